Source: an optimization exercise on an open RTL-to-GDS flow (aim: small area, a short achievable clock period and few clock cycles). Production flows keep margins and buffers that such runs may drop. Where RTL was checked, it was by simulation tests only, not by an equivalence proof against the original. Order is by start time. A run may have started before the one above it ended, and the first run may already hold edits. Not every run is shown, and edits may drop behaviour that the tests do not exercise. Only the layout flow was run in run 2; the RTL was not checked for function there.

==> design.v <==
module D_FF #(
    parameter DWidth = 32,
    parameter RValue = '0
)(
    input   logic                   clk_i,
    input   logic                   rst_ni,
    input   logic                   write_en_i,
    input   logic   [DWidth-1:0]    write_data_i,
    output  logic   [DWidth-1:0]    read_data_o
);
    always_ff @(posedge clk_i) begin
        if (!rst_ni) begin
            read_data_o <= RValue;
        end else if (write_en_i) begin
            read_data_o <= write_data_i;
        end
    end
endmodule
module COUNTER #(
    parameter DWidth = 64,
    parameter RValue = '0,
    parameter FValue = (1 << 64) - 1
)(
    input   logic                   clk_i,
    input   logic                   rst_ni,
    input   logic                   cnt_en_i,
    output  logic                   cnt_done_o,
    output  logic   [DWidth-1:0]    cnt_data_o
);
    localparam      TRUE   = 1'b1;
    localparam      FALSE  = 1'b0;
    always_ff @(posedge clk_i or negedge rst_ni) begin
        if (!rst_ni) begin
            cnt_data_o <= RValue;
            cnt_done_o <= FALSE;
        end else if (cnt_en_i) begin
            if (cnt_data_o == $unsigned(FValue)) begin
                cnt_done_o <= TRUE;
            end else begin
                cnt_done_o <= FALSE;
            end
            cnt_data_o <= cnt_data_o + 1'b1;
        end
    end
endmodule
module MUX2TO1 #(
    parameter DWidth = 32
)(
    input   logic   [DWidth-1:0]    data0_i,
    input   logic   [DWidth-1:0]    data1_i,
    input   logic                   select_i,
    output  logic   [DWidth-1:0]    data_o
);
    always_comb begin
        unique case (select_i)
            1'b0:    data_o = data0_i;
            default: data_o = data1_i;
        endcase
    end
endmodule
module MUX3TO1 #(
    parameter DWidth = 32
)(
    input   logic   [DWidth-1:0]    data0_i,
    input   logic   [DWidth-1:0]    data1_i,
    input   logic   [DWidth-1:0]    data2_i,
    input   logic   [1:0]           select_i,
    output  logic   [DWidth-1:0]    data_o
);
    always_comb begin
        unique case (select_i)
            2'b00:   data_o = data0_i;
            2'b01:   data_o = data1_i;
            2'b10:   data_o = data2_i;
            default: data_o = '0;
        endcase
    end
endmodule
module MUX4TO1 #(
    parameter DWidth = 32
)(
    input   logic   [DWidth-1:0]    data0_i,
    input   logic   [DWidth-1:0]    data1_i,
    input   logic   [DWidth-1:0]    data2_i,
    input   logic   [DWidth-1:0]    data3_i,
    input   logic   [1:0]           select_i,
    output  logic   [DWidth-1:0]    data_o
);
    always_comb begin
        unique case (select_i)
            2'b00:   data_o = data0_i;
            2'b01:   data_o = data1_i;
            2'b10:   data_o = data2_i;
            default: data_o = data3_i;
        endcase
    end
endmodule
module MUX5TO1 #(
    parameter DWidth = 32
)(
    input   logic   [DWidth-1:0]    data0_i,
    input   logic   [DWidth-1:0]    data1_i,
    input   logic   [DWidth-1:0]    data2_i,
    input   logic   [DWidth-1:0]    data3_i,
    input   logic   [DWidth-1:0]    data4_i,
    input   logic   [2:0]           select_i,
    output  logic   [DWidth-1:0]    data_o
);
    always_comb begin
        unique case (select_i)
            3'b000:  data_o = data0_i;
            3'b001:  data_o = data1_i;
            3'b010:  data_o = data2_i;
            3'b011:  data_o = data3_i;
            3'b100:  data_o = data4_i;
            default: data_o = '0;
        endcase
    end
endmodule
module CACHE_SRAM #(
    parameter DWidth = 56,
    parameter Depth  = 128,
    localparam Index = $clog2(Depth)
)(
    input   logic                   clk_i,
    input   logic                   csb_i,
    input   logic                   oeb_i,
    input   logic                   web_i,
    input   logic   [Index-1:0]     addr_i,
    input   logic   [DWidth-1:0]    data_i,
    output  logic   [DWidth-1:0]    data_o
);
    logic   [DWidth-1:0]            mem[0:Depth-1];
    logic   [DWidth-1:0]            rdata_q;
    always_ff @(posedge clk_i) begin
        if (!csb_i) begin
            if (!web_i) begin
                mem[addr_i] <= data_i;
            end else begin
                rdata_q <= mem[addr_i];
            end
        end
    end
    assign  data_o = rdata_q;
endmodule
module INSTR_CACHE #(
    parameter DWidth = 32,
    localparam Depth = 32,
    localparam Tag   = DWidth - 2 - $clog2(Depth),
    localparam Index = $clog2(Depth),
    localparam Valid = 1
)(
    input   logic                   clk_i,
    input   logic                   rst_ni,
    input   logic                   read_i,
    input   logic   [DWidth-1:0]    addr_i,
    input   logic   [DWidth-1:0]    imem_rdata_i,
    input   logic                   imem_ready_i,
    output  logic   [DWidth-1:0]    imem_addr_o,
    output  logic                   imem_req_o,
    output  logic   [DWidth-1:0]    instr_o,
    output  logic                   hit_o
);
    localparam      TRUE   = 1'b1;
    localparam      FALSE  = 1'b0;
    logic   [DWidth-1:0]            latched_instr;
    D_FF #(.DWidth(DWidth), .RValue('0)) FF_INSTR(
        .clk_i                      (clk_i),
        .rst_ni                     (rst_ni),
        .write_en_i                 (hit_o),
        .write_data_i               (instr_o),
        .read_data_o                (latched_instr)
    );
    logic   [DWidth-3:0]            cnt_value;
    logic                           cnt_done;
    COUNTER #(.DWidth(DWidth-2), .RValue('0), .FValue(Depth-1)) COUNTER_ICACHE(
        .clk_i                      (clk_i),
        .rst_ni                     (rst_ni),
        .cnt_en_i                   (!cnt_done),
        .cnt_done_o                 (cnt_done),
        .cnt_data_o                 (cnt_value)
    );
    typedef enum logic [1:0] {  
        StIdle, StRead, StWrite, StReset
    } cache_state_e;
    cache_state_e                   cache_state_d, cache_state_q;
    logic                           cen;
    logic                           wen;
    logic                           oen;
    logic   [DWidth-1:0]            addr;
    logic                           valid;
    logic   [DWidth-1:0]            wdata;
    logic                           hit;
    logic   [Valid+Tag+DWidth-1:0]  cache_line;
    always_comb begin
        unique case (cache_state_q)
            StIdle: begin
                cache_state_d = (read_i) ? StRead : StIdle;
                cen           = ((cache_state_d == StRead));
                wen           = FALSE;
                oen           = TRUE;
                addr          = addr_i;
                valid         = FALSE;
                wdata         = imem_rdata_i;
                hit_o         = FALSE;
                imem_req_o    = FALSE;
                instr_o       = latched_instr;
            end
            StRead: begin
                cache_state_d = (hit) ? (read_i) ? StRead : StIdle : (imem_ready_i) ? StWrite : StRead;
                cen           = ((cache_state_d == StRead) || (cache_state_d == StWrite));
                wen           = ((cache_state_d == StWrite));
                oen           = TRUE;
                addr          = addr_i;
                valid         = ((cache_state_d == StWrite));
                wdata         = imem_rdata_i;
                hit_o         = hit;
                imem_req_o    = !hit;
                instr_o       = (hit) ? cache_line[DWidth-1:0] : latched_instr;
            end
            StWrite: begin
                cache_state_d = (read_i) ? StRead : StIdle;
                cen           = ((cache_state_d == StRead));
                wen           = FALSE;
                oen           = TRUE;
                addr          = addr_i;
                valid         = FALSE;
                wdata         = imem_rdata_i;
                hit_o         = TRUE;
                imem_req_o    = FALSE;
                instr_o       = imem_rdata_i;
            end
            default: begin
                cache_state_d = (cnt_done) ? StIdle : StReset;
                cen           = ((cache_state_d == StReset));
                wen           = ((cache_state_d == StReset));
                oen           = FALSE;
                addr          = {cnt_value, 2'b0};
                valid         = FALSE;
                wdata         = '0;
                hit_o         = FALSE;
                imem_req_o    = FALSE;
                instr_o       = '0;
            end
        endcase
    end
    assign  imem_addr_o = addr_i;
    D_FF #(.DWidth(2), .RValue(StReset)) FF_CACHE_STATE (
        .clk_i                      (clk_i),
        .rst_ni                     (rst_ni),
        .write_en_i                 (1'b1),
        .write_data_i               (cache_state_d[1:0]),
        .read_data_o                (cache_state_q[1:0])
    );
    assign  hit = cache_line[Valid+Tag+DWidth-1] &&
                  (cache_line[Valid+Tag+DWidth-2:DWidth] == addr[DWidth-1:($clog2(Depth)+2)]);
    CACHE_SRAM #(.Depth(Depth), .DWidth(Valid+Tag+DWidth)) ICACHE_SRAM(
        .clk_i                      (clk_i),
        .csb_i                      (!cen),
        .web_i                      (!wen),
        .addr_i                     (addr[Index+1:2]),
        .oeb_i                      (!oen),
        .data_i                     ({valid, addr[DWidth-1:($clog2(Depth)+2)], wdata}),
        .data_o                     (cache_line)
    );
endmodule
module ALU #(
    parameter DWidth  = 32,
    parameter OpWidth = 5,
    localparam ShWidth = $clog2(DWidth)
)(
    input   logic   [DWidth-1:0]    a_i,
    input   logic   [DWidth-1:0]    b_i,
    input   logic   [OpWidth-1:0]   op_sel_i,
    output  logic   [DWidth-1:0]    res_o,
    output  logic                   zero_o
);
    localparam      ADD    = 5'b0_0000;
    localparam      SUB    = 5'b1_0000;
    localparam      SLL    = 5'b0_0001;
    localparam      SLT    = 5'b0_0010;
    localparam      SLTU   = 5'b0_0011;
    localparam      XOR    = 5'b0_0100;
    localparam      SRL    = 5'b0_0101;
    localparam      SRA    = 5'b1_0101;
    localparam      OR     = 5'b0_0110;
    localparam      AND    = 5'b0_0111;
    localparam      MUL    = 5'b0_1000;
    localparam      MULH   = 5'b0_1001;
    localparam      MULHSU = 5'b0_1010;
    localparam      MULHU  = 5'b0_1011;
    logic                           a_tc;
    logic                           b_tc;
    logic   signed [DWidth:0]       mul_a;
    logic   signed [DWidth:0]       mul_b;
    logic   signed [DWidth*2+1:0]   mul_full;
    logic   [DWidth*2-1:0]          mul_result;
    assign  a_tc       = !(op_sel_i[1] & op_sel_i[0]);
    assign  b_tc       = !op_sel_i[1];
    assign  mul_a      = {a_tc & a_i[DWidth-1], a_i};
    assign  mul_b      = {b_tc & b_i[DWidth-1], b_i};
    assign  mul_full   = mul_a * mul_b;
    assign  mul_result = mul_full[DWidth*2-1:0];
    always_comb begin
        unique case(op_sel_i)
            ADD:     res_o = a_i + b_i;
            SUB:     res_o = a_i - b_i;
            SLL:     res_o = a_i << b_i[ShWidth-1:0];
            SLT:     res_o = $signed(a_i) < $signed(b_i);
            SLTU:    res_o = a_i < b_i;
            XOR:     res_o = a_i ^ b_i;
            SRL:     res_o = a_i >> b_i[ShWidth-1:0];
            SRA:     res_o = $unsigned($signed(a_i) >>> b_i[ShWidth-1:0]);
            OR:      res_o = a_i | b_i;
            AND:     res_o = a_i & b_i;
            MUL:     res_o = mul_result[DWidth-1:0];
            MULH,
            MULHSU,
            MULHU:   res_o = mul_result[DWidth*2-1:DWidth];
            default: res_o = '0;
        endcase
    end
    assign  zero_o  = ~(|res_o);
endmodule
module CSR #(
    parameter DWidth = 32,
    parameter AWidth = 12
)(
    input   logic                   clk_i,
    input   logic                   rst_ni,
    input   logic   [DWidth*2-1:0]  cycle_i,
    input   logic   [DWidth*2-1:0]  instret_i,
    input   logic   [AWidth-1:0]    read_addr_i,
    input   logic   [AWidth-1:0]    write_addr_i,
    input   logic   [DWidth-1:0]    write_data_i,
    input   logic                   write_en_i,
    output  logic   [DWidth-1:0]    read_data_o
);
    logic   [DWidth-1:0]            latched_rdata;
    D_FF #(.DWidth(DWidth), .RValue('0)) FF_RDATA (
        .clk_i                      (clk_i),
        .rst_ni                     (rst_ni),
        .write_en_i                 (1'b1),
        .write_data_i               (read_data_o),
        .read_data_o                (latched_rdata)
    );
    logic   [DWidth*2-1:0]          mcycle;
    D_FF #(.DWidth(DWidth*2), .RValue('0)) FF_MCYCLE (
        .clk_i                      (clk_i),
        .rst_ni                     (rst_ni),
        .write_en_i                 (1'b1),
        .write_data_i               (cycle_i),
        .read_data_o                (mcycle)
    );
    logic   [DWidth*2-1:0]          minstret;
    D_FF #(.DWidth(DWidth*2), .RValue('0)) FF_MINSTRET (
        .clk_i                      (clk_i),
        .rst_ni                     (rst_ni),
        .write_en_i                 (1'b1),
        .write_data_i               (instret_i),
        .read_data_o                (minstret)
    );
    always_comb begin
        unique case (read_addr_i)
            'hB00:   read_data_o = mcycle[DWidth-1:0];
            'hB80:   read_data_o = mcycle[DWidth*2-1:DWidth];
            'hB02:   read_data_o = minstret[DWidth-1:0];
            'hB82:   read_data_o = minstret[DWidth*2-1:DWidth];
            default: read_data_o = latched_rdata;
        endcase
    end
endmodule
module REGFILE #(
    parameter DWidth   = 32,
    parameter NumofReg = 32,
    localparam AWidth  = $clog2(NumofReg)
)(
    input   logic                   clk_i,
    input   logic                   rst_ni,
    input   logic   [AWidth-1:0]    read1_addr_i,
    input   logic   [AWidth-1:0]    read2_addr_i,
    input   logic   [AWidth-1:0]    write_addr_i,
    input   logic   [DWidth-1:0]    write_data_i,
    input   logic                   write_en_i,
    output  logic   [DWidth-1:0]    read1_data_o,
    output  logic   [DWidth-1:0]    read2_data_o
);
    logic   [DWidth-1:0]            GPR[0:NumofReg-1];
    assign  GPR[0] = '0;
    assign  read1_data_o = GPR[read1_addr_i];
    assign  read2_data_o = GPR[read2_addr_i];
    logic                           write_en[1:NumofReg-1];
    always_comb begin
        for (int unsigned i = 1; i < NumofReg; i = i + 1) begin
            if ((i == write_addr_i) && write_en_i) begin
                write_en[i] = 1'b1;
            end else begin
                write_en[i] = 1'b0;
            end
        end
    end
    for (genvar j = 1; j < NumofReg; j = j + 1) begin : gen_gpr
        D_FF #(.DWidth(DWidth), .RValue('0)) FF_GPR(
            .clk_i                  (clk_i),
            .rst_ni                 (rst_ni),
            .write_en_i             (write_en[j]),
            .write_data_i           (write_data_i),
            .read_data_o            (GPR[j])
        );
    end
endmodule
module DECODER #(
    parameter DWidth   = 32,
    parameter OpWidth  = 5,
    parameter NumofReg = 32,
    parameter CWidth   = 12,
    localparam AWidth  = $clog2(NumofReg)
)(
    input   logic                   clk_i,
    input   logic                   rst_ni,
    output  logic                   pc_en_o,
    output  logic                   iaddr_en_o,
    input   logic                   imem_ready_i,
    input   logic   [DWidth-1:0]    imem_rdata_i,
    output  logic                   imem_read_o,
    output  logic                   br_sel_o,
    output  logic                   pc_br_en_o,
    output  logic   [DWidth-1:0]    alu_b_imm_o,
    output  logic   [1:0]           alu_a_sel_o,
    output  logic   [1:0]           alu_b_sel_o,
    output  logic   [OpWidth-1:0]   alu_op_sel_o,
    input   logic                   flag_zero_i,
    output  logic   [2:0]           ls_ext_sel_o,
    output  logic   [1:0]           rf_write_sel_o,
    output  logic   [AWidth-1:0]    rf_write_addr_o,
    output  logic                   rf_write_en_o,
    output  logic   [AWidth-1:0]    rf_read1_addr_o,
    output  logic   [AWidth-1:0]    rf_read2_addr_o,
    output  logic                   csr_write_sel_o,
    output  logic                   csr_write_en_o,
    output  logic   [CWidth-1:0]    csr_read_addr_o,
    output  logic   [CWidth-1:0]    csr_write_addr_o,
    output  logic   [DWidth*2-1:0]  csr_instret_o,
    input   logic                   dmem_ready_i,
    output  logic                   dmem_req_o,
    output  logic                   dmem_write_o
);
    localparam      TRUE   = 1'b1;
    localparam      FALSE  = 1'b0;
    localparam      READ   = 1'b0;
    localparam      WRITE  = 1'b1;
    localparam      ADD    = 5'b0_0000;
    localparam      SUB    = 5'b1_0000;
    localparam      SLL    = 5'b0_0001;
    localparam      SLT    = 5'b0_0010;
    localparam      SLTU   = 5'b0_0011;
    localparam      XOR    = 5'b0_0100;
    localparam      SRL    = 5'b0_0101;
    localparam      SRA    = 5'b1_0101;
    localparam      OR     = 5'b0_0110;
    localparam      AND    = 5'b0_0111;
    localparam      MUL    = 5'b0_1000;
    localparam      MULH   = 5'b0_1001;
    localparam      MULHSU = 5'b0_1010;
    localparam      MULHU  = 5'b0_1011;
    localparam      READ1_DATA      = 2'b00;
    localparam      PROGRAM_COUNTER = 2'b01;
    localparam      CSR_RDATA       = 2'b10;
    localparam      N_READ1_DATA    = 2'b11;
    localparam      READ2_DATA      = 2'b00;
    localparam      IMMEDIATE       = 2'b01;
    localparam      N_IMMEDIATE     = 2'b11;
    localparam      PC_ALU          = 1'b0;
    localparam      PC_IMM          = 1'b1;
    localparam      WB_ALU_PC       = 2'b00;
    localparam      WB_DMEM         = 2'b01;
    localparam      WB_JALx         = 2'b10;
    localparam      WB_CSR          = 2'b11;
    localparam      WB_CSR_ALU      = 1'b0;
    localparam      WB_CSR_IMM      = 1'b1;
    localparam      LUI             = 7'b0110111;
    localparam      AUIPC           = 7'b0010111;
    localparam      JAL             = 7'b1101111;
    localparam      JALR            = 7'b1100111;
    localparam      BRANCH          = 7'b1100011;
    localparam      LOAD            = 7'b0000011;
    localparam      STORE           = 7'b0100011;
    localparam      IMM             = 7'b0010011;
    localparam      REG             = 7'b0110011;
    localparam      CSR             = 7'b1110011;
    localparam      BEQ             = 3'b000;
    localparam      BNE             = 3'b001;
    localparam      BLT             = 3'b100;
    localparam      BLTU            = 3'b110;
    localparam      BGE             = 3'b101;
    localparam      BGEU            = 3'b111;
    localparam     CSRRW            = 3'b001;
    localparam     CSRRS            = 3'b010;
    localparam     CSRRC            = 3'b011;
    localparam     CSRRWI           = 3'b101;
    localparam     CSRRSI           = 3'b110;
    localparam     CSRRCI           = 3'b111;
    typedef enum logic [1:0] {  
        StFetch, StExecute, StDmem, StJump
    } dec_state_e;
    dec_state_e                     dec_state_d, dec_state_q;
    logic                           ld_st;
    logic                           jp_br;
    logic                           rf_wb_en;
    logic                           csr_wb_en;
    logic                           dmem_rw;
    always_comb begin
        unique case (dec_state_q)
            StFetch: begin
                dec_state_d      = imem_ready_i ? StExecute : StFetch;
                imem_read_o      = !imem_ready_i;
                pc_en_o          = ((dec_state_d == StExecute));
                iaddr_en_o       = ((dec_state_d == StExecute));
                rf_write_en_o    = FALSE;
                csr_write_en_o   = FALSE;
                pc_br_en_o       = FALSE;
                dmem_write_o     = FALSE;
                dmem_req_o       = FALSE;
            end
            StExecute: begin
                dec_state_d      = ld_st ? StDmem : jp_br ? StJump : StFetch;
                imem_read_o      = ((dec_state_d == StFetch));
                pc_en_o          = jp_br ? TRUE : FALSE;
                iaddr_en_o       = FALSE;
                rf_write_en_o    = ld_st ? FALSE : rf_wb_en ? TRUE : FALSE;
                csr_write_en_o   = csr_wb_en ? TRUE : FALSE;
                pc_br_en_o       = jp_br ? TRUE : FALSE;
                dmem_write_o     = ld_st ? dmem_rw : FALSE;
                dmem_req_o       = ld_st ? TRUE : FALSE;
            end
            StDmem: begin
                dec_state_d      = dmem_ready_i ? StFetch : StDmem;
                imem_read_o      = ((dec_state_d == StFetch));
                pc_en_o          = FALSE;
                iaddr_en_o       = FALSE;
                rf_write_en_o    = dmem_ready_i ? rf_wb_en ? TRUE : FALSE : FALSE;
                csr_write_en_o   = FALSE;
                pc_br_en_o       = FALSE;
                dmem_write_o     = dmem_ready_i ? FALSE : dmem_rw;
                dmem_req_o       = dmem_ready_i ? FALSE : TRUE;
            end
            default: begin  
                dec_state_d      = StFetch;
                imem_read_o      = ((dec_state_d == StFetch));
                pc_en_o          = FALSE;
                iaddr_en_o       = FALSE;
                rf_write_en_o    = FALSE;
                csr_write_en_o   = FALSE;
                pc_br_en_o       = FALSE;
                dmem_write_o     = FALSE;
                dmem_req_o       = FALSE;
            end
        endcase
    end
    D_FF #(.DWidth(2), .RValue(StFetch)) FF_DEC_STATE(
        .clk_i                      (clk_i),
        .rst_ni                     (rst_ni),
        .write_en_i                 (1'b1),
        .write_data_i               (dec_state_d[1:0]),
        .read_data_o                (dec_state_q[1:0])
    );
    COUNTER #(.DWidth(DWidth*2), .RValue('0)) COUNTER_INSTRET(
        .clk_i                      (clk_i),
        .rst_ni                     (rst_ni),
        .cnt_en_i                   ((dec_state_q != StFetch) && ((dec_state_d == StFetch))),
        .cnt_done_o                 (),
        .cnt_data_o                 (csr_instret_o)
    );
    always_comb begin
        unique case (imem_rdata_i[6:0])
            LUI: begin
                alu_b_imm_o          = {imem_rdata_i[31:12], 12'h0};
                alu_a_sel_o          = '0;                      
                alu_b_sel_o          = IMMEDIATE;               
                alu_op_sel_o         = ADD;                     
                rf_read1_addr_o      = '0;                      
                rf_read2_addr_o      = '0;                      
                rf_write_addr_o      = imem_rdata_i[11:7];
                rf_write_sel_o       = WB_ALU_PC;               
                br_sel_o             = '0;                      
                jp_br                = FALSE;
                rf_wb_en             = TRUE;
                ld_st                = FALSE;
                dmem_rw              = '0;                      
                ls_ext_sel_o         = '0;                      
                csr_wb_en            = FALSE;
                csr_read_addr_o      = '0;                      
                csr_write_addr_o     = '0;                      
                csr_write_sel_o      = '0;                      
            end
            AUIPC: begin
                alu_b_imm_o          = {imem_rdata_i[31:12], 12'h0};
                alu_a_sel_o          = PROGRAM_COUNTER;         
                alu_b_sel_o          = IMMEDIATE;               
                alu_op_sel_o         = ADD;                     
                rf_read1_addr_o      = '0;                      
                rf_read2_addr_o      = '0;                      
                rf_write_addr_o      = imem_rdata_i[11:7];
                rf_write_sel_o       = WB_ALU_PC;               
                br_sel_o             = '0;                      
                jp_br                = FALSE;
                rf_wb_en             = TRUE;
                ld_st                = FALSE;
                dmem_rw              = '0;                      
                ls_ext_sel_o         = '0;                      
                csr_wb_en            = FALSE;
                csr_read_addr_o      = '0;                      
                csr_write_addr_o     = '0;                      
                csr_write_sel_o      = '0;                      
            end
            JAL: begin
                alu_b_imm_o          = {{11{imem_rdata_i[31]}}, imem_rdata_i[31], imem_rdata_i[19:12], imem_rdata_i[20], imem_rdata_i[30:21], 1'b0};
                alu_a_sel_o          = PROGRAM_COUNTER;         
                alu_b_sel_o          = IMMEDIATE;               
                alu_op_sel_o         = ADD;                     
                rf_read1_addr_o      = '0;                      
                rf_read2_addr_o      = '0;                      
                rf_write_addr_o      = imem_rdata_i[11:7];
                rf_write_sel_o       = WB_JALx;                 
                br_sel_o             = PC_ALU;                  
                jp_br                = TRUE;
                rf_wb_en             = TRUE;
                ld_st                = FALSE;
                dmem_rw              = '0;                      
                ls_ext_sel_o         = '0;                      
                csr_wb_en            = FALSE;
                csr_read_addr_o      = '0;                      
                csr_write_addr_o     = '0;                      
                csr_write_sel_o      = '0;                      
            end
            JALR: begin
                alu_b_imm_o          = {{20{imem_rdata_i[31]}}, imem_rdata_i[31:20]};
                alu_a_sel_o          = READ1_DATA;              
                alu_b_sel_o          = IMMEDIATE;               
                alu_op_sel_o         = ADD;                     
                rf_read1_addr_o      = imem_rdata_i[19:15];
                rf_read2_addr_o      = '0;                      
                rf_write_addr_o      = imem_rdata_i[11:7];
                rf_write_sel_o       = WB_JALx;                 
                br_sel_o             = PC_ALU;                  
                jp_br                = TRUE;
                rf_wb_en             = TRUE;
                ld_st                = FALSE;
                dmem_rw              = '0;                      
                ls_ext_sel_o         = '0;                      
                csr_wb_en            = FALSE;
                csr_read_addr_o      = '0;                      
                csr_write_addr_o     = '0;                      
                csr_write_sel_o      = '0;                      
            end
            BRANCH: begin
                alu_b_imm_o          = {{19{imem_rdata_i[31]}}, imem_rdata_i[31],imem_rdata_i[7], imem_rdata_i[30:25], imem_rdata_i[11:8], 1'b0};
                alu_a_sel_o          = READ1_DATA;              
                alu_b_sel_o          = READ2_DATA;              
                rf_read1_addr_o      = imem_rdata_i[19:15];
                rf_read2_addr_o      = imem_rdata_i[24:20];
                rf_write_addr_o      = '0;                      
                rf_write_sel_o       = '0;                      
                br_sel_o             = PC_IMM;                  
                unique case (imem_rdata_i[14:12])
                    BEQ: begin
                        alu_op_sel_o = SUB;
                        jp_br        = flag_zero_i;
                    end
                    BNE: begin
                        alu_op_sel_o = SUB;
                        jp_br        = !flag_zero_i;
                    end
                    BLT: begin
                        alu_op_sel_o = SLT;
                        jp_br        = !flag_zero_i;
                    end
                    BLTU: begin
                        alu_op_sel_o = SLTU;
                        jp_br        = !flag_zero_i;
                    end
                    BGE: begin
                        alu_op_sel_o = SLT;
                        jp_br        = flag_zero_i;
                    end
                    BGEU: begin
                        alu_op_sel_o = SLTU;
                        jp_br        = flag_zero_i;
                    end
                    default: begin                              
                        alu_op_sel_o = '0;                      
                        jp_br        = FALSE;
                    end
                endcase
                rf_wb_en             = FALSE;
                ld_st                = FALSE;
                dmem_rw              = '0;                      
                ls_ext_sel_o         = '0;                      
                csr_wb_en            = FALSE;
                csr_read_addr_o      = '0;                      
                csr_write_addr_o     = '0;                      
                csr_write_sel_o      = '0;                      
            end
            LOAD: begin
                alu_b_imm_o          = {{20{imem_rdata_i[31]}}, imem_rdata_i[31:20]};
                alu_a_sel_o          = READ1_DATA;              
                alu_b_sel_o          = IMMEDIATE;               
                alu_op_sel_o         = ADD;                     
                rf_read1_addr_o      = imem_rdata_i[19:15];
                rf_read2_addr_o      = '0;                      
                rf_write_addr_o      = imem_rdata_i[11:7];
                rf_write_sel_o       = WB_DMEM;                 
                br_sel_o             = '0;                      
                jp_br                = FALSE;
                rf_wb_en             = TRUE;
                ld_st                = TRUE;
                dmem_rw              = READ;
                ls_ext_sel_o         = imem_rdata_i[14:12];
                csr_wb_en            = FALSE;
                csr_read_addr_o      = '0;                      
                csr_write_addr_o     = '0;                      
                csr_write_sel_o      = '0;                      
            end
            STORE: begin
                alu_b_imm_o          = {{20{imem_rdata_i[31]}}, imem_rdata_i[31:25], imem_rdata_i[11:7]};
                alu_a_sel_o          = READ1_DATA;              
                alu_b_sel_o          = IMMEDIATE;               
                alu_op_sel_o         = ADD;                     
                rf_read1_addr_o      = imem_rdata_i[19:15];
                rf_read2_addr_o      = imem_rdata_i[24:20];
                rf_write_addr_o      = '0;                      
                rf_write_sel_o       = '0;                      
                br_sel_o             = '0;                      
                jp_br                = FALSE;
                rf_wb_en             = FALSE;
                ld_st                = TRUE;
                dmem_rw              = WRITE;
                ls_ext_sel_o         = imem_rdata_i[14:12];
                csr_wb_en            = FALSE;
                csr_read_addr_o      = '0;                      
                csr_write_addr_o     = '0;                      
                csr_write_sel_o      = '0;                      
            end
            IMM: begin
                unique case ({imem_rdata_i[30], imem_rdata_i[25], imem_rdata_i[14:12]})
                    SLL,
                    SRL,
                    SRA: begin
                        alu_b_imm_o  = {{20{1'b0}}, imem_rdata_i[24:20]};
                        alu_op_sel_o = {imem_rdata_i[30], imem_rdata_i[25], imem_rdata_i[14:12]};
                    end
                    default: begin
                        alu_b_imm_o  = {{20{imem_rdata_i[31]}}, imem_rdata_i[31:20]};
                        alu_op_sel_o = {2'b0, imem_rdata_i[14:12]};
                    end
                endcase
                alu_a_sel_o          = READ1_DATA;              
                alu_b_sel_o          = IMMEDIATE;               
                rf_read1_addr_o      = imem_rdata_i[19:15];
                rf_read2_addr_o      = '0;                      
                rf_write_addr_o      = imem_rdata_i[11:7];
                rf_write_sel_o       = WB_ALU_PC;               
                br_sel_o             = '0;                      
                jp_br                = FALSE;
                rf_wb_en             = TRUE;
                ld_st                = FALSE;
                dmem_rw              = '0;                      
                ls_ext_sel_o         = '0;                      
                csr_wb_en            = FALSE;
                csr_read_addr_o      = '0;                      
                csr_write_addr_o     = '0;                      
                csr_write_sel_o      = '0;                      
            end
            REG: begin
                alu_b_imm_o          = '0;                      
                alu_a_sel_o          = READ1_DATA;              
                alu_b_sel_o          = READ2_DATA;              
                alu_op_sel_o         = {imem_rdata_i[30], imem_rdata_i[25], imem_rdata_i[14:12]};
                rf_read1_addr_o      = imem_rdata_i[19:15];
                rf_read2_addr_o      = imem_rdata_i[24:20];
                rf_write_addr_o      = imem_rdata_i[11:7];
                rf_write_sel_o       = WB_ALU_PC;               
                br_sel_o             = '0;                      
                jp_br                = FALSE;
                rf_wb_en             = TRUE;
                ld_st                = FALSE;
                dmem_rw              = '0;                      
                ls_ext_sel_o         = '0;                      
                csr_wb_en            = FALSE;
                csr_read_addr_o      = '0;                      
                csr_write_addr_o     = '0;                      
                csr_write_sel_o      = '0;                      
            end
            CSR: begin
                rf_read2_addr_o      = '0;                      
                rf_write_addr_o      = imem_rdata_i[11:7];
                rf_write_sel_o       = WB_CSR;                  
                br_sel_o             = '0;                      
                jp_br                = FALSE;
                rf_wb_en             = TRUE;
                ld_st                = FALSE;
                dmem_rw              = '0;                      
                ls_ext_sel_o         = '0;                      
                csr_read_addr_o      = imem_rdata_i[31:20];
                csr_write_addr_o     = imem_rdata_i[31:20];
                unique case (imem_rdata_i[14:12])
                    CSRRW: begin
                        alu_b_imm_o     = '0;                               
                        alu_a_sel_o     = READ1_DATA;                       
                        alu_b_sel_o     = IMMEDIATE;                        
                        alu_op_sel_o    = ADD;                              
                        rf_read1_addr_o = imem_rdata_i[19:15];
                        csr_wb_en       = TRUE;
                        csr_write_sel_o = WB_CSR_ALU;
                    end
                    CSRRS: begin
                        alu_b_imm_o     = '0;                               
                        alu_a_sel_o     = READ1_DATA;                       
                        alu_b_sel_o     = CSR_RDATA;                        
                        alu_op_sel_o    = OR;                               
                        rf_read1_addr_o = imem_rdata_i[19:15];
                        csr_wb_en       = (imem_rdata_i[19:15] == '0) ? FALSE : TRUE;
                        csr_write_sel_o = WB_CSR_ALU;
                    end
                    CSRRC: begin
                        alu_b_imm_o     = '0;
                        alu_a_sel_o     = N_READ1_DATA;                     
                        alu_b_sel_o     = CSR_RDATA;                        
                        alu_op_sel_o    = AND;                              
                        rf_read1_addr_o = imem_rdata_i[19:15];
                        csr_wb_en       = (imem_rdata_i[19:15] == '0) ? FALSE : TRUE;
                        csr_write_sel_o = WB_CSR_ALU;
                    end
                    CSRRWI: begin
                        alu_b_imm_o     = {27'd0, imem_rdata_i[19:15]};     
                        alu_a_sel_o     = '0;                               
                        alu_b_sel_o     = '0;                               
                        alu_op_sel_o    = '0;                               
                        rf_read1_addr_o = '0;                               
                        csr_wb_en       = TRUE;
                        csr_write_sel_o = WB_CSR_IMM;
                    end
                    CSRRSI: begin
                        alu_b_imm_o     = {27'd0, imem_rdata_i[19:15]};     
                        alu_a_sel_o     = CSR_RDATA;                        
                        alu_b_sel_o     = IMMEDIATE;                        
                        alu_op_sel_o    = OR;                               
                        rf_read1_addr_o = '0;                               
                        csr_wb_en       = (imem_rdata_i[19:15] == '0) ? FALSE : TRUE;
                        csr_write_sel_o = WB_CSR_ALU;
                    end
                    CSRRCI: begin
                        alu_b_imm_o     = {27'd0, imem_rdata_i[19:15]};     
                        alu_a_sel_o     = CSR_RDATA;                        
                        alu_b_sel_o     = N_IMMEDIATE;                      
                        alu_op_sel_o    = AND;                              
                        rf_read1_addr_o = imem_rdata_i[19:15];
                        csr_wb_en       = (imem_rdata_i[19:15] == '0) ? FALSE : TRUE;
                        csr_write_sel_o = WB_CSR_ALU;
                    end
                    default: begin  
                        alu_b_imm_o     = '0;
                        alu_a_sel_o     = '0;
                        alu_b_sel_o     = '0;
                        alu_op_sel_o    = '0;
                        rf_read1_addr_o = '0;
                        csr_wb_en       = FALSE;
                        csr_write_sel_o = '0;
                    end
                endcase
            end
            default: begin
                alu_b_imm_o          = '0;
                alu_a_sel_o          = '0;
                alu_b_sel_o          = '0;
                alu_op_sel_o         = '0;
                rf_read1_addr_o      = '0;
                rf_read2_addr_o      = '0;
                rf_write_addr_o      = '0;
                rf_write_sel_o       = '0;
                br_sel_o             = PC_ALU;
                jp_br                = FALSE;
                rf_wb_en             = FALSE;
                ld_st                = FALSE;
                dmem_rw              = '0;
                ls_ext_sel_o         = '0;
                csr_wb_en            = FALSE;
                csr_read_addr_o      = '0;
                csr_write_addr_o     = '0;
                csr_write_sel_o      = '0;
            end
        endcase
    end
endmodule
module SCALAR_CORE #(
    parameter DWidth     = 32,
    localparam NumofReg  = 32,
    localparam AWidth    = $clog2(NumofReg),
    localparam CWidth    = 12,
    localparam OpWidth   = 5
)(
    input   logic                   clk_i,
    input   logic                   rst_ni,
    input   logic                   imem_ready_i,
    input   logic   [DWidth-1:0]    imem_rdata_i,
    output  logic   [DWidth-1:0]    imem_addr_o,
    output  logic                   imem_req_o,
    input   logic                   dmem_ready_i,
    input   logic   [DWidth-1:0]    dmem_rdata_i,
    output  logic   [DWidth-1:0]    dmem_wdata_o,
    output  logic   [DWidth-1:0]    dmem_addr_o,
    output  logic                   dmem_req_o,
    output  logic                   dmem_write_o
);
    logic   [DWidth*2-1:0]          cycle;
    COUNTER #(.DWidth(DWidth*2), .RValue('0)) COUNTER_CYCLE(
        .clk_i                      (clk_i),
        .rst_ni                     (rst_ni),
        .cnt_en_i                   (1'b1),
        .cnt_done_o                 (),
        .cnt_data_o                 (cycle)
    );
    logic   [DWidth-3:0]            inc_iaddr;
    assign inc_iaddr = imem_addr_o[DWidth-1:2] + {{(DWidth-3){1'b0}}, 1'b1};
    logic   [DWidth-1:0]            branch_addr;
    logic                           dec_br_en;
    logic   [DWidth-1:0]            pc_iaddr_d;
    MUX2TO1 #(.DWidth(DWidth)) MUX_PC(
        .data0_i                    ({inc_iaddr, 2'b0}),
        .data1_i                    (branch_addr),
        .select_i                   (dec_br_en),
        .data_o                     (pc_iaddr_d)
    );
    logic                           dec_pc_en;
    logic   [DWidth-1:0]            pc_iaddr_q;
    D_FF #(.DWidth(DWidth), .RValue('0)) FF_PC (
        .clk_i                      (clk_i),
        .rst_ni                     (rst_ni),
        .write_en_i                 (dec_pc_en),
        .write_data_i               (pc_iaddr_d),
        .read_data_o                (pc_iaddr_q)
    );
    logic                           dec_iaddr_en;
    logic   [DWidth-1:0]            ir_addr_q;
    D_FF #(.DWidth(DWidth), .RValue('0)) FF_IADDR(
        .clk_i                      (clk_i),
        .rst_ni                     (rst_ni),
        .write_en_i                 (dec_iaddr_en),
        .write_data_i               (pc_iaddr_q),
        .read_data_o                (ir_addr_q)
    );
    assign  imem_addr_o = pc_iaddr_q;
    logic   [1:0]                   dec_a_sel;
    logic   [DWidth-1:0]            dec_b_imm;
    logic   [1:0]                   dec_b_sel;
    logic   [OpWidth-1:0]           dec_alu_op_sel;
    logic                           alu_zero;
    logic   [2:0]                   dec_ls_ext_sel;
    logic   [1:0]                   dec_rf_write_sel;
    logic                           dec_br_sel;
    logic   [AWidth-1:0]            dec_read1_addr;
    logic   [AWidth-1:0]            dec_read2_addr;
    logic   [AWidth-1:0]            dec_write_addr;
    logic                           dec_write_en;
    logic                           dec_cwrite_sel;
    logic   [CWidth-1:0]            dec_cread_addr;
    logic   [CWidth-1:0]            dec_cwrite_addr;
    logic                           dec_cwrite_en;
    logic   [DWidth*2-1:0]          dec_instret;
    DECODER #(.DWidth(DWidth), .OpWidth(OpWidth), .NumofReg(NumofReg),
              .CWidth(CWidth)) DECODER(
        .clk_i                      (clk_i),
        .rst_ni                     (rst_ni),
        .pc_en_o                    (dec_pc_en),
        .iaddr_en_o                 (dec_iaddr_en),
        .imem_ready_i               (imem_ready_i),
        .imem_rdata_i               (imem_rdata_i),
        .imem_read_o                (imem_req_o),
        .br_sel_o                   (dec_br_sel),
        .pc_br_en_o                 (dec_br_en),
        .alu_b_imm_o                (dec_b_imm),
        .alu_a_sel_o                (dec_a_sel),
        .alu_b_sel_o                (dec_b_sel),
        .alu_op_sel_o               (dec_alu_op_sel),
        .flag_zero_i                (alu_zero),
        .ls_ext_sel_o               (dec_ls_ext_sel),
        .rf_write_sel_o             (dec_rf_write_sel),
        .rf_write_addr_o            (dec_write_addr),
        .rf_write_en_o              (dec_write_en),
        .rf_read1_addr_o            (dec_read1_addr),
        .rf_read2_addr_o            (dec_read2_addr),
        .csr_write_sel_o            (dec_cwrite_sel),
        .csr_write_en_o             (dec_cwrite_en),
        .csr_read_addr_o            (dec_cread_addr),
        .csr_write_addr_o           (dec_cwrite_addr),
        .csr_instret_o              (dec_instret),
        .dmem_ready_i               (dmem_ready_i),
        .dmem_req_o                 (dmem_req_o),
        .dmem_write_o               (dmem_write_o)
    );
    logic   [DWidth-1:0]            rf_write_data;
    logic   [DWidth-1:0]            rf_read1_data;
    logic   [DWidth-1:0]            rf_read2_data;
    REGFILE #(.DWidth(DWidth), .NumofReg(NumofReg)) SRF(
        .clk_i                      (clk_i),
        .rst_ni                     (rst_ni),
        .read1_addr_i               (dec_read1_addr),
        .read2_addr_i               (dec_read2_addr),
        .write_addr_i               (dec_write_addr),
        .write_data_i               (rf_write_data),
        .write_en_i                 (dec_write_en),
        .read1_data_o               (rf_read1_data),
        .read2_data_o               (rf_read2_data)
    );
    logic   [DWidth-1:0]            csr_write_data;
    logic   [DWidth-1:0]            csr_read_data;
    CSR #(.DWidth(DWidth), .AWidth(CWidth)) CSR(
        .clk_i                      (clk_i),
        .rst_ni                     (rst_ni),
        .cycle_i                    (cycle),
        .instret_i                  (dec_instret),
        .read_addr_i                (dec_cread_addr),
        .write_addr_i               (dec_cwrite_addr),
        .write_data_i               (csr_write_data),
        .write_en_i                 (dec_cwrite_en),
        .read_data_o                (csr_read_data)
    );
    logic   [DWidth-1:0]            alu_a;
    logic   [DWidth-1:0]            alu_b;
    MUX4TO1 #(.DWidth(DWidth)) MUX_ALU_A(
        .data0_i                    (rf_read1_data),
        .data1_i                    (ir_addr_q),
        .data2_i                    (csr_read_data),
        .data3_i                    (~rf_read1_data),
        .select_i                   (dec_a_sel),
        .data_o                     (alu_a)
    );
    MUX4TO1 #(.DWidth(DWidth)) MUX_ALU_B(
        .data0_i                    (rf_read2_data),
        .data1_i                    (dec_b_imm),
        .data2_i                    (csr_read_data),
        .data3_i                    (~dec_b_imm),
        .select_i                   (dec_b_sel),
        .data_o                     (alu_b)
    );
    logic   [DWidth-1:0]            alu_res;
    ALU #(.DWidth(DWidth), .OpWidth(OpWidth)) ALU(
        .a_i                        (alu_a),
        .b_i                        (alu_b),
        .op_sel_i                   (dec_alu_op_sel),
        .res_o                      (alu_res),
        .zero_o                     (alu_zero)
    );
    logic   [DWidth-1:0]            br_inc_pc;
    assign br_inc_pc = dec_b_imm + ir_addr_q;
    MUX2TO1 #(.DWidth(DWidth)) MUX_BR(
        .data0_i                    (alu_res),
        .data1_i                    (br_inc_pc),
        .select_i                   (dec_br_sel),
        .data_o                     (branch_addr)
    );
    assign  dmem_addr_o = alu_res;
    MUX5TO1 #(.DWidth(DWidth)) MUX_LD(
        .data0_i                    ({{24{rf_read2_data[7]}}, rf_read2_data[7:0]}),    
        .data1_i                    ({{16{rf_read2_data[15]}}, rf_read2_data[15:0]}),  
        .data2_i                    (rf_read2_data[31:0]),                             
        .data3_i                    ({{24{1'b0}}, rf_read2_data[7:0]}),                
        .data4_i                    ({{16{1'b0}}, rf_read2_data[15:0]}),               
        .select_i                   (dec_ls_ext_sel),
        .data_o                     (dmem_wdata_o)
    );
    logic   [DWidth-1:0]            data_rdata;
    MUX3TO1 #(.DWidth(DWidth)) MUX_ST(
        .data0_i                    ({{24{dmem_rdata_i[7]}}, dmem_rdata_i[7:0]}),      
        .data1_i                    ({{16{dmem_rdata_i[15]}}, dmem_rdata_i[15:0]}),    
        .data2_i                    (dmem_rdata_i[31:0]),                              
        .select_i                   (dec_ls_ext_sel[1:0]),
        .data_o                     (data_rdata)
    );
    MUX4TO1 #(.DWidth(DWidth)) MUX_WB(
        .data0_i                    (alu_res),
        .data1_i                    (data_rdata),
        .data2_i                    ({imem_addr_o[DWidth-1:2], 2'b0}),
        .data3_i                    (csr_read_data),
        .select_i                   (dec_rf_write_sel),
        .data_o                     (rf_write_data)
    );
    MUX2TO1 #(.DWidth(DWidth)) MUX_WB_CSR(
        .data0_i                    (alu_res),
        .data1_i                    (dec_b_imm),
        .select_i                   (dec_cwrite_sel),
        .data_o                     (csr_write_data)
    );
endmodule
module CPU_TOP #(
    parameter DWidth = 32
)(
    input   logic                   clk_i,
    input   logic                   rst_ni,
    input   logic                   imem_ready_i,
    input   logic   [DWidth-1:0]    imem_rdata_i,
    output  logic   [DWidth-1:0]    imem_addr_o,
    output  logic                   imem_req_o,
    input   logic                   dmem_ready_i,
    input   logic   [DWidth-1:0]    dmem_rdata_i,
    output  logic   [DWidth-1:0]    dmem_wdata_o,
    output  logic   [DWidth-1:0]    dmem_addr_o,
    output  logic                   dmem_req_o,
    output  logic                   dmem_write_o
);
    logic                           icache_read;
    logic   [DWidth-1:0]            icache_addr;
    logic   [DWidth-1:0]            icache_rdata;
    logic                           icache_hit;
    INSTR_CACHE #(.DWidth(DWidth)) ICACHE(
        .clk_i                      (clk_i),
        .rst_ni                     (rst_ni),
        .read_i                     (icache_read),
        .addr_i                     (icache_addr),
        .imem_rdata_i               (imem_rdata_i),
        .imem_ready_i               (imem_ready_i),
        .imem_addr_o                (imem_addr_o),
        .imem_req_o                 (imem_req_o),
        .instr_o                    (icache_rdata),
        .hit_o                      (icache_hit)
    );
    SCALAR_CORE #(.DWidth(DWidth)) SCORE(
        .clk_i                      (clk_i),
        .rst_ni                     (rst_ni),
        .imem_ready_i               (icache_hit),
        .imem_rdata_i               (icache_rdata),
        .imem_addr_o                (icache_addr),
        .imem_req_o                 (icache_read),
        .dmem_ready_i               (dmem_ready_i),
        .dmem_rdata_i               (dmem_rdata_i),
        .dmem_wdata_o               (dmem_wdata_o),
        .dmem_addr_o                (dmem_addr_o),
        .dmem_req_o                 (dmem_req_o),
        .dmem_write_o               (dmem_write_o)
    );
endmodule
==> run.sh <==
#!/bin/bash
# synth_recipe.tcl (not shown) runs the flow's synth.tcl, then flattens the netlist and writes it again
# the make line also repeats each setting of config.mk as NAME=value (left out here)
make -C /OpenROAD-flow-scripts/flow DESIGN_CONFIG=/design/flow/config.mk WORK_HOME=/design/flow/orfs CLKGATE_MAP_FILE= SYNTH_SCRIPT=/design/flow/synth_recipe.tcl finish
==> config.mk <==
export PLATFORM = sky130hd
export DESIGN_NAME = CPU_TOP
export DESIGN_NICKNAME = CPU_TOP
export VERILOG_FILES = /design/flow/design.v
export SDC_FILE = /design/flow/constraint.sdc
export NUM_CORES = 8
export LEC_CHECK = 0
export CAP_MARGIN = 20
export CORE_MARGIN = 2
export CORE_UTILIZATION = 30
export PLACE_DENSITY = 0.5
export SETUP_SLACK_MARGIN = 0.4
export SLEW_MARGIN = 20
==> constraint.sdc <==
create_clock -name core_clock -period 26.0 [get_ports {clk_i}]
set_input_delay 5.2000 -clock core_clock [delete_from_list [all_inputs] [get_ports {clk_i}]]
set_output_delay 5.2000 -clock core_clock [all_outputs]
set_load 0.01 [all_outputs]
==> flow_summary.json, run 1 <==
{
  "crit_arrival_ns": 20.18,
  "report.final.slew_viol_count": 0,
  "crit_required_ns": 20.80,
  "nNetsFinal": 19900,
  "htreeDepth": 5,
  "wire_per_inst_um": 39.4,
  "crit_path_frequent_cell": "buf_4",
  "vias": 163000,
  "clk_path_buf_depth": 4,
  "slew_headroom_pct": 6.43,
  "die_x_um": 799,
  "rows": 291,
  "synth_edf_count": 1914,
  "setup_viol": 0,
  "post-place-ws_ns": -0.473,
  "grt_use_total_pct": 32.4,
  "clkTransAtPathRegs_ns": 0.06,
  "antenna_found_initial": 126,
  "hp-class": "register to register",
  "syn_area_um2": 190000,
  "place_area_um2": 208000,
  "final_common_cell": "nand2_1",
  "whs_endpoint": "ICACHE.FF_INSTR.read_data_o[6]",
  "ios": 167,
  "regToRegSetupSlack_ns": 4.68,
  "fin_crit_ns": 25.38,
  "max_freq_mhz": 39.4,
  "r2r-end": "ICACHE.ICACHE_SRAM.rdata_q[21]",
  "worst_slew_pin_slew_ns": 1.39,
  "syn_area_per_cell_um2": 10.6,
  "drc_errors": 0,
  "critical_path_class": "input pin to primary output",
  "status": "finished clean",
  "most-common-layout-cells": "nand2_1, edfxtp_1, a21oi_1, dfxtp_1, inv_1",
  "synthArstFlopShare_pct": 4.78,
  "routed_wl_um": 1070000,
  "cp_slowest_cell": "nor3_1",
  "core_um2": 629000,
  "start_kind": "input pin",
  "finClkSkew_ns": 0.133,
  "slowest_delay_ns": 1.05,
  "n_fill_cell": 62900,
  "drive_above_1_share_pct": 14.5,
  "grt_pass1_wl_um": 1420000,
  "clkLatencyLatePin_ns": 1.06,
  "drv_cap": 0,
  "vias_per_cell": 6.01,
  "cts_hold_buf": 0,
  "r2r_cells": 58,
  "synth_flop_cell": "edfxtp_1",
  "min_from": "ICACHE.FF_INSTR.read_data_o[6]",
  "setup_ws_ns": 0.624,
  "area_delta_synth_final_pct": 16.6,
  "worstReg2RegStart": "ICACHE.FF_CACHE_STATE.read_data_o[0]",
  "ys_seq_elements": 3325,
  "rsz0062_at_grt": "no",
  "critPathCaptureType": "primary output",
  "synth_cells": 17900,
  "dr.pass1.iters": 10,
  "finalHoldViolCount": 0,
  "synth_cell_type_count": 118,
  "fin_crit_sh_pct": 97.6,
  "die_h_um": 799,
  "hpwl_um": 735000,
  "dieArea_um2": 638000,
  "first_global_vias": 155000,
  "drt_iter0_markers": 25100,
  "whs_path_depth": 2,
  "utilization_pct": 35.2,
  "numCtsBuffers": 363,
  "initial_core_util_pct": 30.1,
  "clock-sinks": 3325,
  "yosysWarnings": 20,
  "ant_nets": 0,
  "ys_seq_area_share_pct": 45.6,
  "finish.instance_area_um2": 221000,
  "gp_congestion": 1.03,
  "io_buffers": 166,
  "grt_overflow": 0,
  "grt_max_degree": 187,
  "cts_tree": "yes",
  "crit_path_max_fanout": 8,
  "root_buffer": "clkbuf_16"
}
## layer usage
layer,vias up,wire length (um),track usage [%]
met4,55,73700,17.8
met3,2618,118000,8.84
met5,-,509,0.142
li1,64700,-,-
met1,84400,428000,43.6
met2,10900,446000,47.2
## worst max path at each step
| stage | cells after the start | endpoint | from | slack (ns) |
|---|---|---|---|---|
| after floorplan | 50 | dmem_addr_o[31] | imem_rdata_i[29] | 2.32 |
| after global placement | 50 | dmem_addr_o[30] | imem_rdata_i[21] | -0.50 |
| after detailed placement | 47 | dmem_addr_o[30] | imem_rdata_i[4] | -0.47 |
| after CTS | 52 | dmem_addr_o[27] | imem_rdata_i[19] | 0.42 |
| after global routing | 52 | dmem_addr_o[30] | imem_rdata_i[0] | 0.44 |
| final | 53 | dmem_addr_o[27] | imem_rdata_i[18] | 0.62 |
## sequential cells by signal, summed over array words and instances, names as in the netlist
name,count
SCORE.DECODER.COUNTER_INSTRET.cnt_data_o,64
SCORE.CSR.FF_MCYCLE.read_data_o,64
ICACHE.FF_INSTR.read_data_o,32
SCORE.FF_PC.read_data_o,32
SCORE.COUNTER_CYCLE.cnt_data_o,64
ICACHE.COUNTER_ICACHE.cnt_done_o,1
ICACHE.FF_CACHE_STATE.read_data_o,2
ICACHE.ICACHE_SRAM.mem,1856
SCORE.FF_IADDR.read_data_o,32
ICACHE.COUNTER_ICACHE.cnt_data_o,30
ICACHE.ICACHE_SRAM.rdata_q,58
SCORE.DECODER.FF_DEC_STATE.read_data_o,2
SCORE.SRF.gen_gpr.FF_GPR.read_data_o,992
SCORE.CSR.FF_RDATA.read_data_o,32
SCORE.CSR.FF_MINSTRET.read_data_o,64
## logic make-up (layout without fill, tap and decap cells)
group,after synthesis,count (layout),share of synthesized area [%]
muxes,704,704,6.84
and+or+nand+nor,5804,5804,13.2
buffers and inverters,2468,3192,5.01
other,0,47,0
DFF,3325,3325,45.6
xor gates and xnor gates,329,329,1.52
AOI/OAI and AO/OA,3823,3823,13.5
adders and majority gates,1480,1480,14.2
## through the flow
stage | cells | hold slack (ns) | TNS, ns
final | 27100 | 0.456 | 0
after global routing | 27000 | 0.474 | 0
after CTS | 27000 | 0.454 | 0
after detailed placement | 26300 | 0.445 | -1.06
after global placement | 26300 | 0.440 | -1.04
after floorplan | 17900 | 0.432 | 0
## final cells by class
class	count	area (um^2)	share of cell area, %
inverters	1194	4490	2.03
repair buffers	1344	11400	5.16
diodes	47	118	0.0532
multi-input cells	12100	96200	43.5
flip-flops and latches	3325	86500	39.1
clock buffers	470	9880	4.47
well taps	8350	10400	4.73
clock inverters	184	1980	0.895
## synth_stat cells (all sizes together) (73+ instances only)
master | n | area (um^2)
clkbuf | 950 | 3570
o211ai | 84 | 631
edfxtp | 1914 | 57500
a22oi | 601 | 4510
nand3 | 385 | 1930
ha | 352 | 4400
o21ai | 351 | 1760
xor2 | 107 | 937
xnor2 | 222 | 1940
mux2 | 75 | 848
mux4 | 465 | 10500
nand4 | 194 | 1220
buf | 324 | 1450
fa | 1128 | 22600
nor4 | 86 | 618
nand2 | 3171 | 11900
a21oi | 1456 | 7290
and3 | 172 | 1080
a22o | 105 | 921
nor3 | 178 | 938
dfxtp | 1252 | 25100
a211oi | 152 | 1160
inv | 1178 | 4420
mux2i | 164 | 1640
a21o | 73 | 548
and2 | 198 | 1240
a221oi | 162 | 1450
dfrtp | 159 | 3980
nor2 | 1167 | 4390
## worst max-delay path, delay by kind of cell
kind            cells  cell delay [ns]
fa+ha+maj          10             4.43
buf+inv            16             3.40
mux                 1             0.21
simple gates       12             3.38
compound gates     14             3.48
## timing repair
action                     in CTS  in global routing
resized for setup               8                 56
setup buffers                   7                 35
pin swaps                       2                 15
setup endpoints to repair      17                 18
Testbench counts, summed over its fixed seeds: cycles 417,237.
Power of run 1 is not shown: the default activity estimate is doubtful for this run.
==> run 2, diff against run 1 <==
==> design.v (replaced) <==
module CPU_TOP #(
    parameter DWidth = 32
)(
    input   logic                   clk_i,
    input   logic                   rst_ni,
    input   logic                   imem_ready_i,
    input   logic   [DWidth-1:0]    imem_rdata_i,
    output  logic   [DWidth-1:0]    imem_addr_o,
    output  logic                   imem_req_o,
    input   logic                   dmem_ready_i,
    input   logic   [DWidth-1:0]    dmem_rdata_i,
    output  logic   [DWidth-1:0]    dmem_wdata_o,
    output  logic   [DWidth-1:0]    dmem_addr_o,
    output  logic                   dmem_req_o,
    output  logic                   dmem_write_o
);
    localparam logic [4:0] OP_LUI   = 5'b01101;
    localparam logic [4:0] OP_AUIPC = 5'b00101;
    localparam logic [4:0] OP_JAL   = 5'b11011;
    localparam logic [4:0] OP_JALR  = 5'b11001;
    localparam logic [4:0] OP_BR    = 5'b11000;
    localparam logic [4:0] OP_LD    = 5'b00000;
    localparam logic [4:0] OP_ST    = 5'b01000;
    localparam logic [4:0] OP_IMM   = 5'b00100;
    localparam logic [4:0] OP_REG   = 5'b01100;
    localparam logic [4:0] OP_SYS   = 5'b11100;
    logic   [29:0]  fpc;             
    logic   [29:0]  hi;              
    logic   [4:0]   cnt;             
    logic           ireq;
    logic   [31:0]  lbuf [0:15];
    logic   [29:0]  fdist;
    logic           at_hi, lb_hit, f_out, fill_done, byp;
    assign fdist      = hi - fpc;
    assign at_hi     = (fdist == 30'd0);
    assign lb_hit    = (fdist[29:5] == 25'd0) && (fdist[4:0] != 5'd0) && (fdist[4:0] <= cnt);
    assign f_out     = !(lb_hit || at_hi);
    assign fill_done = ireq && imem_ready_i;
    assign byp       = fill_done && at_hi;
    assign imem_req_o  = ireq;
    assign imem_addr_o = {hi, 2'b00};
    always_ff @(posedge clk_i or negedge rst_ni) begin
        if (!rst_ni) begin
            ireq <= 1'b0;
            hi   <= '0;
            cnt  <= '0;
        end else if (!ireq || fill_done) begin
            if (f_out) begin
                hi   <= fpc;
                cnt  <= '0;
                ireq <= 1'b1;
            end else begin
                if (fill_done) begin
                    hi  <= hi + 30'd1;
                    cnt <= cnt[4] ? cnt : cnt + 5'd1;
                end
                ireq <= fill_done ? at_hi : (fdist[29:1] == 29'd0);
            end
        end
    end
    always_ff @(posedge clk_i) begin
        if (fill_done) lbuf[hi[3:0]] <= imem_rdata_i;
    end
    logic   [31:0]  lword, fword;
    logic           favail, pred_tk;
    logic   [29:0]  pred_tgt;
    assign lword    = lbuf[fpc[3:0]];
    assign fword    = byp ? imem_rdata_i : lword;
    assign favail   = lb_hit || byp;
    assign pred_tk  = lb_hit && (lword[6:0] == 7'b1100011) && lword[31];
    assign pred_tgt = fpc + {{20{lword[31]}}, lword[7], lword[30:25], lword[11:9]};
    logic   [31:0]  ir;
    logic   [29:0]  ir_pc;
    logic           ir_v, ir_pred;
    logic           ex_fire, redirect;
    logic   [29:0]  redir_tgt;
    always_ff @(posedge clk_i or negedge rst_ni) begin
        if (!rst_ni) begin
            ir_v <= 1'b0;
            fpc  <= '0;
        end else if (redirect) begin
            ir_v <= 1'b0;
            fpc  <= redir_tgt;
        end else if (!ir_v || ex_fire) begin
            ir_v <= favail;
            if (favail) fpc <= pred_tk ? pred_tgt : fpc + 30'd1;
        end
    end
    always_ff @(posedge clk_i) begin
        if ((!ir_v || ex_fire) && !redirect && favail) begin
            ir      <= fword;
            ir_pc   <= fpc;
            ir_pred <= pred_tk;
        end
    end
    logic   [4:0]   opc, rd, rs1a, rs2a;
    logic   [2:0]   f3;
    logic           is_lui, is_auipc, is_jal, is_jalr, is_br, is_ld, is_st;
    logic           is_imm, is_reg, is_sys, is_mul, is_alu;
    logic           uses_rs1, uses_rs2, writes_rd;
    assign opc  = ir[6:2];
    assign rd   = ir[11:7];
    assign f3   = ir[14:12];
    assign rs1a = ir[19:15];
    assign rs2a = ir[24:20];
    assign is_lui   = (opc == OP_LUI);
    assign is_auipc = (opc == OP_AUIPC);
    assign is_jal   = (opc == OP_JAL);
    assign is_jalr  = (opc == OP_JALR);
    assign is_br    = (opc == OP_BR);
    assign is_ld    = (opc == OP_LD);
    assign is_st    = (opc == OP_ST);
    assign is_imm   = (opc == OP_IMM);
    assign is_reg   = (opc == OP_REG);
    assign is_sys   = (opc == OP_SYS);
    assign is_mul   = is_reg && ir[25];
    assign is_alu   = is_imm || (is_reg && !ir[25]);
    assign uses_rs1  = is_jalr || is_br || is_ld || is_st || is_imm || is_reg;
    assign uses_rs2  = is_br || is_st || is_reg;
    assign writes_rd = (is_lui || is_auipc || is_jal || is_jalr || is_imm || is_reg || is_sys)
                       && (rd != 5'd0);
    logic   [31:0]  imm_i, imm_s, imm_u, imm;
    assign imm_i = {{20{ir[31]}}, ir[31:20]};
    assign imm_s = {{20{ir[31]}}, ir[31:25], ir[11:7]};
    assign imm_u = {ir[31:12], 12'h0};
    assign imm   = is_st ? imm_s : (is_lui || is_auipc) ? imm_u : imm_i;
    logic   [31:0]  rf [1:31];
    logic   [31:0]  rv1, rv2;
    assign rv1 = (rs1a == 5'd0) ? 32'd0 : rf[rs1a];
    assign rv2 = (rs2a == 5'd0) ? 32'd0 : rf[rs2a];
    logic   [31:0]  opa, opb;
    logic           do_sub;
    logic   [32:0]  addsub;
    logic           eq, ltu, lts;
    assign opa    = is_lui ? 32'd0 : is_auipc ? {ir_pc, 2'b00} : rv1;
    assign opb    = (is_reg || is_br) ? rv2 : imm;
    assign do_sub = is_br || (is_reg && ir[30] && (f3 == 3'b000))
                    || (is_alu && (f3[2:1] == 2'b01));
    assign addsub = {1'b0, opa} + {1'b0, do_sub ? ~opb : opb} + {32'd0, do_sub};
    assign eq     = (opa == opb);
    assign ltu    = !addsub[32];
    assign lts    = (opa[31] != opb[31]) ? opa[31] : addsub[31];
    logic   [31:0]  sh_in, sh_r, sh_l;
    logic   [32:0]  sh_x;
    always_comb begin
        for (int i = 0; i < 32; i++) sh_in[i] = (f3 == 3'b001) ? opa[31-i] : opa[i];
    end
    assign sh_x = $signed({ir[30] && (f3 == 3'b101) && opa[31], sh_in}) >>> opb[4:0];
    assign sh_r = sh_x[31:0];
    always_comb begin
        for (int i = 0; i < 32; i++) sh_l[i] = sh_r[31-i];
    end
    logic   [31:0]  alu_out;
    always_comb begin
        if (is_alu) begin
            unique case (f3)
                3'b000:  alu_out = addsub[31:0];
                3'b001:  alu_out = sh_l;
                3'b010:  alu_out = {31'd0, lts};
                3'b011:  alu_out = {31'd0, ltu};
                3'b100:  alu_out = opa ^ opb;
                3'b101:  alu_out = sh_r;
                3'b110:  alu_out = opa | opb;
                default: alu_out = opa & opb;
            endcase
        end else begin
            alu_out = addsub[31:0];
        end
    end
    logic   [1:0]   mstep;
    logic   [33:0]  macc;
    logic   [23:0]  mlo;
    logic   [32:0]  ma;
    logic   [8:0]   mb;
    logic   [41:0]  mprod, msum;
    logic   [31:0]  mul_res;
    assign ma = {(f3 != 3'b011) && rv1[31], rv1};
    always_comb begin
        unique case (mstep)
            2'd0:    mb = {1'b0, rv2[7:0]};
            2'd1:    mb = {1'b0, rv2[15:8]};
            2'd2:    mb = {1'b0, rv2[23:16]};
            default: mb = {!f3[1] && rv2[31], rv2[31:24]};
        endcase
    end
    assign mprod   = $signed(ma) * $signed(mb);
    assign msum    = $signed({{8{macc[33]}}, macc} & {42{mstep != 2'd0}}) + $signed(mprod);
    assign mul_res = (f3 == 3'b000) ? {msum[7:0], mlo} : msum[39:8];
    logic   [63:0]  mcycle, minstret;
    logic   [31:0]  csr_val;
    assign csr_val = ir[21] ? (ir[27] ? minstret[63:32] : minstret[31:0])
                            : (ir[27] ? mcycle[63:32]   : mcycle[31:0]);
    logic           br_tk;
    logic   [29:0]  link_w, pcrel_tgt;
    always_comb begin
        unique case (f3)
            3'b000:  br_tk = eq;
            3'b001:  br_tk = !eq;
            3'b100:  br_tk = lts;
            3'b101:  br_tk = !lts;
            3'b110:  br_tk = ltu;
            3'b111:  br_tk = !ltu;
            default: br_tk = 1'b0;
        endcase
    end
    assign link_w    = ir_pc + 30'd1;
    assign pcrel_tgt = ir_pc + (is_jal ? {{12{ir[31]}}, ir[19:12], ir[20], ir[30:22]}
                                       : {{20{ir[31]}}, ir[7], ir[30:25], ir[11:9]});
    assign redirect  = ex_fire && (is_jal || is_jalr || (is_br && (br_tk != ir_pred)));
    assign redir_tgt = is_jalr ? addsub[31:2] : (is_br && !br_tk) ? link_w : pcrel_tgt;
    logic           dreq, dwe;
    logic   [31:0]  daddr, dwdata;
    logic           ld_pend;
    logic   [4:0]   ld_rd;
    logic   [1:0]   ld_f3;
    logic           wb_v;
    logic   [4:0]   wb_rd;
    logic   [1:0]   wb_f3;
    logic   [31:0]  wb_raw, wb_data;
    logic           d_done, mem_op;
    assign dmem_req_o   = dreq;
    assign dmem_write_o = dwe;
    assign dmem_addr_o  = daddr;
    assign dmem_wdata_o = dwdata;
    assign d_done = dreq && dmem_ready_i;
    assign mem_op = is_ld || is_st;
    assign wb_data = wb_f3[1] ? wb_raw
                   : wb_f3[0] ? {{16{wb_raw[15]}}, wb_raw[15:0]}
                   :            {{24{wb_raw[7]}},  wb_raw[7:0]};
    logic           haz, stall, ex_wr;
    assign ex_wr = writes_rd && (!is_mul || (mstep == 2'd3));
    assign haz   = (ld_pend && (ld_rd != 5'd0) &&
                       ((uses_rs1 && rs1a == ld_rd) || (uses_rs2 && rs2a == ld_rd) ||
                        (writes_rd && rd == ld_rd)))
                || (wb_v && ((uses_rs1 && rs1a == wb_rd) || (uses_rs2 && rs2a == wb_rd) || ex_wr))
                || (mem_op && dreq && !dmem_ready_i);
    assign stall   = haz || (is_mul && (mstep != 2'd3));
    assign ex_fire = ir_v && !stall;
    always_ff @(posedge clk_i or negedge rst_ni) begin
        if (!rst_ni) begin
            dreq    <= 1'b0;
            ld_pend <= 1'b0;
            wb_v    <= 1'b0;
            mstep   <= '0;
        end else begin
            if (ex_fire && mem_op) dreq <= 1'b1;
            else if (d_done)       dreq <= 1'b0;
            if (ex_fire && is_ld)  ld_pend <= 1'b1;
            else if (d_done)       ld_pend <= 1'b0;
            wb_v <= d_done && ld_pend && (ld_rd != 5'd0);
            if (ir_v && is_mul && !haz) mstep <= mstep + 2'd1;
        end
    end
    always_ff @(posedge clk_i) begin
        if (ex_fire && mem_op) begin
            daddr  <= addsub[31:0];
            dwe    <= is_st;
            dwdata <= f3[1] ? rv2 : f3[0] ? {{16{rv2[15]}}, rv2[15:0]} : {{24{rv2[7]}}, rv2[7:0]};
        end
        if (ex_fire && is_ld) begin
            ld_rd <= rd;
            ld_f3 <= f3[1:0];
        end
        if (d_done) begin
            wb_rd  <= ld_rd;
            wb_f3  <= ld_f3;
            wb_raw <= dmem_rdata_i;
        end
        if (ir_v && is_mul && !haz) begin
            macc <= msum[41:8];
            mlo  <= {msum[7:0], mlo[23:8]};
        end
    end
    logic   [31:0]  wd;
    assign wd = is_mul ? mul_res : is_sys ? csr_val : (is_jal || is_jalr) ? {link_w, 2'b00} : alu_out;
    always_ff @(posedge clk_i) begin
        if (wb_v)
            rf[wb_rd] <= wb_data;
        else if (ex_fire && writes_rd)
            rf[rd] <= wd;
    end
    always_ff @(posedge clk_i or negedge rst_ni) begin
        if (!rst_ni) begin
            mcycle   <= '0;
            minstret <= '0;
        end else begin
            mcycle <= mcycle + 64'd1;
            if (ex_fire) minstret <= minstret + 64'd1;
        end
    end
endmodule
==> run 2 against run 1 <==
  * Still clean
  * Final area shrank 43%
  * Sequential share of layout area is 6.3 points higher
  * Utilization fell by 0.69 points
  * Clock-buffer cell count is 214 lower
  * Fmax grew 100%
  * Synthesized cell count fell by 55%
  * Largest cell class is now registers
==> flow_summary.json, run 2 <==
{
  "status": "finished clean",
  "finalHoldViolCount": 0,
  "ys_seq_elements": 1944,
  "synthMuxAreaShare_pct": 17.9,
  "utilization_pct": 34.5,
  "antenna_found_initial": 27,
  "hp-class": "register to register",
  "die_x_um": 611,
  "crit_path_max_fanout": 68,
  "drive_above_1_share_pct": 19.0,
  "synth_compound_area_share_pct": 7.83,
  "fin_crit_sh_pct": 48.8,
  "rows": 222,
  "gp_congestion": 0.979,
  "synth_cells": 8077,
  "clkLatencyLatePin_ns": 0.91,
  "initial_core_util_pct": 30.2,
  "finClkSkew_ns": 0.0541,
  "htreeDepth": 4,
  "numCtsBuffers": 212,
  "dieArea_um2": 373000,
  "start_kind": "register",
  "crit_required_ns": 26.67,
  "vias": 74800,
  "critPathCaptureType": "register",
  "drv_cap": 0,
  "post-cts-setup-buffers": 0,
  "synth_xor_area_share_pct": 2.76,
  "max_freq_mhz": 78.8,
  "rsz0062_at_grt": "no",
  "dr.pass1.iters": 7,
  "grt_use_total_pct": 22.0,
  "finish.instance_area_um2": 126000,
  "syn_area_per_cell_um2": 13.7,
  "largest_reg_flops": 992,
  "yosysWarnings": 1,
  "synth_fa_ha_area_share_pct": 8.38,
  "clock-sinks": 1944,
  "min_from": "ld_f3[0]",
  "first_global_vias": 74400,
  "cts_hold_buf": 0,
  "io_buffers": 164,
  "synth_cell_type_count": 96,
  "clkTransAtPathRegs_ns": 0.06,
  "drc_errors": 0,
  "ys_seq_area_share_pct": 51.8,
  "grt_max_degree": 122,
  "area_delta_synth_final_pct": 14.2,
  "hpwl_um": 282000,
  "die_h_um": 611,
  "drt_iter0_markers": 8628,
  "synth_top_family_by_area": "multiplexers",
  "yosysTopAreaCell": "edfxtp_1",
  "cts_resized": 0,
  "slowest_delay_ns": 0.92,
  "place_area_um2": 119000,
  "yosysMostFrequentCell": "edfxtp_1",
  "critical_path_class": "register to register",
  "synth_flop_cell": "edfxtp_1",
  "fin_crit_ns": 12.70,
  "grt_overflow": 0,
  "clk_path_buf_depth": 4,
  "crit_arrival_ns": 13.37,
  "cp_slowest_cell": "dfxtp_4",
  "synth_area_leaders": "edfxtp_1, mux4_2, fa_1, dfrtp_1, ha_1",
  "routed_wl_um": 420000,
  "root_buffer": "clkbuf_16",
  "ant_nets": 0,
  "regToRegSetupSlack_ns": 13.30,
  "synthArstFlopShare_pct": 10.3,
  "slew_headroom_pct": 14.2,
  "syn_area_um2": 111000,
  "report.final.slew_viol_count": 0,
  "timing.setup.tns_ns": 0,
  "synth_commonest_cells": "edfxtp_1, mux4_2, nand2_1",
  "setup_viol": 0,
  "worst_slew_pin_slew_ns": 1.27,
  "synth_simple_gate_area_share_pct": 7.70,
  "synth_edf_count": 1734,
  "core_um2": 366000,
  "ios": 167,
  "grt_pass1_wl_um": 584000,
  "wire_per_inst_um": 31.7,
  "nNetsFinal": 8916,
  "cts_tree": "yes",
  "final_common_cell": "edfxtp_1",
  "yosysTopAreaCellShare_pct": 47.1,
  "vias_per_cell": 5.63,
  "most-common-layout-cells": "edfxtp_1, mux4_2, nand2_1, inv_1, nor2_1"
}
==> run 2: cell types whose count changed after synthesis, sizes merged, moves of 574 or more <==
| cell | before | now |
|---|---|---|
| inv | 1178 | 517 |
| clkbuf | 950 | 280 |
| a22oi | 601 | 27 |
| nor2 | 1167 | 521 |
| a21oi | 1456 | 445 |
| nand2 | 3171 | 619 |
| fa | 1128 | 280 |
| dfxtp | 1252 | 10 |
==> run 2: path summary, 6_finish.rpt <==
check                                    end  cells past startpoint
worst max-delay path               rf[4][30]                     36
worst min-delay path                wb_f3[0]                      0
worst max register to register     rf[4][30]                     36
worst min register to register      wb_f3[0]                      0
max in group asynchronous              hi[7]                      3
min in group asynchronous       minstret[55]                      1
==> run 2: final cells by class <==
cell class | count | area [um^2]
repair buffers | 448 | 3850
clock inverters | 137 | 1470
fillers | 35300 | 240000
inverters | 522 | 1960
flip-flops and latches | 1944 | 57300
multi-input cells | 5147 | 50000
clock buffers | 256 | 5600
diodes | 8 | 20.0
well taps | 4816 | 6030
==> run 2: critical path: cells and delay by family, from the launching register on <==
family                     cells  cell delay, ns
and+or+nand+nor                5            0.58
muxes                          3            1.19
DFF                            1            0.92
AOI/OAI and AO/OA             12            3.38
buffers and inverters          9            3.12
xor gates and xnor gates       1            0.57
adders and majority gates      6            2.49
==> run 2: stage by stage <==
step | hold WS, ns | setup slack (ns) | instances
6_report | 0.435 | 13.30 | 13300
5_1_grt | 0.434 | 12.74 | 13300
4_1_cts | 0.436 | 13.40 | 13300
3_5_place_dp | 0.421 | 13.50 | 12900
3_3_place_gp | 0.411 | 13.56 | 12900
2_1_floorplan | 0.400 | 14.53 | 8078
==> run 2: per-layer routing <==
| layer | share of wire, % | track usage, % | up-vias |
|---|---|---|---|
| met2 | 47 | 35.4 | 3415 |
| met3 | 7.2 | 3.05 | 763 |
| li1 | - | - | 31200 |
| met5 | 0.026 | 0 | - |
| met4 | 5.5 | 10.3 | 18 |
| met1 | 41 | 29.3 | 39400 |
==> run 2: logic make-up after synthesis <==
kind of cell               Yosys count
other                                1
buffers and inverters              987
adders and majority gates          573
muxes                             1051
xor gates and xnor gates           349
DFF                               1944
and+or+nand+nor                   1840
AOI/OAI and AO/OA                 1332
Power of run 2 is not shown: the default activity estimate is doubtful for this run.
==> run 3, diff against run 2 <==
--- a/design.v
+++ b/design.v
@@ -1,4 +1,6 @@
 module CPU_TOP #(
-    parameter DWidth = 32
+    parameter DWidth = 32,
+    parameter LbBits = 5,           
+    parameter PfDist = 19           
 )(
     input   logic                   clk_i,
@@ -27,12 +29,12 @@
     logic   [29:0]  fpc;             
     logic   [29:0]  hi;              
-    logic   [4:0]   cnt;             
+    logic   [LbBits:0] cnt;          
     logic           ireq;
-    logic   [31:0]  lbuf [0:15];
+    logic   [31:0]  lbuf [0:(1<<LbBits)-1];
     logic   [29:0]  fdist;
     logic           at_hi, lb_hit, f_out, fill_done, byp;
     assign fdist      = hi - fpc;
     assign at_hi     = (fdist == 30'd0);
-    assign lb_hit    = (fdist[29:5] == 25'd0) && (fdist[4:0] != 5'd0) && (fdist[4:0] <= cnt);
+    assign lb_hit    = (fdist[29:LbBits+1] == '0) && (fdist[LbBits:0] != '0) && (fdist[LbBits:0] <= cnt);
     assign f_out     = !(lb_hit || at_hi);
     assign fill_done = ireq && imem_ready_i;
@@ -53,17 +55,17 @@
                 if (fill_done) begin
                     hi  <= hi + 30'd1;
-                    cnt <= cnt[4] ? cnt : cnt + 5'd1;
+                    cnt <= cnt[LbBits] ? cnt : cnt + 1'b1;
                 end
-                ireq <= fill_done ? at_hi : (fdist[29:1] == 29'd0);
+                ireq <= fill_done ? (fdist < PfDist - 1) : (fdist < PfDist);
             end
         end
     end
     always_ff @(posedge clk_i) begin
-        if (fill_done) lbuf[hi[3:0]] <= imem_rdata_i;
+        if (fill_done) lbuf[hi[LbBits-1:0]] <= imem_rdata_i;
     end
     logic   [31:0]  lword, fword;
     logic           favail, pred_tk;
     logic   [29:0]  pred_tgt;
-    assign lword    = lbuf[fpc[3:0]];
+    assign lword    = lbuf[fpc[LbBits-1:0]];
     assign fword    = byp ? imem_rdata_i : lword;
     assign favail   = lb_hit || byp;
==> run 3 against run 2 <==
  * Clock-buffer cell count is 112 higher
  * Fmax is 3.2% lower
  * Non-clock buffer count rose by 55
  * Clock skew increased by 0.058 ns
  * Final area is 18% higher
  * Synthesized cell count grew 8.6%
  * Sequential share of layout area increased by 3.5 points
  * Cell count is 13% higher
  * Critical path depth fell by 2
  * Hold slack hardly changed
  * Synthesized area grew 17%
==> flow_summary.json, run 3 <==
{
  "status": "finished clean",
  "most-common-layout-cells": "edfxtp_1, mux4_2, nand2_1, nor2_1, inv_1",
  "dieArea_um2": 436000,
  "largest_reg_flops": 1024,
  "vias": 83200,
  "r2r_cells": 34,
  "routed_wl_um": 484000,
  "ys_seq_elements": 2457,
  "crit_arrival_ns": 13.84,
  "ios": 167,
  "grt_pass1_wl_um": 668000,
  "fin_crit_ns": 13.12,
  "drive_above_1_share_pct": 20.2,
  "worst_slew_pin_slew_ns": 1.33,
  "ys_seq_area_share_pct": 56.2,
  "gp_congestion": 0.969,
  "grt_use_total_pct": 21.7,
  "final_common_cell": "edfxtp_1",
  "critPathCaptureType": "register",
  "drv_cap": 0,
  "die_h_um": 660,
  "synth_cells": 8772,
  "drt_iter0_markers": 8866,
  "yosysWarnings": 1,
  "synthArstFlopShare_pct": 8.18,
  "slew_headroom_pct": 10.9,
  "regToRegSetupSlack_ns": 12.88,
  "numCtsBuffers": 288,
  "io_buffers": 164,
  "synth_commonest_cells": "edfxtp_1, mux4_2, nand2_1",
  "rsz0062_at_grt": "no",
  "crit_path_max_fanout": 41,
  "wire_per_inst_um": 32.2,
  "first_global_vias": 83800,
  "yosysMostFrequentCell": "edfxtp_1",
  "grt_overflow": 0,
  "clkTransAtPathRegs_ns": 0.06,
  "yosysTopAreaCell": "edfxtp_1",
  "synth_flop_cell": "edfxtp_1",
  "timing.setup.tns_ns": 0,
  "syn_area_um2": 129000,
  "setup_viol": 0,
  "synth_cell_type_count": 104,
  "antenna_found_initial": 36,
  "cts_hold_buf": 0,
  "root_buffer": "clkbuf_16",
  "whs_endpoint": "wb_f3[1]",
  "nNetsFinal": 9709,
  "finalHoldViolCount": 0,
  "yosysTopAreaCellShare_pct": 52.2,
  "whs_path_depth": 0,
  "core_um2": 430000,
  "syn_area_per_cell_um2": 14.7,
  "hpwl_um": 309000,
  "htreeDepth": 5,
  "drc_errors": 0,
  "ant_nets": 0,
  "max_freq_mhz": 76.2,
  "cts_resized": 0,
  "synth_edf_count": 2246,
  "post-cts-setup-buffers": 0,
  "die_x_um": 660,
  "cp_slowest_cell": "dfxtp_4",
  "hp-class": "register to register",
  "dr.pass1.iters": 5,
  "min_from": "ld_f3[1]",
  "critical_path_class": "register to register",
  "slowest_delay_ns": 0.93,
  "area_delta_synth_final_pct": 15.1,
  "synth_area_leaders": "edfxtp_1, mux4_2, fa_1, dfrtp_1, ha_1",
  "finClkSkew_ns": 0.112,
  "cts_tree": "yes",
  "grt_max_degree": 123,
  "start_kind": "register",
  "r2r-end": "rf[28][29]",
  "report.final.slew_viol_count": 0,
  "rows": 241,
  "vias_per_cell": 5.54,
  "clkLatencyLatePin_ns": 0.97,
  "fin_crit_sh_pct": 50.5,
  "clk_path_buf_depth": 4,
  "initial_core_util_pct": 30.1,
  "n_fill_cell": 41400,
  "clock-sinks": 2457,
  "crit_required_ns": 26.72
}
-- run 3: cell types whose count changed after synthesis, moves of 33 or more --
cell      delta
inv_1       -33
o21ai_0     +59
nor2_1      +78
and3_1      -39
and2_1      -36
edfxtp_1   +512
mux2_2      -56
mux2i_1     +38
mux4_2     +133
-- run 3: area by class of cell --
type	instances	area, um^2	area share [%]
multi-input combinational	5328	53500	36.0
timing repair buffer	503	4270	2.87
clock buffer	368	7690	5.17
antenna	14	35.0	0.0235
clock inverter	154	1600	1.08
sequential	2457	72700	48.9
inverter	489	1840	1.24
tap	5710	7140	4.80
-- run 3: worst max-delay path by stage --
stage	startpoint	end	slack (ns)	cells past startpoint
2_1_floorplan	register	rf[10][31]	15.03	37
5_1_grt	register	rf[26][23]	12.25	35
3_5_place_dp	register	rf[14][23]	12.69	34
3_3_place_gp	register	rf[20][29]	12.76	33
6_report	register	rf[28][29]	12.88	34
4_1_cts	register	rf[12][23]	12.60	34
-- run 3: metal layers --
layer,global-route usage (%),share of wire (%),up-vias
li1,-,-,34500
met3,3.88,7.0,890
met4,9.93,5.2,14
met5,0,0.018,-
met2,35.5,48,3632
met1,28.1,40,44200
-- run 3: cell families (layout without fill, tap and decap cells) --
logic type      after synthesis  after routing  synth area share [%]
flops                      2457           2457                  56.2
simple gates               1837           1837                  6.39
compound gates             1376           1376                  6.75
mux                        1191           1191                  17.9
buf+inv                     988           1514                  3.18
fa+ha+maj                   574            574                  7.18
xor+xnor                    348            348                  2.36
other cells                   1             16               0.00290
-- run 3: metrics by stage --
step | std cells | area [um^2] | utilization [%] | setup slack, ns | hold WS [ns]
2_1_floorplan | 8773 | 129000 | - | 15.03 | 0.400
5_1_grt | 15000 | 149000 | 34.6 | 12.25 | 0.433
6_report | 15000 | 149000 | 34.6 | 12.88 | 0.436
3_5_place_dp | 14500 | 139000 | 32.4 | 12.69 | 0.424
4_1_cts | 15000 | 149000 | 34.6 | 12.60 | 0.428
3_3_place_gp | 14500 | 139000 | 32.4 | 12.76 | 0.411
-- run 3: worst max-delay path, delay by kind of cell, from the launching register on --
| family | cells | cell delay [ns] |
|---|---|---|
| DFF | 1 | 0.93 |
| muxes | 4 | 1.62 |
| adders and majority gates | 6 | 2.76 |
| AOI/OAI and AO/OA | 9 | 3.08 |
| buffers and inverters | 8 | 3.01 |
| and+or+nand+nor | 6 | 0.99 |
| xor gates and xnor gates | 1 | 0.28 |
Testbench counts for the RTL of run 3, summed over its fixed seeds: cycles 191,576.
Power of run 3 is not shown: the default activity estimate is doubtful for this run.
==> run 4, diff against run 3 <==
==> design.v (replaced) <==
module MUL_STEP (
    input   logic   [32:0]  a,
    input   logic   [8:0]   b,
    input   logic   [33:0]  acc,
    input   logic           acc_en,
    output  logic   [41:0]  sum
);
    logic t1, t2, t3, t4, t5, t6, t7, t8, t9, t10, t11, t12, t13, t14, t15, t16, t17, t18, t19, t20, t21, t22, t23, t24, t25, t26, t27, t28, t29, t30, t31, t32, t33, t34, t35, t36, t37, t38, t39, t40, t41, t42, t43, t44, t45, t46, t47, t48, t49, t50, t51, t52, t53, t54, t55, t56, t57, t58, t59, t60, t61, t62, t63, t64, t65, t66, t67, t68, t69, t70, t71, t72, t73, t74, t75, t76, t77, t78, t79, t80, t81, t82, t83, t84, t85, t86, t87, t88, t89, t90, t91, t92, t93, t94, t95, t96, t97, t98, t99, t100, t101, t102, t103, t104, t105, t106, t107, t108, t109, t110, t111, t112, t113, t114, t115, t116, t117, t118, t119, t120, t121, t122, t123, t124, t125, t126, t127, t128, t129, t130, t131, t132, t133, t134, t135, t136, t137, t138, t139, t140, t141, t142, t143, t144, t145, t146, t147, t148, t149, t150, t151, t152, t153, t154, t155, t156, t157, t158, t159, t160, t161, t162, t163, t164, t165, t166, t167, t168, t169, t170, t171, t172, t173, t174, t175, t176, t177, t178, t179, t180, t181, t182, t183, t184, t185, t186, t187, t188, t189, t190, t191, t192, t193, t194, t195, t196, t197, t198, t199, t200, t201, t202, t203, t204, t205, t206, t207, t208, t209, t210, t211, t212, t213, t214, t215, t216, t217, t218, t219, t220, t221, t222, t223, t224, t225, t226, t227, t228, t229, t230, t231, t232, t233, t234, t235, t236, t237, t238, t239, t240, t241, t242, t243, t244, t245, t246, t247, t248, t249, t250, t251, t252, t253, t254, t255, t256, t257, t258, t259, t260, t261, t262, t263, t264, t265, t266, t267, t268, t269, t270, t271, t272, t273, t274, t275, t276, t277, t278, t279, t280, t281, t282, t283, t284, t285, t286, t287, t288, t289, t290, t291, t292, t293, t294, t295, t296, t297, t298, t299, t300, t301, t302, t303, t304, t305, t306, t307, t308, t309, t310, t311, t312, t313, t314, t315, t316, t317, t318, t319, t320, t321, t322, t323, t324, t325, t326, t327, t328, t329, t330, t331, t332, t333, t334, t335, t336, t337, t338, t339, t340, t341, t342, t343, t344, t345, t346, t347, t348, t349, t350, t351, t352, t353, t354, t355, t356, t357, t358, t359, t360, t361, t362, t363, t364, t365, t366, t367, t368, t369, t370, t371, t372, t373, t374, t375, t376, t377, t378, t379, t380, t381, t382, t383, t384, t385, t386, t387, t388, t389, t390, t391, t392, t393, t394, t395, t396, t397, t398, t399, t400, t401, t402, t403, t404, t405, t406, t407, t408, t409, t410, t411, t412, t413, t414, t415, t416, t417, t418, t419, t420, t421, t422, t423, t424, t425, t426, t427, t428, t429, t430, t431, t432, t433, t434, t435, t436, t437, t438, t439, t440, t441, t442, t443, t444, t445, t446, t447, t448, t449, t450, t451, t452, t453, t454, t455, t456, t457, t458, t459, t460, t461, t462, t463, t464, t465, t466, t467, t468, t469, t470, t471, t472, t473, t474, t475, t476, t477, t478, t479, t480, t481, t482, t483, t484, t485, t486, t487, t488, t489, t490, t491, t492, t493, t494, t495, t496, t497, t498, t499, t500, t501, t502, t503, t504, t505, t506, t507, t508, t509, t510, t511, t512, t513, t514, t515, t516, t517, t518, t519, t520, t521, t522, t523, t524, t525, t526, t527, t528, t529, t530, t531, t532, t533, t534, t535, t536, t537, t538, t539, t540, t541, t542, t543, t544, t545, t546, t547, t548, t549, t550, t551, t552, t553, t554, t555, t556, t557, t558, t559, t560, t561, t562, t563, t564, t565, t566, t567, t568, t569, t570, t571, t572, t573, t574, t575, t576, t577, t578, t579, t580, t581, t582, t583, t584, t585, t586, t587, t588, t589, t590, t591, t592, t593, t594, t595, t596, t597, t598, t599, t600, t601, t602, t603, t604, t605, t606, t607, t608, t609, t610, t611, t612, t613, t614, t615, t616, t617, t618, t619, t620, t621, t622, t623, t624, t625, t626, t627, t628, t629, t630, t631, t632, t633, t634, t635, t636, t637, t638, t639, t640, t641, t642, t643, t644, t645, t646, t647, t648, t649, t650, t651, t652, t653, t654, t655, t656, t657, t658, t659, t660, t661, t662, t663, t664, t665, t666, t667, t668, t669, t670, t671, t672, t673, t674, t675, t676, t677, t678, t679, t680, t681, t682, t683, t684, t685, t686, t687, t688, t689, t690, t691, t692, t693, t694, t695, t696, t697, t698, t699, t700, t701, t702, t703, t704, t705, t706, t707, t708, t709, t710, t711, t712, t713, t714, t715, t716, t717, t718, t719, t720, t721, t722, t723, t724, t725, t726, t727, t728, t729, t730, t731, t732, t733, t734, t735, t736, t737, t738, t739, t740, t741, t742, t743, t744, t745, t746, t747, t748, t749, t750, t751, t752, t753, t754, t755, t756, t757, t758, t759, t760, t761, t762, t763, t764, t765, t766, t767, t768, t769, t770, t771, t772, t773, t774, t775, t776, t777, t778, t779, t780, t781, t782, t783, t784, t785, t786, t787, t788, t789, t790, t791, t792, t793, t794, t795, t796, t797, t798, t799, t800, t801, t802, t803, t804, t805, t806, t807, t808, t809, t810, t811, t812, t813, t814, t815, t816, t817, t818, t819, t820, t821, t822, t823, t824, t825, t826, t827, t828, t829, t830, t831, t832, t833, t834, t835, t836, t837, t838, t839, t840, t841, t842, t843, t844, t845, t846, t847, t848, t849, t850, t851, t852, t853, t854, t855, t856, t857, t858, t859, t860, t861, t862, t863, t864, t865, t866, t867, t868, t869, t870, t871, t872, t873, t874, t875, t876, t877;
    assign t1 = a[0] & b[0];
    assign t2 = a[0] & b[1];
    assign t3 = a[0] & b[2];
    assign t4 = a[0] & b[3];
    assign t5 = a[0] & b[4];
    assign t6 = a[0] & b[5];
    assign t7 = a[0] & b[6];
    assign t8 = a[0] & b[7];
    assign t9 = ~(a[0] & b[8]);
    assign t10 = a[1] & b[0];
    assign t11 = a[1] & b[1];
    assign t12 = a[1] & b[2];
    assign t13 = a[1] & b[3];
    assign t14 = a[1] & b[4];
    assign t15 = a[1] & b[5];
    assign t16 = a[1] & b[6];
    assign t17 = a[1] & b[7];
    assign t18 = ~(a[1] & b[8]);
    assign t19 = a[2] & b[0];
    assign t20 = a[2] & b[1];
    assign t21 = a[2] & b[2];
    assign t22 = a[2] & b[3];
    assign t23 = a[2] & b[4];
    assign t24 = a[2] & b[5];
    assign t25 = a[2] & b[6];
    assign t26 = a[2] & b[7];
    assign t27 = ~(a[2] & b[8]);
    assign t28 = a[3] & b[0];
    assign t29 = a[3] & b[1];
    assign t30 = a[3] & b[2];
    assign t31 = a[3] & b[3];
    assign t32 = a[3] & b[4];
    assign t33 = a[3] & b[5];
    assign t34 = a[3] & b[6];
    assign t35 = a[3] & b[7];
    assign t36 = ~(a[3] & b[8]);
    assign t37 = a[4] & b[0];
    assign t38 = a[4] & b[1];
    assign t39 = a[4] & b[2];
    assign t40 = a[4] & b[3];
    assign t41 = a[4] & b[4];
    assign t42 = a[4] & b[5];
    assign t43 = a[4] & b[6];
    assign t44 = a[4] & b[7];
    assign t45 = ~(a[4] & b[8]);
    assign t46 = a[5] & b[0];
    assign t47 = a[5] & b[1];
    assign t48 = a[5] & b[2];
    assign t49 = a[5] & b[3];
    assign t50 = a[5] & b[4];
    assign t51 = a[5] & b[5];
    assign t52 = a[5] & b[6];
    assign t53 = a[5] & b[7];
    assign t54 = ~(a[5] & b[8]);
    assign t55 = a[6] & b[0];
    assign t56 = a[6] & b[1];
    assign t57 = a[6] & b[2];
    assign t58 = a[6] & b[3];
    assign t59 = a[6] & b[4];
    assign t60 = a[6] & b[5];
    assign t61 = a[6] & b[6];
    assign t62 = a[6] & b[7];
    assign t63 = ~(a[6] & b[8]);
    assign t64 = a[7] & b[0];
    assign t65 = a[7] & b[1];
    assign t66 = a[7] & b[2];
    assign t67 = a[7] & b[3];
    assign t68 = a[7] & b[4];
    assign t69 = a[7] & b[5];
    assign t70 = a[7] & b[6];
    assign t71 = a[7] & b[7];
    assign t72 = ~(a[7] & b[8]);
    assign t73 = a[8] & b[0];
    assign t74 = a[8] & b[1];
    assign t75 = a[8] & b[2];
    assign t76 = a[8] & b[3];
    assign t77 = a[8] & b[4];
    assign t78 = a[8] & b[5];
    assign t79 = a[8] & b[6];
    assign t80 = a[8] & b[7];
    assign t81 = ~(a[8] & b[8]);
    assign t82 = a[9] & b[0];
    assign t83 = a[9] & b[1];
    assign t84 = a[9] & b[2];
    assign t85 = a[9] & b[3];
    assign t86 = a[9] & b[4];
    assign t87 = a[9] & b[5];
    assign t88 = a[9] & b[6];
    assign t89 = a[9] & b[7];
    assign t90 = ~(a[9] & b[8]);
    assign t91 = a[10] & b[0];
    assign t92 = a[10] & b[1];
    assign t93 = a[10] & b[2];
    assign t94 = a[10] & b[3];
    assign t95 = a[10] & b[4];
    assign t96 = a[10] & b[5];
    assign t97 = a[10] & b[6];
    assign t98 = a[10] & b[7];
    assign t99 = ~(a[10] & b[8]);
    assign t100 = a[11] & b[0];
    assign t101 = a[11] & b[1];
    assign t102 = a[11] & b[2];
    assign t103 = a[11] & b[3];
    assign t104 = a[11] & b[4];
    assign t105 = a[11] & b[5];
    assign t106 = a[11] & b[6];
    assign t107 = a[11] & b[7];
    assign t108 = ~(a[11] & b[8]);
    assign t109 = a[12] & b[0];
    assign t110 = a[12] & b[1];
    assign t111 = a[12] & b[2];
    assign t112 = a[12] & b[3];
    assign t113 = a[12] & b[4];
    assign t114 = a[12] & b[5];
    assign t115 = a[12] & b[6];
    assign t116 = a[12] & b[7];
    assign t117 = ~(a[12] & b[8]);
    assign t118 = a[13] & b[0];
    assign t119 = a[13] & b[1];
    assign t120 = a[13] & b[2];
    assign t121 = a[13] & b[3];
    assign t122 = a[13] & b[4];
    assign t123 = a[13] & b[5];
    assign t124 = a[13] & b[6];
    assign t125 = a[13] & b[7];
    assign t126 = ~(a[13] & b[8]);
    assign t127 = a[14] & b[0];
    assign t128 = a[14] & b[1];
    assign t129 = a[14] & b[2];
    assign t130 = a[14] & b[3];
    assign t131 = a[14] & b[4];
    assign t132 = a[14] & b[5];
    assign t133 = a[14] & b[6];
    assign t134 = a[14] & b[7];
    assign t135 = ~(a[14] & b[8]);
    assign t136 = a[15] & b[0];
    assign t137 = a[15] & b[1];
    assign t138 = a[15] & b[2];
    assign t139 = a[15] & b[3];
    assign t140 = a[15] & b[4];
    assign t141 = a[15] & b[5];
    assign t142 = a[15] & b[6];
    assign t143 = a[15] & b[7];
    assign t144 = ~(a[15] & b[8]);
    assign t145 = a[16] & b[0];
    assign t146 = a[16] & b[1];
    assign t147 = a[16] & b[2];
    assign t148 = a[16] & b[3];
    assign t149 = a[16] & b[4];
    assign t150 = a[16] & b[5];
    assign t151 = a[16] & b[6];
    assign t152 = a[16] & b[7];
    assign t153 = ~(a[16] & b[8]);
    assign t154 = a[17] & b[0];
    assign t155 = a[17] & b[1];
    assign t156 = a[17] & b[2];
    assign t157 = a[17] & b[3];
    assign t158 = a[17] & b[4];
    assign t159 = a[17] & b[5];
    assign t160 = a[17] & b[6];
    assign t161 = a[17] & b[7];
    assign t162 = ~(a[17] & b[8]);
    assign t163 = a[18] & b[0];
    assign t164 = a[18] & b[1];
    assign t165 = a[18] & b[2];
    assign t166 = a[18] & b[3];
    assign t167 = a[18] & b[4];
    assign t168 = a[18] & b[5];
    assign t169 = a[18] & b[6];
    assign t170 = a[18] & b[7];
    assign t171 = ~(a[18] & b[8]);
    assign t172 = a[19] & b[0];
    assign t173 = a[19] & b[1];
    assign t174 = a[19] & b[2];
    assign t175 = a[19] & b[3];
    assign t176 = a[19] & b[4];
    assign t177 = a[19] & b[5];
    assign t178 = a[19] & b[6];
    assign t179 = a[19] & b[7];
    assign t180 = ~(a[19] & b[8]);
    assign t181 = a[20] & b[0];
    assign t182 = a[20] & b[1];
    assign t183 = a[20] & b[2];
    assign t184 = a[20] & b[3];
    assign t185 = a[20] & b[4];
    assign t186 = a[20] & b[5];
    assign t187 = a[20] & b[6];
    assign t188 = a[20] & b[7];
    assign t189 = ~(a[20] & b[8]);
    assign t190 = a[21] & b[0];
    assign t191 = a[21] & b[1];
    assign t192 = a[21] & b[2];
    assign t193 = a[21] & b[3];
    assign t194 = a[21] & b[4];
    assign t195 = a[21] & b[5];
    assign t196 = a[21] & b[6];
    assign t197 = a[21] & b[7];
    assign t198 = ~(a[21] & b[8]);
    assign t199 = a[22] & b[0];
    assign t200 = a[22] & b[1];
    assign t201 = a[22] & b[2];
    assign t202 = a[22] & b[3];
    assign t203 = a[22] & b[4];
    assign t204 = a[22] & b[5];
    assign t205 = a[22] & b[6];
    assign t206 = a[22] & b[7];
    assign t207 = ~(a[22] & b[8]);
    assign t208 = a[23] & b[0];
    assign t209 = a[23] & b[1];
    assign t210 = a[23] & b[2];
    assign t211 = a[23] & b[3];
    assign t212 = a[23] & b[4];
    assign t213 = a[23] & b[5];
    assign t214 = a[23] & b[6];
    assign t215 = a[23] & b[7];
    assign t216 = ~(a[23] & b[8]);
    assign t217 = a[24] & b[0];
    assign t218 = a[24] & b[1];
    assign t219 = a[24] & b[2];
    assign t220 = a[24] & b[3];
    assign t221 = a[24] & b[4];
    assign t222 = a[24] & b[5];
    assign t223 = a[24] & b[6];
    assign t224 = a[24] & b[7];
    assign t225 = ~(a[24] & b[8]);
    assign t226 = a[25] & b[0];
    assign t227 = a[25] & b[1];
    assign t228 = a[25] & b[2];
    assign t229 = a[25] & b[3];
    assign t230 = a[25] & b[4];
    assign t231 = a[25] & b[5];
    assign t232 = a[25] & b[6];
    assign t233 = a[25] & b[7];
    assign t234 = ~(a[25] & b[8]);
    assign t235 = a[26] & b[0];
    assign t236 = a[26] & b[1];
    assign t237 = a[26] & b[2];
    assign t238 = a[26] & b[3];
    assign t239 = a[26] & b[4];
    assign t240 = a[26] & b[5];
    assign t241 = a[26] & b[6];
    assign t242 = a[26] & b[7];
    assign t243 = ~(a[26] & b[8]);
    assign t244 = a[27] & b[0];
    assign t245 = a[27] & b[1];
    assign t246 = a[27] & b[2];
    assign t247 = a[27] & b[3];
    assign t248 = a[27] & b[4];
    assign t249 = a[27] & b[5];
    assign t250 = a[27] & b[6];
    assign t251 = a[27] & b[7];
    assign t252 = ~(a[27] & b[8]);
    assign t253 = a[28] & b[0];
    assign t254 = a[28] & b[1];
    assign t255 = a[28] & b[2];
    assign t256 = a[28] & b[3];
    assign t257 = a[28] & b[4];
    assign t258 = a[28] & b[5];
    assign t259 = a[28] & b[6];
    assign t260 = a[28] & b[7];
    assign t261 = ~(a[28] & b[8]);
    assign t262 = a[29] & b[0];
    assign t263 = a[29] & b[1];
    assign t264 = a[29] & b[2];
    assign t265 = a[29] & b[3];
    assign t266 = a[29] & b[4];
    assign t267 = a[29] & b[5];
    assign t268 = a[29] & b[6];
    assign t269 = a[29] & b[7];
    assign t270 = ~(a[29] & b[8]);
    assign t271 = a[30] & b[0];
    assign t272 = a[30] & b[1];
    assign t273 = a[30] & b[2];
    assign t274 = a[30] & b[3];
    assign t275 = a[30] & b[4];
    assign t276 = a[30] & b[5];
    assign t277 = a[30] & b[6];
    assign t278 = a[30] & b[7];
    assign t279 = ~(a[30] & b[8]);
    assign t280 = a[31] & b[0];
    assign t281 = a[31] & b[1];
    assign t282 = a[31] & b[2];
    assign t283 = a[31] & b[3];
    assign t284 = a[31] & b[4];
    assign t285 = a[31] & b[5];
    assign t286 = a[31] & b[6];
    assign t287 = a[31] & b[7];
    assign t288 = ~(a[31] & b[8]);
    assign t289 = ~(a[32] & b[0]);
    assign t290 = ~(a[32] & b[1]);
    assign t291 = ~(a[32] & b[2]);
    assign t292 = ~(a[32] & b[3]);
    assign t293 = ~(a[32] & b[4]);
    assign t294 = ~(a[32] & b[5]);
    assign t295 = ~(a[32] & b[6]);
    assign t296 = ~(a[32] & b[7]);
    assign t297 = a[32] & b[8];
    assign t298 = acc[0] & acc_en;
    assign t299 = acc[1] & acc_en;
    assign t300 = acc[2] & acc_en;
    assign t301 = acc[3] & acc_en;
    assign t302 = acc[4] & acc_en;
    assign t303 = acc[5] & acc_en;
    assign t304 = acc[6] & acc_en;
    assign t305 = acc[7] & acc_en;
    assign t306 = acc[8] & acc_en;
    assign t307 = acc[9] & acc_en;
    assign t308 = acc[10] & acc_en;
    assign t309 = acc[11] & acc_en;
    assign t310 = acc[12] & acc_en;
    assign t311 = acc[13] & acc_en;
    assign t312 = acc[14] & acc_en;
    assign t313 = acc[15] & acc_en;
    assign t314 = acc[16] & acc_en;
    assign t315 = acc[17] & acc_en;
    assign t316 = acc[18] & acc_en;
    assign t317 = acc[19] & acc_en;
    assign t318 = acc[20] & acc_en;
    assign t319 = acc[21] & acc_en;
    assign t320 = acc[22] & acc_en;
    assign t321 = acc[23] & acc_en;
    assign t322 = acc[24] & acc_en;
    assign t323 = acc[25] & acc_en;
    assign t324 = acc[26] & acc_en;
    assign t325 = acc[27] & acc_en;
    assign t326 = acc[28] & acc_en;
    assign t327 = acc[29] & acc_en;
    assign t328 = acc[30] & acc_en;
    assign t329 = acc[31] & acc_en;
    assign t330 = acc[32] & acc_en;
    assign t331 = ~(acc[33] & acc_en);
    assign t332 = t9 ^ t17 ^ t25;
    assign t333 = (t9 & t17) | (t9 & t25) | (t17 & t25);
    assign t334 = t18 ^ t26 ^ t34;
    assign t335 = (t18 & t26) | (t18 & t34) | (t26 & t34);
    assign t336 = t27 ^ t35 ^ t43;
    assign t337 = (t27 & t35) | (t27 & t43) | (t35 & t43);
    assign t338 = t36 ^ t44 ^ t52;
    assign t339 = (t36 & t44) | (t36 & t52) | (t44 & t52);
    assign t340 = t45 ^ t53 ^ t61;
    assign t341 = (t45 & t53) | (t45 & t61) | (t53 & t61);
    assign t342 = t54 ^ t62 ^ t70;
    assign t343 = (t54 & t62) | (t54 & t70) | (t62 & t70);
    assign t344 = t63 ^ t71 ^ t79;
    assign t345 = (t63 & t71) | (t63 & t79) | (t71 & t79);
    assign t346 = t72 ^ t80 ^ t88;
    assign t347 = (t72 & t80) | (t72 & t88) | (t80 & t88);
    assign t348 = t81 ^ t89 ^ t97;
    assign t349 = (t81 & t89) | (t81 & t97) | (t89 & t97);
    assign t350 = t90 ^ t98 ^ t106;
    assign t351 = (t90 & t98) | (t90 & t106) | (t98 & t106);
    assign t352 = t99 ^ t107 ^ t115;
    assign t353 = (t99 & t107) | (t99 & t115) | (t107 & t115);
    assign t354 = t108 ^ t116 ^ t124;
    assign t355 = (t108 & t116) | (t108 & t124) | (t116 & t124);
    assign t356 = t117 ^ t125 ^ t133;
    assign t357 = (t117 & t125) | (t117 & t133) | (t125 & t133);
    assign t358 = t126 ^ t134 ^ t142;
    assign t359 = (t126 & t134) | (t126 & t142) | (t134 & t142);
    assign t360 = t135 ^ t143 ^ t151;
    assign t361 = (t135 & t143) | (t135 & t151) | (t143 & t151);
    assign t362 = t144 ^ t152 ^ t160;
    assign t363 = (t144 & t152) | (t144 & t160) | (t152 & t160);
    assign t364 = t153 ^ t161 ^ t169;
    assign t365 = (t153 & t161) | (t153 & t169) | (t161 & t169);
    assign t366 = t162 ^ t170 ^ t178;
    assign t367 = (t162 & t170) | (t162 & t178) | (t170 & t178);
    assign t368 = t171 ^ t179 ^ t187;
    assign t369 = (t171 & t179) | (t171 & t187) | (t179 & t187);
    assign t370 = t180 ^ t188 ^ t196;
    assign t371 = (t180 & t188) | (t180 & t196) | (t188 & t196);
    assign t372 = t189 ^ t197 ^ t205;
    assign t373 = (t189 & t197) | (t189 & t205) | (t197 & t205);
    assign t374 = t198 ^ t206 ^ t214;
    assign t375 = (t198 & t206) | (t198 & t214) | (t206 & t214);
    assign t376 = t207 ^ t215 ^ t223;
    assign t377 = (t207 & t215) | (t207 & t223) | (t215 & t223);
    assign t378 = t216 ^ t224 ^ t232;
    assign t379 = (t216 & t224) | (t216 & t232) | (t224 & t232);
    assign t380 = t225 ^ t233 ^ t241;
    assign t381 = (t225 & t233) | (t225 & t241) | (t233 & t241);
    assign t382 = t249 ^ t257;
    assign t383 = t249 & t257;
    assign t384 = t234 ^ t242 ^ t250;
    assign t385 = (t234 & t242) | (t234 & t250) | (t242 & t250);
    assign t386 = t258 ^ t266;
    assign t387 = t258 & t266;
    assign t388 = t243 ^ t251;
    assign t389 = t243 & t251;
    assign t390 = t6 ^ t14;
    assign t391 = t6 & t14;
    assign t392 = t7 ^ t15 ^ t23;
    assign t393 = (t7 & t15) | (t7 & t23) | (t15 & t23);
    assign t394 = t31 ^ t39;
    assign t395 = t31 & t39;
    assign t396 = t8 ^ t16 ^ t24;
    assign t397 = (t8 & t16) | (t8 & t24) | (t16 & t24);
    assign t398 = t32 ^ t40 ^ t48;
    assign t399 = (t32 & t40) | (t32 & t48) | (t40 & t48);
    assign t400 = t56 ^ t64;
    assign t401 = t56 & t64;
    assign t402 = t33 ^ t41 ^ t49;
    assign t403 = (t33 & t41) | (t33 & t49) | (t41 & t49);
    assign t404 = t57 ^ t65 ^ t73;
    assign t405 = (t57 & t65) | (t57 & t73) | (t65 & t73);
    assign t406 = t306 ^ 1'b1 ^ t332;
    assign t407 = (t306 & 1'b1) | (t306 & t332) | (1'b1 & t332);
    assign t408 = t42 ^ t50 ^ t58;
    assign t409 = (t42 & t50) | (t42 & t58) | (t50 & t58);
    assign t410 = t66 ^ t74 ^ t82;
    assign t411 = (t66 & t74) | (t66 & t82) | (t74 & t82);
    assign t412 = t307 ^ t333 ^ t334;
    assign t413 = (t307 & t333) | (t307 & t334) | (t333 & t334);
    assign t414 = t51 ^ t59 ^ t67;
    assign t415 = (t51 & t59) | (t51 & t67) | (t59 & t67);
    assign t416 = t75 ^ t83 ^ t91;
    assign t417 = (t75 & t83) | (t75 & t91) | (t83 & t91);
    assign t418 = t308 ^ t335 ^ t336;
    assign t419 = (t308 & t335) | (t308 & t336) | (t335 & t336);
    assign t420 = t60 ^ t68 ^ t76;
    assign t421 = (t60 & t68) | (t60 & t76) | (t68 & t76);
    assign t422 = t84 ^ t92 ^ t100;
    assign t423 = (t84 & t92) | (t84 & t100) | (t92 & t100);
    assign t424 = t309 ^ t337 ^ t338;
    assign t425 = (t309 & t337) | (t309 & t338) | (t337 & t338);
    assign t426 = t69 ^ t77 ^ t85;
    assign t427 = (t69 & t77) | (t69 & t85) | (t77 & t85);
    assign t428 = t93 ^ t101 ^ t109;
    assign t429 = (t93 & t101) | (t93 & t109) | (t101 & t109);
    assign t430 = t310 ^ t339 ^ t340;
    assign t431 = (t310 & t339) | (t310 & t340) | (t339 & t340);
    assign t432 = t78 ^ t86 ^ t94;
    assign t433 = (t78 & t86) | (t78 & t94) | (t86 & t94);
    assign t434 = t102 ^ t110 ^ t118;
    assign t435 = (t102 & t110) | (t102 & t118) | (t110 & t118);
    assign t436 = t311 ^ t341 ^ t342;
    assign t437 = (t311 & t341) | (t311 & t342) | (t341 & t342);
    assign t438 = t87 ^ t95 ^ t103;
    assign t439 = (t87 & t95) | (t87 & t103) | (t95 & t103);
    assign t440 = t111 ^ t119 ^ t127;
    assign t441 = (t111 & t119) | (t111 & t127) | (t119 & t127);
    assign t442 = t312 ^ t343 ^ t344;
    assign t443 = (t312 & t343) | (t312 & t344) | (t343 & t344);
    assign t444 = t96 ^ t104 ^ t112;
    assign t445 = (t96 & t104) | (t96 & t112) | (t104 & t112);
    assign t446 = t120 ^ t128 ^ t136;
    assign t447 = (t120 & t128) | (t120 & t136) | (t128 & t136);
    assign t448 = t313 ^ t345 ^ t346;
    assign t449 = (t313 & t345) | (t313 & t346) | (t345 & t346);
    assign t450 = t105 ^ t113 ^ t121;
    assign t451 = (t105 & t113) | (t105 & t121) | (t113 & t121);
    assign t452 = t129 ^ t137 ^ t145;
    assign t453 = (t129 & t137) | (t129 & t145) | (t137 & t145);
    assign t454 = t314 ^ t347 ^ t348;
    assign t455 = (t314 & t347) | (t314 & t348) | (t347 & t348);
    assign t456 = t114 ^ t122 ^ t130;
    assign t457 = (t114 & t122) | (t114 & t130) | (t122 & t130);
    assign t458 = t138 ^ t146 ^ t154;
    assign t459 = (t138 & t146) | (t138 & t154) | (t146 & t154);
    assign t460 = t315 ^ t349 ^ t350;
    assign t461 = (t315 & t349) | (t315 & t350) | (t349 & t350);
    assign t462 = t123 ^ t131 ^ t139;
    assign t463 = (t123 & t131) | (t123 & t139) | (t131 & t139);
    assign t464 = t147 ^ t155 ^ t163;
    assign t465 = (t147 & t155) | (t147 & t163) | (t155 & t163);
    assign t466 = t316 ^ t351 ^ t352;
    assign t467 = (t316 & t351) | (t316 & t352) | (t351 & t352);
    assign t468 = t132 ^ t140 ^ t148;
    assign t469 = (t132 & t140) | (t132 & t148) | (t140 & t148);
    assign t470 = t156 ^ t164 ^ t172;
    assign t471 = (t156 & t164) | (t156 & t172) | (t164 & t172);
    assign t472 = t317 ^ t353 ^ t354;
    assign t473 = (t317 & t353) | (t317 & t354) | (t353 & t354);
    assign t474 = t141 ^ t149 ^ t157;
    assign t475 = (t141 & t149) | (t141 & t157) | (t149 & t157);
    assign t476 = t165 ^ t173 ^ t181;
    assign t477 = (t165 & t173) | (t165 & t181) | (t173 & t181);
    assign t478 = t318 ^ t355 ^ t356;
    assign t479 = (t318 & t355) | (t318 & t356) | (t355 & t356);
    assign t480 = t150 ^ t158 ^ t166;
    assign t481 = (t150 & t158) | (t150 & t166) | (t158 & t166);
    assign t482 = t174 ^ t182 ^ t190;
    assign t483 = (t174 & t182) | (t174 & t190) | (t182 & t190);
    assign t484 = t319 ^ t357 ^ t358;
    assign t485 = (t319 & t357) | (t319 & t358) | (t357 & t358);
    assign t486 = t159 ^ t167 ^ t175;
    assign t487 = (t159 & t167) | (t159 & t175) | (t167 & t175);
    assign t488 = t183 ^ t191 ^ t199;
    assign t489 = (t183 & t191) | (t183 & t199) | (t191 & t199);
    assign t490 = t320 ^ t359 ^ t360;
    assign t491 = (t320 & t359) | (t320 & t360) | (t359 & t360);
    assign t492 = t168 ^ t176 ^ t184;
    assign t493 = (t168 & t176) | (t168 & t184) | (t176 & t184);
    assign t494 = t192 ^ t200 ^ t208;
    assign t495 = (t192 & t200) | (t192 & t208) | (t200 & t208);
    assign t496 = t321 ^ t361 ^ t362;
    assign t497 = (t321 & t361) | (t321 & t362) | (t361 & t362);
    assign t498 = t177 ^ t185 ^ t193;
    assign t499 = (t177 & t185) | (t177 & t193) | (t185 & t193);
    assign t500 = t201 ^ t209 ^ t217;
    assign t501 = (t201 & t209) | (t201 & t217) | (t209 & t217);
    assign t502 = t322 ^ t363 ^ t364;
    assign t503 = (t322 & t363) | (t322 & t364) | (t363 & t364);
    assign t504 = t186 ^ t194 ^ t202;
    assign t505 = (t186 & t194) | (t186 & t202) | (t194 & t202);
    assign t506 = t210 ^ t218 ^ t226;
    assign t507 = (t210 & t218) | (t210 & t226) | (t218 & t226);
    assign t508 = t323 ^ t365 ^ t366;
    assign t509 = (t323 & t365) | (t323 & t366) | (t365 & t366);
    assign t510 = t195 ^ t203 ^ t211;
    assign t511 = (t195 & t203) | (t195 & t211) | (t203 & t211);
    assign t512 = t219 ^ t227 ^ t235;
    assign t513 = (t219 & t227) | (t219 & t235) | (t227 & t235);
    assign t514 = t324 ^ t367 ^ t368;
    assign t515 = (t324 & t367) | (t324 & t368) | (t367 & t368);
    assign t516 = t204 ^ t212 ^ t220;
    assign t517 = (t204 & t212) | (t204 & t220) | (t212 & t220);
    assign t518 = t228 ^ t236 ^ t244;
    assign t519 = (t228 & t236) | (t228 & t244) | (t236 & t244);
    assign t520 = t325 ^ t369 ^ t370;
    assign t521 = (t325 & t369) | (t325 & t370) | (t369 & t370);
    assign t522 = t213 ^ t221 ^ t229;
    assign t523 = (t213 & t221) | (t213 & t229) | (t221 & t229);
    assign t524 = t237 ^ t245 ^ t253;
    assign t525 = (t237 & t245) | (t237 & t253) | (t245 & t253);
    assign t526 = t326 ^ t371 ^ t372;
    assign t527 = (t326 & t371) | (t326 & t372) | (t371 & t372);
    assign t528 = t222 ^ t230 ^ t238;
    assign t529 = (t222 & t230) | (t222 & t238) | (t230 & t238);
    assign t530 = t246 ^ t254 ^ t262;
    assign t531 = (t246 & t254) | (t246 & t262) | (t254 & t262);
    assign t532 = t327 ^ t373 ^ t374;
    assign t533 = (t327 & t373) | (t327 & t374) | (t373 & t374);
    assign t534 = t231 ^ t239 ^ t247;
    assign t535 = (t231 & t239) | (t231 & t247) | (t239 & t247);
    assign t536 = t255 ^ t263 ^ t271;
    assign t537 = (t255 & t263) | (t255 & t271) | (t263 & t271);
    assign t538 = t328 ^ t375 ^ t376;
    assign t539 = (t328 & t375) | (t328 & t376) | (t375 & t376);
    assign t540 = t240 ^ t248 ^ t256;
    assign t541 = (t240 & t248) | (t240 & t256) | (t248 & t256);
    assign t542 = t264 ^ t272 ^ t280;
    assign t543 = (t264 & t272) | (t264 & t280) | (t272 & t280);
    assign t544 = t329 ^ t377 ^ t378;
    assign t545 = (t329 & t377) | (t329 & t378) | (t377 & t378);
    assign t546 = t265 ^ t273 ^ t281;
    assign t547 = (t265 & t273) | (t265 & t281) | (t273 & t281);
    assign t548 = t289 ^ t330 ^ 1'b1;
    assign t549 = (t289 & t330) | (t289 & 1'b1) | (t330 & 1'b1);
    assign t550 = t379 ^ t380 ^ t382;
    assign t551 = (t379 & t380) | (t379 & t382) | (t380 & t382);
    assign t552 = t274 ^ t282 ^ t290;
    assign t553 = (t274 & t282) | (t274 & t290) | (t282 & t290);
    assign t554 = t331 ^ 1'b1 ^ t381;
    assign t555 = (t331 & 1'b1) | (t331 & t381) | (1'b1 & t381);
    assign t556 = t383 ^ t384 ^ t386;
    assign t557 = (t383 & t384) | (t383 & t386) | (t384 & t386);
    assign t558 = t259 ^ t267 ^ t275;
    assign t559 = (t259 & t267) | (t259 & t275) | (t267 & t275);
    assign t560 = t283 ^ t291 ^ 1'b1;
    assign t561 = (t283 & t291) | (t283 & 1'b1) | (t291 & 1'b1);
    assign t562 = t385 ^ t387 ^ t388;
    assign t563 = (t385 & t387) | (t385 & t388) | (t387 & t388);
    assign t564 = t252 ^ t260 ^ t268;
    assign t565 = (t252 & t260) | (t252 & t268) | (t260 & t268);
    assign t566 = t276 ^ t284 ^ t292;
    assign t567 = (t276 & t284) | (t276 & t292) | (t284 & t292);
    assign t568 = 1'b1 ^ t389;
    assign t569 = 1'b1 & t389;
    assign t570 = t261 ^ t269 ^ t277;
    assign t571 = (t261 & t269) | (t261 & t277) | (t269 & t277);
    assign t572 = t285 ^ t293;
    assign t573 = t285 & t293;
    assign t574 = t270 ^ t278;
    assign t575 = t270 & t278;
    assign t576 = t4 ^ t12;
    assign t577 = t4 & t12;
    assign t578 = t5 ^ t13 ^ t21;
    assign t579 = (t5 & t13) | (t5 & t21) | (t13 & t21);
    assign t580 = t29 ^ t37;
    assign t581 = t29 & t37;
    assign t582 = t22 ^ t30 ^ t38;
    assign t583 = (t22 & t30) | (t22 & t38) | (t30 & t38);
    assign t584 = t46 ^ t303 ^ t390;
    assign t585 = (t46 & t303) | (t46 & t390) | (t303 & t390);
    assign t586 = t47 ^ t55 ^ t304;
    assign t587 = (t47 & t55) | (t47 & t304) | (t55 & t304);
    assign t588 = t391 ^ t392 ^ t394;
    assign t589 = (t391 & t392) | (t391 & t394) | (t392 & t394);
    assign t590 = t305 ^ t393 ^ t395;
    assign t591 = (t305 & t393) | (t305 & t395) | (t393 & t395);
    assign t592 = t396 ^ t398 ^ t400;
    assign t593 = (t396 & t398) | (t396 & t400) | (t398 & t400);
    assign t594 = t397 ^ t399 ^ t401;
    assign t595 = (t397 & t399) | (t397 & t401) | (t399 & t401);
    assign t596 = t402 ^ t404 ^ t406;
    assign t597 = (t402 & t404) | (t402 & t406) | (t404 & t406);
    assign t598 = t403 ^ t405 ^ t407;
    assign t599 = (t403 & t405) | (t403 & t407) | (t405 & t407);
    assign t600 = t408 ^ t410 ^ t412;
    assign t601 = (t408 & t410) | (t408 & t412) | (t410 & t412);
    assign t602 = t409 ^ t411 ^ t413;
    assign t603 = (t409 & t411) | (t409 & t413) | (t411 & t413);
    assign t604 = t414 ^ t416 ^ t418;
    assign t605 = (t414 & t416) | (t414 & t418) | (t416 & t418);
    assign t606 = t415 ^ t417 ^ t419;
    assign t607 = (t415 & t417) | (t415 & t419) | (t417 & t419);
    assign t608 = t420 ^ t422 ^ t424;
    assign t609 = (t420 & t422) | (t420 & t424) | (t422 & t424);
    assign t610 = t421 ^ t423 ^ t425;
    assign t611 = (t421 & t423) | (t421 & t425) | (t423 & t425);
    assign t612 = t426 ^ t428 ^ t430;
    assign t613 = (t426 & t428) | (t426 & t430) | (t428 & t430);
    assign t614 = t427 ^ t429 ^ t431;
    assign t615 = (t427 & t429) | (t427 & t431) | (t429 & t431);
    assign t616 = t432 ^ t434 ^ t436;
    assign t617 = (t432 & t434) | (t432 & t436) | (t434 & t436);
    assign t618 = t433 ^ t435 ^ t437;
    assign t619 = (t433 & t435) | (t433 & t437) | (t435 & t437);
    assign t620 = t438 ^ t440 ^ t442;
    assign t621 = (t438 & t440) | (t438 & t442) | (t440 & t442);
    assign t622 = t439 ^ t441 ^ t443;
    assign t623 = (t439 & t441) | (t439 & t443) | (t441 & t443);
    assign t624 = t444 ^ t446 ^ t448;
    assign t625 = (t444 & t446) | (t444 & t448) | (t446 & t448);
    assign t626 = t445 ^ t447 ^ t449;
    assign t627 = (t445 & t447) | (t445 & t449) | (t447 & t449);
    assign t628 = t450 ^ t452 ^ t454;
    assign t629 = (t450 & t452) | (t450 & t454) | (t452 & t454);
    assign t630 = t451 ^ t453 ^ t455;
    assign t631 = (t451 & t453) | (t451 & t455) | (t453 & t455);
    assign t632 = t456 ^ t458 ^ t460;
    assign t633 = (t456 & t458) | (t456 & t460) | (t458 & t460);
    assign t634 = t457 ^ t459 ^ t461;
    assign t635 = (t457 & t459) | (t457 & t461) | (t459 & t461);
    assign t636 = t462 ^ t464 ^ t466;
    assign t637 = (t462 & t464) | (t462 & t466) | (t464 & t466);
    assign t638 = t463 ^ t465 ^ t467;
    assign t639 = (t463 & t465) | (t463 & t467) | (t465 & t467);
    assign t640 = t468 ^ t470 ^ t472;
    assign t641 = (t468 & t470) | (t468 & t472) | (t470 & t472);
    assign t642 = t469 ^ t471 ^ t473;
    assign t643 = (t469 & t471) | (t469 & t473) | (t471 & t473);
    assign t644 = t474 ^ t476 ^ t478;
    assign t645 = (t474 & t476) | (t474 & t478) | (t476 & t478);
    assign t646 = t475 ^ t477 ^ t479;
    assign t647 = (t475 & t477) | (t475 & t479) | (t477 & t479);
    assign t648 = t480 ^ t482 ^ t484;
    assign t649 = (t480 & t482) | (t480 & t484) | (t482 & t484);
    assign t650 = t481 ^ t483 ^ t485;
    assign t651 = (t481 & t483) | (t481 & t485) | (t483 & t485);
    assign t652 = t486 ^ t488 ^ t490;
    assign t653 = (t486 & t488) | (t486 & t490) | (t488 & t490);
    assign t654 = t487 ^ t489 ^ t491;
    assign t655 = (t487 & t489) | (t487 & t491) | (t489 & t491);
    assign t656 = t492 ^ t494 ^ t496;
    assign t657 = (t492 & t494) | (t492 & t496) | (t494 & t496);
    assign t658 = t493 ^ t495 ^ t497;
    assign t659 = (t493 & t495) | (t493 & t497) | (t495 & t497);
    assign t660 = t498 ^ t500 ^ t502;
    assign t661 = (t498 & t500) | (t498 & t502) | (t500 & t502);
    assign t662 = t499 ^ t501 ^ t503;
    assign t663 = (t499 & t501) | (t499 & t503) | (t501 & t503);
    assign t664 = t504 ^ t506 ^ t508;
    assign t665 = (t504 & t506) | (t504 & t508) | (t506 & t508);
    assign t666 = t505 ^ t507 ^ t509;
    assign t667 = (t505 & t507) | (t505 & t509) | (t507 & t509);
    assign t668 = t510 ^ t512 ^ t514;
    assign t669 = (t510 & t512) | (t510 & t514) | (t512 & t514);
    assign t670 = t511 ^ t513 ^ t515;
    assign t671 = (t511 & t513) | (t511 & t515) | (t513 & t515);
    assign t672 = t516 ^ t518 ^ t520;
    assign t673 = (t516 & t518) | (t516 & t520) | (t518 & t520);
    assign t674 = t517 ^ t519 ^ t521;
    assign t675 = (t517 & t519) | (t517 & t521) | (t519 & t521);
    assign t676 = t522 ^ t524 ^ t526;
    assign t677 = (t522 & t524) | (t522 & t526) | (t524 & t526);
    assign t678 = t523 ^ t525 ^ t527;
    assign t679 = (t523 & t525) | (t523 & t527) | (t525 & t527);
    assign t680 = t528 ^ t530 ^ t532;
    assign t681 = (t528 & t530) | (t528 & t532) | (t530 & t532);
    assign t682 = t529 ^ t531 ^ t533;
    assign t683 = (t529 & t531) | (t529 & t533) | (t531 & t533);
    assign t684 = t534 ^ t536 ^ t538;
    assign t685 = (t534 & t536) | (t534 & t538) | (t536 & t538);
    assign t686 = t535 ^ t537 ^ t539;
    assign t687 = (t535 & t537) | (t535 & t539) | (t537 & t539);
    assign t688 = t540 ^ t542 ^ t544;
    assign t689 = (t540 & t542) | (t540 & t544) | (t542 & t544);
    assign t690 = t541 ^ t543 ^ t545;
    assign t691 = (t541 & t543) | (t541 & t545) | (t543 & t545);
    assign t692 = t546 ^ t548 ^ t550;
    assign t693 = (t546 & t548) | (t546 & t550) | (t548 & t550);
    assign t694 = t547 ^ t549 ^ t551;
    assign t695 = (t547 & t549) | (t547 & t551) | (t549 & t551);
    assign t696 = t552 ^ t554 ^ t556;
    assign t697 = (t552 & t554) | (t552 & t556) | (t554 & t556);
    assign t698 = t553 ^ t555 ^ t557;
    assign t699 = (t553 & t555) | (t553 & t557) | (t555 & t557);
    assign t700 = t558 ^ t560 ^ t562;
    assign t701 = (t558 & t560) | (t558 & t562) | (t560 & t562);
    assign t702 = t559 ^ t561 ^ t563;
    assign t703 = (t559 & t561) | (t559 & t563) | (t561 & t563);
    assign t704 = t564 ^ t566 ^ t568;
    assign t705 = (t564 & t566) | (t564 & t568) | (t566 & t568);
    assign t706 = 1'b1 ^ t565 ^ t567;
    assign t707 = (1'b1 & t565) | (1'b1 & t567) | (t565 & t567);
    assign t708 = t569 ^ t570 ^ t572;
    assign t709 = (t569 & t570) | (t569 & t572) | (t570 & t572);
    assign t710 = t286 ^ t294 ^ 1'b1;
    assign t711 = (t286 & t294) | (t286 & 1'b1) | (t294 & 1'b1);
    assign t712 = t571 ^ t573 ^ t574;
    assign t713 = (t571 & t573) | (t571 & t574) | (t573 & t574);
    assign t714 = t279 ^ t287 ^ t295;
    assign t715 = (t279 & t287) | (t279 & t295) | (t287 & t295);
    assign t716 = 1'b1 ^ t575;
    assign t717 = 1'b1 & t575;
    assign t718 = t288 ^ t296;
    assign t719 = t288 & t296;
    assign t720 = t3 ^ t11;
    assign t721 = t3 & t11;
    assign t722 = t20 ^ t28 ^ t301;
    assign t723 = (t20 & t28) | (t20 & t301) | (t28 & t301);
    assign t724 = t302 ^ t577 ^ t578;
    assign t725 = (t302 & t577) | (t302 & t578) | (t577 & t578);
    assign t726 = t579 ^ t581 ^ t582;
    assign t727 = (t579 & t581) | (t579 & t582) | (t581 & t582);
    assign t728 = t583 ^ t585 ^ t586;
    assign t729 = (t583 & t585) | (t583 & t586) | (t585 & t586);
    assign t730 = t587 ^ t589 ^ t590;
    assign t731 = (t587 & t589) | (t587 & t590) | (t589 & t590);
    assign t732 = t591 ^ t593 ^ t594;
    assign t733 = (t591 & t593) | (t591 & t594) | (t593 & t594);
    assign t734 = t595 ^ t597 ^ t598;
    assign t735 = (t595 & t597) | (t595 & t598) | (t597 & t598);
    assign t736 = t599 ^ t601 ^ t602;
    assign t737 = (t599 & t601) | (t599 & t602) | (t601 & t602);
    assign t738 = t603 ^ t605 ^ t606;
    assign t739 = (t603 & t605) | (t603 & t606) | (t605 & t606);
    assign t740 = t607 ^ t609 ^ t610;
    assign t741 = (t607 & t609) | (t607 & t610) | (t609 & t610);
    assign t742 = t611 ^ t613 ^ t614;
    assign t743 = (t611 & t613) | (t611 & t614) | (t613 & t614);
    assign t744 = t615 ^ t617 ^ t618;
    assign t745 = (t615 & t617) | (t615 & t618) | (t617 & t618);
    assign t746 = t619 ^ t621 ^ t622;
    assign t747 = (t619 & t621) | (t619 & t622) | (t621 & t622);
    assign t748 = t623 ^ t625 ^ t626;
    assign t749 = (t623 & t625) | (t623 & t626) | (t625 & t626);
    assign t750 = t627 ^ t629 ^ t630;
    assign t751 = (t627 & t629) | (t627 & t630) | (t629 & t630);
    assign t752 = t631 ^ t633 ^ t634;
    assign t753 = (t631 & t633) | (t631 & t634) | (t633 & t634);
    assign t754 = t635 ^ t637 ^ t638;
    assign t755 = (t635 & t637) | (t635 & t638) | (t637 & t638);
    assign t756 = t639 ^ t641 ^ t642;
    assign t757 = (t639 & t641) | (t639 & t642) | (t641 & t642);
    assign t758 = t643 ^ t645 ^ t646;
    assign t759 = (t643 & t645) | (t643 & t646) | (t645 & t646);
    assign t760 = t647 ^ t649 ^ t650;
    assign t761 = (t647 & t649) | (t647 & t650) | (t649 & t650);
    assign t762 = t651 ^ t653 ^ t654;
    assign t763 = (t651 & t653) | (t651 & t654) | (t653 & t654);
    assign t764 = t655 ^ t657 ^ t658;
    assign t765 = (t655 & t657) | (t655 & t658) | (t657 & t658);
    assign t766 = t659 ^ t661 ^ t662;
    assign t767 = (t659 & t661) | (t659 & t662) | (t661 & t662);
    assign t768 = t663 ^ t665 ^ t666;
    assign t769 = (t663 & t665) | (t663 & t666) | (t665 & t666);
    assign t770 = t667 ^ t669 ^ t670;
    assign t771 = (t667 & t669) | (t667 & t670) | (t669 & t670);
    assign t772 = t671 ^ t673 ^ t674;
    assign t773 = (t671 & t673) | (t671 & t674) | (t673 & t674);
    assign t774 = t675 ^ t677 ^ t678;
    assign t775 = (t675 & t677) | (t675 & t678) | (t677 & t678);
    assign t776 = t679 ^ t681 ^ t682;
    assign t777 = (t679 & t681) | (t679 & t682) | (t681 & t682);
    assign t778 = t683 ^ t685 ^ t686;
    assign t779 = (t683 & t685) | (t683 & t686) | (t685 & t686);
    assign t780 = t687 ^ t689 ^ t690;
    assign t781 = (t687 & t689) | (t687 & t690) | (t689 & t690);
    assign t782 = t691 ^ t693 ^ t694;
    assign t783 = (t691 & t693) | (t691 & t694) | (t693 & t694);
    assign t784 = t695 ^ t697 ^ t698;
    assign t785 = (t695 & t697) | (t695 & t698) | (t697 & t698);
    assign t786 = t699 ^ t701 ^ t702;
    assign t787 = (t699 & t701) | (t699 & t702) | (t701 & t702);
    assign t788 = t703 ^ t705 ^ t706;
    assign t789 = (t703 & t705) | (t703 & t706) | (t705 & t706);
    assign t790 = t707 ^ t709 ^ t710;
    assign t791 = (t707 & t709) | (t707 & t710) | (t709 & t710);
    assign t792 = t711 ^ t713 ^ t714;
    assign t793 = (t711 & t713) | (t711 & t714) | (t713 & t714);
    assign t794 = 1'b1 ^ t715 ^ t717;
    assign t795 = (1'b1 & t715) | (1'b1 & t717) | (t715 & t717);
    assign t796 = t297 ^ 1'b1;
    assign t797 = t297 & 1'b1;
    assign t798 = t2 ^ t10;
    assign t799 = t2 & t10;
    assign t800 = t19 ^ t300 ^ t720;
    assign t801 = (t19 & t300) | (t19 & t720) | (t300 & t720);
    assign t802 = t576 ^ t721 ^ t722;
    assign t803 = (t576 & t721) | (t576 & t722) | (t721 & t722);
    assign t804 = t580 ^ t723 ^ t724;
    assign t805 = (t580 & t723) | (t580 & t724) | (t723 & t724);
    assign t806 = t584 ^ t725 ^ t726;
    assign t807 = (t584 & t725) | (t584 & t726) | (t725 & t726);
    assign t808 = t588 ^ t727 ^ t728;
    assign t809 = (t588 & t727) | (t588 & t728) | (t727 & t728);
    assign t810 = t592 ^ t729 ^ t730;
    assign t811 = (t592 & t729) | (t592 & t730) | (t729 & t730);
    assign t812 = t596 ^ t731 ^ t732;
    assign t813 = (t596 & t731) | (t596 & t732) | (t731 & t732);
    assign t814 = t600 ^ t733 ^ t734;
    assign t815 = (t600 & t733) | (t600 & t734) | (t733 & t734);
    assign t816 = t604 ^ t735 ^ t736;
    assign t817 = (t604 & t735) | (t604 & t736) | (t735 & t736);
    assign t818 = t608 ^ t737 ^ t738;
    assign t819 = (t608 & t737) | (t608 & t738) | (t737 & t738);
    assign t820 = t612 ^ t739 ^ t740;
    assign t821 = (t612 & t739) | (t612 & t740) | (t739 & t740);
    assign t822 = t616 ^ t741 ^ t742;
    assign t823 = (t616 & t741) | (t616 & t742) | (t741 & t742);
    assign t824 = t620 ^ t743 ^ t744;
    assign t825 = (t620 & t743) | (t620 & t744) | (t743 & t744);
    assign t826 = t624 ^ t745 ^ t746;
    assign t827 = (t624 & t745) | (t624 & t746) | (t745 & t746);
    assign t828 = t628 ^ t747 ^ t748;
    assign t829 = (t628 & t747) | (t628 & t748) | (t747 & t748);
    assign t830 = t632 ^ t749 ^ t750;
    assign t831 = (t632 & t749) | (t632 & t750) | (t749 & t750);
    assign t832 = t636 ^ t751 ^ t752;
    assign t833 = (t636 & t751) | (t636 & t752) | (t751 & t752);
    assign t834 = t640 ^ t753 ^ t754;
    assign t835 = (t640 & t753) | (t640 & t754) | (t753 & t754);
    assign t836 = t644 ^ t755 ^ t756;
    assign t837 = (t644 & t755) | (t644 & t756) | (t755 & t756);
    assign t838 = t648 ^ t757 ^ t758;
    assign t839 = (t648 & t757) | (t648 & t758) | (t757 & t758);
    assign t840 = t652 ^ t759 ^ t760;
    assign t841 = (t652 & t759) | (t652 & t760) | (t759 & t760);
    assign t842 = t656 ^ t761 ^ t762;
    assign t843 = (t656 & t761) | (t656 & t762) | (t761 & t762);
    assign t844 = t660 ^ t763 ^ t764;
    assign t845 = (t660 & t763) | (t660 & t764) | (t763 & t764);
    assign t846 = t664 ^ t765 ^ t766;
    assign t847 = (t664 & t765) | (t664 & t766) | (t765 & t766);
    assign t848 = t668 ^ t767 ^ t768;
    assign t849 = (t668 & t767) | (t668 & t768) | (t767 & t768);
    assign t850 = t672 ^ t769 ^ t770;
    assign t851 = (t672 & t769) | (t672 & t770) | (t769 & t770);
    assign t852 = t676 ^ t771 ^ t772;
    assign t853 = (t676 & t771) | (t676 & t772) | (t771 & t772);
    assign t854 = t680 ^ t773 ^ t774;
    assign t855 = (t680 & t773) | (t680 & t774) | (t773 & t774);
    assign t856 = t684 ^ t775 ^ t776;
    assign t857 = (t684 & t775) | (t684 & t776) | (t775 & t776);
    assign t858 = t688 ^ t777 ^ t778;
    assign t859 = (t688 & t777) | (t688 & t778) | (t777 & t778);
    assign t860 = t692 ^ t779 ^ t780;
    assign t861 = (t692 & t779) | (t692 & t780) | (t779 & t780);
    assign t862 = t696 ^ t781 ^ t782;
    assign t863 = (t696 & t781) | (t696 & t782) | (t781 & t782);
    assign t864 = t700 ^ t783 ^ t784;
    assign t865 = (t700 & t783) | (t700 & t784) | (t783 & t784);
    assign t866 = t704 ^ t785 ^ t786;
    assign t867 = (t704 & t785) | (t704 & t786) | (t785 & t786);
    assign t868 = t708 ^ t787 ^ t788;
    assign t869 = (t708 & t787) | (t708 & t788) | (t787 & t788);
    assign t870 = t712 ^ t789 ^ t790;
    assign t871 = (t712 & t789) | (t712 & t790) | (t789 & t790);
    assign t872 = t716 ^ t791 ^ t792;
    assign t873 = (t716 & t791) | (t716 & t792) | (t791 & t792);
    assign t874 = t718 ^ t793 ^ t794;
    assign t875 = (t718 & t793) | (t718 & t794) | (t793 & t794);
    assign t876 = t719 ^ t795 ^ t796;
    assign t877 = (t719 & t795) | (t719 & t796) | (t795 & t796);
    logic   [41:0]  r0, r1;
    assign r0 = {t797, t875, t873, t871, t869, t867, t865, t863, t861, t859, t857, t855, t853, t851, t849, t847, t845, t843, t841, t839, t837, t835, t833, t831, t829, t827, t825, t823, t821, t819, t817, t815, t813, t811, t809, t807, t805, t803, t801, t799, t299, t1};
    assign r1 = {t877, t876, t874, t872, t870, t868, t866, t864, t862, t860, t858, t856, t854, t852, t850, t848, t846, t844, t842, t840, t838, t836, t834, t832, t830, t828, t826, t824, t822, t820, t818, t816, t814, t812, t810, t808, t806, t804, t802, t800, t798, t298};
    assign sum = r0 + r1;
endmodule
module CPU_TOP #(
    parameter DWidth = 32,
    parameter LbBits = 5,           
    parameter PfDist = 30           
)(
    input   logic                   clk_i,
    input   logic                   rst_ni,
    input   logic                   imem_ready_i,
    input   logic   [DWidth-1:0]    imem_rdata_i,
    output  logic   [DWidth-1:0]    imem_addr_o,
    output  logic                   imem_req_o,
    input   logic                   dmem_ready_i,
    input   logic   [DWidth-1:0]    dmem_rdata_i,
    output  logic   [DWidth-1:0]    dmem_wdata_o,
    output  logic   [DWidth-1:0]    dmem_addr_o,
    output  logic                   dmem_req_o,
    output  logic                   dmem_write_o
);
    localparam logic [4:0] OP_LUI   = 5'b01101;
    localparam logic [4:0] OP_AUIPC = 5'b00101;
    localparam logic [4:0] OP_JAL   = 5'b11011;
    localparam logic [4:0] OP_JALR  = 5'b11001;
    localparam logic [4:0] OP_BR    = 5'b11000;
    localparam logic [4:0] OP_LD    = 5'b00000;
    localparam logic [4:0] OP_ST    = 5'b01000;
    localparam logic [4:0] OP_IMM   = 5'b00100;
    localparam logic [4:0] OP_REG   = 5'b01100;
    localparam logic [4:0] OP_SYS   = 5'b11100;
    logic   [29:0]      fpc;             
    logic   [29:0]      ra, hi;
    logic   [LbBits:0]  cnt;
    logic               ireq, rdy_q;
    logic   [31:2]      rdata_q;
    logic   [31:2]      lbuf [0:(1<<LbBits)-1];
    logic   [29:0]      d_hi, d_ra;
    logic               lb_hit, at_hi, covered, byp, ready, restart;
    assign d_hi    = hi - fpc;
    assign d_ra    = ra - fpc;
    assign lb_hit  = (d_hi[29:LbBits+1] == '0) && (d_hi[LbBits:0] != '0) && (d_hi[LbBits:0] <= cnt);
    assign at_hi   = (d_hi == '0);
    assign covered = lb_hit || at_hi || (d_ra == '0);
    assign byp     = rdy_q && at_hi;
    assign ready   = ireq && imem_ready_i;
    assign restart = !covered && (!ireq || imem_ready_i);
    logic               loop_v, pf_this, pf_next;
    logic   [29:0]      loop_start, d_ls;
    assign d_ls    = ra - loop_start;
    assign pf_this = (d_ra == '0) || ((d_ra < PfDist)     && (!loop_v || d_ls < (1 << LbBits)));
    assign pf_next =                  (d_ra < PfDist - 1) && (!loop_v || d_ls < (1 << LbBits) - 1);
    assign imem_req_o  = ireq;
    assign imem_addr_o = {ra, 2'b00};
    always_ff @(posedge clk_i or negedge rst_ni) begin
        if (!rst_ni) begin
            ra    <= '0;
            hi    <= '0;
            cnt   <= '0;
            ireq  <= 1'b0;
            rdy_q <= 1'b0;
        end else if (restart) begin
            ra    <= fpc;
            hi    <= fpc;
            cnt   <= '0;
            ireq  <= 1'b1;
            rdy_q <= 1'b0;
        end else begin
            rdy_q <= ready;
            if (ready) ra <= ra + 30'd1;
            if (!ireq || imem_ready_i)
                ireq <= imem_ready_i ? pf_next : pf_this;
            if (rdy_q) begin
                hi  <= hi + 30'd1;
                cnt <= cnt[LbBits] ? cnt : cnt + 1'b1;
            end
        end
    end
    always_ff @(posedge clk_i) begin
        rdata_q <= imem_rdata_i[31:2];
        if (rdy_q) lbuf[hi[LbBits-1:0]] <= rdata_q;
    end
    logic   [31:2]      lword, fword;
    logic               favail, pred_tk;
    logic   [29:0]      pred_tgt;
    logic   [10:0]      plo;
    logic   [19:0]      fpc_hm1;
    assign lword    = lbuf[fpc[LbBits-1:0]];
    assign fword    = byp ? rdata_q : lword;
    assign favail   = lb_hit || byp;
    logic   [10:0]      plo_l, plo_b;
    assign pred_tk  = (lb_hit && (lword[6:2] == OP_BR) && lword[31])
                   || (byp && (rdata_q[6:2] == OP_BR) && rdata_q[31]);
    assign plo_l    = {1'b0, fpc[9:0]} + {1'b0, lword[7], lword[30:25], lword[11:9]};
    assign plo_b    = {1'b0, fpc[9:0]} + {1'b0, rdata_q[7], rdata_q[30:25], rdata_q[11:9]};
    assign plo      = byp ? plo_b : plo_l;
    assign fpc_hm1  = fpc[29:10] - 20'd1;
    assign pred_tgt = {plo[10] ? fpc[29:10] : fpc_hm1, plo[9:0]};
    logic   [31:2]      ir;
    logic   [29:0]      ir_pc;
    logic               ir_v, ir_pred;
    logic               ex_fire, redirect;
    logic   [29:0]      redir_tgt;
    always_ff @(posedge clk_i or negedge rst_ni) begin
        if (!rst_ni) begin
            loop_v <= 1'b0;
        end else if (redirect) begin
            loop_v <= is_br && br_tk && ir[31];
        end else if ((!ir_v || ex_fire) && favail && pred_tk) begin
            loop_v <= 1'b1;
        end
    end
    always_ff @(posedge clk_i) begin
        if (redirect) begin
            if (is_br && br_tk && ir[31]) loop_start <= redir_tgt;
        end else if ((!ir_v || ex_fire) && favail && pred_tk) begin
            loop_start <= pred_tgt;
        end
    end
    always_ff @(posedge clk_i or negedge rst_ni) begin
        if (!rst_ni) begin
            ir_v <= 1'b0;
            fpc  <= '0;
        end else if (redirect) begin
            ir_v <= 1'b0;
            fpc  <= redir_tgt;
        end else if (!ir_v || ex_fire) begin
            ir_v <= favail;
            if (favail) fpc <= pred_tk ? pred_tgt : fpc + 30'd1;
        end
    end
    always_ff @(posedge clk_i) begin
        if ((!ir_v || ex_fire) && !redirect && favail) begin
            ir      <= fword;
            ir_pc   <= fpc;
            ir_pred <= pred_tk;
        end
    end
    logic   [4:0]   opc, rd, rs1a, rs2a;
    logic   [2:0]   f3;
    logic           is_lui, is_auipc, is_jal, is_jalr, is_br, is_ld, is_st;
    logic           is_imm, is_reg, is_sys, is_mul, is_alu;
    logic           uses_rs1, uses_rs2, writes_rd, sets_rd;
    assign opc  = ir[6:2];
    assign rd   = ir[11:7];
    assign f3   = ir[14:12];
    assign rs1a = ir[19:15];
    assign rs2a = ir[24:20];
    assign is_lui   = (opc == OP_LUI);
    assign is_auipc = (opc == OP_AUIPC);
    assign is_jal   = (opc == OP_JAL);
    assign is_jalr  = (opc == OP_JALR);
    assign is_br    = (opc == OP_BR);
    assign is_ld    = (opc == OP_LD);
    assign is_st    = (opc == OP_ST);
    assign is_imm   = (opc == OP_IMM);
    assign is_reg   = (opc == OP_REG);
    assign is_sys   = (opc == OP_SYS);
    assign is_mul   = is_reg && ir[25];
    assign is_alu   = is_imm || (is_reg && !ir[25]);
    assign uses_rs1  = is_jalr || is_br || is_ld || is_st || is_imm || is_reg;
    assign uses_rs2  = is_br || is_st || is_reg;
    assign writes_rd = (is_lui || is_auipc || is_jal || is_jalr || is_alu || is_sys)
                       && (rd != 5'd0);
    assign sets_rd   = (writes_rd || is_ld || is_mul) && (rd != 5'd0);
    logic   [31:0]  imm;
    always_comb begin
        if (is_st)                 imm = {{20{ir[31]}}, ir[31:25], ir[11:7]};
        else if (is_lui || is_auipc) imm = {ir[31:12], 12'h0};
        else                       imm = {{20{ir[31]}}, ir[31:20]};
    end
    logic   [31:0]  rf [1:31];
    logic   [31:0]  rv1, rv2;
    assign rv1 = (rs1a == 5'd0) ? 32'd0 : rf[rs1a];
    assign rv2 = (rs2a == 5'd0) ? 32'd0 : rf[rs2a];
    logic   [31:0]  opa, opb;
    logic           do_sub;
    logic   [32:0]  addsub;
    logic           eq, ltu, lts;
    assign opa    = is_lui ? 32'd0 : is_auipc ? {ir_pc, 2'b00} : rv1;
    assign opb    = (is_reg || is_br) ? rv2 : imm;
    assign do_sub = is_br || (is_reg && ir[30] && (f3 == 3'b000))
                    || (is_alu && (f3[2:1] == 2'b01));
    assign addsub = {1'b0, opa} + {1'b0, do_sub ? ~opb : opb} + {32'd0, do_sub};
    assign eq     = (opa == opb);
    assign ltu    = !addsub[32];
    assign lts    = (opa[31] != opb[31]) ? opa[31] : addsub[31];
    logic   [31:0]  sh_in, sh_r, sh_l;
    logic   [32:0]  sh_x;
    always_comb begin
        for (int i = 0; i < 32; i++) sh_in[i] = (f3 == 3'b001) ? opa[31-i] : opa[i];
    end
    assign sh_x = $signed({ir[30] && (f3 == 3'b101) && opa[31], sh_in}) >>> opb[4:0];
    assign sh_r = sh_x[31:0];
    always_comb begin
        for (int i = 0; i < 32; i++) sh_l[i] = sh_r[31-i];
    end
    logic   [31:0]  alu_out;
    always_comb begin
        if (is_alu) begin
            unique case (f3)
                3'b000:  alu_out = addsub[31:0];
                3'b001:  alu_out = sh_l;
                3'b010:  alu_out = {31'd0, lts};
                3'b011:  alu_out = {31'd0, ltu};
                3'b100:  alu_out = opa ^ opb;
                3'b101:  alu_out = sh_r;
                3'b110:  alu_out = opa | opb;
                default: alu_out = opa & opb;
            endcase
        end else begin
            alu_out = addsub[31:0];
        end
    end
    logic   [63:0]  mcycle, minstret;
    logic   [31:0]  csr_val;
    assign csr_val = ir[21] ? (ir[27] ? minstret[63:32] : minstret[31:0])
                            : (ir[27] ? mcycle[63:32]   : mcycle[31:0]);
    logic           br_tk;
    logic   [29:0]  link_w, pcrel_tgt;
    always_comb begin
        unique case (f3)
            3'b000:  br_tk = eq;
            3'b001:  br_tk = !eq;
            3'b100:  br_tk = lts;
            3'b101:  br_tk = !lts;
            3'b110:  br_tk = ltu;
            3'b111:  br_tk = !ltu;
            default: br_tk = 1'b0;
        endcase
    end
    assign link_w    = ir_pc + 30'd1;
    assign pcrel_tgt = ir_pc + (is_jal ? {{12{ir[31]}}, ir[19:12], ir[20], ir[30:22]}
                                       : {{20{ir[31]}}, ir[7], ir[30:25], ir[11:9]});
    assign redirect  = ex_fire && (is_jal || is_jalr || (is_br && (br_tk != ir_pred)));
    assign redir_tgt = is_jalr ? addsub[31:2] : (is_br && !br_tk) ? link_w : pcrel_tgt;
    logic           mul_busy, mul_lo;
    logic   [1:0]   mstep;
    logic   [4:0]   mul_rd;
    logic   [32:0]  ma_q, mb_q;
    logic   [33:0]  macc;
    logic   [23:0]  mlo;
    logic   [41:0]  msum;
    logic           mres_v, mres_we, mul_done;
    logic   [4:0]   mres_rd;
    logic   [31:0]  mres;
    MUL_STEP MSTEP (
        .a      (ma_q),
        .b      ((mstep == 2'd3) ? mb_q[8:0] : {1'b0, mb_q[7:0]}),
        .acc    (macc),
        .acc_en (mstep != 2'd0),
        .sum    (msum)
    );
    assign mul_done = mul_busy && (mstep == 2'd3) && (!mres_v || mres_we);
    always_ff @(posedge clk_i or negedge rst_ni) begin
        if (!rst_ni) begin
            mul_busy <= 1'b0;
            mstep    <= '0;
            mres_v   <= 1'b0;
        end else begin
            if (ex_fire && is_mul) begin
                mul_busy <= 1'b1;
                mstep    <= '0;
            end else if (mul_busy && mstep != 2'd3) begin
                mstep    <= mstep + 2'd1;
            end else if (mul_done) begin
                mul_busy <= 1'b0;
            end
            if (mul_done)     mres_v <= (mul_rd != 5'd0);
            else if (mres_we) mres_v <= 1'b0;
        end
    end
    always_ff @(posedge clk_i) begin
        if (ex_fire && is_mul) begin
            ma_q   <= {(f3 != 3'b011) && rv1[31], rv1};
            mb_q   <= {!f3[1] && rv2[31], rv2};
            mul_rd <= rd;
            mul_lo <= (f3 == 3'b000);
        end else if (mul_busy && mstep != 2'd3) begin
            macc   <= msum[41:8];
            mlo    <= {msum[7:0], mlo[23:8]};
            mb_q   <= {8'd0, mb_q[32:8]};
        end
        if (mul_done) begin
            mres    <= mul_lo ? {msum[7:0], mlo} : msum[39:8];
            mres_rd <= mul_rd;
        end
    end
    logic           dreq, dwe;
    logic   [31:0]  daddr, dwdata;
    logic           ld_pend;             
    logic   [4:0]   ld_rd;
    logic   [1:0]   ld_f3;
    logic           q_v, q_we;
    logic   [31:0]  q_addr, q_wdata;
    logic   [4:0]   q_rd;
    logic   [1:0]   q_f3;
    logic           mem_op, mem_issue, to_port;
    logic   [31:0]  st_data;
    assign dmem_req_o   = dreq;
    assign dmem_write_o = dwe;
    assign dmem_addr_o  = daddr;
    assign dmem_wdata_o = dwdata;
    assign mem_op    = is_ld || is_st;
    assign mem_issue = ex_fire && mem_op;
    assign to_port   = !dreq || dmem_ready_i;
    assign st_data   = f3[1] ? rv2 : f3[0] ? {{16{rv2[15]}}, rv2[15:0]} : {{24{rv2[7]}}, rv2[7:0]};
    always_ff @(posedge clk_i or negedge rst_ni) begin
        if (!rst_ni) begin
            dreq    <= 1'b0;
            ld_pend <= 1'b0;
            q_v     <= 1'b0;
        end else if (mem_issue) begin
            if (to_port) begin
                dreq    <= 1'b1;
                ld_pend <= is_ld;
            end else begin
                q_v     <= 1'b1;
            end
        end else if (dmem_ready_i) begin
            if (q_v) begin
                ld_pend <= !q_we;
                q_v     <= 1'b0;
            end else begin
                dreq    <= 1'b0;
                ld_pend <= 1'b0;
            end
        end
    end
    always_ff @(posedge clk_i) begin
        if (mem_issue && to_port) begin
            daddr  <= addsub[31:0];
            dwe    <= is_st;
            dwdata <= st_data;
            ld_rd  <= rd;
            ld_f3  <= f3[1:0];
        end else if (dmem_ready_i && q_v) begin
            daddr  <= q_addr;
            dwe    <= q_we;
            dwdata <= q_wdata;
            ld_rd  <= q_rd;
            ld_f3  <= q_f3;
        end
        if (mem_issue && !to_port) begin
            q_addr  <= addsub[31:0];
            q_we    <= is_st;
            q_wdata <= st_data;
            q_rd    <= rd;
            q_f3    <= f3[1:0];
        end
    end
    logic           wbl_v, wbl_we, wb_force;
    logic   [4:0]   wbl_rd;
    logic   [1:0]   wbl_f3;
    logic   [31:0]  wbl_raw, wbl_data;
    assign wbl_data = wbl_f3[1] ? wbl_raw
                    : wbl_f3[0] ? {{16{wbl_raw[15]}}, wbl_raw[15:0]}
                    :             {{24{wbl_raw[7]}},  wbl_raw[7:0]};
    assign wb_force = wbl_v && ld_pend;
    always_ff @(posedge clk_i or negedge rst_ni) begin
        if (!rst_ni)                              wbl_v <= 1'b0;
        else if (dmem_ready_i && ld_pend)         wbl_v <= (ld_rd != 5'd0);
        else if (wbl_we)                          wbl_v <= 1'b0;
    end
    always_ff @(posedge clk_i) begin
        if (dmem_ready_i && ld_pend) begin
            wbl_raw <= dmem_rdata_i;
            wbl_rd <= ld_rd;
            wbl_f3 <= ld_f3;
        end
    end
    logic           haz, ex_wr, ex_we;
    function automatic logic dep(input logic v, input logic [4:0] r);
        dep = v && (r != 5'd0) &&
              ((uses_rs1 && rs1a == r) || (uses_rs2 && rs2a == r) || (sets_rd && rd == r));
    endfunction
    assign ex_wr = writes_rd;
    assign haz   = dep(ld_pend, ld_rd) || dep(q_v && !q_we, q_rd) || dep(wbl_v, wbl_rd)
                || dep(mul_busy, mul_rd) || dep(mres_v, mres_rd)
                || (ex_wr && wb_force)
                || (mem_op && q_v)
                || (is_mul && mul_busy && !(mstep == 2'd3 && !mres_v));
    assign ex_fire = ir_v && !haz;
    logic   [31:0]  wd;
    assign wd      = is_sys ? csr_val : (is_jal || is_jalr) ? {link_w, 2'b00} : alu_out;
    assign ex_we   = ex_fire && ex_wr;
    assign wbl_we  = wbl_v && (wb_force || !ex_we);
    assign mres_we = mres_v && !wbl_v && !ex_we;
    always_ff @(posedge clk_i) begin
        if (ex_we)
            rf[rd] <= wd;
        else if (wbl_we)
            rf[wbl_rd] <= wbl_data;
        else if (mres_we)
            rf[mres_rd] <= mres;
    end
    always_ff @(posedge clk_i or negedge rst_ni) begin
        if (!rst_ni) begin
            mcycle   <= '0;
            minstret <= '0;
        end else begin
            mcycle <= mcycle + 64'd1;
            if (ex_fire) minstret <= minstret + 64'd1;
        end
    end
endmodule
==> flow/run.sh (new file) <==
#!/bin/bash
# The standard ORFS layout (standard.sh), with its timing repair aiming for
# setup slack well beyond the design's clock period, so that the resizer
# sizes and buffers the design for a shorter clock than 26 ns.
set -euo pipefail
bash standard.sh SETUP_SLACK_MARGIN=20 finish > standard_flow.log 2>&1
==> standard.sh (new file) <==
#!/bin/bash
# synth_recipe.tcl (not shown) runs the flow's synth.tcl, then flattens the netlist and writes it again
# the make line also repeats each setting of config.mk as NAME=value (left out here)
make -C /OpenROAD-flow-scripts/flow DESIGN_CONFIG=/design/flow/config.mk WORK_HOME=/design/flow/orfs CLKGATE_MAP_FILE= SYNTH_SCRIPT=/design/flow/synth_recipe.tcl "${@:-finish}"
--- a/config.mk
+++ b/config.mk
@@ -10,4 +10,3 @@
 export CORE_UTILIZATION = 30
 export PLACE_DENSITY = 0.5
-export SETUP_SLACK_MARGIN = 0.4
 export SLEW_MARGIN = 20
removed: run.sh
==> run 4 against run 3 <==
  * Final area increased by 19%
  * Still clean on timing, DRC and antenna
  * Die area increased by 9.7%
  * Synthesized cell count increased by 19%
  * Via count increased by 22%
==> flow_summary.json, run 4 <==
{
  "rsz0062_at_grt": "yes",
  "whs_endpoint": "wbl_f3[0]",
  "r2r-end": "loop_start[24]",
  "drt_iter0_markers": 12400,
  "ys_seq_area_share_pct": 55.4,
  "cp_slowest_cell": "edfxtp_1",
  "drv_cap": 0,
  "grt_use_total_pct": 23.1,
  "synth_fa_ha_area_share_pct": 6.29,
  "synth_xor_area_share_pct": 2.96,
  "grt_pass1_wl_um": 786000,
  "synth_top_family_by_area": "multiplexers",
  "gp_congestion": 0.968,
  "setup_ws_ns": 18.91,
  "critical_path_class": "register to primary output",
  "largest_reg_flops": 992,
  "most-common-layout-cells": "edfxtp_1, nand2_1, mux4_2, buf_4, nor2_1",
  "synth_flop_cell": "edfxtp_1",
  "finalHoldViolCount": 0,
  "worst-path-buf-inv": 1,
  "path_depth": 1,
  "core_um2": 471000,
  "grt_max_degree": 144,
  "regToRegSetupSlack_ns": 19.02,
  "cp_top_family": "flip-flops",
  "fin_crit_sh_pct": 27.3,
  "cts_tree": "yes",
  "synth_cell_type_count": 118,
  "crit_required_ns": 20.80,
  "report.final.slew_viol_count": 0,
  "hp-class": "register to register",
  "cts_hold_buf": 0,
  "htreeDepth": 5,
  "max_freq_mhz": 141,
  "yosysTopAreaCellShare_pct": 50.7,
  "synth_cells": 10400,
  "clkLatencyLatePin_ns": 1.00,
  "slowest_delay_ns": 0.66,
  "vias": 101000,
  "dieArea_um2": 478000,
  "final_common_cell": "edfxtp_1",
  "start_kind": "register",
  "drc_errors": 0,
  "setup_viol": 0,
  "synth_simple_gate_area_share_pct": 8.49,
  "clkTransAtPathRegs_ns": 0.06,
  "synth_commonest_cells": "edfxtp_1, nand2_1, mux4_2",
  "hpwl_um": 351000,
  "area_delta_synth_final_pct": 24.4,
  "post-place-ws_ns": 15.29,
  "die_x_um": 692,
  "min_from": "ld_f3[0]",
  "syn_area_per_cell_um2": 13.6,
  "finClkSkew_ns": 0.119,
  "drive_above_1_share_pct": 28.6,
  "die_h_um": 692,
  "routed_wl_um": 575000,
  "crit_arrival_ns": 1.89,
  "synth_area_leaders": "edfxtp_1, mux4_2, dfrtp_1, fa_1, mux2i_1",
  "vias_per_cell": 5.68,
  "clock-sinks": 2669,
  "antenna_found_initial": 26,
  "critical_path.cell_chain": "buf_2",
  "yosysTopAreaCell": "edfxtp_1",
  "rows": 252,
  "utilization_pct": 37.5,
  "root_buffer": "clkbuf_16",
  "nNetsFinal": 12000,
  "yosysWarnings": 1,
  "numCtsBuffers": 301,
  "wire_per_inst_um": 32.3,
  "synthArstFlopShare_pct": 8.84,
  "synth_edf_count": 2393,
  "grt_overflow": 0,
  "crit_path_max_fanout": 1,
  "timing.setup.tns_ns": 0,
  "worst_slew_pin_slew_ns": 1.39,
  "ys_seq_elements": 2669,
  "first_global_vias": 99400,
  "r2r_cells": 27,
  "critPathCaptureType": "primary output",
  "ios": 167,
  "syn_area_um2": 142000,
  "status": "finished clean",
  "dr.pass1.iters": 6,
  "yosysMostFrequentCell": "edfxtp_1",
  "fin_crit_ns": 7.09,
  "clk_path_buf_depth": 4,
  "synth_compound_area_share_pct": 8.15,
  "whs_path_depth": 0,
  "synthMuxAreaShare_pct": 15.3,
  "io_buffers": 162,
  "ant_nets": 0,
  "initial_core_util_pct": 30.1,
  "slew_headroom_pct": 6.80
}
run 4: cell types whose count changed after synthesis, moves of 102 or more:
| cell | change |
|---|---|
| xnor2_1 | +105 |
| edfxtp_1 | +147 |
| clkbuf_1 | +102 |
| mux4_2 | -125 |
| a22oi_1 | +116 |
| nand2_1 | +367 |
| and2_1 | +142 |
| mux2i_1 | +125 |
run 4: stage by stage:
step	cells	hold WS (ns)	instance area, um^2
2_1_floorplan	10400	0.400	144000
4_1_cts	17600	0.415	173000
3_3_place_gp	16600	0.408	153000
5_1_grt	17800	0.431	176000
3_5_place_dp	16600	0.412	153000
6_report	17800	0.430	176000
run 4: final cells by class:
type / count / area [um^2]
clock buffer: 398 / 8160
multi-input combinational: 6628 / 64900
clock inverter: 149 / 1340
timing repair buffer: 1171 / 13300
sequential: 2669 / 78700
inverter: 553 / 2200
antenna: 16 / 40.0
timing repair inverter: 1 / 8.76
fill: 44400 / 295000
tap: 6223 / 7790
run 4: timing repair:
action	4_1_cts	5_1_grt
resized for setup	1405	384
pin swaps	242	196
cloned	91	22
setup buffers	399	155
setup endpoints to repair	2680	2488
run 4: kinds of logic (layout without fill, tap and decap cells):
| kind of cell | Yosys count | count (layout) |
|---|---|---|
| compound gates | 1759 | 1767 |
| other cells | 1 | 18 |
| flops | 2669 | 2669 |
| simple gates | 2571 | 2589 |
| mux | 1232 | 1232 |
| fa+ha+maj | 559 | 559 |
| buf+inv | 1167 | 2272 |
| xor+xnor | 479 | 479 |
run 4: worst max path at each step:
stage               slack (ns)         endpoint    startpoint
floorplan                18.51        q_addr[0]  dmem_ready_i
global placement         15.29   loop_start[18]      register
detailed placement       15.29           ir[20]      register
CTS                      18.88  dmem_wdata_o[1]     dwdata[1]
global route             18.85  dmem_wdata_o[8]     dwdata[8]
finish                   18.91  dmem_wdata_o[1]     dwdata[1]
run 4: metal layers:
layer | routed length (um) | vias up | GRT usage (%)
li1 | - | 41700 | -
met1 | 236000 | 53200 | 31.6
met2 | 257000 | 5209 | 35.6
met3 | 53100 | 1054 | 4.69
met4 | 29600 | 14 | 9.52
met5 | 82 | - | 0
Testbench counts for the RTL of run 4, summed over its fixed seeds: cycles 172,768.
Power of run 4 is not shown: the default activity estimate is doubtful for this run.
==> run 5, diff against run 4 <==
==> design.v (replaced) <==
module MUL_STEP (
    input   logic   [31:0]  a,
    input   logic   [7:0]   b,
    input   logic   [31:0]  s_in,
    input   logic   [31:0]  c_in,
    input   logic           cin,
    input   logic           corr,
    input   logic   [31:0]  x1,
    input   logic   [31:0]  x2,
    output  logic   [39:0]  s,
    output  logic   [39:0]  c
);
    logic t1, t2, t3, t4, t5, t6, t7, t8, t9, t10, t11, t12, t13, t14, t15, t16, t17, t18, t19, t20, t21, t22, t23, t24, t25, t26, t27, t28, t29, t30, t31, t32, t33, t34, t35, t36, t37, t38, t39, t40, t41, t42, t43, t44, t45, t46, t47, t48, t49, t50, t51, t52, t53, t54, t55, t56, t57, t58, t59, t60, t61, t62, t63, t64, t65, t66, t67, t68, t69, t70, t71, t72, t73, t74, t75, t76, t77, t78, t79, t80, t81, t82, t83, t84, t85, t86, t87, t88, t89, t90, t91, t92, t93, t94, t95, t96, t97, t98, t99, t100, t101, t102, t103, t104, t105, t106, t107, t108, t109, t110, t111, t112, t113, t114, t115, t116, t117, t118, t119, t120, t121, t122, t123, t124, t125, t126, t127, t128, t129, t130, t131, t132, t133, t134, t135, t136, t137, t138, t139, t140, t141, t142, t143, t144, t145, t146, t147, t148, t149, t150, t151, t152, t153, t154, t155, t156, t157, t158, t159, t160, t161, t162, t163, t164, t165, t166, t167, t168, t169, t170, t171, t172, t173, t174, t175, t176, t177, t178, t179, t180, t181, t182, t183, t184, t185, t186, t187, t188, t189, t190, t191, t192, t193, t194, t195, t196, t197, t198, t199, t200, t201, t202, t203, t204, t205, t206, t207, t208, t209, t210, t211, t212, t213, t214, t215, t216, t217, t218, t219, t220, t221, t222, t223, t224, t225, t226, t227, t228, t229, t230, t231, t232, t233, t234, t235, t236, t237, t238, t239, t240, t241, t242, t243, t244, t245, t246, t247, t248, t249, t250, t251, t252, t253, t254, t255, t256, t257, t258, t259, t260, t261, t262, t263, t264, t265, t266, t267, t268, t269, t270, t271, t272, t273, t274, t275, t276, t277, t278, t279, t280, t281, t282, t283, t284, t285, t286, t287, t288, t289, t290, t291, t292, t293, t294, t295, t296, t297, t298, t299, t300, t301, t302, t303, t304, t305, t306, t307, t308, t309, t310, t311, t312, t313, t314, t315, t316, t317, t318, t319, t320, t321, t322, t323, t324, t325, t326, t327, t328, t329, t330, t331, t332, t333, t334, t335, t336, t337, t338, t339, t340, t341, t342, t343, t344, t345, t346, t347, t348, t349, t350, t351, t352, t353, t354, t355, t356, t357, t358, t359, t360, t361, t362, t363, t364, t365, t366, t367, t368, t369, t370, t371, t372, t373, t374, t375, t376, t377, t378, t379, t380, t381, t382, t383, t384, t385, t386, t387, t388, t389, t390, t391, t392, t393, t394, t395, t396, t397, t398, t399, t400, t401, t402, t403, t404, t405, t406, t407, t408, t409, t410, t411, t412, t413, t414, t415, t416, t417, t418, t419, t420, t421, t422, t423, t424, t425, t426, t427, t428, t429, t430, t431, t432, t433, t434, t435, t436, t437, t438, t439, t440, t441, t442, t443, t444, t445, t446, t447, t448, t449, t450, t451, t452, t453, t454, t455, t456, t457, t458, t459, t460, t461, t462, t463, t464, t465, t466, t467, t468, t469, t470, t471, t472, t473, t474, t475, t476, t477, t478, t479, t480, t481, t482, t483, t484, t485, t486, t487, t488, t489, t490, t491, t492, t493, t494, t495, t496, t497, t498, t499, t500, t501, t502, t503, t504, t505, t506, t507, t508, t509, t510, t511, t512, t513, t514, t515, t516, t517, t518, t519, t520, t521, t522, t523, t524, t525, t526, t527, t528, t529, t530, t531, t532, t533, t534, t535, t536, t537, t538, t539, t540, t541, t542, t543, t544, t545, t546, t547, t548, t549, t550, t551, t552, t553, t554, t555, t556, t557, t558, t559, t560, t561, t562, t563, t564, t565, t566, t567, t568, t569, t570, t571, t572, t573, t574, t575, t576, t577, t578, t579, t580, t581, t582, t583, t584, t585, t586, t587, t588, t589, t590, t591, t592, t593, t594, t595, t596, t597, t598, t599, t600, t601, t602, t603, t604, t605, t606, t607, t608, t609, t610, t611, t612, t613, t614, t615, t616, t617, t618, t619, t620, t621, t622, t623, t624, t625, t626, t627, t628, t629, t630, t631, t632, t633, t634, t635, t636, t637, t638, t639, t640, t641, t642, t643, t644, t645, t646, t647, t648, t649, t650, t651, t652, t653, t654, t655, t656, t657, t658, t659, t660, t661, t662, t663, t664, t665, t666, t667, t668, t669, t670, t671, t672, t673, t674, t675, t676, t677, t678, t679, t680, t681, t682, t683, t684, t685, t686, t687, t688, t689, t690, t691, t692, t693, t694, t695, t696, t697, t698, t699, t700, t701, t702, t703, t704, t705, t706, t707, t708, t709, t710, t711, t712, t713, t714, t715, t716, t717, t718, t719, t720, t721, t722, t723, t724, t725, t726, t727, t728, t729, t730, t731, t732, t733, t734, t735, t736, t737, t738, t739, t740, t741, t742, t743, t744, t745, t746, t747, t748, t749, t750, t751, t752, t753, t754, t755, t756, t757, t758, t759, t760, t761, t762, t763, t764, t765, t766, t767, t768, t769, t770, t771, t772, t773, t774, t775, t776, t777, t778, t779, t780, t781, t782, t783, t784, t785, t786, t787, t788, t789, t790, t791, t792, t793, t794, t795, t796, t797, t798, t799, t800, t801, t802, t803, t804, t805, t806, t807, t808, t809, t810, t811, t812, t813, t814, t815, t816, t817, t818, t819, t820, t821, t822, t823, t824, t825, t826, t827, t828, t829, t830, t831, t832, t833, t834, t835, t836, t837, t838, t839, t840, t841, t842, t843, t844, t845, t846, t847, t848, t849, t850, t851, t852, t853, t854, t855, t856, t857, t858, t859, t860, t861, t862, t863, t864, t865, t866, t867, t868, t869, t870, t871, t872, t873, t874, t875, t876, t877, t878, t879, t880, t881, t882, t883, t884, t885, t886, t887, t888, t889, t890, t891, t892, t893, t894, t895, t896, t897, t898, t899, t900, t901, t902, t903, t904, t905, t906, t907, t908, t909, t910, t911, t912, t913, t914, t915, t916, t917, t918, t919, t920, t921, t922, t923, t924, t925, t926, t927, t928, t929, t930, t931, t932, t933, t934, t935, t936, t937, t938, t939, t940, t941, t942, t943, t944, t945, t946, t947, t948, t949, t950, t951, t952, t953, t954, t955, t956, t957, t958, t959, t960, t961, t962, t963, t964, t965, t966, t967, t968, t969, t970, t971, t972, t973, t974, t975, t976, t977, t978, t979, t980, t981, t982, t983, t984, t985, t986, t987, t988, t989, t990, t991, t992, t993, t994, t995, t996, t997, t998, t999, t1000, t1001, t1002, t1003, t1004, t1005, t1006, t1007, t1008, t1009, t1010, t1011, t1012, t1013, t1014, t1015, t1016, t1017, t1018, t1019, t1020, t1021, t1022, t1023, t1024, t1025, t1026;
    assign t1 = a[0] & b[0];
    assign t2 = a[0] & b[1];
    assign t3 = a[0] & b[2];
    assign t4 = a[0] & b[3];
    assign t5 = a[0] & b[4];
    assign t6 = a[0] & b[5];
    assign t7 = a[0] & b[6];
    assign t8 = a[0] & b[7];
    assign t9 = a[1] & b[0];
    assign t10 = a[1] & b[1];
    assign t11 = a[1] & b[2];
    assign t12 = a[1] & b[3];
    assign t13 = a[1] & b[4];
    assign t14 = a[1] & b[5];
    assign t15 = a[1] & b[6];
    assign t16 = a[1] & b[7];
    assign t17 = a[2] & b[0];
    assign t18 = a[2] & b[1];
    assign t19 = a[2] & b[2];
    assign t20 = a[2] & b[3];
    assign t21 = a[2] & b[4];
    assign t22 = a[2] & b[5];
    assign t23 = a[2] & b[6];
    assign t24 = a[2] & b[7];
    assign t25 = a[3] & b[0];
    assign t26 = a[3] & b[1];
    assign t27 = a[3] & b[2];
    assign t28 = a[3] & b[3];
    assign t29 = a[3] & b[4];
    assign t30 = a[3] & b[5];
    assign t31 = a[3] & b[6];
    assign t32 = a[3] & b[7];
    assign t33 = a[4] & b[0];
    assign t34 = a[4] & b[1];
    assign t35 = a[4] & b[2];
    assign t36 = a[4] & b[3];
    assign t37 = a[4] & b[4];
    assign t38 = a[4] & b[5];
    assign t39 = a[4] & b[6];
    assign t40 = a[4] & b[7];
    assign t41 = a[5] & b[0];
    assign t42 = a[5] & b[1];
    assign t43 = a[5] & b[2];
    assign t44 = a[5] & b[3];
    assign t45 = a[5] & b[4];
    assign t46 = a[5] & b[5];
    assign t47 = a[5] & b[6];
    assign t48 = a[5] & b[7];
    assign t49 = a[6] & b[0];
    assign t50 = a[6] & b[1];
    assign t51 = a[6] & b[2];
    assign t52 = a[6] & b[3];
    assign t53 = a[6] & b[4];
    assign t54 = a[6] & b[5];
    assign t55 = a[6] & b[6];
    assign t56 = a[6] & b[7];
    assign t57 = a[7] & b[0];
    assign t58 = a[7] & b[1];
    assign t59 = a[7] & b[2];
    assign t60 = a[7] & b[3];
    assign t61 = a[7] & b[4];
    assign t62 = a[7] & b[5];
    assign t63 = a[7] & b[6];
    assign t64 = a[7] & b[7];
    assign t65 = a[8] & b[0];
    assign t66 = a[8] & b[1];
    assign t67 = a[8] & b[2];
    assign t68 = a[8] & b[3];
    assign t69 = a[8] & b[4];
    assign t70 = a[8] & b[5];
    assign t71 = a[8] & b[6];
    assign t72 = a[8] & b[7];
    assign t73 = a[9] & b[0];
    assign t74 = a[9] & b[1];
    assign t75 = a[9] & b[2];
    assign t76 = a[9] & b[3];
    assign t77 = a[9] & b[4];
    assign t78 = a[9] & b[5];
    assign t79 = a[9] & b[6];
    assign t80 = a[9] & b[7];
    assign t81 = a[10] & b[0];
    assign t82 = a[10] & b[1];
    assign t83 = a[10] & b[2];
    assign t84 = a[10] & b[3];
    assign t85 = a[10] & b[4];
    assign t86 = a[10] & b[5];
    assign t87 = a[10] & b[6];
    assign t88 = a[10] & b[7];
    assign t89 = a[11] & b[0];
    assign t90 = a[11] & b[1];
    assign t91 = a[11] & b[2];
    assign t92 = a[11] & b[3];
    assign t93 = a[11] & b[4];
    assign t94 = a[11] & b[5];
    assign t95 = a[11] & b[6];
    assign t96 = a[11] & b[7];
    assign t97 = a[12] & b[0];
    assign t98 = a[12] & b[1];
    assign t99 = a[12] & b[2];
    assign t100 = a[12] & b[3];
    assign t101 = a[12] & b[4];
    assign t102 = a[12] & b[5];
    assign t103 = a[12] & b[6];
    assign t104 = a[12] & b[7];
    assign t105 = a[13] & b[0];
    assign t106 = a[13] & b[1];
    assign t107 = a[13] & b[2];
    assign t108 = a[13] & b[3];
    assign t109 = a[13] & b[4];
    assign t110 = a[13] & b[5];
    assign t111 = a[13] & b[6];
    assign t112 = a[13] & b[7];
    assign t113 = a[14] & b[0];
    assign t114 = a[14] & b[1];
    assign t115 = a[14] & b[2];
    assign t116 = a[14] & b[3];
    assign t117 = a[14] & b[4];
    assign t118 = a[14] & b[5];
    assign t119 = a[14] & b[6];
    assign t120 = a[14] & b[7];
    assign t121 = a[15] & b[0];
    assign t122 = a[15] & b[1];
    assign t123 = a[15] & b[2];
    assign t124 = a[15] & b[3];
    assign t125 = a[15] & b[4];
    assign t126 = a[15] & b[5];
    assign t127 = a[15] & b[6];
    assign t128 = a[15] & b[7];
    assign t129 = a[16] & b[0];
    assign t130 = a[16] & b[1];
    assign t131 = a[16] & b[2];
    assign t132 = a[16] & b[3];
    assign t133 = a[16] & b[4];
    assign t134 = a[16] & b[5];
    assign t135 = a[16] & b[6];
    assign t136 = a[16] & b[7];
    assign t137 = a[17] & b[0];
    assign t138 = a[17] & b[1];
    assign t139 = a[17] & b[2];
    assign t140 = a[17] & b[3];
    assign t141 = a[17] & b[4];
    assign t142 = a[17] & b[5];
    assign t143 = a[17] & b[6];
    assign t144 = a[17] & b[7];
    assign t145 = a[18] & b[0];
    assign t146 = a[18] & b[1];
    assign t147 = a[18] & b[2];
    assign t148 = a[18] & b[3];
    assign t149 = a[18] & b[4];
    assign t150 = a[18] & b[5];
    assign t151 = a[18] & b[6];
    assign t152 = a[18] & b[7];
    assign t153 = a[19] & b[0];
    assign t154 = a[19] & b[1];
    assign t155 = a[19] & b[2];
    assign t156 = a[19] & b[3];
    assign t157 = a[19] & b[4];
    assign t158 = a[19] & b[5];
    assign t159 = a[19] & b[6];
    assign t160 = a[19] & b[7];
    assign t161 = a[20] & b[0];
    assign t162 = a[20] & b[1];
    assign t163 = a[20] & b[2];
    assign t164 = a[20] & b[3];
    assign t165 = a[20] & b[4];
    assign t166 = a[20] & b[5];
    assign t167 = a[20] & b[6];
    assign t168 = a[20] & b[7];
    assign t169 = a[21] & b[0];
    assign t170 = a[21] & b[1];
    assign t171 = a[21] & b[2];
    assign t172 = a[21] & b[3];
    assign t173 = a[21] & b[4];
    assign t174 = a[21] & b[5];
    assign t175 = a[21] & b[6];
    assign t176 = a[21] & b[7];
    assign t177 = a[22] & b[0];
    assign t178 = a[22] & b[1];
    assign t179 = a[22] & b[2];
    assign t180 = a[22] & b[3];
    assign t181 = a[22] & b[4];
    assign t182 = a[22] & b[5];
    assign t183 = a[22] & b[6];
    assign t184 = a[22] & b[7];
    assign t185 = a[23] & b[0];
    assign t186 = a[23] & b[1];
    assign t187 = a[23] & b[2];
    assign t188 = a[23] & b[3];
    assign t189 = a[23] & b[4];
    assign t190 = a[23] & b[5];
    assign t191 = a[23] & b[6];
    assign t192 = a[23] & b[7];
    assign t193 = a[24] & b[0];
    assign t194 = a[24] & b[1];
    assign t195 = a[24] & b[2];
    assign t196 = a[24] & b[3];
    assign t197 = a[24] & b[4];
    assign t198 = a[24] & b[5];
    assign t199 = a[24] & b[6];
    assign t200 = a[24] & b[7];
    assign t201 = a[25] & b[0];
    assign t202 = a[25] & b[1];
    assign t203 = a[25] & b[2];
    assign t204 = a[25] & b[3];
    assign t205 = a[25] & b[4];
    assign t206 = a[25] & b[5];
    assign t207 = a[25] & b[6];
    assign t208 = a[25] & b[7];
    assign t209 = a[26] & b[0];
    assign t210 = a[26] & b[1];
    assign t211 = a[26] & b[2];
    assign t212 = a[26] & b[3];
    assign t213 = a[26] & b[4];
    assign t214 = a[26] & b[5];
    assign t215 = a[26] & b[6];
    assign t216 = a[26] & b[7];
    assign t217 = a[27] & b[0];
    assign t218 = a[27] & b[1];
    assign t219 = a[27] & b[2];
    assign t220 = a[27] & b[3];
    assign t221 = a[27] & b[4];
    assign t222 = a[27] & b[5];
    assign t223 = a[27] & b[6];
    assign t224 = a[27] & b[7];
    assign t225 = a[28] & b[0];
    assign t226 = a[28] & b[1];
    assign t227 = a[28] & b[2];
    assign t228 = a[28] & b[3];
    assign t229 = a[28] & b[4];
    assign t230 = a[28] & b[5];
    assign t231 = a[28] & b[6];
    assign t232 = a[28] & b[7];
    assign t233 = a[29] & b[0];
    assign t234 = a[29] & b[1];
    assign t235 = a[29] & b[2];
    assign t236 = a[29] & b[3];
    assign t237 = a[29] & b[4];
    assign t238 = a[29] & b[5];
    assign t239 = a[29] & b[6];
    assign t240 = a[29] & b[7];
    assign t241 = a[30] & b[0];
    assign t242 = a[30] & b[1];
    assign t243 = a[30] & b[2];
    assign t244 = a[30] & b[3];
    assign t245 = a[30] & b[4];
    assign t246 = a[30] & b[5];
    assign t247 = a[30] & b[6];
    assign t248 = a[30] & b[7];
    assign t249 = a[31] & b[0];
    assign t250 = a[31] & b[1];
    assign t251 = a[31] & b[2];
    assign t252 = a[31] & b[3];
    assign t253 = a[31] & b[4];
    assign t254 = a[31] & b[5];
    assign t255 = a[31] & b[6];
    assign t256 = a[31] & b[7];
    assign t257 = s_in[0];
    assign t258 = c_in[0];
    assign t259 = s_in[1];
    assign t260 = c_in[1];
    assign t261 = s_in[2];
    assign t262 = c_in[2];
    assign t263 = s_in[3];
    assign t264 = c_in[3];
    assign t265 = s_in[4];
    assign t266 = c_in[4];
    assign t267 = s_in[5];
    assign t268 = c_in[5];
    assign t269 = s_in[6];
    assign t270 = c_in[6];
    assign t271 = s_in[7];
    assign t272 = c_in[7];
    assign t273 = s_in[8];
    assign t274 = c_in[8];
    assign t275 = s_in[9];
    assign t276 = c_in[9];
    assign t277 = s_in[10];
    assign t278 = c_in[10];
    assign t279 = s_in[11];
    assign t280 = c_in[11];
    assign t281 = s_in[12];
    assign t282 = c_in[12];
    assign t283 = s_in[13];
    assign t284 = c_in[13];
    assign t285 = s_in[14];
    assign t286 = c_in[14];
    assign t287 = s_in[15];
    assign t288 = c_in[15];
    assign t289 = s_in[16];
    assign t290 = c_in[16];
    assign t291 = s_in[17];
    assign t292 = c_in[17];
    assign t293 = s_in[18];
    assign t294 = c_in[18];
    assign t295 = s_in[19];
    assign t296 = c_in[19];
    assign t297 = s_in[20];
    assign t298 = c_in[20];
    assign t299 = s_in[21];
    assign t300 = c_in[21];
    assign t301 = s_in[22];
    assign t302 = c_in[22];
    assign t303 = s_in[23];
    assign t304 = c_in[23];
    assign t305 = s_in[24];
    assign t306 = c_in[24];
    assign t307 = s_in[25];
    assign t308 = c_in[25];
    assign t309 = s_in[26];
    assign t310 = c_in[26];
    assign t311 = s_in[27];
    assign t312 = c_in[27];
    assign t313 = s_in[28];
    assign t314 = c_in[28];
    assign t315 = s_in[29];
    assign t316 = c_in[29];
    assign t317 = s_in[30];
    assign t318 = c_in[30];
    assign t319 = s_in[31];
    assign t320 = c_in[31];
    assign t321 = cin;
    assign t322 = corr & ~x1[0];
    assign t323 = corr & ~x2[0];
    assign t324 = corr & ~x1[1];
    assign t325 = corr & ~x2[1];
    assign t326 = corr & ~x1[2];
    assign t327 = corr & ~x2[2];
    assign t328 = corr & ~x1[3];
    assign t329 = corr & ~x2[3];
    assign t330 = corr & ~x1[4];
    assign t331 = corr & ~x2[4];
    assign t332 = corr & ~x1[5];
    assign t333 = corr & ~x2[5];
    assign t334 = corr & ~x1[6];
    assign t335 = corr & ~x2[6];
    assign t336 = corr & ~x1[7];
    assign t337 = corr & ~x2[7];
    assign t338 = corr & ~x1[8];
    assign t339 = corr & ~x2[8];
    assign t340 = corr & ~x1[9];
    assign t341 = corr & ~x2[9];
    assign t342 = corr & ~x1[10];
    assign t343 = corr & ~x2[10];
    assign t344 = corr & ~x1[11];
    assign t345 = corr & ~x2[11];
    assign t346 = corr & ~x1[12];
    assign t347 = corr & ~x2[12];
    assign t348 = corr & ~x1[13];
    assign t349 = corr & ~x2[13];
    assign t350 = corr & ~x1[14];
    assign t351 = corr & ~x2[14];
    assign t352 = corr & ~x1[15];
    assign t353 = corr & ~x2[15];
    assign t354 = corr & ~x1[16];
    assign t355 = corr & ~x2[16];
    assign t356 = corr & ~x1[17];
    assign t357 = corr & ~x2[17];
    assign t358 = corr & ~x1[18];
    assign t359 = corr & ~x2[18];
    assign t360 = corr & ~x1[19];
    assign t361 = corr & ~x2[19];
    assign t362 = corr & ~x1[20];
    assign t363 = corr & ~x2[20];
    assign t364 = corr & ~x1[21];
    assign t365 = corr & ~x2[21];
    assign t366 = corr & ~x1[22];
    assign t367 = corr & ~x2[22];
    assign t368 = corr & ~x1[23];
    assign t369 = corr & ~x2[23];
    assign t370 = corr & ~x1[24];
    assign t371 = corr & ~x2[24];
    assign t372 = corr & ~x1[25];
    assign t373 = corr & ~x2[25];
    assign t374 = corr & ~x1[26];
    assign t375 = corr & ~x2[26];
    assign t376 = corr & ~x1[27];
    assign t377 = corr & ~x2[27];
    assign t378 = corr & ~x1[28];
    assign t379 = corr & ~x2[28];
    assign t380 = corr & ~x1[29];
    assign t381 = corr & ~x2[29];
    assign t382 = corr & ~x1[30];
    assign t383 = corr & ~x2[30];
    assign t384 = corr & ~x1[31];
    assign t385 = corr & ~x2[31];
    assign t386 = corr;
    assign t387 = t8 ^ t15;
    assign t388 = t8 & t15;
    assign t389 = t16 ^ t23 ^ t30;
    assign t390 = (t16 & t23) | (t16 & t30) | (t23 & t30);
    assign t391 = t37 ^ t44 ^ t51;
    assign t392 = (t37 & t44) | (t37 & t51) | (t44 & t51);
    assign t393 = t24 ^ t31 ^ t38;
    assign t394 = (t24 & t31) | (t24 & t38) | (t31 & t38);
    assign t395 = t45 ^ t52 ^ t59;
    assign t396 = (t45 & t52) | (t45 & t59) | (t52 & t59);
    assign t397 = t66 ^ t73 ^ t275;
    assign t398 = (t66 & t73) | (t66 & t275) | (t73 & t275);
    assign t399 = t32 ^ t39 ^ t46;
    assign t400 = (t32 & t39) | (t32 & t46) | (t39 & t46);
    assign t401 = t53 ^ t60 ^ t67;
    assign t402 = (t53 & t60) | (t53 & t67) | (t60 & t67);
    assign t403 = t74 ^ t81 ^ t277;
    assign t404 = (t74 & t81) | (t74 & t277) | (t81 & t277);
    assign t405 = t40 ^ t47 ^ t54;
    assign t406 = (t40 & t47) | (t40 & t54) | (t47 & t54);
    assign t407 = t61 ^ t68 ^ t75;
    assign t408 = (t61 & t68) | (t61 & t75) | (t68 & t75);
    assign t409 = t82 ^ t89 ^ t279;
    assign t410 = (t82 & t89) | (t82 & t279) | (t89 & t279);
    assign t411 = t48 ^ t55 ^ t62;
    assign t412 = (t48 & t55) | (t48 & t62) | (t55 & t62);
    assign t413 = t69 ^ t76 ^ t83;
    assign t414 = (t69 & t76) | (t69 & t83) | (t76 & t83);
    assign t415 = t90 ^ t97 ^ t281;
    assign t416 = (t90 & t97) | (t90 & t281) | (t97 & t281);
    assign t417 = t56 ^ t63 ^ t70;
    assign t418 = (t56 & t63) | (t56 & t70) | (t63 & t70);
    assign t419 = t77 ^ t84 ^ t91;
    assign t420 = (t77 & t84) | (t77 & t91) | (t84 & t91);
    assign t421 = t98 ^ t105 ^ t283;
    assign t422 = (t98 & t105) | (t98 & t283) | (t105 & t283);
    assign t423 = t64 ^ t71 ^ t78;
    assign t424 = (t64 & t71) | (t64 & t78) | (t71 & t78);
    assign t425 = t85 ^ t92 ^ t99;
    assign t426 = (t85 & t92) | (t85 & t99) | (t92 & t99);
    assign t427 = t106 ^ t113 ^ t285;
    assign t428 = (t106 & t113) | (t106 & t285) | (t113 & t285);
    assign t429 = t72 ^ t79 ^ t86;
    assign t430 = (t72 & t79) | (t72 & t86) | (t79 & t86);
    assign t431 = t93 ^ t100 ^ t107;
    assign t432 = (t93 & t100) | (t93 & t107) | (t100 & t107);
    assign t433 = t114 ^ t121 ^ t287;
    assign t434 = (t114 & t121) | (t114 & t287) | (t121 & t287);
    assign t435 = t80 ^ t87 ^ t94;
    assign t436 = (t80 & t87) | (t80 & t94) | (t87 & t94);
    assign t437 = t101 ^ t108 ^ t115;
    assign t438 = (t101 & t108) | (t101 & t115) | (t108 & t115);
    assign t439 = t122 ^ t129 ^ t289;
    assign t440 = (t122 & t129) | (t122 & t289) | (t129 & t289);
    assign t441 = t88 ^ t95 ^ t102;
    assign t442 = (t88 & t95) | (t88 & t102) | (t95 & t102);
    assign t443 = t109 ^ t116 ^ t123;
    assign t444 = (t109 & t116) | (t109 & t123) | (t116 & t123);
    assign t445 = t130 ^ t137 ^ t291;
    assign t446 = (t130 & t137) | (t130 & t291) | (t137 & t291);
    assign t447 = t96 ^ t103 ^ t110;
    assign t448 = (t96 & t103) | (t96 & t110) | (t103 & t110);
    assign t449 = t117 ^ t124 ^ t131;
    assign t450 = (t117 & t124) | (t117 & t131) | (t124 & t131);
    assign t451 = t138 ^ t145 ^ t293;
    assign t452 = (t138 & t145) | (t138 & t293) | (t145 & t293);
    assign t453 = t104 ^ t111 ^ t118;
    assign t454 = (t104 & t111) | (t104 & t118) | (t111 & t118);
    assign t455 = t125 ^ t132 ^ t139;
    assign t456 = (t125 & t132) | (t125 & t139) | (t132 & t139);
    assign t457 = t146 ^ t153 ^ t295;
    assign t458 = (t146 & t153) | (t146 & t295) | (t153 & t295);
    assign t459 = t112 ^ t119 ^ t126;
    assign t460 = (t112 & t119) | (t112 & t126) | (t119 & t126);
    assign t461 = t133 ^ t140 ^ t147;
    assign t462 = (t133 & t140) | (t133 & t147) | (t140 & t147);
    assign t463 = t154 ^ t161 ^ t297;
    assign t464 = (t154 & t161) | (t154 & t297) | (t161 & t297);
    assign t465 = t120 ^ t127 ^ t134;
    assign t466 = (t120 & t127) | (t120 & t134) | (t127 & t134);
    assign t467 = t141 ^ t148 ^ t155;
    assign t468 = (t141 & t148) | (t141 & t155) | (t148 & t155);
    assign t469 = t162 ^ t169 ^ t299;
    assign t470 = (t162 & t169) | (t162 & t299) | (t169 & t299);
    assign t471 = t128 ^ t135 ^ t142;
    assign t472 = (t128 & t135) | (t128 & t142) | (t135 & t142);
    assign t473 = t149 ^ t156 ^ t163;
    assign t474 = (t149 & t156) | (t149 & t163) | (t156 & t163);
    assign t475 = t170 ^ t177 ^ t301;
    assign t476 = (t170 & t177) | (t170 & t301) | (t177 & t301);
    assign t477 = t136 ^ t143 ^ t150;
    assign t478 = (t136 & t143) | (t136 & t150) | (t143 & t150);
    assign t479 = t157 ^ t164 ^ t171;
    assign t480 = (t157 & t164) | (t157 & t171) | (t164 & t171);
    assign t481 = t178 ^ t185 ^ t303;
    assign t482 = (t178 & t185) | (t178 & t303) | (t185 & t303);
    assign t483 = t144 ^ t151 ^ t158;
    assign t484 = (t144 & t151) | (t144 & t158) | (t151 & t158);
    assign t485 = t165 ^ t172 ^ t179;
    assign t486 = (t165 & t172) | (t165 & t179) | (t172 & t179);
    assign t487 = t186 ^ t193 ^ t305;
    assign t488 = (t186 & t193) | (t186 & t305) | (t193 & t305);
    assign t489 = t152 ^ t159 ^ t166;
    assign t490 = (t152 & t159) | (t152 & t166) | (t159 & t166);
    assign t491 = t173 ^ t180 ^ t187;
    assign t492 = (t173 & t180) | (t173 & t187) | (t180 & t187);
    assign t493 = t194 ^ t201 ^ t307;
    assign t494 = (t194 & t201) | (t194 & t307) | (t201 & t307);
    assign t495 = t160 ^ t167 ^ t174;
    assign t496 = (t160 & t167) | (t160 & t174) | (t167 & t174);
    assign t497 = t181 ^ t188 ^ t195;
    assign t498 = (t181 & t188) | (t181 & t195) | (t188 & t195);
    assign t499 = t202 ^ t209 ^ t309;
    assign t500 = (t202 & t209) | (t202 & t309) | (t209 & t309);
    assign t501 = t168 ^ t175 ^ t182;
    assign t502 = (t168 & t175) | (t168 & t182) | (t175 & t182);
    assign t503 = t189 ^ t196 ^ t203;
    assign t504 = (t189 & t196) | (t189 & t203) | (t196 & t203);
    assign t505 = t210 ^ t217 ^ t311;
    assign t506 = (t210 & t217) | (t210 & t311) | (t217 & t311);
    assign t507 = t176 ^ t183 ^ t190;
    assign t508 = (t176 & t183) | (t176 & t190) | (t183 & t190);
    assign t509 = t197 ^ t204 ^ t211;
    assign t510 = (t197 & t204) | (t197 & t211) | (t204 & t211);
    assign t511 = t218 ^ t225 ^ t313;
    assign t512 = (t218 & t225) | (t218 & t313) | (t225 & t313);
    assign t513 = t184 ^ t191 ^ t198;
    assign t514 = (t184 & t191) | (t184 & t198) | (t191 & t198);
    assign t515 = t205 ^ t212 ^ t219;
    assign t516 = (t205 & t212) | (t205 & t219) | (t212 & t219);
    assign t517 = t226 ^ t233 ^ t315;
    assign t518 = (t226 & t233) | (t226 & t315) | (t233 & t315);
    assign t519 = t192 ^ t199 ^ t206;
    assign t520 = (t192 & t199) | (t192 & t206) | (t199 & t206);
    assign t521 = t213 ^ t220 ^ t227;
    assign t522 = (t213 & t220) | (t213 & t227) | (t220 & t227);
    assign t523 = t234 ^ t241 ^ t317;
    assign t524 = (t234 & t241) | (t234 & t317) | (t241 & t317);
    assign t525 = t200 ^ t207 ^ t214;
    assign t526 = (t200 & t207) | (t200 & t214) | (t207 & t214);
    assign t527 = t221 ^ t228 ^ t235;
    assign t528 = (t221 & t228) | (t221 & t235) | (t228 & t235);
    assign t529 = t242 ^ t249 ^ t319;
    assign t530 = (t242 & t249) | (t242 & t319) | (t249 & t319);
    assign t531 = t208 ^ t215 ^ t222;
    assign t532 = (t208 & t215) | (t208 & t222) | (t215 & t222);
    assign t533 = t229 ^ t236;
    assign t534 = t229 & t236;
    assign t535 = t216 ^ t223;
    assign t536 = t216 & t223;
    assign t537 = t5 ^ t12;
    assign t538 = t5 & t12;
    assign t539 = t6 ^ t13 ^ t20;
    assign t540 = (t6 & t13) | (t6 & t20) | (t13 & t20);
    assign t541 = t27 ^ t34;
    assign t542 = t27 & t34;
    assign t543 = t7 ^ t14 ^ t21;
    assign t544 = (t7 & t14) | (t7 & t21) | (t14 & t21);
    assign t545 = t28 ^ t35 ^ t42;
    assign t546 = (t28 & t35) | (t28 & t42) | (t35 & t42);
    assign t547 = t49 ^ t269;
    assign t548 = t49 & t269;
    assign t549 = t22 ^ t29 ^ t36;
    assign t550 = (t22 & t29) | (t22 & t36) | (t29 & t36);
    assign t551 = t43 ^ t50 ^ t57;
    assign t552 = (t43 & t50) | (t43 & t57) | (t50 & t57);
    assign t553 = t271 ^ t272 ^ t387;
    assign t554 = (t271 & t272) | (t271 & t387) | (t272 & t387);
    assign t555 = t58 ^ t65 ^ t273;
    assign t556 = (t58 & t65) | (t58 & t273) | (t65 & t273);
    assign t557 = t274 ^ t322 ^ t323;
    assign t558 = (t274 & t322) | (t274 & t323) | (t322 & t323);
    assign t559 = t388 ^ t389 ^ t391;
    assign t560 = (t388 & t389) | (t388 & t391) | (t389 & t391);
    assign t561 = t276 ^ t324 ^ t325;
    assign t562 = (t276 & t324) | (t276 & t325) | (t324 & t325);
    assign t563 = t386 ^ t390 ^ t392;
    assign t564 = (t386 & t390) | (t386 & t392) | (t390 & t392);
    assign t565 = t393 ^ t395 ^ t397;
    assign t566 = (t393 & t395) | (t393 & t397) | (t395 & t397);
    assign t567 = t278 ^ t326 ^ t327;
    assign t568 = (t278 & t326) | (t278 & t327) | (t326 & t327);
    assign t569 = t394 ^ t396 ^ t398;
    assign t570 = (t394 & t396) | (t394 & t398) | (t396 & t398);
    assign t571 = t399 ^ t401 ^ t403;
    assign t572 = (t399 & t401) | (t399 & t403) | (t401 & t403);
    assign t573 = t280 ^ t328 ^ t329;
    assign t574 = (t280 & t328) | (t280 & t329) | (t328 & t329);
    assign t575 = t400 ^ t402 ^ t404;
    assign t576 = (t400 & t402) | (t400 & t404) | (t402 & t404);
    assign t577 = t405 ^ t407 ^ t409;
    assign t578 = (t405 & t407) | (t405 & t409) | (t407 & t409);
    assign t579 = t282 ^ t330 ^ t331;
    assign t580 = (t282 & t330) | (t282 & t331) | (t330 & t331);
    assign t581 = t406 ^ t408 ^ t410;
    assign t582 = (t406 & t408) | (t406 & t410) | (t408 & t410);
    assign t583 = t411 ^ t413 ^ t415;
    assign t584 = (t411 & t413) | (t411 & t415) | (t413 & t415);
    assign t585 = t284 ^ t332 ^ t333;
    assign t586 = (t284 & t332) | (t284 & t333) | (t332 & t333);
    assign t587 = t412 ^ t414 ^ t416;
    assign t588 = (t412 & t414) | (t412 & t416) | (t414 & t416);
    assign t589 = t417 ^ t419 ^ t421;
    assign t590 = (t417 & t419) | (t417 & t421) | (t419 & t421);
    assign t591 = t286 ^ t334 ^ t335;
    assign t592 = (t286 & t334) | (t286 & t335) | (t334 & t335);
    assign t593 = t418 ^ t420 ^ t422;
    assign t594 = (t418 & t420) | (t418 & t422) | (t420 & t422);
    assign t595 = t423 ^ t425 ^ t427;
    assign t596 = (t423 & t425) | (t423 & t427) | (t425 & t427);
    assign t597 = t288 ^ t336 ^ t337;
    assign t598 = (t288 & t336) | (t288 & t337) | (t336 & t337);
    assign t599 = t424 ^ t426 ^ t428;
    assign t600 = (t424 & t426) | (t424 & t428) | (t426 & t428);
    assign t601 = t429 ^ t431 ^ t433;
    assign t602 = (t429 & t431) | (t429 & t433) | (t431 & t433);
    assign t603 = t290 ^ t338 ^ t339;
    assign t604 = (t290 & t338) | (t290 & t339) | (t338 & t339);
    assign t605 = t430 ^ t432 ^ t434;
    assign t606 = (t430 & t432) | (t430 & t434) | (t432 & t434);
    assign t607 = t435 ^ t437 ^ t439;
    assign t608 = (t435 & t437) | (t435 & t439) | (t437 & t439);
    assign t609 = t292 ^ t340 ^ t341;
    assign t610 = (t292 & t340) | (t292 & t341) | (t340 & t341);
    assign t611 = t436 ^ t438 ^ t440;
    assign t612 = (t436 & t438) | (t436 & t440) | (t438 & t440);
    assign t613 = t441 ^ t443 ^ t445;
    assign t614 = (t441 & t443) | (t441 & t445) | (t443 & t445);
    assign t615 = t294 ^ t342 ^ t343;
    assign t616 = (t294 & t342) | (t294 & t343) | (t342 & t343);
    assign t617 = t442 ^ t444 ^ t446;
    assign t618 = (t442 & t444) | (t442 & t446) | (t444 & t446);
    assign t619 = t447 ^ t449 ^ t451;
    assign t620 = (t447 & t449) | (t447 & t451) | (t449 & t451);
    assign t621 = t296 ^ t344 ^ t345;
    assign t622 = (t296 & t344) | (t296 & t345) | (t344 & t345);
    assign t623 = t448 ^ t450 ^ t452;
    assign t624 = (t448 & t450) | (t448 & t452) | (t450 & t452);
    assign t625 = t453 ^ t455 ^ t457;
    assign t626 = (t453 & t455) | (t453 & t457) | (t455 & t457);
    assign t627 = t298 ^ t346 ^ t347;
    assign t628 = (t298 & t346) | (t298 & t347) | (t346 & t347);
    assign t629 = t454 ^ t456 ^ t458;
    assign t630 = (t454 & t456) | (t454 & t458) | (t456 & t458);
    assign t631 = t459 ^ t461 ^ t463;
    assign t632 = (t459 & t461) | (t459 & t463) | (t461 & t463);
    assign t633 = t300 ^ t348 ^ t349;
    assign t634 = (t300 & t348) | (t300 & t349) | (t348 & t349);
    assign t635 = t460 ^ t462 ^ t464;
    assign t636 = (t460 & t462) | (t460 & t464) | (t462 & t464);
    assign t637 = t465 ^ t467 ^ t469;
    assign t638 = (t465 & t467) | (t465 & t469) | (t467 & t469);
    assign t639 = t302 ^ t350 ^ t351;
    assign t640 = (t302 & t350) | (t302 & t351) | (t350 & t351);
    assign t641 = t466 ^ t468 ^ t470;
    assign t642 = (t466 & t468) | (t466 & t470) | (t468 & t470);
    assign t643 = t471 ^ t473 ^ t475;
    assign t644 = (t471 & t473) | (t471 & t475) | (t473 & t475);
    assign t645 = t304 ^ t352 ^ t353;
    assign t646 = (t304 & t352) | (t304 & t353) | (t352 & t353);
    assign t647 = t472 ^ t474 ^ t476;
    assign t648 = (t472 & t474) | (t472 & t476) | (t474 & t476);
    assign t649 = t477 ^ t479 ^ t481;
    assign t650 = (t477 & t479) | (t477 & t481) | (t479 & t481);
    assign t651 = t306 ^ t354 ^ t355;
    assign t652 = (t306 & t354) | (t306 & t355) | (t354 & t355);
    assign t653 = t478 ^ t480 ^ t482;
    assign t654 = (t478 & t480) | (t478 & t482) | (t480 & t482);
    assign t655 = t483 ^ t485 ^ t487;
    assign t656 = (t483 & t485) | (t483 & t487) | (t485 & t487);
    assign t657 = t308 ^ t356 ^ t357;
    assign t658 = (t308 & t356) | (t308 & t357) | (t356 & t357);
    assign t659 = t484 ^ t486 ^ t488;
    assign t660 = (t484 & t486) | (t484 & t488) | (t486 & t488);
    assign t661 = t489 ^ t491 ^ t493;
    assign t662 = (t489 & t491) | (t489 & t493) | (t491 & t493);
    assign t663 = t310 ^ t358 ^ t359;
    assign t664 = (t310 & t358) | (t310 & t359) | (t358 & t359);
    assign t665 = t490 ^ t492 ^ t494;
    assign t666 = (t490 & t492) | (t490 & t494) | (t492 & t494);
    assign t667 = t495 ^ t497 ^ t499;
    assign t668 = (t495 & t497) | (t495 & t499) | (t497 & t499);
    assign t669 = t312 ^ t360 ^ t361;
    assign t670 = (t312 & t360) | (t312 & t361) | (t360 & t361);
    assign t671 = t496 ^ t498 ^ t500;
    assign t672 = (t496 & t498) | (t496 & t500) | (t498 & t500);
    assign t673 = t501 ^ t503 ^ t505;
    assign t674 = (t501 & t503) | (t501 & t505) | (t503 & t505);
    assign t675 = t314 ^ t362 ^ t363;
    assign t676 = (t314 & t362) | (t314 & t363) | (t362 & t363);
    assign t677 = t502 ^ t504 ^ t506;
    assign t678 = (t502 & t504) | (t502 & t506) | (t504 & t506);
    assign t679 = t507 ^ t509 ^ t511;
    assign t680 = (t507 & t509) | (t507 & t511) | (t509 & t511);
    assign t681 = t316 ^ t364 ^ t365;
    assign t682 = (t316 & t364) | (t316 & t365) | (t364 & t365);
    assign t683 = t508 ^ t510 ^ t512;
    assign t684 = (t508 & t510) | (t508 & t512) | (t510 & t512);
    assign t685 = t513 ^ t515 ^ t517;
    assign t686 = (t513 & t515) | (t513 & t517) | (t515 & t517);
    assign t687 = t318 ^ t366 ^ t367;
    assign t688 = (t318 & t366) | (t318 & t367) | (t366 & t367);
    assign t689 = t514 ^ t516 ^ t518;
    assign t690 = (t514 & t516) | (t514 & t518) | (t516 & t518);
    assign t691 = t519 ^ t521 ^ t523;
    assign t692 = (t519 & t521) | (t519 & t523) | (t521 & t523);
    assign t693 = t320 ^ t368 ^ t369;
    assign t694 = (t320 & t368) | (t320 & t369) | (t368 & t369);
    assign t695 = t520 ^ t522 ^ t524;
    assign t696 = (t520 & t522) | (t520 & t524) | (t522 & t524);
    assign t697 = t525 ^ t527 ^ t529;
    assign t698 = (t525 & t527) | (t525 & t529) | (t527 & t529);
    assign t699 = t243 ^ t250 ^ t370;
    assign t700 = (t243 & t250) | (t243 & t370) | (t250 & t370);
    assign t701 = t371 ^ t526 ^ t528;
    assign t702 = (t371 & t526) | (t371 & t528) | (t526 & t528);
    assign t703 = t530 ^ t531 ^ t533;
    assign t704 = (t530 & t531) | (t530 & t533) | (t531 & t533);
    assign t705 = t230 ^ t237 ^ t244;
    assign t706 = (t230 & t237) | (t230 & t244) | (t237 & t244);
    assign t707 = t251 ^ t372 ^ t373;
    assign t708 = (t251 & t372) | (t251 & t373) | (t372 & t373);
    assign t709 = t532 ^ t534 ^ t535;
    assign t710 = (t532 & t534) | (t532 & t535) | (t534 & t535);
    assign t711 = t224 ^ t231 ^ t238;
    assign t712 = (t224 & t231) | (t224 & t238) | (t231 & t238);
    assign t713 = t245 ^ t252 ^ t374;
    assign t714 = (t245 & t252) | (t245 & t374) | (t252 & t374);
    assign t715 = t375 ^ t536;
    assign t716 = t375 & t536;
    assign t717 = t232 ^ t239 ^ t246;
    assign t718 = (t232 & t239) | (t232 & t246) | (t239 & t246);
    assign t719 = t253 ^ t376;
    assign t720 = t253 & t376;
    assign t721 = t240 ^ t247;
    assign t722 = t240 & t247;
    assign t723 = t3 ^ t10;
    assign t724 = t3 & t10;
    assign t725 = t4 ^ t11 ^ t18;
    assign t726 = (t4 & t11) | (t4 & t18) | (t11 & t18);
    assign t727 = t25 ^ t263;
    assign t728 = t25 & t263;
    assign t729 = t19 ^ t26 ^ t33;
    assign t730 = (t19 & t26) | (t19 & t33) | (t26 & t33);
    assign t731 = t265 ^ t266 ^ t537;
    assign t732 = (t265 & t266) | (t265 & t537) | (t266 & t537);
    assign t733 = t41 ^ t267 ^ t268;
    assign t734 = (t41 & t267) | (t41 & t268) | (t267 & t268);
    assign t735 = t538 ^ t539 ^ t541;
    assign t736 = (t538 & t539) | (t538 & t541) | (t539 & t541);
    assign t737 = t270 ^ t540 ^ t542;
    assign t738 = (t270 & t540) | (t270 & t542) | (t540 & t542);
    assign t739 = t543 ^ t545 ^ t547;
    assign t740 = (t543 & t545) | (t543 & t547) | (t545 & t547);
    assign t741 = t544 ^ t546 ^ t548;
    assign t742 = (t544 & t546) | (t544 & t548) | (t546 & t548);
    assign t743 = t549 ^ t551 ^ t553;
    assign t744 = (t549 & t551) | (t549 & t553) | (t551 & t553);
    assign t745 = t550 ^ t552 ^ t554;
    assign t746 = (t550 & t552) | (t550 & t554) | (t552 & t554);
    assign t747 = t555 ^ t557 ^ t559;
    assign t748 = (t555 & t557) | (t555 & t559) | (t557 & t559);
    assign t749 = t556 ^ t558 ^ t560;
    assign t750 = (t556 & t558) | (t556 & t560) | (t558 & t560);
    assign t751 = t561 ^ t563 ^ t565;
    assign t752 = (t561 & t563) | (t561 & t565) | (t563 & t565);
    assign t753 = t562 ^ t564 ^ t566;
    assign t754 = (t562 & t564) | (t562 & t566) | (t564 & t566);
    assign t755 = t567 ^ t569 ^ t571;
    assign t756 = (t567 & t569) | (t567 & t571) | (t569 & t571);
    assign t757 = t568 ^ t570 ^ t572;
    assign t758 = (t568 & t570) | (t568 & t572) | (t570 & t572);
    assign t759 = t573 ^ t575 ^ t577;
    assign t760 = (t573 & t575) | (t573 & t577) | (t575 & t577);
    assign t761 = t574 ^ t576 ^ t578;
    assign t762 = (t574 & t576) | (t574 & t578) | (t576 & t578);
    assign t763 = t579 ^ t581 ^ t583;
    assign t764 = (t579 & t581) | (t579 & t583) | (t581 & t583);
    assign t765 = t580 ^ t582 ^ t584;
    assign t766 = (t580 & t582) | (t580 & t584) | (t582 & t584);
    assign t767 = t585 ^ t587 ^ t589;
    assign t768 = (t585 & t587) | (t585 & t589) | (t587 & t589);
    assign t769 = t586 ^ t588 ^ t590;
    assign t770 = (t586 & t588) | (t586 & t590) | (t588 & t590);
    assign t771 = t591 ^ t593 ^ t595;
    assign t772 = (t591 & t593) | (t591 & t595) | (t593 & t595);
    assign t773 = t592 ^ t594 ^ t596;
    assign t774 = (t592 & t594) | (t592 & t596) | (t594 & t596);
    assign t775 = t597 ^ t599 ^ t601;
    assign t776 = (t597 & t599) | (t597 & t601) | (t599 & t601);
    assign t777 = t598 ^ t600 ^ t602;
    assign t778 = (t598 & t600) | (t598 & t602) | (t600 & t602);
    assign t779 = t603 ^ t605 ^ t607;
    assign t780 = (t603 & t605) | (t603 & t607) | (t605 & t607);
    assign t781 = t604 ^ t606 ^ t608;
    assign t782 = (t604 & t606) | (t604 & t608) | (t606 & t608);
    assign t783 = t609 ^ t611 ^ t613;
    assign t784 = (t609 & t611) | (t609 & t613) | (t611 & t613);
    assign t785 = t610 ^ t612 ^ t614;
    assign t786 = (t610 & t612) | (t610 & t614) | (t612 & t614);
    assign t787 = t615 ^ t617 ^ t619;
    assign t788 = (t615 & t617) | (t615 & t619) | (t617 & t619);
    assign t789 = t616 ^ t618 ^ t620;
    assign t790 = (t616 & t618) | (t616 & t620) | (t618 & t620);
    assign t791 = t621 ^ t623 ^ t625;
    assign t792 = (t621 & t623) | (t621 & t625) | (t623 & t625);
    assign t793 = t622 ^ t624 ^ t626;
    assign t794 = (t622 & t624) | (t622 & t626) | (t624 & t626);
    assign t795 = t627 ^ t629 ^ t631;
    assign t796 = (t627 & t629) | (t627 & t631) | (t629 & t631);
    assign t797 = t628 ^ t630 ^ t632;
    assign t798 = (t628 & t630) | (t628 & t632) | (t630 & t632);
    assign t799 = t633 ^ t635 ^ t637;
    assign t800 = (t633 & t635) | (t633 & t637) | (t635 & t637);
    assign t801 = t634 ^ t636 ^ t638;
    assign t802 = (t634 & t636) | (t634 & t638) | (t636 & t638);
    assign t803 = t639 ^ t641 ^ t643;
    assign t804 = (t639 & t641) | (t639 & t643) | (t641 & t643);
    assign t805 = t640 ^ t642 ^ t644;
    assign t806 = (t640 & t642) | (t640 & t644) | (t642 & t644);
    assign t807 = t645 ^ t647 ^ t649;
    assign t808 = (t645 & t647) | (t645 & t649) | (t647 & t649);
    assign t809 = t646 ^ t648 ^ t650;
    assign t810 = (t646 & t648) | (t646 & t650) | (t648 & t650);
    assign t811 = t651 ^ t653 ^ t655;
    assign t812 = (t651 & t653) | (t651 & t655) | (t653 & t655);
    assign t813 = t652 ^ t654 ^ t656;
    assign t814 = (t652 & t654) | (t652 & t656) | (t654 & t656);
    assign t815 = t657 ^ t659 ^ t661;
    assign t816 = (t657 & t659) | (t657 & t661) | (t659 & t661);
    assign t817 = t658 ^ t660 ^ t662;
    assign t818 = (t658 & t660) | (t658 & t662) | (t660 & t662);
    assign t819 = t663 ^ t665 ^ t667;
    assign t820 = (t663 & t665) | (t663 & t667) | (t665 & t667);
    assign t821 = t664 ^ t666 ^ t668;
    assign t822 = (t664 & t666) | (t664 & t668) | (t666 & t668);
    assign t823 = t669 ^ t671 ^ t673;
    assign t824 = (t669 & t671) | (t669 & t673) | (t671 & t673);
    assign t825 = t670 ^ t672 ^ t674;
    assign t826 = (t670 & t672) | (t670 & t674) | (t672 & t674);
    assign t827 = t675 ^ t677 ^ t679;
    assign t828 = (t675 & t677) | (t675 & t679) | (t677 & t679);
    assign t829 = t676 ^ t678 ^ t680;
    assign t830 = (t676 & t678) | (t676 & t680) | (t678 & t680);
    assign t831 = t681 ^ t683 ^ t685;
    assign t832 = (t681 & t683) | (t681 & t685) | (t683 & t685);
    assign t833 = t682 ^ t684 ^ t686;
    assign t834 = (t682 & t684) | (t682 & t686) | (t684 & t686);
    assign t835 = t687 ^ t689 ^ t691;
    assign t836 = (t687 & t689) | (t687 & t691) | (t689 & t691);
    assign t837 = t688 ^ t690 ^ t692;
    assign t838 = (t688 & t690) | (t688 & t692) | (t690 & t692);
    assign t839 = t693 ^ t695 ^ t697;
    assign t840 = (t693 & t695) | (t693 & t697) | (t695 & t697);
    assign t841 = t694 ^ t696 ^ t698;
    assign t842 = (t694 & t696) | (t694 & t698) | (t696 & t698);
    assign t843 = t699 ^ t701 ^ t703;
    assign t844 = (t699 & t701) | (t699 & t703) | (t701 & t703);
    assign t845 = t700 ^ t702 ^ t704;
    assign t846 = (t700 & t702) | (t700 & t704) | (t702 & t704);
    assign t847 = t705 ^ t707 ^ t709;
    assign t848 = (t705 & t707) | (t705 & t709) | (t707 & t709);
    assign t849 = t706 ^ t708 ^ t710;
    assign t850 = (t706 & t708) | (t706 & t710) | (t708 & t710);
    assign t851 = t711 ^ t713 ^ t715;
    assign t852 = (t711 & t713) | (t711 & t715) | (t713 & t715);
    assign t853 = t377 ^ t712 ^ t714;
    assign t854 = (t377 & t712) | (t377 & t714) | (t712 & t714);
    assign t855 = t716 ^ t717 ^ t719;
    assign t856 = (t716 & t717) | (t716 & t719) | (t717 & t719);
    assign t857 = t254 ^ t378 ^ t379;
    assign t858 = (t254 & t378) | (t254 & t379) | (t378 & t379);
    assign t859 = t718 ^ t720 ^ t721;
    assign t860 = (t718 & t720) | (t718 & t721) | (t720 & t721);
    assign t861 = t248 ^ t255 ^ t380;
    assign t862 = (t248 & t255) | (t248 & t380) | (t255 & t380);
    assign t863 = t381 ^ t722;
    assign t864 = t381 & t722;
    assign t865 = t256 ^ t382;
    assign t866 = t256 & t382;
    assign t867 = t1 ^ t257;
    assign t868 = t1 & t257;
    assign t869 = t2 ^ t9 ^ t259;
    assign t870 = (t2 & t9) | (t2 & t259) | (t9 & t259);
    assign t871 = t17 ^ t261 ^ t262;
    assign t872 = (t17 & t261) | (t17 & t262) | (t261 & t262);
    assign t873 = t264 ^ t724 ^ t725;
    assign t874 = (t264 & t724) | (t264 & t725) | (t724 & t725);
    assign t875 = t726 ^ t728 ^ t729;
    assign t876 = (t726 & t728) | (t726 & t729) | (t728 & t729);
    assign t877 = t730 ^ t732 ^ t733;
    assign t878 = (t730 & t732) | (t730 & t733) | (t732 & t733);
    assign t879 = t734 ^ t736 ^ t737;
    assign t880 = (t734 & t736) | (t734 & t737) | (t736 & t737);
    assign t881 = t738 ^ t740 ^ t741;
    assign t882 = (t738 & t740) | (t738 & t741) | (t740 & t741);
    assign t883 = t742 ^ t744 ^ t745;
    assign t884 = (t742 & t744) | (t742 & t745) | (t744 & t745);
    assign t885 = t746 ^ t748 ^ t749;
    assign t886 = (t746 & t748) | (t746 & t749) | (t748 & t749);
    assign t887 = t750 ^ t752 ^ t753;
    assign t888 = (t750 & t752) | (t750 & t753) | (t752 & t753);
    assign t889 = t754 ^ t756 ^ t757;
    assign t890 = (t754 & t756) | (t754 & t757) | (t756 & t757);
    assign t891 = t758 ^ t760 ^ t761;
    assign t892 = (t758 & t760) | (t758 & t761) | (t760 & t761);
    assign t893 = t762 ^ t764 ^ t765;
    assign t894 = (t762 & t764) | (t762 & t765) | (t764 & t765);
    assign t895 = t766 ^ t768 ^ t769;
    assign t896 = (t766 & t768) | (t766 & t769) | (t768 & t769);
    assign t897 = t770 ^ t772 ^ t773;
    assign t898 = (t770 & t772) | (t770 & t773) | (t772 & t773);
    assign t899 = t774 ^ t776 ^ t777;
    assign t900 = (t774 & t776) | (t774 & t777) | (t776 & t777);
    assign t901 = t778 ^ t780 ^ t781;
    assign t902 = (t778 & t780) | (t778 & t781) | (t780 & t781);
    assign t903 = t782 ^ t784 ^ t785;
    assign t904 = (t782 & t784) | (t782 & t785) | (t784 & t785);
    assign t905 = t786 ^ t788 ^ t789;
    assign t906 = (t786 & t788) | (t786 & t789) | (t788 & t789);
    assign t907 = t790 ^ t792 ^ t793;
    assign t908 = (t790 & t792) | (t790 & t793) | (t792 & t793);
    assign t909 = t794 ^ t796 ^ t797;
    assign t910 = (t794 & t796) | (t794 & t797) | (t796 & t797);
    assign t911 = t798 ^ t800 ^ t801;
    assign t912 = (t798 & t800) | (t798 & t801) | (t800 & t801);
    assign t913 = t802 ^ t804 ^ t805;
    assign t914 = (t802 & t804) | (t802 & t805) | (t804 & t805);
    assign t915 = t806 ^ t808 ^ t809;
    assign t916 = (t806 & t808) | (t806 & t809) | (t808 & t809);
    assign t917 = t810 ^ t812 ^ t813;
    assign t918 = (t810 & t812) | (t810 & t813) | (t812 & t813);
    assign t919 = t814 ^ t816 ^ t817;
    assign t920 = (t814 & t816) | (t814 & t817) | (t816 & t817);
    assign t921 = t818 ^ t820 ^ t821;
    assign t922 = (t818 & t820) | (t818 & t821) | (t820 & t821);
    assign t923 = t822 ^ t824 ^ t825;
    assign t924 = (t822 & t824) | (t822 & t825) | (t824 & t825);
    assign t925 = t826 ^ t828 ^ t829;
    assign t926 = (t826 & t828) | (t826 & t829) | (t828 & t829);
    assign t927 = t830 ^ t832 ^ t833;
    assign t928 = (t830 & t832) | (t830 & t833) | (t832 & t833);
    assign t929 = t834 ^ t836 ^ t837;
    assign t930 = (t834 & t836) | (t834 & t837) | (t836 & t837);
    assign t931 = t838 ^ t840 ^ t841;
    assign t932 = (t838 & t840) | (t838 & t841) | (t840 & t841);
    assign t933 = t842 ^ t844 ^ t845;
    assign t934 = (t842 & t844) | (t842 & t845) | (t844 & t845);
    assign t935 = t846 ^ t848 ^ t849;
    assign t936 = (t846 & t848) | (t846 & t849) | (t848 & t849);
    assign t937 = t850 ^ t852 ^ t853;
    assign t938 = (t850 & t852) | (t850 & t853) | (t852 & t853);
    assign t939 = t854 ^ t856 ^ t857;
    assign t940 = (t854 & t856) | (t854 & t857) | (t856 & t857);
    assign t941 = t858 ^ t860 ^ t861;
    assign t942 = (t858 & t860) | (t858 & t861) | (t860 & t861);
    assign t943 = t383 ^ t862 ^ t864;
    assign t944 = (t383 & t862) | (t383 & t864) | (t862 & t864);
    assign t945 = t384 ^ t385;
    assign t946 = t384 & t385;
    assign t947 = t258 ^ t321;
    assign t948 = t258 & t321;
    assign t949 = t260 ^ t868 ^ t869;
    assign t950 = (t260 & t868) | (t260 & t869) | (t868 & t869);
    assign t951 = t723 ^ t870 ^ t871;
    assign t952 = (t723 & t870) | (t723 & t871) | (t870 & t871);
    assign t953 = t727 ^ t872 ^ t873;
    assign t954 = (t727 & t872) | (t727 & t873) | (t872 & t873);
    assign t955 = t731 ^ t874 ^ t875;
    assign t956 = (t731 & t874) | (t731 & t875) | (t874 & t875);
    assign t957 = t735 ^ t876 ^ t877;
    assign t958 = (t735 & t876) | (t735 & t877) | (t876 & t877);
    assign t959 = t739 ^ t878 ^ t879;
    assign t960 = (t739 & t878) | (t739 & t879) | (t878 & t879);
    assign t961 = t743 ^ t880 ^ t881;
    assign t962 = (t743 & t880) | (t743 & t881) | (t880 & t881);
    assign t963 = t747 ^ t882 ^ t883;
    assign t964 = (t747 & t882) | (t747 & t883) | (t882 & t883);
    assign t965 = t751 ^ t884 ^ t885;
    assign t966 = (t751 & t884) | (t751 & t885) | (t884 & t885);
    assign t967 = t755 ^ t886 ^ t887;
    assign t968 = (t755 & t886) | (t755 & t887) | (t886 & t887);
    assign t969 = t759 ^ t888 ^ t889;
    assign t970 = (t759 & t888) | (t759 & t889) | (t888 & t889);
    assign t971 = t763 ^ t890 ^ t891;
    assign t972 = (t763 & t890) | (t763 & t891) | (t890 & t891);
    assign t973 = t767 ^ t892 ^ t893;
    assign t974 = (t767 & t892) | (t767 & t893) | (t892 & t893);
    assign t975 = t771 ^ t894 ^ t895;
    assign t976 = (t771 & t894) | (t771 & t895) | (t894 & t895);
    assign t977 = t775 ^ t896 ^ t897;
    assign t978 = (t775 & t896) | (t775 & t897) | (t896 & t897);
    assign t979 = t779 ^ t898 ^ t899;
    assign t980 = (t779 & t898) | (t779 & t899) | (t898 & t899);
    assign t981 = t783 ^ t900 ^ t901;
    assign t982 = (t783 & t900) | (t783 & t901) | (t900 & t901);
    assign t983 = t787 ^ t902 ^ t903;
    assign t984 = (t787 & t902) | (t787 & t903) | (t902 & t903);
    assign t985 = t791 ^ t904 ^ t905;
    assign t986 = (t791 & t904) | (t791 & t905) | (t904 & t905);
    assign t987 = t795 ^ t906 ^ t907;
    assign t988 = (t795 & t906) | (t795 & t907) | (t906 & t907);
    assign t989 = t799 ^ t908 ^ t909;
    assign t990 = (t799 & t908) | (t799 & t909) | (t908 & t909);
    assign t991 = t803 ^ t910 ^ t911;
    assign t992 = (t803 & t910) | (t803 & t911) | (t910 & t911);
    assign t993 = t807 ^ t912 ^ t913;
    assign t994 = (t807 & t912) | (t807 & t913) | (t912 & t913);
    assign t995 = t811 ^ t914 ^ t915;
    assign t996 = (t811 & t914) | (t811 & t915) | (t914 & t915);
    assign t997 = t815 ^ t916 ^ t917;
    assign t998 = (t815 & t916) | (t815 & t917) | (t916 & t917);
    assign t999 = t819 ^ t918 ^ t919;
    assign t1000 = (t819 & t918) | (t819 & t919) | (t918 & t919);
    assign t1001 = t823 ^ t920 ^ t921;
    assign t1002 = (t823 & t920) | (t823 & t921) | (t920 & t921);
    assign t1003 = t827 ^ t922 ^ t923;
    assign t1004 = (t827 & t922) | (t827 & t923) | (t922 & t923);
    assign t1005 = t831 ^ t924 ^ t925;
    assign t1006 = (t831 & t924) | (t831 & t925) | (t924 & t925);
    assign t1007 = t835 ^ t926 ^ t927;
    assign t1008 = (t835 & t926) | (t835 & t927) | (t926 & t927);
    assign t1009 = t839 ^ t928 ^ t929;
    assign t1010 = (t839 & t928) | (t839 & t929) | (t928 & t929);
    assign t1011 = t843 ^ t930 ^ t931;
    assign t1012 = (t843 & t930) | (t843 & t931) | (t930 & t931);
    assign t1013 = t847 ^ t932 ^ t933;
    assign t1014 = (t847 & t932) | (t847 & t933) | (t932 & t933);
    assign t1015 = t851 ^ t934 ^ t935;
    assign t1016 = (t851 & t934) | (t851 & t935) | (t934 & t935);
    assign t1017 = t855 ^ t936 ^ t937;
    assign t1018 = (t855 & t936) | (t855 & t937) | (t936 & t937);
    assign t1019 = t859 ^ t938 ^ t939;
    assign t1020 = (t859 & t938) | (t859 & t939) | (t938 & t939);
    assign t1021 = t863 ^ t940 ^ t941;
    assign t1022 = (t863 & t940) | (t863 & t941) | (t940 & t941);
    assign t1023 = t865 ^ t942 ^ t943;
    assign t1024 = (t865 & t942) | (t865 & t943) | (t942 & t943);
    assign t1025 = t866 ^ t944 ^ t945;
    assign t1026 = (t866 & t944) | (t866 & t945) | (t944 & t945);
    assign s = {t1024, t1022, t1020, t1018, t1016, t1014, t1012, t1010, t1008, t1006, t1004, t1002, t1000, t998, t996, t994, t992, t990, t988, t986, t984, t982, t980, t978, t976, t974, t972, t970, t968, t966, t964, t962, t960, t958, t956, t954, t952, t950, t948, t867};
    assign c = {t1025, t1023, t1021, t1019, t1017, t1015, t1013, t1011, t1009, t1007, t1005, t1003, t1001, t999, t997, t995, t993, t991, t989, t987, t985, t983, t981, t979, t977, t975, t973, t971, t969, t967, t965, t963, t961, t959, t957, t955, t953, t951, t949, t947};
endmodule
module PADD #(
    parameter W = 32
)(
    input   logic   [W-1:0] a,
    input   logic   [W-1:0] b,
    input   logic           cin,
    output  logic   [W-1:0] sum,
    output  logic           cout
);
    localparam L = $clog2(W);
    logic   [W-1:0] g [0:L];
    logic   [W-1:0] p [0:L];
    logic   [W:0]   c;
    always_comb begin
        g[0] = a & b;
        p[0] = a ^ b;
        g[0][0] = g[0][0] | (p[0][0] & cin);
        for (int k = 0; k < L; k++) begin
            for (int i = 0; i < W; i++) begin
                if ((i >> k) & 1) begin
                    g[k+1][i] = g[k][i] | (p[k][i] & g[k][((i >> k) << k) - 1]);
                    p[k+1][i] = p[k][i] & p[k][((i >> k) << k) - 1];
                end else begin
                    g[k+1][i] = g[k][i];
                    p[k+1][i] = p[k][i];
                end
            end
        end
        c[0] = cin;
        for (int i = 0; i < W; i++) c[i+1] = g[L][i];
    end
    assign sum  = p[0] ^ c[W-1:0];
    assign cout = c[W];
endmodule
module CPU_TOP #(
    parameter DWidth = 32,
    parameter LbBits = 5,           
    parameter PfDist = 30           
)(
    input   logic                   clk_i,
    input   logic                   rst_ni,
    input   logic                   imem_ready_i,
    input   logic   [DWidth-1:0]    imem_rdata_i,
    output  logic   [DWidth-1:0]    imem_addr_o,
    output  logic                   imem_req_o,
    input   logic                   dmem_ready_i,
    input   logic   [DWidth-1:0]    dmem_rdata_i,
    output  logic   [DWidth-1:0]    dmem_wdata_o,
    output  logic   [DWidth-1:0]    dmem_addr_o,
    output  logic                   dmem_req_o,
    output  logic                   dmem_write_o
);
    localparam logic [4:0] OP_LUI   = 5'b01101;
    localparam logic [4:0] OP_AUIPC = 5'b00101;
    localparam logic [4:0] OP_JAL   = 5'b11011;
    localparam logic [4:0] OP_JALR  = 5'b11001;
    localparam logic [4:0] OP_BR    = 5'b11000;
    localparam logic [4:0] OP_LD    = 5'b00000;
    localparam logic [4:0] OP_ST    = 5'b01000;
    localparam logic [4:0] OP_IMM   = 5'b00100;
    localparam logic [4:0] OP_REG   = 5'b01100;
    localparam logic [4:0] OP_SYS   = 5'b11100;
    logic   [29:0]      fpc;             
    logic   [29:0]      ra, hi;
    logic   [LbBits:0]  cnt;
    logic               ireq, rdy_q;
    logic   [31:2]      rdata_q;
    logic   [31:2]      lbuf [0:(1<<LbBits)-1];
    logic   [29:0]      d_hi, d_ra;
    logic               lb_hit, at_hi, covered, ready, restart;
    logic               byp;             
    assign d_hi    = hi - fpc;
    assign d_ra    = d_hi + {29'd0, rdy_q};      
    assign lb_hit  = (d_hi[29:LbBits+1] == '0) && (d_hi[LbBits:0] != '0) && (d_hi[LbBits:0] <= cnt);
    assign at_hi   = (d_hi == '0);
    assign covered = lb_hit || at_hi || (d_ra == '0);
    assign ready   = ireq && imem_ready_i;
    assign restart = !covered && (!ireq || imem_ready_i);
    logic               loop_v, pf_this, pf_next;
    logic   [LbBits:0]  d_ls;
    assign pf_this = (d_ra == '0) || ((d_ra < PfDist)     && (!loop_v || !d_ls[LbBits]));
    assign pf_next =                  (d_ra < PfDist - 1) && (!loop_v || d_ls < (1 << LbBits) - 1);
    assign imem_req_o  = ireq;
    assign imem_addr_o = {ra, 2'b00};
    always_ff @(posedge clk_i or negedge rst_ni) begin
        if (!rst_ni) begin
            ra    <= '0;
            hi    <= '0;
            cnt   <= '0;
            ireq  <= 1'b0;
            rdy_q <= 1'b0;
        end else if (restart) begin
            ra    <= fpc;
            hi    <= fpc;
            cnt   <= '0;
            ireq  <= 1'b1;
            rdy_q <= 1'b0;
        end else begin
            rdy_q <= ready;
            if (ready) ra <= ra + 30'd1;
            if (!ireq || imem_ready_i)
                ireq <= imem_ready_i ? pf_next : pf_this;
            if (rdy_q) begin
                hi  <= hi + 30'd1;
                cnt <= cnt[LbBits] ? cnt : cnt + 1'b1;
            end
        end
    end
    always_ff @(posedge clk_i or negedge rst_ni) begin
        if (!rst_ni) byp <= 1'b0;
        else         byp <= ready && (d_ra == '0) && !redirect;
    end
    always_ff @(posedge clk_i) begin
        rdata_q <= imem_rdata_i[31:2];
        if (rdy_q) lbuf[hi[LbBits-1:0]] <= rdata_q;
    end
    logic   [31:2]      lword, fword;
    logic               favail, pred_tk;
    logic   [29:0]      pred_tgt;
    logic   [10:0]      plo;
    logic   [19:0]      fpc_hm1;
    assign lword    = lbuf[fpc[LbBits-1:0]];
    assign fword    = byp ? rdata_q : lword;
    assign favail   = lb_hit || byp;
    logic   [10:0]      plo_l, plo_b;
    assign pred_tk  = (lb_hit && (lword[6:2] == OP_BR) && lword[31])
                   || (byp && (rdata_q[6:2] == OP_BR) && rdata_q[31]);
    assign plo_l    = {1'b0, fpc[9:0]} + {1'b0, lword[7], lword[30:25], lword[11:9]};
    assign plo_b    = {1'b0, fpc[9:0]} + {1'b0, rdata_q[7], rdata_q[30:25], rdata_q[11:9]};
    assign plo      = byp ? plo_b : plo_l;
    assign fpc_hm1  = fpc[29:10] - 20'd1;
    assign pred_tgt = {plo[10] ? fpc[29:10] : fpc_hm1, plo[9:0]};
    logic   [31:2]      ir;
    logic   [29:0]      ir_pc;
    logic               ir_v, ir_pred;
    logic               ex_fire, redirect;
    logic   [29:0]      redir_tgt;
    always_ff @(posedge clk_i or negedge rst_ni) begin
        if (!rst_ni) begin
            loop_v <= 1'b0;
        end else if (redirect) begin
            loop_v <= 1'b0;
        end else if ((!ir_v || ex_fire) && favail && pred_tk) begin
            loop_v <= 1'b1;
        end
    end
    logic           lpend;
    always_ff @(posedge clk_i or negedge rst_ni) begin
        if (!rst_ni) lpend <= 1'b0;
        else         lpend <= (!ir_v || ex_fire) && !redirect && favail && pred_tk;
    end
    always_ff @(posedge clk_i) begin
        if (lpend)
            d_ls <= (d_ra[29:LbBits] != '0) ? (LbBits+1)'(1 << LbBits)
                                            : {1'b0, d_ra[LbBits-1:0]} + (LbBits+1)'(ready);
        else if (restart)
            d_ls <= '0;
        else if (ready && !d_ls[LbBits])
            d_ls <= d_ls + 1'b1;
    end
    always_ff @(posedge clk_i or negedge rst_ni) begin
        if (!rst_ni) begin
            ir_v <= 1'b0;
            fpc  <= '0;
        end else if (redirect) begin
            ir_v <= 1'b0;
            fpc  <= redir_tgt;
        end else if (!ir_v || ex_fire) begin
            ir_v <= favail;
            if (favail) fpc <= pred_tk ? pred_tgt : fpc + 30'd1;
        end
    end
    always_ff @(posedge clk_i) begin
        if ((!ir_v || ex_fire) && !redirect && favail) begin
            ir      <= fword;
            ir_pc   <= fpc;
            ir_pred <= pred_tk;
        end
    end
    logic   [4:0]   opc, rd, rs1a, rs2a;
    logic   [2:0]   f3;
    logic           is_lui, is_auipc, is_jal, is_jalr, is_br, is_ld, is_st;
    logic           is_imm, is_reg, is_sys, is_mul, is_alu;
    logic           uses_rs1, uses_rs2, writes_rd, sets_rd;
    assign opc  = ir[6:2];
    assign rd   = ir[11:7];
    assign f3   = ir[14:12];
    assign rs1a = ir[19:15];
    assign rs2a = ir[24:20];
    assign is_lui   = (opc == OP_LUI);
    assign is_auipc = (opc == OP_AUIPC);
    assign is_jal   = (opc == OP_JAL);
    assign is_jalr  = (opc == OP_JALR);
    assign is_br    = (opc == OP_BR);
    assign is_ld    = (opc == OP_LD);
    assign is_st    = (opc == OP_ST);
    assign is_imm   = (opc == OP_IMM);
    assign is_reg   = (opc == OP_REG);
    assign is_sys   = (opc == OP_SYS);
    assign is_mul   = is_reg && ir[25];
    assign is_alu   = is_imm || (is_reg && !ir[25]);
    assign uses_rs1  = is_jalr || is_br || is_ld || is_st || is_imm || is_reg;
    assign uses_rs2  = is_br || is_st || is_reg;
    assign writes_rd = (is_lui || is_auipc || is_jal || is_jalr || is_alu || is_sys)
                       && (rd != 5'd0);
    assign sets_rd   = (writes_rd || is_ld || is_mul) && (rd != 5'd0);
    logic   [31:0]  imm;
    always_comb begin
        if (is_st)                 imm = {{20{ir[31]}}, ir[31:25], ir[11:7]};
        else if (is_lui || is_auipc) imm = {ir[31:12], 12'h0};
        else                       imm = {{20{ir[31]}}, ir[31:20]};
    end
    logic   [31:0]  rf [1:31];
    logic   [31:0]  rv1, rv2;
    logic           f1_wbl, f2_wbl, f1_mres, f2_mres;
    assign f1_wbl  = wbl_v  && (rs1a == wbl_rd);
    assign f2_wbl  = wbl_v  && (rs2a == wbl_rd);
    assign f1_mres = mres_v && (rs1a == mres_rd);
    assign f2_mres = mres_v && (rs2a == mres_rd);
    logic   [31:0]  rr1, rr2;
    assign rr1 = (rs1a == 5'd0) ? 32'd0 : rf[rs1a];
    assign rr2 = (rs2a == 5'd0) ? 32'd0 : rf[rs2a];
    assign rv1 = f1_wbl ? wbl_data : f1_mres ? mres : rr1;
    assign rv2 = f2_wbl ? wbl_data : f2_mres ? mres : rr2;
    logic   [31:0]  opa, opb;
    logic           do_sub;
    logic   [32:0]  addsub;
    logic           ltu, lts;
    assign opa    = is_lui ? 32'd0 : is_auipc ? {ir_pc, 2'b00} : rv1;
    assign opb    = (is_reg || is_br) ? rv2 : imm;
    assign do_sub = (is_reg && ir[30] && (f3 == 3'b000))
                    || (is_alu && (f3[2:1] == 2'b01));
    PADD #(.W(32)) ADDER (
        .a      (opa),
        .b      (do_sub ? ~opb : opb),
        .cin    (do_sub),
        .sum    (addsub[31:0]),
        .cout   (addsub[32])
    );
    assign ltu    = !addsub[32];
    assign lts    = (opa[31] != opb[31]) ? opa[31] : addsub[31];
    logic   [31:0]  sh_in, sh_r, sh_l;
    logic   [32:0]  sh_x;
    always_comb begin
        for (int i = 0; i < 32; i++) sh_in[i] = (f3 == 3'b001) ? opa[31-i] : opa[i];
    end
    assign sh_x = $signed({ir[30] && (f3 == 3'b101) && opa[31], sh_in}) >>> opb[4:0];
    assign sh_r = sh_x[31:0];
    always_comb begin
        for (int i = 0; i < 32; i++) sh_l[i] = sh_r[31-i];
    end
    logic   [31:0]  alu_out;
    always_comb begin
        if (is_alu) begin
            unique case (f3)
                3'b000:  alu_out = addsub[31:0];
                3'b001:  alu_out = sh_l;
                3'b010:  alu_out = {31'd0, lts};
                3'b011:  alu_out = {31'd0, ltu};
                3'b100:  alu_out = opa ^ opb;
                3'b101:  alu_out = sh_r;
                3'b110:  alu_out = opa | opb;
                default: alu_out = opa & opb;
            endcase
        end else begin
            alu_out = addsub[31:0];
        end
    end
    logic   [63:0]  mcycle, minstret;
    logic   [31:0]  csr_val;
    assign csr_val = ir[21] ? (ir[27] ? minstret[63:32] : minstret[31:0])
                            : (ir[27] ? mcycle[63:32]   : mcycle[31:0]);
    logic           br_tk;
    logic   [29:0]  link_w, pcrel_tgt;
    logic           b_eq, b_lt, b_ltu;
    assign b_eq  = (rv1 == rv2);
    logic   [31:0]  b_diff;
    logic           b_nb;
    PADD #(.W(32)) BR_CMP (
        .a      (rv1),
        .b      (~rv2),
        .cin    (1'b1),
        .sum    (b_diff),
        .cout   (b_nb)
    );
    assign b_ltu = !b_nb;
    assign b_lt  = (rv1[31] != rv2[31]) ? rv1[31] : b_ltu;
    always_comb begin
        unique case (f3)
            3'b000:  br_tk = b_eq;
            3'b001:  br_tk = !b_eq;
            3'b100:  br_tk = b_lt;
            3'b101:  br_tk = !b_lt;
            3'b110:  br_tk = b_ltu;
            3'b111:  br_tk = !b_ltu;
            default: br_tk = 1'b0;
        endcase
    end
    assign link_w    = ir_pc + 30'd1;
    assign pcrel_tgt = ir_pc + (is_jal ? {{12{ir[31]}}, ir[19:12], ir[20], ir[30:22]}
                                       : {{20{ir[31]}}, ir[7], ir[30:25], ir[11:9]});
    assign redirect  = ex_fire && (is_jal || is_jalr || (is_br && (br_tk != ir_pred)));
    assign redir_tgt = is_jalr ? addsub[31:2] : (is_br && !br_tk) ? link_w : pcrel_tgt;
    logic           mul_busy, mul_lo, m_sa, m_sb;
    logic   [1:0]   mstep;
    logic   [4:0]   mul_rd;
    logic   [31:0]  ma_q, mb_q, mb_org;
    logic   [31:0]  acc_s, acc_c;
    logic           acc_ci;
    logic   [23:0]  mlo;
    logic   [39:0]  ms, mc;
    logic   [8:0]   mlo9;
    logic           mres_v, mres_we, mul_done;
    logic   [4:0]   mres_rd;
    logic   [31:0]  mres;
    assign mb_org = {mb_q[7:0], mb_q[31:8]};
    MUL_STEP MSTEP (
        .a      (ma_q),
        .b      (mb_q[7:0]),
        .s_in   (acc_s & {32{mstep != 2'd0}}),
        .c_in   (acc_c & {32{mstep != 2'd0}}),
        .cin    (acc_ci && (mstep != 2'd0)),
        .corr   (mstep == 2'd3),
        .x1     (mb_org & {32{m_sa}}),
        .x2     (ma_q & {32{m_sb}}),
        .s      (ms),
        .c      (mc)
    );
    assign mlo9     = {1'b0, ms[7:0]} + {1'b0, mc[7:0]};
    logic   [31:0]  mhi;
    PADD #(.W(32)) MUL_ADD (
        .a      (ms[39:8]),
        .b      (mc[39:8]),
        .cin    (mlo9[8]),
        .sum    (mhi),
        .cout   ()
    );
    assign mul_done = mul_busy && (mstep == 2'd3) && (!mres_v || mres_we);
    always_ff @(posedge clk_i or negedge rst_ni) begin
        if (!rst_ni) begin
            mul_busy <= 1'b0;
            mstep    <= '0;
            mres_v   <= 1'b0;
        end else begin
            if (ex_fire && is_mul) begin
                mul_busy <= 1'b1;
                mstep    <= '0;
            end else if (mul_busy && mstep != 2'd3) begin
                mstep    <= mstep + 2'd1;
            end else if (mul_done) begin
                mul_busy <= 1'b0;
            end
            if (mul_done)     mres_v <= (mul_rd != 5'd0);
            else if (mres_we) mres_v <= 1'b0;
        end
    end
    always_ff @(posedge clk_i) begin
        if (ex_fire && is_mul) begin
            ma_q   <= rv1;
            mb_q   <= rv2;
            m_sa   <= (f3 != 3'b011) && rv1[31];
            m_sb   <= !f3[1] && rv2[31];
            mul_rd <= rd;
            mul_lo <= (f3 == 3'b000);
        end else if (mul_busy && mstep != 2'd3) begin
            acc_s  <= ms[39:8];
            acc_c  <= mc[39:8];
            acc_ci <= mlo9[8];
            mlo    <= {mlo9[7:0], mlo[23:8]};
            mb_q   <= {mb_q[7:0], mb_q[31:8]};
        end
        if (mul_done) begin
            mres    <= mul_lo ? {mlo9[7:0], mlo} : mhi;
            mres_rd <= mul_rd;
        end
    end
    logic           dreq, dwe;
    logic   [31:0]  daddr, dwdata;
    logic           ld_pend;             
    logic   [4:0]   ld_rd;
    logic   [1:0]   ld_f3;
    logic           q_v, q_we;
    logic   [31:0]  q_addr, q_wdata;
    logic   [4:0]   q_rd;
    logic   [1:0]   q_f3;
    logic           mem_op, mem_issue, to_port;
    logic   [31:0]  st_data;
    assign dmem_req_o   = dreq;
    assign dmem_write_o = dwe;
    assign dmem_addr_o  = daddr;
    assign dmem_wdata_o = dwdata;
    assign mem_op    = is_ld || is_st;
    assign mem_issue = ex_fire && mem_op;
    assign to_port   = !dreq || dmem_ready_i;
    assign st_data   = f3[1] ? rv2 : f3[0] ? {{16{rv2[15]}}, rv2[15:0]} : {{24{rv2[7]}}, rv2[7:0]};
    always_ff @(posedge clk_i or negedge rst_ni) begin
        if (!rst_ni) begin
            dreq    <= 1'b0;
            ld_pend <= 1'b0;
            q_v     <= 1'b0;
        end else if (mem_issue) begin
            if (to_port) begin
                dreq    <= 1'b1;
                ld_pend <= is_ld;
            end else begin
                q_v     <= 1'b1;
            end
        end else if (dmem_ready_i) begin
            if (q_v) begin
                ld_pend <= !q_we;
                q_v     <= 1'b0;
            end else begin
                dreq    <= 1'b0;
                ld_pend <= 1'b0;
            end
        end
    end
    always_ff @(posedge clk_i or negedge rst_ni) begin
        if (!rst_ni) begin
            daddr  <= '0;
            dwe    <= 1'b0;
            dwdata <= '0;
        end else if (mem_issue && to_port) begin
            daddr  <= addsub[31:0];
            dwe    <= is_st;
            dwdata <= st_data;
        end else if (dmem_ready_i && q_v) begin
            daddr  <= q_addr;
            dwe    <= q_we;
            dwdata <= q_wdata;
        end
    end
    always_ff @(posedge clk_i) begin
        if (mem_issue && to_port) begin
            ld_rd  <= rd;
            ld_f3  <= f3[1:0];
        end else if (dmem_ready_i && q_v) begin
            ld_rd  <= q_rd;
            ld_f3  <= q_f3;
        end
        if (mem_issue && !to_port) begin
            q_addr  <= addsub[31:0];
            q_we    <= is_st;
            q_wdata <= st_data;
            q_rd    <= rd;
            q_f3    <= f3[1:0];
        end
    end
    logic           wbl_v, wbl_we, wb_force;
    logic   [4:0]   wbl_rd;
    logic   [1:0]   wbl_f3;
    logic   [31:0]  wbl_raw, wbl_data;
    assign wbl_data = wbl_f3[1] ? wbl_raw
                    : wbl_f3[0] ? {{16{wbl_raw[15]}}, wbl_raw[15:0]}
                    :             {{24{wbl_raw[7]}},  wbl_raw[7:0]};
    assign wb_force = wbl_v && ld_pend;
    always_ff @(posedge clk_i or negedge rst_ni) begin
        if (!rst_ni)                              wbl_v <= 1'b0;
        else if (dmem_ready_i && ld_pend)         wbl_v <= (ld_rd != 5'd0);
        else if (wbl_we)                          wbl_v <= 1'b0;
    end
    always_ff @(posedge clk_i) begin
        if (dmem_ready_i && ld_pend) begin
            wbl_raw <= dmem_rdata_i;
            wbl_rd <= ld_rd;
            wbl_f3 <= ld_f3;
        end
    end
    logic           haz, ex_wr, ex_we;
    function automatic logic waw(input logic v, input logic [4:0] r);
        waw = v && (r != 5'd0) && sets_rd && (rd == r);
    endfunction
    function automatic logic dep(input logic v, input logic [4:0] r);
        dep = v && (r != 5'd0) &&
              ((uses_rs1 && rs1a == r) || (uses_rs2 && rs2a == r) || (sets_rd && rd == r));
    endfunction
    assign ex_wr = writes_rd;
    assign haz   = dep(ld_pend, ld_rd) || dep(q_v && !q_we, q_rd) || waw(wbl_v, wbl_rd)
                || dep(mul_busy, mul_rd) || waw(mres_v, mres_rd)
                || (ex_wr && wb_force)
                || (mem_op && q_v)
                || (is_mul && mul_busy && !(mstep == 2'd3 && !mres_v));
    assign ex_fire = ir_v && !haz;
    logic   [31:0]  wd;
    assign wd      = is_sys ? csr_val : (is_jal || is_jalr) ? {link_w, 2'b00} : alu_out;
    assign ex_we   = ex_fire && ex_wr;
    assign wbl_we  = wbl_v && (wb_force || !ex_we);
    assign mres_we = mres_v && !wbl_v && !ex_we;
    always_ff @(posedge clk_i) begin
        if (ex_we)
            rf[rd] <= wd;
        else if (wbl_we)
            rf[wbl_rd] <= wbl_data;
        else if (mres_we)
            rf[mres_rd] <= mres;
    end
    always_ff @(posedge clk_i or negedge rst_ni) begin
        if (!rst_ni) begin
            mcycle   <= '0;
            minstret <= '0;
        end else begin
            mcycle <= mcycle + 64'd1;
            if (ex_fire) minstret <= minstret + 64'd1;
        end
    end
endmodule
--- a/flow/run.sh
+++ b/flow/run.sh
@@ -4,3 +4,3 @@
 # sizes and buffers the design for a shorter clock than 26 ns.
 set -euo pipefail
-bash standard.sh SETUP_SLACK_MARGIN=20 finish > standard_flow.log 2>&1
+bash standard.sh SETUP_SLACK_MARGIN=19.6 finish > standard_flow.log 2>&1
--- a/config.mk
+++ b/config.mk
@@ -9,4 +9,6 @@
 export CORE_MARGIN = 2
 export CORE_UTILIZATION = 30
+export CTS_CLUSTER_DIAMETER = 80
+export CTS_CLUSTER_SIZE = 30
 export PLACE_DENSITY = 0.5
 export SLEW_MARGIN = 20
==> run 5 against run 4 <==
  * Now fails the layout checks on max-capacitance violations, max-slew violations
  * Die area fell by 0.42%
  * Cell count fell by 3.4%
  * Sequential share of layout area rose by 1.8 points
  * Clock skew rose by 0.0032 ns
  * Synthesized cell count fell by 2.4%
  * Non-clock buffer count fell by 109
  * Utilization fell by 1.3 points
  * Register-to-register slack got worse by 0.06 ns
  * Fmax rose by 0.73%
  * Critical endpoint is now mres[30]
==> flow_summary.json, run 5 <==
{
  "drc_errors": 0,
  "yosysTopAreaCell": "edfxtp_1",
  "die_h_um": 690,
  "crit_path_max_fanout": 64,
  "setup_viol": 0,
  "nNetsFinal": 11500,
  "yosysWarnings": 4,
  "ios": 167,
  "synth_cells": 10200,
  "synth_flop_cell": "edfxtp_1",
  "drive_above_1_share_pct": 25.6,
  "slew_headroom_pct": -13.6,
  "slowest_delay_ns": 0.55,
  "dr.pass1.iters": 8,
  "synth_edf_count": 2335,
  "hp-class": "register to register",
  "grt_overflow": 0,
  "synthArstFlopShare_pct": 11.3,
  "numCtsBuffers": 160,
  "clkLatencyLatePin_ns": 0.98,
  "start_kind": "register",
  "clkTransAtPathRegs_ns": 0.12,
  "finalHoldViolCount": 0,
  "grt_max_degree": 123,
  "initial_core_util_pct": 30.2,
  "synth_xor_area_share_pct": 2.81,
  "fin_crit_ns": 7.04,
  "whs_ns": 0.464,
  "ant_nets": 0,
  "antenna_found_initial": 31,
  "setup_ws_ns": 18.96,
  "wire_per_inst_um": 33.7,
  "grt_pass1_wl_um": 792000,
  "crit_required_ns": 26.69,
  "vias_per_cell": 5.73,
  "synth_top_family_by_area": "multiplexers",
  "critPathCaptureType": "register",
  "fin_cells": 17200,
  "cp_top_family": "adder cells",
  "first_global_vias": 98200,
  "most-common-layout-cells": "edfxtp_1, nand2_1, mux4_2, buf_4, inv_1",
  "dieArea_um2": 476000,
  "ys_seq_elements": 2678,
  "fin_crit_sh_pct": 27.1,
  "report.final.slew_viol_count": 8,
  "routed_wl_um": 580000,
  "synth_fa_ha_area_share_pct": 6.91,
  "vias": 98500,
  "clock-sinks": 2678,
  "worst_slew_pin_slew_ns": 1.70,
  "yosysMostFrequentCell": "edfxtp_1",
  "grt_use_total_pct": 23.4,
  "post-place-ws_ns": 15.05,
  "drv_cap": 3,
  "status": "finished with violations",
  "critical_path_class": "register to register",
  "dp_cells": 16300,
  "cp_slowest_cell": "fa_1",
  "io_buffers": 162,
  "clk_path_buf_depth": 4,
  "core_um2": 468000,
  "hpwl_um": 356000,
  "max_freq_mhz": 142,
  "rows": 251,
  "yosysTopAreaCellShare_pct": 49.6,
  "largest_reg_flops": 992,
  "rsz0062_at_grt": "yes",
  "cts_tree": "yes",
  "final_common_cell": "edfxtp_1",
  "synth_commonest_cells": "edfxtp_1, nand2_1, mux4_2",
  "finClkSkew_ns": 0.122,
  "ys_seq_area_share_pct": 55.6,
  "crit_arrival_ns": 7.73,
  "synthMuxAreaShare_pct": 14.8,
  "synth_area_leaders": "edfxtp_1, mux4_2, dfrtp_1, fa_1, ha_1",
  "root_buffer": "clkbuf_16",
  "syn_area_um2": 141000,
  "timing.setup.tns_ns": 0,
  "die_x_um": 690,
  "so_faults": "max-capacitance violations, max-slew violations",
  "worst-path-buf-inv": 6,
  "synth_simple_gate_area_share_pct": 8.21,
  "area_delta_synth_final_pct": 19.9,
  "synth_compound_area_share_pct": 8.48,
  "drt_iter0_markers": 12200,
  "syn_area_per_cell_um2": 13.9,
  "htreeDepth": 4,
  "synth_cell_type_count": 103,
  "gp_congestion": 0.983
}
-- run 5: repair_timing --
| item | in CTS | in global routing |
|---|---|---|
| cloned | 79 | 29 |
| buffers inserted | 332 | 174 |
| hold buffers | 0 | 0 |
| hold endpoints to repair | 0 | 0 |
| resized for setup | 1142 | 304 |
| pin swaps | 174 | 184 |
| endpoints found under the setup margin | 2386 | 2167 |
-- run 5: logic make-up after synthesis --
kind of cell,after synthesis
AOI/OAI and AO/OA,1810
xor gates and xnor gates,453
adders and majority gates,589
buffers and inverters,1108
DFF,2678
muxes,1124
other,1
and+or+nand+nor,2422
-- run 5: routing by layer --
metal / track usage (%) / vias to the layer above / share of wire (%)
met5: 0 / - / 0.046
met4: 13.5 / 12 / 7.2
met3: 4.33 / 1126 / 8.1
met2: 36.8 / 4924 / 45
met1: 30.2 / 52100 / 39
li1: - / 40300 / -
-- run 5: stage by stage --
step	instance area (um^2)	util, %
2_1_floorplan	142000	-
3_3_place_gp	152000	32.4
3_5_place_dp	152000	32.4
4_1_cts	166000	35.4
5_1_grt	169000	36.2
6_report	169000	36.2
-- run 5: final cells by class --
cell class / count / area [um^2]
Antenna cell: 25 / 62.6
Clock inverter: 113 / 1910
Timing Repair inverter: 2 / 22.5
Fill cell: 44500 / 299000
Clock buffer: 176 / 4240
Sequential cell: 2678 / 78600
Timing Repair Buffer: 1062 / 11800
Inverter: 506 / 1980
Tap cell: 6198 / 7750
Multi-Input combinational cell: 6436 / 63000
-- run 5: path summary, 6_finish.rpt --
check	startpoint	to	slack [ns]	cells past startpoint
hold reg to reg	mlo[23]	mlo[15]	0.46	0
setup / recovery	mstep[1]	mres[30]	18.96	27
max in group asynchronous	rst_ni	daddr[6]	20.08	2
hold / removal	mlo[23]	mlo[15]	0.46	0
min in group asynchronous	rst_ni	daddr[16]	4.34	1
setup reg to reg	mstep[1]	mres[30]	18.96	27
-- run 5: worst register-to-register path, stage by stage (launching register included) --
cell and delay (ns):
dfrtp_1 0.38, buf_4 0.11, ha_2 0.44, buf_8 0.44, a21boi_0 0.40, fa_1 0.52, fa_2 0.42, fa_1 0.52
inv_1 0.06, fa_1 0.55, inv_2 0.06, ha_1 0.27, a21o_1 0.11, a21o_1 0.12, a21o_1 0.19, a21oi_4 0.09
o31ai_4 0.26, o211a_4 0.26, o2111ai_4 0.15, buf_4 0.17, nand3_2 0.05, o2111ai_2 0.11, and3_4 0.20, a211o_4 0.36
buf_6 0.13, o21bai_4 0.15, xnor2_4 0.16, o21ai_2 0.08
Testbench counts for the RTL of run 5, summed over its fixed seeds: cycles 171,664.
Power of run 5 is not shown: the default activity estimate is doubtful for this run.
==> run 6, diff against run 5 <==
--- a/design.v
+++ b/design.v
@@ -1346,5 +1346,5 @@
     logic           mul_busy, mul_lo, m_sa, m_sb;
     logic   [1:0]   mstep;
-    logic   [4:0]   mul_rd;
+    logic   [4:0]   mul_rd, mres_rd;
     logic   [31:0]  ma_q, mb_q, mb_org;
     logic   [31:0]  acc_s, acc_c;
@@ -1353,6 +1353,5 @@
     logic   [39:0]  ms, mc;
     logic   [8:0]   mlo9;
-    logic           mres_v, mres_we, mul_done;
-    logic   [4:0]   mres_rd;
+    logic           mres_v, mres_we;
     logic   [31:0]  mres;
     assign mb_org = {mb_q[7:0], mb_q[31:8]};
@@ -1369,14 +1368,13 @@
         .c      (mc)
     );
-    assign mlo9     = {1'b0, ms[7:0]} + {1'b0, mc[7:0]};
-    logic   [31:0]  mhi;
+    assign mlo9    = {1'b0, ms[7:0]} + {1'b0, mc[7:0]};
+    assign mres_rd = mul_rd;
     PADD #(.W(32)) MUL_ADD (
-        .a      (ms[39:8]),
-        .b      (mc[39:8]),
-        .cin    (mlo9[8]),
-        .sum    (mhi),
+        .a      (acc_s),
+        .b      (acc_c),
+        .cin    (acc_ci),
+        .sum    (mres),
         .cout   ()
     );
-    assign mul_done = mul_busy && (mstep == 2'd3) && (!mres_v || mres_we);
     always_ff @(posedge clk_i or negedge rst_ni) begin
         if (!rst_ni) begin
@@ -1388,11 +1386,10 @@
                 mul_busy <= 1'b1;
                 mstep    <= '0;
-            end else if (mul_busy && mstep != 2'd3) begin
+            end else if (mul_busy) begin
                 mstep    <= mstep + 2'd1;
-            end else if (mul_done) begin
-                mul_busy <= 1'b0;
+                if (mstep == 2'd3) mul_busy <= 1'b0;
             end
-            if (mul_done)     mres_v <= (mul_rd != 5'd0);
-            else if (mres_we) mres_v <= 1'b0;
+            if (mul_busy && mstep == 2'd3) mres_v <= (mul_rd != 5'd0);
+            else if (mres_we)              mres_v <= 1'b0;
         end
     end
@@ -1405,15 +1402,11 @@
             mul_rd <= rd;
             mul_lo <= (f3 == 3'b000);
-        end else if (mul_busy && mstep != 2'd3) begin
-            acc_s  <= ms[39:8];
-            acc_c  <= mc[39:8];
-            acc_ci <= mlo9[8];
+        end else if (mul_busy) begin
+            acc_s  <= (mstep == 2'd3 && mul_lo) ? {mlo9[7:0], mlo} : ms[39:8];
+            acc_c  <= (mstep == 2'd3 && mul_lo) ? 32'd0 : mc[39:8];
+            acc_ci <= !(mstep == 2'd3 && mul_lo) && mlo9[8];
             mlo    <= {mlo9[7:0], mlo[23:8]};
             mb_q   <= {mb_q[7:0], mb_q[31:8]};
         end
-        if (mul_done) begin
-            mres    <= mul_lo ? {mlo9[7:0], mlo} : mhi;
-            mres_rd <= mul_rd;
-        end
     end
     logic           dreq, dwe;
@@ -1522,5 +1515,5 @@
                 || (ex_wr && wb_force)
                 || (mem_op && q_v)
-                || (is_mul && mul_busy && !(mstep == 2'd3 && !mres_v));
+                || (is_mul && (mul_busy || (mres_v && wbl_v)));
     assign ex_fire = ir_v && !haz;
     logic   [31:0]  wd;
==> flow/run.sh (replaced) <==
#!/bin/bash
# The standard ORFS layout (standard.sh), with its timing repair aiming for
# setup slack well beyond the design's clock period, so that the resizer
# sizes and buffers the design for a shorter clock than 26 ns. A hook at the
# end of global routing repairs max slew / max capacitance again after the
# timing repair (flow/post_grt.tcl).
set -euo pipefail
bash standard.sh SETUP_SLACK_MARGIN=19.6 \
  POST_GLOBAL_ROUTE_TCL="$PWD/flow/post_grt.tcl" \
  finish > standard_flow.log 2>&1
==> flow/post_grt.tcl (new file) <==
# Hook run at the end of ORFS's global route step (POST_GLOBAL_ROUTE_TCL).
# The timing repair after global routing can leave a few nets over their
# max slew or max capacitance (for instance when it clones a gate onto a
# weak driver). Repair those nets again, as ORFS does before the timing
# repair, and re-legalise the placement and the global routes.
puts "post-GRT: repair_design after repair_timing"
report_check_types -max_slew -max_capacitance -violators
repair_design_helper
log_cmd global_route -start_incremental
log_cmd detailed_placement
log_cmd global_route -end_incremental \
  -congestion_report_file $::env(REPORTS_DIR)/congestion_post_grt_hook.rpt
log_cmd estimate_parasitics -global_routing
report_check_types -max_slew -max_capacitance -violators
--- a/config.mk
+++ b/config.mk
@@ -8,7 +8,8 @@
 export CAP_MARGIN = 20
 export CORE_MARGIN = 2
-export CORE_UTILIZATION = 30
+export CORE_UTILIZATION = 40
 export CTS_CLUSTER_DIAMETER = 80
 export CTS_CLUSTER_SIZE = 30
-export PLACE_DENSITY = 0.5
+export PLACE_DENSITY = 0.6
 export SLEW_MARGIN = 20
+export TNS_END_PERCENT = 20
==> run 6 against run 5 <==
  * Sequential cell count shrank 37
  * Highest routed layer unchanged
  * Largest cell class unchanged
  * First-iteration DRC count grew 11%
  * Wire length shrank 4.2%
  * Critical path type unchanged
  * Clock-buffer cell count shrank 7
  * Critical path depth shrank 10
  * Sequential share of layout area grew 1.2 points
  * Worst setup slack lost 0.20 ns
  * Die area shrank 25%
  * The run now finishes clean
  * Global-route usage grew 7.0 points
  * Via count grew 0.31%
  * Hold slack lost 0.021 ns
==> flow_summary.json, run 6 <==
{
  "status": "finished clean",
  "critical_path.cell_chain": "buf_4 > xnor2_1 > nand3_1 > nor2_2 > buf_4 > nand2_1 > o31ai_2 > a21o_1 > inv_2 > mux2i_1 > mux2i_1 > a211oi_1 > a211oi_1 > o32ai_1 > a221oi_2 > o31ai_4 > buf_4",
  "post-cts-setup-buffers": 223,
  "crit_start": "ir[17]",
  "die_x_um": 600,
  "synth_commonest_cells": "edfxtp_1, mux4_2, nand2_1",
  "largest_reg_flops": 992,
  "drive_above_1_share_pct": 22.2,
  "finish.instance_area_um2": 163000,
  "cts_hold_buf": 0,
  "clk_path_buf_depth": 4,
  "final_common_cell": "edfxtp_1",
  "dieArea_um2": 360000,
  "fin_crit_ns": 7.25,
  "worst_slew_pin_slew_ns": 1.30,
  "crit_arrival_ns": 7.92,
  "core_um2": 353000,
  "cp_slowest_cell": "o32ai_1",
  "report.final.slew_viol_count": 0,
  "yosysTopAreaCell": "edfxtp_1",
  "die_h_um": 600,
  "ys_seq_elements": 2641,
  "critPathCaptureType": "register",
  "ios": 167,
  "yosysTopAreaCellShare_pct": 48.6,
  "yosysMostFrequentCell": "edfxtp_1",
  "worstReg2RegStart": "ir[17]",
  "yosysWarnings": 4,
  "syn_area_um2": 142000,
  "syn_area_per_cell_um2": 13.9,
  "drc_errors": 0,
  "area_delta_synth_final_pct": 14.6,
  "antenna_found_initial": 33,
  "crit_path_frequent_cell": "buf_4",
  "ys_seq_area_share_pct": 54.5,
  "slew_headroom_pct": 13.6,
  "setup_viol": 0,
  "synth_cell_type_count": 110,
  "cts_tree": "yes",
  "vias": 98800,
  "gp_congestion": 1.08,
  "timing.setup.tns_ns": 0,
  "initial_core_util_pct": 40.2,
  "synth_edf_count": 2298,
  "synthArstFlopShare_pct": 11.5,
  "cp_top_family": "compound AO/OA/AOI/OAI gates",
  "crit_path_max_fanout": 31,
  "ant_nets": 0,
  "drv_cap": 0,
  "htreeDepth": 4,
  "crit_required_ns": 26.67,
  "clock-sinks": 2641,
  "vias_per_cell": 6.39,
  "io_buffers": 162,
  "first_global_vias": 95900,
  "synth_cells": 10200,
  "grt_max_degree": 110,
  "clkTransAtPathRegs_ns": 0.11,
  "rows": 218,
  "place_area_um2": 151000,
  "fin_cells": 15500,
  "wire_per_inst_um": 35.9,
  "cts_resized": 666,
  "finalHoldViolCount": 0,
  "hpwl_um": 356000,
  "fin_crit_sh_pct": 27.9,
  "nNetsFinal": 11300,
  "most-common-layout-cells": "edfxtp_1, mux4_2, nand2_1, buf_4, inv_1",
  "worst-path-buf-inv": 4,
  "min_from": "ld_f3[1]",
  "dp_cells": 14900,
  "n_fill_cell": 31000,
  "synth_area_leaders": "edfxtp_1, mux4_2, dfrtp_1, fa_1, ha_1",
  "numCtsBuffers": 139,
  "routed_wl_um": 556000,
  "slowest_delay_ns": 1.02,
  "root_buffer": "clkbuf_16",
  "hp-class": "register to register",
  "grt_use_total_pct": 30.3,
  "critical_path_class": "register to register",
  "grt_overflow": 0,
  "start_kind": "register",
  "dr.pass1.iters": 8,
  "grt_pass1_wl_um": 764000,
  "synth_flop_cell": "edfxtp_1",
  "drt_iter0_markers": 13500,
  "max_freq_mhz": 138,
  "finClkSkew_ns": 0.0905,
  "clkLatencyLatePin_ns": 0.92
}
[run 6: cell types whose count changed in the layout (fill, tap and decap cells not counted), sizes merged, moves of 40 or more]
cell,change
a211oi,+91
a22oi,-43
and2,+40
buf,-300
dlygate4sd2,+94
mux2,+60
mux4,+42
nand2,-122
[run 6: cell type report]
type	instances	area, um^2	share of cell area (%)
multi-input combinational	6485	63400	39.0
sequential	2641	77500	47.6
timing repair buffer	841	8950	5.50
clock inverter	73	1060	0.653
antenna	20	50.0	0.0308
tap	4730	5920	3.64
clock buffer	169	3770	2.32
inverter	506	1970	1.21
[run 6: through the flow]
stage / hold WS (ns) / worst slack [ns] / utilization, %
2_1_floorplan: 0.400 / 19.13 / -
3_5_place_dp: 0.417 / 15.44 / 42.7
6_report: 0.443 / 18.75 / 46.1
3_3_place_gp: 0.404 / 15.56 / 42.7
4_1_cts: 0.444 / 19.05 / 45.7
[run 6: metal layers]
metal / global-route usage [%] / up-vias / routed length [um]
li1: - / 40100 / -
met5: 0 / - / 59
met1: 39.5 / 51400 / 208000
met3: 6.52 / 1311 / 56500
met4: 19.1 / 8 / 43500
met2: 46.3 / 6044 / 247000
[run 6: path summary, 6_finish.rpt]
check | slack (ns) | endpoint | cells after the start
max in group asynchronous | 19.89 | ireq | 4
worst min register to register | 0.44 | wbl_f3[1] | 0
worst min-delay path | 0.44 | wbl_f3[1] | 0
worst max register to register | 18.75 | rf[10][10] | 17
worst max-delay path | 18.75 | rf[10][10] | 17
min in group asynchronous | 4.30 | dwdata[24] | 1
[run 6: kinds of logic (layout without fill, tap and decap cells)]
kind of cell	count (synthesis)	in the layout	synth area share, %
xor gates and xnor gates	420	420	2.60
and+or+nand+nor	2359	2362	8.10
buffers and inverters	1108	1589	3.23
DFF	2641	2641	54.5
adders and majority gates	589	589	6.88
other	1	22	0.00264
AOI/OAI and AO/OA	1856	1868	8.66
muxes	1244	1244	16.0
Testbench counts for the RTL of run 6, summed over its fixed seeds: cycles 172,942.
Power of run 6 is not shown: the default activity estimate is doubtful for this run.
==> run 7, diff against run 6 <==
--- a/design.v
+++ b/design.v
@@ -1112,9 +1112,19 @@
     logic               lb_hit, at_hi, covered, ready, restart;
     logic               byp;             
+    logic   [29:0]      hi_inc;
+    assign hi_inc  = hi + 30'd1;
     assign d_hi    = hi - fpc;
     assign d_ra    = d_hi + {29'd0, rdy_q};      
-    assign lb_hit  = (d_hi[29:LbBits+1] == '0) && (d_hi[LbBits:0] != '0) && (d_hi[LbBits:0] <= cnt);
-    assign at_hi   = (d_hi == '0);
-    assign covered = lb_hit || at_hi || (d_ra == '0);
+    logic   [LbBits+1:0]    d_lo;
+    logic   [29:LbBits+1]   fpc_up1;
+    logic                   up_eq, up_eq1;
+    assign d_lo    = {1'b0, hi[LbBits:0]} - {1'b0, fpc[LbBits:0]};
+    assign fpc_up1 = fpc[29:LbBits+1] + 1'b1;
+    assign up_eq   = (hi[29:LbBits+1] == fpc[29:LbBits+1]);
+    assign up_eq1  = (hi[29:LbBits+1] == fpc_up1);
+    assign lb_hit  = (d_lo[LbBits+1] ? up_eq1 : up_eq)
+                  && (d_lo[LbBits:0] != '0) && (d_lo[LbBits:0] <= cnt);
+    assign at_hi   = (hi == fpc);
+    assign covered = lb_hit || at_hi || (rdy_q && (hi_inc == fpc));
     assign ready   = ireq && imem_ready_i;
     assign restart = !covered && (!ireq || imem_ready_i);
@@ -1140,9 +1150,9 @@
         end else begin
             rdy_q <= ready;
-            if (ready) ra <= ra + 30'd1;
+            if (ready) ra <= hi_inc;
             if (!ireq || imem_ready_i)
                 ireq <= imem_ready_i ? pf_next : pf_this;
             if (rdy_q) begin
-                hi  <= hi + 30'd1;
+                hi  <= hi_inc;
                 cnt <= cnt[LbBits] ? cnt : cnt + 1'b1;
             end
@@ -1254,15 +1264,18 @@
     end
     logic   [31:0]  rf [1:31];
+    logic           exr_v;
+    logic   [31:0]  exr;
+    logic   [4:0]   exr_rd;
     logic   [31:0]  rv1, rv2;
-    logic           f1_wbl, f2_wbl, f1_mres, f2_mres;
+    logic           f1_exr, f2_exr, f1_wbl, f2_wbl;
+    assign f1_exr  = exr_v  && (rs1a == exr_rd);
+    assign f2_exr  = exr_v  && (rs2a == exr_rd);
     assign f1_wbl  = wbl_v  && (rs1a == wbl_rd);
     assign f2_wbl  = wbl_v  && (rs2a == wbl_rd);
-    assign f1_mres = mres_v && (rs1a == mres_rd);
-    assign f2_mres = mres_v && (rs2a == mres_rd);
     logic   [31:0]  rr1, rr2;
     assign rr1 = (rs1a == 5'd0) ? 32'd0 : rf[rs1a];
     assign rr2 = (rs2a == 5'd0) ? 32'd0 : rf[rs2a];
-    assign rv1 = f1_wbl ? wbl_data : f1_mres ? mres : rr1;
-    assign rv2 = f2_wbl ? wbl_data : f2_mres ? mres : rr2;
+    assign rv1 = f1_exr ? exr : f1_wbl ? wbl_data : rr1;
+    assign rv2 = f2_exr ? exr : f2_wbl ? wbl_data : rr2;
     logic   [31:0]  opa, opb;
     logic           do_sub;
@@ -1309,8 +1322,15 @@
         end
     end
-    logic   [63:0]  mcycle, minstret;
+    logic   [31:0]  mc_lo, mc_hi, mi_lo, mi_hi;
+    logic   [31:0]  mi_lo_inc, mi_hi_inc, mi_lo_t, mi_hi_t;
+    logic           fire_q, mi_lo_max;
     logic   [31:0]  csr_val;
-    assign csr_val = ir[21] ? (ir[27] ? minstret[63:32] : minstret[31:0])
-                            : (ir[27] ? mcycle[63:32]   : mcycle[31:0]);
+    assign mi_lo_inc = mi_lo + 32'd1;
+    assign mi_hi_inc = mi_hi + 32'd1;
+    assign mi_lo_max = (mi_lo == 32'hFFFF_FFFF);
+    assign mi_lo_t   = fire_q ? mi_lo_inc : mi_lo;
+    assign mi_hi_t   = (fire_q && mi_lo_max) ? mi_hi_inc : mi_hi;
+    assign csr_val = ir[21] ? (ir[27] ? mi_hi_t : mi_lo_t)
+                            : (ir[27] ? mc_hi   : mc_lo);
     logic           br_tk;
     logic   [29:0]  link_w, pcrel_tgt;
@@ -1474,5 +1494,5 @@
             ld_f3  <= q_f3;
         end
-        if (mem_issue && !to_port) begin
+        if (mem_issue) begin
             q_addr  <= addsub[31:0];
             q_we    <= is_st;
@@ -1512,17 +1532,25 @@
     assign ex_wr = writes_rd;
     assign haz   = dep(ld_pend, ld_rd) || dep(q_v && !q_we, q_rd) || waw(wbl_v, wbl_rd)
-                || dep(mul_busy, mul_rd) || waw(mres_v, mres_rd)
+                || dep(mul_busy, mul_rd) || dep(mres_v, mres_rd)
                 || (ex_wr && wb_force)
                 || (mem_op && q_v)
-                || (is_mul && (mul_busy || (mres_v && wbl_v)));
+                || (is_mul && (mul_busy || (mres_v && (exr_v || wbl_v))));
     assign ex_fire = ir_v && !haz;
     logic   [31:0]  wd;
     assign wd      = is_sys ? csr_val : (is_jal || is_jalr) ? {link_w, 2'b00} : alu_out;
     assign ex_we   = ex_fire && ex_wr;
-    assign wbl_we  = wbl_v && (wb_force || !ex_we);
-    assign mres_we = mres_v && !wbl_v && !ex_we;
+    assign wbl_we  = wbl_v && !exr_v;
+    assign mres_we = mres_v && !exr_v && !wbl_v;
+    always_ff @(posedge clk_i or negedge rst_ni) begin
+        if (!rst_ni) exr_v <= 1'b0;
+        else         exr_v <= ex_we;
+    end
     always_ff @(posedge clk_i) begin
-        if (ex_we)
-            rf[rd] <= wd;
+        if (ex_we) begin
+            exr    <= wd;
+            exr_rd <= rd;
+        end
+        if (exr_v)
+            rf[exr_rd] <= exr;
         else if (wbl_we)
             rf[wbl_rd] <= wbl_data;
@@ -1532,9 +1560,17 @@
     always_ff @(posedge clk_i or negedge rst_ni) begin
         if (!rst_ni) begin
-            mcycle   <= '0;
-            minstret <= '0;
+            mc_lo  <= '0;
+            mc_hi  <= '0;
+            mi_lo  <= '0;
+            mi_hi  <= '0;
+            fire_q <= 1'b0;
         end else begin
-            mcycle <= mcycle + 64'd1;
-            if (ex_fire) minstret <= minstret + 64'd1;
+            mc_lo  <= mc_lo + 32'd1;
+            if (mc_lo == 32'hFFFF_FFFF) mc_hi <= mc_hi + 32'd1;
+            fire_q <= ex_fire;
+            if (fire_q) begin
+                mi_lo <= mi_lo_inc;
+                if (mi_lo_max) mi_hi <= mi_hi_inc;
+            end
         end
     end
==> flow/run.sh (replaced) <==
#!/bin/bash
# The standard ORFS layout (standard.sh), with its timing repair aiming for
# setup slack well beyond the design's clock period, so that the resizer
# sizes and buffers the design for a shorter clock than 26 ns. Ports are
# buffered with buf_4 (every input and output still gets its buffer). A hook
# at the end of global routing repairs max slew / max capacitance again after
# the timing repair (flow/post_grt.tcl).
set -euo pipefail
bash standard.sh SETUP_SLACK_MARGIN=20 \
  BUFFER_PORTS_ARGS="-buffer_cell sky130_fd_sc_hd__buf_4" \
  POST_GLOBAL_ROUTE_TCL="$PWD/flow/post_grt.tcl" \
  finish > standard_flow.log 2>&1
--- a/config.mk
+++ b/config.mk
@@ -9,7 +9,6 @@
 export CORE_MARGIN = 2
 export CORE_UTILIZATION = 40
-export CTS_CLUSTER_DIAMETER = 80
-export CTS_CLUSTER_SIZE = 30
+export CTS_CLUSTER_DIAMETER = 50
+export CTS_CLUSTER_SIZE = 20
 export PLACE_DENSITY = 0.6
 export SLEW_MARGIN = 20
-export TNS_END_PERCENT = 20
==> run 7 against run 6 <==
  * Still clean on timing, DRC and antenna
  * Final area grew 5.1%
  * Sequential cell count rose by 39
  * First-iteration DRC count fell by 7.4%
  * Cell count rose by 3.1%
  * Global-route usage decreased by 2.3 points
  * Critical path depth decreased by 16
  * Hold slack better by 0.0067 ns
  * Clock-buffer cell count is 174 higher
  * Sequential share of layout area fell by 1.7 points
  * Critical path type is now register to primary output
  * Largest cell class unchanged
  * Highest routed layer unchanged
==> flow_summary.json, run 7 <==
{
  "status": "finished clean",
  "yosysTopAreaCellShare_pct": 48.8,
  "initial_core_util_pct": 40.1,
  "slew_headroom_pct": 19.0,
  "clkTransAtPathRegs_ns": 0.07,
  "htreeDepth": 5,
  "cts_resized": 743,
  "start_kind": "register",
  "cts_hold_buf": 0,
  "crit_arrival_ns": 1.59,
  "routed_wl_um": 523000,
  "critical_path.cell_chain": "buf_6",
  "most-common-layout-cells": "edfxtp_1, nand2_1, mux4_2, buf_4, inv_1",
  "first_global_vias": 98000,
  "dr.pass1.iters": 9,
  "nNetsFinal": 11600,
  "core_um2": 358000,
  "timing.setup.tns_ns": 0,
  "critPathCaptureType": "primary output",
  "grt_overflow": 0,
  "root_buffer": "clkbuf_16",
  "gp_congestion": 0.981,
  "synth_commonest_cells": "edfxtp_1, nand2_1, mux4_2",
  "drt_iter0_markers": 12500,
  "dieArea_um2": 364000,
  "clkLatencyLatePin_ns": 0.96,
  "die_h_um": 603,
  "final_common_cell": "edfxtp_1",
  "clock-sinks": 2680,
  "post-cts-setup-buffers": 274,
  "yosysWarnings": 4,
  "largest_reg_flops": 992,
  "vias_per_cell": 6.17,
  "ys_seq_area_share_pct": 54.7,
  "numCtsBuffers": 314,
  "ant_nets": 0,
  "cp_slowest_cell": "dfrtp_2",
  "syn_area_per_cell_um2": 13.9,
  "antenna_found_initial": 24,
  "crit_required_ns": 20.80,
  "yosysTopAreaCell": "edfxtp_1",
  "drc_errors": 0,
  "worst-path-buf-inv": 1,
  "slowest_delay_ns": 0.47,
  "fin_crit_sh_pct": 26.1,
  "worst_slew_pin_slew_ns": 1.21,
  "ios": 167,
  "area_delta_synth_final_pct": 19.0,
  "report.final.slew_viol_count": 0,
  "fin_crit_ns": 6.79,
  "synth_flop_cell": "edfxtp_1",
  "synth_cell_type_count": 130,
  "drive_above_1_share_pct": 25.7,
  "synth_cells": 10400,
  "rows": 220,
  "clk_path_buf_depth": 4,
  "synth_edf_count": 2335,
  "cp_top_family": "flip-flops",
  "finalHoldViolCount": 0,
  "max_freq_mhz": 147,
  "ys_seq_elements": 2680,
  "drv_cap": 0,
  "grt_pass1_wl_um": 732000,
  "finClkSkew_ns": 0.0895,
  "vias": 98400,
  "n_fill_cell": 30900,
  "wire_per_inst_um": 32.8,
  "synth_area_leaders": "edfxtp_1, mux4_2, dfrtp_1, fa_1, mux2i_1",
  "ff_latch_area_um2": 78600,
  "multi_input_area_um2": 63700,
  "synthArstFlopShare_pct": 11.4,
  "hp-class": "register to register",
  "hpwl_um": 329000,
  "cts_tree": "yes",
  "yosysMostFrequentCell": "edfxtp_1",
  "setup_viol": 0,
  "die_x_um": 603,
  "critical_path_class": "register to primary output",
  "grt_max_degree": 131,
  "syn_area_um2": 144000,
  "io_buffers": 162,
  "grt_use_total_pct": 28.1,
  "crit_path_max_fanout": 2
}
-- run 7: cell types whose count changed after synthesis, moves of 27 or more --
cell	before	now
a211oi_1	171	93
a21o_1	88	61
a22oi_1	57	113
buf_2	70	115
clkbuf_1	399	369
edfxtp_1	2298	2335
ha_1	271	300
mux2i_1	320	444
mux4_2	809	706
nor2_1	513	558
nor3_1	151	95
o22ai_1	64	98
xnor2_1	258	302
xor2_1	161	192
-- run 7: metal layers --
layer	routed length, um	track usage [%]	part of all wire (%)
met5	66	0	0.013
met3	47500	5.38	9.1
met1	201000	36.6	38
met2	235000	43.6	45
met4	39100	17.2	7.5
-- run 7: final cells by class --
| cell class | instances | share of cell area (%) |
|---|---|---|
| antenna | 5 | 0.00732 |
| clock buffer | 343 | 4.81 |
| clock inverter | 234 | 1.66 |
| inverter | 496 | 1.17 |
| multi-input combinational | 6542 | 37.3 |
| sequential | 2680 | 46.0 |
| tap | 4773 | 3.49 |
| timing repair buffer | 871 | 5.60 |
| timing repair inverter | 2 | 0.0161 |
-- run 7: worst paths after layout --
check                               from               to  slack (ns)  depth (start not counted)
worst max-delay path               ra[9]  imem_addr_o[11]       19.21                          1
worst min-delay path            ld_f3[1]        wbl_f3[1]        0.45                          0
worst max register to register  register          exr[29]       19.60                         28
worst min register to register  ld_f3[1]        wbl_f3[1]        0.45                          0
max in group asynchronous         rst_ni              dwe       20.42                          2
min in group asynchronous         rst_ni        daddr[24]        4.28                          1
-- run 7: per-stage QoR --
stage | hold WS (ns) | instances | utilization, % | instance area, um^2 | setup WS, ns
4_1_cts | 0.444 | 15800 | 47.1 | 169000 | 19.16
2_1_floorplan | 0.400 | 10400 | - | 144000 | 19.53
3_3_place_gp | 0.424 | 14900 | 42.0 | 151000 | 15.76
3_5_place_dp | 0.430 | 14900 | 42.1 | 151000 | 15.71
6_report | 0.450 | 15900 | 47.7 | 171000 | 19.21
-- run 7: kinds of logic (layout without fill, tap and decap cells) --
logic type / Yosys count / in the layout / share of synthesized area (%)
and+or+nand+nor: 2339 / 2340 / 7.90
buffers and inverters: 1142 / 1946 / 3.57
DFF: 2680 / 2680 / 54.7
other: 1 / 7 / 0.00261
adders and majority gates: 623 / 623 / 7.11
muxes: 1288 / 1288 / 15.4
xor gates and xnor gates: 494 / 494 / 3.01
AOI/OAI and AO/OA: 1794 / 1795 / 8.36
Testbench counts for the RTL of run 7, summed over its fixed seeds: cycles 174,517.
Power of run 7 is not shown: the default activity estimate is doubtful for this run.
==> run 8, diff against run 7 <==
--- a/config.mk
+++ b/config.mk
@@ -9,6 +9,7 @@
 export CORE_MARGIN = 2
 export CORE_UTILIZATION = 40
-export CTS_CLUSTER_DIAMETER = 50
-export CTS_CLUSTER_SIZE = 20
+export CTS_CLUSTER_DIAMETER = 60
+export CTS_CLUSTER_SIZE = 25
 export PLACE_DENSITY = 0.6
 export SLEW_MARGIN = 20
+export TNS_END_PERCENT = 20
==> run 8 against run 7 <==
  * Synthesized cell count unchanged
  * Sequential share of layout area increased by 1.8 points
  * Utilization decreased by 1.8 points
  * Largest cell class unchanged
  * First-iteration DRC count increased by 1.5%
  * Via count decreased by 1.2%
  * Die area unchanged
  * Wire length decreased by 1.8%
  * Final area decreased by 3.8%
==> flow_summary.json, run 8 <==
{
  "crit_arrival_ns": 1.64,
  "cts_tree": "yes",
  "fin_crit_sh_pct": 26.3,
  "initial_core_util_pct": 40.1,
  "final_common_cell": "edfxtp_1",
  "start_kind": "register",
  "slew_headroom_pct": 13.3,
  "numCtsBuffers": 232,
  "clk_path_buf_depth": 4,
  "grt_overflow": 0,
  "finClkSkew_ns": 0.0778,
  "cts_resized": 429,
  "whs_path_depth": 0,
  "cp_top_family": "flip-flops",
  "drv_cap": 0,
  "status": "finished clean",
  "most-common-layout-cells": "edfxtp_1, nand2_1, mux4_2, buf_4, nor2_1",
  "ant_nets": 0,
  "yosysMostFrequentCell": "edfxtp_1",
  "hpwl_um": 327000,
  "timing.setup.tns_ns": 0,
  "ys_seq_elements": 2680,
  "vias_per_cell": 6.22,
  "grt_pass1_wl_um": 724000,
  "drive_above_1_share_pct": 21.9,
  "die_h_um": 603,
  "report.final.slew_viol_count": 0,
  "antenna_found_initial": 30,
  "rows": 220,
  "synth_commonest_cells": "edfxtp_1, nand2_1, mux4_2",
  "yosysTopAreaCellShare_pct": 48.8,
  "nNetsFinal": 11300,
  "hp-class": "register to register",
  "routed_wl_um": 513000,
  "whs_ns": 0.437,
  "fin_crit_ns": 6.84,
  "worst_slew_pin_slew_ns": 1.29,
  "critical_path_class": "register to primary output",
  "clkLatencyLatePin_ns": 0.99,
  "crit_path_max_fanout": 2,
  "cp_slowest_cell": "dfrtp_2",
  "max_freq_mhz": 146,
  "yosysTopAreaCell": "edfxtp_1",
  "cts_hold_buf": 0,
  "crit_required_ns": 20.80,
  "die_x_um": 603,
  "gp_congestion": 0.974,
  "syn_area_per_cell_um2": 13.9,
  "n_fill_cell": 31300,
  "area_delta_synth_final_pct": 14.5,
  "vias": 97200,
  "dieArea_um2": 364000,
  "drc_errors": 0,
  "worst-path-buf-inv": 1,
  "ys_seq_area_share_pct": 54.7,
  "htreeDepth": 4,
  "largest_reg_flops": 992,
  "synth_edf_count": 2335,
  "critPathCaptureType": "primary output",
  "synth_flop_cell": "edfxtp_1",
  "first_global_vias": 96500,
  "drt_iter0_markers": 12700,
  "dr.pass1.iters": 6,
  "clock-sinks": 2680,
  "synth_area_leaders": "edfxtp_1, mux4_2, dfrtp_1, fa_1, mux2i_1",
  "critical_path.cell_chain": "buf_6",
  "path_depth": 1,
  "grt_max_degree": 120,
  "finalHoldViolCount": 0,
  "syn_area_um2": 144000,
  "wire_per_inst_um": 32.9,
  "io_buffers": 162,
  "synth_cell_type_count": 130,
  "grt_use_total_pct": 27.7,
  "setup_viol": 0,
  "ios": 167,
  "post-cts-setup-buffers": 195,
  "root_buffer": "clkbuf_16",
  "clkTransAtPathRegs_ns": 0.07,
  "r2r_cells": 23,
  "yosysWarnings": 4,
  "slowest_delay_ns": 0.52,
  "synthArstFlopShare_pct": 11.4,
  "core_um2": 358000,
  "synth_cells": 10400
}
[run 8: layer usage]
layer  share of wire [%]  vias up  track usage [%]
met3                 8.9     1148             4.58
met5               0.014        -                0
met1                  39    50500             37.0
met2                  45     5405             43.1
li1                    -    40200                -
met4                 6.9       10             15.9
[run 8: logic make-up (layout without fill, tap and decap cells)]
group / after synthesis / after routing / share of synthesized area (%)
AO/OA/AOI/OAI: 1794 / 1794 / 8.36
XOR/XNOR: 494 / 494 / 3.01
adder cells (fa/ha/maj): 623 / 623 / 7.11
buffers and inverters: 1142 / 1619 / 3.57
flip-flops: 2680 / 2680 / 54.7
multiplexers: 1288 / 1288 / 15.4
other: 1 / 11 / 0.00261
AND/OR/NAND/NOR: 2339 / 2340 / 7.90
[run 8: layout make-up]
| type | count | area, um^2 | area share, % |
|---|---|---|---|
| Timing Repair inverter | 2 | 17.5 | 0.0106 |
| Antenna cell | 9 | 22.5 | 0.0137 |
| Clock buffer | 250 | 5990 | 3.64 |
| Tap cell | 4773 | 5970 | 3.63 |
| Sequential cell | 2680 | 78600 | 47.8 |
| Clock inverter | 181 | 2420 | 1.47 |
| Multi-Input combinational cell | 6541 | 62300 | 37.9 |
| Timing Repair Buffer | 690 | 7210 | 4.38 |
| Inverter | 496 | 1960 | 1.19 |
[run 8: per-stage QoR]
| step | std cells | cell area (um^2) | utilization, % | worst slack [ns] |
|---|---|---|---|---|
| final | 15600 | 165000 | 45.9 | 19.16 |
| after CTS | 15600 | 164000 | 45.7 | 19.13 |
| after detailed placement | 14900 | 151000 | 42.0 | 15.92 |
| after global placement | 14900 | 151000 | 42.0 | 16.01 |
| after floorplan | 10400 | 144000 | - | 19.53 |
[run 8: final timing paths]
kind | from | end | slack (ns)
setup / recovery | dwe | dmem_write_o | 19.16
hold / removal | ld_f3[1] | wbl_f3[1] | 0.44
setup reg to reg | register | exr[13] | 19.46
hold reg to reg | ld_f3[1] | wbl_f3[1] | 0.44
max in group asynchronous | rst_ni | dwe | 20.19
min in group asynchronous | rst_ni | mi_hi[29] | 4.23
Power of run 8 is not shown: the default activity estimate is doubtful for this run.
==> run 9, diff against run 8 <==
==> flow/run.sh (replaced) <==
#!/bin/bash
# The standard ORFS layout (standard.sh), with its timing repair aiming for
# setup slack well beyond the design's clock period, so that the resizer
# sizes and buffers the design for a shorter clock than 26 ns. Ports are
# buffered with buf_4 (every input and output still gets its buffer).
# Two hooks: after global placement, each output register is moved next to
# its port buffer (flow/post_gpl.tcl); after global routing, max slew / max
# capacitance are repaired again after the timing repair (flow/post_grt.tcl).
set -euo pipefail
bash standard.sh SETUP_SLACK_MARGIN=19.6 \
  BUFFER_PORTS_ARGS="-buffer_cell sky130_fd_sc_hd__buf_4" \
  POST_GLOBAL_PLACE_TCL="$PWD/flow/post_gpl.tcl" \
  POST_GLOBAL_ROUTE_TCL="$PWD/flow/post_grt.tcl" \
  finish > standard_flow.log 2>&1
==> flow/post_gpl.tcl (new file) <==
# Hook run at the end of ORFS's global placement (POST_GLOBAL_PLACE_TCL).
# Each output port is driven by its port buffer, which global placement puts
# next to the pin; the flip-flop that drives that buffer is moved next to the
# buffer, so that the register-to-output path has no long wire. Detailed
# placement legalises the moved cells afterwards.
set block [ord::get_db_block]
set moved 0
foreach bterm [$block getBTerms] {
  if {[$bterm getIoType] != "OUTPUT"} { continue }
  set net [$bterm getNet]
  if {$net == "NULL"} { continue }
  set buf ""
  foreach it [$net getITerms] {
    if {[$it isOutputSignal]} { set buf [$it getInst] }
  }
  if {$buf == ""} { continue }
  set in_net ""
  foreach it [$buf getITerms] {
    if {[$it isInputSignal]} { set in_net [$it getNet] }
  }
  if {$in_net == "" || $in_net == "NULL"} { continue }
  set drv ""
  foreach it [$in_net getITerms] {
    if {[$it isOutputSignal]} { set drv [$it getInst] }
  }
  if {$drv == ""} { continue }
  if {![[$drv getMaster] isSequential]} { continue }
  set loc [$buf getLocation]
  $drv setLocation [lindex $loc 0] [lindex $loc 1]
  incr moved
}
puts "post-GPL: moved $moved output flip-flops next to their port buffers"
==> run 9 against run 8 <==
  * Still clean on timing, DRC and antenna
  * Wire length about the same
  * Fmax increased by 0.88%
  * Sequential share of layout area increased by 0.33 points
  * Via count decreased by 0.35%
  * Sequential cell count unchanged
  * Critical path depth unchanged
  * Final area decreased by 0.68%
==> flow_summary.json, run 9 <==
{
  "status": "finished clean",
  "fin_crit_ns": 6.78,
  "multi_input_area_um2": 62100,
  "hp-class": "register to register",
  "yosysTopAreaCellShare_pct": 48.8,
  "grt_use_met2_pct": 42.6,
  "critPathCaptureType": "primary output",
  "max_freq_mhz": 148,
  "rows": 220,
  "syn_area_per_cell_um2": 13.9,
  "finClkSkew_ns": 0.0771,
  "grt_pass1_wl_um": 723000,
  "dieArea_um2": 364000,
  "nNetsFinal": 11300,
  "syn_area_um2": 144000,
  "synth_cell_type_count": 130,
  "post-cts-setup-buffers": 122,
  "drc_errors": 0,
  "clk_path_buf_depth": 4,
  "drt_iter0_markers": 12700,
  "root_buffer": "clkbuf_16",
  "ant_nets": 0,
  "yosysWarnings": 4,
  "core_um2": 358000,
  "r2r_cells": 27,
  "report.final.slew_viol_count": 0,
  "htreeDepth": 4,
  "regToRegSetupSlack_ns": 19.26,
  "ios": 167,
  "synth_flop_cell": "edfxtp_1",
  "synth_commonest_cells": "edfxtp_1, nand2_1, mux4_2",
  "routed_wl_um": 513000,
  "ys_seq_area_share_pct": 54.7,
  "grt_max_degree": 115,
  "cp_top_family": "flip-flops",
  "cts_resized": 338,
  "area_delta_synth_final_pct": 13.8,
  "critical_path_class": "register to primary output",
  "vias": 96900,
  "fin_crit_sh_pct": 26.1,
  "most-common-layout-cells": "edfxtp_1, nand2_1, mux4_2, buf_4, nor2_1",
  "r2r-end": "exr[31]",
  "synthArstFlopShare_pct": 11.4,
  "synth_area_leaders": "edfxtp_1, mux4_2, dfrtp_1, fa_1, mux2i_1",
  "worst-path-buf-inv": 1,
  "finalHoldViolCount": 0,
  "crit_path_max_fanout": 2,
  "gr-usage-met1_pct": 36.2,
  "cts_tree": "yes",
  "ys_seq_elements": 2680,
  "cp_slowest_cell": "dfrtp_2",
  "start_kind": "register",
  "largest_reg_flops": 992,
  "crit_arrival_ns": 1.58,
  "die_x_um": 603,
  "synth_cells": 10400,
  "n_fill_cell": 31300,
  "wire_per_inst_um": 33.0,
  "drv_cap": 0,
  "initial_core_util_pct": 40.1,
  "busiest_layer": "met2",
  "vias_per_cell": 6.22,
  "ff_latch_area_um2": 78600,
  "whs_path_depth": 1,
  "final_common_cell": "edfxtp_1",
  "hpwl_um": 328000,
  "yosysMostFrequentCell": "edfxtp_1",
  "grtUsageMet3_pct": 5.22,
  "timing.setup.tns_ns": 0,
  "first_global_vias": 96300,
  "yosysTopAreaCell": "edfxtp_1",
  "cts_hold_buf": 0,
  "antenna_found_initial": 35,
  "whs_endpoint": "mi_hi[28]",
  "grt_overflow": 0,
  "grt_use_total_pct": 27.7,
  "dr.pass1.iters": 7,
  "worst_slew_pin_slew_ns": 1.17,
  "drive_above_1_share_pct": 21.2,
  "slowest_delay_ns": 0.43,
  "die_h_um": 603,
  "clkLatencyLatePin_ns": 0.99,
  "setup_viol": 0,
  "clock-sinks": 2680,
  "numCtsBuffers": 230,
  "critical_path.cell_chain": "buf_4",
  "synth_edf_count": 2335,
  "crit_required_ns": 20.80,
  "clkTransAtPathRegs_ns": 0.08,
  "min_from": "mi_hi[28]",
  "slew_headroom_pct": 21.7,
  "io_buffers": 162
}
==> run 9: changes by cell type in the layout (fill, tap and decap cells not counted), moves of 9 or more <==
cell | before | now
buf_12 | 35 | 19
buf_6 | 52 | 28
clkinvlp_4 | 18 | 7
diode_2 | 9 | 25
buf_16 | 34 | 25
buf_4 | 530 | 504
==> run 9: layout make-up <==
| cell class | instances | share of cell area, % |
|---|---|---|
| sequential | 2680 | 48.1 |
| timing repair inverter | 2 | 0.0107 |
| timing repair buffer | 616 | 3.76 |
| multi-input combinational | 6541 | 38.0 |
| antenna | 25 | 0.0383 |
| inverter | 496 | 1.17 |
| tap | 4773 | 3.65 |
| clock buffer | 250 | 3.63 |
| clock inverter | 183 | 1.62 |
==> run 9: how the worst max path moves through the flow <==
stage / slack, ns / endpoint / cells past startpoint / startpoint
3_3_place_gp: 15.21 / exr[31] / 22 / register
3_5_place_dp: 15.60 / exr[31] / 22 / register
6_report: 19.22 / imem_addr_o[4] / 1 / ra[2]
2_1_floorplan: 19.52 / d_ls[4] / 9 / imem_ready_i
4_1_cts: 19.20 / imem_addr_o[3] / 1 / ra[1]
==> run 9: layer usage <==
metal / vias up / routed length [um]
li1: 40000 / -
met1: 50200 / 197000
met2: 5304 / 230000
met3: 1313 / 46300
met4: 20 / 39500
met5: - / 168
==> run 9: per-stage QoR <==
| step | util (%) | hold WS (ns) | std cells | area, um^2 | setup slack [ns] |
|---|---|---|---|---|---|
| detailed placement | 42.0 | 0.462 | 14900 | 151000 | 15.60 |
| global placement | 42.0 | 0.453 | 14900 | 151000 | 15.21 |
| floorplan | - | 0.400 | 10400 | 144000 | 19.52 |
| CTS | 45.4 | 0.478 | 15500 | 163000 | 19.20 |
| finish | 45.6 | 0.479 | 15600 | 163000 | 19.22 |
==> run 9: cell families (layout without fill, tap and decap cells) <==
kind of cell / after synthesis / after routing / synth area share (%)
other: 1 / 27 / 0.00261
XOR/XNOR: 494 / 494 / 3.01
buffers and inverters: 1142 / 1547 / 3.57
multiplexers: 1288 / 1288 / 15.4
AO/OA/AOI/OAI: 1794 / 1794 / 8.36
AND/OR/NAND/NOR: 2339 / 2340 / 7.90
adder cells (fa/ha/maj): 623 / 623 / 7.11
flip-flops: 2680 / 2680 / 54.7
==> run 9: worst reg2reg max path, delay by kind of cell, from the launching register on <==
kind / cells / cell delay (ns)
XOR/XNOR: 2 / 0.31
flip-flops: 1 / 0.39
AND/OR/NAND/NOR: 1 / 0.04
multiplexers: 3 / 1.43
AO/OA/AOI/OAI: 14 / 3.09
buffers and inverters: 6 / 0.88
adder cells (fa/ha/maj): 1 / 0.35
Power of run 9 is not shown: the default activity estimate is doubtful for this run.
==> run 10, diff against run 9 <==
--- a/design.v
+++ b/design.v
@@ -1135,22 +1135,25 @@
     assign imem_req_o  = ireq;
     assign imem_addr_o = {ra, 2'b00};
+    logic               ra_new, ra_keep, ireq_upd;
+    assign ra_new   = !restart && ready;
+    assign ra_keep  = !restart && !ready;
+    assign ireq_upd = !ireq || imem_ready_i;
+    always_ff @(posedge clk_i) begin
+        ra   <= {30{rst_ni}} & (({30{restart}} & fpc) | ({30{ra_new}} & hi_inc)
+                                | ({30{ra_keep}} & ra));
+        ireq <= rst_ni && (restart || (ireq_upd && (imem_ready_i ? pf_next : pf_this))
+                                   || (!ireq_upd && ireq));
+    end
     always_ff @(posedge clk_i or negedge rst_ni) begin
         if (!rst_ni) begin
-            ra    <= '0;
             hi    <= '0;
             cnt   <= '0;
-            ireq  <= 1'b0;
             rdy_q <= 1'b0;
         end else if (restart) begin
-            ra    <= fpc;
             hi    <= fpc;
             cnt   <= '0;
-            ireq  <= 1'b1;
             rdy_q <= 1'b0;
         end else begin
             rdy_q <= ready;
-            if (ready) ra <= hi_inc;
-            if (!ireq || imem_ready_i)
-                ireq <= imem_ready_i ? pf_next : pf_this;
             if (rdy_q) begin
                 hi  <= hi_inc;
@@ -1451,10 +1454,8 @@
     always_ff @(posedge clk_i or negedge rst_ni) begin
         if (!rst_ni) begin
-            dreq    <= 1'b0;
             ld_pend <= 1'b0;
             q_v     <= 1'b0;
         end else if (mem_issue) begin
             if (to_port) begin
-                dreq    <= 1'b1;
                 ld_pend <= is_ld;
             end else begin
@@ -1466,23 +1467,17 @@
                 q_v     <= 1'b0;
             end else begin
-                dreq    <= 1'b0;
                 ld_pend <= 1'b0;
             end
         end
     end
-    always_ff @(posedge clk_i or negedge rst_ni) begin
-        if (!rst_ni) begin
-            daddr  <= '0;
-            dwe    <= 1'b0;
-            dwdata <= '0;
-        end else if (mem_issue && to_port) begin
-            daddr  <= addsub[31:0];
-            dwe    <= is_st;
-            dwdata <= st_data;
-        end else if (dmem_ready_i && q_v) begin
-            daddr  <= q_addr;
-            dwe    <= q_we;
-            dwdata <= q_wdata;
-        end
+    logic           d_ld_ex, d_ld_q, d_keep;
+    assign d_ld_ex = mem_issue && to_port;
+    assign d_ld_q  = dmem_ready_i && q_v;
+    assign d_keep  = !d_ld_ex && !d_ld_q;
+    always_ff @(posedge clk_i) begin
+        dreq   <= rst_ni && (mem_issue || d_ld_q || (!dmem_ready_i && dreq));
+        daddr  <= ({32{d_ld_ex}} & addsub[31:0]) | ({32{d_ld_q}} & q_addr)  | ({32{d_keep}} & daddr);
+        dwdata <= ({32{d_ld_ex}} & st_data)      | ({32{d_ld_q}} & q_wdata) | ({32{d_keep}} & dwdata);
+        dwe    <= (d_ld_ex && is_st) || (d_ld_q && q_we) || (d_keep && dwe);
     end
     always_ff @(posedge clk_i) begin
==> run 10 against run 9 <==
  * Sequential share of layout area shrank 0.33 points
  * Cell count grew 0.93%
  * Synthesized area shrank 0.73%
  * Utilization grew 0.45 points
  * Clock skew grew 0.040 ns
  * Worst setup slack gained 0.018 ns
  * Wire length grew 0.84%
  * Via count grew 1.5%
==> flow_summary.json, run 10 <==
{
  "status": "finished clean",
  "dieArea_um2": 361000,
  "whs_endpoint": "wbl_f3[1]",
  "root_buffer": "clkbuf_16",
  "dr.pass1.iters": 9,
  "crit_required_ns": 20.80,
  "worst_slew_pin_slew_ns": 1.35,
  "ant_nets": 0,
  "finClkSkew_ns": 0.117,
  "initial_core_util_pct": 40.1,
  "yosysMostFrequentCell": "edfxtp_1",
  "nNetsFinal": 11400,
  "htreeDepth": 4,
  "largest_reg_flops": 992,
  "synthArstFlopShare_pct": 7.76,
  "n_fill_cell": 31000,
  "die_h_um": 601,
  "max_freq_mhz": 148,
  "clkLatencyLatePin_ns": 1.03,
  "fin_crit_ns": 6.76,
  "drc_errors": 0,
  "routed_wl_um": 518000,
  "clkTransAtPathRegs_ns": 0.08,
  "syn_area_per_cell_um2": 13.6,
  "wire_per_inst_um": 32.9,
  "vias": 98300,
  "ios": 167,
  "worst-path-buf-inv": 2,
  "ys_seq_elements": 2680,
  "vias_per_cell": 6.26,
  "post-cts-setup-buffers": 79,
  "crit_arrival_ns": 1.56,
  "critical_path.cell_chain": "buf_12 > buf_6",
  "critPathCaptureType": "primary output",
  "min_from": "ld_f3[1]",
  "syn_area_um2": 143000,
  "cts_tree": "yes",
  "numCtsBuffers": 239,
  "synth_cells": 10500,
  "io_buffers": 162,
  "critical_path_class": "register to primary output",
  "synth_cell_type_count": 104,
  "antenna_found_initial": 27,
  "drv_cap": 0,
  "grt_max_degree": 106,
  "area_delta_synth_final_pct": 14.8,
  "fin_crit_sh_pct": 26.0,
  "clk_path_buf_depth": 4,
  "ys_seq_area_share_pct": 54.7,
  "synth_commonest_cells": "edfxtp_1, nand2_1, mux4_2",
  "hp-class": "register to register",
  "finalHoldViolCount": 0,
  "timing.setup.tns_ns": 0,
  "hpwl_um": 336000,
  "core_um2": 355000,
  "drt_iter0_markers": 13000,
  "clock-sinks": 2680,
  "first_global_vias": 95600,
  "crit_path_max_fanout": 2,
  "final_common_cell": "edfxtp_1",
  "synth_edf_count": 2335,
  "whs_path_depth": 0,
  "grt_use_total_pct": 27.8,
  "rows": 219,
  "yosysTopAreaCellShare_pct": 49.2,
  "synth_flop_cell": "edfxtp_1",
  "start_kind": "register",
  "grt_pass1_wl_um": 723000,
  "cts_hold_buf": 0,
  "cp_top_family": "flip-flops",
  "slew_headroom_pct": 9.62,
  "cts_resized": 280,
  "die_x_um": 601,
  "most-common-layout-cells": "edfxtp_1, nand2_1, mux4_2, buf_4, nor2_1",
  "yosysWarnings": 4,
  "slowest_delay_ns": 0.36,
  "setup_viol": 0,
  "r2r-end": "exr[16]",
  "report.final.slew_viol_count": 0,
  "r2r_cells": 22,
  "drive_above_1_share_pct": 21.1,
  "grt_overflow": 0,
  "regToRegSetupSlack_ns": 19.49,
  "yosysTopAreaCell": "edfxtp_1",
  "cp_slowest_cell": "dfxtp_4",
  "synth_area_leaders": "edfxtp_1, mux4_2, fa_1, dfrtp_1, mux2i_1"
}
run 10: how the worst max path moves through the flow:
stage	from	end	slack (ns)	cells past startpoint
floorplan	dmem_ready_i	ld_f3[0]	19.56	7
global placement	register	exr[25]	14.89	26
detailed placement	register	exr[25]	14.84	26
finish	ireq	imem_req_o	19.24	2
CTS	ireq	imem_req_o	19.17	2
run 10: per-layer routing:
layer	GRT usage [%]	part of all wire (%)	up-vias	routed length (um)
met5	0	0.0077	-	40
met4	16.1	7.1	6	36700
met3	5.57	9.9	1209	51200
met2	42.6	45	5780	232000
met1	36.7	38	50800	198000
li1	-	-	40500	-
run 10: area by class of cell:
cell class,instances,area [um^2],share of cell area (%)
flip-flops and latches,2680,78200,47.8
repair buffers,663,6580,4.02
diodes,13,32.5,0.0199
well taps,4751,5940,3.63
clock inverters,205,2920,1.78
inverters,492,1870,1.14
multi-input cells,6658,62000,37.9
clock buffers,248,6070,3.71
run 10: worst register-to-register path: stages (launching register included):
cell       delay, ns
dfxtp_4         0.41
buf_16          0.17
buf_12          0.16
clkbuf_16       0.19
mux4_2          0.52
mux4_2          0.52
mux2i_4         0.30
o221ai_1        0.21
o21ai_2         0.35
mux2_2          0.33
xnor2_1         0.08
ha_1            0.38
a21o_1          0.18
a21oi_1         0.17
a21bo_2         0.25
o21a_4          0.17
a21oi_4         0.24
fa_2            0.51
inv_2           0.24
a221oi_2        0.13
o21ai_1         0.20
a21oi_1         0.10
a211oi_2        0.48
run 10: through the flow:
stage          worst slack [ns]  util, %  cell area [um^2]  hold slack (ns)  cells
3_3_place_gp              14.89     42.3            150000            0.425  15100
3_5_place_dp              14.84     42.3            150000            0.436  15100
4_1_cts                   19.17     45.6            162000            0.392  15600
6_report                  19.24     46.0            164000            0.427  15700
2_1_floorplan             19.56        -            143000            0.400  10500
run 10: cells by family after synthesis:
family	share of synthesized area, %
XOR/XNOR	3.04
AO/OA/AOI/OAI	8.62
buffers and inverters	3.28
flip-flops	54.7
multiplexers	14.9
other	0.00263
AND/OR/NAND/NOR	8.19
adder cells (fa/ha/maj)	7.17
Testbench counts for the RTL of run 10, summed over its fixed seeds: cycles 174,517.
Power of run 10 is not shown: the default activity estimate is doubtful for this run.
==> run 11, diff against run 10 <==
--- a/flow/run.sh
+++ b/flow/run.sh
@@ -5,6 +5,7 @@
 # buffered with buf_4 (every input and output still gets its buffer).
 # Two hooks: after global placement, each output register is moved next to
-# its port buffer (flow/post_gpl.tcl); after global routing, max slew / max
-# capacitance are repaired again after the timing repair (flow/post_grt.tcl).
+# its port buffer (flow/post_gpl.tcl); after global routing, those registers
+# are sized up, and max slew / max capacitance are repaired again after the
+# timing repair (flow/post_grt.tcl).
 set -euo pipefail
 bash standard.sh SETUP_SLACK_MARGIN=19.6 \
==> flow/post_grt.tcl (replaced) <==
# Hook run at the end of ORFS's global route step (POST_GLOBAL_ROUTE_TCL).
# 1. The flip-flops that drive the output ports' buffers are sized up to
#    the strongest flip-flop of their type: they set the clock-to-output
#    time, which the timing repair leaves alone.
# 2. The timing repair after global routing can leave a few nets over their
#    max slew or max capacitance (for instance when it clones a gate onto a
#    weak driver). Repair those nets again, as ORFS does before the timing
#    repair, and re-legalise the placement and the global routes.
set block [ord::get_db_block]
set sized 0
foreach bterm [$block getBTerms] {
  if {[$bterm getIoType] != "OUTPUT"} { continue }
  set net [$bterm getNet]
  if {$net == "NULL"} { continue }
  set buf ""
  foreach it [$net getITerms] {
    if {[$it isOutputSignal]} { set buf [$it getInst] }
  }
  if {$buf == ""} { continue }
  set in_net ""
  foreach it [$buf getITerms] {
    if {[$it isInputSignal]} { set in_net [$it getNet] }
  }
  if {$in_net == "" || $in_net == "NULL"} { continue }
  set drv ""
  foreach it [$in_net getITerms] {
    if {[$it isOutputSignal]} { set drv [$it getInst] }
  }
  if {$drv == ""} { continue }
  set master [[$drv getMaster] getName]
  if {[regexp {^(sky130_fd_sc_hd__df[a-z]+)_[12]$} $master -> base]} {
    replace_cell [$drv getName] ${base}_4
    incr sized
  }
}
puts "post-GRT: sized up $sized output flip-flops"

puts "post-GRT: repair_design after repair_timing"
repair_design_helper
log_cmd global_route -start_incremental
log_cmd detailed_placement
log_cmd global_route -end_incremental \
  -congestion_report_file $::env(REPORTS_DIR)/congestion_post_grt_hook.rpt
log_cmd estimate_parasitics -global_routing
==> run 11 against run 10 <==
  * Synthesized cell count is the same
  * The run now fails in global routing
  * Synthesized area is the same
==> flow_summary.json, run 11 <==
{
  "status": "did not finish",
  "lastStage": "global routing",
  "error": "[ERROR EST-0104] inconsistent parasitics state",
  "synth_edf_count": 2335,
  "antenna_found_initial": 27,
  "root_buffer": "clkbuf_16",
  "synth_cells": 10500,
  "io_buffers": 162,
  "synth_area_leaders": "edfxtp_1, mux4_2, fa_1, dfrtp_1, mux2i_1",
  "hpwl_um": 336000,
  "rows": 219,
  "ys_seq_area_share_pct": 54.7,
  "grt_max_degree": 106,
  "initial_core_util_pct": 40.1,
  "yosysWarnings": 4,
  "synth_commonest_cells": "edfxtp_1, nand2_1, mux4_2",
  "synthArstFlopShare_pct": 7.76,
  "cts_hold_buf": 0,
  "htreeDepth": 4,
  "dp_cells": 15100,
  "synth_cell_type_count": 104,
  "clk_path_buf_depth": 4,
  "crit_endpoint": "imem_req_o",
  "synth_flop_cell": "edfxtp_1",
  "endpoint_type": "output port",
  "syn_area_per_cell_um2": 13.6,
  "numCtsBuffers": 239,
  "yosysTopAreaCellShare_pct": 49.2,
  "yosysTopAreaCell": "edfxtp_1",
  "syn_area_um2": 143000,
  "yosysMostFrequentCell": "edfxtp_1",
  "ys_seq_elements": 2680,
  "die_x_um": 601,
  "ios": 167,
  "clock-sinks": 2680,
  "die_h_um": 601
}
-- run 11: worst min-delay path by stage --
stage / end / cells past startpoint / slack, ns
CTS: wbl_f3[1] / 0 / 0.39
detailed placement: wbl_f3[1] / 0 / 0.44
global placement: wbl_f3[1] / 0 / 0.42
floorplan: wbl_f3[0] / 0 / 0.40
-- run 11: cell families after synthesis --
logic type | synth area share (%)
other | 0.00263
xor gates and xnor gates | 3.04
buffers and inverters | 3.28
DFF | 54.7
AOI/OAI and AO/OA | 8.62
and+or+nand+nor | 8.19
muxes | 14.9
adders and majority gates | 7.17
-- run 11: timing repair --
item,in CTS
buffers inserted,79
gates cloned,22
resized for setup,280
pin swaps,24
endpoints found under the setup margin,341
-- run 11: stage by stage --
stage,setup slack [ns],util (%),area [um^2]
2_1_floorplan,19.56,-,143000
3_3_place_gp,14.89,42.3,150000
3_5_place_dp,14.84,42.3,150000
4_1_cts,19.17,45.6,162000
==> run 12, diff against run 11 <==
==> flow/run.sh (replaced) <==
#!/bin/bash
# The standard ORFS layout (standard.sh), with its timing repair aiming for
# setup slack well beyond the design's clock period, so that the resizer
# sizes and buffers the design for a shorter clock than 26 ns. Ports are
# buffered with buf_4 (every input and output still gets its buffer).
# Three hooks: after global placement, each output register is moved next to
# its port buffer (flow/post_gpl.tcl); before detailed placement, those
# registers are sized up (flow/pre_dpl.tcl); after global routing, max slew /
# max capacitance are repaired again after the timing repair
# (flow/post_grt.tcl).
set -euo pipefail
bash standard.sh SETUP_SLACK_MARGIN=19.6 \
  BUFFER_PORTS_ARGS="-buffer_cell sky130_fd_sc_hd__buf_4" \
  POST_GLOBAL_PLACE_TCL="$PWD/flow/post_gpl.tcl" \
  PRE_DETAIL_PLACE_TCL="$PWD/flow/pre_dpl.tcl" \
  POST_GLOBAL_ROUTE_TCL="$PWD/flow/post_grt.tcl" \
  finish > standard_flow.log 2>&1
==> flow/post_grt.tcl (replaced) <==
# Hook run at the end of ORFS's global route step (POST_GLOBAL_ROUTE_TCL).
# The timing repair after global routing can leave a few nets over their
# max slew or max capacitance (for instance when it clones a gate onto a
# weak driver). Repair those nets again, as ORFS does before the timing
# repair, and re-legalise the placement and the global routes.
puts "post-GRT: repair_design after repair_timing"
report_check_types -max_slew -max_capacitance -violators
repair_design_helper
log_cmd global_route -start_incremental
log_cmd detailed_placement
log_cmd global_route -end_incremental \
  -congestion_report_file $::env(REPORTS_DIR)/congestion_post_grt_hook.rpt
log_cmd estimate_parasitics -global_routing
report_check_types -max_slew -max_capacitance -violators
==> flow/pre_dpl.tcl (new file) <==
# Hook run before ORFS's detailed placement (PRE_DETAIL_PLACE_TCL).
# The flip-flops that drive the output ports' buffers set the clock-to-output
# time, which the timing repair leaves alone: size them up to the strongest
# flip-flop of their type. Detailed placement then legalises them.
set block [ord::get_db_block]
set sized 0
foreach bterm [$block getBTerms] {
  if {[$bterm getIoType] != "OUTPUT"} { continue }
  set net [$bterm getNet]
  if {$net == "NULL"} { continue }
  set buf ""
  foreach it [$net getITerms] {
    if {[$it isOutputSignal]} { set buf [$it getInst] }
  }
  if {$buf == ""} { continue }
  set in_net ""
  foreach it [$buf getITerms] {
    if {[$it isInputSignal]} { set in_net [$it getNet] }
  }
  if {$in_net == "" || $in_net == "NULL"} { continue }
  foreach it [$in_net getITerms] {
    if {![$it isOutputSignal]} { continue }
    set inst [$it getInst]
    set master [[$inst getMaster] getName]
    if {[regexp {^(sky130_fd_sc_hd__df[a-z]+)_[12]$} $master -> base]} {
      replace_cell [$inst getName] ${base}_4
      incr sized
    }
  }
}
puts "pre-DPL: sized up $sized output flip-flops"
==> run 12 against run 11 <==
  * Now clean on timing, DRC and antenna
  * Synthesized area is the same
  * Synthesized cell count is the same
==> flow_summary.json, run 12 <==
{
  "synth_simple_gate_area_share_pct": 8.19,
  "cts_resized": 266,
  "crit_path_end": "imem_req_o",
  "grt_max_degree": 106,
  "yosysTopAreaCellShare_pct": 49.2,
  "slew_headroom_pct": 16.9,
  "r2r-end": "exr[25]",
  "crit_path_max_fanout": 2,
  "finClkSkew_ns": 0.0949,
  "synth_cells": 10500,
  "synthArstFlopShare_pct": 7.76,
  "clkTransAtPathRegs_ns": 0.08,
  "htreeDepth": 4,
  "hp-class": "register to register",
  "rows": 219,
  "numCtsBuffers": 236,
  "yosysWarnings": 4,
  "critPathCaptureType": "primary output",
  "drt_iter0_markers": 13600,
  "synth_commonest_cells": "edfxtp_1, nand2_1, mux4_2",
  "synth_compound_area_share_pct": 8.62,
  "initial_core_util_pct": 40.1,
  "drc_errors": 0,
  "fin_crit_ns": 6.75,
  "status": "finished clean",
  "synth_flop_cell": "edfxtp_1",
  "syn_area_um2": 143000,
  "synth_top_family_by_area": "multiplexers",
  "setup_viol": 0,
  "final_common_cell": "edfxtp_1",
  "vias": 97800,
  "io_buffers": 162,
  "ant_nets": 0,
  "syn_area_per_cell_um2": 13.6,
  "antenna_found_initial": 34,
  "wl_met3_um": 48200,
  "grt_use_total_pct": 27.8,
  "crit_arrival_ns": 1.55,
  "crit_start": "ireq",
  "synth_area_leaders": "edfxtp_1, mux4_2, fa_1, dfrtp_1, mux2i_1",
  "clk_path_buf_depth": 4,
  "top_layer": "met5",
  "dieArea_um2": 361000,
  "post-cts-setup-buffers": 85,
  "fin_crit_sh_pct": 26.0,
  "first_global_vias": 95900,
  "most-common-layout-cells": "edfxtp_1, nand2_1, mux4_2, buf_4, nor2_1",
  "drv_cap": 0,
  "slowest_delay_ns": 0.36,
  "critical_path_class": "register to primary output",
  "die_x_um": 601,
  "hpwl_um": 337000,
  "dr.pass1.iters": 6,
  "ios": 167,
  "clkLatencyLatePin_ns": 0.99,
  "synth_edf_count": 2335,
  "yosysMostFrequentCell": "edfxtp_1",
  "report.final.slew_viol_count": 0,
  "ys_seq_area_share_pct": 54.7,
  "drive_above_1_share_pct": 21.3,
  "max_freq_mhz": 148,
  "largest_reg_flops": 992,
  "ys_seq_elements": 2680,
  "start_kind": "register",
  "synth_cell_type_count": 104,
  "core_um2": 355000,
  "worst_slew_pin_slew_ns": 1.23,
  "routed_wl_um": 517000,
  "cts_hold_buf": 0,
  "grt_pass1_wl_um": 723000,
  "synth_fa_ha_area_share_pct": 7.17,
  "area_delta_synth_final_pct": 14.6,
  "crit_required_ns": 20.80,
  "cts_tree": "yes",
  "timing.setup.tns_ns": 0,
  "critical_path.cell_chain": "buf_12 > buf_6",
  "clock-sinks": 2680,
  "grt_overflow": 0,
  "nNetsFinal": 11400,
  "r2r_cells": 25,
  "vias_per_cell": 6.23,
  "wire_per_inst_um": 32.9,
  "root_buffer": "clkbuf_16",
  "synth_xor_area_share_pct": 3.04,
  "regToRegSetupSlack_ns": 19.48,
  "wl_met2_um": 230000,
  "n_fill_cell": 31200,
  "cp_slowest_cell": "dfxtp_4",
  "wl_met1_um": 201000,
  "finalHoldViolCount": 0,
  "die_h_um": 601,
  "yosysTopAreaCell": "edfxtp_1",
  "synthMuxAreaShare_pct": 14.9
}
## run 12: cell counts after synthesis
Identical to the previous run, type by type.
## run 12: cell families (layout without fill, tap and decap cells)
logic type | after synthesis | in the layout
flops | 2680 | 2680
buf+inv | 1143 | 1570
other cells | 1 | 25
xor+xnor | 495 | 495
fa+ha+maj | 623 | 623
mux | 1216 | 1216
simple gates | 2455 | 2458
compound gates | 1864 | 1864
## run 12: worst min path at each step
stage,startpoint,cells after the start,endpoint,slack [ns]
finish,mlo[18],0,mlo[10],0.45
global placement,ld_f3[1],0,wbl_f3[1],0.42
floorplan,ld_f3[0],0,wbl_f3[0],0.40
detailed placement,ld_f3[1],0,wbl_f3[1],0.44
CTS,ld_f3[1],0,wbl_f3[1],0.45
## run 12: layer usage
metal / up-vias / track usage [%]
met5: - / 0
met4: 18 / 16.5
met3: 1179 / 5.66
met2: 5497 / 42.4
met1: 50600 / 36.6
li1: 40400 / -
## run 12: cell type report
type	instances	area (um^2)	area share (%)
antenna	23	57.6	0.0352
inverter	492	1870	1.14
tap	4751	5940	3.64
clock inverter	197	2770	1.70
multi-input combinational	6658	62000	37.9
sequential	2680	78500	48.0
timing repair buffer	634	6210	3.80
clock buffer	247	6070	3.72
## run 12: per-stage QoR
| step | area, um^2 | std cells | util [%] | setup WS [ns] | hold slack (ns) |
|---|---|---|---|---|---|
| 2_1_floorplan | 143000 | 10500 | - | 19.56 | 0.400 |
| 3_3_place_gp | 150000 | 15100 | 42.3 | 14.89 | 0.425 |
| 3_5_place_dp | 151000 | 15100 | 42.4 | 14.84 | 0.436 |
| 4_1_cts | 162000 | 15600 | 45.6 | 19.17 | 0.455 |
| 6_report | 163000 | 15700 | 46.0 | 19.25 | 0.453 |
## run 12: worst max-delay path, delay by kind of cell (launching register included)
family	cells	cell delay, ns
buffers and inverters	2	0.23
DFF	1	0.36
Power of run 12 is not shown: the default activity estimate is doubtful for this run.
==> run 13, diff against run 12 <==
==> run.sh (new file) <==
#!/bin/bash
# synth_recipe.tcl (not shown) runs the flow's synth.tcl, then flattens the netlist and writes it again
# the make line also repeats each setting of config.mk as NAME=value (left out here)
make -C /OpenROAD-flow-scripts/flow DESIGN_CONFIG=/design/flow/config.mk WORK_HOME=/design/flow/orfs CLKGATE_MAP_FILE= SYNTH_SCRIPT=/design/flow/synth_recipe.tcl finish
--- a/config.mk
+++ b/config.mk
@@ -12,4 +12,4 @@
 export CTS_CLUSTER_SIZE = 25
 export PLACE_DENSITY = 0.6
+export SETUP_SLACK_MARGIN = 5
 export SLEW_MARGIN = 20
-export TNS_END_PERCENT = 20
removed: flow/run.sh
removed: flow/post_gpl.tcl
removed: flow/post_grt.tcl
removed: flow/pre_dpl.tcl
removed: standard.sh
==> run 13 against run 12 <==
  * Fmax decreased by 37%
  * Synthesized area unchanged
  * Final area decreased by 2.7%
  * Via count decreased by 1.9%
  * Non-clock buffer count decreased by 125
  * Die area unchanged
  * Cell count decreased by 1.1%
  * First-iteration DRC count decreased by 10%
  * Worst setup slack got worse by 4.0 ns
  * Critical path depth increased by 24
  * Register-to-register slack got worse by 4.2 ns
  * Sequential share of layout area increased by 1.1 points
  * Critical path type is now register to register
  * Critical endpoint is now exr[25]
==> flow_summary.json, run 13 <==
{
  "status": "finished clean",
  "most-common-layout-cells": "edfxtp_1, nand2_1, mux4_2, nor2_1, inv_1",
  "nNetsFinal": 11300,
  "start_kind": "register",
  "crit_arrival_ns": 11.33,
  "critical_path_class": "register to register",
  "dieArea_um2": 361000,
  "yosysTopAreaCellShare_pct": 49.2,
  "cts_tree": "yes",
  "finalHoldViolCount": 0,
  "ys_seq_elements": 2680,
  "grt_use_total_pct": 27.3,
  "clk_path_buf_depth": 4,
  "synthArstFlopShare_pct": 7.76,
  "first_global_vias": 95000,
  "yosysWarnings": 4,
  "max_freq_mhz": 93.0,
  "ios": 167,
  "yosysTopAreaCell": "edfxtp_1",
  "hp-class": "register to register",
  "drive_above_1_share_pct": 16.0,
  "crit_path_max_fanout": 57,
  "initial_core_util_pct": 40.1,
  "gp_congestion": 0.989,
  "die_x_um": 601,
  "fin_crit_sh_pct": 41.4,
  "n_fill_cell": 31600,
  "yosysMostFrequentCell": "edfxtp_1",
  "fin_crit_ns": 10.76,
  "synth_flop_cell": "edfxtp_1",
  "routed_wl_um": 503000,
  "wire_per_inst_um": 32.4,
  "critPathCaptureType": "register",
  "cts_hold_buf": 0,
  "grt_pass1_wl_um": 710000,
  "rows": 219,
  "cts_resized": 0,
  "ys_seq_area_share_pct": 54.7,
  "synth_cells": 10500,
  "finClkSkew_ns": 0.0945,
  "core_um2": 355000,
  "crit_required_ns": 26.58,
  "antenna_found_initial": 32,
  "drv_cap": 0,
  "syn_area_per_cell_um2": 13.6,
  "htreeDepth": 4,
  "synth_commonest_cells": "edfxtp_1, nand2_1, mux4_2",
  "largest_reg_flops": 992,
  "final_common_cell": "edfxtp_1",
  "slew_headroom_pct": 15.4,
  "vias": 95900,
  "area_delta_synth_final_pct": 11.5,
  "drt_iter0_markers": 12100,
  "synth_edf_count": 2335,
  "hpwl_um": 338000,
  "timing.setup.tns_ns": 0,
  "numCtsBuffers": 221,
  "synth_area_leaders": "edfxtp_1, mux4_2, fa_1, dfrtp_1, mux2i_1",
  "post-cts-setup-buffers": 0,
  "grt_overflow": 0,
  "clkLatencyLatePin_ns": 0.98,
  "grt_max_degree": 120,
  "io_buffers": 162,
  "syn_area_um2": 143000,
  "root_buffer": "clkbuf_16",
  "report.final.slew_viol_count": 0,
  "setup_viol": 0,
  "vias_per_cell": 6.18,
  "ant_nets": 0,
  "clock-sinks": 2680,
  "die_h_um": 601,
  "drc_errors": 0,
  "dr.pass1.iters": 9,
  "worst_slew_pin_slew_ns": 1.23,
  "synth_cell_type_count": 104,
  "rsz0062_at_grt": "no",
  "clkTransAtPathRegs_ns": 0.09
}
[run 13: cell types whose count changed in the layout (fill, tap and decap cells not counted), moves of 25 or more]
cell	before	now
clkbuf_16	254	224
a21oi_1	409	437
buf_4	529	340
buf_12	30	5
clkdlybuf4s50_1	0	161
dfxtp_1	29	126
dfxtp_4	104	6
[run 13: kinds of logic after synthesis]
family          after synthesis  synth area share, %
flops                      2680                 54.7
other cells                   1              0.00263
buf+inv                    1143                 3.28
compound gates             1864                 8.62
xor+xnor                    495                 3.04
fa+ha+maj                   623                 7.17
simple gates               2455                 8.19
mux                        1216                 14.9
[run 13: area by class of cell]
class                           count  area (um^2)  area share [%]
Timing Repair Buffer              509         4310            2.71
Inverter                          492         1850            1.16
Clock buffer                      240         5690            3.57
Antenna cell                       12         30.0          0.0189
Clock inverter                    173         2320            1.46
Tap cell                         4751         5940            3.74
Multi-Input combinational cell   6655        60800            38.2
Sequential cell                  2680        78100            49.1
[run 13: metrics by stage]
| step | utilization (%) | cell area, um^2 | hold slack, ns | instances | setup slack [ns] |
|---|---|---|---|---|---|
| 5_1_grt | 44.7 | 159000 | 0.447 | 15500 | 15.23 |
| 4_1_cts | 44.7 | 159000 | 0.435 | 15500 | 15.61 |
| 3_5_place_dp | 42.5 | 151000 | 0.416 | 15100 | 15.66 |
| 6_report | 44.7 | 159000 | 0.438 | 15500 | 15.24 |
| 2_1_floorplan | - | 143000 | 0.400 | 10500 | 17.75 |
| 3_3_place_gp | 42.4 | 151000 | 0.414 | 15100 | 15.67 |
[run 13: final timing paths]
check / start / end / slack [ns] / cells after the start
min in group asynchronous: rst_ni / mc_hi[15] / 4.30 / 1
worst min-delay path: ld_f3[1] / wbl_f3[1] / 0.44 / 0
worst max-delay path: register / exr[25] / 15.24 / 26
max in group asynchronous: rst_ni / fpc[0] / 20.26 / 2
worst max register to register: register / exr[25] / 15.24 / 26
worst min register to register: ld_f3[1] / wbl_f3[1] / 0.44 / 0
[run 13: worst max-delay path, stage by stage, from the launching register on]
cell      delay [ns]
dfxtp_4         0.62
buf_4           0.75
buf_4           0.69
buf_4           0.77
mux4_2          0.41
a211oi_1        0.24
a211oi_1        0.08
a21oi_1         0.57
nor2_1          0.12
a21oi_1         0.15
a21oi_1         0.08
inv_1           0.55
o21ai_0         0.30
xor2_1          0.30
ha_1            0.30
a21o_1          0.19
a21oi_1         0.68
nand3_1         0.15
o21a_1          0.26
a21oi_1         0.39
o31ai_1         0.22
and2_1          0.24
o21a_1          0.19
nor2_1          0.68
a21oi_1         0.17
and2_0          0.19
a211oi_1        0.94
[run 13: metal layers]
metal	part of all wire, %	vias up	track usage, %
li1	-	40100	-
met1	40	49800	36.7
met2	45	4972	41.9
met3	8.5	1056	4.60
met4	6.7	10	15.5
met5	0.019	-	0
Power of run 13 is not shown: the default activity estimate is doubtful for this run.

## static timing again, ports no longer ideal
Ports are ideal in the flow. The routed layouts listed here were re-timed in OpenROAD. Step 1, drivers: a clkbuf_16 drives clk_i and a buf_2 each remaining input, both assumed. Step 2 moves the port delays by t, midway between the first and last clock arrival at a register: inputs arrive t later, outputs are due t later. That takes back most of the time a late clock gives input paths. Slacks: no drivers / after step 1 / after step 2; pairs: no drivers / after step 1.
run | t, ns | setup slack, ns | worst setup path after step 2 | clock arrival spread, ns | worst slew at a driven data input, ns
run 1 | 1.119 | 0.624 / 0.548 / 0.548 | input to output | 0.138 / 0.138 | 0.27
run 2 | 0.994 | 13.302 / 13.302 / 13.302 | register to register | 0.054 / 0.055 | 0.19
run 3 | 1.021 | 12.876 / 12.876 / 12.876 | register to register | 0.112 / 0.112 | 0.15
run 4 | 1.050 | 18.906 / 18.799 / 18.882 | input to register | 0.119 / 0.119 | 0.19
run 5 | 1.037 | 18.958 / 18.958 / 18.614 | input to register | 0.131 / 0.130 | 0.19
run 6 | 0.980 | 18.754 / 18.754 / 18.324 | input to register | 0.090 / 0.090 | 0.10
run 7 | 1.025 | 19.211 / 19.106 / 19.141 | input to register | 0.090 / 0.090 | 0.13
run 8 | 1.059 | 19.165 / 19.059 / 18.797 | input to register | 0.078 / 0.078 | 0.10
run 9 | 1.056 | 19.224 / 19.120 / 18.558 | input to register | 0.078 / 0.078 | 0.09
run 10 | 1.076 | 19.242 / 19.137 / 18.423 | input to register | 0.119 / 0.119 | 0.15
run 12 | 1.060 | 19.246 / 19.141 / 18.444 | input to register | 0.110 / 0.110 | 0.17
run 13 | 1.042 | 15.243 / 15.243 / 15.243 | register to register | 0.095 / 0.095 | 0.15
For run 10, which loses most, drivers alone change the setup slack by -0.105 ns; drivers and shift together by -0.819 ns.
